From an optimization exercise on the open Yosys and OpenROAD flow, aimed at small area; shortcuts taken in it are not production practice. Where RTL was checked, it was by simulation tests only, not by an equivalence proof against the original. Runs are listed by start time; runs that overlapped did not see each other's results, and the first one shown may already differ from the original design. Some runs may be left out. An edit can pass the tests and still lose a function that they never use. No functional check of the RTL was part of runs 2, 3, 6 to 8, 15 to 17, 21, 24 and 27. Power is estimated from default activity; no workload was simulated.

===== flow/run.sh =====
#!/bin/bash
# synth_recipe.tcl (not shown) runs the flow's synth.tcl, then flattens the netlist and writes it again
# the make line also repeats each setting of config.mk as NAME=value (left out here)
make -C /OpenROAD-flow-scripts/flow DESIGN_CONFIG=/design/flow/config.mk WORK_HOME=/design/flow/orfs CLKGATE_MAP_FILE= SYNTH_SCRIPT=/design/flow/synth_recipe.tcl finish

===== flow/config.mk =====
export PLATFORM = sky130hd
export DESIGN_NAME = cpu65xx
export DESIGN_NICKNAME = cpu65xx
export VERILOG_FILES = /design/flow/design.v
export SDC_FILE = /design/flow/constraint.sdc
export NUM_CORES = 4
export LEC_CHECK = 0
export CAP_MARGIN = 20
export CORE_MARGIN = 2
export CORE_UTILIZATION = 40
export SLEW_MARGIN = 20

===== flow/constraint.sdc =====
create_clock -name core_clock -period 10.0 [get_ports {clk}]
set_input_delay 2.0000 -clock core_clock [delete_from_list [all_inputs] [get_ports {clk}]]
set_output_delay 2.0000 -clock core_clock [all_outputs]
set_load 0.01 [all_outputs]

===== flow/design.v =====
module cpu65xx
(
  clk,
  enable,
  reset,
  nmi_n,
  irq_n,
  so_n,
  din,
  dout,
  addr,
  we,
  debugOpcode,
  debugPc,
  debugA,
  debugX,
  debugY,
  debugS
);
parameter pipelineOpcode = 1'b0;
parameter pipelineAluMux = 1'b0;
parameter pipelineAluOut = 1'b0;
input         clk;
input         enable;
input         reset;
input         nmi_n;
input         irq_n;
input         so_n;
input   [7:0] din;
output  [7:0] dout;
output [15:0] addr;
output        we;
output  [7:0] debugOpcode;
output [15:0] debugPc;
output  [7:0] debugA;
output  [7:0] debugX;
output  [7:0] debugY;
output  [7:0] debugS;
localparam [4:0]
  opcodeFetch       = 5'b00000,   
  cycle2            = 5'b00001,
  cycle3            = 5'b00010,
  cyclePreIndirect  = 5'b00011,
  cycleIndirect     = 5'b00100,
  cycleBranchTaken  = 5'b00101,
  cycleBranchPage   = 5'b00110,
  cyclePreRead      = 5'b00111,   
  cycleRead         = 5'b01000,   
  cycleRead2        = 5'b01001,   
  cycleRmw          = 5'b01010,   
  cyclePreWrite     = 5'b01011,   
  cycleWrite        = 5'b01100,   
  cycleStack1       = 5'b01101,
  cycleStack2       = 5'b01110,
  cycleStack3       = 5'b01111,
  cycleStack4       = 5'b10000,
  cycleJump         = 5'b10001,   
  cycleEnd          = 5'b10010;
  reg  [4:0] theCpuCycle;
  reg  [4:0] nextCpuCycle;
  reg        updateRegisters;
  reg        processIrq;
  reg        nmiReg;
  reg        nmiEdge;
  reg        irqReg;  
  reg        soReg;   
localparam [15:0]
          immediate        = 16'b1000000000000000,
          implied          = 16'b0000000000000000,
          readZp           = 16'b1010000000000000,
          writeZp          = 16'b1010000000010000,
          rmwZp            = 16'b1010000000001000,
          readZpX          = 16'b1010000010000000,
          writeZpX         = 16'b1010000010010000,
          rmwZpX           = 16'b1010000010001000,
          readZpY          = 16'b1010000001000000,
          writeZpY         = 16'b1010000001010000,
          rmwZpY           = 16'b1010000001001000,
          readIndX         = 16'b1001000010000000,
          writeIndX        = 16'b1001000010010000,
          rmwIndX          = 16'b1001000010001000,
          readIndY         = 16'b1001000001000000,
          writeIndY        = 16'b1001000001010000,
          rmwIndY          = 16'b1001000001001000,
          readAbs          = 16'b1100000000000000,
          writeAbs         = 16'b1100000000010000,
          rmwAbs           = 16'b1100000000001000,
          readAbsX         = 16'b1100000010000000,
          writeAbsX        = 16'b1100000010010000,
          rmwAbsX          = 16'b1100000010001000,
          readAbsY         = 16'b1100000001000000,
          writeAbsY        = 16'b1100000001010000,
          rmwAbsY          = 16'b1100000001001000,
          push             = 16'b0000010000000000,
          pop              = 16'b0000010000100000,
          jsr              = 16'b1000101000000000,
          jumpAbs          = 16'b1000001000000000,
          jumpInd          = 16'b1100001000000000,
          relative         = 16'b1000000100000000,
          rts              = 16'b0000101000100100,
          rti              = 16'b0000111000100010,
          brk              = 16'b1000111000000001,
          xxxxxxxx         = 16'b0000000000000000;
localparam [7:0]
  aluInA   = 8'b10000000,
  aluInE   = 8'b01000000,
  aluInEXT = 8'b01100100,
  aluInET  = 8'b01000100,
  aluInX   = 8'b00100000,
  aluInXH  = 8'b00100010,
  aluInY   = 8'b00010000,
  aluInYH  = 8'b00010010,
  aluInS   = 8'b00001000,
  aluInT   = 8'b00000100,
  aluInAX  = 8'b10100000,
  aluInAXH = 8'b10100010,
  aluInAT  = 8'b10000100,
  aluInXT  = 8'b00100100,
  aluInST  = 8'b00001100,
  aluInSet = 8'b00000000,
  aluInClr = 8'b00000001,
  aluInXXX = 8'b00000000;
localparam [3:0]
  aluModeInp = 4'b0000,
  aluModeP   = 4'b0001,
  aluModeInc = 4'b0010,
  aluModeDec = 4'b0011,
  aluModeFlg = 4'b0100,
  aluModeBit = 4'b0101,
  aluModeLsr = 4'b1000,
  aluModeRor = 4'b1001,
  aluModeAsl = 4'b1010,
  aluModeRol = 4'b1011,
  aluModeAnc = 4'b1111;
localparam [2:0]
  aluModePss = 3'b000,
  aluModeCmp = 3'b001,
  aluModeAdc = 3'b010,
  aluModeSbc = 3'b011,
  aluModeAnd = 3'b100,
  aluModeOra = 3'b101,
  aluModeEor = 3'b110,
  aluModeArr = 3'b111;
localparam [9:0]
  aluInp = { aluModeInp, aluModePss, 3'b000 },
  aluP   = { aluModeP  , aluModePss, 3'b000 },
  aluInc = { aluModeInc, aluModePss, 3'b000 },
  aluDec = { aluModeDec, aluModePss, 3'b000 },
  aluFlg = { aluModeFlg, aluModePss, 3'b000 },
  aluBit = { aluModeBit, aluModeAnd, 3'b000 },
  aluRor = { aluModeRor, aluModePss, 3'b000 },
  aluLsr = { aluModeLsr, aluModePss, 3'b000 },
  aluRol = { aluModeRol, aluModePss, 3'b000 },
  aluAsl = { aluModeAsl, aluModePss, 3'b000 },
  aluCmp = { aluModeInp, aluModeCmp, 3'b100 },
  aluCpx = { aluModeInp, aluModeCmp, 3'b010 },
  aluCpy = { aluModeInp, aluModeCmp, 3'b001 },
  aluAdc = { aluModeInp, aluModeAdc, 3'b000 },
  aluSbc = { aluModeInp, aluModeSbc, 3'b000 },
  aluAnd = { aluModeInp, aluModeAnd, 3'b000 },
  aluOra = { aluModeInp, aluModeOra, 3'b000 },
  aluEor = { aluModeInp, aluModeEor, 3'b000 },
  aluSlo = { aluModeAsl, aluModeOra, 3'b000 },
  aluSre = { aluModeLsr, aluModeEor, 3'b000 },
  aluRra = { aluModeRor, aluModeAdc, 3'b000 },
  aluRla = { aluModeRol, aluModeAnd, 3'b000 },
  aluDcp = { aluModeDec, aluModeCmp, 3'b100 },
  aluIsc = { aluModeInc, aluModeSbc, 3'b000 },
  aluAnc = { aluModeAnc, aluModeAnd, 3'b000 },
  aluArr = { aluModeRor, aluModeArr, 3'b000 },
  aluSbx = { aluModeInp, aluModeCmp, 3'b110 },
  aluXXX = { 4'b0000   , 3'b000    , 3'b000 };
localparam [0:0]
  stackInc = 1'b0,
  stackDec = 1'b1,
  stackXXX = 1'b0;
  wire [43:0] opcodeInfoTable [0:255];
  assign opcodeInfoTable[8'h00] = { 4'b0000, 6'b000100, brk       , aluInXXX , aluP   };   
  assign opcodeInfoTable[8'h01] = { 4'b1000, 6'b100010, readIndX  , aluInT   , aluOra };   
  assign opcodeInfoTable[8'h02] = { 4'b0000, 6'b000000, xxxxxxxx  , aluInXXX , aluXXX };   
  assign opcodeInfoTable[8'h03] = { 4'b1000, 6'b100011, rmwIndX   , aluInT   , aluSlo };   
  assign opcodeInfoTable[8'h04] = { 4'b0000, 6'b000000, readZp    , aluInXXX , aluXXX };   
  assign opcodeInfoTable[8'h05] = { 4'b1000, 6'b100010, readZp    , aluInT   , aluOra };   
  assign opcodeInfoTable[8'h06] = { 4'b0000, 6'b100011, rmwZp     , aluInT   , aluAsl };   
  assign opcodeInfoTable[8'h07] = { 4'b1000, 6'b100011, rmwZp     , aluInT   , aluSlo };   
  assign opcodeInfoTable[8'h08] = { 4'b0000, 6'b000000, push      , aluInXXX , aluP   };   
  assign opcodeInfoTable[8'h09] = { 4'b1000, 6'b100010, immediate , aluInT   , aluOra };   
  assign opcodeInfoTable[8'h0A] = { 4'b1000, 6'b100011, implied   , aluInA   , aluAsl };   
  assign opcodeInfoTable[8'h0B] = { 4'b1000, 6'b100011, immediate , aluInT   , aluAnc };   
  assign opcodeInfoTable[8'h0C] = { 4'b0000, 6'b000000, readAbs   , aluInXXX , aluXXX };   
  assign opcodeInfoTable[8'h0D] = { 4'b1000, 6'b100010, readAbs   , aluInT   , aluOra };   
  assign opcodeInfoTable[8'h0E] = { 4'b0000, 6'b100011, rmwAbs    , aluInT   , aluAsl };   
  assign opcodeInfoTable[8'h0F] = { 4'b1000, 6'b100011, rmwAbs    , aluInT   , aluSlo };   
  assign opcodeInfoTable[8'h10] = { 4'b0000, 6'b000000, relative  , aluInXXX , aluXXX };   
  assign opcodeInfoTable[8'h11] = { 4'b1000, 6'b100010, readIndY  , aluInT   , aluOra };   
  assign opcodeInfoTable[8'h12] = { 4'b0000, 6'b000000, xxxxxxxx  , aluInXXX , aluXXX };   
  assign opcodeInfoTable[8'h13] = { 4'b1000, 6'b100011, rmwIndY   , aluInT   , aluSlo };   
  assign opcodeInfoTable[8'h14] = { 4'b0000, 6'b000000, readZpX   , aluInXXX , aluXXX };   
  assign opcodeInfoTable[8'h15] = { 4'b1000, 6'b100010, readZpX   , aluInT   , aluOra };   
  assign opcodeInfoTable[8'h16] = { 4'b0000, 6'b100011, rmwZpX    , aluInT   , aluAsl };   
  assign opcodeInfoTable[8'h17] = { 4'b1000, 6'b100011, rmwZpX    , aluInT   , aluSlo };   
  assign opcodeInfoTable[8'h18] = { 4'b0000, 6'b000001, implied   , aluInClr , aluFlg };   
  assign opcodeInfoTable[8'h19] = { 4'b1000, 6'b100010, readAbsY  , aluInT   , aluOra };   
  assign opcodeInfoTable[8'h1A] = { 4'b0000, 6'b000000, implied   , aluInXXX , aluXXX };   
  assign opcodeInfoTable[8'h1B] = { 4'b1000, 6'b100011, rmwAbsY   , aluInT   , aluSlo };   
  assign opcodeInfoTable[8'h1C] = { 4'b0000, 6'b000000, readAbsX  , aluInXXX , aluXXX };   
  assign opcodeInfoTable[8'h1D] = { 4'b1000, 6'b100010, readAbsX  , aluInT   , aluOra };   
  assign opcodeInfoTable[8'h1E] = { 4'b0000, 6'b100011, rmwAbsX   , aluInT   , aluAsl };   
  assign opcodeInfoTable[8'h1F] = { 4'b1000, 6'b100011, rmwAbsX   , aluInT   , aluSlo };   
  assign opcodeInfoTable[8'h20] = { 4'b0000, 6'b000000, jsr       , aluInXXX , aluXXX };   
  assign opcodeInfoTable[8'h21] = { 4'b1000, 6'b100010, readIndX  , aluInT   , aluAnd };   
  assign opcodeInfoTable[8'h22] = { 4'b0000, 6'b000000, xxxxxxxx  , aluInXXX , aluXXX };   
  assign opcodeInfoTable[8'h23] = { 4'b1000, 6'b100011, rmwIndX   , aluInT   , aluRla };   
  assign opcodeInfoTable[8'h24] = { 4'b0000, 6'b110010, readZp    , aluInT   , aluBit };   
  assign opcodeInfoTable[8'h25] = { 4'b1000, 6'b100010, readZp    , aluInT   , aluAnd };   
  assign opcodeInfoTable[8'h26] = { 4'b0000, 6'b100011, rmwZp     , aluInT   , aluRol };   
  assign opcodeInfoTable[8'h27] = { 4'b1000, 6'b100011, rmwZp     , aluInT   , aluRla };   
  assign opcodeInfoTable[8'h28] = { 4'b0000, 6'b111111, pop       , aluInT   , aluFlg };   
  assign opcodeInfoTable[8'h29] = { 4'b1000, 6'b100010, immediate , aluInT   , aluAnd };   
  assign opcodeInfoTable[8'h2A] = { 4'b1000, 6'b100011, implied   , aluInA   , aluRol };   
  assign opcodeInfoTable[8'h2B] = { 4'b1000, 6'b100011, immediate , aluInT   , aluAnc };   
  assign opcodeInfoTable[8'h2C] = { 4'b0000, 6'b110010, readAbs   , aluInT   , aluBit };   
  assign opcodeInfoTable[8'h2D] = { 4'b1000, 6'b100010, readAbs   , aluInT   , aluAnd };   
  assign opcodeInfoTable[8'h2E] = { 4'b0000, 6'b100011, rmwAbs    , aluInT   , aluRol };   
  assign opcodeInfoTable[8'h2F] = { 4'b1000, 6'b100011, rmwAbs    , aluInT   , aluRla };   
  assign opcodeInfoTable[8'h30] = { 4'b0000, 6'b000000, relative  , aluInXXX , aluXXX };   
  assign opcodeInfoTable[8'h31] = { 4'b1000, 6'b100010, readIndY  , aluInT   , aluAnd };   
  assign opcodeInfoTable[8'h32] = { 4'b0000, 6'b000000, xxxxxxxx  , aluInXXX , aluXXX };   
  assign opcodeInfoTable[8'h33] = { 4'b1000, 6'b100011, rmwIndY   , aluInT   , aluRla };   
  assign opcodeInfoTable[8'h34] = { 4'b0000, 6'b000000, readZpX   , aluInXXX , aluXXX };   
  assign opcodeInfoTable[8'h35] = { 4'b1000, 6'b100010, readZpX   , aluInT   , aluAnd };   
  assign opcodeInfoTable[8'h36] = { 4'b0000, 6'b100011, rmwZpX    , aluInT   , aluRol };   
  assign opcodeInfoTable[8'h37] = { 4'b1000, 6'b100011, rmwZpX    , aluInT   , aluRla };   
  assign opcodeInfoTable[8'h38] = { 4'b0000, 6'b000001, implied   , aluInSet , aluFlg };   
  assign opcodeInfoTable[8'h39] = { 4'b1000, 6'b100010, readAbsY  , aluInT   , aluAnd };   
  assign opcodeInfoTable[8'h3A] = { 4'b0000, 6'b000000, implied   , aluInXXX , aluXXX };   
  assign opcodeInfoTable[8'h3B] = { 4'b1000, 6'b100011, rmwAbsY   , aluInT   , aluRla };   
  assign opcodeInfoTable[8'h3C] = { 4'b0000, 6'b000000, readAbsX  , aluInXXX , aluXXX };   
  assign opcodeInfoTable[8'h3D] = { 4'b1000, 6'b100010, readAbsX  , aluInT   , aluAnd };   
  assign opcodeInfoTable[8'h3E] = { 4'b0000, 6'b100011, rmwAbsX   , aluInT   , aluRol };   
  assign opcodeInfoTable[8'h3F] = { 4'b1000, 6'b100011, rmwAbsX   , aluInT   , aluRla };   
  assign opcodeInfoTable[8'h40] = { 4'b0000, 6'b111111, rti       , aluInT   , aluFlg };   
  assign opcodeInfoTable[8'h41] = { 4'b1000, 6'b100010, readIndX  , aluInT   , aluEor };   
  assign opcodeInfoTable[8'h42] = { 4'b0000, 6'b000000, xxxxxxxx  , aluInXXX , aluXXX };   
  assign opcodeInfoTable[8'h43] = { 4'b1000, 6'b100011, rmwIndX   , aluInT   , aluSre };   
  assign opcodeInfoTable[8'h44] = { 4'b0000, 6'b000000, readZp    , aluInXXX , aluXXX };   
  assign opcodeInfoTable[8'h45] = { 4'b1000, 6'b100010, readZp    , aluInT   , aluEor };   
  assign opcodeInfoTable[8'h46] = { 4'b0000, 6'b100011, rmwZp     , aluInT   , aluLsr };   
  assign opcodeInfoTable[8'h47] = { 4'b1000, 6'b100011, rmwZp     , aluInT   , aluSre };   
  assign opcodeInfoTable[8'h48] = { 4'b0000, 6'b000000, push      , aluInA   , aluInp };   
  assign opcodeInfoTable[8'h49] = { 4'b1000, 6'b100010, immediate , aluInT   , aluEor };   
  assign opcodeInfoTable[8'h4A] = { 4'b1000, 6'b100011, implied   , aluInA   , aluLsr };   
  assign opcodeInfoTable[8'h4B] = { 4'b1000, 6'b100011, immediate , aluInAT  , aluLsr };   
  assign opcodeInfoTable[8'h4C] = { 4'b0000, 6'b000000, jumpAbs   , aluInXXX , aluXXX };   
  assign opcodeInfoTable[8'h4D] = { 4'b1000, 6'b100010, readAbs   , aluInT   , aluEor };   
  assign opcodeInfoTable[8'h4E] = { 4'b0000, 6'b100011, rmwAbs    , aluInT   , aluLsr };   
  assign opcodeInfoTable[8'h4F] = { 4'b1000, 6'b100011, rmwAbs    , aluInT   , aluSre };   
  assign opcodeInfoTable[8'h50] = { 4'b0000, 6'b000000, relative  , aluInXXX , aluXXX };   
  assign opcodeInfoTable[8'h51] = { 4'b1000, 6'b100010, readIndY  , aluInT   , aluEor };   
  assign opcodeInfoTable[8'h52] = { 4'b0000, 6'b000000, xxxxxxxx  , aluInXXX , aluXXX };   
  assign opcodeInfoTable[8'h53] = { 4'b1000, 6'b100011, rmwIndY   , aluInT   , aluSre };   
  assign opcodeInfoTable[8'h54] = { 4'b0000, 6'b000000, readZpX   , aluInXXX , aluXXX };   
  assign opcodeInfoTable[8'h55] = { 4'b1000, 6'b100010, readZpX   , aluInT   , aluEor };   
  assign opcodeInfoTable[8'h56] = { 4'b0000, 6'b100011, rmwZpX    , aluInT   , aluLsr };   
  assign opcodeInfoTable[8'h57] = { 4'b1000, 6'b100011, rmwZpX    , aluInT   , aluSre };   
  assign opcodeInfoTable[8'h58] = { 4'b0000, 6'b000100, implied   , aluInClr , aluXXX };   
  assign opcodeInfoTable[8'h59] = { 4'b1000, 6'b100010, readAbsY  , aluInT   , aluEor };   
  assign opcodeInfoTable[8'h5A] = { 4'b0000, 6'b000000, implied   , aluInXXX , aluXXX };   
  assign opcodeInfoTable[8'h5B] = { 4'b1000, 6'b100011, rmwAbsY   , aluInT   , aluSre };   
  assign opcodeInfoTable[8'h5C] = { 4'b0000, 6'b000000, readAbsX  , aluInXXX , aluXXX };   
  assign opcodeInfoTable[8'h5D] = { 4'b1000, 6'b100010, readAbsX  , aluInT   , aluEor };   
  assign opcodeInfoTable[8'h5E] = { 4'b0000, 6'b100011, rmwAbsX   , aluInT   , aluLsr };   
  assign opcodeInfoTable[8'h5F] = { 4'b1000, 6'b100011, rmwAbsX   , aluInT   , aluSre };   
  assign opcodeInfoTable[8'h60] = { 4'b0000, 6'b000000, rts       , aluInXXX , aluXXX };   
  assign opcodeInfoTable[8'h61] = { 4'b1000, 6'b110011, readIndX  , aluInT   , aluAdc };   
  assign opcodeInfoTable[8'h62] = { 4'b0000, 6'b000000, xxxxxxxx  , aluInXXX , aluXXX };   
  assign opcodeInfoTable[8'h63] = { 4'b1000, 6'b110011, rmwIndX   , aluInT   , aluRra };   
  assign opcodeInfoTable[8'h64] = { 4'b0000, 6'b000000, readZp    , aluInXXX , aluXXX };   
  assign opcodeInfoTable[8'h65] = { 4'b1000, 6'b110011, readZp    , aluInT   , aluAdc };   
  assign opcodeInfoTable[8'h66] = { 4'b0000, 6'b100011, rmwZp     , aluInT   , aluRor };   
  assign opcodeInfoTable[8'h67] = { 4'b1000, 6'b110011, rmwZp     , aluInT   , aluRra };   
  assign opcodeInfoTable[8'h68] = { 4'b1000, 6'b100010, pop       , aluInT   , aluInp };   
  assign opcodeInfoTable[8'h69] = { 4'b1000, 6'b110011, immediate , aluInT   , aluAdc };   
  assign opcodeInfoTable[8'h6A] = { 4'b1000, 6'b100011, implied   , aluInA   , aluRor };   
  assign opcodeInfoTable[8'h6B] = { 4'b1000, 6'b110011, immediate , aluInAT  , aluArr };   
  assign opcodeInfoTable[8'h6C] = { 4'b0000, 6'b000000, jumpInd   , aluInXXX , aluXXX };   
  assign opcodeInfoTable[8'h6D] = { 4'b1000, 6'b110011, readAbs   , aluInT   , aluAdc };   
  assign opcodeInfoTable[8'h6E] = { 4'b0000, 6'b100011, rmwAbs    , aluInT   , aluRor };   
  assign opcodeInfoTable[8'h6F] = { 4'b1000, 6'b110011, rmwAbs    , aluInT   , aluRra };   
  assign opcodeInfoTable[8'h70] = { 4'b0000, 6'b000000, relative  , aluInXXX , aluXXX };   
  assign opcodeInfoTable[8'h71] = { 4'b1000, 6'b110011, readIndY  , aluInT   , aluAdc };   
  assign opcodeInfoTable[8'h72] = { 4'b0000, 6'b000000, xxxxxxxx  , aluInXXX , aluXXX };   
  assign opcodeInfoTable[8'h73] = { 4'b1000, 6'b110011, rmwIndY   , aluInT   , aluRra };   
  assign opcodeInfoTable[8'h74] = { 4'b0000, 6'b000000, readZpX   , aluInXXX , aluXXX };   
  assign opcodeInfoTable[8'h75] = { 4'b1000, 6'b110011, readZpX   , aluInT   , aluAdc };   
  assign opcodeInfoTable[8'h76] = { 4'b0000, 6'b100011, rmwZpX    , aluInT   , aluRor };   
  assign opcodeInfoTable[8'h77] = { 4'b1000, 6'b110011, rmwZpX    , aluInT   , aluRra };   
  assign opcodeInfoTable[8'h78] = { 4'b0000, 6'b000100, implied   , aluInSet , aluXXX };   
  assign opcodeInfoTable[8'h79] = { 4'b1000, 6'b110011, readAbsY  , aluInT   , aluAdc };   
  assign opcodeInfoTable[8'h7A] = { 4'b0000, 6'b000000, implied   , aluInXXX , aluXXX };   
  assign opcodeInfoTable[8'h7B] = { 4'b1000, 6'b110011, rmwAbsY   , aluInT   , aluRra };   
  assign opcodeInfoTable[8'h7C] = { 4'b0000, 6'b000000, readAbsX  , aluInXXX , aluXXX };   
  assign opcodeInfoTable[8'h7D] = { 4'b1000, 6'b110011, readAbsX  , aluInT   , aluAdc };   
  assign opcodeInfoTable[8'h7E] = { 4'b0000, 6'b100011, rmwAbsX   , aluInT   , aluRor };   
  assign opcodeInfoTable[8'h7F] = { 4'b1000, 6'b110011, rmwAbsX   , aluInT   , aluRra };   
  assign opcodeInfoTable[8'h80] = { 4'b0000, 6'b000000, immediate , aluInXXX , aluXXX };   
  assign opcodeInfoTable[8'h81] = { 4'b0000, 6'b000000, writeIndX , aluInA   , aluInp };   
  assign opcodeInfoTable[8'h82] = { 4'b0000, 6'b000000, immediate , aluInXXX , aluXXX };   
  assign opcodeInfoTable[8'h83] = { 4'b0000, 6'b000000, writeIndX , aluInAX  , aluInp };   
  assign opcodeInfoTable[8'h84] = { 4'b0000, 6'b000000, writeZp   , aluInY   , aluInp };   
  assign opcodeInfoTable[8'h85] = { 4'b0000, 6'b000000, writeZp   , aluInA   , aluInp };   
  assign opcodeInfoTable[8'h86] = { 4'b0000, 6'b000000, writeZp   , aluInX   , aluInp };   
  assign opcodeInfoTable[8'h87] = { 4'b0000, 6'b000000, writeZp   , aluInAX  , aluInp };   
  assign opcodeInfoTable[8'h88] = { 4'b0010, 6'b100010, implied   , aluInY   , aluDec };   
  assign opcodeInfoTable[8'h89] = { 4'b0000, 6'b000000, immediate , aluInXXX , aluXXX };   
  assign opcodeInfoTable[8'h8A] = { 4'b1000, 6'b100010, implied   , aluInX   , aluInp };   
  assign opcodeInfoTable[8'h8B] = { 4'b1000, 6'b100010, immediate , aluInEXT , aluInp };   
  assign opcodeInfoTable[8'h8C] = { 4'b0000, 6'b000000, writeAbs  , aluInY   , aluInp };   
  assign opcodeInfoTable[8'h8D] = { 4'b0000, 6'b000000, writeAbs  , aluInA   , aluInp };   
  assign opcodeInfoTable[8'h8E] = { 4'b0000, 6'b000000, writeAbs  , aluInX   , aluInp };   
  assign opcodeInfoTable[8'h8F] = { 4'b0000, 6'b000000, writeAbs  , aluInAX  , aluInp };   
  assign opcodeInfoTable[8'h90] = { 4'b0000, 6'b000000, relative  , aluInXXX , aluXXX };   
  assign opcodeInfoTable[8'h91] = { 4'b0000, 6'b000000, writeIndY , aluInA   , aluInp };   
  assign opcodeInfoTable[8'h92] = { 4'b0000, 6'b000000, xxxxxxxx  , aluInXXX , aluXXX };   
  assign opcodeInfoTable[8'h93] = { 4'b0000, 6'b000000, writeIndY , aluInAXH , aluInp };   
  assign opcodeInfoTable[8'h94] = { 4'b0000, 6'b000000, writeZpX  , aluInY   , aluInp };   
  assign opcodeInfoTable[8'h95] = { 4'b0000, 6'b000000, writeZpX  , aluInA   , aluInp };   
  assign opcodeInfoTable[8'h96] = { 4'b0000, 6'b000000, writeZpY  , aluInX   , aluInp };   
  assign opcodeInfoTable[8'h97] = { 4'b0000, 6'b000000, writeZpY  , aluInAX  , aluInp };   
  assign opcodeInfoTable[8'h98] = { 4'b1000, 6'b100010, implied   , aluInY   , aluInp };   
  assign opcodeInfoTable[8'h99] = { 4'b0000, 6'b000000, writeAbsY , aluInA   , aluInp };   
  assign opcodeInfoTable[8'h9A] = { 4'b0001, 6'b000000, implied   , aluInX   , aluInp };   
  assign opcodeInfoTable[8'h9B] = { 4'b0001, 6'b000000, writeAbsY , aluInAXH , aluInp };   
  assign opcodeInfoTable[8'h9C] = { 4'b0000, 6'b000000, writeAbsX , aluInYH  , aluInp };   
  assign opcodeInfoTable[8'h9D] = { 4'b0000, 6'b000000, writeAbsX , aluInA   , aluInp };   
  assign opcodeInfoTable[8'h9E] = { 4'b0000, 6'b000000, writeAbsY , aluInXH  , aluInp };   
  assign opcodeInfoTable[8'h9F] = { 4'b0000, 6'b000000, writeAbsY , aluInAXH , aluInp };   
  assign opcodeInfoTable[8'hA0] = { 4'b0010, 6'b100010, immediate , aluInT   , aluInp };   
  assign opcodeInfoTable[8'hA1] = { 4'b1000, 6'b100010, readIndX  , aluInT   , aluInp };   
  assign opcodeInfoTable[8'hA2] = { 4'b0100, 6'b100010, immediate , aluInT   , aluInp };   
  assign opcodeInfoTable[8'hA3] = { 4'b1100, 6'b100010, readIndX  , aluInT   , aluInp };   
  assign opcodeInfoTable[8'hA4] = { 4'b0010, 6'b100010, readZp    , aluInT   , aluInp };   
  assign opcodeInfoTable[8'hA5] = { 4'b1000, 6'b100010, readZp    , aluInT   , aluInp };   
  assign opcodeInfoTable[8'hA6] = { 4'b0100, 6'b100010, readZp    , aluInT   , aluInp };   
  assign opcodeInfoTable[8'hA7] = { 4'b1100, 6'b100010, readZp    , aluInT   , aluInp };   
  assign opcodeInfoTable[8'hA8] = { 4'b0010, 6'b100010, implied   , aluInA   , aluInp };   
  assign opcodeInfoTable[8'hA9] = { 4'b1000, 6'b100010, immediate , aluInT   , aluInp };   
  assign opcodeInfoTable[8'hAA] = { 4'b0100, 6'b100010, implied   , aluInA   , aluInp };   
  assign opcodeInfoTable[8'hAB] = { 4'b1100, 6'b100010, immediate , aluInET  , aluInp };   
  assign opcodeInfoTable[8'hAC] = { 4'b0010, 6'b100010, readAbs   , aluInT   , aluInp };   
  assign opcodeInfoTable[8'hAD] = { 4'b1000, 6'b100010, readAbs   , aluInT   , aluInp };   
  assign opcodeInfoTable[8'hAE] = { 4'b0100, 6'b100010, readAbs   , aluInT   , aluInp };   
  assign opcodeInfoTable[8'hAF] = { 4'b1100, 6'b100010, readAbs   , aluInT   , aluInp };   
  assign opcodeInfoTable[8'hB0] = { 4'b0000, 6'b000000, relative  , aluInXXX , aluXXX };   
  assign opcodeInfoTable[8'hB1] = { 4'b1000, 6'b100010, readIndY  , aluInT   , aluInp };   
  assign opcodeInfoTable[8'hB2] = { 4'b0000, 6'b000000, xxxxxxxx  , aluInXXX , aluXXX };   
  assign opcodeInfoTable[8'hB3] = { 4'b1100, 6'b100010, readIndY  , aluInT   , aluInp };   
  assign opcodeInfoTable[8'hB4] = { 4'b0010, 6'b100010, readZpX   , aluInT   , aluInp };   
  assign opcodeInfoTable[8'hB5] = { 4'b1000, 6'b100010, readZpX   , aluInT   , aluInp };   
  assign opcodeInfoTable[8'hB6] = { 4'b0100, 6'b100010, readZpY   , aluInT   , aluInp };   
  assign opcodeInfoTable[8'hB7] = { 4'b1100, 6'b100010, readZpY   , aluInT   , aluInp };   
  assign opcodeInfoTable[8'hB8] = { 4'b0000, 6'b010000, implied   , aluInClr , aluFlg };   
  assign opcodeInfoTable[8'hB9] = { 4'b1000, 6'b100010, readAbsY  , aluInT   , aluInp };   
  assign opcodeInfoTable[8'hBA] = { 4'b0100, 6'b100010, implied   , aluInS   , aluInp };   
  assign opcodeInfoTable[8'hBB] = { 4'b1101, 6'b100010, readAbsY  , aluInST  , aluInp };   
  assign opcodeInfoTable[8'hBC] = { 4'b0010, 6'b100010, readAbsX  , aluInT   , aluInp };   
  assign opcodeInfoTable[8'hBD] = { 4'b1000, 6'b100010, readAbsX  , aluInT   , aluInp };   
  assign opcodeInfoTable[8'hBE] = { 4'b0100, 6'b100010, readAbsY  , aluInT   , aluInp };   
  assign opcodeInfoTable[8'hBF] = { 4'b1100, 6'b100010, readAbsY  , aluInT   , aluInp };   
  assign opcodeInfoTable[8'hC0] = { 4'b0000, 6'b100011, immediate , aluInT   , aluCpy };   
  assign opcodeInfoTable[8'hC1] = { 4'b0000, 6'b100011, readIndX  , aluInT   , aluCmp };   
  assign opcodeInfoTable[8'hC2] = { 4'b0000, 6'b000000, immediate , aluInXXX , aluXXX };   
  assign opcodeInfoTable[8'hC3] = { 4'b0000, 6'b100011, rmwIndX   , aluInT   , aluDcp };   
  assign opcodeInfoTable[8'hC4] = { 4'b0000, 6'b100011, readZp    , aluInT   , aluCpy };   
  assign opcodeInfoTable[8'hC5] = { 4'b0000, 6'b100011, readZp    , aluInT   , aluCmp };   
  assign opcodeInfoTable[8'hC6] = { 4'b0000, 6'b100010, rmwZp     , aluInT   , aluDec };   
  assign opcodeInfoTable[8'hC7] = { 4'b0000, 6'b100011, rmwZp     , aluInT   , aluDcp };   
  assign opcodeInfoTable[8'hC8] = { 4'b0010, 6'b100010, implied   , aluInY   , aluInc };   
  assign opcodeInfoTable[8'hC9] = { 4'b0000, 6'b100011, immediate , aluInT   , aluCmp };   
  assign opcodeInfoTable[8'hCA] = { 4'b0100, 6'b100010, implied   , aluInX   , aluDec };   
  assign opcodeInfoTable[8'hCB] = { 4'b0100, 6'b100011, immediate , aluInT   , aluSbx };   
  assign opcodeInfoTable[8'hCC] = { 4'b0000, 6'b100011, readAbs   , aluInT   , aluCpy };   
  assign opcodeInfoTable[8'hCD] = { 4'b0000, 6'b100011, readAbs   , aluInT   , aluCmp };   
  assign opcodeInfoTable[8'hCE] = { 4'b0000, 6'b100010, rmwAbs    , aluInT   , aluDec };   
  assign opcodeInfoTable[8'hCF] = { 4'b0000, 6'b100011, rmwAbs    , aluInT   , aluDcp };   
  assign opcodeInfoTable[8'hD0] = { 4'b0000, 6'b000000, relative  , aluInXXX , aluXXX };   
  assign opcodeInfoTable[8'hD1] = { 4'b0000, 6'b100011, readIndY  , aluInT   , aluCmp };   
  assign opcodeInfoTable[8'hD2] = { 4'b0000, 6'b000000, xxxxxxxx  , aluInXXX , aluXXX };   
  assign opcodeInfoTable[8'hD3] = { 4'b0000, 6'b100011, rmwIndY   , aluInT   , aluDcp };   
  assign opcodeInfoTable[8'hD4] = { 4'b0000, 6'b000000, readZpX   , aluInXXX , aluXXX };   
  assign opcodeInfoTable[8'hD5] = { 4'b0000, 6'b100011, readZpX   , aluInT   , aluCmp };   
  assign opcodeInfoTable[8'hD6] = { 4'b0000, 6'b100010, rmwZpX    , aluInT   , aluDec };   
  assign opcodeInfoTable[8'hD7] = { 4'b0000, 6'b100011, rmwZpX    , aluInT   , aluDcp };   
  assign opcodeInfoTable[8'hD8] = { 4'b0000, 6'b001000, implied   , aluInClr , aluXXX };   
  assign opcodeInfoTable[8'hD9] = { 4'b0000, 6'b100011, readAbsY  , aluInT   , aluCmp };   
  assign opcodeInfoTable[8'hDA] = { 4'b0000, 6'b000000, implied   , aluInXXX , aluXXX };   
  assign opcodeInfoTable[8'hDB] = { 4'b0000, 6'b100011, rmwAbsY   , aluInT   , aluDcp };   
  assign opcodeInfoTable[8'hDC] = { 4'b0000, 6'b000000, readAbsX  , aluInXXX , aluXXX };   
  assign opcodeInfoTable[8'hDD] = { 4'b0000, 6'b100011, readAbsX  , aluInT   , aluCmp };   
  assign opcodeInfoTable[8'hDE] = { 4'b0000, 6'b100010, rmwAbsX   , aluInT   , aluDec };   
  assign opcodeInfoTable[8'hDF] = { 4'b0000, 6'b100011, rmwAbsX   , aluInT   , aluDcp };   
  assign opcodeInfoTable[8'hE0] = { 4'b0000, 6'b100011, immediate , aluInT   , aluCpx };   
  assign opcodeInfoTable[8'hE1] = { 4'b1000, 6'b110011, readIndX  , aluInT   , aluSbc };   
  assign opcodeInfoTable[8'hE2] = { 4'b0000, 6'b000000, immediate , aluInXXX , aluXXX };   
  assign opcodeInfoTable[8'hE3] = { 4'b1000, 6'b110011, rmwIndX   , aluInT   , aluIsc };   
  assign opcodeInfoTable[8'hE4] = { 4'b0000, 6'b100011, readZp    , aluInT   , aluCpx };   
  assign opcodeInfoTable[8'hE5] = { 4'b1000, 6'b110011, readZp    , aluInT   , aluSbc };   
  assign opcodeInfoTable[8'hE6] = { 4'b0000, 6'b100010, rmwZp     , aluInT   , aluInc };   
  assign opcodeInfoTable[8'hE7] = { 4'b1000, 6'b110011, rmwZp     , aluInT   , aluIsc };   
  assign opcodeInfoTable[8'hE8] = { 4'b0100, 6'b100010, implied   , aluInX   , aluInc };   
  assign opcodeInfoTable[8'hE9] = { 4'b1000, 6'b110011, immediate , aluInT   , aluSbc };   
  assign opcodeInfoTable[8'hEA] = { 4'b0000, 6'b000000, implied   , aluInXXX , aluXXX };   
  assign opcodeInfoTable[8'hEB] = { 4'b1000, 6'b110011, immediate , aluInT   , aluSbc };   
  assign opcodeInfoTable[8'hEC] = { 4'b0000, 6'b100011, readAbs   , aluInT   , aluCpx };   
  assign opcodeInfoTable[8'hED] = { 4'b1000, 6'b110011, readAbs   , aluInT   , aluSbc };   
  assign opcodeInfoTable[8'hEE] = { 4'b0000, 6'b100010, rmwAbs    , aluInT   , aluInc };   
  assign opcodeInfoTable[8'hEF] = { 4'b1000, 6'b110011, rmwAbs    , aluInT   , aluIsc };   
  assign opcodeInfoTable[8'hF0] = { 4'b0000, 6'b000000, relative  , aluInXXX , aluXXX };   
  assign opcodeInfoTable[8'hF1] = { 4'b1000, 6'b110011, readIndY  , aluInT   , aluSbc };   
  assign opcodeInfoTable[8'hF2] = { 4'b0000, 6'b000000, xxxxxxxx  , aluInXXX , aluXXX };   
  assign opcodeInfoTable[8'hF3] = { 4'b1000, 6'b110011, rmwIndY   , aluInT   , aluIsc };   
  assign opcodeInfoTable[8'hF4] = { 4'b0000, 6'b000000, readZpX   , aluInXXX , aluXXX };   
  assign opcodeInfoTable[8'hF5] = { 4'b1000, 6'b110011, readZpX   , aluInT   , aluSbc };   
  assign opcodeInfoTable[8'hF6] = { 4'b0000, 6'b100010, rmwZpX    , aluInT   , aluInc };   
  assign opcodeInfoTable[8'hF7] = { 4'b1000, 6'b110011, rmwZpX    , aluInT   , aluIsc };   
  assign opcodeInfoTable[8'hF8] = { 4'b0000, 6'b001000, implied   , aluInSet , aluXXX };   
  assign opcodeInfoTable[8'hF9] = { 4'b1000, 6'b110011, readAbsY  , aluInT   , aluSbc };   
  assign opcodeInfoTable[8'hFA] = { 4'b0000, 6'b000000, implied   , aluInXXX , aluXXX };   
  assign opcodeInfoTable[8'hFB] = { 4'b1000, 6'b110011, rmwAbsY   , aluInT   , aluIsc };   
  assign opcodeInfoTable[8'hFC] = { 4'b0000, 6'b000000, readAbsX  , aluInXXX , aluXXX };   
  assign opcodeInfoTable[8'hFD] = { 4'b1000, 6'b110011, readAbsX  , aluInT   , aluSbc };   
  assign opcodeInfoTable[8'hFE] = { 4'b0000, 6'b100010, rmwAbsX   , aluInT   , aluInc };   
  assign opcodeInfoTable[8'hFF] = { 4'b1000, 6'b110011, rmwAbsX   , aluInT   , aluIsc };   
  reg  [43:0] opcInfo;
  wire [43:0] nextOpcInfo;      
  reg  [43:0] nextOpcInfoReg;   
  reg  [ 7:0] theOpcode;
  wire [ 7:0] nextOpcode;
  reg  [15:0] PC;               
localparam [3:0]
  nextAddrHold       = 4'b0000,
  nextAddrIncr       = 4'b0001,
  nextAddrIncrL      = 4'b0010,  
  nextAddrIncrH      = 4'b0011,  
  nextAddrDecrH      = 4'b0100,  
  nextAddrPc         = 4'b0101,
  nextAddrIrq        = 4'b0110,
  nextAddrReset      = 4'b0111,
  nextAddrAbs        = 4'b1000,
  nextAddrAbsIndexed = 4'b1001,
  nextAddrZeroPage   = 4'b1010,
  nextAddrZPIndexed  = 4'b1011,
  nextAddrStack      = 4'b1100,
  nextAddrRelative   = 4'b1101;
  reg   [3:0] nextAddr;
  reg  [15:0] myAddr;
  wire [15:0] myAddrIncr;
  wire  [7:0] myAddrIncrH;
  wire  [7:0] myAddrDecrH;
  reg         theWe;
  reg         irqActive;
  reg   [7:0] doReg;
  reg   [7:0] T;
  reg   [7:0] A;  
  reg   [7:0] X;  
  reg   [7:0] Y;  
  reg   [7:0] S;  
  reg         C;  
  reg         Z;  
  reg         I;  
  reg         D;  
  reg         V;  
  reg         N;  
  wire  [7:0] aluInput;
  wire  [7:0] aluCmpInput;
  wire  [7:0] aluRegisterOut;
  wire  [7:0] aluRmwOut;
  wire        aluC;
  wire        aluZ;
  wire        aluV;
  wire        aluN;
  reg   [7:0] aluInputReg;
  reg   [7:0] aluCmpInputReg;
  reg   [7:0] aluRmwReg;
  reg   [7:0] aluNineReg;
  reg         aluCReg;
  reg         aluZReg;
  reg         aluVReg;
  reg         aluNReg;
  reg   [8:0] indexOut;
  wire  [7:0] aluTemp;
  wire  [7:0] aluTemp0;
  wire  [7:0] aluTemp1;
  wire  [7:0] aluTemp2;
  wire  [7:0] aluTemp3;
  wire  [7:0] aluTemp4;
  wire  [7:0] aluTemp5;
  wire  [7:0] aluTemp6;
  wire  [7:0] cmpTemp;
  wire  [7:0] cmpTemp0;
  wire  [7:0] cmpTemp1;
  wire  [7:0] cmpTemp2;
  wire  [5:0] lowBits;
  wire  [8:0] nineBits;
  wire  [8:0] nineBits0;
  wire  [8:0] nineBits1;
  wire  [8:0] rmwBits;
  wire        varC;
  wire        varC0;
  wire        varZ;
  wire        varV;
  wire        varV0;
  wire        varV1;
  wire        varN;
  wire  [3:0] aluMode1;
  wire  [2:0] aluMode2;
  wire  [7:0] myNextOpcode;
  reg   [7:0] sIncDec;
  reg         updateFlag;
  assign aluTemp0 =                        8'hFF;
  assign aluTemp1 = opcInfo[17]     ? (aluTemp0 & A)           : aluTemp0;
  assign aluTemp2 = opcInfo[16]     ? (aluTemp1 & (A | 8'hEE)) : aluTemp1;
  assign aluTemp3 = opcInfo[15]     ? (aluTemp2 & X)           : aluTemp2;
  assign aluTemp4 = opcInfo[14]     ? (aluTemp3 & Y)           : aluTemp3;
  assign aluTemp5 = opcInfo[13]     ? (aluTemp4 & S)           : aluTemp4;
  assign aluTemp6 = opcInfo[12]     ? (aluTemp5 & T)           : aluTemp5;
  assign aluTemp  = opcInfo[10] ? 8'h00                    : aluTemp6;
  always @(posedge clk)
  begin
    aluInputReg <= aluTemp;
  end
  assign aluInput = pipelineAluMux ? aluInputReg : aluTemp;
  assign cmpTemp0 =                      8'hFF;
  assign cmpTemp1 = opcInfo[2] ? (cmpTemp0 & A) : cmpTemp0;
  assign cmpTemp2 = opcInfo[1] ? (cmpTemp1 & X) : cmpTemp1;
  assign cmpTemp  = opcInfo[0] ? (cmpTemp2 & Y) : cmpTemp2;
  always @(posedge clk)
  begin
    aluCmpInputReg <= cmpTemp;
  end
  assign aluCmpInput = pipelineAluMux ? aluCmpInputReg : cmpTemp;
  assign varV0 = aluInput[6];
  assign aluMode1 = opcInfo[9:6];
  assign rmwBits = (aluMode1 == aluModeInp) ? {C, aluInput} :
                   (aluMode1 == aluModeP  ) ? {C, N, V, 1'b1, ~irqActive, D, I, Z, C} :
                   (aluMode1 == aluModeInc) ? {C, aluInput + 8'd1} :
                   (aluMode1 == aluModeDec) ? {C, aluInput - 8'd1} :
                   (aluMode1 == aluModeAsl) ? {aluInput, 1'b0} :
                   (aluMode1 == aluModeFlg) ? {aluInput[0], aluInput} :
                   (aluMode1 == aluModeLsr) ? {aluInput[0], 1'b0, aluInput[7:1]} :
                   (aluMode1 == aluModeRol) ? {aluInput, C} :
                   (aluMode1 == aluModeRor) ? {aluInput[0], C, aluInput[7:1]} :
                   (aluMode1 == aluModeAnc) ? {aluInput[7] & A[7], aluInput} :
                   {C, aluInput};
  assign aluMode2 = opcInfo[5:3];
  assign lowBits = (aluMode2 == aluModeAdc) ? {1'b0, A[3:0], rmwBits[8]} + {1'b0, rmwBits[3:0], 1'b1} :
                   (aluMode2 == aluModeSbc) ? {1'b0, A[3:0], rmwBits[8]} + {1'b0, ~rmwBits[3:0], 1'b1} :
                   {6'b111111};
  assign nineBits0 = (aluMode2 == aluModeAdc) ? {1'b0, A} + {1'b0, rmwBits[7:0]} + {8'b00000000, rmwBits[8]} :
                     (aluMode2 == aluModeSbc) ? {1'b0, A} + {1'b0, ~rmwBits[7:0]} + {8'b00000000, rmwBits[8]} :
                     (aluMode2 == aluModeCmp) ? {1'b0, aluCmpInput} + {1'b0, ~rmwBits[7:0]} + 9'd1 :
                     (aluMode2 == aluModeAnd) ? {rmwBits[8], A & rmwBits[7:0]} :
                     (aluMode2 == aluModeEor) ? {rmwBits[8], A ^ rmwBits[7:0]} :
                     (aluMode2 == aluModeOra) ? {rmwBits[8], A | rmwBits[7:0]} :
                     rmwBits;
  assign varZ = (aluMode1 == aluModeFlg) ? rmwBits[1] :
                (nineBits0[7:0] == 8'd0) ? 1'b1 :
                1'b0;
  assign nineBits1[3:0] = (aluMode2 == aluModeAdc) & D & (lowBits[5:1] > 5'd9)
                          ? nineBits0[3:0] + 4'd6 : nineBits0[3:0];
  assign nineBits1[8:4] = (aluMode2 == aluModeAdc) & D & (lowBits[5:1] > 5'd9)
                          & ~lowBits[5]
                          ? nineBits0[8:4] + 5'd1 : nineBits0[8:4];
  assign varN = (aluMode1 == aluModeBit) || (aluMode1 == aluModeFlg) ? rmwBits[7] : nineBits1[7];
  assign varC0 = (aluMode2 == aluModeArr) ? aluInput[7] : nineBits1[8];
  assign varV1 = (aluMode2 == aluModeArr) ? aluInput[7] ^ aluInput[6] : varV0;
  assign varV = (aluMode2 == aluModeAdc) ? (A[7] ^ nineBits1[7]) & (rmwBits[7] ^ nineBits1[7]) :
                (aluMode2 == aluModeSbc) ? (A[7] ^ nineBits1[7]) & (~rmwBits[7] ^ nineBits1[7]) :
                varV1;
  assign nineBits[8:4] = (aluMode2 == aluModeAdc) & D & (nineBits1[8:4] > 5'd9) ? nineBits1[8:4] + 5'd6 :
                         (aluMode2 == aluModeSbc) & D & ~nineBits1[8] ? nineBits1[8:4] - 5'd6 :
                         (aluMode2 == aluModeArr) & D & (({1'b0, aluInput[7:4]} + {4'd0, aluInput[4]}) > 5'd5) ? nineBits1[8:4] + 5'd6 :
                         nineBits1[8:4];
  assign nineBits[3:0] = (aluMode2 == aluModeSbc) & D & ~lowBits[5] ? nineBits1[3:0] - 4'd6 :
                         (aluMode2 == aluModeArr) & D & (({1'b0, aluInput[3:0]} + {4'd0, aluInput[0]}) > 5'd5) ? nineBits1[3:0] + 4'd6 :
                         nineBits1[3:0];
  assign varC = (aluMode2 == aluModeAdc) & D & (nineBits1[8:4] > 5'd9) ? 1'b1 :
                (aluMode2 == aluModeArr) & D & (({1'b0, aluInput[7:4]} + {4'd0, aluInput[4]}) > 5'd5) ? 1'b1 :
                (aluMode2 == aluModeArr) & D ? 1'b0 :
                varC0;
  always @(posedge clk)
  begin
    aluRmwReg <= rmwBits[7:0];
    aluNineReg <= nineBits[7:0];
    aluCReg <= varC;
    aluZReg <= varZ;
    aluVReg <= varV;
    aluNReg <= varN;
  end
  assign aluRmwOut = pipelineAluOut ? aluRmwReg : rmwBits[7:0];
  assign aluRegisterOut = pipelineAluOut ? aluNineReg : nineBits[7:0];
  assign aluC = pipelineAluOut ? aluCReg : varC;
  assign aluZ = pipelineAluOut ? aluZReg : varZ;
  assign aluV = pipelineAluOut ? aluVReg : varV;
  assign aluN = pipelineAluOut ? aluNReg : varN;
  always @(posedge clk)
  begin
    if (enable) begin
      if ((theCpuCycle == cycleStack4) || reset) begin
        nmiReg <= 1'b1;
      end
      if ((nextCpuCycle != cycleBranchTaken) && (nextCpuCycle != opcodeFetch)) begin
        irqReg <= irq_n;
        nmiEdge <= nmi_n;
        if (nmiEdge && !nmi_n) begin
          nmiReg <= 1'b0;
        end
      end
      processIrq <= !((nmiReg && (irqReg || I)) || opcInfo[18]);
    end
  end
  assign myNextOpcode = reset ? 8'h4C :
                        processIrq ? 8'h00 :
                        din;
  assign nextOpcode = myNextOpcode;
  assign nextOpcInfo = opcodeInfoTable[nextOpcode];
  always @(posedge clk)
  begin
    nextOpcInfoReg <= nextOpcInfo;
  end
  always @(posedge clk)
  begin
    if (enable) begin
      if (reset || (theCpuCycle == opcodeFetch)) begin
        opcInfo <= nextOpcInfo;
        if (pipelineOpcode) begin
          opcInfo <= nextOpcInfoReg;
        end
      end
    end
  end
  always @(posedge clk)
  begin
    if (enable) begin
      if (theCpuCycle == opcodeFetch) begin
        irqActive <= 1'b0;
        if (processIrq) begin
          irqActive <= 1'b1;
        end
        theOpcode <= nextOpcode;
      end
    end
  end
  always @(*)
  begin
    updateRegisters = 1'b0;
    if (enable) begin
      if (opcInfo[19]) begin
        if (theCpuCycle == cycleRead) begin
          updateRegisters = 1'b1;
        end
      end else if (theCpuCycle == opcodeFetch) begin
        updateRegisters = 1'b1;
      end
    end
  end
  assign debugOpcode = theOpcode;
  always @(posedge clk)
  begin
    if (enable) begin
      theCpuCycle <= nextCpuCycle;
    end
    if (reset) begin
      theCpuCycle <= cycle2;
    end
  end
  always @(*)
  begin
    nextCpuCycle = opcodeFetch;
    case (theCpuCycle)
      opcodeFetch : begin
        nextCpuCycle = cycle2;
      end
      cycle2 : begin
        if (opcInfo[26]) begin
          if ( ((N == theOpcode[5]) && (theOpcode[7:6] == 2'b00))
            || ((V == theOpcode[5]) && (theOpcode[7:6] == 2'b01))
            || ((C == theOpcode[5]) && (theOpcode[7:6] == 2'b10))
            || ((Z == theOpcode[5]) && (theOpcode[7:6] == 2'b11)) ) begin
            nextCpuCycle = cycleBranchTaken;
          end
        end else if (opcInfo[23]) begin
          nextCpuCycle = cycleStack1;
        end else if (opcInfo[29] && opcInfo[28]) begin
          nextCpuCycle = cycleStack2;
        end else if (opcInfo[29]) begin
          nextCpuCycle = cycleStack1;
        end else if (opcInfo[28]) begin
          nextCpuCycle = cycleWrite;
        end else if (opcInfo[32]) begin
          nextCpuCycle = cycle3;
        end else if (opcInfo[30]) begin
          if (opcInfo[25]) begin
            nextCpuCycle = cyclePreIndirect;
          end else begin
            nextCpuCycle = cycleIndirect;
          end
        end else if (opcInfo[31]) begin
          if (opcInfo[22]) begin
            if (opcInfo[25] || opcInfo[24]) begin
              nextCpuCycle = cyclePreWrite;
            end else begin
              nextCpuCycle = cycleWrite;
            end
          end else begin
            if (opcInfo[25] || opcInfo[24]) begin
              nextCpuCycle = cyclePreRead;
            end else begin
              nextCpuCycle = cycleRead2;
            end
          end
        end else if (opcInfo[27]) begin
          nextCpuCycle = cycleJump;
        end
      end
      cycle3 : begin
        nextCpuCycle = cycleRead;
        if (opcInfo[22]) begin
          if (opcInfo[25] || opcInfo[24]) begin
            nextCpuCycle = cyclePreWrite;
          end else begin
            nextCpuCycle = cycleWrite;
          end
        end
        if (opcInfo[30] && opcInfo[25]) begin
          if (opcInfo[22]) begin
            nextCpuCycle = cycleWrite;
          end else begin
            nextCpuCycle = cycleRead2;
          end
        end
      end
      cyclePreIndirect : begin
        nextCpuCycle = cycleIndirect;
      end
      cycleIndirect : begin
        nextCpuCycle = cycle3;
      end
      cycleBranchTaken : begin
        if (indexOut[8] != T[7]) begin
          nextCpuCycle = cycleBranchPage;
        end
      end
      cyclePreRead : begin
        if (opcInfo[31]) begin
          nextCpuCycle = cycleRead2;
        end
      end
      cycleRead : begin
        if (opcInfo[27]) begin
          nextCpuCycle = cycleJump;
        end else if (indexOut[8]) begin
          nextCpuCycle = cycleRead2;
        end else if (opcInfo[21]) begin
          nextCpuCycle = cycleRmw;
          if (opcInfo[25] || opcInfo[24]) begin
            nextCpuCycle = cycleRead2;
          end
        end
      end
      cycleRead2 : begin
        if (opcInfo[21]) begin
          nextCpuCycle = cycleRmw;
        end
      end
      cycleRmw : begin
         nextCpuCycle = cycleWrite;
      end
      cyclePreWrite : begin
        nextCpuCycle = cycleWrite;
      end
      cycleStack1 : begin
        nextCpuCycle = cycleRead;
        if (opcInfo[29]) begin
          nextCpuCycle = cycleStack2;
        end
      end
      cycleStack2 : begin
        nextCpuCycle = cycleStack3;
        if (opcInfo[19]) begin
          nextCpuCycle = cycleRead;
        end
        if (!opcInfo[28] && opcInfo[23]) begin
          nextCpuCycle = cycleJump;
        end
      end
      cycleStack3 : begin
        nextCpuCycle = cycleRead;
        if (!opcInfo[28] || opcInfo[23]) begin
          nextCpuCycle = cycleJump;
        end else if (opcInfo[29]) begin
          nextCpuCycle = cycleStack4;
        end
      end
      cycleStack4 : begin
        nextCpuCycle = cycleRead;
      end
      cycleJump : begin
        if (opcInfo[20]) begin
          nextCpuCycle = cycleEnd;
        end
      end
      default : begin
      end
    endcase
  end
  always @(posedge clk)
  begin
    if (enable) begin
      case (theCpuCycle)
        cycle2 : begin
          T <= din;
        end
        cycleStack1, cycleStack2 : begin
          if (opcInfo[23]) begin
            T <= din;
          end
        end
        cycleIndirect, cycleRead, cycleRead2 : begin
          T <= din;
        end
        default : begin
        end
      endcase
    end
  end
  always @(posedge clk)
  begin
    if (updateRegisters) begin
      if (opcInfo[43]) begin
        A <= aluRegisterOut;
      end
    end
  end
  always @(posedge clk)
  begin
    if (updateRegisters) begin
      if (opcInfo[42]) begin
        X <= aluRegisterOut;
      end
    end
  end
  always @(posedge clk)
  begin
    if (updateRegisters) begin
      if (opcInfo[41]) begin
        Y <= aluRegisterOut;
      end
    end
  end
  always @(posedge clk)
  begin
  if (updateRegisters) begin
      if (opcInfo[34]) begin
        C <= aluC;
      end
    end
  end
  always @(posedge clk)
  begin
    if (updateRegisters) begin
      if (opcInfo[35]) begin
        Z <= aluZ;
      end
    end
  end
  always @(posedge clk)
  begin
    if (updateRegisters) begin
      if (opcInfo[36]) begin
        I <= aluInput[2];
      end
    end
  end
  always @(posedge clk)
  begin
    if (updateRegisters) begin
      if (opcInfo[37]) begin
        D <= aluInput[3];
      end
    end
  end
  always @(posedge clk)
  begin
    if (updateRegisters) begin
      if (opcInfo[38]) begin
        V <= aluV;
      end
    end
    if (enable) begin
      if (soReg && !so_n) begin
        V <= 1'b1;
      end
      soReg <= so_n;
    end
  end
  always @(posedge clk)
  begin
    if (updateRegisters) begin
      if (opcInfo[39]) begin
        N <= aluN;
      end
    end
  end
  always @(*)
  begin
    if (opcInfo[23]) begin
      sIncDec = S + 1;
    end else begin
      sIncDec = S - 1;
    end
    updateFlag = 1'b0;
    case (nextCpuCycle)
      cycleStack1 : begin
        if (opcInfo[23] || opcInfo[28]) begin
          updateFlag = 1'b1;
        end
      end
      cycleStack2, cycleStack3, cycleStack4 : begin
        updateFlag = 1'b1;
      end
      cycleRead : begin
        if (opcInfo[19]) begin
          updateFlag = 1'b1;
        end
      end
      cycleWrite : begin
        if (opcInfo[28]) begin
          updateFlag = 1'b1;
        end
      end
      default : begin
      end
    endcase
  end
  always @(posedge clk)
  begin
    if (enable) begin
      if (updateFlag) begin
        S <= sIncDec;
      end
    end
    if (updateRegisters) begin
      if (opcInfo[40]) begin
        S <= aluRegisterOut;
      end
    end
  end
  always @(posedge clk)
  begin
    if (enable) begin
      doReg <= aluRmwOut;
      if (opcInfo[11]) begin
        doReg <= aluRmwOut & myAddrIncrH;
      end
      case (nextCpuCycle)
        cycleStack2 : begin
          if (opcInfo[18] && !irqActive) begin
            doReg <= myAddrIncr[15:8];
          end else begin
            doReg <= PC[15:8];
          end
        end
        cycleStack3 : begin
          doReg <= PC[7:0];
        end
        cycleRmw : begin
          doReg <= din;  
        end
        default : begin
        end
      endcase
    end
  end
  assign dout = doReg;
  always @(posedge clk)
  begin
    if (enable) begin
      theWe <= 1'b0;
      case (nextCpuCycle)
        cycleStack1 : begin
          if (!opcInfo[23]
              && (!opcInfo[29] || opcInfo[28])) begin
             theWe <= 1'b1;
          end
        end
        cycleStack2, cycleStack3, cycleStack4 : begin
          if (!opcInfo[23]) begin
            theWe <= 1'b1;
          end
        end
        cycleRmw, cycleWrite : begin
          theWe <= 1'b1;
        end
        default : begin
        end
      endcase
    end
  end
  assign we = theWe;
  always @(posedge clk)
  begin
    if (enable) begin
      case (theCpuCycle)
        opcodeFetch : begin
          PC <= myAddr;
        end
        cycle2 :  begin
          if (!irqActive) begin
            if (opcInfo[33]) begin
              PC <= myAddrIncr;
             end else begin
              PC <= myAddr;
            end
          end
        end
        cycle3 : begin
          if (opcInfo[32]) begin
            PC <= myAddrIncr;
          end
        end
        default: begin
        end
      endcase
    end
  end
  assign debugPc = PC;
  always @(*)
  begin
    nextAddr = nextAddrIncr;
    case (theCpuCycle)
      cycle2 : begin
        if (opcInfo[29] || opcInfo[28]) begin
          nextAddr = nextAddrStack;
        end else if (opcInfo[32]) begin
          nextAddr = nextAddrIncr;
        end else if (opcInfo[31]) begin
          nextAddr = nextAddrZeroPage;
        end else if (opcInfo[30]) begin
          nextAddr = nextAddrZeroPage;
        end else if (opcInfo[33]) begin
          nextAddr = nextAddrIncr;
        end else begin
          nextAddr = nextAddrHold;
        end
      end
      cycle3 : begin
        if (opcInfo[30] && opcInfo[25]) begin
          nextAddr = nextAddrAbs;
        end else begin
          nextAddr = nextAddrAbsIndexed;
        end
      end
      cyclePreIndirect : begin
        nextAddr = nextAddrZPIndexed;
      end
      cycleIndirect : begin
         nextAddr = nextAddrIncrL;
      end
      cycleBranchTaken : begin
        nextAddr = nextAddrRelative;
      end
      cycleBranchPage : begin
        if (!T[7]) begin
          nextAddr = nextAddrIncrH;
        end else begin
          nextAddr = nextAddrDecrH;
        end
      end
      cyclePreRead : begin
        nextAddr = nextAddrZPIndexed;
      end
      cycleRead : begin
        nextAddr = nextAddrPc;
        if (opcInfo[27]) begin
          nextAddr = nextAddrIncrL;
        end else if (indexOut[8]) begin
          nextAddr = nextAddrIncrH;
        end else if (opcInfo[21]) begin
          nextAddr = nextAddrHold;
        end
      end
      cycleRead2 : begin
        nextAddr = nextAddrPc;
        if (opcInfo[21]) begin
          nextAddr = nextAddrHold;
        end
      end
      cycleRmw : begin
        nextAddr = nextAddrHold;
      end
      cyclePreWrite : begin
        nextAddr = nextAddrHold;
        if (opcInfo[31]) begin
          nextAddr = nextAddrZPIndexed;
        end else if (indexOut[8]) begin
          nextAddr = nextAddrIncrH;
        end
      end
      cycleWrite : begin
        nextAddr = nextAddrPc;
      end
      cycleStack1, cycleStack2 : begin
        nextAddr = nextAddrStack;
      end
      cycleStack3 : begin
        nextAddr = nextAddrStack;
        if (!opcInfo[28]) begin
          nextAddr = nextAddrPc;
        end
      end
      cycleStack4 : begin
        nextAddr = nextAddrIrq;
      end
      cycleJump : begin
        nextAddr = nextAddrAbs;
      end
      default : begin
      end
    endcase
    if (reset) begin
      nextAddr = nextAddrReset;
    end
  end
  always @(*)
  begin
    if (opcInfo[25]) begin
      indexOut = {1'b0, T} + {1'b0, X};
    end else if (opcInfo[24]) begin
      indexOut = {1'b0, T} + {1'b0, Y};
    end else if (opcInfo[26]) begin
      indexOut = {1'b0, T} + {1'b0, myAddr[7:0]};
    end else begin
      indexOut = {1'b0, T};
    end
  end
  always @(posedge clk)
  begin
    if (enable) begin
      case (nextAddr)
        nextAddrIncr : begin
          myAddr <= myAddrIncr;
        end
        nextAddrIncrL : begin
          myAddr[7:0] <= myAddrIncr[7:0];
        end
        nextAddrIncrH : begin
          myAddr[15:8] <= myAddrIncrH;
        end
        nextAddrDecrH : begin
          myAddr[15:8] <= myAddrDecrH;
        end
        nextAddrPc : begin
          myAddr <= PC;
        end
        nextAddrIrq : begin
          myAddr <= 16'hFFFE;
          if (!nmiReg) begin
            myAddr <= 16'hFFFA;
          end
        end
        nextAddrReset : begin
          myAddr <= 16'hFFFC;
        end
        nextAddrAbs : begin
          myAddr <= {din, T};
        end
        nextAddrAbsIndexed : begin
         myAddr <= {din, indexOut[7:0]};
        end
        nextAddrZeroPage : begin
          myAddr <= {8'd0, din};
        end
        nextAddrZPIndexed : begin
          myAddr <= {8'd0, indexOut[7:0]};
        end
        nextAddrStack : begin
          myAddr <= {8'd1, S};
        end
        nextAddrRelative : begin
          myAddr[7:0] <= indexOut[7:0];
        end
        default : begin
        end
      endcase
    end
  end
  assign myAddrIncr = myAddr + 1'b1;
  assign myAddrIncrH = myAddr[15:8] + 1'b1;
  assign myAddrDecrH = myAddr[15:8] - 1'b1;
  assign addr = myAddr;
  assign debugA = A;
  assign debugX = X;
  assign debugY = Y;
  assign debugS = S;
endmodule

==> results of run 1 <==
## critical path: stages (launching register included)
cell	delay [ps]
edfxtp_1	720
nor2_1	330
nand2_1	120
or2_2	380
o22ai_1	150
a311oi_1	70
a21oi_1	780
inv_1	270
fa_1	500
fa_1	440
a21o_1	180
a21oi_1	310
o21bai_1	100
a21oi_1	310
xnor2_1	160
o22ai_1	100
a21o_1	270
nor4_4	260
xor2_2	290
mux2i_1	620
a221oi_1	190
a211o_1	240
## cell families (layout without fill, tap and decap cells)
group	after synthesis	count (layout)	synth area share [%]
multiplexers	30	30	2.195
AO/OA/AOI/OAI	678	678	29.05
XOR/XNOR	94	94	5.319
AND/OR/NAND/NOR	724	724	22.35
adder cells (fa/ha/maj)	91	91	7.722
flip-flops	149	149	27.75
buffers and inverters	220	258	5.615
## per-layer routing
layer / routed length [µm] / part of all wire [%]
met1: 27070 / 40
met5: 0 / 0
met3: 7073 / 10
met2: 29700 / 44
met4: 4174 / 6.1
## path summary, 6_finish.rpt
check             to  slack (ps)  depth (start not counted)
setup reg to reg   V        3090                         21
hold reg to reg    I         550                          1
setup / recovery   V        3090                         21
hold / removal     I         550                          1
## cells in the final DEF, fill, tap and decap left out, types with 42 or more instances in the layout
master,count
inv_1,89
edfxtp_1,135
nand2_1,194
nand3_1,66
nor2_1,221
xnor2_1,58
nand2b_1,42
clkdlybuf4s50_1,94
o22ai_1,56
ha_1,82
o21ai_0,115
a21oi_1,188
## layout make-up
cell class	count	area share [%]
clock buffer	19	2.464
clock inverter	13	0.8332
inverter	105	2.293
sequential	149	24.67
tap	518	3.689
timing repair buffer	121	6.509
multi-input combinational	1617	59.55
## power by group
part / switching [mW] / internal, mW / total [mW]
Sequential: 0.167 / 0.798 / 0.964
Clock: 0.288 / 0.372 / 0.659
Combinational: 0.793 / 0.529 / 1.32
==> results_dict.tcl, run 1 <==
set metrics [dict create \
    htreeDepth 4 \
    synth_seq_cells 149 \
    setup_slack_ps 3090 \
    diodes 0 \
    n_fill_cell 3920 \
    grt_pass1_vias 15870 \
    setup_tns_ps 0 \
    syn_area_per_cell_um2 7.865 \
    ios 95 \
    drc 0 \
    synth_top_area_share_pct 25.95 \
    holdBufCountCts 0 \
    synth_flop_cell "edfxtp_1" \
    top_usage_layer "met2" \
    drt_iter0_drc 2350 \
    p_per_area_nw_per_um2 167.7 \
    multi_input_area_um2 10460 \
    root_buffer "clkbuf_16" \
    hold_path_class "flip-flop to flip-flop" \
    post_cts_resized 0 \
    grt_pass1_wl_mm 101.7 \
    holdWs_ps 554.9 \
    synth.distinct_cells 109 \
    die_w_um 201.6 \
    startpoint_type "flip-flop" \
    drive_gt1_share_pct 7.164 \
    r2r-start "opcInfo[7]" \
    vias_per_cell 6.613 \
    place_inst 2509 \
    crit_type "flip-flop to flip-flop" \
    vias 16810 \
    grt-ovfl-total 0 \
    hp-start "opcInfo[36]" \
    finalCritPeriodShare_pct 69.10 \
    synth-edff-count 135 \
    final_net_count 2116 \
    regArea_um2 4334 \
    ant_nets 0 \
    wl_mm 68.02 \
    skew_ps 14.68 \
    use_met1_pct 42.34 \
    postSynthCellCount 1986 \
    cts.sink_count 149 \
    met3_usage_pct 8.487 \
    post_drt_wl_per_cell_um 26.76 \
    synth_top_area_cell "edfxtp_1" \
    gp_congestion 1.060 \
    ir_drop_uv 105.5 \
    hold_violations 0 \
    p_leak_nw 6.557 \
    placed_cell_area_um2 16960 \
    die_h_um 201.6 \
    drt_pass1_iterations 7 \
    stdcell_count 2542 \
    pre_cts_ws_ps 3145 \
    antenna_found_initial 0 \
    clock_latency_ps 440 \
    max_flop_register "opcInfo" \
    initial_core_util_pct 40.51 \
    post-cts-setup-buffers 0 \
    syn_area_um2 15620 \
    top_regs "opcInfo (43), PC (16), myAddr (16)" \
    report.power.total_mw 2.946 \
    final_util_pct 45.57 \
    rows 72 \
    setup_viol 0 \
    grt.met2_usage_pct 50.02 \
    drv_cap 0 \
    post-synth-top-count-cell "nor2_1" \
    maxClockFrequency_mhz 144.7 \
    synth_area_leaders "edfxtp_1 (26%), ha_1 (6.6%), a21oi_1 (6.0%)" \
    die_area_um2 40650 \
    grt.total_usage_pct 32.85 \
    synthesis.nets 2091 \
    startpoint "opcInfo[7]" \
    grt_max_degree 49 \
    synth_common_cells "nor2_1 (223), nand2_1 (194), a21oi_1 (188), edfxtp_1 (135), o21ai_0 (115)" \
    cts_tree "yes" \
    clkTransAtPathRegs_ps 60 \
    ys_warn_count 1 \
    fin_area_um2 17570 \
    coreArea_um2 38560 \
    worst_slew_pin_slew_ps 1262 \
    async_flop_share_pct 0 \
    min_period_ps 6910 \
    max-clock-path-buffers 2 \
    relSlewSlack_pct 15.56 \
    maxSlewViolCount 0 \
    endpoint_kind "flip-flop" \
    dpl.hpwl_mm 51.25 \
    cts_buffers 17 \
    largest_reg_flops 43 \
    outcome "no timing/DRC/antenna violations" \
    arrival_ps 7230 \
    yosysSeqAreaShare_pct 27.75 \
    path_max_fanout 23 \
    cp_data_required_time_ps 10320 \
    area_growth_pct 12.49 \
    io_buffer_count 94 \
    rsz0062_at_grt "false" \
]
==> inputs of run 2 (changes only) <==
--- a/flow/design.v
+++ b/flow/design.v
@@ -431,7 +431,7 @@
   assign opcodeInfoTable[8'hFD] = { 4'b1000, 6'b110011, readAbsX  , aluInT   , aluSbc };   
   assign opcodeInfoTable[8'hFE] = { 4'b0000, 6'b100010, rmwAbsX   , aluInT   , aluInc };   
   assign opcodeInfoTable[8'hFF] = { 4'b1000, 6'b110011, rmwAbsX   , aluInT   , aluIsc };   
-  reg  [43:0] opcInfo;
+  wire [43:0] opcInfo;
   wire [43:0] nextOpcInfo;      
   reg  [43:0] nextOpcInfoReg;   
   reg  [ 7:0] theOpcode;
@@ -517,34 +517,22 @@
   wire  [7:0] myNextOpcode;
   reg   [7:0] sIncDec;
   reg         updateFlag;
-  assign aluTemp0 =                        8'hFF;
-  assign aluTemp1 = opcInfo[17]     ? (aluTemp0 & A)           : aluTemp0;
-  assign aluTemp2 = opcInfo[16]     ? (aluTemp1 & (A | 8'hEE)) : aluTemp1;
-  assign aluTemp3 = opcInfo[15]     ? (aluTemp2 & X)           : aluTemp2;
-  assign aluTemp4 = opcInfo[14]     ? (aluTemp3 & Y)           : aluTemp3;
-  assign aluTemp5 = opcInfo[13]     ? (aluTemp4 & S)           : aluTemp4;
-  assign aluTemp6 = opcInfo[12]     ? (aluTemp5 & T)           : aluTemp5;
-  assign aluTemp  = opcInfo[10] ? 8'h00                    : aluTemp6;
-  always @(posedge clk)
-  begin
-    aluInputReg <= aluTemp;
-  end
-  assign aluInput = pipelineAluMux ? aluInputReg : aluTemp;
-  assign cmpTemp0 =                      8'hFF;
-  assign cmpTemp1 = opcInfo[2] ? (cmpTemp0 & A) : cmpTemp0;
-  assign cmpTemp2 = opcInfo[1] ? (cmpTemp1 & X) : cmpTemp1;
-  assign cmpTemp  = opcInfo[0] ? (cmpTemp2 & Y) : cmpTemp2;
-  always @(posedge clk)
-  begin
-    aluCmpInputReg <= cmpTemp;
-  end
-  assign aluCmpInput = pipelineAluMux ? aluCmpInputReg : cmpTemp;
-  assign varV0 = aluInput[6];
+  assign aluInput = opcInfo[10] ? 8'h00 :
+                    ((opcInfo[17] ? A : 8'hFF) &
+                     (opcInfo[16] ? (A | 8'hEE) : 8'hFF) &
+                     (opcInfo[15] ? X : 8'hFF) &
+                     (opcInfo[14] ? Y : 8'hFF) &
+                     (opcInfo[13] ? S : 8'hFF) &
+                     (opcInfo[12] ? T : 8'hFF));
+  assign aluCmpInput = (opcInfo[2] ? A : 8'hFF) &
+                       (opcInfo[1] ? X : 8'hFF) &
+                       (opcInfo[0] ? Y : 8'hFF);
   assign aluMode1 = opcInfo[9:6];
-  assign rmwBits = (aluMode1 == aluModeInp) ? {C, aluInput} :
-                   (aluMode1 == aluModeP  ) ? {C, N, V, 1'b1, ~irqActive, D, I, Z, C} :
-                   (aluMode1 == aluModeInc) ? {C, aluInput + 8'd1} :
-                   (aluMode1 == aluModeDec) ? {C, aluInput - 8'd1} :
+  assign aluMode2 = opcInfo[5:3];
+  wire       modeIncDec = (aluMode1 == aluModeInc) || (aluMode1 == aluModeDec);
+  wire [7:0] incDecOut  = aluInput + {{7{aluMode1[0]}}, 1'b1};
+  assign rmwBits = (aluMode1 == aluModeP  ) ? {C, N, V, 1'b1, ~irqActive, D, I, Z, C} :
+                   modeIncDec               ? {C, incDecOut} :
                    (aluMode1 == aluModeAsl) ? {aluInput, 1'b0} :
                    (aluMode1 == aluModeFlg) ? {aluInput[0], aluInput} :
                    (aluMode1 == aluModeLsr) ? {aluInput[0], 1'b0, aluInput[7:1]} :
@@ -552,57 +540,53 @@
                    (aluMode1 == aluModeRor) ? {aluInput[0], C, aluInput[7:1]} :
                    (aluMode1 == aluModeAnc) ? {aluInput[7] & A[7], aluInput} :
                    {C, aluInput};
-  assign aluMode2 = opcInfo[5:3];
-  assign lowBits = (aluMode2 == aluModeAdc) ? {1'b0, A[3:0], rmwBits[8]} + {1'b0, rmwBits[3:0], 1'b1} :
-                   (aluMode2 == aluModeSbc) ? {1'b0, A[3:0], rmwBits[8]} + {1'b0, ~rmwBits[3:0], 1'b1} :
-                   {6'b111111};
-  assign nineBits0 = (aluMode2 == aluModeAdc) ? {1'b0, A} + {1'b0, rmwBits[7:0]} + {8'b00000000, rmwBits[8]} :
-                     (aluMode2 == aluModeSbc) ? {1'b0, A} + {1'b0, ~rmwBits[7:0]} + {8'b00000000, rmwBits[8]} :
-                     (aluMode2 == aluModeCmp) ? {1'b0, aluCmpInput} + {1'b0, ~rmwBits[7:0]} + 9'd1 :
-                     (aluMode2 == aluModeAnd) ? {rmwBits[8], A & rmwBits[7:0]} :
-                     (aluMode2 == aluModeEor) ? {rmwBits[8], A ^ rmwBits[7:0]} :
-                     (aluMode2 == aluModeOra) ? {rmwBits[8], A | rmwBits[7:0]} :
+  wire modeAdc = (aluMode2 == aluModeAdc);
+  wire modeSbc = (aluMode2 == aluModeSbc);
+  wire modeCmp = (aluMode2 == aluModeCmp);
+  wire modeArr = (aluMode2 == aluModeArr);
+  wire modeSub = modeSbc || modeCmp;
+  wire [7:0] addA   = modeCmp ? aluCmpInput : A;
+  wire [7:0] addB   = rmwBits[7:0] ^ {8{modeSub}};
+  wire       addCin = modeCmp | rmwBits[8];
+  wire [4:0] sumLo  = {1'b0, addA[3:0]} + {1'b0, addB[3:0]} + {4'd0, addCin};
+  wire       decLo  = modeAdc & D & (sumLo > 5'd9);
+  wire [4:0] sumHi  = {1'b0, addA[7:4]} + {1'b0, addB[7:4]} + {4'd0, sumLo[4] | decLo};
+  wire       decCy  = decLo & ~sumLo[4];
+  wire       zeroHi = (sumHi[3:1] == 3'd0) & (sumHi[0] == decCy);
+  assign nineBits0 = (modeAdc | modeSub)         ? {sumHi, sumLo[3:0]} :
+                     (aluMode2 == aluModeAnd)    ? {rmwBits[8], A & rmwBits[7:0]} :
+                     (aluMode2 == aluModeEor)    ? {rmwBits[8], A ^ rmwBits[7:0]} :
+                     (aluMode2 == aluModeOra)    ? {rmwBits[8], A | rmwBits[7:0]} :
                      rmwBits;
   assign varZ = (aluMode1 == aluModeFlg) ? rmwBits[1] :
-                (nineBits0[7:0] == 8'd0) ? 1'b1 :
-                1'b0;
-  assign nineBits1[3:0] = (aluMode2 == aluModeAdc) & D & (lowBits[5:1] > 5'd9)
-                          ? nineBits0[3:0] + 4'd6 : nineBits0[3:0];
-  assign nineBits1[8:4] = (aluMode2 == aluModeAdc) & D & (lowBits[5:1] > 5'd9)
-                          & ~lowBits[5]
-                          ? nineBits0[8:4] + 5'd1 : nineBits0[8:4];
+                (modeAdc | modeSub) ? (zeroHi & (sumLo[3:0] == 4'd0)) :
+                (nineBits0[7:0] == 8'd0);
+  assign nineBits1[8:4] = modeAdc ? sumHi : nineBits0[8:4];
   assign varN = (aluMode1 == aluModeBit) || (aluMode1 == aluModeFlg) ? rmwBits[7] : nineBits1[7];
-  assign varC0 = (aluMode2 == aluModeArr) ? aluInput[7] : nineBits1[8];
-  assign varV1 = (aluMode2 == aluModeArr) ? aluInput[7] ^ aluInput[6] : varV0;
-  assign varV = (aluMode2 == aluModeAdc) ? (A[7] ^ nineBits1[7]) & (rmwBits[7] ^ nineBits1[7]) :
-                (aluMode2 == aluModeSbc) ? (A[7] ^ nineBits1[7]) & (~rmwBits[7] ^ nineBits1[7]) :
-                varV1;
-  assign nineBits[8:4] = (aluMode2 == aluModeAdc) & D & (nineBits1[8:4] > 5'd9) ? nineBits1[8:4] + 5'd6 :
-                         (aluMode2 == aluModeSbc) & D & ~nineBits1[8] ? nineBits1[8:4] - 5'd6 :
-                         (aluMode2 == aluModeArr) & D & (({1'b0, aluInput[7:4]} + {4'd0, aluInput[4]}) > 5'd5) ? nineBits1[8:4] + 5'd6 :
-                         nineBits1[8:4];
-  assign nineBits[3:0] = (aluMode2 == aluModeSbc) & D & ~lowBits[5] ? nineBits1[3:0] - 4'd6 :
-                         (aluMode2 == aluModeArr) & D & (({1'b0, aluInput[3:0]} + {4'd0, aluInput[0]}) > 5'd5) ? nineBits1[3:0] + 4'd6 :
-                         nineBits1[3:0];
-  assign varC = (aluMode2 == aluModeAdc) & D & (nineBits1[8:4] > 5'd9) ? 1'b1 :
-                (aluMode2 == aluModeArr) & D & (({1'b0, aluInput[7:4]} + {4'd0, aluInput[4]}) > 5'd5) ? 1'b1 :
-                (aluMode2 == aluModeArr) & D ? 1'b0 :
-                varC0;
-  always @(posedge clk)
-  begin
-    aluRmwReg <= rmwBits[7:0];
-    aluNineReg <= nineBits[7:0];
-    aluCReg <= varC;
-    aluZReg <= varZ;
-    aluVReg <= varV;
-    aluNReg <= varN;
-  end
-  assign aluRmwOut = pipelineAluOut ? aluRmwReg : rmwBits[7:0];
-  assign aluRegisterOut = pipelineAluOut ? aluNineReg : nineBits[7:0];
-  assign aluC = pipelineAluOut ? aluCReg : varC;
-  assign aluZ = pipelineAluOut ? aluZReg : varZ;
-  assign aluV = pipelineAluOut ? aluVReg : varV;
-  assign aluN = pipelineAluOut ? aluNReg : varN;
+  assign varV = modeAdc ? (A[7] ^ nineBits1[7]) & (rmwBits[7] ^ nineBits1[7]) :
+                modeSbc ? (A[7] ^ nineBits1[7]) & (~rmwBits[7] ^ nineBits1[7]) :
+                modeArr ? aluInput[7] ^ aluInput[6] :
+                aluInput[6];
+  wire arrHi = modeArr & D & (({1'b0, aluInput[7:4]} + {4'd0, aluInput[4]}) > 5'd5);
+  wire arrLo = modeArr & D & (({1'b0, aluInput[3:0]} + {4'd0, aluInput[0]}) > 5'd5);
+  wire adcHi = modeAdc & D & (nineBits1[8:4] > 5'd9);
+  wire sbcHi = modeSbc & D & ~nineBits1[8];
+  wire sbcLo = modeSbc & D & ~sumLo[4];
+  wire fixHi = adcHi | arrHi;
+  wire fixLo = decLo | arrLo;
+  assign nineBits[7:4] = nineBits1[7:4] + {sbcHi, fixHi, fixHi | sbcHi, 1'b0};
+  assign nineBits[3:0] = nineBits0[3:0] + {sbcLo, fixLo, fixLo | sbcLo, 1'b0};
+  assign nineBits[8]   = 1'b0;
+  assign varC = fixHi ? 1'b1 :
+                (modeArr & D) ? 1'b0 :
+                modeArr ? aluInput[7] :
+                nineBits1[8];
+  assign aluRmwOut = rmwBits[7:0];
+  assign aluRegisterOut = nineBits[7:0];
+  assign aluC = varC;
+  assign aluZ = varZ;
+  assign aluV = varV;
+  assign aluN = varN;
   always @(posedge clk)
   begin
     if (enable) begin
@@ -628,25 +612,14 @@
   begin
     nextOpcInfoReg <= nextOpcInfo;
   end
-  always @(posedge clk)
-  begin
-    if (enable) begin
-      if (reset || (theCpuCycle == opcodeFetch)) begin
-        opcInfo <= nextOpcInfo;
-        if (pipelineOpcode) begin
-          opcInfo <= nextOpcInfoReg;
-        end
-      end
-    end
-  end
+  assign opcInfo = opcodeInfoTable[theOpcode];
   always @(posedge clk)
   begin
     if (enable) begin
       if (theCpuCycle == opcodeFetch) begin
-        irqActive <= 1'b0;
-        if (processIrq) begin
-          irqActive <= 1'b1;
-        end
+        irqActive <= processIrq;
+      end
+      if (reset || (theCpuCycle == opcodeFetch)) begin
         theOpcode <= nextOpcode;
       end
     end
==> results_dict.tcl, run 2 <==
set metrics [dict create \
    post_cts_resized 0 \
    r2r-start "theOpcode[2]" \
    drt_pass1_iterations 8 \
    ys_warn_count 1 \
    drive_gt1_share_pct 8.374 \
    min_period_ps 9554 \
    top_regs "PC (16), myAddr (16)" \
    synth_seq_cells 106 \
    p_per_area_nw_per_um2 172.2 \
    endpoint_kind "flip-flop" \
    async_flop_share_pct 0 \
    die_w_um 189.7 \
    drc 0 \
    hold_path_class "flip-flop to flip-flop" \
    syn_area_per_cell_um2 7.716 \
    maxSlewViolCount 0 \
    startpoint_type "flip-flop" \
    clkTransAtPathRegs_ps 100 \
    io_buffer_count 94 \
    cts_buffers 9 \
    relSlewSlack_pct 22.85 \
    synth_area_leaders "edfxtp_1 (20%), ha_1 (6.4%), nor2_1 (5.7%)" \
    vias_per_cell 6.921 \
    crit_type "flip-flop to flip-flop" \
    skew_ps 21.29 \
    worst_slew_pin_slew_ps 1153 \
    postSynthCellCount 1787 \
    n_fill_cell 3469 \
    area_growth_pct 14.40 \
    holdBufCountCts 0 \
    ir_drop_uv 126.3 \
    htreeDepth 3 \
    setup_viol 0 \
    antenna_found_initial 7 \
    fin_area_um2 15770 \
    post-cts-setup-buffers 0 \
    cts.sink_count 106 \
    cp_top_family "compound AO/OA/AOI/OAI gates" \
    max-clock-path-buffers 2 \
    synth_top_area_cell "edfxtp_1" \
    p_leak_nw 5.850 \
    synth_top_area_share_pct 20.04 \
    holdPathStages 2 \
    synth-edff-count 92 \
    drv_cap 0 \
    grt-ovfl-total 0 \
    r2r_slack_ps 450 \
    post-synth-top-count-cell "nor2_1" \
    path_max_fanout 19 \
    die_h_um 189.7 \
    crit_slowest_cell "edfxtp_1" \
    mostFrequentLayoutCell "nor2_1" \
    setup_tns_ps 0 \
    rsz0062_at_grt "false" \
    ios 95 \
    finalCritPeriodShare_pct 95.54 \
    reg2reg_depth 35 \
    grt_max_degree 70 \
    cpPeakStageDelay_ps 680 \
    cts_tree "yes" \
    grt.total_usage_pct 37.97 \
    grt_pass1_wl_mm 101.1 \
    root_buffer "clkbuf_16" \
    cp_data_required_time_ps 10340 \
    clock_latency_ps 400 \
    yosysSeqAreaShare_pct 22.07 \
    drt_iter0_drc 2196 \
    initial_core_util_pct 40.91 \
    coreArea_um2 33700 \
    pre_cts_ws_ps 746.7 \
    hp-start "PC[15]" \
    arrival_ps 9890 \
    rows 67 \
    placed_cell_area_um2 15460 \
    min_to "myAddr[15]" \
    grt_pass1_vias 14900 \
    vias 16020 \
    report.power.total_mw 2.717 \
    die_area_um2 35970 \
    syn_area_um2 13790 \
    dpl.hpwl_mm 53.93 \
    setup_slack_ps 445.7 \
    synth_flop_cell "edfxtp_1" \
    gp_congestion 1.029 \
    path_buf_inv 2 \
    synthesis.nets 1883 \
    synth_common_cells "nor2_1 (211), nand2_1 (140), a21oi_1 (114), o21ai_0 (93), edfxtp_1 (92)" \
    synth.distinct_cells 97 \
    final_cell_mix "nor2_1 (211), nand2_1 (140), a21oi_1 (114)" \
    final_net_count 1954 \
    cpMostUsedCell "fa_1" \
    outcome "no timing/DRC/antenna violations" \
    hold_violations 0 \
    r2r_end "S[7]" \
    maxClockFrequency_mhz 104.7 \
    post_drt_wl_per_cell_um 30.08 \
    wl_mm 69.64 \
    ant_nets 0 \
]
run 2: cell count changes after synthesis, sizes merged, moves of 14 or more:
| cell | before | now |
|---|---|---|
| a21oi | 188 | 114 |
| nor3 | 43 | 61 |
| clkbuf | 86 | 69 |
| nor2 | 227 | 211 |
| o22ai | 56 | 27 |
| edfxtp | 135 | 92 |
| nand2 | 200 | 140 |
| xnor2 | 58 | 44 |
| inv | 98 | 69 |
| o21ai | 122 | 95 |
| buf | 29 | 57 |
run 2: layout make-up:
| type | instances | area, µm² | share of cell area [%] |
|---|---|---|---|
| diodes | 4 | 10.01 | 0.06346 |
| clock buffers | 9 | 225.2 | 1.428 |
| clock inverters | 7 | 80.08 | 0.5077 |
| inverters | 72 | 270.3 | 1.713 |
| multi-input cells | 1483 | 9903 | 62.78 |
| flip-flops and latches | 106 | 3043 | 19.29 |
| well taps | 448 | 560.5 | 3.554 |
| repair buffers | 186 | 1682 | 10.66 |
run 2: worst reg2reg max path, delay by kind of cell (launching register included):
family / cells / cell delay [ps]
AOI/OAI and AO/OA: 15 / 2750
and+or+nand+nor: 8 / 2450
adders and majority gates: 6 / 2150
xor gates and xnor gates: 4 / 890
DFF: 1 / 680
buffers and inverters: 2 / 550
run 2: report_power, final:
group / switching (mW) / internal [mW] / leakage (nW)
Sequential: 0.126 / 0.588 / 0.967
Clock: 0.216 / 0.179 / 0.146
Combinational: 0.972 / 0.635 / 4.74
Total: 1.31 / 1.40 / 5.85
run 2: per-stage QoR:
step                      utilization, %  instances  hold slack, ps
after floorplan                        -       1787           451.0
after global placement             45.87       2295           589.6
after detailed placement           45.87       2295           600.0
after CTS                          46.78       2311           608.8
after global routing               46.78       2311           636.7
final                              46.81       2315           605.4
run 2: kinds of logic (layout without fill, tap and decap cells):
family / Yosys count / after routing / share of synthesized area [%]
AND/OR/NAND/NOR: 706 / 706 / 26.30
AO/OA/AOI/OAI: 581 / 581 / 29.79
buffers and inverters: 198 / 274 / 6.234
flip-flops: 106 / 106 / 22.07
XOR/XNOR: 89 / 89 / 5.653
adder cells (fa/ha/maj): 82 / 82 / 8.040
multiplexers: 25 / 25 / 1.915
other: 0 / 4 / 0
run 2: how the worst max path moves through the flow:
stage / startpoint / to / slack [ps] / cells past startpoint
after CTS: theOpcode[5] / S[7] / 710 / 37
after global placement: theOpcode[0] / S[7] / 800 / 32
final: theOpcode[2] / S[7] / 450 / 35
after detailed placement: theOpcode[5] / S[7] / 750 / 37
after floorplan: theOpcode[6] / S[7] / 1520 / 36
after global routing: theOpcode[4] / S[7] / 60 / 35
run 2: routing by layer:
layer,track usage [%],part of all wire (%),vias to the layer above
met5,0,0.033,-
met4,17.29,4.9,4
met3,8.486,11,226
met2,58.03,43,1177
met1,51.11,40,7660
li1,-,-,6956
==> inputs of run 3 (changes only) <==
==> flow/design.v (replaced) <==
module cpu65xx
(
  clk,
  enable,
  reset,
  nmi_n,
  irq_n,
  so_n,
  din,
  dout,
  addr,
  we,
  debugOpcode,
  debugPc,
  debugA,
  debugX,
  debugY,
  debugS
);
parameter pipelineOpcode = 1'b0;
parameter pipelineAluMux = 1'b0;
parameter pipelineAluOut = 1'b0;
input         clk;
input         enable;
input         reset;
input         nmi_n;
input         irq_n;
input         so_n;
input   [7:0] din;
output  [7:0] dout;
output [15:0] addr;
output        we;
output  [7:0] debugOpcode;
output [15:0] debugPc;
output  [7:0] debugA;
output  [7:0] debugX;
output  [7:0] debugY;
output  [7:0] debugS;
localparam [4:0]
  opcodeFetch       = 5'b00000,   
  cycle2            = 5'b00001,
  cycle3            = 5'b00010,
  cyclePreIndirect  = 5'b00011,
  cycleIndirect     = 5'b00100,
  cycleBranchTaken  = 5'b00101,
  cycleBranchPage   = 5'b00110,
  cyclePreRead      = 5'b00111,   
  cycleRead         = 5'b01000,   
  cycleRead2        = 5'b01001,   
  cycleRmw          = 5'b01010,   
  cyclePreWrite     = 5'b01011,   
  cycleWrite        = 5'b01100,   
  cycleStack1       = 5'b01101,
  cycleStack2       = 5'b01110,
  cycleStack3       = 5'b01111,
  cycleStack4       = 5'b10000,
  cycleJump         = 5'b10001,   
  cycleEnd          = 5'b10010;
  reg  [4:0] theCpuCycle;
  reg  [4:0] nextCpuCycle;
  reg        updateRegisters;
  reg        processIrq;
  reg        nmiReg;
  reg        nmiEdge;
  reg        irqReg;  
  reg        soReg;   
localparam [15:0]
          immediate        = 16'b1000000000000000,
          implied          = 16'b0000000000000000,
          readZp           = 16'b1010000000000000,
          writeZp          = 16'b1010000000010000,
          rmwZp            = 16'b1010000000001000,
          readZpX          = 16'b1010000010000000,
          writeZpX         = 16'b1010000010010000,
          rmwZpX           = 16'b1010000010001000,
          readZpY          = 16'b1010000001000000,
          writeZpY         = 16'b1010000001010000,
          rmwZpY           = 16'b1010000001001000,
          readIndX         = 16'b1001000010000000,
          writeIndX        = 16'b1001000010010000,
          rmwIndX          = 16'b1001000010001000,
          readIndY         = 16'b1001000001000000,
          writeIndY        = 16'b1001000001010000,
          rmwIndY          = 16'b1001000001001000,
          readAbs          = 16'b1100000000000000,
          writeAbs         = 16'b1100000000010000,
          rmwAbs           = 16'b1100000000001000,
          readAbsX         = 16'b1100000010000000,
          writeAbsX        = 16'b1100000010010000,
          rmwAbsX          = 16'b1100000010001000,
          readAbsY         = 16'b1100000001000000,
          writeAbsY        = 16'b1100000001010000,
          rmwAbsY          = 16'b1100000001001000,
          push             = 16'b0000010000000000,
          pop              = 16'b0000010000100000,
          jsr              = 16'b1000101000000000,
          jumpAbs          = 16'b1000001000000000,
          jumpInd          = 16'b1100001000000000,
          relative         = 16'b1000000100000000,
          rts              = 16'b0000101000100100,
          rti              = 16'b0000111000100010,
          brk              = 16'b1000111000000001,
          xxxxxxxx         = 16'b0000000000000000;
localparam [7:0]
  aluInA   = 8'b10000000,
  aluInE   = 8'b01000000,
  aluInEXT = 8'b01100100,
  aluInET  = 8'b01000100,
  aluInX   = 8'b00100000,
  aluInXH  = 8'b00100010,
  aluInY   = 8'b00010000,
  aluInYH  = 8'b00010010,
  aluInS   = 8'b00001000,
  aluInT   = 8'b00000100,
  aluInAX  = 8'b10100000,
  aluInAXH = 8'b10100010,
  aluInAT  = 8'b10000100,
  aluInXT  = 8'b00100100,
  aluInST  = 8'b00001100,
  aluInSet = 8'b00000000,
  aluInClr = 8'b00000001,
  aluInXXX = 8'b00000000;
localparam [3:0]
  aluModeInp = 4'b0000,
  aluModeP   = 4'b0001,
  aluModeInc = 4'b0010,
  aluModeDec = 4'b0011,
  aluModeFlg = 4'b0100,
  aluModeBit = 4'b0101,
  aluModeLsr = 4'b1000,
  aluModeRor = 4'b1001,
  aluModeAsl = 4'b1010,
  aluModeRol = 4'b1011,
  aluModeAnc = 4'b1111;
localparam [2:0]
  aluModePss = 3'b000,
  aluModeCmp = 3'b001,
  aluModeAdc = 3'b010,
  aluModeSbc = 3'b011,
  aluModeAnd = 3'b100,
  aluModeOra = 3'b101,
  aluModeEor = 3'b110,
  aluModeArr = 3'b111;
localparam [9:0]
  aluInp = { aluModeInp, aluModePss, 3'b000 },
  aluP   = { aluModeP  , aluModePss, 3'b000 },
  aluInc = { aluModeInc, aluModePss, 3'b000 },
  aluDec = { aluModeDec, aluModePss, 3'b000 },
  aluFlg = { aluModeFlg, aluModePss, 3'b000 },
  aluBit = { aluModeBit, aluModeAnd, 3'b000 },
  aluRor = { aluModeRor, aluModePss, 3'b000 },
  aluLsr = { aluModeLsr, aluModePss, 3'b000 },
  aluRol = { aluModeRol, aluModePss, 3'b000 },
  aluAsl = { aluModeAsl, aluModePss, 3'b000 },
  aluCmp = { aluModeInp, aluModeCmp, 3'b100 },
  aluCpx = { aluModeInp, aluModeCmp, 3'b010 },
  aluCpy = { aluModeInp, aluModeCmp, 3'b001 },
  aluAdc = { aluModeInp, aluModeAdc, 3'b000 },
  aluSbc = { aluModeInp, aluModeSbc, 3'b000 },
  aluAnd = { aluModeInp, aluModeAnd, 3'b000 },
  aluOra = { aluModeInp, aluModeOra, 3'b000 },
  aluEor = { aluModeInp, aluModeEor, 3'b000 },
  aluSlo = { aluModeAsl, aluModeOra, 3'b000 },
  aluSre = { aluModeLsr, aluModeEor, 3'b000 },
  aluRra = { aluModeRor, aluModeAdc, 3'b000 },
  aluRla = { aluModeRol, aluModeAnd, 3'b000 },
  aluDcp = { aluModeDec, aluModeCmp, 3'b100 },
  aluIsc = { aluModeInc, aluModeSbc, 3'b000 },
  aluAnc = { aluModeAnc, aluModeAnd, 3'b000 },
  aluArr = { aluModeRor, aluModeArr, 3'b000 },
  aluSbx = { aluModeInp, aluModeCmp, 3'b110 },
  aluXXX = { 4'b0000   , 3'b000    , 3'b000 };
localparam [0:0]
  stackInc = 1'b0,
  stackDec = 1'b1,
  stackXXX = 1'b0;
  wire [43:0] opcInfo;
  reg  [ 7:0] theOpcode;
  wire [ 7:0] nextOpcode;
  reg  [15:0] PC;               
localparam [3:0]
  nextAddrHold       = 4'b0000,
  nextAddrIncr       = 4'b0001,
  nextAddrIncrL      = 4'b0010,  
  nextAddrIncrH      = 4'b0011,  
  nextAddrDecrH      = 4'b0100,  
  nextAddrPc         = 4'b0101,
  nextAddrIrq        = 4'b0110,
  nextAddrReset      = 4'b0111,
  nextAddrAbs        = 4'b1000,
  nextAddrAbsIndexed = 4'b1001,
  nextAddrZeroPage   = 4'b1010,
  nextAddrZPIndexed  = 4'b1011,
  nextAddrStack      = 4'b1100,
  nextAddrRelative   = 4'b1101;
  reg   [3:0] nextAddr;
  reg  [15:0] myAddr;
  wire [15:0] myAddrIncr;
  wire  [7:0] myAddrIncrH;
  wire  [7:0] myAddrDecrH;
  reg         theWe;
  reg         irqActive;
  reg   [7:0] doReg;
  reg   [7:0] T;
  reg   [7:0] A;  
  reg   [7:0] X;  
  reg   [7:0] Y;  
  reg   [7:0] S;  
  reg         C;  
  reg         Z;  
  reg         I;  
  reg         D;  
  reg         V;  
  reg         N;  
  wire  [7:0] aluInput;
  wire  [7:0] aluCmpInput;
  wire  [7:0] aluRegisterOut;
  wire  [7:0] aluRmwOut;
  wire        aluC;
  wire        aluZ;
  wire        aluV;
  wire        aluN;
  reg   [7:0] aluInputReg;
  reg   [7:0] aluCmpInputReg;
  reg   [7:0] aluRmwReg;
  reg   [7:0] aluNineReg;
  reg         aluCReg;
  reg         aluZReg;
  reg         aluVReg;
  reg         aluNReg;
  reg   [8:0] indexOut;
  wire  [7:0] aluTemp;
  wire  [7:0] aluTemp0;
  wire  [7:0] aluTemp1;
  wire  [7:0] aluTemp2;
  wire  [7:0] aluTemp3;
  wire  [7:0] aluTemp4;
  wire  [7:0] aluTemp5;
  wire  [7:0] aluTemp6;
  wire  [7:0] cmpTemp;
  wire  [7:0] cmpTemp0;
  wire  [7:0] cmpTemp1;
  wire  [7:0] cmpTemp2;
  wire  [5:0] lowBits;
  wire  [8:0] nineBits;
  wire  [8:0] nineBits0;
  wire  [8:0] nineBits1;
  wire  [8:0] rmwBits;
  wire        varC;
  wire        varC0;
  wire        varZ;
  wire        varV;
  wire        varV0;
  wire        varV1;
  wire        varN;
  wire  [3:0] aluMode1;
  wire  [2:0] aluMode2;
  wire  [7:0] myNextOpcode;
  reg   [7:0] sIncDec;
  reg         updateFlag;
  assign aluInput = opcInfo[10] ? 8'h00 :
                    ((opcInfo[17] ? A : 8'hFF) &
                     (opcInfo[16] ? (A | 8'hEE) : 8'hFF) &
                     (opcInfo[15] ? X : 8'hFF) &
                     (opcInfo[14] ? Y : 8'hFF) &
                     (opcInfo[13] ? S : 8'hFF) &
                     (opcInfo[12] ? T : 8'hFF));
  assign aluCmpInput = (opcInfo[2] ? A : 8'hFF) &
                       (opcInfo[1] ? X : 8'hFF) &
                       (opcInfo[0] ? Y : 8'hFF);
  assign aluMode1 = opcInfo[9:6];
  assign aluMode2 = opcInfo[5:3];
  wire       modeIncDec = (aluMode1 == aluModeInc) || (aluMode1 == aluModeDec);
  wire [7:0] incDecOut  = aluInput + {{7{aluMode1[0]}}, 1'b1};
  assign rmwBits = (aluMode1 == aluModeP  ) ? {C, N, V, 1'b1, ~irqActive, D, I, Z, C} :
                   modeIncDec               ? {C, incDecOut} :
                   (aluMode1 == aluModeAsl) ? {aluInput, 1'b0} :
                   (aluMode1 == aluModeFlg) ? {aluInput[0], aluInput} :
                   (aluMode1 == aluModeLsr) ? {aluInput[0], 1'b0, aluInput[7:1]} :
                   (aluMode1 == aluModeRol) ? {aluInput, C} :
                   (aluMode1 == aluModeRor) ? {aluInput[0], C, aluInput[7:1]} :
                   (aluMode1 == aluModeAnc) ? {aluInput[7] & A[7], aluInput} :
                   {C, aluInput};
  wire modeAdc = (aluMode2 == aluModeAdc);
  wire modeSbc = (aluMode2 == aluModeSbc);
  wire modeCmp = (aluMode2 == aluModeCmp);
  wire modeArr = (aluMode2 == aluModeArr);
  wire modeSub = modeSbc || modeCmp;
  wire [7:0] addA   = modeCmp ? aluCmpInput : A;
  wire [7:0] addB   = rmwBits[7:0] ^ {8{modeSub}};
  wire       addCin = modeCmp | rmwBits[8];
  wire [4:0] sumLo  = {1'b0, addA[3:0]} + {1'b0, addB[3:0]} + {4'd0, addCin};
  wire       decLo  = modeAdc & D & (sumLo > 5'd9);
  wire [4:0] sumHi  = {1'b0, addA[7:4]} + {1'b0, addB[7:4]} + {4'd0, sumLo[4] | decLo};
  wire       decCy  = decLo & ~sumLo[4];
  wire       zeroHi = (sumHi[3:1] == 3'd0) & (sumHi[0] == decCy);
  assign nineBits0 = (modeAdc | modeSub)         ? {sumHi, sumLo[3:0]} :
                     (aluMode2 == aluModeAnd)    ? {rmwBits[8], A & rmwBits[7:0]} :
                     (aluMode2 == aluModeEor)    ? {rmwBits[8], A ^ rmwBits[7:0]} :
                     (aluMode2 == aluModeOra)    ? {rmwBits[8], A | rmwBits[7:0]} :
                     rmwBits;
  assign varZ = (aluMode1 == aluModeFlg) ? rmwBits[1] :
                (modeAdc | modeSub) ? (zeroHi & (sumLo[3:0] == 4'd0)) :
                (nineBits0[7:0] == 8'd0);
  assign nineBits1[8:4] = modeAdc ? sumHi : nineBits0[8:4];
  assign varN = (aluMode1 == aluModeBit) || (aluMode1 == aluModeFlg) ? rmwBits[7] : nineBits1[7];
  assign varV = modeAdc ? (A[7] ^ nineBits1[7]) & (rmwBits[7] ^ nineBits1[7]) :
                modeSbc ? (A[7] ^ nineBits1[7]) & (~rmwBits[7] ^ nineBits1[7]) :
                modeArr ? aluInput[7] ^ aluInput[6] :
                aluInput[6];
  wire arrHi = modeArr & D & (({1'b0, aluInput[7:4]} + {4'd0, aluInput[4]}) > 5'd5);
  wire arrLo = modeArr & D & (({1'b0, aluInput[3:0]} + {4'd0, aluInput[0]}) > 5'd5);
  wire adcHi = modeAdc & D & (nineBits1[8:4] > 5'd9);
  wire sbcHi = modeSbc & D & ~nineBits1[8];
  wire sbcLo = modeSbc & D & ~sumLo[4];
  wire fixHi = adcHi | arrHi;
  wire fixLo = decLo | arrLo;
  assign nineBits[7:4] = nineBits1[7:4] + {sbcHi, fixHi, fixHi | sbcHi, 1'b0};
  assign nineBits[3:0] = nineBits0[3:0] + {sbcLo, fixLo, fixLo | sbcLo, 1'b0};
  assign nineBits[8]   = 1'b0;
  assign varC = fixHi ? 1'b1 :
                (modeArr & D) ? 1'b0 :
                modeArr ? aluInput[7] :
                nineBits1[8];
  assign aluRmwOut = rmwBits[7:0];
  assign aluRegisterOut = nineBits[7:0];
  assign aluC = varC;
  assign aluZ = varZ;
  assign aluV = varV;
  assign aluN = varN;
  always @(posedge clk)
  begin
    if (enable) begin
      if ((theCpuCycle == cycleStack4) || reset) begin
        nmiReg <= 1'b1;
      end
      if ((nextCpuCycle != cycleBranchTaken) && (nextCpuCycle != opcodeFetch)) begin
        irqReg <= irq_n;
        nmiEdge <= nmi_n;
        if (nmiEdge && !nmi_n) begin
          nmiReg <= 1'b0;
        end
      end
      processIrq <= !((nmiReg && (irqReg || I)) || opcInfo[18]);
    end
  end
  assign myNextOpcode = reset ? 8'h4C :
                        processIrq ? 8'h00 :
                        din;
  assign nextOpcode = myNextOpcode;
  wire dec000;
  wire dec001;
  wire dec002;
  wire dec003;
  wire dec004;
  wire dec005;
  wire dec006;
  wire dec007;
  wire dec008;
  wire dec009;
  wire dec010;
  wire dec011;
  wire dec012;
  wire dec013;
  wire dec014;
  wire dec015;
  wire dec016;
  wire dec017;
  wire dec018;
  wire dec019;
  wire dec020;
  wire dec021;
  wire dec022;
  wire dec023;
  wire dec024;
  wire dec025;
  wire dec026;
  wire dec027;
  wire dec028;
  wire dec029;
  wire dec030;
  wire dec031;
  wire dec032;
  wire dec033;
  wire dec034;
  wire dec035;
  wire dec036;
  wire dec037;
  wire dec038;
  wire dec039;
  wire dec040;
  wire dec041;
  wire dec042;
  wire dec043;
  wire dec044;
  wire dec045;
  wire dec046;
  wire dec047;
  wire dec048;
  wire dec049;
  wire dec050;
  wire dec051;
  wire dec052;
  wire dec053;
  wire dec054;
  wire dec055;
  wire dec056;
  wire dec057;
  wire dec058;
  wire dec059;
  wire dec060;
  wire dec061;
  wire dec062;
  wire dec063;
  wire dec064;
  wire dec065;
  wire dec066;
  wire dec067;
  wire dec068;
  wire dec069;
  wire dec070;
  wire dec071;
  wire dec072;
  wire dec073;
  wire dec074;
  wire dec075;
  wire dec076;
  wire dec077;
  wire dec078;
  wire dec079;
  wire dec080;
  wire dec081;
  wire dec082;
  wire dec083;
  wire dec084;
  wire dec085;
  wire dec086;
  wire dec087;
  wire dec088;
  wire dec089;
  wire dec090;
  wire dec091;
  wire dec092;
  wire dec093;
  wire dec094;
  wire dec095;
  wire dec096;
  wire dec097;
  wire dec098;
  wire dec099;
  wire dec100;
  wire dec101;
  wire dec102;
  wire dec103;
  wire dec104;
  wire dec105;
  wire dec106;
  wire dec107;
  wire dec108;
  wire dec109;
  wire dec110;
  wire dec111;
  wire dec112;
  wire dec113;
  wire dec114;
  wire dec115;
  wire dec116;
  wire dec117;
  wire dec118;
  wire dec119;
  wire dec120;
  wire dec121;
  wire dec122;
  wire dec123;
  wire dec124;
  wire dec125;
  wire dec126;
  wire dec127;
  wire dec128;
  wire dec129;
  wire dec130;
  wire dec131;
  wire dec132;
  wire dec133;
  wire dec134;
  wire dec135;
  wire dec136;
  wire dec137;
  wire dec138;
  wire dec139;
  wire dec140;
  wire dec141;
  wire dec142;
  wire dec143;
  wire dec144;
  wire dec145;
  wire dec146;
  wire dec147;
  wire dec148;
  wire dec149;
  wire dec150;
  wire dec151;
  wire dec152;
  wire dec153;
  wire dec154;
  wire dec155;
  wire dec156;
  wire dec157;
  wire dec158;
  wire dec159;
  wire dec160;
  wire dec161;
  wire dec162;
  wire dec163;
  wire dec164;
  wire dec165;
  wire dec166;
  wire dec167;
  wire dec168;
  wire dec169;
  wire dec170;
  wire dec171;
  wire dec172;
  wire dec173;
  wire dec174;
  wire dec175;
  wire dec176;
  wire dec177;
  wire dec178;
  wire dec179;
  wire dec180;
  wire dec181;
  wire dec182;
  wire dec183;
  wire dec184;
  wire dec185;
  wire dec186;
  wire dec187;
  wire dec188;
  wire dec189;
  wire dec190;
  wire dec191;
  wire dec192;
  wire dec193;
  wire dec194;
  wire dec195;
  wire dec196;
  wire dec197;
  wire dec198;
  wire dec199;
  wire dec200;
  wire dec201;
  wire dec202;
  wire dec203;
  wire dec204;
  wire dec205;
  wire dec206;
  wire dec207;
  wire dec208;
  wire dec209;
  wire dec210;
  wire dec211;
  wire dec212;
  assign dec168 = ~theOpcode[1];
  assign dec169 = theOpcode[7] & ~(theOpcode[6]);
  assign dec170 = dec169 & ~(dec168);
  assign dec171 = ~(theOpcode[4] & theOpcode[2]);
  assign dec172 = dec170 & ~(dec171);
  assign dec173 = theOpcode[2] | ~(theOpcode[4]);
  assign dec174 = theOpcode[0] & ~(dec173);
  assign opcInfo[24] = dec174 | dec172;
  assign dec175 = ~(theOpcode[0] | theOpcode[1]);
  assign dec176 = dec173 | theOpcode[3];
  assign opcInfo[26] = dec175 & ~(dec176);
  assign dec177 = ~theOpcode[4];
  assign dec178 = ~(theOpcode[3] | theOpcode[2]);
  assign dec179 = ~(dec178 & dec177);
  assign dec180 = theOpcode[0] & ~(dec179);
  assign dec181 = ~(dec171 | dec170);
  assign opcInfo[25] = dec181 | dec180;
  assign dec182 = ~theOpcode[5];
  assign dec183 = theOpcode[6] & ~(dec179);
  assign dec184 = ~(dec183 & dec168);
  assign dec185 = dec182 & ~(dec184);
  assign dec186 = ~(theOpcode[2] | theOpcode[0]);
  assign dec187 = ~dec186;
  assign dec188 = dec175 | dec169;
  assign dec189 = dec187 & ~(dec188);
  assign dec190 = theOpcode[5] & theOpcode[0];
  assign dec191 = theOpcode[5] & theOpcode[2];
  assign dec192 = theOpcode[6] | theOpcode[4];
  assign dec193 = dec191 & ~(dec192);
  assign dec194 = dec193 | dec190;
  assign dec195 = dec194 | dec189;
  assign dec196 = dec195 | dec185;
  assign dec197 = ~theOpcode[6];
  assign dec198 = theOpcode[7] & ~(theOpcode[4]);
  assign dec199 = dec198 & ~(dec197);
  assign dec200 = dec199 & ~(theOpcode[1]);
  assign dec201 = dec200 & ~(theOpcode[3]);
  assign dec202 = theOpcode[3] & ~(theOpcode[2]);
  assign dec203 = ~(dec169 & theOpcode[5]);
  assign dec204 = dec173 & ~(dec203);
  assign dec205 = dec204 & ~(dec202);
  assign dec206 = dec205 | dec201;
  assign dec207 = ~(theOpcode[7] | theOpcode[4]);
  assign dec208 = ~(dec207 & dec202);
  assign dec209 = theOpcode[5] & ~(dec208);
  assign dec210 = dec209 & ~(theOpcode[1]);
  assign dec211 = ~theOpcode[0];
  assign dec212 = ~(theOpcode[4] | theOpcode[2]);
  assign dec000 = ~(theOpcode[3] & theOpcode[1]);
  assign dec001 = dec212 & ~(dec000);
  assign dec002 = dec001 & ~(dec211);
  assign dec003 = dec199 & theOpcode[2];
  assign dec004 = dec003 | dec002;
  assign dec005 = dec004 | dec210;
  assign dec006 = dec005 | dec206;
  assign opcInfo[12] = dec006 | dec196;
  assign dec007 = theOpcode[7] & ~(theOpcode[5]);
  assign dec008 = dec007 & ~(theOpcode[6]);
  assign dec009 = theOpcode[0] & ~(theOpcode[1]);
  assign dec010 = dec008 & ~(dec009);
  assign dec011 = theOpcode[3] & theOpcode[2];
  assign dec012 = ~(dec011 & theOpcode[4]);
  assign dec013 = dec012 & ~(dec174);
  assign opcInfo[11] = dec010 & ~(dec013);
  assign dec014 = theOpcode[3] & ~(dec173);
  assign dec015 = theOpcode[5] & ~(theOpcode[0]);
  assign dec016 = dec015 & ~(theOpcode[1]);
  assign dec017 = ~(dec016 & dec169);
  assign dec018 = ~(theOpcode[5] | theOpcode[0]);
  assign dec019 = dec018 & ~(theOpcode[1]);
  assign dec020 = dec019 & ~(dec169);
  assign dec021 = dec017 & ~(dec020);
  assign opcInfo[10] = dec014 & ~(dec021);
  assign dec022 = dec207 & ~(dec000);
  assign dec023 = theOpcode[1] & ~(dec186);
  assign dec024 = dec023 & ~(theOpcode[7]);
  assign dec025 = ~(dec024 | dec022);
  assign opcInfo[9] = ~dec025;
  assign dec026 = ~dec178;
  assign dec027 = ~theOpcode[7];
  assign dec028 = dec027 & ~(dec192);
  assign dec029 = ~(dec028 & dec026);
  assign dec030 = dec016 & ~(dec029);
  assign dec031 = ~dec019;
  assign dec032 = ~(dec207 & dec178);
  assign dec033 = theOpcode[6] & ~(dec032);
  assign dec034 = dec033 & ~(dec031);
  assign dec035 = dec034 | dec030;
  assign dec036 = ~(theOpcode[6] | theOpcode[7]);
  assign dec037 = ~dec036;
  assign dec038 = dec002 & ~(dec037);
  assign dec039 = ~dec175;
  assign dec040 = dec014 & ~(dec039);
  assign dec041 = theOpcode[6] | ~(theOpcode[5]);
  assign dec042 = dec040 & ~(dec041);
  assign dec043 = dec040 & ~(dec037);
  assign dec044 = dec043 | dec042;
  assign dec045 = dec044 | dec038;
  assign opcInfo[8] = dec045 | dec035;
  assign dec046 = ~(dec170 & theOpcode[5]);
  assign opcInfo[13] = dec014 & ~(dec046);
  assign dec047 = theOpcode[3] & ~(theOpcode[4]);
  assign dec048 = dec047 & ~(theOpcode[2]);
  assign dec049 = ~(dec019 & dec048);
  assign dec050 = theOpcode[7] & ~(dec049);
  assign dec051 = ~(dec019 & dec169);
  assign dec052 = dec026 & ~(dec051);
  assign opcInfo[14] = dec052 | dec050;
  assign dec053 = theOpcode[5] & ~(dec025);
  assign dec054 = theOpcode[6] & theOpcode[7];
  assign dec055 = dec054 & ~(dec168);
  assign dec056 = dec048 | dec186;
  assign dec057 = dec055 & ~(dec056);
  assign dec058 = dec057 & ~(theOpcode[5]);
  assign dec059 = dec058 | dec053;
  assign dec060 = theOpcode[2] | ~(dec019);
  assign dec061 = dec191 & ~(theOpcode[0]);
  assign dec062 = dec060 & ~(dec061);
  assign dec063 = dec028 & ~(dec062);
  assign dec064 = ~(dec018 & dec047);
  assign dec065 = dec055 & ~(dec064);
  assign dec066 = dec065 | dec038;
  assign dec067 = dec197 & ~(dec049);
  assign dec068 = dec067 | dec066;
  assign dec069 = dec068 | dec063;
  assign opcInfo[6] = dec069 | dec059;
  assign dec070 = theOpcode[6] | ~(theOpcode[0]);
  assign dec071 = dec027 & ~(dec070);
  assign dec072 = ~dec190;
  assign dec073 = dec022 & ~(theOpcode[2]);
  assign dec074 = dec073 & ~(dec072);
  assign dec075 = dec074 | dec071;
  assign dec076 = theOpcode[5] | ~(theOpcode[0]);
  assign dec077 = dec027 & ~(dec076);
  assign dec078 = dec077 & ~(dec001);
  assign dec079 = ~(dec193 & dec027);
  assign dec080 = dec168 & ~(dec079);
  assign dec081 = dec080 | dec078;
  assign opcInfo[5] = dec081 | dec075;
  assign dec082 = dec202 & dec175;
  assign dec083 = dec060 & ~(dec082);
  assign opcInfo[28] = dec207 & ~(dec083);
  assign dec084 = ~(dec001 & dec182);
  assign dec085 = theOpcode[0] & ~(dec007);
  assign dec086 = ~(dec085 & theOpcode[6]);
  assign opcInfo[4] = dec084 & ~(dec086);
  assign dec087 = dec054 & ~(dec211);
  assign dec088 = dec200 & ~(dec202);
  assign dec089 = dec088 | dec087;
  assign dec090 = dec190 & ~(dec197);
  assign dec091 = dec090 & dec001;
  assign dec092 = dec078 & ~(theOpcode[6]);
  assign dec093 = dec092 | dec091;
  assign opcInfo[3] = dec093 | dec089;
  assign dec094 = dec197 & ~(dec025);
  assign dec095 = dec082 & dec199;
  assign dec096 = dec095 | dec065;
  assign dec097 = dec096 | dec057;
  assign dec098 = dec097 | dec050;
  assign opcInfo[7] = dec098 | dec094;
  assign opcInfo[29] = dec175 & ~(dec032);
  assign dec099 = theOpcode[7] | ~(theOpcode[6]);
  assign dec100 = dec177 & ~(dec099);
  assign dec101 = ~(dec011 & dec175);
  assign dec102 = dec100 & ~(dec101);
  assign opcInfo[27] = dec102 | opcInfo[29];
  assign opcInfo[20] = dec033 & dec016;
  assign dec103 = ~(dec100 & dec019);
  assign opcInfo[19] = dec178 & ~(dec103);
  assign dec104 = dec048 | dec169;
  assign opcInfo[21] = dec023 & ~(dec104);
  assign dec105 = ~(dec033 | dec209);
  assign opcInfo[23] = dec175 & ~(dec105);
  assign dec106 = dec001 & ~(theOpcode[6]);
  assign dec107 = ~(dec106 | dec209);
  assign dec108 = dec041 & ~(dec107);
  assign dec109 = dec085 | dec073;
  assign dec110 = dec014 & ~(dec051);
  assign dec111 = dec110 | dec109;
  assign opcInfo[43] = dec111 | dec108;
  assign dec112 = ~dec015;
  assign dec113 = dec088 & ~(dec112);
  assign dec114 = ~(dec007 & theOpcode[6]);
  assign dec115 = dec001 & ~(dec114);
  assign dec116 = dec115 & ~(dec211);
  assign opcInfo[1] = dec116 | dec113;
  assign opcInfo[0] = dec088 & dec018;
  assign dec117 = dec000 & ~(dec023);
  assign dec118 = dec008 & ~(dec117);
  assign dec119 = ~(dec016 & dec202);
  assign dec120 = dec199 & ~(dec119);
  assign dec121 = ~(dec018 & theOpcode[7]);
  assign dec122 = dec001 & ~(dec121);
  assign dec123 = dec122 | dec120;
  assign opcInfo[15] = dec123 | dec118;
  assign opcInfo[22] = dec008 & ~(dec056);
  assign dec124 = ~(dec015 & dec048);
  assign dec125 = ~(dec076 | dec048);
  assign dec126 = dec124 & ~(dec125);
  assign dec127 = dec169 & ~(dec126);
  assign dec128 = dec073 & dec070;
  assign dec129 = ~(dec099 | theOpcode[2]);
  assign dec130 = dec129 & ~(dec064);
  assign dec131 = dec130 | dec128;
  assign opcInfo[17] = dec131 | dec127;
  assign dec132 = dec176 & ~(dec046);
  assign dec133 = dec132 | dec120;
  assign dec134 = dec170 & ~(dec072);
  assign dec135 = dec134 | dec115;
  assign opcInfo[42] = dec135 | dec133;
  assign dec136 = ~(dec014 & dec170);
  assign opcInfo[40] = dec112 & ~(dec136);
  assign dec137 = dec014 & ~(dec017);
  assign dec138 = dec090 | dec137;
  assign opcInfo[38] = dec138 | dec035;
  assign dec139 = ~(dec016 & dec048);
  assign dec140 = dec036 & ~(dec139);
  assign dec141 = dec040 & dec054;
  assign dec142 = dec141 | dec034;
  assign opcInfo[37] = dec142 | dec140;
  assign dec143 = dec204 & ~(dec039);
  assign opcInfo[41] = dec143 | dec050;
  assign opcInfo[2] = dec054 & ~(dec076);
  assign dec144 = theOpcode[3] & ~(dec046);
  assign dec145 = ~(dec022 | dec204);
  assign dec146 = ~(dec145 & dec107);
  assign dec147 = dec146 | dec144;
  assign dec148 = dec047 & ~(dec114);
  assign dec149 = dec082 & dec008;
  assign dec150 = dec149 | dec200;
  assign dec151 = dec150 | dec148;
  assign dec152 = dec151 | dec196;
  assign opcInfo[35] = dec152 | dec147;
  assign opcInfo[16] = dec002 & dec169;
  assign dec153 = dec183 & ~(dec031);
  assign dec154 = dec036 & ~(dec119);
  assign dec155 = dec154 | dec043;
  assign dec156 = dec155 | dec153;
  assign dec157 = dec090 | ~(dec025);
  assign dec158 = dec157 | dec089;
  assign opcInfo[34] = dec158 | dec156;
  assign dec159 = dec040 & ~(dec099);
  assign dec160 = dec019 & ~(dec032);
  assign dec161 = dec160 | dec140;
  assign opcInfo[36] = dec161 | dec159;
  assign opcInfo[18] = dec160 & ~(theOpcode[6]);
  assign dec162 = ~theOpcode[3];
  assign dec163 = dec186 | dec162;
  assign dec164 = dec163 | dec212;
  assign opcInfo[32] = dec103 & ~(dec164);
  assign opcInfo[31] = theOpcode[2] & ~(theOpcode[3]);
  assign opcInfo[30] = dec178 & ~(dec211);
  assign dec165 = theOpcode[1] & ~(dec198);
  assign dec166 = dec165 | dec100;
  assign dec167 = dec162 & ~(dec166);
  assign opcInfo[33] = dec167 | dec187;
  assign \opcodeInfoTable[255]  = 44'h8cf02201098;
  assign \opcodeInfoTable[254]  = 44'h08b02201080;
  assign \opcodeInfoTable[253]  = 44'h8cf02001018;
  assign \opcodeInfoTable[252]  = 44'h00302000000;
  assign \opcodeInfoTable[251]  = 44'h8cf01201098;
  assign \opcodeInfoTable[250]  = 44'h00000000000;
  assign \opcodeInfoTable[249]  = 44'h8cf01001018;
  assign \opcodeInfoTable[248]  = 44'h02000000000;
  assign \opcodeInfoTable[247]  = 44'h8ce82201098;
  assign \opcodeInfoTable[246]  = 44'h08a82201080;
  assign \opcodeInfoTable[245]  = 44'h8ce82001018;
  assign \opcodeInfoTable[244]  = 44'h00282000000;
  assign \opcodeInfoTable[243]  = 44'h8ce41201098;
  assign \opcodeInfoTable[242]  = 44'h00000000000;
  assign \opcodeInfoTable[241]  = 44'h8ce41001018;
  assign \opcodeInfoTable[240]  = 44'h00204000000;
  assign \opcodeInfoTable[239]  = 44'h8cf00201098;
  assign \opcodeInfoTable[238]  = 44'h08b00201080;
  assign \opcodeInfoTable[237]  = 44'h8cf00001018;
  assign \opcodeInfoTable[236]  = 44'h08f0000100a;
  assign \opcodeInfoTable[235]  = 44'h8ce00001018;
  assign \opcodeInfoTable[234]  = 44'h00000000000;
  assign \opcodeInfoTable[233]  = 44'h8ce00001018;
  assign \opcodeInfoTable[232]  = 44'h48800008080;
  assign \opcodeInfoTable[231]  = 44'h8ce80201098;
  assign \opcodeInfoTable[230]  = 44'h08a80201080;
  assign \opcodeInfoTable[229]  = 44'h8ce80001018;
  assign \opcodeInfoTable[228]  = 44'h08e8000100a;
  assign \opcodeInfoTable[227]  = 44'h8ce42201098;
  assign \opcodeInfoTable[226]  = 44'h00200000000;
  assign \opcodeInfoTable[225]  = 44'h8ce42001018;
  assign \opcodeInfoTable[224]  = 44'h08e0000100a;
  assign \opcodeInfoTable[223]  = 44'h08f022010cc;
  assign \opcodeInfoTable[222]  = 44'h08b022010c0;
  assign \opcodeInfoTable[221]  = 44'h08f0200100c;
  assign \opcodeInfoTable[220]  = 44'h00302000000;
  assign \opcodeInfoTable[219]  = 44'h08f012010cc;
  assign \opcodeInfoTable[218]  = 44'h00000000000;
  assign \opcodeInfoTable[217]  = 44'h08f0100100c;
  assign \opcodeInfoTable[216]  = 44'h02000000400;
  assign \opcodeInfoTable[215]  = 44'h08e822010cc;
  assign \opcodeInfoTable[214]  = 44'h08a822010c0;
  assign \opcodeInfoTable[213]  = 44'h08e8200100c;
  assign \opcodeInfoTable[212]  = 44'h00282000000;
  assign \opcodeInfoTable[211]  = 44'h08e412010cc;
  assign \opcodeInfoTable[210]  = 44'h00000000000;
  assign \opcodeInfoTable[209]  = 44'h08e4100100c;
  assign \opcodeInfoTable[208]  = 44'h00204000000;
  assign \opcodeInfoTable[207]  = 44'h08f002010cc;
  assign \opcodeInfoTable[206]  = 44'h08b002010c0;
  assign \opcodeInfoTable[205]  = 44'h08f0000100c;
  assign \opcodeInfoTable[204]  = 44'h08f00001009;
  assign \opcodeInfoTable[203]  = 44'h48e0000100e;
  assign \opcodeInfoTable[202]  = 44'h488000080c0;
  assign \opcodeInfoTable[201]  = 44'h08e0000100c;
  assign \opcodeInfoTable[200]  = 44'h28800004080;
  assign \opcodeInfoTable[199]  = 44'h08e802010cc;
  assign \opcodeInfoTable[198]  = 44'h08a802010c0;
  assign \opcodeInfoTable[197]  = 44'h08e8000100c;
  assign \opcodeInfoTable[196]  = 44'h08e80001009;
  assign \opcodeInfoTable[195]  = 44'h08e422010cc;
  assign \opcodeInfoTable[194]  = 44'h00200000000;
  assign \opcodeInfoTable[193]  = 44'h08e4200100c;
  assign \opcodeInfoTable[192]  = 44'h08e00001009;
  assign \opcodeInfoTable[191]  = 44'hc8b01001000;
  assign \opcodeInfoTable[190]  = 44'h48b01001000;
  assign \opcodeInfoTable[189]  = 44'h88b02001000;
  assign \opcodeInfoTable[188]  = 44'h28b02001000;
  assign \opcodeInfoTable[187]  = 44'hd8b01003000;
  assign \opcodeInfoTable[186]  = 44'h48800002000;
  assign \opcodeInfoTable[185]  = 44'h88b01001000;
  assign \opcodeInfoTable[184]  = 44'h04000000500;
  assign \opcodeInfoTable[183]  = 44'hc8a81001000;
  assign \opcodeInfoTable[182]  = 44'h48a81001000;
  assign \opcodeInfoTable[181]  = 44'h88a82001000;
  assign \opcodeInfoTable[180]  = 44'h28a82001000;
  assign \opcodeInfoTable[179]  = 44'hc8a41001000;
  assign \opcodeInfoTable[178]  = 44'h00000000000;
  assign \opcodeInfoTable[177]  = 44'h88a41001000;
  assign \opcodeInfoTable[176]  = 44'h00204000000;
  assign \opcodeInfoTable[175]  = 44'hc8b00001000;
  assign \opcodeInfoTable[174]  = 44'h48b00001000;
  assign \opcodeInfoTable[173]  = 44'h88b00001000;
  assign \opcodeInfoTable[172]  = 44'h28b00001000;
  assign \opcodeInfoTable[171]  = 44'hc8a00011000;
  assign \opcodeInfoTable[170]  = 44'h48800020000;
  assign \opcodeInfoTable[169]  = 44'h88a00001000;
  assign \opcodeInfoTable[168]  = 44'h28800020000;
  assign \opcodeInfoTable[167]  = 44'hc8a80001000;
  assign \opcodeInfoTable[166]  = 44'h48a80001000;
  assign \opcodeInfoTable[165]  = 44'h88a80001000;
  assign \opcodeInfoTable[164]  = 44'h28a80001000;
  assign \opcodeInfoTable[163]  = 44'hc8a42001000;
  assign \opcodeInfoTable[162]  = 44'h48a00001000;
  assign \opcodeInfoTable[161]  = 44'h88a42001000;
  assign \opcodeInfoTable[160]  = 44'h28a00001000;
  assign \opcodeInfoTable[159]  = 44'h00301428800;
  assign \opcodeInfoTable[158]  = 44'h00301408800;
  assign \opcodeInfoTable[157]  = 44'h00302420000;
  assign \opcodeInfoTable[156]  = 44'h00302404800;
  assign \opcodeInfoTable[155]  = 44'h10301428800;
  assign \opcodeInfoTable[154]  = 44'h10000008000;
  assign \opcodeInfoTable[153]  = 44'h00301420000;
  assign \opcodeInfoTable[152]  = 44'h88800004000;
  assign \opcodeInfoTable[151]  = 44'h00281428000;
  assign \opcodeInfoTable[150]  = 44'h00281408000;
  assign \opcodeInfoTable[149]  = 44'h00282420000;
  assign \opcodeInfoTable[148]  = 44'h00282404000;
  assign \opcodeInfoTable[147]  = 44'h00241428800;
  assign \opcodeInfoTable[146]  = 44'h00000000000;
  assign \opcodeInfoTable[145]  = 44'h00241420000;
  assign \opcodeInfoTable[144]  = 44'h00204000000;
  assign \opcodeInfoTable[143]  = 44'h00300428000;
  assign \opcodeInfoTable[142]  = 44'h00300408000;
  assign \opcodeInfoTable[141]  = 44'h00300420000;
  assign \opcodeInfoTable[140]  = 44'h00300404000;
  assign \opcodeInfoTable[139]  = 44'h88a00019000;
  assign \opcodeInfoTable[138]  = 44'h88800008000;
  assign \opcodeInfoTable[137]  = 44'h00200000000;
  assign \opcodeInfoTable[136]  = 44'h288000040c0;
  assign \opcodeInfoTable[135]  = 44'h00280428000;
  assign \opcodeInfoTable[134]  = 44'h00280408000;
  assign \opcodeInfoTable[133]  = 44'h00280420000;
  assign \opcodeInfoTable[132]  = 44'h00280404000;
  assign \opcodeInfoTable[131]  = 44'h00242428000;
  assign \opcodeInfoTable[130]  = 44'h00200000000;
  assign \opcodeInfoTable[129]  = 44'h00242420000;
  assign \opcodeInfoTable[128]  = 44'h00200000000;
  assign \opcodeInfoTable[127]  = 44'h8cf02201250;
  assign \opcodeInfoTable[126]  = 44'h08f02201240;
  assign \opcodeInfoTable[125]  = 44'h8cf02001010;
  assign \opcodeInfoTable[124]  = 44'h00302000000;
  assign \opcodeInfoTable[123]  = 44'h8cf01201250;
  assign \opcodeInfoTable[122]  = 44'h00000000000;
  assign \opcodeInfoTable[121]  = 44'h8cf01001010;
  assign \opcodeInfoTable[120]  = 44'h01000000000;
  assign \opcodeInfoTable[119]  = 44'h8ce82201250;
  assign \opcodeInfoTable[118]  = 44'h08e82201240;
  assign \opcodeInfoTable[117]  = 44'h8ce82001010;
  assign \opcodeInfoTable[116]  = 44'h00282000000;
  assign \opcodeInfoTable[115]  = 44'h8ce41201250;
  assign \opcodeInfoTable[114]  = 44'h00000000000;
  assign \opcodeInfoTable[113]  = 44'h8ce41001010;
  assign \opcodeInfoTable[112]  = 44'h00204000000;
  assign \opcodeInfoTable[111]  = 44'h8cf00201250;
  assign \opcodeInfoTable[110]  = 44'h08f00201240;
  assign \opcodeInfoTable[109]  = 44'h8cf00001010;
  assign \opcodeInfoTable[108]  = 44'h00308000000;
  assign \opcodeInfoTable[107]  = 44'h8ce00021278;
  assign \opcodeInfoTable[106]  = 44'h88c00020240;
  assign \opcodeInfoTable[105]  = 44'h8ce00001010;
  assign \opcodeInfoTable[104]  = 44'h88810801000;
  assign \opcodeInfoTable[103]  = 44'h8ce80201250;
  assign \opcodeInfoTable[102]  = 44'h08e80201240;
  assign \opcodeInfoTable[101]  = 44'h8ce80001010;
  assign \opcodeInfoTable[100]  = 44'h00280000000;
  assign \opcodeInfoTable[99]  = 44'h8ce42201250;
  assign \opcodeInfoTable[98]  = 44'h00000000000;
  assign \opcodeInfoTable[97]  = 44'h8ce42001010;
  assign \opcodeInfoTable[96]  = 44'h00028900000;
  assign \opcodeInfoTable[95]  = 44'h88f02201230;
  assign \opcodeInfoTable[94]  = 44'h08f02201200;
  assign \opcodeInfoTable[93]  = 44'h88b02001030;
  assign \opcodeInfoTable[92]  = 44'h00302000000;
  assign \opcodeInfoTable[91]  = 44'h88f01201230;
  assign \opcodeInfoTable[90]  = 44'h00000000000;
  assign \opcodeInfoTable[89]  = 44'h88b01001030;
  assign \opcodeInfoTable[88]  = 44'h01000000400;
  assign \opcodeInfoTable[87]  = 44'h88e82201230;
  assign \opcodeInfoTable[86]  = 44'h08e82201200;
  assign \opcodeInfoTable[85]  = 44'h88a82001030;
  assign \opcodeInfoTable[84]  = 44'h00282000000;
  assign \opcodeInfoTable[83]  = 44'h88e41201230;
  assign \opcodeInfoTable[82]  = 44'h00000000000;
  assign \opcodeInfoTable[81]  = 44'h88a41001030;
  assign \opcodeInfoTable[80]  = 44'h00204000000;
  assign \opcodeInfoTable[79]  = 44'h88f00201230;
  assign \opcodeInfoTable[78]  = 44'h08f00201200;
  assign \opcodeInfoTable[77]  = 44'h88b00001030;
  assign \opcodeInfoTable[76]  = 44'h00208000000;
  assign \opcodeInfoTable[75]  = 44'h88e00021200;
  assign \opcodeInfoTable[74]  = 44'h88c00020200;
  assign \opcodeInfoTable[73]  = 44'h88a00001030;
  assign \opcodeInfoTable[72]  = 44'h00010020000;
  assign \opcodeInfoTable[71]  = 44'h88e80201230;
  assign \opcodeInfoTable[70]  = 44'h08e80201200;
  assign \opcodeInfoTable[69]  = 44'h88a80001030;
  assign \opcodeInfoTable[68]  = 44'h00280000000;
  assign \opcodeInfoTable[67]  = 44'h88e42201230;
  assign \opcodeInfoTable[66]  = 44'h00000000000;
  assign \opcodeInfoTable[65]  = 44'h88a42001030;
  assign \opcodeInfoTable[64]  = 44'h0fc38881100;
  assign \opcodeInfoTable[63]  = 44'h88f022012e0;
  assign \opcodeInfoTable[62]  = 44'h08f022012c0;
  assign \opcodeInfoTable[61]  = 44'h88b02001020;
  assign \opcodeInfoTable[60]  = 44'h00302000000;
  assign \opcodeInfoTable[59]  = 44'h88f012012e0;
  assign \opcodeInfoTable[58]  = 44'h00000000000;
  assign \opcodeInfoTable[57]  = 44'h88b01001020;
  assign \opcodeInfoTable[56]  = 44'h00400000100;
  assign \opcodeInfoTable[55]  = 44'h88e822012e0;
  assign \opcodeInfoTable[54]  = 44'h08e822012c0;
  assign \opcodeInfoTable[53]  = 44'h88a82001020;
  assign \opcodeInfoTable[52]  = 44'h00282000000;
  assign \opcodeInfoTable[51]  = 44'h88e412012e0;
  assign \opcodeInfoTable[50]  = 44'h00000000000;
  assign \opcodeInfoTable[49]  = 44'h88a41001020;
  assign \opcodeInfoTable[48]  = 44'h00204000000;
  assign \opcodeInfoTable[47]  = 44'h88f002012e0;
  assign \opcodeInfoTable[46]  = 44'h08f002012c0;
  assign \opcodeInfoTable[45]  = 44'h88b00001020;
  assign \opcodeInfoTable[44]  = 44'h0cb00001160;
  assign \opcodeInfoTable[43]  = 44'h88e000013e0;
  assign \opcodeInfoTable[42]  = 44'h88c000202c0;
  assign \opcodeInfoTable[41]  = 44'h88a00001020;
  assign \opcodeInfoTable[40]  = 44'h0fc10801100;
  assign \opcodeInfoTable[39]  = 44'h88e802012e0;
  assign \opcodeInfoTable[38]  = 44'h08e802012c0;
  assign \opcodeInfoTable[37]  = 44'h88a80001020;
  assign \opcodeInfoTable[36]  = 44'h0ca80001160;
  assign \opcodeInfoTable[35]  = 44'h88e422012e0;
  assign \opcodeInfoTable[34]  = 44'h00000000000;
  assign \opcodeInfoTable[33]  = 44'h88a42001020;
  assign \opcodeInfoTable[32]  = 44'h00228000000;
  assign \opcodeInfoTable[31]  = 44'h88f022012a8;
  assign \opcodeInfoTable[30]  = 44'h08f02201280;
  assign \opcodeInfoTable[29]  = 44'h88b02001028;
  assign \opcodeInfoTable[28]  = 44'h00302000000;
  assign \opcodeInfoTable[27]  = 44'h88f012012a8;
  assign \opcodeInfoTable[26]  = 44'h00000000000;
  assign \opcodeInfoTable[25]  = 44'h88b01001028;
  assign \opcodeInfoTable[24]  = 44'h00400000500;
  assign \opcodeInfoTable[23]  = 44'h88e822012a8;
  assign \opcodeInfoTable[22]  = 44'h08e82201280;
  assign \opcodeInfoTable[21]  = 44'h88a82001028;
  assign \opcodeInfoTable[20]  = 44'h00282000000;
  assign \opcodeInfoTable[19]  = 44'h88e412012a8;
  assign \opcodeInfoTable[18]  = 44'h00000000000;
  assign \opcodeInfoTable[17]  = 44'h88a41001028;
  assign \opcodeInfoTable[16]  = 44'h00204000000;
  assign \opcodeInfoTable[15]  = 44'h88f002012a8;
  assign \opcodeInfoTable[14]  = 44'h08f00201280;
  assign \opcodeInfoTable[13]  = 44'h88b00001028;
  assign \opcodeInfoTable[12]  = 44'h00300000000;
  assign \opcodeInfoTable[11]  = 44'h88e000013e0;
  assign \opcodeInfoTable[10]  = 44'h88c00020280;
  assign \opcodeInfoTable[9]  = 44'h88a00001028;
  assign \opcodeInfoTable[8]  = 44'h00010000040;
  assign \opcodeInfoTable[7]  = 44'h88e802012a8;
  assign \opcodeInfoTable[6]  = 44'h08e80201280;
  assign \opcodeInfoTable[5]  = 44'h88a80001028;
  assign \opcodeInfoTable[4]  = 44'h00280000000;
  assign \opcodeInfoTable[3]  = 44'h88e422012a8;
  assign \opcodeInfoTable[2]  = 44'h00000000000;
  assign \opcodeInfoTable[1]  = 44'h88a42001028;
  assign \opcodeInfoTable[0]  = 44'h01238040040;
  assign opcInfo[39] = opcInfo[35];
  always @(posedge clk)
  begin
    if (enable) begin
      if (theCpuCycle == opcodeFetch) begin
        irqActive <= processIrq;
      end
      if (reset || (theCpuCycle == opcodeFetch)) begin
        theOpcode <= nextOpcode;
      end
    end
  end
  always @(*)
  begin
    updateRegisters = 1'b0;
    if (enable) begin
      if (opcInfo[19]) begin
        if (theCpuCycle == cycleRead) begin
          updateRegisters = 1'b1;
        end
      end else if (theCpuCycle == opcodeFetch) begin
        updateRegisters = 1'b1;
      end
    end
  end
  assign debugOpcode = theOpcode;
  always @(posedge clk)
  begin
    if (enable) begin
      theCpuCycle <= nextCpuCycle;
    end
    if (reset) begin
      theCpuCycle <= cycle2;
    end
  end
  always @(*)
  begin
    nextCpuCycle = opcodeFetch;
    case (theCpuCycle)
      opcodeFetch : begin
        nextCpuCycle = cycle2;
      end
      cycle2 : begin
        if (opcInfo[26]) begin
          if ( ((N == theOpcode[5]) && (theOpcode[7:6] == 2'b00))
            || ((V == theOpcode[5]) && (theOpcode[7:6] == 2'b01))
            || ((C == theOpcode[5]) && (theOpcode[7:6] == 2'b10))
            || ((Z == theOpcode[5]) && (theOpcode[7:6] == 2'b11)) ) begin
            nextCpuCycle = cycleBranchTaken;
          end
        end else if (opcInfo[23]) begin
          nextCpuCycle = cycleStack1;
        end else if (opcInfo[29] && opcInfo[28]) begin
          nextCpuCycle = cycleStack2;
        end else if (opcInfo[29]) begin
          nextCpuCycle = cycleStack1;
        end else if (opcInfo[28]) begin
          nextCpuCycle = cycleWrite;
        end else if (opcInfo[32]) begin
          nextCpuCycle = cycle3;
        end else if (opcInfo[30]) begin
          if (opcInfo[25]) begin
            nextCpuCycle = cyclePreIndirect;
          end else begin
            nextCpuCycle = cycleIndirect;
          end
        end else if (opcInfo[31]) begin
          if (opcInfo[22]) begin
            if (opcInfo[25] || opcInfo[24]) begin
              nextCpuCycle = cyclePreWrite;
            end else begin
              nextCpuCycle = cycleWrite;
            end
          end else begin
            if (opcInfo[25] || opcInfo[24]) begin
              nextCpuCycle = cyclePreRead;
            end else begin
              nextCpuCycle = cycleRead2;
            end
          end
        end else if (opcInfo[27]) begin
          nextCpuCycle = cycleJump;
        end
      end
      cycle3 : begin
        nextCpuCycle = cycleRead;
        if (opcInfo[22]) begin
          if (opcInfo[25] || opcInfo[24]) begin
            nextCpuCycle = cyclePreWrite;
          end else begin
            nextCpuCycle = cycleWrite;
          end
        end
        if (opcInfo[30] && opcInfo[25]) begin
          if (opcInfo[22]) begin
            nextCpuCycle = cycleWrite;
          end else begin
            nextCpuCycle = cycleRead2;
          end
        end
      end
      cyclePreIndirect : begin
        nextCpuCycle = cycleIndirect;
      end
      cycleIndirect : begin
        nextCpuCycle = cycle3;
      end
      cycleBranchTaken : begin
        if (indexOut[8] != T[7]) begin
          nextCpuCycle = cycleBranchPage;
        end
      end
      cyclePreRead : begin
        if (opcInfo[31]) begin
          nextCpuCycle = cycleRead2;
        end
      end
      cycleRead : begin
        if (opcInfo[27]) begin
          nextCpuCycle = cycleJump;
        end else if (indexOut[8]) begin
          nextCpuCycle = cycleRead2;
        end else if (opcInfo[21]) begin
          nextCpuCycle = cycleRmw;
          if (opcInfo[25] || opcInfo[24]) begin
            nextCpuCycle = cycleRead2;
          end
        end
      end
      cycleRead2 : begin
        if (opcInfo[21]) begin
          nextCpuCycle = cycleRmw;
        end
      end
      cycleRmw : begin
         nextCpuCycle = cycleWrite;
      end
      cyclePreWrite : begin
        nextCpuCycle = cycleWrite;
      end
      cycleStack1 : begin
        nextCpuCycle = cycleRead;
        if (opcInfo[29]) begin
          nextCpuCycle = cycleStack2;
        end
      end
      cycleStack2 : begin
        nextCpuCycle = cycleStack3;
        if (opcInfo[19]) begin
          nextCpuCycle = cycleRead;
        end
        if (!opcInfo[28] && opcInfo[23]) begin
          nextCpuCycle = cycleJump;
        end
      end
      cycleStack3 : begin
        nextCpuCycle = cycleRead;
        if (!opcInfo[28] || opcInfo[23]) begin
          nextCpuCycle = cycleJump;
        end else if (opcInfo[29]) begin
          nextCpuCycle = cycleStack4;
        end
      end
      cycleStack4 : begin
        nextCpuCycle = cycleRead;
      end
      cycleJump : begin
        if (opcInfo[20]) begin
          nextCpuCycle = cycleEnd;
        end
      end
      default : begin
      end
    endcase
  end
  always @(posedge clk)
  begin
    if (enable) begin
      case (theCpuCycle)
        cycle2 : begin
          T <= din;
        end
        cycleStack1, cycleStack2 : begin
          if (opcInfo[23]) begin
            T <= din;
          end
        end
        cycleIndirect, cycleRead, cycleRead2 : begin
          T <= din;
        end
        default : begin
        end
      endcase
    end
  end
  always @(posedge clk)
  begin
    if (updateRegisters) begin
      if (opcInfo[43]) begin
        A <= aluRegisterOut;
      end
    end
  end
  always @(posedge clk)
  begin
    if (updateRegisters) begin
      if (opcInfo[42]) begin
        X <= aluRegisterOut;
      end
    end
  end
  always @(posedge clk)
  begin
    if (updateRegisters) begin
      if (opcInfo[41]) begin
        Y <= aluRegisterOut;
      end
    end
  end
  always @(posedge clk)
  begin
  if (updateRegisters) begin
      if (opcInfo[34]) begin
        C <= aluC;
      end
    end
  end
  always @(posedge clk)
  begin
    if (updateRegisters) begin
      if (opcInfo[35]) begin
        Z <= aluZ;
      end
    end
  end
  always @(posedge clk)
  begin
    if (updateRegisters) begin
      if (opcInfo[36]) begin
        I <= aluInput[2];
      end
    end
  end
  always @(posedge clk)
  begin
    if (updateRegisters) begin
      if (opcInfo[37]) begin
        D <= aluInput[3];
      end
    end
  end
  always @(posedge clk)
  begin
    if (updateRegisters) begin
      if (opcInfo[38]) begin
        V <= aluV;
      end
    end
    if (enable) begin
      if (soReg && !so_n) begin
        V <= 1'b1;
      end
      soReg <= so_n;
    end
  end
  always @(posedge clk)
  begin
    if (updateRegisters) begin
      if (opcInfo[39]) begin
        N <= aluN;
      end
    end
  end
  always @(*)
  begin
    sIncDec = S + {{7{~opcInfo[23]}}, 1'b1};
    updateFlag = 1'b0;
    case (nextCpuCycle)
      cycleStack1 : begin
        if (opcInfo[23] || opcInfo[28]) begin
          updateFlag = 1'b1;
        end
      end
      cycleStack2, cycleStack3, cycleStack4 : begin
        updateFlag = 1'b1;
      end
      cycleRead : begin
        if (opcInfo[19]) begin
          updateFlag = 1'b1;
        end
      end
      cycleWrite : begin
        if (opcInfo[28]) begin
          updateFlag = 1'b1;
        end
      end
      default : begin
      end
    endcase
  end
  always @(posedge clk)
  begin
    if (enable) begin
      if (updateFlag) begin
        S <= sIncDec;
      end
    end
    if (updateRegisters) begin
      if (opcInfo[40]) begin
        S <= aluRegisterOut;
      end
    end
  end
  always @(posedge clk)
  begin
    if (enable) begin
      doReg <= aluRmwOut;
      if (opcInfo[11]) begin
        doReg <= aluRmwOut & myAddrIncrH;
      end
      case (nextCpuCycle)
        cycleStack2 : begin
          if (opcInfo[18] && !irqActive) begin
            doReg <= myAddrIncr[15:8];
          end else begin
            doReg <= PC[15:8];
          end
        end
        cycleStack3 : begin
          doReg <= PC[7:0];
        end
        cycleRmw : begin
          doReg <= din;  
        end
        default : begin
        end
      endcase
    end
  end
  assign dout = doReg;
  always @(posedge clk)
  begin
    if (enable) begin
      theWe <= 1'b0;
      case (nextCpuCycle)
        cycleStack1 : begin
          if (!opcInfo[23]
              && (!opcInfo[29] || opcInfo[28])) begin
             theWe <= 1'b1;
          end
        end
        cycleStack2, cycleStack3, cycleStack4 : begin
          if (!opcInfo[23]) begin
            theWe <= 1'b1;
          end
        end
        cycleRmw, cycleWrite : begin
          theWe <= 1'b1;
        end
        default : begin
        end
      endcase
    end
  end
  assign we = theWe;
  always @(posedge clk)
  begin
    if (enable) begin
      case (theCpuCycle)
        opcodeFetch : begin
          PC <= myAddr;
        end
        cycle2 :  begin
          if (!irqActive) begin
            if (opcInfo[33]) begin
              PC <= myAddrIncr;
             end else begin
              PC <= myAddr;
            end
          end
        end
        cycle3 : begin
          if (opcInfo[32]) begin
            PC <= myAddrIncr;
          end
        end
        default: begin
        end
      endcase
    end
  end
  assign debugPc = PC;
  always @(*)
  begin
    nextAddr = nextAddrIncr;
    case (theCpuCycle)
      cycle2 : begin
        if (opcInfo[29] || opcInfo[28]) begin
          nextAddr = nextAddrStack;
        end else if (opcInfo[32]) begin
          nextAddr = nextAddrIncr;
        end else if (opcInfo[31]) begin
          nextAddr = nextAddrZeroPage;
        end else if (opcInfo[30]) begin
          nextAddr = nextAddrZeroPage;
        end else if (opcInfo[33]) begin
          nextAddr = nextAddrIncr;
        end else begin
          nextAddr = nextAddrHold;
        end
      end
      cycle3 : begin
        if (opcInfo[30] && opcInfo[25]) begin
          nextAddr = nextAddrAbs;
        end else begin
          nextAddr = nextAddrAbsIndexed;
        end
      end
      cyclePreIndirect : begin
        nextAddr = nextAddrZPIndexed;
      end
      cycleIndirect : begin
         nextAddr = nextAddrIncrL;
      end
      cycleBranchTaken : begin
        nextAddr = nextAddrRelative;
      end
      cycleBranchPage : begin
        if (!T[7]) begin
          nextAddr = nextAddrIncrH;
        end else begin
          nextAddr = nextAddrDecrH;
        end
      end
      cyclePreRead : begin
        nextAddr = nextAddrZPIndexed;
      end
      cycleRead : begin
        nextAddr = nextAddrPc;
        if (opcInfo[27]) begin
          nextAddr = nextAddrIncrL;
        end else if (indexOut[8]) begin
          nextAddr = nextAddrIncrH;
        end else if (opcInfo[21]) begin
          nextAddr = nextAddrHold;
        end
      end
      cycleRead2 : begin
        nextAddr = nextAddrPc;
        if (opcInfo[21]) begin
          nextAddr = nextAddrHold;
        end
      end
      cycleRmw : begin
        nextAddr = nextAddrHold;
      end
      cyclePreWrite : begin
        nextAddr = nextAddrHold;
        if (opcInfo[31]) begin
          nextAddr = nextAddrZPIndexed;
        end else if (indexOut[8]) begin
          nextAddr = nextAddrIncrH;
        end
      end
      cycleWrite : begin
        nextAddr = nextAddrPc;
      end
      cycleStack1, cycleStack2 : begin
        nextAddr = nextAddrStack;
      end
      cycleStack3 : begin
        nextAddr = nextAddrStack;
        if (!opcInfo[28]) begin
          nextAddr = nextAddrPc;
        end
      end
      cycleStack4 : begin
        nextAddr = nextAddrIrq;
      end
      cycleJump : begin
        nextAddr = nextAddrAbs;
      end
      default : begin
      end
    endcase
    if (reset) begin
      nextAddr = nextAddrReset;
    end
  end
  always @(*)
  begin
    indexOut = {1'b0, T} + {1'b0, ({8{opcInfo[25]}} & X) |
                                  ({8{opcInfo[24]}} & Y) |
                                  ({8{opcInfo[26]}} & myAddr[7:0])};
  end
  always @(posedge clk)
  begin
    if (enable) begin
      case (nextAddr)
        nextAddrIncr : begin
          myAddr <= myAddrIncr;
        end
        nextAddrIncrL : begin
          myAddr[7:0] <= myAddrIncr[7:0];
        end
        nextAddrIncrH : begin
          myAddr[15:8] <= myAddrIncrH;
        end
        nextAddrDecrH : begin
          myAddr[15:8] <= myAddrDecrH;
        end
        nextAddrPc : begin
          myAddr <= PC;
        end
        nextAddrIrq : begin
          myAddr <= 16'hFFFE;
          if (!nmiReg) begin
            myAddr <= 16'hFFFA;
          end
        end
        nextAddrReset : begin
          myAddr <= 16'hFFFC;
        end
        nextAddrAbs : begin
          myAddr <= {din, T};
        end
        nextAddrAbsIndexed : begin
         myAddr <= {din, indexOut[7:0]};
        end
        nextAddrZeroPage : begin
          myAddr <= {8'd0, din};
        end
        nextAddrZPIndexed : begin
          myAddr <= {8'd0, indexOut[7:0]};
        end
        nextAddrStack : begin
          myAddr <= {8'd1, S};
        end
        nextAddrRelative : begin
          myAddr[7:0] <= indexOut[7:0];
        end
        default : begin
        end
      endcase
    end
  end
  wire [8:0] myAddrLoIncr = {1'b0, myAddr[7:0]} + 9'd1;
  wire       hiDec = (nextAddr == nextAddrDecrH);
  wire       hiInc = (nextAddr == nextAddrIncrH) ||
                     (opcInfo[11] && (theCpuCycle == cyclePreWrite));
  wire [7:0] hiAdd = myAddr[15:8] + {{7{hiDec}}, hiDec | hiInc | myAddrLoIncr[8]};
  assign myAddrIncr = {hiAdd, myAddrLoIncr[7:0]};
  assign myAddrIncrH = hiAdd;
  assign myAddrDecrH = hiAdd;
  assign addr = myAddr;
  assign debugA = A;
  assign debugX = X;
  assign debugY = Y;
  assign debugS = S;
endmodule
==> results_dict.tcl, run 3 <==
set metrics [dict create \
    outcome "no timing/DRC/antenna violations" \
    relSlewSlack_pct 31.75 \
    path_max_fanout 25 \
    n_fill_cell 2761 \
    crit_type "flip-flop to flip-flop" \
    r2r-start "theOpcode[4]" \
    startpoint_type "flip-flop" \
    die_h_um 172.0 \
    rows 61 \
    synth_top_area_cell "edfxtp_1" \
    grt_pass1_wl_mm 68.27 \
    syn_area_um2 11290 \
    max-clock-path-buffers 2 \
    stdcell_count 1772 \
    p_leak_nw 4.781 \
    synth_mux_area_share_pct 3.935 \
    synth.distinct_cells 114 \
    gp_congestion 1.012 \
    die_area_um2 29580 \
    synthesis.nets 1418 \
    synth_compound_area_share_pct 28.76 \
    drv_cap 0 \
    r2r_slack_ps 1060 \
    postSynthCellCount 1334 \
    syn_area_per_cell_um2 8.462 \
    rsz0062_at_grt "false" \
    vias_per_cell 6.605 \
    post-synth-top-count-cell "nor2_1" \
    cp_top_family "adder cells" \
    maxSlewViolCount 0 \
    cts.sink_count 106 \
    final_net_count 1473 \
    worst_slew_pin_slew_ps 1024 \
    setup_viol 0 \
    drive_gt1_share_pct 8.824 \
    report.power.total_mw 1.959 \
    area_growth_pct 14.07 \
    synth_flop_cell "edfxtp_1" \
    maxClockFrequency_mhz 111.9 \
    antenna_found_initial 0 \
    setup_tns_ps 0 \
    final_cell_mix "nor2_1 (117), a21oi_1 (108), clkdlybuf4s50_1 (94)" \
    grt_pass1_vias 10910 \
    initial_core_util_pct 40.63 \
    synth_xor_area_share_pct 4.489 \
    cp_data_required_time_ps 10100 \
    synth_common_cells "nor2_1 (117), a21oi_1 (108), edfxtp_1 (92), nand2_1 (87), inv_1 (76)" \
    post-cts-setup-buffers 0 \
    endpoint_kind "flip-flop" \
    drc 0 \
    ios 95 \
    p_per_area_nw_per_um2 152.1 \
    cpMostUsedCell "fa_1" \
    top_regs "PC (16), myAddr (16)" \
    min_period_ps 8937 \
    ant_nets 0 \
    synth-edff-count 92 \
    hp-start "processIrq" \
    clkTransAtPathRegs_ps 80 \
    htreeDepth 3 \
    io_buffer_count 94 \
    synth-simple-area-share_pct 21.81 \
    cpPeakStageDelay_ps 730 \
    diodes 0 \
    drt_iter0_drc 1820 \
    crit_slowest_cell "edfxtp_1" \
    grt-ovfl-total 0 \
    wl_mm 45.61 \
    synth_top_area_share_pct 24.47 \
    grt_max_degree 40 \
    finalCritPeriodShare_pct 89.37 \
    root_buffer "clkbuf_16" \
    clock_latency_ps 370 \
    async_flop_share_pct 0 \
    synth_area_leaders "edfxtp_1 (24%), ha_1 (6.7%), a21oi_1 (4.8%)" \
    arrival_ps 9040 \
    drt_pass1_iterations 8 \
    ir_drop_uv 125.6 \
    skew_ps 13.48 \
    ys_warn_count 257 \
    place_inst 1756 \
    path_buf_inv 4 \
    startpoint "theOpcode[4]" \
    coreArea_um2 27780 \
    vias 11700 \
    grt.total_usage_pct 30.91 \
    synth_seq_cells 106 \
    yosysSeqAreaShare_pct 26.96 \
    dpl.hpwl_mm 35.37 \
    hold_violations 0 \
    die_w_um 172.0 \
    cts_tree "yes" \
    holdBufCountCts 0 \
    post_drt_wl_per_cell_um 25.74 \
    synthAdderAreaFrac_pct 8.424 \
    hold_path_class "flip-flop to flip-flop" \
    synth_top_family_by_area "compound AO/OA/AOI/OAI gates" \
    mostFrequentLayoutCell "nor2_1" \
    cts_buffers 9 \
    post_cts_resized 0 \
    final_util_pct 46.35 \
]
-- run 3: cell count changes in the layout (fill, tap and decap cells not counted), sizes merged, moves of 11 or more --
cell	change
a22o	-11
nor2	-92
nor3	-33
o21ai	-25
xor2	-27
ha	-11
a2111oi	-12
buf	-68
mux2	+16
o32ai	-14
nand2	-53
-- run 3: cell families after synthesis --
group,Yosys count
AOI/OAI and AO/OA,454
DFF,106
xor gates and xnor gates,57
adders and majority gates,70
buffers and inverters,153
and+or+nand+nor,453
muxes,41
-- run 3: metrics by stage --
stage	worst slack (ps)	cell area (µm²)	hold slack, ps
2_1_floorplan	2540	11290	451.0
3_3_place_gp	1448	12570	478.9
3_5_place_dp	1236	12570	469.6
4_1_cts	1220	12860	500.9
5_1_grt	554.7	12880	529.9
6_report	1063	12880	505.4
-- run 3: worst paths after layout --
check	endpoint	cells past startpoint
setup / recovery	A[7]	33
hold / removal	irqActive	0
setup reg to reg	A[7]	33
hold reg to reg	irqActive	0
-- run 3: worst reg2reg max path: cells and delay by family (launching register included) --
| kind | cells | cell delay (ps) |
|---|---|---|
| buffers and inverters | 4 | 670 |
| AND/OR/NAND/NOR | 9 | 2030 |
| multiplexers | 1 | 260 |
| flip-flops | 1 | 730 |
| AO/OA/AOI/OAI | 9 | 2030 |
| adder cells (fa/ha/maj) | 6 | 2230 |
| XOR/XNOR | 4 | 720 |
-- run 3: power breakdown --
part | total, mW | switching (mW) | internal [mW]
combinational | 0.932 | 0.551 | 0.381
clock | 0.370 | 0.193 | 0.177
sequential | 0.657 | 0.0966 | 0.560
total | 1.96 | 0.841 | 1.12
-- run 3: layer usage --
metal / vias up / wire length, µm / global-route usage, %
li1: 5192 / - / -
met1: 5654 / 19380 / 44.16
met2: 759 / 19640 / 45.99
met3: 99 / 4955 / 6.821
met4: 0 / 1635 / 10.41
met5: - / 0 / 0
-- run 3: cell type report --
type | instances | area, µm² | area share, %
inverters | 79 | 296.5 | 2.303
clock buffers | 9 | 225.2 | 1.749
repair buffers | 118 | 1134 | 8.804
multi-input cells | 1075 | 7635 | 59.29
clock inverters | 7 | 70.07 | 0.5442
flip-flops and latches | 106 | 3043 | 23.63
well taps | 378 | 473.0 | 3.673
==> inputs of run 4 (changes only) <==
--- a/flow/design.v
+++ b/flow/design.v
@@ -201,6 +201,7 @@
   reg         theWe;
   reg         irqActive;
   reg   [7:0] doReg;
+  reg         Vprev;   
   reg   [7:0] T;
   reg   [7:0] A;  
   reg   [7:0] X;  
@@ -272,7 +273,7 @@
   assign aluMode2 = opcInfo[5:3];
   wire       modeIncDec = (aluMode1 == aluModeInc) || (aluMode1 == aluModeDec);
   wire [7:0] incDecOut  = aluInput + {{7{aluMode1[0]}}, 1'b1};
-  assign rmwBits = (aluMode1 == aluModeP  ) ? {C, N, V, 1'b1, ~irqActive, D, I, Z, C} :
+  assign rmwBits = (aluMode1 == aluModeP  ) ? {C, N, Vprev, 1'b1, ~irqActive, D, I, Z, C} :
                    modeIncDec               ? {C, incDecOut} :
                    (aluMode1 == aluModeAsl) ? {aluInput, 1'b0} :
                    (aluMode1 == aluModeFlg) ? {aluInput[0], aluInput} :
@@ -1332,6 +1333,7 @@
       end
     end
     if (enable) begin
+      Vprev <= V;
       if (soReg && !so_n) begin
         V <= 1'b1;
       end
@@ -1386,56 +1388,37 @@
       end
     end
   end
-  always @(posedge clk)
+  always @(*)
   begin
-    if (enable) begin
-      doReg <= aluRmwOut;
-      if (opcInfo[11]) begin
-        doReg <= aluRmwOut & myAddrIncrH;
-      end
-      case (nextCpuCycle)
-        cycleStack2 : begin
-          if (opcInfo[18] && !irqActive) begin
-            doReg <= myAddrIncr[15:8];
-          end else begin
-            doReg <= PC[15:8];
-          end
-        end
-        cycleStack3 : begin
-          doReg <= PC[7:0];
-        end
-        cycleRmw : begin
-          doReg <= din;  
-        end
-        default : begin
-        end
-      endcase
-    end
+    case (theCpuCycle)
+      cycleRmw : begin
+        doReg = T;
+      end
+      cycleStack2 : begin
+        doReg = PC[15:8];
+      end
+      cycleStack3 : begin
+        doReg = PC[7:0];
+      end
+      default : begin
+        doReg = aluRmwOut & (opcInfo[11] ? myAddrIncrH : 8'hFF);
+      end
+    endcase
   end
   assign dout = doReg;
-  always @(posedge clk)
+  always @(*)
   begin
-    if (enable) begin
-      theWe <= 1'b0;
-      case (nextCpuCycle)
-        cycleStack1 : begin
-          if (!opcInfo[23]
-              && (!opcInfo[29] || opcInfo[28])) begin
-             theWe <= 1'b1;
-          end
-        end
-        cycleStack2, cycleStack3, cycleStack4 : begin
-          if (!opcInfo[23]) begin
-            theWe <= 1'b1;
-          end
-        end
-        cycleRmw, cycleWrite : begin
-          theWe <= 1'b1;
-        end
-        default : begin
-        end
-      endcase
-    end
+    theWe = 1'b0;
+    case (theCpuCycle)
+      cycleStack2, cycleStack3, cycleStack4 : begin
+        theWe = !opcInfo[23];
+      end
+      cycleRmw, cycleWrite : begin
+        theWe = 1'b1;
+      end
+      default : begin
+      end
+    endcase
   end
   assign we = theWe;
   always @(posedge clk)
@@ -1622,7 +1605,7 @@
   wire [8:0] myAddrLoIncr = {1'b0, myAddr[7:0]} + 9'd1;
   wire       hiDec = (nextAddr == nextAddrDecrH);
   wire       hiInc = (nextAddr == nextAddrIncrH) ||
-                     (opcInfo[11] && (theCpuCycle == cyclePreWrite));
+                     (opcInfo[11] && (theCpuCycle == cycleWrite) && !indexOut[8]);
   wire [7:0] hiAdd = myAddr[15:8] + {{7{hiDec}}, hiDec | hiInc | myAddrLoIncr[8]};
   assign myAddrIncr = {hiAdd, myAddrLoIncr[7:0]};
   assign myAddrIncrH = hiAdd;
==> results_dict.tcl, run 4 <==
set metrics [dict create \
    coreArea_um2 25910 \
    diodes 0 \
    vias_per_cell 6.481 \
    clock_latency_ps 370 \
    post_drt_wl_per_cell_um 24.95 \
    outcome "no timing/DRC/antenna violations" \
    final_cell_mix "nor2_1 (118), clkdlybuf4s50_1 (94), a21oi_1 (91)" \
    rsz0062_at_grt "false" \
    io_buffer_count 94 \
    initial_core_util_pct 40.53 \
    swShare_pct 41.42 \
    holdPathStages 0 \
    min_to "Vprev" \
    ys_warn_count 257 \
    ant_nets 0 \
    dpl.hpwl_mm 31.49 \
    synth_top_area_share_pct 24.02 \
    synth_common_cells "nor2_1 (119), a21oi_1 (92), edfxtp_1 (84), nand2_1 (75)" \
    synth_seq_cells 98 \
    crit_type "flip-flop to primary output" \
    cpPeakStageDelay_ps 570 \
    power_switching_mw 0.7459 \
    post-synth-top-count-cell "nor2_1" \
    vias 10730 \
    cp_data_required_time_ps 8000 \
    clock_power_share_pct 19.6 \
    final_util_pct 46.82 \
    grt.total_usage_pct 29.08 \
    drv_cap 0 \
    synth.distinct_cells 104 \
    maxClockFrequency_mhz 109.5 \
    synth_flop_cell "edfxtp_1" \
    crit_slowest_cell "clkdlybuf4s50_1" \
    postSynthCellCount 1247 \
    r2r_slack_ps 950 \
    ios 95 \
    async_flop_share_pct 0 \
    arrival_ps 7130 \
    synthesis.nets 1331 \
    rows 59 \
    grt-ovfl-total 0 \
    p_leak_nw 4.491 \
    comb_power_share_pct 46.9 \
    final_net_count 1400 \
    path_max_fanout 12 \
    endpoint_kind "primary output" \
    grt_pass1_wl_mm 62.73 \
    hold_path_class "flip-flop to flip-flop" \
    hp-start "V" \
    reg2reg_depth 35 \
    max-clock-path-buffers 2 \
    maxSlewViolCount 0 \
    r2r_end "S[7]" \
    r2r-start "theOpcode[5]" \
    pwr-share-seq_pct 33.5 \
    p_per_area_nw_per_um2 148.4 \
    grt_max_degree 28 \
    clkTransAtPathRegs_ps 80 \
    internal-power_mw 1.055 \
    cpMostUsedCell "o21ai_0" \
    cts.sink_count 98 \
    grt_pass1_vias 10140 \
    min_period_ps 9132 \
    cts_tree "yes" \
    syn_area_per_cell_um2 8.421 \
    worst_slew_pin_slew_ps 1057 \
    startpoint_type "flip-flop" \
    cts_buffers 9 \
    htreeDepth 3 \
    antenna_found_initial 0 \
    ir_drop_uv 88.53 \
    die_area_um2 27570 \
    die_h_um 166.0 \
    skew_ps 19.42 \
    drt_pass1_iterations 6 \
    syn_area_um2 10500 \
    hold_violations 0 \
    relSlewSlack_pct 29.29 \
    finalCritPeriodShare_pct 91.32 \
    setup_tns_ps 0 \
    wl_mm 41.31 \
    drive_gt1_share_pct 10.90 \
    setup_viol 0 \
    synth_area_leaders "edfxtp_1 (24%), ha_1 (7.1%), a21oi_1 (4.4%)" \
    synth-edff-count 84 \
    holdBufCountCts 0 \
    root_buffer "clkbuf_16" \
    holdWs_ps 466.0 \
    mostFrequentLayoutCell "nor2_1" \
    die_w_um 166.0 \
    synth_top_area_cell "edfxtp_1" \
    area_growth_pct 15.51 \
    drc 0 \
    gp_congestion 1.010 \
    yosysSeqAreaShare_pct 26.69 \
    drt_iter0_drc 1325 \
    top_regs "PC (16), myAddr (16)" \
]
-- run 4: cell types whose count changed after synthesis, moves of 16 or more --
cell / change
nand3_1: -19
o22ai_1: -19
a21oi_1: -16
mux2i_1: -16
o21ai_0: +16
-- run 4: logic make-up after synthesis --
family	Yosys count	share of synthesized area [%]
buf+inv	157	6.481
simple gates	417	20.90
xor+xnor	59	4.921
flops	98	26.69
fa+ha+maj	70	9.055
mux	29	3.134
compound gates	417	28.82
-- run 4: metrics by stage --
step / instance area, µm² / setup slack [ps] / power (mW) / cells
after floorplan: 10500 / 1833 / 1.119 / 1247
after global placement: 11780 / 1117 / 1.423 / 1635
after detailed placement: 11790 / 857.0 / 1.429 / 1635
after CTS: 12080 / 445.8 / 1.781 / 1651
after global routing: 12130 / 186.0 / 1.892 / 1656
final: 12130 / 867.5 / 1.801 / 1656
-- run 4: metal layers --
layer / track usage (%) / up-vias / share of wire (%)
met2: 46.78 / 642 / 45
met3: 3.003 / 117 / 8.1
li1: - / 4864 / -
met1: 40.00 / 5109 / 42
met5: 0 / - / 0
met4: 12.10 / 0 / 4.3
-- run 4: power by group through the flow --
stage | Sequential (mW) | Combinational [mW] | Clock, mW
after global placement | 0.610 | 0.813 | 0
after CTS | 0.601 | 0.826 | 0.354
final | 0.603 | 0.844 | 0.353
after global routing | 0.607 | 0.915 | 0.371
after detailed placement | 0.609 | 0.820 | 0
after floorplan | 0.577 | 0.542 | 0
-- run 4: timing repair --
item	in CTS	in global routing
buffers inserted	0	5
setup endpoints to repair	0	1
gates resized for setup	0	4
-- run 4: worst max-delay path by stage --
| stage | start | end | slack, ps | cells past startpoint |
|---|---|---|---|---|
| floorplan | theOpcode[2] | dout[7] | 1830 | 33 |
| global placement | theOpcode[0] | dout[7] | 1120 | 31 |
| detailed placement | theOpcode[3] | dout[7] | 860 | 28 |
| CTS | theOpcode[6] | dout[7] | 450 | 31 |
| global route | theOpcode[6] | dout[7] | 190 | 31 |
| finish | theOpcode[6] | dout[7] | 870 | 31 |
-- run 4: critical path, delay by kind of cell, from the launching register on --
kind,cells,cell delay (ps)
buffers and inverters,5,1130
AOI/OAI and AO/OA,13,2600
and+or+nand+nor,8,1530
adders and majority gates,3,670
xor gates and xnor gates,2,370
DFF,1,480
-- run 4: final cells by class --
class                   count  area [µm²]
well taps                 335       419.2
inverters                  79       296.5
multi-input cells         992        7061
clock inverters             6       56.30
fillers                  2587       13780
flip-flops and latches     98        2803
clock buffers              10       239.0
repair buffers            136        1256
==> inputs of run 5 (changes only) <==
==> flow/flow/run.sh (new file) <==
#!/bin/bash
# Standard ORFS layout (standard.sh), with two changes:
#  - the port buffers are the smallest buffer (buf_1) instead of the
#    default choice;
#  - clock tree synthesis inserts no dummy loads.
set -euo pipefail
export BUFFER_PORTS_ARGS="-buffer_cell sky130_fd_sc_hd__buf_1"
export CTS_ARGS="-sink_clustering_enable -repair_clock_nets -dont_use_dummy_load"
bash standard.sh > standard.log 2>&1
==> flow/standard.sh (new file) <==
#!/bin/bash
# synth_recipe.tcl (not shown) runs the flow's synth.tcl, then flattens the netlist and writes it again
# the make line also repeats each setting of config.mk as NAME=value (left out here)
make -C /OpenROAD-flow-scripts/flow DESIGN_CONFIG=/design/flow/config.mk WORK_HOME=/design/flow/orfs CLKGATE_MAP_FILE= SYNTH_SCRIPT=/design/flow/synth_recipe.tcl "${@:-finish}"
removed: flow/run.sh
==> results_dict.tcl, run 5 <==
set metrics [dict create \
    grt_max_degree 41 \
    finalCritPeriodShare_pct 93.13 \
    die_area_um2 27570 \
    crit_type "flip-flop to primary output" \
    path_max_fanout 16 \
    pwr-share-seq_pct 35.9 \
    clock_power_share_pct 18.0 \
    hold_violations 0 \
    post-synth-top-count-cell "nor2_1" \
    rsz0062_at_grt "false" \
    min_period_ps 9313 \
    fin_area_um2 11370 \
    io_buffer_count 94 \
    mostFrequentLayoutCell "nor2_1" \
    worst_slew_pin_slew_ps 1028 \
    setup_tns_ps 0 \
    maxSlewViolCount 0 \
    diodes 0 \
    coreArea_um2 25910 \
    r2r_slack_ps 750 \
    setup_viol 0 \
    die_w_um 166.0 \
    vias_per_cell 6.628 \
    comb_power_share_pct 46.1 \
    crit_slowest_cell "edfxtp_1" \
    startpoint "theOpcode[0]" \
    drc 0 \
    gp_congestion 1.001 \
    power_switching_mw 0.7189 \
    synthAdderAreaFrac_pct 9.055 \
    synth_flop_cell "edfxtp_1" \
    synth.distinct_cells 104 \
    n_fill_cell 2570 \
    ir_drop_uv 90.13 \
    synth_top_area_share_pct 24.02 \
    hold_path_class "flip-flop to flip-flop" \
    cp_data_required_time_ps 8000 \
    htreeDepth 3 \
    synth-edff-count 84 \
    cts.sink_count 98 \
    placed_cell_area_um2 11130 \
    r2r-start "theOpcode[4]" \
    p_per_area_nw_per_um2 148.7 \
    arrival_ps 7310 \
    antenna_found_initial 1 \
    syn_area_per_cell_um2 8.421 \
    relSlewSlack_pct 30.89 \
    holdBufCountCts 0 \
    area_growth_pct 8.317 \
    ios 95 \
    startpoint_type "flip-flop" \
    drt_iter0_drc 1408 \
    wl_mm 42.10 \
    final_net_count 1388 \
    yosysSeqAreaShare_pct 26.69 \
    synth_top_area_cell "edfxtp_1" \
    ant_nets 0 \
    drt_pass1_iterations 6 \
    grt_pass1_vias 10050 \
    cts_buffers 9 \
    reg2reg_depth 35 \
    synth_compound_area_share_pct 28.82 \
    synth_top_family_by_area "compound AO/OA/AOI/OAI gates" \
    synth_common_cells "nor2_1 (119), a21oi_1 (92), edfxtp_1 (84), nand2_1 (75)" \
    internal-power_mw 0.9727 \
    drv_cap 0 \
    vias 10850 \
    final_cell_mix "nor2_1 (118), buf_1 (94), a21oi_1 (92)" \
    clock_latency_ps 360 \
    top_regs "PC (16), myAddr (16)" \
    grt.total_usage_pct 29.45 \
    synth_xor_area_share_pct 4.921 \
    grt-ovfl-total 0 \
    grt_pass1_wl_mm 63.16 \
    outcome "no timing/DRC/antenna violations" \
    async_flop_share_pct 0 \
    report.power.total_mw 1.692 \
    rows 59 \
    synth-simple-area-share_pct 20.90 \
    synth_mux_area_share_pct 3.134 \
    cpMostUsedCell "o21ai_0" \
    ys_warn_count 257 \
    clkTransAtPathRegs_ps 60 \
    endpoint_kind "primary output" \
    cp-endpoint "dout[7]" \
    synth_seq_cells 98 \
    cts_tree "yes" \
    post_drt_wl_per_cell_um 25.72 \
    syn_area_um2 10500 \
    swShare_pct 42.50 \
    r2r_end "S[7]" \
    skew_ps 25.40 \
    die_h_um 166.0 \
    synthesis.nets 1331 \
    p_leak_nw 4.143 \
    root_buffer "clkbuf_16" \
    drive_gt1_share_pct 9.601 \
    initial_core_util_pct 40.53 \
    max-clock-path-buffers 2 \
    dpl.hpwl_mm 32.02 \
    maxClockFrequency_mhz 107.4 \
    postSynthCellCount 1247 \
    synth_area_leaders "edfxtp_1 (24%), ha_1 (7.1%), a21oi_1 (4.4%)" \
    cpPeakStageDelay_ps 670 \
]
## run 5: layout make-up
| class | instances | area [µm²] | area share [%] |
|---|---|---|---|
| multi-input combinational | 992 | 7049 | 61.97 |
| sequential | 98 | 2803 | 24.64 |
| timing repair buffer | 124 | 581.8 | 5.115 |
| tap | 335 | 419.2 | 3.685 |
| inverter | 79 | 296.5 | 2.607 |
| clock buffer | 9 | 225.2 | 1.980 |
## run 5: metal layers
metal	GRT usage, %	routed length [µm]	vias up
met3	3.932	3669	125
met2	46.92	19260	690
met1	40.52	17460	5199
li1	-	-	4836
met5	0	0	-
met4	11.76	1708	0
## run 5: worst max-delay path: cells and delay by family (launching register included)
kind,cells,cell delay (ps)
AO/OA/AOI/OAI,12,2600
AND/OR/NAND/NOR,9,1580
buffers and inverters,6,1020
adder cells (fa/ha/maj),3,730
flip-flops,1,670
XOR/XNOR,2,370
## run 5: power by group through the flow
stage / clock network, mW / logic [mW] / registers (mW)
global placement: 0 / 0.754 / 0.612
global route: 0.318 / 0.850 / 0.610
detailed placement: 0 / 0.758 / 0.612
CTS: 0.309 / 0.763 / 0.604
floorplan: 0 / 0.542 / 0.577
finish: 0.305 / 0.780 / 0.607
## run 5: cell families after synthesis
| family | Yosys count |
|---|---|
| muxes | 29 |
| DFF | 98 |
| and+or+nand+nor | 417 |
| xor gates and xnor gates | 59 |
| adders and majority gates | 70 |
| AOI/OAI and AO/OA | 417 |
| buffers and inverters | 157 |
## run 5: how the worst min path moves through the flow
stage / start / to / cells past startpoint
finish: processIrq / irqActive / 0
global route: processIrq / irqActive / 0
CTS: processIrq / irqActive / 0
detailed placement: V / Vprev / 0
global placement: V / Vprev / 0
floorplan: V / Vprev / 0
## run 5: timing repair
action / CTS / global route
resized for setup: 0 / 2
buffers inserted: 0 / 1
setup endpoints to repair: 0 / 5
## run 5: through the flow
stage	setup WS, ps	hold WS [ps]	util (%)	std cells
floorplan	1833	425.5	-	1247
global placement	855.6	448.9	42.95	1627
detailed placement	797.3	467.6	42.95	1627
CTS	646.4	468.0	43.82	1636
global route	187.7	496.1	43.90	1637
finish	686.5	470.1	43.90	1637
==> run 6: too many edits to list; what changed since run 5 <==
flow/design.v: 1618 -> 3265 lines; modules unchanged: 0
  cpu65xx: edited, 1618 -> 3265 lines, shown in part
==> module cpu65xx as of run 6, first 104 of 3265 lines <==
module cpu65xx(clk, enable, reset, nmi_n, irq_n, so_n, din, dout, addr, we, debugOpcode, debugPc, debugA, debugX, debugY, debugS);
  input clk;
  wire clk;
  input enable;
  wire enable;
  input reset;
  wire reset;
  input nmi_n;
  wire nmi_n;
  input irq_n;
  wire irq_n;
  input so_n;
  wire so_n;
  input [7:0] din;
  wire [7:0] din;
  output [7:0] dout;
  wire [7:0] dout;
  output [15:0] addr;
  reg [15:0] addr;
  output we;
  wire we;
  output [7:0] debugOpcode;
  reg [7:0] debugOpcode;
  output [15:0] debugPc;
  reg [15:0] debugPc;
  output [7:0] debugA;
  reg [7:0] debugA;
  output [7:0] debugX;
  reg [7:0] debugX;
  output [7:0] debugY;
  reg [7:0] debugY;
  output [7:0] debugS;
  reg [7:0] debugS;
  wire [7:0] _0000_;
  wire _0001_;
  wire _0002_;
  wire _0003_;
  wire _0004_;
  wire _0005_;
  wire _0006_;
  wire _0007_;
  wire _0008_;
  wire _0009_;
  wire _0010_;
  wire _0011_;
  wire _0012_;
  wire _0013_;
  wire _0014_;
  wire _0015_;
  wire _0016_;
  wire _0017_;
  wire _0018_;
  wire _0019_;
  wire _0020_;
  wire _0021_;
  wire _0022_;
  wire _0023_;
  wire _0024_;
  wire _0025_;
  wire _0026_;
  wire _0027_;
  wire _0028_;
  wire _0029_;
  wire _0030_;
  wire _0031_;
  wire _0032_;
  wire _0033_;
  wire _0034_;
  wire _0035_;
  wire _0036_;
  wire _0037_;
  wire _0038_;
  wire _0039_;
  wire _0040_;
  wire _0041_;
  wire _0042_;
  wire _0043_;
  wire _0044_;
  wire _0045_;
  wire _0046_;
  wire _0047_;
  wire _0048_;
  wire _0049_;
  wire _0050_;
  wire _0051_;
  wire _0052_;
  wire _0053_;
  wire _0054_;
  wire _0055_;
  wire _0056_;
  wire _0057_;
  wire _0058_;
  wire _0059_;
  wire _0060_;
  wire _0061_;
  wire _0062_;
  wire _0063_;
  wire _0064_;
  wire _0065_;
  wire _0066_;
  wire _0067_;
  wire _0068_;
  wire _0069_;
  wire _0070_;
==> flow/flow/run.sh (replaced) <==
#!/bin/bash
# Standard ORFS layout (standard.sh), with two changes:
#  - the port buffers are the smallest buffer (buf_1) instead of the
#    default choice;
#  - clock tree synthesis uses clkbuf_8 and inserts no dummy loads.
set -euo pipefail
export BUFFER_PORTS_ARGS="-buffer_cell sky130_fd_sc_hd__buf_1"
export CTS_ARGS="-sink_clustering_enable -repair_clock_nets -dont_use_dummy_load -buf_list sky130_fd_sc_hd__clkbuf_8"
bash standard.sh > standard.log 2>&1
==> results_dict.tcl, run 6 <==
set metrics [dict create \
    failed_checks "negative setup slack" \
    synth_top_area_cell "edfxtp_1" \
    async_flop_share_pct 0 \
    gp_congestion 1.002 \
    endpoint_kind "primary output" \
    clock_latency_ps 410 \
    cts_buffers 9 \
    drive_gt1_share_pct 13.26 \
    dpl.hpwl_mm 29.76 \
    arrival_ps 8350 \
    grt-ovfl-total 0 \
    drc 0 \
    drv_cap 0 \
    maxSlewViolCount 0 \
    p_per_area_nw_per_um2 134.0 \
    final_cell_mix "nor2_1 (107), nand2_1 (101), buf_1 (91)" \
    hold_path_class "flip-flop to flip-flop" \
    mostFrequentLayoutCell "nor2_1" \
    antenna_found_initial 1 \
    p_leak_nw 4.121 \
    final_net_count 1314 \
    skew_ps 45.22 \
    synth_flop_cell "edfxtp_1" \
    rows 57 \
    cpPeakStageDelay_ps 540 \
    synthesis.nets 1218 \
    crit_slowest_cell "or4b_4" \
    initial_core_util_pct 40.67 \
    path_max_fanout 4 \
    setup_slack_ps -347.6 \
    report.power.total_mw 1.477 \
    grt_pass1_vias 9763 \
    setup_tns_ps -591.2 \
    fin_area_um2 11020 \
    ys_warn_count 1 \
    synth-edff-count 90 \
    setup_viol 3 \
    synth_area_leaders "edfxtp_1 (27%), fa_1 (5.1%), ha_1 (4.6%)" \
    ios 95 \
    top_regs "addr (16), debugPc (16)" \
    max-clock-path-buffers 2 \
    drt_iter0_drc 1501 \
    synth_common_cells "nor2_1 (108), nand2_1 (103), edfxtp_1 (90), a21oi_1 (61), inv_1 (59)" \
    placed_cell_area_um2 10750 \
    ir_drop_uv 74.94 \
    ant_nets 0 \
    finalCritPeriodShare_pct 103.5 \
    hold_violations 0 \
    maxClockFrequency_mhz 96.64 \
    synth_seq_cells 98 \
    die_area_um2 25920 \
    coreArea_um2 24250 \
    vias_per_cell 6.535 \
    grt_max_degree 37 \
    io_buffer_count 94 \
    cts.sink_count 98 \
    outcome "finished with violations" \
    root_buffer "clkbuf_8" \
    synth_top_area_share_pct 27.41 \
    die_h_um 161.0 \
    drt_pass1_iterations 6 \
    cts_tree "yes" \
    min_period_ps 10350 \
    clkTransAtPathRegs_ps 90 \
    vias 10210 \
    yosysSeqAreaShare_pct 29.03 \
    wl_mm 39.60 \
    holdWs_ps 506.5 \
    crit_type "flip-flop to primary output" \
    grt_pass1_wl_mm 60.09 \
    syn_area_um2 9861 \
    cpMostUsedCell "fa_2" \
    synth.distinct_cells 101 \
    die_w_um 161.0 \
    startpoint_type "flip-flop" \
    grt.total_usage_pct 30.19 \
    post-synth-top-count-cell "nor2_1" \
    syn_area_per_cell_um2 8.627 \
    worst_slew_pin_slew_ps 1092 \
    rsz0062_at_grt "true" \
    post_drt_wl_per_cell_um 25.35 \
    relSlewSlack_pct 27.18 \
    area_growth_pct 11.80 \
    htreeDepth 3 \
    cp_data_required_time_ps 8000 \
    postSynthCellCount 1143 \
]
run 6: changes by cell type in the layout (fill, tap and decap cells not counted), moves of 11 or more:
cell / change
nand2_1: +26
fa_2: +12
xnor2_1: -32
nor2_1: -11
o21ai_0: -16
o221a_2: -13
ha_1: -26
o22ai_1: +13
buf_4: +31
a21oi_1: -31
inv_1: -16
run 6: area by class of cell:
type	count	area, µm²
fill	2470	13220
tap	324	405.4
inverter	64	244.0
multi-input combinational	911	6559
clock buffer	9	123.9
antenna	1	2.502
sequential	98	2863
timing repair buffer	155	827.0
run 6: critical path, delay by kind of cell (launching register included):
family / cells / cell delay [ps]
flip-flops: 1 / 380
adder cells (fa/ha/maj): 14 / 4430
AO/OA/AOI/OAI: 8 / 1500
AND/OR/NAND/NOR: 5 / 1180
buffers and inverters: 4 / 360
XOR/XNOR: 1 / 140
run 6: path summary, 6_finish.rpt:
kind	slack (ps)	cells past startpoint	endpoint	from
max reg2reg	530	32	debugS[7]	debugOpcode[2]
min	510	0	irqActive	processIrq
min reg2reg	510	0	irqActive	processIrq
max	-350	32	dout[7]	debugOpcode[6]
run 6: power by group:
group          internal, mW  total [mW]  switching [mW]
Combinational         0.269       0.704           0.435
Clock                0.0811       0.217           0.136
Sequential            0.506       0.557          0.0509
run 6: logic make-up after synthesis:
family,after synthesis,synth area share (%)
AO/OA/AOI/OAI,360,26.77
XOR/XNOR,25,2.221
adder cells (fa/ha/maj),61,9.643
buffers and inverters,134,5.659
flip-flops,98,29.03
multiplexers,37,4.162
AND/OR/NAND/NOR,428,22.51
run 6: metal layers:
layer / wire, µm / global-route usage [%]
met1: 15720 / 40.49
met2: 17600 / 46.31
met3: 4116 / 6.086
met4: 2164 / 15.54
met5: 0 / 0
run 6: per-stage QoR:
step	instances	setup WS (ps)	util, %
after floorplan	1143	-369.4	-
after global placement	1541	-40.47	44.34
after detailed placement	1541	-171.9	44.34
after CTS	1559	-334.3	45.33
after global routing	1561	-664.9	45.45
final	1562	-347.6	45.46
run 6: repair_timing:
action	4_1_cts	5_1_grt
resized for setup	11	3
endpoints found under the setup margin	4	6
setup buffers	9	2
hold buffers	0	0
pin swaps	11	2
==> inputs of run 7 (changes only) <==
==> flow/design.v (replaced) <==
module cpu65xx
(
  clk,
  enable,
  reset,
  nmi_n,
  irq_n,
  so_n,
  din,
  dout,
  addr,
  we,
  debugOpcode,
  debugPc,
  debugA,
  debugX,
  debugY,
  debugS
);
parameter pipelineOpcode = 1'b0;
parameter pipelineAluMux = 1'b0;
parameter pipelineAluOut = 1'b0;
input         clk;
input         enable;
input         reset;
input         nmi_n;
input         irq_n;
input         so_n;
input   [7:0] din;
output  [7:0] dout;
output [15:0] addr;
output        we;
output  [7:0] debugOpcode;
output [15:0] debugPc;
output  [7:0] debugA;
output  [7:0] debugX;
output  [7:0] debugY;
output  [7:0] debugS;
localparam [4:0]
  opcodeFetch       = 5'b00000,   
  cycle2            = 5'b00001,
  cycle3            = 5'b00010,
  cyclePreIndirect  = 5'b00011,
  cycleIndirect     = 5'b00100,
  cycleBranchTaken  = 5'b00101,
  cycleBranchPage   = 5'b00110,
  cyclePreRead      = 5'b00111,   
  cycleRead         = 5'b01000,   
  cycleRead2        = 5'b01001,   
  cycleRmw          = 5'b01010,   
  cyclePreWrite     = 5'b01011,   
  cycleWrite        = 5'b01100,   
  cycleStack1       = 5'b01101,
  cycleStack2       = 5'b01110,
  cycleStack3       = 5'b01111,
  cycleStack4       = 5'b10000,
  cycleJump         = 5'b10001,   
  cycleEnd          = 5'b10010;
  reg  [4:0] theCpuCycle;
  reg  [4:0] nextCpuCycle;
  reg        updateRegisters;
  reg        processIrq;
  reg        nmiReg;
  reg        nmiEdge;
  reg        irqReg;  
  reg        soReg;   
localparam [15:0]
          immediate        = 16'b1000000000000000,
          implied          = 16'b0000000000000000,
          readZp           = 16'b1010000000000000,
          writeZp          = 16'b1010000000010000,
          rmwZp            = 16'b1010000000001000,
          readZpX          = 16'b1010000010000000,
          writeZpX         = 16'b1010000010010000,
          rmwZpX           = 16'b1010000010001000,
          readZpY          = 16'b1010000001000000,
          writeZpY         = 16'b1010000001010000,
          rmwZpY           = 16'b1010000001001000,
          readIndX         = 16'b1001000010000000,
          writeIndX        = 16'b1001000010010000,
          rmwIndX          = 16'b1001000010001000,
          readIndY         = 16'b1001000001000000,
          writeIndY        = 16'b1001000001010000,
          rmwIndY          = 16'b1001000001001000,
          readAbs          = 16'b1100000000000000,
          writeAbs         = 16'b1100000000010000,
          rmwAbs           = 16'b1100000000001000,
          readAbsX         = 16'b1100000010000000,
          writeAbsX        = 16'b1100000010010000,
          rmwAbsX          = 16'b1100000010001000,
          readAbsY         = 16'b1100000001000000,
          writeAbsY        = 16'b1100000001010000,
          rmwAbsY          = 16'b1100000001001000,
          push             = 16'b0000010000000000,
          pop              = 16'b0000010000100000,
          jsr              = 16'b1000101000000000,
          jumpAbs          = 16'b1000001000000000,
          jumpInd          = 16'b1100001000000000,
          relative         = 16'b1000000100000000,
          rts              = 16'b0000101000100100,
          rti              = 16'b0000111000100010,
          brk              = 16'b1000111000000001,
          xxxxxxxx         = 16'b0000000000000000;
localparam [7:0]
  aluInA   = 8'b10000000,
  aluInE   = 8'b01000000,
  aluInEXT = 8'b01100100,
  aluInET  = 8'b01000100,
  aluInX   = 8'b00100000,
  aluInXH  = 8'b00100010,
  aluInY   = 8'b00010000,
  aluInYH  = 8'b00010010,
  aluInS   = 8'b00001000,
  aluInT   = 8'b00000100,
  aluInAX  = 8'b10100000,
  aluInAXH = 8'b10100010,
  aluInAT  = 8'b10000100,
  aluInXT  = 8'b00100100,
  aluInST  = 8'b00001100,
  aluInSet = 8'b00000000,
  aluInClr = 8'b00000001,
  aluInXXX = 8'b00000000;
localparam [3:0]
  aluModeInp = 4'b0000,
  aluModeP   = 4'b0001,
  aluModeInc = 4'b0010,
  aluModeDec = 4'b0011,
  aluModeFlg = 4'b0100,
  aluModeBit = 4'b0101,
  aluModeLsr = 4'b1000,
  aluModeRor = 4'b1001,
  aluModeAsl = 4'b1010,
  aluModeRol = 4'b1011,
  aluModeAnc = 4'b1111;
localparam [2:0]
  aluModePss = 3'b000,
  aluModeCmp = 3'b001,
  aluModeAdc = 3'b010,
  aluModeSbc = 3'b011,
  aluModeAnd = 3'b100,
  aluModeOra = 3'b101,
  aluModeEor = 3'b110,
  aluModeArr = 3'b111;
localparam [9:0]
  aluInp = { aluModeInp, aluModePss, 3'b000 },
  aluP   = { aluModeP  , aluModePss, 3'b000 },
  aluInc = { aluModeInc, aluModePss, 3'b000 },
  aluDec = { aluModeDec, aluModePss, 3'b000 },
  aluFlg = { aluModeFlg, aluModePss, 3'b000 },
  aluBit = { aluModeBit, aluModeAnd, 3'b000 },
  aluRor = { aluModeRor, aluModePss, 3'b000 },
  aluLsr = { aluModeLsr, aluModePss, 3'b000 },
  aluRol = { aluModeRol, aluModePss, 3'b000 },
  aluAsl = { aluModeAsl, aluModePss, 3'b000 },
  aluCmp = { aluModeInp, aluModeCmp, 3'b100 },
  aluCpx = { aluModeInp, aluModeCmp, 3'b010 },
  aluCpy = { aluModeInp, aluModeCmp, 3'b001 },
  aluAdc = { aluModeInp, aluModeAdc, 3'b000 },
  aluSbc = { aluModeInp, aluModeSbc, 3'b000 },
  aluAnd = { aluModeInp, aluModeAnd, 3'b000 },
  aluOra = { aluModeInp, aluModeOra, 3'b000 },
  aluEor = { aluModeInp, aluModeEor, 3'b000 },
  aluSlo = { aluModeAsl, aluModeOra, 3'b000 },
  aluSre = { aluModeLsr, aluModeEor, 3'b000 },
  aluRra = { aluModeRor, aluModeAdc, 3'b000 },
  aluRla = { aluModeRol, aluModeAnd, 3'b000 },
  aluDcp = { aluModeDec, aluModeCmp, 3'b100 },
  aluIsc = { aluModeInc, aluModeSbc, 3'b000 },
  aluAnc = { aluModeAnc, aluModeAnd, 3'b000 },
  aluArr = { aluModeRor, aluModeArr, 3'b000 },
  aluSbx = { aluModeInp, aluModeCmp, 3'b110 },
  aluXXX = { 4'b0000   , 3'b000    , 3'b000 };
localparam [0:0]
  stackInc = 1'b0,
  stackDec = 1'b1,
  stackXXX = 1'b0;
  wire [43:0] opcInfo;
  reg  [ 7:0] theOpcode;
  wire [ 7:0] nextOpcode;
  reg  [15:0] PC;               
localparam [3:0]
  nextAddrHold       = 4'b0000,
  nextAddrIncr       = 4'b0001,
  nextAddrIncrL      = 4'b0010,  
  nextAddrIncrH      = 4'b0011,  
  nextAddrDecrH      = 4'b0100,  
  nextAddrPc         = 4'b0101,
  nextAddrIrq        = 4'b0110,
  nextAddrReset      = 4'b0111,
  nextAddrAbs        = 4'b1000,
  nextAddrAbsIndexed = 4'b1001,
  nextAddrZeroPage   = 4'b1010,
  nextAddrZPIndexed  = 4'b1011,
  nextAddrStack      = 4'b1100,
  nextAddrRelative   = 4'b1101;
  reg   [3:0] nextAddr;
  reg  [15:0] myAddr;
  wire [15:0] myAddrIncr;
  wire  [7:0] myAddrIncrH;
  wire  [7:0] myAddrDecrH;
  reg         theWe;
  reg         irqActive;
  reg   [7:0] doReg;
  reg         Vprev;   
  reg   [7:0] T;
  reg   [7:0] A;  
  reg   [7:0] X;  
  reg   [7:0] Y;  
  reg   [7:0] S;  
  reg         C;  
  reg         Z;  
  reg         I;  
  reg         D;  
  reg         V;  
  reg         N;  
  wire  [7:0] aluInput;
  wire  [7:0] aluCmpInput;
  wire  [7:0] aluRegisterOut;
  wire  [7:0] aluRmwOut;
  wire        aluC;
  wire        aluZ;
  wire        aluV;
  wire        aluN;
  reg   [7:0] aluInputReg;
  reg   [7:0] aluCmpInputReg;
  reg   [7:0] aluRmwReg;
  reg   [7:0] aluNineReg;
  reg         aluCReg;
  reg         aluZReg;
  reg         aluVReg;
  reg         aluNReg;
  reg   [8:0] indexOut;
  wire  [7:0] aluTemp;
  wire  [7:0] aluTemp0;
  wire  [7:0] aluTemp1;
  wire  [7:0] aluTemp2;
  wire  [7:0] aluTemp3;
  wire  [7:0] aluTemp4;
  wire  [7:0] aluTemp5;
  wire  [7:0] aluTemp6;
  wire  [7:0] cmpTemp;
  wire  [7:0] cmpTemp0;
  wire  [7:0] cmpTemp1;
  wire  [7:0] cmpTemp2;
  wire  [5:0] lowBits;
  wire  [8:0] nineBits;
  wire  [8:0] nineBits0;
  wire  [8:0] nineBits1;
  wire  [8:0] rmwBits;
  wire        varC;
  wire        varC0;
  wire        varZ;
  wire        varV;
  wire        varV0;
  wire        varV1;
  wire        varN;
  wire  [3:0] aluMode1;
  wire  [2:0] aluMode2;
  wire  [7:0] myNextOpcode;
  reg   [7:0] sIncDec;
  reg         updateFlag;
  assign aluInput = opcInfo[10] ? 8'h00 :
                    ((opcInfo[17] ? A : 8'hFF) &
                     (opcInfo[16] ? (A | 8'hEE) : 8'hFF) &
                     (opcInfo[15] ? X : 8'hFF) &
                     (opcInfo[14] ? Y : 8'hFF) &
                     (opcInfo[13] ? S : 8'hFF) &
                     (opcInfo[12] ? T : 8'hFF));
  assign aluCmpInput = (opcInfo[2] ? A : 8'hFF) &
                       (opcInfo[1] ? X : 8'hFF) &
                       (opcInfo[0] ? Y : 8'hFF);
  assign aluMode1 = opcInfo[9:6];
  assign aluMode2 = opcInfo[5:3];
  wire       modeIncDec = (aluMode1 == aluModeInc) || (aluMode1 == aluModeDec);
  wire [7:0] incDecOut  = aluInput + {{7{aluMode1[0]}}, 1'b1};
  assign rmwBits = (aluMode1 == aluModeP  ) ? {C, N, Vprev, 1'b1, ~irqActive, D, I, Z, C} :
                   modeIncDec               ? {C, incDecOut} :
                   (aluMode1 == aluModeAsl) ? {aluInput, 1'b0} :
                   (aluMode1 == aluModeFlg) ? {aluInput[0], aluInput} :
                   (aluMode1 == aluModeLsr) ? {aluInput[0], 1'b0, aluInput[7:1]} :
                   (aluMode1 == aluModeRol) ? {aluInput, C} :
                   (aluMode1 == aluModeRor) ? {aluInput[0], C, aluInput[7:1]} :
                   (aluMode1 == aluModeAnc) ? {aluInput[7] & A[7], aluInput} :
                   {C, aluInput};
  wire modeAdc = (aluMode2 == aluModeAdc);
  wire modeSbc = (aluMode2 == aluModeSbc);
  wire modeCmp = (aluMode2 == aluModeCmp);
  wire modeArr = (aluMode2 == aluModeArr);
  wire modeSub = modeSbc || modeCmp;
  wire [7:0] addA   = modeCmp ? aluCmpInput : A;
  wire [7:0] addB   = rmwBits[7:0] ^ {8{modeSub}};
  wire       addCin = modeCmp | rmwBits[8];
  wire [4:0] sumLo  = {1'b0, addA[3:0]} + {1'b0, addB[3:0]} + {4'd0, addCin};
  wire       decLo  = modeAdc & D & (sumLo > 5'd9);
  wire [4:0] sumHi  = {1'b0, addA[7:4]} + {1'b0, addB[7:4]} + {4'd0, sumLo[4] | decLo};
  wire       decCy  = decLo & ~sumLo[4];
  wire       zeroHi = (sumHi[3:1] == 3'd0) & (sumHi[0] == decCy);
  assign nineBits0 = (modeAdc | modeSub)         ? {sumHi, sumLo[3:0]} :
                     (aluMode2 == aluModeAnd)    ? {rmwBits[8], A & rmwBits[7:0]} :
                     (aluMode2 == aluModeEor)    ? {rmwBits[8], A ^ rmwBits[7:0]} :
                     (aluMode2 == aluModeOra)    ? {rmwBits[8], A | rmwBits[7:0]} :
                     rmwBits;
  assign varZ = (aluMode1 == aluModeFlg) ? rmwBits[1] :
                (modeAdc | modeSub) ? (zeroHi & (sumLo[3:0] == 4'd0)) :
                (nineBits0[7:0] == 8'd0);
  assign nineBits1[8:4] = modeAdc ? sumHi : nineBits0[8:4];
  assign varN = (aluMode1 == aluModeBit) || (aluMode1 == aluModeFlg) ? rmwBits[7] : nineBits1[7];
  assign varV = modeAdc ? (A[7] ^ nineBits1[7]) & (rmwBits[7] ^ nineBits1[7]) :
                modeSbc ? (A[7] ^ nineBits1[7]) & (~rmwBits[7] ^ nineBits1[7]) :
                modeArr ? aluInput[7] ^ aluInput[6] :
                aluInput[6];
  wire arrHi = modeArr & D & (({1'b0, aluInput[7:4]} + {4'd0, aluInput[4]}) > 5'd5);
  wire arrLo = modeArr & D & (({1'b0, aluInput[3:0]} + {4'd0, aluInput[0]}) > 5'd5);
  wire adcHi = modeAdc & D & (nineBits1[8:4] > 5'd9);
  wire sbcHi = modeSbc & D & ~nineBits1[8];
  wire sbcLo = modeSbc & D & ~sumLo[4];
  wire fixHi = adcHi | arrHi;
  wire fixLo = decLo | arrLo;
  assign nineBits[7:4] = nineBits1[7:4] + {sbcHi, fixHi, fixHi | sbcHi, 1'b0};
  assign nineBits[3:0] = nineBits0[3:0] + {sbcLo, fixLo, fixLo | sbcLo, 1'b0};
  assign nineBits[8]   = 1'b0;
  assign varC = fixHi ? 1'b1 :
                (modeArr & D) ? 1'b0 :
                modeArr ? aluInput[7] :
                nineBits1[8];
  assign aluRmwOut = rmwBits[7:0];
  assign aluRegisterOut = nineBits[7:0];
  assign aluC = varC;
  assign aluZ = varZ;
  assign aluV = varV;
  assign aluN = varN;
  always @(posedge clk)
  begin
    if (enable) begin
      if ((theCpuCycle == cycleStack4) || reset) begin
        nmiReg <= 1'b1;
      end
      if ((nextCpuCycle != cycleBranchTaken) && (nextCpuCycle != opcodeFetch)) begin
        irqReg <= irq_n;
        nmiEdge <= nmi_n;
        if (nmiEdge && !nmi_n) begin
          nmiReg <= 1'b0;
        end
      end
      processIrq <= !((nmiReg && (irqReg || I)) || opcInfo[18]);
    end
  end
  assign myNextOpcode = reset ? 8'h4C :
                        processIrq ? 8'h00 :
                        din;
  assign nextOpcode = myNextOpcode;
  wire dec000;
  wire dec001;
  wire dec002;
  wire dec003;
  wire dec004;
  wire dec005;
  wire dec006;
  wire dec007;
  wire dec008;
  wire dec009;
  wire dec010;
  wire dec011;
  wire dec012;
  wire dec013;
  wire dec014;
  wire dec015;
  wire dec016;
  wire dec017;
  wire dec018;
  wire dec019;
  wire dec020;
  wire dec021;
  wire dec022;
  wire dec023;
  wire dec024;
  wire dec025;
  wire dec026;
  wire dec027;
  wire dec028;
  wire dec029;
  wire dec030;
  wire dec031;
  wire dec032;
  wire dec033;
  wire dec034;
  wire dec035;
  wire dec036;
  wire dec037;
  wire dec038;
  wire dec039;
  wire dec040;
  wire dec041;
  wire dec042;
  wire dec043;
  wire dec044;
  wire dec045;
  wire dec046;
  wire dec047;
  wire dec048;
  wire dec049;
  wire dec050;
  wire dec051;
  wire dec052;
  wire dec053;
  wire dec054;
  wire dec055;
  wire dec056;
  wire dec057;
  wire dec058;
  wire dec059;
  wire dec060;
  wire dec061;
  wire dec062;
  wire dec063;
  wire dec064;
  wire dec065;
  wire dec066;
  wire dec067;
  wire dec068;
  wire dec069;
  wire dec070;
  wire dec071;
  wire dec072;
  wire dec073;
  wire dec074;
  wire dec075;
  wire dec076;
  wire dec077;
  wire dec078;
  wire dec079;
  wire dec080;
  wire dec081;
  wire dec082;
  wire dec083;
  wire dec084;
  wire dec085;
  wire dec086;
  wire dec087;
  wire dec088;
  wire dec089;
  wire dec090;
  wire dec091;
  wire dec092;
  wire dec093;
  wire dec094;
  wire dec095;
  wire dec096;
  wire dec097;
  wire dec098;
  wire dec099;
  wire dec100;
  wire dec101;
  wire dec102;
  wire dec103;
  wire dec104;
  wire dec105;
  wire dec106;
  wire dec107;
  wire dec108;
  wire dec109;
  wire dec110;
  wire dec111;
  wire dec112;
  wire dec113;
  wire dec114;
  wire dec115;
  wire dec116;
  wire dec117;
  wire dec118;
  wire dec119;
  wire dec120;
  wire dec121;
  wire dec122;
  wire dec123;
  wire dec124;
  wire dec125;
  wire dec126;
  wire dec127;
  wire dec128;
  wire dec129;
  wire dec130;
  wire dec131;
  wire dec132;
  wire dec133;
  wire dec134;
  wire dec135;
  wire dec136;
  wire dec137;
  wire dec138;
  wire dec139;
  wire dec140;
  wire dec141;
  wire dec142;
  wire dec143;
  wire dec144;
  wire dec145;
  wire dec146;
  wire dec147;
  wire dec148;
  wire dec149;
  wire dec150;
  wire dec151;
  wire dec152;
  wire dec153;
  wire dec154;
  wire dec155;
  wire dec156;
  wire dec157;
  wire dec158;
  wire dec159;
  wire dec160;
  wire dec161;
  wire dec162;
  wire dec163;
  wire dec164;
  wire dec165;
  wire dec166;
  wire dec167;
  wire dec168;
  wire dec169;
  wire dec170;
  wire dec171;
  wire dec172;
  wire dec173;
  wire dec174;
  wire dec175;
  wire dec176;
  wire dec177;
  wire dec178;
  wire dec179;
  wire dec180;
  wire dec181;
  wire dec182;
  wire dec183;
  wire dec184;
  wire dec185;
  wire dec186;
  wire dec187;
  wire dec188;
  wire dec189;
  wire dec190;
  wire dec191;
  wire dec192;
  wire dec193;
  wire dec194;
  wire dec195;
  wire dec196;
  wire dec197;
  wire dec198;
  wire dec199;
  wire dec200;
  wire dec201;
  wire dec202;
  wire dec203;
  wire dec204;
  wire dec205;
  wire dec206;
  wire dec207;
  wire dec208;
  wire dec209;
  wire dec210;
  wire dec211;
  wire dec212;
  assign dec168 = ~theOpcode[1];
  assign dec169 = theOpcode[7] & ~(theOpcode[6]);
  assign dec170 = dec169 & ~(dec168);
  assign dec171 = ~(theOpcode[4] & theOpcode[2]);
  assign dec172 = dec170 & ~(dec171);
  assign dec173 = theOpcode[2] | ~(theOpcode[4]);
  assign dec174 = theOpcode[0] & ~(dec173);
  assign opcInfo[24] = dec174 | dec172;
  assign dec175 = ~(theOpcode[0] | theOpcode[1]);
  assign dec176 = dec173 | theOpcode[3];
  assign opcInfo[26] = dec175 & ~(dec176);
  assign dec177 = ~theOpcode[4];
  assign dec178 = ~(theOpcode[3] | theOpcode[2]);
  assign dec179 = ~(dec178 & dec177);
  assign dec180 = theOpcode[0] & ~(dec179);
  assign dec181 = ~(dec171 | dec170);
  assign opcInfo[25] = dec181 | dec180;
  assign dec182 = ~theOpcode[5];
  assign dec183 = theOpcode[6] & ~(dec179);
  assign dec184 = ~(dec183 & dec168);
  assign dec185 = dec182 & ~(dec184);
  assign dec186 = ~(theOpcode[2] | theOpcode[0]);
  assign dec187 = ~dec186;
  assign dec188 = dec175 | dec169;
  assign dec189 = dec187 & ~(dec188);
  assign dec190 = theOpcode[5] & theOpcode[0];
  assign dec191 = theOpcode[5] & theOpcode[2];
  assign dec192 = theOpcode[6] | theOpcode[4];
  assign dec193 = dec191 & ~(dec192);
  assign dec194 = dec193 | dec190;
  assign dec195 = dec194 | dec189;
  assign dec196 = dec195 | dec185;
  assign dec197 = ~theOpcode[6];
  assign dec198 = theOpcode[7] & ~(theOpcode[4]);
  assign dec199 = dec198 & ~(dec197);
  assign dec200 = dec199 & ~(theOpcode[1]);
  assign dec201 = dec200 & ~(theOpcode[3]);
  assign dec202 = theOpcode[3] & ~(theOpcode[2]);
  assign dec203 = ~(dec169 & theOpcode[5]);
  assign dec204 = dec173 & ~(dec203);
  assign dec205 = dec204 & ~(dec202);
  assign dec206 = dec205 | dec201;
  assign dec207 = ~(theOpcode[7] | theOpcode[4]);
  assign dec208 = ~(dec207 & dec202);
  assign dec209 = theOpcode[5] & ~(dec208);
  assign dec210 = dec209 & ~(theOpcode[1]);
  assign dec211 = ~theOpcode[0];
  assign dec212 = ~(theOpcode[4] | theOpcode[2]);
  assign dec000 = ~(theOpcode[3] & theOpcode[1]);
  assign dec001 = dec212 & ~(dec000);
  assign dec002 = dec001 & ~(dec211);
  assign dec003 = dec199 & theOpcode[2];
  assign dec004 = dec003 | dec002;
  assign dec005 = dec004 | dec210;
  assign dec006 = dec005 | dec206;
  assign opcInfo[12] = dec006 | dec196;
  assign dec007 = theOpcode[7] & ~(theOpcode[5]);
  assign dec008 = dec007 & ~(theOpcode[6]);
  assign dec009 = theOpcode[0] & ~(theOpcode[1]);
  assign dec010 = dec008 & ~(dec009);
  assign dec011 = theOpcode[3] & theOpcode[2];
  assign dec012 = ~(dec011 & theOpcode[4]);
  assign dec013 = dec012 & ~(dec174);
  assign opcInfo[11] = dec010 & ~(dec013);
  assign dec014 = theOpcode[3] & ~(dec173);
  assign dec015 = theOpcode[5] & ~(theOpcode[0]);
  assign dec016 = dec015 & ~(theOpcode[1]);
  assign dec017 = ~(dec016 & dec169);
  assign dec018 = ~(theOpcode[5] | theOpcode[0]);
  assign dec019 = dec018 & ~(theOpcode[1]);
  assign dec020 = dec019 & ~(dec169);
  assign dec021 = dec017 & ~(dec020);
  assign opcInfo[10] = dec014 & ~(dec021);
  assign dec022 = dec207 & ~(dec000);
  assign dec023 = theOpcode[1] & ~(dec186);
  assign dec024 = dec023 & ~(theOpcode[7]);
  assign dec025 = ~(dec024 | dec022);
  assign opcInfo[9] = ~dec025;
  assign dec026 = ~dec178;
  assign dec027 = ~theOpcode[7];
  assign dec028 = dec027 & ~(dec192);
  assign dec029 = ~(dec028 & dec026);
  assign dec030 = dec016 & ~(dec029);
  assign dec031 = ~dec019;
  assign dec032 = ~(dec207 & dec178);
  assign dec033 = theOpcode[6] & ~(dec032);
  assign dec034 = dec033 & ~(dec031);
  assign dec035 = dec034 | dec030;
  assign dec036 = ~(theOpcode[6] | theOpcode[7]);
  assign dec037 = ~dec036;
  assign dec038 = dec002 & ~(dec037);
  assign dec039 = ~dec175;
  assign dec040 = dec014 & ~(dec039);
  assign dec041 = theOpcode[6] | ~(theOpcode[5]);
  assign dec042 = dec040 & ~(dec041);
  assign dec043 = dec040 & ~(dec037);
  assign dec044 = dec043 | dec042;
  assign dec045 = dec044 | dec038;
  assign opcInfo[8] = dec045 | dec035;
  assign dec046 = ~(dec170 & theOpcode[5]);
  assign opcInfo[13] = dec014 & ~(dec046);
  assign dec047 = theOpcode[3] & ~(theOpcode[4]);
  assign dec048 = dec047 & ~(theOpcode[2]);
  assign dec049 = ~(dec019 & dec048);
  assign dec050 = theOpcode[7] & ~(dec049);
  assign dec051 = ~(dec019 & dec169);
  assign dec052 = dec026 & ~(dec051);
  assign opcInfo[14] = dec052 | dec050;
  assign dec053 = theOpcode[5] & ~(dec025);
  assign dec054 = theOpcode[6] & theOpcode[7];
  assign dec055 = dec054 & ~(dec168);
  assign dec056 = dec048 | dec186;
  assign dec057 = dec055 & ~(dec056);
  assign dec058 = dec057 & ~(theOpcode[5]);
  assign dec059 = dec058 | dec053;
  assign dec060 = theOpcode[2] | ~(dec019);
  assign dec061 = dec191 & ~(theOpcode[0]);
  assign dec062 = dec060 & ~(dec061);
  assign dec063 = dec028 & ~(dec062);
  assign dec064 = ~(dec018 & dec047);
  assign dec065 = dec055 & ~(dec064);
  assign dec066 = dec065 | dec038;
  assign dec067 = dec197 & ~(dec049);
  assign dec068 = dec067 | dec066;
  assign dec069 = dec068 | dec063;
  assign opcInfo[6] = dec069 | dec059;
  assign dec070 = theOpcode[6] | ~(theOpcode[0]);
  assign dec071 = dec027 & ~(dec070);
  assign dec072 = ~dec190;
  assign dec073 = dec022 & ~(theOpcode[2]);
  assign dec074 = dec073 & ~(dec072);
  assign dec075 = dec074 | dec071;
  assign dec076 = theOpcode[5] | ~(theOpcode[0]);
  assign dec077 = dec027 & ~(dec076);
  assign dec078 = dec077 & ~(dec001);
  assign dec079 = ~(dec193 & dec027);
  assign dec080 = dec168 & ~(dec079);
  assign dec081 = dec080 | dec078;
  assign opcInfo[5] = dec081 | dec075;
  assign dec082 = dec202 & dec175;
  assign dec083 = dec060 & ~(dec082);
  assign opcInfo[28] = dec207 & ~(dec083);
  assign dec084 = ~(dec001 & dec182);
  assign dec085 = theOpcode[0] & ~(dec007);
  assign dec086 = ~(dec085 & theOpcode[6]);
  assign opcInfo[4] = dec084 & ~(dec086);
  assign dec087 = dec054 & ~(dec211);
  assign dec088 = dec200 & ~(dec202);
  assign dec089 = dec088 | dec087;
  assign dec090 = dec190 & ~(dec197);
  assign dec091 = dec090 & dec001;
  assign dec092 = dec078 & ~(theOpcode[6]);
  assign dec093 = dec092 | dec091;
  assign opcInfo[3] = dec093 | dec089;
  assign dec094 = dec197 & ~(dec025);
  assign dec095 = dec082 & dec199;
  assign dec096 = dec095 | dec065;
  assign dec097 = dec096 | dec057;
  assign dec098 = dec097 | dec050;
  assign opcInfo[7] = dec098 | dec094;
  assign opcInfo[29] = dec175 & ~(dec032);
  assign dec099 = theOpcode[7] | ~(theOpcode[6]);
  assign dec100 = dec177 & ~(dec099);
  assign dec101 = ~(dec011 & dec175);
  assign dec102 = dec100 & ~(dec101);
  assign opcInfo[27] = dec102 | opcInfo[29];
  assign opcInfo[20] = dec033 & dec016;
  assign dec103 = ~(dec100 & dec019);
  assign opcInfo[19] = dec178 & ~(dec103);
  assign dec104 = dec048 | dec169;
  assign opcInfo[21] = dec023 & ~(dec104);
  assign dec105 = ~(dec033 | dec209);
  assign opcInfo[23] = dec175 & ~(dec105);
  assign dec106 = dec001 & ~(theOpcode[6]);
  assign dec107 = ~(dec106 | dec209);
  assign dec108 = dec041 & ~(dec107);
  assign dec109 = dec085 | dec073;
  assign dec110 = dec014 & ~(dec051);
  assign dec111 = dec110 | dec109;
  assign opcInfo[43] = dec111 | dec108;
  assign dec112 = ~dec015;
  assign dec113 = dec088 & ~(dec112);
  assign dec114 = ~(dec007 & theOpcode[6]);
  assign dec115 = dec001 & ~(dec114);
  assign dec116 = dec115 & ~(dec211);
  assign opcInfo[1] = dec116 | dec113;
  assign opcInfo[0] = dec088 & dec018;
  assign dec117 = dec000 & ~(dec023);
  assign dec118 = dec008 & ~(dec117);
  assign dec119 = ~(dec016 & dec202);
  assign dec120 = dec199 & ~(dec119);
  assign dec121 = ~(dec018 & theOpcode[7]);
  assign dec122 = dec001 & ~(dec121);
  assign dec123 = dec122 | dec120;
  assign opcInfo[15] = dec123 | dec118;
  assign opcInfo[22] = dec008 & ~(dec056);
  assign dec124 = ~(dec015 & dec048);
  assign dec125 = ~(dec076 | dec048);
  assign dec126 = dec124 & ~(dec125);
  assign dec127 = dec169 & ~(dec126);
  assign dec128 = dec073 & dec070;
  assign dec129 = ~(dec099 | theOpcode[2]);
  assign dec130 = dec129 & ~(dec064);
  assign dec131 = dec130 | dec128;
  assign opcInfo[17] = dec131 | dec127;
  assign dec132 = dec176 & ~(dec046);
  assign dec133 = dec132 | dec120;
  assign dec134 = dec170 & ~(dec072);
  assign dec135 = dec134 | dec115;
  assign opcInfo[42] = dec135 | dec133;
  assign dec136 = ~(dec014 & dec170);
  assign opcInfo[40] = dec112 & ~(dec136);
  assign dec137 = dec014 & ~(dec017);
  assign dec138 = dec090 | dec137;
  assign opcInfo[38] = dec138 | dec035;
  assign dec139 = ~(dec016 & dec048);
  assign dec140 = dec036 & ~(dec139);
  assign dec141 = dec040 & dec054;
  assign dec142 = dec141 | dec034;
  assign opcInfo[37] = dec142 | dec140;
  assign dec143 = dec204 & ~(dec039);
  assign opcInfo[41] = dec143 | dec050;
  assign opcInfo[2] = dec054 & ~(dec076);
  assign dec144 = theOpcode[3] & ~(dec046);
  assign dec145 = ~(dec022 | dec204);
  assign dec146 = ~(dec145 & dec107);
  assign dec147 = dec146 | dec144;
  assign dec148 = dec047 & ~(dec114);
  assign dec149 = dec082 & dec008;
  assign dec150 = dec149 | dec200;
  assign dec151 = dec150 | dec148;
  assign dec152 = dec151 | dec196;
  assign opcInfo[35] = dec152 | dec147;
  assign opcInfo[16] = dec002 & dec169;
  assign dec153 = dec183 & ~(dec031);
  assign dec154 = dec036 & ~(dec119);
  assign dec155 = dec154 | dec043;
  assign dec156 = dec155 | dec153;
  assign dec157 = dec090 | ~(dec025);
  assign dec158 = dec157 | dec089;
  assign opcInfo[34] = dec158 | dec156;
  assign dec159 = dec040 & ~(dec099);
  assign dec160 = dec019 & ~(dec032);
  assign dec161 = dec160 | dec140;
  assign opcInfo[36] = dec161 | dec159;
  assign opcInfo[18] = dec160 & ~(theOpcode[6]);
  assign dec162 = ~theOpcode[3];
  assign dec163 = dec186 | dec162;
  assign dec164 = dec163 | dec212;
  assign opcInfo[32] = dec103 & ~(dec164);
  assign opcInfo[31] = theOpcode[2] & ~(theOpcode[3]);
  assign opcInfo[30] = dec178 & ~(dec211);
  assign dec165 = theOpcode[1] & ~(dec198);
  assign dec166 = dec165 | dec100;
  assign dec167 = dec162 & ~(dec166);
  assign opcInfo[33] = dec167 | dec187;
  assign opcInfo[39] = opcInfo[35];
  always @(posedge clk)
  begin
    if (enable) begin
      if (theCpuCycle == opcodeFetch) begin
        irqActive <= processIrq;
      end
      if (reset || (theCpuCycle == opcodeFetch)) begin
        theOpcode <= nextOpcode;
      end
    end
  end
  always @(*)
  begin
    updateRegisters = 1'b0;
    if (enable) begin
      if (opcInfo[19]) begin
        if (theCpuCycle == cycleRead) begin
          updateRegisters = 1'b1;
        end
      end else if (theCpuCycle == opcodeFetch) begin
        updateRegisters = 1'b1;
      end
    end
  end
  assign debugOpcode = theOpcode;
  always @(posedge clk)
  begin
    if (enable) begin
      theCpuCycle <= nextCpuCycle;
    end
    if (reset) begin
      theCpuCycle <= cycle2;
    end
  end
  always @(*)
  begin
    nextCpuCycle = opcodeFetch;
    case (theCpuCycle)
      opcodeFetch : begin
        nextCpuCycle = cycle2;
      end
      cycle2 : begin
        if (opcInfo[26]) begin
          if ( ((N == theOpcode[5]) && (theOpcode[7:6] == 2'b00))
            || ((V == theOpcode[5]) && (theOpcode[7:6] == 2'b01))
            || ((C == theOpcode[5]) && (theOpcode[7:6] == 2'b10))
            || ((Z == theOpcode[5]) && (theOpcode[7:6] == 2'b11)) ) begin
            nextCpuCycle = cycleBranchTaken;
          end
        end else if (opcInfo[23]) begin
          nextCpuCycle = cycleStack1;
        end else if (opcInfo[29] && opcInfo[28]) begin
          nextCpuCycle = cycleStack2;
        end else if (opcInfo[29]) begin
          nextCpuCycle = cycleStack1;
        end else if (opcInfo[28]) begin
          nextCpuCycle = cycleWrite;
        end else if (opcInfo[32]) begin
          nextCpuCycle = cycle3;
        end else if (opcInfo[30]) begin
          if (opcInfo[25]) begin
            nextCpuCycle = cyclePreIndirect;
          end else begin
            nextCpuCycle = cycleIndirect;
          end
        end else if (opcInfo[31]) begin
          if (opcInfo[22]) begin
            if (opcInfo[25] || opcInfo[24]) begin
              nextCpuCycle = cyclePreWrite;
            end else begin
              nextCpuCycle = cycleWrite;
            end
          end else begin
            if (opcInfo[25] || opcInfo[24]) begin
              nextCpuCycle = cyclePreRead;
            end else begin
              nextCpuCycle = cycleRead2;
            end
          end
        end else if (opcInfo[27]) begin
          nextCpuCycle = cycleJump;
        end
      end
      cycle3 : begin
        nextCpuCycle = cycleRead;
        if (opcInfo[22]) begin
          if (opcInfo[25] || opcInfo[24]) begin
            nextCpuCycle = cyclePreWrite;
          end else begin
            nextCpuCycle = cycleWrite;
          end
        end
        if (opcInfo[30] && opcInfo[25]) begin
          if (opcInfo[22]) begin
            nextCpuCycle = cycleWrite;
          end else begin
            nextCpuCycle = cycleRead2;
          end
        end
      end
      cyclePreIndirect : begin
        nextCpuCycle = cycleIndirect;
      end
      cycleIndirect : begin
        nextCpuCycle = cycle3;
      end
      cycleBranchTaken : begin
        if (indexOut[8] != T[7]) begin
          nextCpuCycle = cycleBranchPage;
        end
      end
      cyclePreRead : begin
        if (opcInfo[31]) begin
          nextCpuCycle = cycleRead2;
        end
      end
      cycleRead : begin
        if (opcInfo[27]) begin
          nextCpuCycle = cycleJump;
        end else if (indexOut[8]) begin
          nextCpuCycle = cycleRead2;
        end else if (opcInfo[21]) begin
          nextCpuCycle = cycleRmw;
          if (opcInfo[25] || opcInfo[24]) begin
            nextCpuCycle = cycleRead2;
          end
        end
      end
      cycleRead2 : begin
        if (opcInfo[21]) begin
          nextCpuCycle = cycleRmw;
        end
      end
      cycleRmw : begin
         nextCpuCycle = cycleWrite;
      end
      cyclePreWrite : begin
        nextCpuCycle = cycleWrite;
      end
      cycleStack1 : begin
        nextCpuCycle = cycleRead;
        if (opcInfo[29]) begin
          nextCpuCycle = cycleStack2;
        end
      end
      cycleStack2 : begin
        nextCpuCycle = cycleStack3;
        if (opcInfo[19]) begin
          nextCpuCycle = cycleRead;
        end
        if (!opcInfo[28] && opcInfo[23]) begin
          nextCpuCycle = cycleJump;
        end
      end
      cycleStack3 : begin
        nextCpuCycle = cycleRead;
        if (!opcInfo[28] || opcInfo[23]) begin
          nextCpuCycle = cycleJump;
        end else if (opcInfo[29]) begin
          nextCpuCycle = cycleStack4;
        end
      end
      cycleStack4 : begin
        nextCpuCycle = cycleRead;
      end
      cycleJump : begin
        if (opcInfo[20]) begin
          nextCpuCycle = cycleEnd;
        end
      end
      default : begin
      end
    endcase
  end
  always @(posedge clk)
  begin
    if (enable) begin
      case (theCpuCycle)
        cycle2 : begin
          T <= din;
        end
        cycleStack1, cycleStack2 : begin
          if (opcInfo[23]) begin
            T <= din;
          end
        end
        cycleIndirect, cycleRead, cycleRead2 : begin
          T <= din;
        end
        default : begin
        end
      endcase
    end
  end
  always @(posedge clk)
  begin
    if (updateRegisters) begin
      if (opcInfo[43]) begin
        A <= aluRegisterOut;
      end
    end
  end
  always @(posedge clk)
  begin
    if (updateRegisters) begin
      if (opcInfo[42]) begin
        X <= aluRegisterOut;
      end
    end
  end
  always @(posedge clk)
  begin
    if (updateRegisters) begin
      if (opcInfo[41]) begin
        Y <= aluRegisterOut;
      end
    end
  end
  always @(posedge clk)
  begin
  if (updateRegisters) begin
      if (opcInfo[34]) begin
        C <= aluC;
      end
    end
  end
  always @(posedge clk)
  begin
    if (updateRegisters) begin
      if (opcInfo[35]) begin
        Z <= aluZ;
      end
    end
  end
  always @(posedge clk)
  begin
    if (updateRegisters) begin
      if (opcInfo[36]) begin
        I <= aluInput[2];
      end
    end
  end
  always @(posedge clk)
  begin
    if (updateRegisters) begin
      if (opcInfo[37]) begin
        D <= aluInput[3];
      end
    end
  end
  always @(posedge clk)
  begin
    if (updateRegisters) begin
      if (opcInfo[38]) begin
        V <= aluV;
      end
    end
    if (enable) begin
      Vprev <= V;
      if (soReg && !so_n) begin
        V <= 1'b1;
      end
      soReg <= so_n;
    end
  end
  always @(posedge clk)
  begin
    if (updateRegisters) begin
      if (opcInfo[39]) begin
        N <= aluN;
      end
    end
  end
  always @(*)
  begin
    sIncDec = S + {{7{~opcInfo[23]}}, 1'b1};
    updateFlag = 1'b0;
    case (nextCpuCycle)
      cycleStack1 : begin
        if (opcInfo[23] || opcInfo[28]) begin
          updateFlag = 1'b1;
        end
      end
      cycleStack2, cycleStack3, cycleStack4 : begin
        updateFlag = 1'b1;
      end
      cycleRead : begin
        if (opcInfo[19]) begin
          updateFlag = 1'b1;
        end
      end
      cycleWrite : begin
        if (opcInfo[28]) begin
          updateFlag = 1'b1;
        end
      end
      default : begin
      end
    endcase
  end
  always @(posedge clk)
  begin
    if (enable) begin
      if (updateFlag) begin
        S <= sIncDec;
      end
    end
    if (updateRegisters) begin
      if (opcInfo[40]) begin
        S <= aluRegisterOut;
      end
    end
  end
  always @(*)
  begin
    case (theCpuCycle)
      cycleRmw : begin
        doReg = T;
      end
      cycleStack2 : begin
        doReg = PC[15:8];
      end
      cycleStack3 : begin
        doReg = PC[7:0];
      end
      default : begin
        doReg = aluRmwOut & (opcInfo[11] ? (indexOut[8] ? myAddr[15:8] : myAddrIncrH) : 8'hFF);
      end
    endcase
  end
  assign dout = doReg;
  always @(*)
  begin
    theWe = 1'b0;
    case (theCpuCycle)
      cycleStack2, cycleStack3, cycleStack4 : begin
        theWe = !opcInfo[23];
      end
      cycleRmw, cycleWrite : begin
        theWe = 1'b1;
      end
      default : begin
      end
    endcase
  end
  assign we = theWe;
  always @(posedge clk)
  begin
    if (enable) begin
      case (theCpuCycle)
        opcodeFetch : begin
          PC <= myAddr;
        end
        cycle2 :  begin
          if (!irqActive) begin
            if (opcInfo[33]) begin
              PC <= myAddrIncr;
             end else begin
              PC <= myAddr;
            end
          end
        end
        cycle3 : begin
          if (opcInfo[32]) begin
            PC <= myAddrIncr;
          end
        end
        default: begin
        end
      endcase
    end
  end
  assign debugPc = PC;
  always @(*)
  begin
    nextAddr = nextAddrIncr;
    case (theCpuCycle)
      cycle2 : begin
        if (opcInfo[29] || opcInfo[28]) begin
          nextAddr = nextAddrStack;
        end else if (opcInfo[32]) begin
          nextAddr = nextAddrIncr;
        end else if (opcInfo[31]) begin
          nextAddr = nextAddrZeroPage;
        end else if (opcInfo[30]) begin
          nextAddr = nextAddrZeroPage;
        end else if (opcInfo[33]) begin
          nextAddr = nextAddrIncr;
        end else begin
          nextAddr = nextAddrHold;
        end
      end
      cycle3 : begin
        if (opcInfo[30] && opcInfo[25]) begin
          nextAddr = nextAddrAbs;
        end else begin
          nextAddr = nextAddrAbsIndexed;
        end
      end
      cyclePreIndirect : begin
        nextAddr = nextAddrZPIndexed;
      end
      cycleIndirect : begin
         nextAddr = nextAddrIncrL;
      end
      cycleBranchTaken : begin
        nextAddr = nextAddrRelative;
      end
      cycleBranchPage : begin
        if (!T[7]) begin
          nextAddr = nextAddrIncrH;
        end else begin
          nextAddr = nextAddrDecrH;
        end
      end
      cyclePreRead : begin
        nextAddr = nextAddrZPIndexed;
      end
      cycleRead : begin
        nextAddr = nextAddrPc;
        if (opcInfo[27]) begin
          nextAddr = nextAddrIncrL;
        end else if (indexOut[8]) begin
          nextAddr = nextAddrIncrH;
        end else if (opcInfo[21]) begin
          nextAddr = nextAddrHold;
        end
      end
      cycleRead2 : begin
        nextAddr = nextAddrPc;
        if (opcInfo[21]) begin
          nextAddr = nextAddrHold;
        end
      end
      cycleRmw : begin
        nextAddr = nextAddrHold;
      end
      cyclePreWrite : begin
        nextAddr = nextAddrHold;
        if (opcInfo[31]) begin
          nextAddr = nextAddrZPIndexed;
        end else if (indexOut[8]) begin
          nextAddr = nextAddrIncrH;
        end
      end
      cycleWrite : begin
        nextAddr = nextAddrPc;
      end
      cycleStack1, cycleStack2 : begin
        nextAddr = nextAddrStack;
      end
      cycleStack3 : begin
        nextAddr = nextAddrStack;
        if (!opcInfo[28]) begin
          nextAddr = nextAddrPc;
        end
      end
      cycleStack4 : begin
        nextAddr = nextAddrIrq;
      end
      cycleJump : begin
        nextAddr = nextAddrAbs;
      end
      default : begin
      end
    endcase
    if (reset) begin
      nextAddr = nextAddrReset;
    end
  end
  always @(*)
  begin
    indexOut = {1'b0, T} + {1'b0, ({8{opcInfo[25]}} & X) |
                                  ({8{opcInfo[24]}} & Y) |
                                  ({8{opcInfo[26]}} & myAddr[7:0])};
  end
  always @(posedge clk)
  begin
    if (enable) begin
      case (nextAddr)
        nextAddrIncr : begin
          myAddr <= myAddrIncr;
        end
        nextAddrIncrL : begin
          myAddr[7:0] <= myAddrIncr[7:0];
        end
        nextAddrIncrH : begin
          myAddr[15:8] <= myAddrIncrH;
        end
        nextAddrDecrH : begin
          myAddr[15:8] <= myAddrDecrH;
        end
        nextAddrPc : begin
          myAddr <= PC;
        end
        nextAddrIrq : begin
          myAddr <= 16'hFFFE;
          if (!nmiReg) begin
            myAddr <= 16'hFFFA;
          end
        end
        nextAddrReset : begin
          myAddr <= 16'hFFFC;
        end
        nextAddrAbs : begin
          myAddr <= {din, T};
        end
        nextAddrAbsIndexed : begin
         myAddr <= {din, indexOut[7:0]};
        end
        nextAddrZeroPage : begin
          myAddr <= {8'd0, din};
        end
        nextAddrZPIndexed : begin
          myAddr <= {8'd0, indexOut[7:0]};
        end
        nextAddrStack : begin
          myAddr <= {8'd1, S};
        end
        nextAddrRelative : begin
          myAddr[7:0] <= indexOut[7:0];
        end
        default : begin
        end
      endcase
    end
  end
  wire [8:0] myAddrLoIncr = {1'b0, myAddr[7:0]} + 9'd1;
  wire       hiDec = (nextAddr == nextAddrDecrH);
  wire       hiInc = (nextAddr == nextAddrIncrH) || (theCpuCycle == cycleWrite);
  wire [7:0] hiAdd = myAddr[15:8] + {{7{hiDec}}, hiDec | hiInc | myAddrLoIncr[8]};
  assign myAddrIncr = {hiAdd, myAddrLoIncr[7:0]};
  assign myAddrIncrH = hiAdd;
  assign myAddrDecrH = hiAdd;
  assign addr = myAddr;
  assign debugA = A;
  assign debugX = X;
  assign debugY = Y;
  assign debugS = S;
endmodule
==> flow/flow/run.sh (replaced) <==
#!/bin/bash
# Standard ORFS layout (standard.sh), with two changes:
#  - the port buffers are the smallest buffer (buf_1) instead of the
#    default choice;
#  - clock tree synthesis inserts no dummy loads.
set -euo pipefail
export BUFFER_PORTS_ARGS="-buffer_cell sky130_fd_sc_hd__buf_1"
export CTS_ARGS="-sink_clustering_enable -repair_clock_nets -dont_use_dummy_load"
bash standard.sh > standard.log 2>&1
==> results_dict.tcl, run 7 <==
set metrics [dict create \
    reg2reg_depth 33 \
    maxClockFrequency_mhz 107.6 \
    setup_slack_ps 704.1 \
    finalCritPeriodShare_pct 92.96 \
    endpoint_kind "primary output" \
    htreeDepth 3 \
    cts_buffers 9 \
    grt-ovfl-total 0 \
    post-synth-top-count-cell "nand2_1" \
    syn_area_per_cell_um2 8.234 \
    synth.distinct_cells 94 \
    rows 59 \
    drt_iter0_drc 1442 \
    multi_input_area_um2 7062 \
    drc 0 \
    initial_core_util_pct 40.41 \
    fin_area_um2 11380 \
    r2r_end "S[7]" \
    pre_cts_ws_ps 742.1 \
    crit_slowest_cell "or4_4" \
    antenna_found_initial 2 \
    ys_warn_count 1 \
    coreArea_um2 25840 \
    io_buffer_count 94 \
    post_drt_wl_per_cell_um 24.12 \
    die_w_um 165.6 \
    synth-edff-count 84 \
    post-cts-setup-buffers 0 \
    mostFrequentLayoutCell "nand2_1" \
    p_per_area_nw_per_um2 156.6 \
    rsz0062_at_grt "false" \
    cpMostUsedCell "inv_1" \
    holdPathStages 0 \
    skew_ps 22.19 \
    diodes 0 \
    drv_cap 0 \
    cpPeakStageDelay_ps 630 \
    ios 95 \
    gp_congestion 1.007 \
    grt.total_usage_pct 29.23 \
    syn_area_um2 10440 \
    vias 10740 \
    stdcell_count 1664 \
    min_to "Vprev" \
    final_net_count 1415 \
    synth_area_leaders "edfxtp_1 (24%), ha_1 (7.2%), nand2_1 (4.6%)" \
    min_period_ps 9296 \
    outcome "no timing/DRC/antenna violations" \
    cts.sink_count 98 \
    synth_top_area_cell "edfxtp_1" \
    crit_type "flip-flop to primary output" \
    cp_data_required_time_ps 8000 \
    r2r-start "theOpcode[2]" \
    drt_pass1_iterations 6 \
    hold_path_class "flip-flop to flip-flop" \
    final_cell_mix "nand2_1 (127), nor2_1 (123), buf_1 (94)" \
    regArea_um2 2803 \
    use_met1_pct 39.96 \
    grt_pass1_wl_mm 60.46 \
    p_leak_nw 4.309 \
    grt_pass1_vias 9889 \
    die_h_um 165.6 \
    setup_viol 0 \
    cts_tree "yes" \
    async_flop_share_pct 0 \
    placed_cell_area_um2 11140 \
    path_max_fanout 39 \
    relSlewSlack_pct 28.91 \
    clkTransAtPathRegs_ps 60 \
    n_fill_cell 2621 \
    ant_nets 0 \
    hp-start "V" \
    drive_gt1_share_pct 7.148 \
    synth_seq_cells 98 \
    grt.met2_usage_pct 46.72 \
    worst_slew_pin_slew_ps 1057 \
    dpl.hpwl_mm 30.45 \
    setup_tns_ps 0 \
    max-clock-path-buffers 2 \
    top_usage_layer "met2" \
    synth_common_cells "nand2_1 (127), nor2_1 (125), a21oi_1 (85), edfxtp_1 (84)" \
    wl_mm 40.14 \
    top_regs "PC (16), myAddr (16)" \
    grt_max_degree 47 \
    arrival_ps 7300 \
    report.power.total_mw 1.782 \
    postSynthCellCount 1268 \
    maxSlewViolCount 0 \
    holdWs_ps 463.1 \
    area_growth_pct 8.988 \
    root_buffer "clkbuf_16" \
    hold_violations 0 \
    synthesis.nets 1352 \
    synth_top_area_share_pct 24.16 \
    clock_latency_ps 370 \
    synth_flop_cell "edfxtp_1" \
    die_area_um2 27410 \
    startpoint_type "flip-flop" \
    vias_per_cell 6.456 \
    final_util_pct 44.04 \
    met3_usage_pct 3.347 \
    r2r_slack_ps 1340 \
    yosysSeqAreaShare_pct 26.84 \
    place_inst 1655 \
    ir_drop_uv 92.18 \
]
[run 7: timing repair]
action	in CTS	in global routing
resized for setup	0	6
endpoints found under the setup margin	0	1
hold buffers	0	0
[run 7: routing by layer]
metal | wire length [µm] | part of all wire [%]
met4 | 1798 | 4.5
met5 | 0 | 0
met3 | 3367 | 8.4
met2 | 18290 | 46
met1 | 16690 | 42
[run 7: layout make-up]
type                    count  share of cell area (%)
multi-input cells        1028                   62.06
flip-flops and latches     98                   24.63
repair buffers            131                   5.574
well taps                 335                   3.683
inverters                  63                   2.078
clock buffers               9                   1.979
[run 7: worst max-delay path, delay by kind of cell, from the launching register on]
family                     cells  cell delay [ps]
adders and majority gates      3              630
xor gates and xnor gates       2              370
DFF                            1              360
AOI/OAI and AO/OA             13             2900
and+or+nand+nor                8             1670
buffers and inverters          6             1010
[run 7: logic make-up after synthesis]
| group | Yosys count | share of synthesized area, % |
|---|---|---|
| fa+ha+maj | 70 | 9.107 |
| compound gates | 397 | 27.24 |
| xor+xnor | 65 | 5.452 |
| mux | 31 | 3.283 |
| simple gates | 465 | 22.44 |
| flops | 98 | 26.84 |
| buf+inv | 142 | 5.632 |
[run 7: how the worst max path moves through the flow]
stage / startpoint / endpoint / slack (ps) / depth (start not counted)
5_1_grt: theOpcode[1] / dout[7] / 60 / 32
3_3_place_gp: theOpcode[1] / dout[7] / 930 / 31
3_5_place_dp: theOpcode[1] / dout[7] / 740 / 31
2_1_floorplan: theOpcode[2] / dout[7] / 1210 / 34
6_report: theOpcode[1] / dout[7] / 700 / 32
4_1_cts: theOpcode[1] / dout[7] / 340 / 31
[run 7: report_power, final]
group          switching [mW]  internal [mW]
Clock                   0.149          0.159
Combinational           0.515          0.334
Sequential              0.102          0.522
==> run 8: too many edits to list; what changed since run 7 <==
flow/design.v: 1361 -> 3319 lines; modules unchanged: 0
  cpu65xx: edited, 1361 -> 3319 lines, shown in part
==> module cpu65xx as of run 8, first 104 of 3319 lines <==
module cpu65xx(clk, enable, reset, nmi_n, irq_n, so_n, din, dout, addr, we, debugOpcode, debugPc, debugA, debugX, debugY, debugS);
  input clk;
  wire clk;
  input enable;
  wire enable;
  input reset;
  wire reset;
  input nmi_n;
  wire nmi_n;
  input irq_n;
  wire irq_n;
  input so_n;
  wire so_n;
  input [7:0] din;
  wire [7:0] din;
  output [7:0] dout;
  wire [7:0] dout;
  output [15:0] addr;
  reg [15:0] addr;
  output we;
  wire we;
  output [7:0] debugOpcode;
  reg [7:0] debugOpcode;
  output [15:0] debugPc;
  reg [15:0] debugPc;
  output [7:0] debugA;
  reg [7:0] debugA;
  output [7:0] debugX;
  reg [7:0] debugX;
  output [7:0] debugY;
  reg [7:0] debugY;
  output [7:0] debugS;
  reg [7:0] debugS;
  wire [7:0] _0000_;
  wire _0001_;
  wire _0002_;
  wire _0003_;
  wire _0004_;
  wire _0005_;
  wire _0006_;
  wire _0007_;
  wire _0008_;
  wire _0009_;
  wire _0010_;
  wire _0011_;
  wire _0012_;
  wire _0013_;
  wire _0014_;
  wire _0015_;
  wire _0016_;
  wire _0017_;
  wire _0018_;
  wire _0019_;
  wire _0020_;
  wire _0021_;
  wire _0022_;
  wire _0023_;
  wire _0024_;
  wire _0025_;
  wire _0026_;
  wire _0027_;
  wire _0028_;
  wire _0029_;
  wire _0030_;
  wire _0031_;
  wire _0032_;
  wire _0033_;
  wire _0034_;
  wire _0035_;
  wire _0036_;
  wire _0037_;
  wire _0038_;
  wire _0039_;
  wire _0040_;
  wire _0041_;
  wire _0042_;
  wire _0043_;
  wire _0044_;
  wire _0045_;
  wire _0046_;
  wire _0047_;
  wire _0048_;
  wire _0049_;
  wire _0050_;
  wire _0051_;
  wire _0052_;
  wire _0053_;
  wire _0054_;
  wire _0055_;
  wire _0056_;
  wire _0057_;
  wire _0058_;
  wire _0059_;
  wire _0060_;
  wire _0061_;
  wire _0062_;
  wire _0063_;
  wire _0064_;
  wire _0065_;
  wire _0066_;
  wire _0067_;
  wire _0068_;
  wire _0069_;
  wire _0070_;
==> results_dict.tcl, run 8 <==
set metrics [dict create \
    r2r_end "debugS[7]" \
    coreArea_um2 23610 \
    grt.total_usage_pct 30.09 \
    wl_mm 39.36 \
    top_usage_layer "met1" \
    crit_slowest_cell "edfxtp_1" \
    grt-ovfl-total 0 \
    p_leak_nw 3.884 \
    root_buffer "clkbuf_16" \
    worst_slew_pin_slew_ps 1018 \
    holdPathStages 0 \
    synth_top_area_share_pct 27.87 \
    r2r-start "debugOpcode[2]" \
    clock_latency_ps 370 \
    cts_tree "yes" \
    antenna_found_initial 1 \
    path_max_fanout 5 \
    synth-edff-count 90 \
    synth_area_leaders "edfxtp_1 (28%), fa_1 (5.6%), nor2_1 (4.4%)" \
    setup_tns_ps -462.2 \
    endpoint_kind "primary output" \
    r2r_slack_ps 770 \
    syn_area_um2 9696 \
    hp-start "V" \
    die_area_um2 25500 \
    use_met1_pct 44.80 \
    min_to "Vprev" \
    arrival_ps 8310 \
    grt_pass1_vias 9233 \
    post_drt_wl_per_cell_um 25.61 \
    top_regs "addr (16), debugPc (16)" \
    postSynthCellCount 1133 \
    drive_gt1_share_pct 12.15 \
    final_net_count 1294 \
    place_inst 1515 \
    drc 0 \
    startpoint_type "flip-flop" \
    drt_pass1_iterations 7 \
    syn_area_per_cell_um2 8.557 \
    cp_data_required_time_ps 8000 \
    ios 95 \
    grt_pass1_wl_mm 59.11 \
    failed_checks "negative setup slack" \
    max-clock-path-buffers 2 \
    crit_type "flip-flop to primary output" \
    synth_top_area_cell "edfxtp_1" \
    p_per_area_nw_per_um2 145.4 \
    maxSlewViolCount 0 \
    drt_iter0_drc 1298 \
    yosysSeqAreaShare_pct 29.53 \
    holdBufCountCts 0 \
    path_buf_inv 3 \
    synth_flop_cell "edfxtp_1" \
    min_period_ps 10310 \
    setup_viol 2 \
    ys_warn_count 1 \
    dpl.hpwl_mm 29.56 \
    grt_max_degree 44 \
    die_w_um 159.7 \
    cpPeakStageDelay_ps 460 \
    die_h_um 159.7 \
    holdWs_ps 482.6 \
    rsz0062_at_grt "true" \
    relSlewSlack_pct 31.86 \
    hold_path_class "flip-flop to flip-flop" \
    htreeDepth 3 \
    cpMostUsedCell "fa_2" \
    cts.sink_count 98 \
    async_flop_share_pct 0 \
    setup_slack_ps -312.2 \
    synth_common_cells "nor2_1 (113), nand2_1 (95), edfxtp_1 (90), a21oi_1 (70), o21ai_0 (58)" \
    cts_buffers 9 \
    reg2reg_depth 39 \
    initial_core_util_pct 41.06 \
    outcome "finished with violations" \
    drv_cap 0 \
    synthesis.nets 1207 \
    hold_violations 0 \
    gp_congestion 0.9790 \
    finalCritPeriodShare_pct 103.1 \
    synth.distinct_cells 93 \
    met3_usage_pct 4.805 \
    area_growth_pct 12.62 \
    maxClockFrequency_mhz 96.97 \
    cp_num_cells 33 \
    skew_ps 26.50 \
    cp_top_family "adder cells" \
    vias_per_cell 6.617 \
    vias 10170 \
    rows 56 \
    grt.met2_usage_pct 43.31 \
    diodes 0 \
    ir_drop_uv 96.97 \
    io_buffer_count 94 \
    final_cell_mix "nor2_1 (112), nand2_1 (94), buf_1 (91)" \
    mostFrequentLayoutCell "nor2_1" \
    pre_cts_ws_ps -23.45 \
    stdcell_count 1537 \
    synth_seq_cells 98 \
    clkTransAtPathRegs_ps 60 \
    ant_nets 0 \
    post-synth-top-count-cell "nor2_1" \
    final_util_pct 46.24 \
]
## run 8: per-stage QoR
step           area, µm²  total power, mW
6_report           10920            1.588
3_3_place_gp       10530            1.250
2_1_floorplan       9861            1.028
4_1_cts            10820            1.564
5_1_grt            10920            1.670
3_5_place_dp       10540            1.250
## run 8: timing repair
action                                  CTS  global route
pin swaps                                 3             3
resized for setup                         7             5
endpoints found under the setup margin    2             4
setup buffers                             4             9
## run 8: cells by family (layout without fill, tap and decap cells)
| logic type | count (synthesis) | in the layout | synth area share [%] |
|---|---|---|---|
| and+or+nand+nor | 413 | 413 | 21.54 |
| xor gates and xnor gates | 28 | 28 | 2.529 |
| AOI/OAI and AO/OA | 373 | 373 | 27.16 |
| muxes | 36 | 36 | 4.078 |
| buffers and inverters | 125 | 210 | 5.330 |
| DFF | 98 | 98 | 29.53 |
| adders and majority gates | 60 | 60 | 9.834 |
## run 8: worst max path at each step
stage | startpoint | endpoint | slack (ps)
2_1_floorplan | debugOpcode[4] | dout[7] | -260
3_3_place_gp | debugOpcode[7] | dout[7] | 100
3_5_place_dp | debugOpcode[7] | dout[7] | -20
4_1_cts | debugOpcode[6] | dout[7] | -250
5_1_grt | debugOpcode[6] | dout[7] | -550
6_report | debugOpcode[6] | dout[7] | -310
## run 8: final cells by class
type / instances / area [µm²]
inverter: 53 / 198.9
sequential: 98 / 2863
timing repair buffer: 148 / 762.0
fill: 2372 / 12690
tap: 319 / 399.1
clock buffer: 9 / 225.2
multi-input combinational: 910 / 6471
## run 8: where the power goes
group          total, mW  internal [mW]  switching, mW  leakage (nW)
sequential         0.564          0.510         0.0539         0.897
combinational      0.712          0.268          0.443          2.88
clock              0.312          0.159          0.153         0.111
## run 8: layer usage
metal | vias up | routed length, µm
li1 | 4494 | -
met3 | 88 | 4076
met1 | 4919 | 16860
met4 | 2 | 1602
met5 | - | 13
met2 | 667 | 16810
==> run 9: too many edits to list; what changed since run 8 <==
flow/design.v: 3319 -> 3297 lines; modules unchanged: 0
  cpu65xx: edited, 3319 -> 3297 lines, shown in part
==> module cpu65xx as of run 9, first 104 of 3297 lines <==
module cpu65xx(clk, enable, reset, nmi_n, irq_n, so_n, din, dout, addr, we, debugOpcode, debugPc, debugA, debugX, debugY, debugS);
  input clk;
  wire clk;
  input enable;
  wire enable;
  input reset;
  wire reset;
  input nmi_n;
  wire nmi_n;
  input irq_n;
  wire irq_n;
  input so_n;
  wire so_n;
  input [7:0] din;
  wire [7:0] din;
  output [7:0] dout;
  wire [7:0] dout;
  output [15:0] addr;
  reg [15:0] addr;
  output we;
  wire we;
  output [7:0] debugOpcode;
  reg [7:0] debugOpcode;
  output [15:0] debugPc;
  reg [15:0] debugPc;
  output [7:0] debugA;
  reg [7:0] debugA;
  output [7:0] debugX;
  reg [7:0] debugX;
  output [7:0] debugY;
  reg [7:0] debugY;
  output [7:0] debugS;
  reg [7:0] debugS;
  wire [7:0] _0000_;
  wire _0001_;
  wire _0002_;
  wire _0003_;
  wire _0004_;
  wire _0005_;
  wire _0006_;
  wire _0007_;
  wire _0008_;
  wire _0009_;
  wire _0010_;
  wire _0011_;
  wire _0012_;
  wire _0013_;
  wire _0014_;
  wire _0015_;
  wire _0016_;
  wire _0017_;
  wire _0018_;
  wire _0019_;
  wire _0020_;
  wire _0021_;
  wire _0022_;
  wire _0023_;
  wire _0024_;
  wire _0025_;
  wire _0026_;
  wire _0027_;
  wire _0028_;
  wire _0029_;
  wire _0030_;
  wire _0031_;
  wire _0032_;
  wire _0033_;
  wire _0034_;
  wire _0035_;
  wire _0036_;
  wire _0037_;
  wire _0038_;
  wire _0039_;
  wire _0040_;
  wire _0041_;
  wire _0042_;
  wire _0043_;
  wire _0044_;
  wire _0045_;
  wire _0046_;
  wire _0047_;
  wire _0048_;
  wire _0049_;
  wire _0050_;
  wire _0051_;
  wire _0052_;
  wire _0053_;
  wire _0054_;
  wire _0055_;
  wire _0056_;
  wire _0057_;
  wire _0058_;
  wire _0059_;
  wire _0060_;
  wire _0061_;
  wire _0062_;
  wire _0063_;
  wire _0064_;
  wire _0065_;
  wire _0066_;
  wire _0067_;
  wire _0068_;
  wire _0069_;
  wire _0070_;
--- a/flow/config.mk
+++ b/flow/config.mk
@@ -5,6 +5,7 @@
 export SDC_FILE = /design/flow/constraint.sdc
 export NUM_CORES = 4
 export LEC_CHECK = 0
+export ABC_AREA = 1
 export CAP_MARGIN = 20
 export CORE_MARGIN = 2
 export CORE_UTILIZATION = 40
==> results_dict.tcl, run 9 <==
set metrics [dict create \
    cts_tree "yes" \
    setup_tns_ps 0 \
    finalCritPeriodShare_pct 91.12 \
    synth_flop_cell "edfxtp_1" \
    post_cts_resized 0 \
    ir_drop_uv 81.56 \
    synthesis.nets 1431 \
    n_fill_cell 2608 \
    synth_seq_cells 98 \
    maxClockFrequency_mhz 109.7 \
    internal-power_mw 0.8827 \
    initial_core_util_pct 40.80 \
    min_period_ps 9112 \
    grt_max_degree 25 \
    cts.sink_count 98 \
    cpMostUsedCell "fa_1" \
    final_net_count 1524 \
    regArea_um2 2863 \
    area_growth_pct 9.241 \
    vias_per_cell 5.700 \
    endpoint_kind "flip-flop" \
    holdBufCountCts 0 \
    ys_warn_count 1 \
    synth_top_area_share_pct 27.16 \
    rsz0062_at_grt "false" \
    die_h_um 161.7 \
    async_flop_share_pct 0 \
    crit_slowest_cell "edfxtp_1" \
    yosysSeqAreaShare_pct 28.77 \
    p_per_area_nw_per_um2 140.7 \
    clkTransAtPathRegs_ps 90 \
    root_buffer "clkbuf_16" \
    post_drt_wl_per_cell_um 21.34 \
    final_cell_mix "nand2_1 (297), inv_1 (216), nor2_1 (137)" \
    syn_area_um2 9952 \
    maxSlewViolCount 0 \
    drv_cap 0 \
    outcome "no timing/DRC/antenna violations" \
    drc 0 \
    relSlewSlack_pct 26.17 \
    coreArea_um2 24390 \
    die_area_um2 26160 \
    synth_top_area_cell "edfxtp_1" \
    clock_power_share_pct 20.2 \
    swShare_pct 42.29 \
    syn_area_per_cell_um2 7.394 \
    path_max_fanout 10 \
    setup_viol 0 \
    post-synth-top-count-cell "nand2_1" \
    hold_path_class "flip-flop to flip-flop" \
    vias 10040 \
    synth.distinct_cells 67 \
    p_leak_nw 4.892 \
    postSynthCellCount 1346 \
    multi_input_area_um2 6043 \
    htreeDepth 3 \
    grt.total_usage_pct 28.81 \
    grt-ovfl-total 0 \
    drt_pass1_iterations 5 \
    ant_nets 0 \
    cp_data_required_time_ps 10080 \
    cpPeakStageDelay_ps 770 \
    arrival_ps 9200 \
    grt_pass1_vias 9644 \
    mostFrequentLayoutCell "nand2_1" \
    comb_power_share_pct 43.0 \
    clock_latency_ps 370 \
    startpoint_type "flip-flop" \
    die_w_um 161.7 \
    grt_pass1_wl_mm 57.50 \
    max-clock-path-buffers 2 \
    top_regs "addr (16), debugPc (16)" \
    hold_violations 0 \
    synth_area_leaders "edfxtp_1 (27%), nand2_1 (11%), inv_1 (8.1%)" \
    dpl.hpwl_mm 30.54 \
    antenna_found_initial 2 \
    drive_gt1_share_pct 12.04 \
    report.power.total_mw 1.530 \
    wl_mm 37.59 \
    worst_slew_pin_slew_ps 1107 \
    post-cts-setup-buffers 0 \
    ios 95 \
    cts_buffers 9 \
    power_switching_mw 0.6468 \
    crit_type "flip-flop to flip-flop" \
    skew_ps 36.74 \
    synth-edff-count 90 \
    io_buffer_count 94 \
    pwr-share-seq_pct 36.8 \
    gp_congestion 0.9568 \
    rows 57 \
    drt_iter0_drc 1176 \
    synth_common_cells "nand2_1 (297), inv_1 (216), nor2_1 (137), edfxtp_1 (90)" \
]
-- run 9: cell types whose count changed after synthesis, sizes merged, moves of 19 or more --
cell,change
nand2,+243
inv,+194
nand3,+57
nor2,+54
clkbuf,-40
o21ai,+28
nand2b,-22
a21oi,-19
-- run 9: power groups by stage --
| stage | Sequential [mW] | Clock, mW | Combinational, mW |
|---|---|---|---|
| after detailed placement | 0.571 | 0 | 0.643 |
| after global routing | 0.567 | 0.326 | 0.730 |
| after global placement | 0.571 | 0 | 0.646 |
| after floorplan | 0.560 | 0 | 0.439 |
| after CTS | 0.562 | 0.314 | 0.649 |
| final | 0.563 | 0.308 | 0.658 |
-- run 9: worst max-delay path: cells and delay by family, from the launching register on --
| family | cells | cell delay [ps] |
|---|---|---|
| flip-flops | 1 | 770 |
| AND/OR/NAND/NOR | 7 | 880 |
| XOR/XNOR | 1 | 150 |
| adder cells (fa/ha/maj) | 14 | 5110 |
| buffers and inverters | 7 | 810 |
| AO/OA/AOI/OAI | 7 | 1140 |
-- run 9: logic make-up after synthesis --
kind of cell / after synthesis / synth area share, %
buffers and inverters: 265 / 10.69
adders and majority gates: 71 / 10.96
and+or+nand+nor: 654 / 32.20
DFF: 98 / 28.77
AOI/OAI and AO/OA: 233 / 14.94
xor gates and xnor gates: 18 / 1.660
muxes: 7 / 0.7921
-- run 9: cell type report --
class,instances,share of cell area [%]
diodes,1,0.02302
flip-flops and latches,98,26.33
clock buffers,9,2.072
inverters,247,8.597
repair buffers,100,3.660
multi-input cells,983,55.59
well taps,324,3.729
-- run 9: layer usage --
layer | track usage [%] | vias up | share of wire [%]
met3 | 3.805 | 90 | 7.9
li1 | - | 4633 | -
met2 | 43.40 | 500 | 43
met5 | 0 | - | 0.035
met4 | 11.63 | 2 | 4.2
met1 | 41.87 | 4818 | 44
-- run 9: per-stage QoR --
step                      setup WS, ps  util (%)  area [µm²]  cells  hold slack (ps)
after floorplan                   1986         -        9952   1346            430.8
after global placement            1125     43.58       10630   1751            490.3
after detailed placement         937.8     43.58       10630   1751            485.5
after CTS                        950.8     44.51       10860   1760            492.5
after global routing             356.3     44.56       10870   1761            525.9
final                            887.7     44.57       10870   1762            486.2
-- run 9: worst paths after layout --
path                                     start          end  slack [ps]  depth (start not counted)
worst max-delay path            debugOpcode[7]  debugPc[15]         890                         36
worst min register to register               V        Vprev         490                          0
worst min-delay path                         V        Vprev         490                          0
worst max register to register  debugOpcode[7]  debugPc[15]         890                         36
==> inputs of run 10 (changes only) <==
==> flow/flow/run.sh (replaced) <==
#!/bin/bash
# Standard ORFS layout (standard.sh), with two changes:
#  - the port buffers are the smallest buffer (buf_1) instead of the
#    default choice;
#  - clock tree synthesis clusters up to 50 sinks per buffer and inserts
#    no dummy loads.
set -euo pipefail
export BUFFER_PORTS_ARGS="-buffer_cell sky130_fd_sc_hd__buf_1"
export CTS_ARGS="-sink_clustering_enable -sink_clustering_size 50 -sink_clustering_max_diameter 300 -repair_clock_nets -dont_use_dummy_load"
bash standard.sh > standard.log 2>&1
--- a/flow/config.mk
+++ b/flow/config.mk
@@ -5,7 +5,6 @@
 export SDC_FILE = /design/flow/constraint.sdc
 export NUM_CORES = 4
 export LEC_CHECK = 0
-export ABC_AREA = 1
 export CAP_MARGIN = 20
 export CORE_MARGIN = 2
 export CORE_UTILIZATION = 40
==> results_dict.tcl, run 10 <==
set metrics [dict create \
    holdBufCountCts 0 \
    coreArea_um2 24320 \
    swShare_pct 39.83 \
    finalCritPeriodShare_pct 94.71 \
    io_buffer_count 94 \
    ys_warn_count 1 \
    crit_type "flip-flop to flip-flop" \
    report.power.total_mw 1.500 \
    hold_path_class "flip-flop to flip-flop" \
    worst_slew_pin_slew_ps 962.8 \
    power_switching_mw 0.5974 \
    async_flop_share_pct 0 \
    rsz0062_at_grt "false" \
    drt_iter0_drc 1462 \
    cts.sink_count 98 \
    diodes 0 \
    reg2reg_depth 32 \
    grt-ovfl-total 0 \
    cts_buffers 9 \
    cp_data_required_time_ps 10290 \
    min_to "Vprev" \
    crit_slowest_cell "edfxtp_1" \
    synth_compound_area_share_pct 25.59 \
    hp-start "V" \
    synthAdderAreaFrac_pct 11.01 \
    synth_xor_area_share_pct 2.740 \
    synth_mux_area_share_pct 3.990 \
    synth.distinct_cells 115 \
    setup_tns_ps 0 \
    yosysSeqAreaShare_pct 28.89 \
    startpoint_type "flip-flop" \
    cpMostUsedCell "fa_1" \
    max-clock-path-buffers 2 \
    ant_nets 0 \
    postSynthCellCount 1107 \
    stdcell_count 1493 \
    arrival_ps 9770 \
    pwr-share-seq_pct 38.2 \
    die_h_um 161.4 \
    holdPathStages 0 \
    post-cts-setup-buffers 0 \
    mostFrequentLayoutCell "nor2_1" \
    synth_top_area_cell "edfxtp_1" \
    clock_power_share_pct 20.4 \
    drt_pass1_iterations 7 \
    n_fill_cell 2453 \
    r2r_slack_ps 530 \
    initial_core_util_pct 40.75 \
    r2r-start "debugOpcode[2]" \
    syn_area_per_cell_um2 8.952 \
    synth_area_leaders "edfxtp_1 (27%), ha_1 (5.6%), fa_1 (5.5%)" \
    gp_congestion 0.9568 \
    top_regs "addr (16), debugPc (16)" \
    clock_latency_ps 360 \
    maxClockFrequency_mhz 105.6 \
    endpoint_kind "flip-flop" \
    min_period_ps 9471 \
    skew_ps 17.76 \
    multi_input_area_um2 6485 \
    post-synth-top-count-cell "nor2_1" \
    synth_top_family_by_area "compound AO/OA/AOI/OAI gates" \
    vias 9806 \
    synth_top_area_share_pct 27.27 \
    final_net_count 1256 \
    outcome "no timing/DRC/antenna violations" \
    setup_viol 0 \
    synthesis.nets 1192 \
    die_w_um 161.4 \
    internal-power_mw 0.9023 \
    grt_max_degree 38 \
    antenna_found_initial 0 \
    synth_flop_cell "edfxtp_1" \
    hold_violations 0 \
    path_max_fanout 22 \
    clkTransAtPathRegs_ps 60 \
    synth_seq_cells 98 \
    cpPeakStageDelay_ps 900 \
    grt_pass1_wl_mm 59.95 \
    post_cts_resized 0 \
    grt.total_usage_pct 30.22 \
    rows 57 \
    root_buffer "clkbuf_16" \
    p_per_area_nw_per_um2 139.4 \
    htreeDepth 3 \
    post_drt_wl_per_cell_um 26.45 \
    drc 0 \
    drive_gt1_share_pct 10.61 \
    synth_common_cells "nor2_1 (114), edfxtp_1 (90), nand2_1 (72), a21oi_1 (68), inv_1 (51)" \
    drv_cap 0 \
    ios 95 \
    wl_mm 39.48 \
    relSlewSlack_pct 35.81 \
    ir_drop_uv 90.08 \
    vias_per_cell 6.568 \
    synth-edff-count 90 \
    grt_pass1_vias 9376 \
    dpl.hpwl_mm 30.59 \
    cts_tree "yes" \
    syn_area_um2 9910 \
    die_area_um2 26050 \
    r2r_end "debugS[7]" \
    final_cell_mix "nor2_1 (114), buf_1 (94), edfxtp_1 (90)" \
    area_growth_pct 8.586 \
    place_inst 1483 \
    synth-simple-area-share_pct 21.96 \
    regArea_um2 2863 \
    p_leak_nw 3.899 \
    comb_power_share_pct 41.4 \
    maxSlewViolCount 0 \
]
-- run 10: changes by cell type in the layout (fill, tap and decap cells not counted), sizes merged, moves of 19 or more --
cell,previous run,this run
nand2,338,73
o21ai,91,56
nand2b,0,20
nor2b,0,21
a21oi,51,70
inv,245,53
nor2,168,117
buf,100,121
and2,1,25
nand3,90,38
-- run 10: kinds of logic (layout without fill, tap and decap cells) --
family,after synthesis,in the layout
adder cells (fa/ha/maj),71,71
AND/OR/NAND/NOR,403,403
multiplexers,35,35
buffers and inverters,124,186
XOR/XNOR,31,31
flip-flops,98,98
AO/OA/AOI/OAI,345,345
-- run 10: stage by stage --
| step | setup slack (ps) | hold WS [ps] | util (%) | instance area, µm² |
|---|---|---|---|---|
| after floorplan | 1397 | 426.9 | - | 9910 |
| after global placement | 932.6 | 459.9 | 43.27 | 10520 |
| after detailed placement | 718.1 | 462.9 | 43.27 | 10520 |
| after CTS | 676.0 | 476.0 | 44.20 | 10750 |
| after global routing | 114.2 | 489.1 | 44.25 | 10760 |
| final | 528.5 | 470.3 | 44.25 | 10760 |
-- run 10: layer usage --
layer	GRT usage [%]	routed length, µm	vias to the layer above
li1	-	-	4327
met1	41.48	16230	4763
met2	48.29	18260	626
met3	5.598	3716	90
met4	9.740	1276	0
met5	0	0	-
-- run 10: layout make-up --
cell class / count / area share [%]
Inverter: 55 / 1.919
Sequential cell: 98 / 26.60
Clock buffer: 9 / 2.093
Tap cell: 324 / 3.767
Timing Repair Buffer: 122 / 5.349
Multi-Input combinational cell: 885 / 60.27
-- run 10: power groups by stage --
stage / sequential [mW] / combinational (mW) / clock [mW]
floorplan: 0.554 / 0.423 / 0
finish: 0.573 / 0.620 / 0.306
CTS: 0.571 / 0.607 / 0.309
detailed placement: 0.580 / 0.603 / 0
global route: 0.577 / 0.676 / 0.323
global placement: 0.581 / 0.604 / 0
-- run 10: worst max path at each step --
stage	from	endpoint	slack, ps	depth (start not counted)
after floorplan	debugOpcode[4]	debugPc[15]	1400	33
after global placement	debugOpcode[2]	debugS[7]	930	32
after detailed placement	debugOpcode[2]	debugS[7]	720	32
after CTS	debugOpcode[2]	debugS[7]	680	32
after global routing	debugOpcode[2]	debugS[7]	110	32
final	debugOpcode[2]	debugS[7]	530	32
-- run 10: critical path, delay by kind of cell, from the launching register on --
| kind | cells | cell delay, ps |
|---|---|---|
| AO/OA/AOI/OAI | 9 | 1720 |
| XOR/XNOR | 3 | 850 |
| adder cells (fa/ha/maj) | 10 | 3680 |
| buffers and inverters | 2 | 400 |
| flip-flops | 1 | 900 |
| multiplexers | 2 | 360 |
| AND/OR/NAND/NOR | 6 | 1450 |
==> inputs of run 11 (changes only) <==
==> flow/flow/run.sh (replaced) <==
#!/bin/bash
# Standard ORFS layout (standard.sh), with two changes:
#  - the port buffers are the smallest buffer (buf_1) instead of the
#    default choice;
#  - clock tree synthesis inserts no dummy loads.
set -euo pipefail
export BUFFER_PORTS_ARGS="-buffer_cell sky130_fd_sc_hd__buf_1"
export CTS_ARGS="-sink_clustering_enable -repair_clock_nets -dont_use_dummy_load"
bash standard.sh > standard.log 2>&1
==> results_dict.tcl, run 11 <==
set metrics [dict create \
    relSlewSlack_pct 35.81 \
    endpoint_kind "flip-flop" \
    arrival_ps 9770 \
    synth-edff-count 90 \
    dpl.hpwl_mm 30.59 \
    drv_cap 0 \
    clkTransAtPathRegs_ps 60 \
    holdWs_ps 470.3 \
    cp_data_required_time_ps 10290 \
    n_fill_cell 2453 \
    top_regs "addr (16), debugPc (16)" \
    hold_path_class "flip-flop to flip-flop" \
    worst_slew_pin_slew_ps 962.8 \
    htreeDepth 3 \
    max-clock-path-buffers 2 \
    die_w_um 161.4 \
    crit_slowest_cell "edfxtp_1" \
    syn_area_um2 9910 \
    cts.sink_count 98 \
    die_h_um 161.4 \
    p_leak_nw 3.899 \
    synth_flop_cell "edfxtp_1" \
    post_drt_wl_per_cell_um 26.45 \
    post-cts-setup-buffers 0 \
    fin_area_um2 10760 \
    maxSlewViolCount 0 \
    final_net_count 1256 \
    gp_congestion 0.9568 \
    clock_latency_ps 360 \
    die_area_um2 26050 \
    post_cts_resized 0 \
    cpMostUsedCell "fa_1" \
    cpPeakStageDelay_ps 900 \
    hold_violations 0 \
    async_flop_share_pct 0 \
    outcome "no timing/DRC/antenna violations" \
    rows 57 \
    mostFrequentLayoutCell "nor2_1" \
    post-synth-top-count-cell "nor2_1" \
    ant_nets 0 \
    root_buffer "clkbuf_16" \
    area_growth_pct 8.586 \
    diodes 0 \
    setup_viol 0 \
    skew_ps 17.76 \
    coreArea_um2 24320 \
    synth_common_cells "nor2_1 (114), edfxtp_1 (90), nand2_1 (72), a21oi_1 (68), inv_1 (51)" \
    grt_max_degree 38 \
    startpoint_type "flip-flop" \
    cts_buffers 9 \
    maxClockFrequency_mhz 105.6 \
    yosysSeqAreaShare_pct 28.89 \
    grt-ovfl-total 0 \
    grt_pass1_vias 9376 \
    place_inst 1483 \
    synth_top_area_share_pct 27.27 \
    cts_tree "yes" \
    path_max_fanout 22 \
    synthesis.nets 1192 \
    holdBufCountCts 0 \
    io_buffer_count 94 \
    drt_iter0_drc 1462 \
    drt_pass1_iterations 7 \
    drc 0 \
    vias 9806 \
    synth.distinct_cells 115 \
    p_per_area_nw_per_um2 139.4 \
    ys_warn_count 1 \
    min_period_ps 9471 \
    regArea_um2 2863 \
    stdcell_count 1493 \
    grt_pass1_wl_mm 59.95 \
    setup_tns_ps 0 \
    multi_input_area_um2 6485 \
    vias_per_cell 6.568 \
    postSynthCellCount 1107 \
    final_cell_mix "nor2_1 (114), buf_1 (94), edfxtp_1 (90)" \
    final_util_pct 44.25 \
    syn_area_per_cell_um2 8.952 \
    ir_drop_uv 90.08 \
    synth_area_leaders "edfxtp_1 (27%), ha_1 (5.6%), fa_1 (5.5%)" \
    initial_core_util_pct 40.75 \
    synth_top_area_cell "edfxtp_1" \
    crit_type "flip-flop to flip-flop" \
    drive_gt1_share_pct 10.61 \
    rsz0062_at_grt "false" \
    grt.total_usage_pct 30.22 \
    antenna_found_initial 0 \
    wl_mm 39.48 \
    finalCritPeriodShare_pct 94.71 \
    synth_seq_cells 98 \
    placed_cell_area_um2 10520 \
    ios 95 \
]
## run 11: report_power, final
part	internal [mW]	total (mW)	leakage, nW	switching, mW
logic	0.235	0.620	2.89	0.385
registers	0.508	0.573	0.895	0.0653
clock network	0.159	0.306	0.111	0.147
## run 11: final cells by class
type / count / share of cell area [%]
multi-input combinational: 885 / 60.27
sequential: 98 / 26.60
timing repair buffer: 122 / 5.349
tap: 324 / 3.767
clock buffer: 9 / 2.093
inverter: 55 / 1.919
## run 11: worst paths after layout
check,from,endpoint,slack (ps),cells after the start
worst max register to register,debugOpcode[2],debugS[7],530,32
worst min-delay path,V,Vprev,470,0
worst min register to register,V,Vprev,470,0
worst max-delay path,debugOpcode[2],debugS[7],530,32
## run 11: cells by family after synthesis
kind of cell | synth area share, %
adder cells (fa/ha/maj) | 11.01
XOR/XNOR | 2.740
AND/OR/NAND/NOR | 21.96
flip-flops | 28.89
AO/OA/AOI/OAI | 25.59
buffers and inverters | 5.821
multiplexers | 3.990
## run 11: stage by stage
step	worst slack [ps]	power [mW]
2_1_floorplan	1397	0.9768
3_3_place_gp	932.6	1.185
3_5_place_dp	718.1	1.183
4_1_cts	676.0	1.487
5_1_grt	114.2	1.575
6_report	528.5	1.500
## run 11: critical path, delay by kind of cell, from the launching register on
| family | cells | cell delay, ps |
|---|---|---|
| adders and majority gates | 10 | 3680 |
| and+or+nand+nor | 6 | 1450 |
| buffers and inverters | 2 | 400 |
| xor gates and xnor gates | 3 | 850 |
| AOI/OAI and AO/OA | 9 | 1720 |
| muxes | 2 | 360 |
| DFF | 1 | 900 |
## run 11: per-layer routing
metal	GRT usage, %	vias up	routed length, µm
li1	-	4327	-
met1	41.48	4763	16230
met2	48.29	626	18260
met3	5.598	90	3716
met4	9.740	0	1276
met5	0	-	0
==> inputs of run 12 (changes only) <==
==> flow/flow/run.sh (replaced) <==
#!/bin/bash
# Standard ORFS layout (standard.sh), with two changes:
#  - the port buffers are the smallest buffer (buf_1) instead of the
#    default choice;
#  - clock tree synthesis uses clkbuf_8 below the root buffer and
#    inserts no dummy loads.
set -euo pipefail
export BUFFER_PORTS_ARGS="-buffer_cell sky130_fd_sc_hd__buf_1"
export CTS_ARGS="-sink_clustering_enable -repair_clock_nets -dont_use_dummy_load -root_buf sky130_fd_sc_hd__clkbuf_16 -buf_list sky130_fd_sc_hd__clkbuf_8"
bash standard.sh > standard.log 2>&1
==> results_dict.tcl, run 12 <==
set metrics [dict create \
    drive_gt1_share_pct 10.61 \
    syn_area_per_cell_um2 8.952 \
    top_regs "addr (16), debugPc (16)" \
    path_max_fanout 22 \
    clkTransAtPathRegs_ps 60 \
    gp_congestion 0.9568 \
    cp_top_family "adder cells" \
    holdWs_ps 470.3 \
    wl_met1_mm 16.23 \
    hold_violations 0 \
    setup_viol 0 \
    arrival_ps 9770 \
    die_w_um 161.4 \
    root_buffer "clkbuf_16" \
    ir_drop_uv 90.08 \
    cp_data_required_time_ps 10290 \
    synth.distinct_cells 115 \
    post-synth-top-count-cell "nor2_1" \
    drv_cap 0 \
    drt_pass1_iterations 7 \
    placed_cell_area_um2 10520 \
    syn_area_um2 9910 \
    p_per_area_nw_per_um2 139.4 \
    crit_type "flip-flop to flip-flop" \
    synth-edff-count 90 \
    diodes 0 \
    synth_top_area_share_pct 27.27 \
    fin_area_um2 10760 \
    startpoint_type "flip-flop" \
    skew_ps 17.76 \
    antenna_found_initial 0 \
    maxClockFrequency_mhz 105.6 \
    coreArea_um2 24320 \
    grt_pass1_wl_mm 59.95 \
    relSlewSlack_pct 35.81 \
    initial_core_util_pct 40.75 \
    area_growth_pct 8.586 \
    worst_slew_pin_slew_ps 962.8 \
    cts_buffers 9 \
    crit_slowest_cell "edfxtp_1" \
    synth_top_area_cell "edfxtp_1" \
    rsz0062_at_grt "false" \
    post_drt_wl_per_cell_um 26.45 \
    htreeDepth 3 \
    endpoint_kind "flip-flop" \
    finalCritPeriodShare_pct 94.71 \
    clock_latency_ps 360 \
    grt-ovfl-total 0 \
    cts_tree "yes" \
    grt_pass1_vias 9376 \
    highest_layer "met4" \
    cpMostUsedCell "fa_1" \
    dr_wl_met3_mm 3.716 \
    final_cell_mix "nor2_1 (114), buf_1 (94), edfxtp_1 (90)" \
    maxSlewViolCount 0 \
    r2r_slack_ps 530 \
    vias_per_cell 6.568 \
    grt_max_degree 38 \
    synthesis.nets 1192 \
    wl_mm 39.48 \
    p_leak_nw 3.899 \
    dpl.hpwl_mm 30.59 \
    async_flop_share_pct 0 \
    die_area_um2 26050 \
    die_h_um 161.4 \
    synth_common_cells "nor2_1 (114), edfxtp_1 (90), nand2_1 (72), a21oi_1 (68), inv_1 (51)" \
    drt_iter0_drc 1462 \
    ys_warn_count 1 \
    setup_tns_ps 0 \
    yosysSeqAreaShare_pct 28.89 \
    outcome "no timing/DRC/antenna violations" \
    final_net_count 1256 \
    drc 0 \
    post_cts_resized 0 \
    ant_nets 0 \
    wl_met2_mm 18.26 \
    cpPeakStageDelay_ps 900 \
    mostFrequentLayoutCell "nor2_1" \
    min_period_ps 9471 \
    synth_seq_cells 98 \
    post-cts-setup-buffers 0 \
    grt.total_usage_pct 30.22 \
    io_buffer_count 94 \
    ios 95 \
    cts.sink_count 98 \
    path_buf_inv 2 \
    synth_flop_cell "edfxtp_1" \
    max-clock-path-buffers 2 \
    hold_path_class "flip-flop to flip-flop" \
    rows 57 \
    synth_area_leaders "edfxtp_1 (27%), ha_1 (5.6%), fa_1 (5.5%)" \
    holdBufCountCts 0 \
    vias 9806 \
    postSynthCellCount 1107 \
]
-- run 12: final timing paths --
path             startpoint         to  cells past startpoint
max          debugOpcode[2]  debugS[7]                     32
min                       V      Vprev                      0
max reg2reg  debugOpcode[2]  debugS[7]                     32
min reg2reg               V      Vprev                      0
-- run 12: cell families (layout without fill, tap and decap cells) --
group	count (synthesis)	in the layout	share of synthesized area [%]
compound gates	345	345	25.59
xor+xnor	31	31	2.740
fa+ha+maj	71	71	11.01
buf+inv	124	186	5.821
flops	98	98	28.89
mux	35	35	3.990
simple gates	403	403	21.96
-- run 12: stage by stage --
step / instances / power, mW / utilization, % / setup slack, ps
global route: 1493 / 1.575 / 44.25 / 114.2
CTS: 1492 / 1.487 / 44.20 / 676.0
detailed placement: 1483 / 1.183 / 43.27 / 718.1
floorplan: 1107 / 0.9768 / - / 1397
global placement: 1483 / 1.185 / 43.27 / 932.6
finish: 1493 / 1.500 / 44.25 / 528.5
-- run 12: layout make-up --
cell class                 instances  area [µm²]
sequential                        98        2863
multi-input combinational        885        6485
tap                              324       405.4
clock buffer                       9       225.2
fill                            2453       13560
timing repair buffer             122       575.6
inverter                          55       206.4
-- run 12: where the power goes --
group	leakage (nW)	switching [mW]	internal [mW]
Sequential	0.895	0.0653	0.508
Combinational	2.89	0.385	0.235
Clock	0.111	0.147	0.159
Total	3.90	0.597	0.902
-- run 12: layer usage --
layer  vias up  GRT usage, %
li1       4327             -
met1      4763         41.48
met2       626         48.29
met3        90         5.598
met4         0         9.740
met5         -             0
-- run 12: worst register-to-register path: cells and delay by family, from the launching register on --
family | cells | cell delay, ps
adders and majority gates | 10 | 3680
AOI/OAI and AO/OA | 9 | 1720
and+or+nand+nor | 6 | 1450
DFF | 1 | 900
xor gates and xnor gates | 3 | 850
buffers and inverters | 2 | 400
muxes | 2 | 360
==> inputs of run 13 (changes only) <==
==> flow/flow/run.sh (replaced) <==
#!/bin/bash
# Standard ORFS layout (standard.sh), with two changes:
#  - the port buffers are the smallest buffer (buf_1) instead of the
#    default choice;
#  - clock tree synthesis inserts no dummy loads.
set -euo pipefail
export BUFFER_PORTS_ARGS="-buffer_cell sky130_fd_sc_hd__buf_1"
export CTS_ARGS="-sink_clustering_enable -repair_clock_nets -dont_use_dummy_load"
bash standard.sh > standard.log 2>&1
--- a/flow/config.mk
+++ b/flow/config.mk
@@ -7,5 +7,5 @@
 export LEC_CHECK = 0
 export CAP_MARGIN = 20
 export CORE_MARGIN = 2
-export CORE_UTILIZATION = 40
+export CORE_UTILIZATION = 55
 export SLEW_MARGIN = 20
==> results_dict.tcl, run 13 <==
set metrics [dict create \
    outcome "no timing/DRC/antenna violations" \
    syn_area_per_cell_um2 8.952 \
    synthesis.nets 1192 \
    vias 9820 \
    maxSlewViolCount 0 \
    ys_warn_count 1 \
    worst_slew_pin_slew_ps 1035 \
    report.power.total_mw 1.488 \
    die_area_um2 19110 \
    area_growth_pct 6.995 \
    r2r-start "debugOpcode[4]" \
    setup_viol 0 \
    ant_nets 0 \
    async_flop_share_pct 0 \
    synth_seq_cells 98 \
    post-cts-setup-buffers 0 \
    crit_type "flip-flop to flip-flop" \
    drt_iter0_drc 1450 \
    place_inst 1384 \
    rows 49 \
    final_util_pct 59.43 \
    drc 0 \
    maxClockFrequency_mhz 107.0 \
    clock_power_share_pct 20.0 \
    wl_mm 37.72 \
    die_w_um 138.2 \
    root_buffer "clkbuf_16" \
    synth_top_area_cell "edfxtp_1" \
    n_fill_cell 1659 \
    top_regs "addr (16), debugPc (16)" \
    antenna_found_initial 1 \
    grt-ovfl-total 0 \
    synth_area_leaders "edfxtp_1 (27%), ha_1 (5.6%), fa_1 (5.5%)" \
    p_leak_nw 3.873 \
    holdBufCountCts 0 \
    skew_ps 26.79 \
    mostFrequentLayoutCell "nor2_1" \
    synth_flop_cell "edfxtp_1" \
    p_per_area_nw_per_um2 140.3 \
    cpPeakStageDelay_ps 810 \
    post_cts_resized 0 \
    startpoint "debugOpcode[4]" \
    ir_drop_uv 95.96 \
    fin_area_um2 10600 \
    vias_per_cell 7.044 \
    drv_cap 0 \
    htreeDepth 3 \
    grt_max_degree 41 \
    path_max_fanout 20 \
    multi_input_area_um2 6481 \
    setup_slack_ps 654.2 \
    startpoint_type "flip-flop" \
    hold_path_class "flip-flop to flip-flop" \
    postSynthCellCount 1107 \
    yosysSeqAreaShare_pct 28.89 \
    post_drt_wl_per_cell_um 27.06 \
    grt_pass1_vias 9280 \
    synth-edff-count 90 \
    stdcell_count 1394 \
    max-clock-path-buffers 2 \
    cts_tree "yes" \
    finalCritPeriodShare_pct 93.46 \
    min_period_ps 9346 \
    initial_core_util_pct 55.54 \
    hold_violations 0 \
    synth_top_area_share_pct 27.27 \
    grt.total_usage_pct 38.88 \
    clkTransAtPathRegs_ps 60 \
    swShare_pct 39.52 \
    final_net_count 1251 \
    holdWs_ps 472.1 \
    comb_power_share_pct 41.4 \
    synth.distinct_cells 115 \
    cts_buffers 9 \
    internal-power_mw 0.9000 \
    grt_pass1_wl_mm 57.13 \
    drive_gt1_share_pct 10.14 \
    cp_data_required_time_ps 10290 \
    endpoint_kind "flip-flop" \
    relSlewSlack_pct 31.01 \
    syn_area_um2 9910 \
    hp-start "V" \
    synth_common_cells "nor2_1 (114), edfxtp_1 (90), nand2_1 (72), a21oi_1 (68), inv_1 (51)" \
    rsz0062_at_grt "false" \
    post-synth-top-count-cell "nor2_1" \
    clock_latency_ps 350 \
    regArea_um2 2863 \
    placed_cell_area_um2 10380 \
    final_cell_mix "nor2_1 (114), buf_1 (94), edfxtp_1 (90)" \
    dpl.hpwl_mm 28.84 \
    setup_tns_ps 0 \
    cts.sink_count 98 \
    arrival_ps 9630 \
    die_h_um 138.2 \
    coreArea_um2 17840 \
    ios 95 \
    power_switching_mw 0.5880 \
    pwr-share-seq_pct 38.5 \
    gp_congestion 1.007 \
    io_buffer_count 94 \
    pre_cts_ws_ps 790.7 \
    drt_pass1_iterations 9 \
    crit_slowest_cell "edfxtp_1" \
]
[run 13: worst paths after layout]
check,end,slack [ps],cells past startpoint
setup / recovery,debugS[7],650,33
hold / removal,Vprev,470,0
setup reg to reg,debugS[7],650,33
hold reg to reg,Vprev,470,0
[run 13: logic make-up (layout without fill, tap and decap cells)]
family	Yosys count	in the layout	share of synthesized area (%)
AO/OA/AOI/OAI	345	345	25.59
adder cells (fa/ha/maj)	71	71	11.01
other	0	1	0
AND/OR/NAND/NOR	403	403	21.96
XOR/XNOR	31	31	2.740
flip-flops	98	98	28.89
buffers and inverters	124	181	5.821
multiplexers	35	35	3.990
[run 13: layout make-up]
cell class	instances	share of cell area, %
sequential	98	27.00
inverter	55	1.947
multi-input combinational	885	61.13
antenna	1	0.02360
timing repair buffer	117	5.074
tap	229	2.702
clock buffer	9	2.124
[run 13: power by group through the flow]
stage               logic [mW]  clock network [mW]  registers (mW)
finish                   0.617               0.298           0.573
global route             0.666               0.313           0.576
CTS                      0.601               0.302           0.570
detailed placement       0.597                   0           0.579
global placement         0.595                   0           0.579
floorplan                0.423                   0           0.554
[run 13: critical path: cells and delay by family, from the launching register on]
family / cells / cell delay [ps]
adder cells (fa/ha/maj): 10 / 3370
AO/OA/AOI/OAI: 10 / 1880
AND/OR/NAND/NOR: 5 / 1440
XOR/XNOR: 4 / 1060
flip-flops: 1 / 810
buffers and inverters: 2 / 370
multiplexers: 2 / 360
[run 13: layer usage]
metal | part of all wire (%) | GRT usage [%] | wire length, µm
met5 | 0 | 0 | 0
met4 | 5.7 | 19.60 | 2151
met3 | 11 | 6.962 | 4104
met2 | 46 | 61.33 | 17210
met1 | 38 | 51.71 | 14250
==> inputs of run 14 (changes only) <==
--- a/flow/config.mk
+++ b/flow/config.mk
@@ -5,7 +5,8 @@
 export SDC_FILE = /design/flow/constraint.sdc
 export NUM_CORES = 4
 export LEC_CHECK = 0
+export ABC_CLOCK_PERIOD_IN_PS = 14000
 export CAP_MARGIN = 20
 export CORE_MARGIN = 2
-export CORE_UTILIZATION = 55
+export CORE_UTILIZATION = 40
 export SLEW_MARGIN = 20
==> results_dict.tcl, run 14 <==
set metrics [dict create \
    diodes 0 \
    post-cts-setup-buffers 0 \
    synth_seq_cells 98 \
    cpPeakStageDelay_ps 900 \
    drt_pass1_iterations 7 \
    clkTransAtPathRegs_ps 60 \
    setup_viol 0 \
    final_net_count 1256 \
    initial_core_util_pct 40.75 \
    synth_flop_cell "edfxtp_1" \
    postSynthCellCount 1107 \
    ant_nets 0 \
    die_area_um2 26050 \
    syn_area_per_cell_um2 8.952 \
    drv_cap 0 \
    synth_common_cells "nor2_1 (114), edfxtp_1 (90), nand2_1 (72), a21oi_1 (68), inv_1 (51)" \
    endpoint_kind "flip-flop" \
    synth_area_leaders "edfxtp_1 (27%), ha_1 (5.6%), fa_1 (5.5%)" \
    area_growth_pct 8.586 \
    relSlewSlack_pct 35.81 \
    synth-edff-count 90 \
    htreeDepth 3 \
    wl_met1_mm 16.23 \
    grt_max_degree 38 \
    grt_pass1_vias 9376 \
    hold_path_class "flip-flop to flip-flop" \
    startpoint_type "flip-flop" \
    p_leak_nw 3.899 \
    post-synth-top-count-cell "nor2_1" \
    clock_latency_ps 360 \
    max-clock-path-buffers 2 \
    rows 57 \
    dpl.hpwl_mm 30.59 \
    drive_gt1_share_pct 10.61 \
    p_per_area_nw_per_um2 139.4 \
    root_buffer "clkbuf_16" \
    maxSlewViolCount 0 \
    top_regs "addr (16), debugPc (16)" \
    ys_warn_count 1 \
    worst_slew_pin_slew_ps 962.8 \
    wl_mm 39.48 \
    synth_top_area_cell "edfxtp_1" \
    die_w_um 161.4 \
    hold_violations 0 \
    grt_pass1_wl_mm 59.95 \
    cp_data_required_time_ps 10290 \
    holdWs_ps 470.3 \
    min_period_ps 9471 \
    die_h_um 161.4 \
    cts_buffers 9 \
    final_cell_mix "nor2_1 (114), buf_1 (94), edfxtp_1 (90)" \
    skew_ps 17.76 \
    vias_per_cell 6.568 \
    finalCritPeriodShare_pct 94.71 \
    cpMostUsedCell "fa_1" \
    synthesis.nets 1192 \
    grt-ovfl-total 0 \
    rsz0062_at_grt "false" \
    highest_layer "met4" \
    synth.distinct_cells 115 \
    async_flop_share_pct 0 \
    ir_drop_uv 90.08 \
    yosysSeqAreaShare_pct 28.89 \
    maxClockFrequency_mhz 105.6 \
    vias 9806 \
    syn_area_um2 9910 \
    wl_met2_mm 18.26 \
    crit_type "flip-flop to flip-flop" \
    grt.total_usage_pct 30.22 \
    post_drt_wl_per_cell_um 26.45 \
    setup_tns_ps 0 \
    drc 0 \
    mostFrequentLayoutCell "nor2_1" \
    drt_iter0_drc 1462 \
    gp_congestion 0.9568 \
    cts_tree "yes" \
    outcome "no timing/DRC/antenna violations" \
    io_buffer_count 94 \
    path_max_fanout 22 \
    post_cts_resized 0 \
    cts.sink_count 98 \
    antenna_found_initial 0 \
    arrival_ps 9770 \
    dr_wl_met3_mm 3.716 \
    stdcell_count 1493 \
    place_inst 1483 \
    ios 95 \
    holdBufCountCts 0 \
    synth_top_area_share_pct 27.27 \
    crit_slowest_cell "edfxtp_1" \
    coreArea_um2 24320 \
]
run 14: cell counts after synthesis:
No cell type changed its count.
run 14: layout make-up:
cell class / count / area (µm²)
Tap cell: 324 / 405.4
Timing Repair Buffer: 122 / 575.6
Sequential cell: 98 / 2863
Clock buffer: 9 / 225.2
Multi-Input combinational cell: 885 / 6485
Inverter: 55 / 206.4
Fill cell: 2453 / 13560
run 14: layer usage:
layer | track usage (%) | vias to the layer above
met1 | 41.48 | 4763
met2 | 48.29 | 626
li1 | - | 4327
met5 | 0 | -
met3 | 5.598 | 90
met4 | 9.740 | 0
run 14: final timing paths:
kind	slack (ps)	startpoint	to	cells past startpoint
worst max-delay path	530	debugOpcode[2]	debugS[7]	32
worst min register to register	470	V	Vprev	0
worst min-delay path	470	V	Vprev	0
worst max register to register	530	debugOpcode[2]	debugS[7]	32
run 14: kinds of logic (layout without fill, tap and decap cells):
| group | Yosys count | after routing | share of synthesized area (%) |
|---|---|---|---|
| and+or+nand+nor | 403 | 403 | 21.96 |
| adders and majority gates | 71 | 71 | 11.01 |
| xor gates and xnor gates | 31 | 31 | 2.740 |
| muxes | 35 | 35 | 3.990 |
| AOI/OAI and AO/OA | 345 | 345 | 25.59 |
| DFF | 98 | 98 | 28.89 |
| buffers and inverters | 124 | 186 | 5.821 |
run 14: critical path, delay by kind of cell, from the launching register on:
| kind | cells | cell delay [ps] |
|---|---|---|
| compound gates | 9 | 1720 |
| xor+xnor | 3 | 850 |
| fa+ha+maj | 10 | 3680 |
| buf+inv | 2 | 400 |
| flops | 1 | 900 |
| mux | 2 | 360 |
| simple gates | 6 | 1450 |
run 14: stage by stage:
stage / setup WS (ps) / utilization (%) / total power [mW] / area [µm²]
detailed placement: 718.1 / 43.27 / 1.183 / 10520
floorplan: 1397 / - / 0.9768 / 9910
global placement: 932.6 / 43.27 / 1.185 / 10520
CTS: 676.0 / 44.20 / 1.487 / 10750
finish: 528.5 / 44.25 / 1.500 / 10760
global route: 114.2 / 44.25 / 1.575 / 10760
run 14: power breakdown:
| part | internal, mW | total, mW | leakage [nW] | switching (mW) |
|---|---|---|---|---|
| registers | 0.508 | 0.573 | 0.895 | 0.0653 |
| logic | 0.235 | 0.620 | 2.89 | 0.385 |
| clock network | 0.159 | 0.306 | 0.111 | 0.147 |
| total | 0.902 | 1.50 | 3.90 | 0.597 |
## Run 15: large edit since run 14, in outline
flow/design.v: 3297 -> 2901 lines; modules unchanged: 0
  cpu65xx: edited, 3297 -> 2901 lines, shown in part
==> module cpu65xx as of run 15, first 104 of 2901 lines <==
module cpu65xx(clk, enable, reset, nmi_n, irq_n, so_n, din, dout, addr, we, debugOpcode, debugPc, debugA, debugX, debugY, debugS);
  input clk;
  wire clk;
  input enable;
  wire enable;
  input reset;
  wire reset;
  input nmi_n;
  wire nmi_n;
  input irq_n;
  wire irq_n;
  input so_n;
  wire so_n;
  input [7:0] din;
  wire [7:0] din;
  output [7:0] dout;
  wire [7:0] dout;
  output [15:0] addr;
  reg [15:0] addr;
  output we;
  wire we;
  output [7:0] debugOpcode;
  reg [7:0] debugOpcode;
  output [15:0] debugPc;
  reg [15:0] debugPc;
  output [7:0] debugA;
  reg [7:0] debugA;
  output [7:0] debugX;
  reg [7:0] debugX;
  output [7:0] debugY;
  reg [7:0] debugY;
  output [7:0] debugS;
  reg [7:0] debugS;
  wire [7:0] _0000_;
  wire _0001_;
  wire _0002_;
  wire _0003_;
  wire _0004_;
  wire _0005_;
  wire _0006_;
  wire _0007_;
  wire _0008_;
  wire _0009_;
  wire _0010_;
  wire _0011_;
  wire _0012_;
  wire _0013_;
  wire _0014_;
  wire _0015_;
  wire _0016_;
  wire _0017_;
  wire _0018_;
  wire _0019_;
  wire _0020_;
  wire _0021_;
  wire _0022_;
  wire _0023_;
  wire _0024_;
  wire _0025_;
  wire _0026_;
  wire _0027_;
  wire _0028_;
  wire _0029_;
  wire _0030_;
  wire _0031_;
  wire _0032_;
  wire _0033_;
  wire _0034_;
  wire _0035_;
  wire _0036_;
  wire _0037_;
  wire _0038_;
  wire _0039_;
  wire _0040_;
  wire _0041_;
  wire _0042_;
  wire _0043_;
  wire _0044_;
  wire _0045_;
  wire _0046_;
  wire _0047_;
  wire _0048_;
  wire _0049_;
  wire _0050_;
  wire _0051_;
  wire _0052_;
  wire _0053_;
  wire _0054_;
  wire _0055_;
  wire _0056_;
  wire _0057_;
  wire _0058_;
  wire _0059_;
  wire _0060_;
  wire _0061_;
  wire _0062_;
  wire _0063_;
  wire _0064_;
  wire _0065_;
  wire _0066_;
  wire _0067_;
  wire _0068_;
  wire _0069_;
  wire _0070_;
--- a/flow/config.mk
+++ b/flow/config.mk
@@ -5,7 +5,6 @@
 export SDC_FILE = /design/flow/constraint.sdc
 export NUM_CORES = 4
 export LEC_CHECK = 0
-export ABC_CLOCK_PERIOD_IN_PS = 14000
 export CAP_MARGIN = 20
 export CORE_MARGIN = 2
 export CORE_UTILIZATION = 40
==> results_dict.tcl, run 15 <==
set metrics [dict create \
    synth_seq_cells 98 \
    diodes 0 \
    crit_type "flip-flop to flip-flop" \
    drc 0 \
    holdBufCountCts 0 \
    vias_per_cell 6.461 \
    cp_data_required_time_ps 10310 \
    maxClockFrequency_mhz 104.7 \
    drive_gt1_share_pct 12.81 \
    synth_flop_cell "edfxtp_1" \
    synth-edff-count 84 \
    drv_cap 0 \
    clock_power_share_pct 17.6 \
    path_max_fanout 5 \
    cts.sink_count 98 \
    fin_area_um2 10910 \
    clock_latency_ps 360 \
    power_switching_mw 0.7688 \
    grt-ovfl-total 0 \
    n_fill_cell 2301 \
    area_growth_pct 15.67 \
    gp_congestion 1.103 \
    die_h_um 157.6 \
    die_area_um2 24830 \
    hold_violations 0 \
    setup_viol 0 \
    crit_slowest_cell "or4_1" \
    synth.distinct_cells 96 \
    grt_max_degree 27 \
    yosysSeqAreaShare_pct 29.70 \
    min_period_ps 9550 \
    async_flop_share_pct 0 \
    coreArea_um2 23330 \
    root_buffer "clkbuf_16" \
    final_net_count 1312 \
    placed_cell_area_um2 10520 \
    rows 56 \
    grt_pass1_wl_mm 56.94 \
    final_cell_mix "nand2_1 (110), nor2_1 (97), buf_1 (94)" \
    cts_buffers 9 \
    startpoint_type "flip-flop" \
    ios 95 \
    r2r-start "debugOpcode[2]" \
    synth_common_cells "nand2_1 (110), nor2_1 (100), edfxtp_1 (84), o21ai_0 (65), ha_1 (63)" \
    top_regs "addr (16), debugPc (16)" \
    hold_path_class "flip-flop to flip-flop" \
    initial_core_util_pct 40.44 \
    ir_drop_uv 111.5 \
    synthesis.nets 1185 \
    internal-power_mw 1.016 \
    ys_warn_count 1 \
    endpoint_kind "flip-flop" \
    mostFrequentLayoutCell "nand2_1" \
    vias 9982 \
    p_per_area_nw_per_um2 163.5 \
    startpoint "debugOpcode[2]" \
    grt_pass1_vias 9096 \
    reg2reg_depth 44 \
    dpl.hpwl_mm 29.94 \
    finalCritPeriodShare_pct 95.50 \
    maxSlewViolCount 0 \
    holdPathStages 0 \
    postSynthCellCount 1101 \
    cts_tree "yes" \
    io_buffer_count 94 \
    relSlewSlack_pct 26.98 \
    comb_power_share_pct 47.9 \
    post_drt_wl_per_cell_um 25.06 \
    arrival_ps 9860 \
    place_inst 1529 \
    max-clock-path-buffers 2 \
    wl_mm 38.72 \
    swShare_pct 43.08 \
    post-synth-top-count-cell "nand2_1" \
    path_buf_inv 6 \
    ant_nets 0 \
    worst_slew_pin_slew_ps 1090 \
    hp-start "V" \
    min_to "Vprev" \
    r2r_slack_ps 450 \
    grt.total_usage_pct 30.79 \
    skew_ps 25.27 \
    cpMostUsedCell "ha_1" \
    p_leak_nw 4.170 \
    clkTransAtPathRegs_ps 80 \
    synth_top_area_share_pct 26.73 \
    syn_area_per_cell_um2 8.570 \
    drt_pass1_iterations 8 \
    stdcell_count 1545 \
    htreeDepth 3 \
    die_w_um 157.6 \
    setup_tns_ps 0 \
    pwr-share-seq_pct 34.5 \
    antenna_found_initial 0 \
    drt_iter0_drc 1379 \
    outcome "no timing/DRC/antenna violations" \
    synth_top_area_cell "edfxtp_1" \
    cp_top_family "simple AND/OR/NAND/NOR gates" \
    synth_area_leaders "edfxtp_1 (27%), ha_1 (8.4%), nand2_1 (4.4%)" \
    syn_area_um2 9435 \
    cpPeakStageDelay_ps 560 \
    r2r_end "debugS[6]" \
]
## run 15: cells by family after synthesis
| family | Yosys count | synth area share [%] |
|---|---|---|
| simple gates | 405 | 21.40 |
| compound gates | 333 | 25.55 |
| buf+inv | 113 | 4.655 |
| flops | 98 | 29.70 |
| fa+ha+maj | 70 | 9.840 |
| mux | 45 | 5.331 |
| xor+xnor | 37 | 3.514 |
## run 15: layout make-up
class,count,area (µm²),share of cell area (%)
Inverter,61,229.0,2.098
Timing Repair Buffer,168,933.4,8.552
Clock buffer,9,225.2,2.064
Sequential cell,98,2803,25.68
Multi-Input combinational cell,890,6325,57.95
Tap cell,319,399.1,3.657
## run 15: timing repair
action                                  in CTS  in global routing
gates cloned                                 0                  0
endpoints found under the setup margin       1                 14
buffers inserted                             0                  7
pin swaps                                    0                  9
endpoints found under the hold margin        0                  0
resized for setup                            1                 26
## run 15: per-layer routing
| layer | global-route usage [%] | up-vias | share of wire [%] |
|---|---|---|---|
| li1 | - | 4435 | - |
| met2 | 44.44 | 659 | 42 |
| met4 | 15.54 | 0 | 4.9 |
| met5 | 0 | - | 0 |
| met3 | 6.625 | 114 | 10 |
| met1 | 43.28 | 4774 | 43 |
## run 15: how the worst max path moves through the flow
stage	depth (start not counted)	endpoint
global route	52	debugS[6]
global placement	44	debugS[6]
detailed placement	44	debugS[6]
floorplan	50	debugA[7]
finish	44	debugS[6]
CTS	44	debugS[6]
## run 15: stage by stage
step	worst slack [ps]	util, %	total power [mW]	hold WS (ps)
3_5_place_dp	-11.86	45.09	1.432	474.0
3_3_place_gp	256.6	45.09	1.430	465.4
2_1_floorplan	54.00	-	1.129	426.5
6_report	449.6	46.78	1.785	489.0
4_1_cts	94.11	46.06	1.744	491.1
5_1_grt	-74.32	46.78	1.875	504.2
## run 15: power groups by stage
stage                     Combinational [mW]  Clock, mW  Sequential [mW]
final                                  0.854      0.314            0.616
after global routing                   0.929      0.326            0.620
after CTS                              0.815      0.315            0.614
after detailed placement               0.810          0            0.623
after global placement                 0.807          0            0.623
after floorplan                        0.528          0            0.600
--- run 16: outline of the changes from run 15 ---
flow/design.v: 2901 -> 3442 lines; modules unchanged: 0
  cpu65xx: edited, 2901 -> 3442 lines, shown in part
==> module cpu65xx, changes in run 16, first 110 of 3526 lines <==
@@ -1311,14 +1311,283 @@
   wire _1277_;
   wire _1278_;
   wire _1279_;
-  wire [7:0] _1280_;
-  wire [7:0] _1281_;
-  wire [15:0] _1282_;
+  wire _1280_;
+  wire _1281_;
+  wire _1282_;
+  wire _1283_;
+  wire _1284_;
+  wire _1285_;
+  wire _1286_;
+  wire _1287_;
+  wire _1288_;
+  wire _1289_;
+  wire _1290_;
+  wire _1291_;
+  wire _1292_;
+  wire _1293_;
+  wire _1294_;
+  wire _1295_;
+  wire _1296_;
+  wire _1297_;
+  wire _1298_;
+  wire _1299_;
+  wire _1300_;
+  wire _1301_;
+  wire _1302_;
+  wire _1303_;
+  wire _1304_;
+  wire _1305_;
+  wire _1306_;
+  wire _1307_;
+  wire _1308_;
+  wire _1309_;
+  wire _1310_;
+  wire _1311_;
+  wire _1312_;
+  wire _1313_;
+  wire _1314_;
+  wire _1315_;
+  wire _1316_;
+  wire _1317_;
+  wire _1318_;
+  wire _1319_;
+  wire _1320_;
+  wire _1321_;
+  wire _1322_;
+  wire _1323_;
+  wire _1324_;
+  wire _1325_;
+  wire _1326_;
+  wire _1327_;
+  wire _1328_;
+  wire _1329_;
+  wire _1330_;
+  wire _1331_;
+  wire _1332_;
+  wire _1333_;
+  wire _1334_;
+  wire _1335_;
+  wire _1336_;
+  wire _1337_;
+  wire _1338_;
+  wire _1339_;
+  wire _1340_;
+  wire _1341_;
+  wire _1342_;
+  wire _1343_;
+  wire _1344_;
+  wire _1345_;
+  wire _1346_;
+  wire _1347_;
+  wire _1348_;
+  wire _1349_;
+  wire _1350_;
+  wire _1351_;
+  wire _1352_;
+  wire _1353_;
+  wire _1354_;
+  wire _1355_;
+  wire _1356_;
+  wire _1357_;
+  wire _1358_;
+  wire _1359_;
+  wire _1360_;
+  wire _1361_;
+  wire _1362_;
+  wire _1363_;
+  wire _1364_;
+  wire _1365_;
+  wire _1366_;
+  wire _1367_;
+  wire _1368_;
+  wire _1369_;
+  wire _1370_;
+  wire _1371_;
+  wire _1372_;
+  wire _1373_;
+  wire _1374_;
+  wire _1375_;
+  wire _1376_;
+  wire _1377_;
+  wire _1378_;
+  wire _1379_;
+  wire _1380_;
+  wire _1381_;
+  wire _1382_;
==> results_dict.tcl, run 16 <==
set metrics [dict create \
    cts_tree "yes" \
    holdWs_ps 475.0 \
    cts_buffers 9 \
    gp_congestion 1.030 \
    mostFrequentLayoutCell "nor2_1" \
    async_flop_share_pct 0 \
    coreArea_um2 25910 \
    synth_top_area_cell "edfxtp_1" \
    die_area_um2 27620 \
    grt.total_usage_pct 31.08 \
    maxSlewViolCount 0 \
    drt_iter0_drc 1613 \
    syn_area_per_cell_um2 8.492 \
    setup_tns_ps 0 \
    post_cts_resized 0 \
    finalCritPeriodShare_pct 93.84 \
    max-clock-path-buffers 2 \
    place_inst 1610 \
    final_net_count 1374 \
    postSynthCellCount 1239 \
    vias_per_cell 6.775 \
    cp_data_required_time_ps 10080 \
    p_leak_nw 4.290 \
    root_buffer "clkbuf_16" \
    drv_cap 0 \
    area_growth_pct 7.682 \
    top_regs "addr (16), debugPc (16)" \
    ant_nets 0 \
    rsz0062_at_grt "false" \
    ir_drop_uv 86.36 \
    synth_common_cells "nor2_1 (132), nand2_1 (110), edfxtp_1 (89), a21oi_1 (82), o21ai_0 (77)" \
    cpMostUsedCell "fa_1" \
    post-cts-setup-buffers 0 \
    setup_slack_ps 615.5 \
    post-synth-top-count-cell "nor2_1" \
    cts.sink_count 99 \
    final_cell_mix "nor2_1 (132), nand2_1 (110), buf_1 (94)" \
    stdcell_count 1619 \
    worst_slew_pin_slew_ps 1072 \
    ios 95 \
    cpPeakStageDelay_ps 810 \
    outcome "no timing/DRC/antenna violations" \
    report.power.total_mw 1.528 \
    startpoint_type "flip-flop" \
    synth_top_area_share_pct 25.40 \
    crit_slowest_cell "edfxtp_1" \
    dpl.hpwl_mm 33.95 \
    grt_pass1_vias 10240 \
    multi_input_area_um2 6990 \
    skew_ps 32.78 \
    yosysSeqAreaShare_pct 27.30 \
    htreeDepth 3 \
    rows 59 \
    post_drt_wl_per_cell_um 27.16 \
    n_fill_cell 2634 \
    setup_viol 0 \
    syn_area_um2 10520 \
    synth.distinct_cells 108 \
    hold_violations 0 \
    synthesis.nets 1327 \
    synth_seq_cells 99 \
    antenna_found_initial 0 \
    p_per_area_nw_per_um2 134.9 \
    synth_area_leaders "edfxtp_1 (25%), ha_1 (5.6%), fa_1 (5.1%)" \
    arrival_ps 9470 \
    io_buffer_count 94 \
    maxClockFrequency_mhz 106.6 \
    holdBufCountCts 0 \
    synth_flop_cell "edfxtp_1" \
    grt_max_degree 47 \
    fin_area_um2 11330 \
    synth-edff-count 89 \
    wl_mm 43.98 \
    vias 10970 \
    clock_latency_ps 370 \
    drt_pass1_iterations 6 \
    clkTransAtPathRegs_ps 70 \
    relSlewSlack_pct 28.54 \
    ys_warn_count 1 \
    die_h_um 166.2 \
    endpoint_kind "flip-flop" \
    regArea_um2 2873 \
    hold_path_class "flip-flop to flip-flop" \
    crit_type "flip-flop to flip-flop" \
    grt_pass1_wl_mm 65.73 \
    min_period_ps 9384 \
    pre_cts_ws_ps 704.7 \
    initial_core_util_pct 40.61 \
    drive_gt1_share_pct 8.801 \
    drc 0 \
    grt-ovfl-total 0 \
    diodes 0 \
    path_max_fanout 21 \
    final_util_pct 43.73 \
    placed_cell_area_um2 11100 \
    die_w_um 166.2 \
]
==> run 16: changes by cell type after synthesis, sizes merged, moves of 17 or more <==
cell / previous run / this run
a21oi: 61 / 82
buf: 9 / 41
fa: 7 / 27
mux2i: 31 / 11
nor2: 102 / 133
o22ai: 5 / 22
==> run 16: metal layers <==
layer / vias up / wire (µm) / part of all wire (%) / track usage [%]
li1: 4774 / - / - / -
met1: 5309 / 17590 / 40 / 41.00
met2: 741 / 19950 / 45 / 49.94
met3: 144 / 4304 / 9.8 / 5.601
met4: 0 / 2134 / 4.9 / 13.80
met5: - / 0 / 0 / 0
==> run 16: logic make-up (layout without fill, tap and decap cells) <==
logic type / after synthesis / after routing / share of synthesized area (%)
mux: 38 / 38 / 4.043
flops: 99 / 99 / 27.30
buf+inv: 157 / 202 / 6.350
fa+ha+maj: 74 / 74 / 10.73
simple gates: 440 / 440 / 21.54
compound gates: 404 / 404 / 27.66
xor+xnor: 27 / 27 / 2.378
==> run 16: power breakdown <==
| part | internal (mW) | leakage [nW] | total [mW] | switching (mW) |
|---|---|---|---|---|
| Clock | 0.160 | 0.111 | 0.315 | 0.155 |
| Combinational | 0.230 | 3.28 | 0.640 | 0.410 |
| Sequential | 0.509 | 0.899 | 0.574 | 0.0648 |
| Total | 0.898 | 4.29 | 1.53 | 0.630 |
==> run 16: area by class of cell <==
type	instances	share of cell area, %
Clock buffer	9	1.988
Multi-Input combinational cell	983	61.70
Inverter	73	2.419
Timing Repair Buffer	120	4.837
Sequential cell	99	25.36
Tap cell	335	3.700
==> run 16: final timing paths <==
kind | startpoint | endpoint | slack, ps | depth (start not counted)
max | debugOpcode[2] | addr[15] | 620 | 28
max reg2reg | debugOpcode[2] | addr[15] | 620 | 28
min reg2reg | V | Vprev | 480 | 0
min | V | Vprev | 480 | 0
==> run 16: worst max-delay path, delay by kind of cell, from the launching register on <==
family                     cells  cell delay, ps
xor gates and xnor gates       1             150
and+or+nand+nor                4            1320
DFF                            1             810
AOI/OAI and AO/OA              7            1370
buffers and inverters          2             160
adders and majority gates     14            5330
--- run 17: outline of the changes from run 16 ---
flow/design.v: 3442 -> 3030 lines; modules unchanged: 0
  cpu65xx: edited, 3442 -> 3030 lines, shown in part
==> module cpu65xx as of run 17, first 104 of 3030 lines <==
module cpu65xx(clk, enable, reset, nmi_n, irq_n, so_n, din, dout, addr, we, debugOpcode, debugPc, debugA, debugX, debugY, debugS);
  input clk;
  wire clk;
  input enable;
  wire enable;
  input reset;
  wire reset;
  input nmi_n;
  wire nmi_n;
  input irq_n;
  wire irq_n;
  input so_n;
  wire so_n;
  input [7:0] din;
  wire [7:0] din;
  output [7:0] dout;
  wire [7:0] dout;
  output [15:0] addr;
  reg [15:0] addr;
  output we;
  wire we;
  output [7:0] debugOpcode;
  reg [7:0] debugOpcode;
  output [15:0] debugPc;
  reg [15:0] debugPc;
  output [7:0] debugA;
  reg [7:0] debugA;
  output [7:0] debugX;
  reg [7:0] debugX;
  output [7:0] debugY;
  reg [7:0] debugY;
  output [7:0] debugS;
  reg [7:0] debugS;
  wire [7:0] _0000_;
  wire _0001_;
  wire _0002_;
  wire _0003_;
  wire _0004_;
  wire _0005_;
  wire _0006_;
  wire _0007_;
  wire _0008_;
  wire _0009_;
  wire _0010_;
  wire _0011_;
  wire _0012_;
  wire _0013_;
  wire _0014_;
  wire _0015_;
  wire _0016_;
  wire _0017_;
  wire _0018_;
  wire _0019_;
  wire _0020_;
  wire _0021_;
  wire _0022_;
  wire _0023_;
  wire _0024_;
  wire _0025_;
  wire _0026_;
  wire _0027_;
  wire _0028_;
  wire _0029_;
  wire _0030_;
  wire _0031_;
  wire _0032_;
  wire _0033_;
  wire _0034_;
  wire _0035_;
  wire _0036_;
  wire _0037_;
  wire _0038_;
  wire _0039_;
  wire _0040_;
  wire _0041_;
  wire _0042_;
  wire _0043_;
  wire _0044_;
  wire _0045_;
  wire _0046_;
  wire _0047_;
  wire _0048_;
  wire _0049_;
  wire _0050_;
  wire _0051_;
  wire _0052_;
  wire _0053_;
  wire _0054_;
  wire _0055_;
  wire _0056_;
  wire _0057_;
  wire _0058_;
  wire _0059_;
  wire _0060_;
  wire _0061_;
  wire _0062_;
  wire _0063_;
  wire _0064_;
  wire _0065_;
  wire _0066_;
  wire _0067_;
  wire _0068_;
  wire _0069_;
  wire _0070_;
==> results_dict.tcl, run 17 <==
set metrics [dict create \
    drc 0 \
    diodes 0 \
    final_cell_mix "nor2_1 (134), nand2_1 (102), buf_1 (94)" \
    mostFrequentLayoutCell "nor2_1" \
    yosysSeqAreaShare_pct 28.58 \
    gp_congestion 1.062 \
    area_growth_pct 15.66 \
    startpoint_type "flip-flop" \
    coreArea_um2 24320 \
    root_buffer "clkbuf_16" \
    path_buf_inv 5 \
    path_max_fanout 6 \
    outcome "no timing/DRC/antenna violations" \
    ios 95 \
    regArea_um2 2833 \
    setup_viol 0 \
    initial_core_util_pct 40.76 \
    die_area_um2 26060 \
    dpl.hpwl_mm 33.55 \
    multi_input_area_um2 6665 \
    cpMostUsedCell "ha_1" \
    hold_violations 0 \
    drt_iter0_drc 1283 \
    min_to "irqActive" \
    vias_per_cell 6.437 \
    die_h_um 161.4 \
    hp-start "processIrq" \
    worst_slew_pin_slew_ps 1081 \
    hold_path_class "flip-flop to flip-flop" \
    synth_top_area_cell "edfxtp_1" \
    io_buffer_count 94 \
    synth_flop_cell "edfxtp_1" \
    rows 57 \
    reg2reg_depth 51 \
    holdBufCountCts 0 \
    min_period_ps 9592 \
    syn_area_um2 9913 \
    cts.sink_count 99 \
    drv_cap 0 \
    maxSlewViolCount 0 \
    antenna_found_initial 0 \
    stdcell_count 1635 \
    place_inst 1617 \
    n_fill_cell 2392 \
    holdWs_ps 490.7 \
    cp_top_family "simple AND/OR/NAND/NOR gates" \
    drive_gt1_share_pct 14.57 \
    htreeDepth 3 \
    cts_buffers 9 \
    post_drt_wl_per_cell_um 26.32 \
    r2r_slack_ps 410 \
    vias 10520 \
    grt.total_usage_pct 32.67 \
    max-clock-path-buffers 2 \
    endpoint_kind "flip-flop" \
    ir_drop_uv 86.72 \
    placed_cell_area_um2 11040 \
    cts_tree "yes" \
    grt_pass1_wl_mm 64.15 \
    wl_mm 43.03 \
    arrival_ps 9830 \
    fin_area_um2 11470 \
    maxClockFrequency_mhz 104.3 \
    syn_area_per_cell_um2 8.415 \
    r2r_end "debugS[7]" \
    synthesis.nets 1252 \
    synth_seq_cells 99 \
    clkTransAtPathRegs_ps 60 \
    p_per_area_nw_per_um2 139.0 \
    drt_pass1_iterations 6 \
    synth_top_area_share_pct 25.75 \
    holdPathStages 0 \
    cpPeakStageDelay_ps 510 \
    crit_type "flip-flop to flip-flop" \
    ant_nets 0 \
    p_leak_nw 4.384 \
    synth-edff-count 85 \
    grt_pass1_vias 9894 \
    clock_latency_ps 370 \
    grt-ovfl-total 0 \
    final_net_count 1387 \
    relSlewSlack_pct 27.96 \
    postSynthCellCount 1178 \
    skew_ps 29.48 \
    top_regs "addr (16), debugPc (16)" \
    async_flop_share_pct 0 \
    synth_common_cells "nor2_1 (135), nand2_1 (102), edfxtp_1 (85), a21oi_1 (83), o21ai_0 (71)" \
    startpoint "debugOpcode[2]" \
    post-synth-top-count-cell "nor2_1" \
    r2r-start "debugOpcode[2]" \
    report.power.total_mw 1.594 \
    ys_warn_count 1 \
    finalCritPeriodShare_pct 95.92 \
    grt_max_degree 32 \
    crit_slowest_cell "edfxtp_1" \
    cp_data_required_time_ps 10230 \
    synth_area_leaders "edfxtp_1 (26%), ha_1 (6.6%), nor2_1 (5.1%)" \
    synth.distinct_cells 111 \
    die_w_um 161.4 \
]
[run 17: report_power, final]
part / total [mW] / switching (mW) / internal [mW]
sequential: 0.571 / 0.0628 / 0.508
combinational: 0.705 / 0.440 / 0.265
clock: 0.318 / 0.158 / 0.160
total: 1.59 / 0.661 / 0.933
[run 17: worst register-to-register path: cells and delay by family (launching register included)]
family	cells	cell delay [ps]
buffers and inverters	5	580
XOR/XNOR	5	900
AO/OA/AOI/OAI	14	2000
flip-flops	1	510
adder cells (fa/ha/maj)	9	2440
multiplexers	2	380
AND/OR/NAND/NOR	16	2720
[run 17: worst max-delay path by stage]
stage	endpoint	slack (ps)	depth (start not counted)
finish	debugS[7]	410	51
global route	debugS[7]	-80	53
CTS	debugS[7]	30	53
detailed placement	debugS[7]	-90	50
global placement	debugS[7]	240	50
floorplan	debugS[7]	5	53
[run 17: final cells by class]
cell class	count	area share, %
Inverter	63	2.073
Clock buffer	9	1.964
Multi-Input combinational cell	952	58.13
Tap cell	324	3.536
Timing Repair Buffer	188	9.592
Sequential cell	99	24.71
[run 17: kinds of logic after synthesis]
logic type | count (synthesis) | share of synthesized area, %
XOR/XNOR | 44 | 3.887
AND/OR/NAND/NOR | 433 | 21.71
flip-flops | 99 | 28.58
buffers and inverters | 127 | 5.642
AO/OA/AOI/OAI | 373 | 27.54
adder cells (fa/ha/maj) | 61 | 8.280
multiplexers | 41 | 4.367
[run 17: routing by layer]
layer	GRT usage (%)	share of wire, %	wire length, µm	vias to the layer above
met2	50.17	44	19050	662
met3	5.701	9.2	3979	150
met4	15.91	5.5	2356	0
met5	0	0	0	-
li1	-	-	-	4694
met1	44.48	41	17650	5018
[run 17: what timing repair did]
action | 4_1_cts | 5_1_grt
setup endpoints to repair | 4 | 13
pin swaps | 0 | 7
setup buffers | 1 | 8
hold endpoints to repair | 0 | 0
resized for setup | 3 | 26
[run 17: per-stage QoR]
| stage | setup TNS [ps] | utilization, % | setup slack, ps |
|---|---|---|---|
| after floorplan | 0 | - | 5.145 |
| after global placement | 0 | 45.38 | 243.9 |
| after detailed placement | -94.34 | 45.38 | -94.34 |
| after CTS | 0 | 46.38 | 27.61 |
| after global routing | -81.59 | 47.15 | -81.59 |
| final | 0 | 47.15 | 408.0 |
==> inputs of run 18 (changes only) <==
==> flow/design.v: back to that of run 9 <==
--- a/flow/config.mk
+++ b/flow/config.mk
@@ -7,5 +7,6 @@
 export LEC_CHECK = 0
 export CAP_MARGIN = 20
 export CORE_MARGIN = 2
-export CORE_UTILIZATION = 40
+export CORE_UTILIZATION = 55
+export GPL_TIMING_DRIVEN = 0
 export SLEW_MARGIN = 20
==> results_dict.tcl, run 18 <==
set metrics [dict create \
    r2r-start "debugOpcode[4]" \
    maxClockFrequency_mhz 103.9 \
    cpMostUsedCell "fa_1" \
    final_cell_mix "nor2_1 (114), buf_1 (94), edfxtp_1 (90)" \
    syn_area_um2 9910 \
    p_leak_nw 3.971 \
    startpoint_type "flip-flop" \
    finalCritPeriodShare_pct 96.29 \
    cp_top_family "adder cells" \
    area_growth_pct 9.217 \
    drive_gt1_share_pct 10.81 \
    stdcell_count 1442 \
    synth.distinct_cells 115 \
    top_regs "addr (16), debugPc (16)" \
    wl_mm 39.54 \
    initial_core_util_pct 55.54 \
    grt_pass1_wl_mm 59.36 \
    grt-ovfl-total 0 \
    post-synth-top-count-cell "nor2_1" \
    place_inst 1431 \
    n_fill_cell 1633 \
    ios 95 \
    arrival_ps 9920 \
    grt_max_degree 17 \
    synth-edff-count 90 \
    path_max_fanout 10 \
    ys_warn_count 1 \
    ir_drop_uv 107.8 \
    crit_type "flip-flop to flip-flop" \
    crit_slowest_cell "xnor2_1" \
    cts_buffers 9 \
    synthesis.nets 1192 \
    min_period_ps 9629 \
    drt_iter0_drc 1871 \
    synth_common_cells "nor2_1 (114), edfxtp_1 (90), nand2_1 (72), a21oi_1 (68), inv_1 (51)" \
    die_w_um 138.2 \
    cp_num_cells 31 \
    startpoint "debugOpcode[4]" \
    cp_data_required_time_ps 10290 \
    setup_tns_ps 0 \
    path_buf_inv 2 \
    drt_pass1_iterations 7 \
    hold_path_class "flip-flop to flip-flop" \
    syn_area_per_cell_um2 8.952 \
    synth_seq_cells 98 \
    setup_viol 0 \
    root_buffer "clkbuf_16" \
    die_area_um2 19110 \
    cts_tree "yes" \
    reg2reg_depth 31 \
    rows 49 \
    clock_latency_ps 360 \
    worst_slew_pin_slew_ps 1144 \
    htreeDepth 3 \
    skew_ps 21.50 \
    hold_violations 0 \
    yosysSeqAreaShare_pct 28.89 \
    pre_cts_ws_ps 194.8 \
    vias 10360 \
    holdWs_ps 490.7 \
    p_per_area_nw_per_um2 140.0 \
    synth_area_leaders "edfxtp_1 (27%), ha_1 (5.6%), fa_1 (5.5%)" \
    outcome "no timing/DRC/antenna violations" \
    gp_congestion 1.037 \
    mostFrequentLayoutCell "nor2_1" \
    hp-start "processIrq" \
    clkTransAtPathRegs_ps 70 \
    max-clock-path-buffers 2 \
    final_net_count 1299 \
    setup_slack_ps 371.4 \
    postSynthCellCount 1107 \
    holdPathStages 0 \
    synth_top_area_cell "edfxtp_1" \
    drv_cap 0 \
    rsz0062_at_grt "false" \
    regArea_um2 2863 \
    maxSlewViolCount 0 \
    ant_nets 0 \
    synth_flop_cell "edfxtp_1" \
    async_flop_share_pct 0 \
    grt_pass1_vias 9738 \
    grt.total_usage_pct 40.45 \
    coreArea_um2 17840 \
    endpoint_kind "flip-flop" \
    vias_per_cell 7.182 \
    die_h_um 138.2 \
    dpl.hpwl_mm 30.71 \
    final_util_pct 60.66 \
    io_buffer_count 94 \
    relSlewSlack_pct 23.56 \
    cts.sink_count 98 \
    drc 0 \
    post_drt_wl_per_cell_um 27.42 \
    antenna_found_initial 0 \
    cpPeakStageDelay_ps 610 \
    synth_top_area_share_pct 27.27 \
    multi_input_area_um2 6492 \
]
==> run 18: stage by stage <==
step / area, µm² / power, mW
after floorplan: 9910 / 0.9768
after global placement: 10550 / 1.179
after detailed placement: 10580 / 1.186
after CTS: 10800 / 1.486
after global routing: 10820 / 1.577
final: 10820 / 1.515
==> run 18: logic make-up after synthesis <==
family,after synthesis,synth area share [%]
multiplexers,35,3.990
XOR/XNOR,31,2.740
AND/OR/NAND/NOR,403,21.96
AO/OA/AOI/OAI,345,25.59
adder cells (fa/ha/maj),71,11.01
buffers and inverters,124,5.821
flip-flops,98,28.89
==> run 18: repair_timing <==
action                                  4_1_cts  5_1_grt
setup buffers                                 0        1
endpoints found under the setup margin        0        3
gates resized for setup                       0        3
hold buffers                                  0        0
==> run 18: worst paths after layout <==
check        slack (ps)        end
max                 370  debugS[7]
min                 490  irqActive
max reg2reg         370  debugS[7]
min reg2reg         490  irqActive
==> run 18: cell type report <==
type | instances | area share [%]
repair buffers | 96 | 3.468
plain buffers | 69 | 3.434
clock buffers | 9 | 2.081
multi-input cells | 885 | 59.99
diodes | 1 | 0.02312
inverters | 55 | 1.908
flip-flops and latches | 98 | 26.45
well taps | 229 | 2.647
==> run 18: power breakdown <==
part / internal (mW) / switching, mW / total [mW]
clock: 0.159 / 0.147 / 0.306
combinational: 0.239 / 0.408 / 0.647
sequential: 0.508 / 0.0540 / 0.562
==> run 18: per-layer routing <==
layer	wire length (µm)	global-route usage, %	share of wire [%]	up-vias
met2	17470	63.34	44	829
met1	15020	53.72	38	4961
met4	2139	17.24	5.4	0
met5	0	0	0	-
met3	4915	10.05	12	165
li1	-	-	-	4401
==> inputs of run 19 (changes only) <==
==> flow/config.mk (replaced) <==
export PLATFORM = sky130hd
export DESIGN_NAME = cpu65xx
export DESIGN_NICKNAME = cpu65xx
export VERILOG_FILES = /design/flow/design.v
export SDC_FILE = /design/flow/constraint.sdc
export NUM_CORES = 4
export LEC_CHECK = 0
export CAP_MARGIN = 5
export CORE_MARGIN = 2
export CORE_UTILIZATION = 55
export SLEW_MARGIN = 5
==> results_dict.tcl, run 19 <==
set metrics [dict create \
    setup_tns_ps 0 \
    ys_warn_count 1 \
    drive_gt1_share_pct 10.14 \
    pre_cts_ws_ps 790.7 \
    clock_latency_ps 360 \
    relSlewSlack_pct 14.74 \
    ant_nets 0 \
    synth.distinct_cells 115 \
    synth_seq_cells 98 \
    crit_type "flip-flop to flip-flop" \
    endpoint_kind "flip-flop" \
    drv_cap 0 \
    rows 49 \
    coreArea_um2 17840 \
    clock_power_share_pct 20.2 \
    initial_core_util_pct 55.54 \
    die_h_um 138.2 \
    ir_drop_uv 96.00 \
    setup_slack_ps 636.1 \
    max-clock-path-buffers 2 \
    async_flop_share_pct 0 \
    outcome "no timing/DRC/antenna violations" \
    grt-ovfl-total 0 \
    post-cts-setup-buffers 0 \
    dpl.hpwl_mm 28.84 \
    skew_ps 27.81 \
    cp_data_required_time_ps 10290 \
    synth_flop_cell "edfxtp_1" \
    synth_area_leaders "edfxtp_1 (27%), ha_1 (5.6%), fa_1 (5.5%)" \
    synthesis.nets 1192 \
    maxSlewViolCount 0 \
    drt_iter0_drc 1449 \
    antenna_found_initial 1 \
    die_w_um 138.2 \
    p_leak_nw 3.873 \
    pwr-share-seq_pct 38.5 \
    postSynthCellCount 1107 \
    hold_violations 0 \
    io_buffer_count 94 \
    die_area_um2 19110 \
    hold_path_class "flip-flop to flip-flop" \
    internal-power_mw 0.8999 \
    clkTransAtPathRegs_ps 60 \
    cpPeakStageDelay_ps 810 \
    worst_slew_pin_slew_ps 1268 \
    synth-edff-count 90 \
    area_growth_pct 6.995 \
    holdWs_ps 476.8 \
    grt_pass1_wl_mm 57.13 \
    wl_mm 37.71 \
    mostFrequentLayoutCell "nor2_1" \
    min_period_ps 9364 \
    yosysSeqAreaShare_pct 28.89 \
    ios 95 \
    final_net_count 1251 \
    cts_tree "yes" \
    syn_area_um2 9910 \
    vias 9864 \
    comb_power_share_pct 41.4 \
    cts.sink_count 98 \
    startpoint_type "flip-flop" \
    htreeDepth 3 \
    top_regs "addr (16), debugPc (16)" \
    setup_viol 0 \
    arrival_ps 9650 \
    grt.total_usage_pct 38.88 \
    synth_top_area_share_pct 27.27 \
    path_max_fanout 20 \
    finalCritPeriodShare_pct 93.64 \
    rsz0062_at_grt "false" \
    post_drt_wl_per_cell_um 27.05 \
    root_buffer "clkbuf_16" \
    cts_buffers 9 \
    gp_congestion 1.007 \
    syn_area_per_cell_um2 8.952 \
    synth_top_area_cell "edfxtp_1" \
    drc 0 \
    synth_common_cells "nor2_1 (114), edfxtp_1 (90), nand2_1 (72), a21oi_1 (68), inv_1 (51)" \
    drt_pass1_iterations 11 \
    maxClockFrequency_mhz 106.8 \
    vias_per_cell 7.076 \
    holdBufCountCts 0 \
    swShare_pct 39.58 \
    report.power.total_mw 1.489 \
    p_per_area_nw_per_um2 140.5 \
    power_switching_mw 0.5895 \
    post_cts_resized 0 \
    final_cell_mix "nor2_1 (114), buf_1 (94), edfxtp_1 (90)" \
    grt_max_degree 41 \
    post-synth-top-count-cell "nor2_1" \
    grt_pass1_vias 9280 \
    crit_slowest_cell "edfxtp_1" \
]
## run 19: cell counts after synthesis
No cell type changed its count.
## run 19: area by class of cell
| type | count | area (µm²) |
|---|---|---|
| Antenna cell | 1 | 2.502 |
| Clock buffer | 9 | 225.2 |
| Fill cell | 1659 | 7238 |
| Inverter | 55 | 206.4 |
| Multi-Input combinational cell | 885 | 6481 |
| Sequential cell | 98 | 2863 |
| Tap cell | 229 | 286.5 |
| Timing Repair Buffer | 117 | 538.0 |
## run 19: final timing paths
check	from	endpoint	slack [ps]	cells after the start
setup reg to reg	debugOpcode[4]	debugS[7]	640	33
setup / recovery	debugOpcode[4]	debugS[7]	640	33
hold reg to reg	V	Vprev	480	0
hold / removal	V	Vprev	480	0
## run 19: worst max-delay path: cells and delay by family, from the launching register on
family	cells	cell delay [ps]
flops	1	810
xor+xnor	4	1060
compound gates	10	1890
mux	2	360
simple gates	5	1450
buf+inv	2	370
fa+ha+maj	10	3380
## run 19: logic make-up (layout without fill, tap and decap cells)
group | count (synthesis) | count (layout) | synth area share [%]
compound gates | 345 | 345 | 25.59
xor+xnor | 31 | 31 | 2.740
fa+ha+maj | 71 | 71 | 11.01
buf+inv | 124 | 181 | 5.821
flops | 98 | 98 | 28.89
mux | 35 | 35 | 3.990
other cells | 0 | 1 | 0
simple gates | 403 | 403 | 21.96
## run 19: stage by stage
stage	cells	cell area, µm²	util [%]
detailed placement	1384	10380	58.15
global route	1393	10600	59.42
global placement	1384	10380	58.15
floorplan	1107	9910	-
finish	1394	10600	59.43
CTS	1393	10600	59.42
## run 19: routing by layer
metal | track usage (%) | share of wire, % | vias up
met5 | 0 | 0 | -
met4 | 19.60 | 5.8 | 0
met3 | 6.962 | 11 | 129
met2 | 61.33 | 46 | 721
met1 | 51.71 | 38 | 4698
li1 | - | - | 4316
## run 19: power by group through the flow
stage               logic, mW  clock network (mW)  registers (mW)
CTS                     0.601               0.302           0.570
global route            0.666               0.313           0.576
floorplan               0.423                   0           0.554
finish                  0.616               0.300           0.573
global placement        0.595                   0           0.579
detailed placement      0.597                   0           0.579
==> run 20: too many edits to list; what changed since run 19 <==
flow/design.v: 3297 -> 3249 lines; modules unchanged: 0
  cpu65xx: edited, 3297 -> 3249 lines, shown in part
==> module cpu65xx as of run 20, first 104 of 3249 lines <==
module cpu65xx(clk, enable, reset, nmi_n, irq_n, so_n, din, dout, addr, we, debugOpcode, debugPc, debugA, debugX, debugY, debugS);
  input clk;
  wire clk;
  input enable;
  wire enable;
  input reset;
  wire reset;
  input nmi_n;
  wire nmi_n;
  input irq_n;
  wire irq_n;
  input so_n;
  wire so_n;
  input [7:0] din;
  wire [7:0] din;
  output [7:0] dout;
  wire [7:0] dout;
  output [15:0] addr;
  reg [15:0] addr;
  output we;
  wire we;
  output [7:0] debugOpcode;
  reg [7:0] debugOpcode;
  output [15:0] debugPc;
  reg [15:0] debugPc;
  output [7:0] debugA;
  reg [7:0] debugA;
  output [7:0] debugX;
  reg [7:0] debugX;
  output [7:0] debugY;
  reg [7:0] debugY;
  output [7:0] debugS;
  reg [7:0] debugS;
  wire [7:0] _0000_;
  wire _0001_;
  wire _0002_;
  wire _0003_;
  wire _0004_;
  wire _0005_;
  wire _0006_;
  wire _0007_;
  wire _0008_;
  wire _0009_;
  wire _0010_;
  wire _0011_;
  wire _0012_;
  wire _0013_;
  wire _0014_;
  wire _0015_;
  wire _0016_;
  wire _0017_;
  wire _0018_;
  wire _0019_;
  wire _0020_;
  wire _0021_;
  wire _0022_;
  wire _0023_;
  wire _0024_;
  wire _0025_;
  wire _0026_;
  wire _0027_;
  wire _0028_;
  wire _0029_;
  wire _0030_;
  wire _0031_;
  wire _0032_;
  wire _0033_;
  wire _0034_;
  wire _0035_;
  wire _0036_;
  wire _0037_;
  wire _0038_;
  wire _0039_;
  wire _0040_;
  wire _0041_;
  wire _0042_;
  wire _0043_;
  wire _0044_;
  wire _0045_;
  wire _0046_;
  wire _0047_;
  wire _0048_;
  wire _0049_;
  wire _0050_;
  wire _0051_;
  wire _0052_;
  wire _0053_;
  wire _0054_;
  wire _0055_;
  wire _0056_;
  wire _0057_;
  wire _0058_;
  wire _0059_;
  wire _0060_;
  wire _0061_;
  wire _0062_;
  wire _0063_;
  wire _0064_;
  wire _0065_;
  wire _0066_;
  wire _0067_;
  wire _0068_;
  wire _0069_;
  wire _0070_;
==> flow/config.mk (replaced) <==
export PLATFORM = sky130hd
export DESIGN_NAME = cpu65xx
export DESIGN_NICKNAME = cpu65xx
export VERILOG_FILES = /design/flow/design.v
export SDC_FILE = /design/flow/constraint.sdc
export NUM_CORES = 4
export LEC_CHECK = 0
export CAP_MARGIN = 20
export CORE_MARGIN = 2
export CORE_UTILIZATION = 40
export SLEW_MARGIN = 20
==> results_dict.tcl, run 20 <==
set metrics [dict create \
    synth_seq_cells 98 \
    ir_drop_uv 107.0 \
    coreArea_um2 24180 \
    synth_area_leaders "edfxtp_1 (28%), fa_1 (5.9%), ha_1 (5.1%)" \
    wl_met1_mm 16.05 \
    dr_wl_met3_mm 3.553 \
    cpPeakStageDelay_ps 830 \
    post-cts-setup-buffers 0 \
    drv_cap 0 \
    clock_latency_ps 370 \
    drt_iter0_drc 1318 \
    reg2reg_depth 31 \
    drive_gt1_share_pct 8.944 \
    n_fill_cell 2413 \
    post_drt_wl_per_cell_um 25.08 \
    dpl.hpwl_mm 29.11 \
    min_to "Vprev" \
    ant_nets 0 \
    synth_top_area_share_pct 27.55 \
    max-clock-path-buffers 2 \
    drc 0 \
    synth_flop_cell "edfxtp_1" \
    wl_met2_mm 16.44 \
    relSlewSlack_pct 27.27 \
    htreeDepth 3 \
    antenna_found_initial 0 \
    vias_per_cell 6.495 \
    synth_common_cells "nand2_1 (103), edfxtp_1 (90), nor2_1 (84), a21oi_1 (78), o21ai_0 (55)" \
    wl_mm 37.58 \
    mostFrequentLayoutCell "nand2_1" \
    holdWs_ps 477.7 \
    top_regs "addr (16), debugPc (16)" \
    finalCritPeriodShare_pct 94.83 \
    synth_top_area_cell "edfxtp_1" \
    grt-ovfl-total 0 \
    arrival_ps 9560 \
    outcome "no timing/DRC/antenna violations" \
    grt_max_degree 37 \
    p_leak_nw 3.864 \
    cp_data_required_time_ps 10070 \
    final_net_count 1259 \
    diodes 0 \
    syn_area_um2 9808 \
    skew_ps 28.64 \
    io_buffer_count 94 \
    highest_layer "met4" \
    maxSlewViolCount 0 \
    rows 57 \
    setup_tns_ps 0 \
    ys_warn_count 1 \
    syn_area_per_cell_um2 8.828 \
    rsz0062_at_grt "false" \
    synthesis.nets 1194 \
    min_period_ps 9483 \
    drt_pass1_iterations 5 \
    cts_tree "yes" \
    worst_slew_pin_slew_ps 1091 \
    cpMostUsedCell "fa_1" \
    holdPathStages 0 \
    root_buffer "clkbuf_16" \
    die_area_um2 25790 \
    hold_violations 0 \
    grt_pass1_wl_mm 56.25 \
    ios 95 \
    vias 9729 \
    r2r_slack_ps 520 \
    postSynthCellCount 1111 \
    r2r_end "addr[15]" \
    path_max_fanout 24 \
    yosysSeqAreaShare_pct 29.19 \
    grt.total_usage_pct 28.41 \
    die_h_um 160.6 \
    holdBufCountCts 0 \
    maxClockFrequency_mhz 105.4 \
    clkTransAtPathRegs_ps 80 \
    post_cts_resized 0 \
    initial_core_util_pct 40.57 \
    grt_pass1_vias 9003 \
    r2r-start "debugOpcode[4]" \
    cts_buffers 9 \
    startpoint_type "flip-flop" \
    final_cell_mix "nand2_1 (103), buf_1 (94), edfxtp_1 (90)" \
    crit_slowest_cell "edfxtp_1" \
    async_flop_share_pct 0 \
    synth-edff-count 90 \
    gp_congestion 0.9845 \
    synth.distinct_cells 100 \
    die_w_um 160.6 \
    crit_type "flip-flop to flip-flop" \
    setup_viol 0 \
    p_per_area_nw_per_um2 140.9 \
    hold_path_class "flip-flop to flip-flop" \
    cts.sink_count 98 \
    post-synth-top-count-cell "nand2_1" \
    area_growth_pct 9.223 \
    hp-start "V" \
    endpoint_kind "flip-flop" \
]
run 20: cell types whose count changed after synthesis, sizes merged, moves of 11 or more:
| cell | change |
|---|---|
| o22ai | -14 |
| and2 | -11 |
| nor2 | -30 |
| nand2 | +30 |
run 20: report_power, final:
group | switching, mW | internal [mW]
registers | 0.0602 | 0.512
clock network | 0.151 | 0.159
logic | 0.390 | 0.236
total | 0.602 | 0.908
run 20: area by class of cell:
cell class	count	area, µm²	area share [%]
Timing Repair Buffer	130	620.6	5.793
Tap cell	324	405.4	3.784
Clock buffer	9	225.2	2.102
Inverter	56	210.2	1.962
Sequential cell	98	2863	26.72
Multi-Input combinational cell	881	6389	59.64
run 20: logic make-up (layout without fill, tap and decap cells):
group | Yosys count | after routing | synth area share (%)
adder cells (fa/ha/maj) | 69 | 69 | 11.02
XOR/XNOR | 27 | 27 | 2.411
AO/OA/AOI/OAI | 368 | 368 | 27.24
multiplexers | 28 | 28 | 3.227
AND/OR/NAND/NOR | 389 | 389 | 21.18
buffers and inverters | 132 | 195 | 5.741
flip-flops | 98 | 98 | 29.19
run 20: per-stage QoR:
| stage | utilization (%) | total power [mW] | setup slack (ps) | area, µm² | std cells |
|---|---|---|---|---|---|
| 2_1_floorplan | - | 0.9873 | 1333 | 9808 | 1111 |
| 3_3_place_gp | 43.36 | 1.188 | 745.8 | 10480 | 1488 |
| 3_5_place_dp | 43.36 | 1.193 | 675.7 | 10480 | 1488 |
| 4_1_cts | 44.29 | 1.496 | 655.3 | 10710 | 1497 |
| 5_1_grt | 44.31 | 1.583 | 138.4 | 10710 | 1498 |
| 6_report | 44.31 | 1.510 | 516.5 | 10710 | 1498 |
run 20: worst max path at each step:
stage | from | end | slack (ps) | cells after the start
6_report | debugOpcode[4] | addr[15] | 520 | 31
5_1_grt | debugOpcode[4] | debugS[7] | 140 | 34
4_1_cts | debugOpcode[4] | addr[15] | 660 | 31
3_5_place_dp | debugOpcode[4] | addr[15] | 680 | 31
3_3_place_gp | debugOpcode[4] | addr[15] | 750 | 31
2_1_floorplan | debugOpcode[4] | debugPc[15] | 1330 | 34
run 20: worst max-delay path, delay by kind of cell, from the launching register on:
kind	cells	cell delay, ps
AO/OA/AOI/OAI	8	1550
buffers and inverters	5	860
flip-flops	1	830
adder cells (fa/ha/maj)	14	5260
XOR/XNOR	1	150
AND/OR/NAND/NOR	3	550
run 20: per-layer routing:
metal	track usage, %	vias up
met1	40.18	4701
met3	5.114	85
met2	43.03	612
met4	11.51	0
li1	-	4331
met5	0	-
==> run 21: too many edits to list; what changed since run 20 <==
flow/design.v: 3249 -> 3370 lines; modules unchanged: 0
  cpu65xx: edited, 3249 -> 3370 lines, shown in part
==> module cpu65xx, changes in run 21, first 99 of 3506 lines <==
@@ -1485,1749 +1485,1869 @@
   wire _1451_;
   wire _1452_;
   wire _1453_;
-  wire [7:0] _1454_;
-  wire [7:0] _1455_;
-  wire [15:0] _1456_;
+  wire _1454_;
+  wire _1455_;
+  wire _1456_;
+  wire _1457_;
+  wire _1458_;
+  wire _1459_;
+  wire _1460_;
+  wire _1461_;
+  wire _1462_;
+  wire _1463_;
+  wire _1464_;
+  wire _1465_;
+  wire _1466_;
+  wire _1467_;
+  wire _1468_;
+  wire _1469_;
+  wire _1470_;
+  wire _1471_;
+  wire _1472_;
+  wire _1473_;
+  wire _1474_;
+  wire _1475_;
+  wire _1476_;
+  wire _1477_;
+  wire _1478_;
+  wire _1479_;
+  wire _1480_;
+  wire _1481_;
+  wire _1482_;
+  wire _1483_;
+  wire _1484_;
+  wire _1485_;
+  wire _1486_;
+  wire _1487_;
+  wire _1488_;
+  wire _1489_;
+  wire _1490_;
+  wire _1491_;
+  wire _1492_;
+  wire _1493_;
+  wire _1494_;
+  wire _1495_;
+  wire _1496_;
+  wire _1497_;
+  wire _1498_;
+  wire _1499_;
+  wire _1500_;
+  wire _1501_;
+  wire _1502_;
+  wire _1503_;
+  wire _1504_;
+  wire _1505_;
+  wire _1506_;
+  wire _1507_;
+  wire _1508_;
+  wire _1509_;
+  wire _1510_;
+  wire _1511_;
+  wire _1512_;
+  wire _1513_;
+  wire _1514_;
+  wire _1515_;
   reg C;
   reg D;
   reg I;
   reg N;
-  reg [7:0] T;
+  wire [7:0] T;
   reg V;
   reg Vprev;
   reg Z;
   wire [7:0] aluInput;
-  wire aluN;
   wire [7:0] aluRegisterOut;
-  wire aluZ;
-  reg irqActive;
+  reg \ctrl.T7 ;
+  reg \ctrl.irqActive ;
+  wire [4:0] \ctrl.nextCpuCycle ;
+  reg [4:0] \ctrl.theCpuCycle ;
   reg irqReg;
-  wire [4:0] nextCpuCycle;
   reg nmiEdge;
   reg nmiReg;
   reg processIrq;
   reg soReg;
-  reg [4:0] theCpuCycle;
-  assign _0664_ = ~T[3];
-  assign _0665_ = ~(debugOpcode[4] | debugOpcode[2]);
-  assign _0666_ = _0665_ & ~(debugOpcode[3]);
-  assign _0667_ = debugOpcode[6] & ~(debugOpcode[5]);
-  assign _0668_ = ~_0667_;
==> results_dict.tcl, run 21 <==
set metrics [dict create \
    rsz0062_at_grt "false" \
    synth_area_leaders "edfxtp_1 (27%), fa_1 (5.8%), ha_1 (4.7%)" \
    ant_nets 0 \
    pwr-share-seq_pct 36.4 \
    reg2reg_depth 37 \
    drt_pass1_iterations 6 \
    syn_area_um2 10030 \
    synth_common_cells "nor2_1 (114), nand2_1 (98), edfxtp_1 (90), inv_1 (68), o21ai_0 (65)" \
    synth-edff-count 90 \
    die_w_um 162.4 \
    rows 57 \
    startpoint "debugOpcode[2]" \
    antenna_found_initial 1 \
    drt_iter0_drc 1360 \
    dpl.hpwl_mm 30.15 \
    clkTransAtPathRegs_ps 80 \
    relSlewSlack_pct 26.26 \
    initial_core_util_pct 41.01 \
    finalCritPeriodShare_pct 95.36 \
    startpoint_type "flip-flop" \
    holdWs_ps 480.9 \
    synth.distinct_cells 107 \
    setup_tns_ps 0 \
    syn_area_per_cell_um2 8.707 \
    final_cell_mix "nor2_1 (114), nand2_1 (97), buf_1 (94)" \
    grt-ovfl-total 0 \
    top_regs "addr (16), debugPc (16)" \
    min_to "Vprev" \
    holdPathStages 0 \
    postSynthCellCount 1152 \
    gp_congestion 0.9938 \
    endpoint_kind "flip-flop" \
    cts_tree "yes" \
    synth_top_area_share_pct 26.94 \
    cts_buffers 9 \
    grt_max_degree 45 \
    synth_top_area_cell "edfxtp_1" \
    skew_ps 29.97 \
    post_drt_wl_per_cell_um 25.31 \
    cpPeakStageDelay_ps 580 \
    async_flop_share_pct 0 \
    min_period_ps 9536 \
    worst_slew_pin_slew_ps 1106 \
    synth_flop_cell "edfxtp_1" \
    swShare_pct 40.14 \
    p_leak_nw 3.911 \
    cts.sink_count 98 \
    io_buffer_count 94 \
    mostFrequentLayoutCell "nor2_1" \
    drv_cap 0 \
    htreeDepth 3 \
    clock_latency_ps 370 \
    hold_path_class "flip-flop to flip-flop" \
    hp-start "V" \
    crit_type "flip-flop to flip-flop" \
    root_buffer "clkbuf_16" \
    r2r-start "debugOpcode[2]" \
    outcome "no timing/DRC/antenna violations" \
    final_net_count 1294 \
    hold_violations 0 \
    yosysSeqAreaShare_pct 28.54 \
    synthesis.nets 1233 \
    diodes 0 \
    crit_slowest_cell "or4_1" \
    wl_mm 38.86 \
    ios 95 \
    power_switching_mw 0.6333 \
    coreArea_um2 24460 \
    comb_power_share_pct 44.4 \
    grt.total_usage_pct 29.40 \
    post-synth-top-count-cell "nor2_1" \
    drc 0 \
    r2r_slack_ps 460 \
    drive_gt1_share_pct 11.15 \
    p_per_area_nw_per_um2 144.8 \
    ys_warn_count 1 \
    grt_pass1_vias 9439 \
    r2r_end "addr[15]" \
    cp_data_required_time_ps 10120 \
    arrival_ps 9660 \
    cpMostUsedCell "fa_1" \
    vias_per_cell 6.448 \
    ir_drop_uv 78.14 \
    maxSlewViolCount 0 \
    die_h_um 162.4 \
    path_max_fanout 15 \
    internal-power_mw 0.9443 \
    vias 9898 \
    die_area_um2 26360 \
    synth_seq_cells 98 \
    max-clock-path-buffers 2 \
    clock_power_share_pct 19.2 \
    grt_pass1_wl_mm 58.64 \
    setup_viol 0 \
    maxClockFrequency_mhz 104.9 \
    area_growth_pct 8.632 \
]
## run 21: metrics by stage
step	cell area (µm²)	setup slack [ps]	std cells	power (mW)	utilization, %
after floorplan	10030	354.1	1152	1.034	-
after global placement	10670	521.8	1526	1.262	43.60
after detailed placement	10670	307.9	1526	1.264	43.60
after CTS	10890	318.5	1535	1.567	44.52
after global routing	10900	34.04	1535	1.660	44.55
final	10900	464.0	1535	1.578	44.55
## run 21: power groups by stage
stage | sequential (mW) | clock [mW] | combinational, mW
floorplan | 0.561 | 0 | 0.473
global placement | 0.580 | 0 | 0.681
detailed placement | 0.581 | 0 | 0.683
CTS | 0.572 | 0.307 | 0.688
global route | 0.577 | 0.320 | 0.763
finish | 0.574 | 0.304 | 0.700
## run 21: how the worst max path moves through the flow
stage | to | cells past startpoint
2_1_floorplan | addr[15] | 41
3_3_place_gp | addr[15] | 40
3_5_place_dp | addr[15] | 40
4_1_cts | addr[15] | 40
5_1_grt | addr[15] | 37
6_report | addr[15] | 37
## run 21: kinds of logic after synthesis
kind of cell	count (synthesis)	share of synthesized area, %
AND/OR/NAND/NOR	408	21.33
AO/OA/AOI/OAI	362	25.66
buffers and inverters	143	6.025
flip-flops	98	28.54
adder cells (fa/ha/maj)	67	10.53
multiplexers	48	5.376
XOR/XNOR	26	2.545
## run 21: layout make-up
type / instances / area, µm²
fillers: 2508 / 13570
multi-input cells: 911 / 6566
flip-flops and latches: 98 / 2863
repair buffers: 123 / 574.3
well taps: 324 / 405.4
inverters: 70 / 262.8
clock buffers: 9 / 225.2
## run 21: worst max-delay path: cells and delay by family (launching register included)
kind,cells,cell delay [ps]
compound gates,3,350
buf+inv,7,590
xor+xnor,1,310
simple gates,9,1910
flops,1,560
fa+ha+maj,16,5320
mux,1,260
## run 21: timing repair
| item | CTS | global route |
|---|---|---|
| resized for setup | 0 | 3 |
| setup buffers | 0 | 0 |
| hold buffers | 0 | 0 |
| setup endpoints to repair | 0 | 1 |
## run 21: routing by layer
layer  up-vias  routed length (µm)  part of all wire [%]  track usage, %
met5         -                  13                 0.033               0
met4         2                1812                   4.7           12.39
met3       114                3573                   9.2           5.373
met2       577               17600                    45           47.27
met1      4732               15850                    41           39.04
li1       4473                   -                     -               -
==> inputs of run 22 (changes only) <==
==> flow/design.v: back to that of run 20 <==
--- a/flow/config.mk
+++ b/flow/config.mk
@@ -7,5 +7,5 @@
 export LEC_CHECK = 0
 export CAP_MARGIN = 20
 export CORE_MARGIN = 2
-export CORE_UTILIZATION = 40
+export CORE_UTILIZATION = 65
 export SLEW_MARGIN = 20
==> results_dict.tcl, run 22 <==
set metrics [dict create \
    die_w_um 126.8 \
    endpoint_kind "flip-flop" \
    cpMostUsedCell "fa_1" \
    cp_top_family "adder cells" \
    post-synth-top-count-cell "nand2_1" \
    mostFrequentLayoutCell "nand2_1" \
    io_buffer_count 94 \
    maxClockFrequency_mhz 105.7 \
    min_period_ps 9465 \
    final_cell_mix "nand2_1 (103), buf_1 (94), edfxtp_1 (90)" \
    synth_top_area_cell "edfxtp_1" \
    place_inst 1343 \
    grt-ovfl-total 0 \
    post-cts-setup-buffers 0 \
    drv_cap 0 \
    vias_per_cell 7.487 \
    rsz0062_at_grt "false" \
    stdcell_count 1352 \
    path_buf_inv 5 \
    post_drt_wl_per_cell_um 26.61 \
    hold_path_class "flip-flop to flip-flop" \
    synthesis.nets 1194 \
    coreArea_um2 14640 \
    grt.total_usage_pct 44.09 \
    clkTransAtPathRegs_ps 80 \
    crit_slowest_cell "edfxtp_1" \
    initial_core_util_pct 66.98 \
    die_h_um 126.8 \
    relSlewSlack_pct 19.01 \
    diodes 0 \
    max-clock-path-buffers 2 \
    synth_common_cells "nand2_1 (103), edfxtp_1 (90), nor2_1 (84), a21oi_1 (78), o21ai_0 (55)" \
    synth_seq_cells 98 \
    p_per_area_nw_per_um2 144.3 \
    cp_data_required_time_ps 10090 \
    synth.distinct_cells 100 \
    clock_latency_ps 360 \
    cts_tree "yes" \
    hold_violations 0 \
    async_flop_share_pct 0 \
    maxSlewViolCount 0 \
    antenna_found_initial 0 \
    startpoint "debugOpcode[2]" \
    drt_iter0_drc 2000 \
    drive_gt1_share_pct 8.476 \
    postSynthCellCount 1111 \
    dpl.hpwl_mm 27.12 \
    syn_area_per_cell_um2 8.828 \
    cts_buffers 9 \
    holdWs_ps 476.7 \
    setup_tns_ps 0 \
    cpPeakStageDelay_ps 630 \
    synth-edff-count 90 \
    root_buffer "clkbuf_16" \
    skew_ps 20.88 \
    p_leak_nw 3.834 \
    post_cts_resized 0 \
    path_max_fanout 21 \
    ys_warn_count 1 \
    holdBufCountCts 0 \
    arrival_ps 9560 \
    final_net_count 1253 \
    rows 44 \
    ant_nets 0 \
    setup_viol 0 \
    top_regs "addr (16), debugPc (16)" \
    synth_top_area_share_pct 27.55 \
    ios 95 \
    grt_max_degree 34 \
    synth_flop_cell "edfxtp_1" \
    finalCritPeriodShare_pct 94.65 \
    cts.sink_count 98 \
    crit_type "flip-flop to flip-flop" \
    startpoint_type "flip-flop" \
    area_growth_pct 7.004 \
    r2r_slack_ps 540 \
    outcome "no timing/DRC/antenna violations" \
    synth_area_leaders "edfxtp_1 (28%), fa_1 (5.9%), ha_1 (5.1%)" \
    die_area_um2 16090 \
    htreeDepth 3 \
    grt_pass1_wl_mm 54.48 \
    syn_area_um2 9808 \
    fin_area_um2 10500 \
    vias 10120 \
    gp_congestion 1.005 \
    drt_pass1_iterations 7 \
    worst_slew_pin_slew_ps 1206 \
    wl_mm 35.97 \
    r2r-start "debugOpcode[2]" \
    placed_cell_area_um2 10270 \
    drc 0 \
    yosysSeqAreaShare_pct 29.19 \
    hp-start "V" \
    ir_drop_uv 100.4 \
    grt_pass1_vias 9284 \
]
[run 22: cell count changes after synthesis, sizes merged, moves of 10 or more]
cell and change:
a21o +10, a21oi +18, a22oi +14, a31oi -12
buf -11, clkbuf +14, inv -16, mux2 -18
nor2 -31, nor2b +11, o21ai -12, o22ai -20
[run 22: layer usage]
layer | share of wire [%] | track usage, % | vias up
li1 | - | - | 4324
met1 | 38 | 62.25 | 4726
met2 | 42 | 64.17 | 929
met3 | 15 | 11.64 | 144
met4 | 5.3 | 19.07 | 0
met5 | 0 | 0 | -
[run 22: per-stage QoR]
| step | util [%] | total power [mW] | setup WS (ps) |
|---|---|---|---|
| 6_report | 71.67 | 1.514 | 535.4 |
| 5_1_grt | 71.67 | 1.569 | 130.1 |
| 4_1_cts | 71.67 | 1.486 | 668.4 |
| 3_5_place_dp | 70.13 | 1.181 | 733.6 |
| 3_3_place_gp | 70.13 | 1.166 | 892.0 |
| 2_1_floorplan | - | 0.9873 | 1333 |
[run 22: final timing paths]
path	endpoint	cells after the start
worst max-delay path	addr[15]	31
worst max register to register	addr[15]	31
worst min register to register	Vprev	0
worst min-delay path	Vprev	0
[run 22: cells by family (layout without fill, tap and decap cells)]
family | count (synthesis) | after routing | share of synthesized area, %
muxes | 28 | 28 | 3.227
and+or+nand+nor | 389 | 389 | 21.18
DFF | 98 | 98 | 29.19
xor gates and xnor gates | 27 | 27 | 2.411
adders and majority gates | 69 | 69 | 11.02
AOI/OAI and AO/OA | 368 | 368 | 27.24
buffers and inverters | 132 | 189 | 5.741
[run 22: worst register-to-register path, delay by kind of cell (launching register included)]
kind            cells  cell delay [ps]
fa+ha+maj          14             5290
buf+inv             5              850
compound gates      7             1230
simple gates        4             1050
xor+xnor            1              170
flops               1              630
[run 22: cell type report]
class                      count  area, µm²
inverter                      56      210.2
timing repair buffer         124      578.1
tap                          184      230.2
clock buffer                   9      225.2
sequential                    98       2863
fill                        1152       4149
multi-input combinational    881       6389
[run 22: power breakdown]
group / switching (mW) / total [mW] / internal, mW
Combinational: 0.397 / 0.633 / 0.236
Sequential: 0.0576 / 0.570 / 0.512
Clock: 0.152 / 0.312 / 0.159
==> inputs of run 23 (changes only) <==
--- a/flow/config.mk
+++ b/flow/config.mk
@@ -7,5 +7,5 @@
 export LEC_CHECK = 0
 export CAP_MARGIN = 20
 export CORE_MARGIN = 2
-export CORE_UTILIZATION = 65
+export CORE_UTILIZATION = 55
 export SLEW_MARGIN = 20
==> results_dict.tcl, run 23 <==
set metrics [dict create \
    vias 9923 \
    ios 95 \
    drv_cap 0 \
    drive_gt1_share_pct 8.640 \
    initial_core_util_pct 56.51 \
    endpoint_kind "flip-flop" \
    finalCritPeriodShare_pct 95.01 \
    yosysSeqAreaShare_pct 29.19 \
    hold_violations 0 \
    synth.distinct_cells 100 \
    cp_data_required_time_ps 10290 \
    post-synth-top-count-cell "nand2_1" \
    synth_common_cells "nand2_1 (103), edfxtp_1 (90), nor2_1 (84), a21oi_1 (78), o21ai_0 (55)" \
    post_cts_resized 0 \
    ys_warn_count 1 \
    diodes 0 \
    synth_area_leaders "edfxtp_1 (28%), fa_1 (5.9%), ha_1 (5.1%)" \
    fin_area_um2 10560 \
    placed_cell_area_um2 10330 \
    wl_mm 36.93 \
    io_buffer_count 94 \
    min_period_ps 9501 \
    synth_top_area_share_pct 27.55 \
    vias_per_cell 7.118 \
    hp-start "processIrq" \
    rows 48 \
    htreeDepth 3 \
    area_growth_pct 7.654 \
    holdBufCountCts 0 \
    maxClockFrequency_mhz 105.3 \
    top_regs "addr (16), debugPc (16)" \
    gp_congestion 1.008 \
    arrival_ps 9790 \
    cts_tree "yes" \
    setup_viol 0 \
    drc 0 \
    met3_usage_pct 11.11 \
    cpMostUsedCell "fa_1" \
    async_flop_share_pct 0 \
    grt_pass1_vias 9002 \
    multi_input_area_um2 6394 \
    grt_pass1_wl_mm 54.95 \
    die_area_um2 18920 \
    synthesis.nets 1194 \
    r2r-start "debugOpcode[4]" \
    setup_tns_ps 0 \
    path_buf_inv 4 \
    cp_top_family "adder cells" \
    grt-ovfl-total 0 \
    maxSlewViolCount 0 \
    startpoint "debugOpcode[4]" \
    post-cts-setup-buffers 0 \
    cts_buffers 9 \
    grt_max_degree 37 \
    top_usage_layer "met2" \
    final_net_count 1254 \
    ant_nets 0 \
    max-clock-path-buffers 2 \
    crit_slowest_cell "edfxtp_1" \
    root_buffer "clkbuf_16" \
    synth_top_area_cell "edfxtp_1" \
    clkTransAtPathRegs_ps 70 \
    ir_drop_uv 110.4 \
    mostFrequentLayoutCell "nand2_1" \
    use_met1_pct 56.60 \
    skew_ps 25.36 \
    clock_latency_ps 360 \
    report.power.total_mw 1.510 \
    die_h_um 137.5 \
    die_w_um 137.5 \
    cpPeakStageDelay_ps 950 \
    drt_iter0_drc 1606 \
    dpl.hpwl_mm 28.12 \
    synth_flop_cell "edfxtp_1" \
    outcome "no timing/DRC/antenna violations" \
    postSynthCellCount 1111 \
    synth_seq_cells 98 \
    synth-edff-count 90 \
    grt.total_usage_pct 39.52 \
    p_per_area_nw_per_um2 143.0 \
    coreArea_um2 17360 \
    drt_pass1_iterations 6 \
    grt.met2_usage_pct 56.74 \
    worst_slew_pin_slew_ps 1198 \
    crit_type "flip-flop to flip-flop" \
    post_drt_wl_per_cell_um 26.49 \
    startpoint_type "flip-flop" \
    final_cell_mix "nand2_1 (103), buf_1 (94), edfxtp_1 (90)" \
    regArea_um2 2863 \
    antenna_found_initial 0 \
    syn_area_um2 9808 \
    relSlewSlack_pct 20.14 \
    path_max_fanout 28 \
    cts.sink_count 98 \
    p_leak_nw 3.840 \
    n_fill_cell 1585 \
    rsz0062_at_grt "false" \
    syn_area_per_cell_um2 8.828 \
    hold_path_class "flip-flop to flip-flop" \
]
[run 23: area by class of cell]
type	instances	area share, %
multi-input cells	881	60.55
flip-flops and latches	98	27.11
repair buffers	125	5.546
well taps	225	2.666
clock buffers	9	2.133
inverters	56	1.991
[run 23: final timing paths]
check | cells past startpoint | end | slack (ps)
setup / recovery | 34 | debugS[7] | 500
hold / removal | 0 | irqActive | 500
setup reg to reg | 34 | debugS[7] | 500
hold reg to reg | 0 | irqActive | 500
[run 23: cells by family after synthesis]
| group | after synthesis | synth area share [%] |
|---|---|---|
| AND/OR/NAND/NOR | 389 | 21.18 |
| buffers and inverters | 132 | 5.741 |
| adder cells (fa/ha/maj) | 69 | 11.02 |
| AO/OA/AOI/OAI | 368 | 27.24 |
| multiplexers | 28 | 3.227 |
| XOR/XNOR | 27 | 2.411 |
| flip-flops | 98 | 29.19 |
[run 23: power breakdown]
part	internal, mW	leakage (nW)	switching, mW	total (mW)
combinational	0.233	2.83	0.392	0.625
clock	0.159	0.111	0.153	0.312
sequential	0.512	0.896	0.0606	0.573
total	0.905	3.84	0.605	1.51
[run 23: stage by stage]
| stage | util [%] | hold slack (ps) | setup WS [ps] | cells |
|---|---|---|---|---|
| CTS | 60.81 | 489.1 | 650.6 | 1394 |
| global route | 60.83 | 499.1 | 1.276 | 1394 |
| global placement | 59.51 | 454.6 | 716.2 | 1385 |
| finish | 60.83 | 499.6 | 498.8 | 1394 |
| floorplan | - | 425.6 | 1333 | 1111 |
| detailed placement | 59.51 | 479.4 | 680.7 | 1385 |
[run 23: layer usage]
layer  vias to the layer above  routed length (µm)
met1                      4748               15100
met3                        94                4587
li1                       4324                   -
met4                         0                1386
met5                         -                   0
met2                       757               15850
## Run 24: large edit since run 23, in outline
flow/design.v: 3249 -> 2969 lines; modules unchanged: 0
  cpu65xx: edited, 3249 -> 2969 lines, shown in part
==> module cpu65xx as of run 24, first 104 of 2969 lines <==
module cpu65xx(clk, enable, reset, nmi_n, irq_n, so_n, din, dout, addr, we, debugOpcode, debugPc, debugA, debugX, debugY, debugS);
  input clk;
  wire clk;
  input enable;
  wire enable;
  input reset;
  wire reset;
  input nmi_n;
  wire nmi_n;
  input irq_n;
  wire irq_n;
  input so_n;
  wire so_n;
  input [7:0] din;
  wire [7:0] din;
  output [7:0] dout;
  wire [7:0] dout;
  output [15:0] addr;
  reg [15:0] addr;
  output we;
  wire we;
  output [7:0] debugOpcode;
  reg [7:0] debugOpcode;
  output [15:0] debugPc;
  reg [15:0] debugPc;
  output [7:0] debugA;
  reg [7:0] debugA;
  output [7:0] debugX;
  reg [7:0] debugX;
  output [7:0] debugY;
  reg [7:0] debugY;
  output [7:0] debugS;
  reg [7:0] debugS;
  wire [7:0] _0000_;
  wire _0001_;
  wire _0002_;
  wire _0003_;
  wire _0004_;
  wire _0005_;
  wire _0006_;
  wire _0007_;
  wire _0008_;
  wire _0009_;
  wire _0010_;
  wire _0011_;
  wire _0012_;
  wire _0013_;
  wire _0014_;
  wire _0015_;
  wire _0016_;
  wire _0017_;
  wire _0018_;
  wire _0019_;
  wire _0020_;
  wire _0021_;
  wire _0022_;
  wire _0023_;
  wire _0024_;
  wire _0025_;
  wire _0026_;
  wire _0027_;
  wire _0028_;
  wire _0029_;
  wire _0030_;
  wire _0031_;
  wire _0032_;
  wire _0033_;
  wire _0034_;
  wire _0035_;
  wire _0036_;
  wire _0037_;
  wire _0038_;
  wire _0039_;
  wire _0040_;
  wire _0041_;
  wire _0042_;
  wire _0043_;
  wire _0044_;
  wire _0045_;
  wire _0046_;
  wire _0047_;
  wire _0048_;
  wire _0049_;
  wire _0050_;
  wire _0051_;
  wire _0052_;
  wire _0053_;
  wire _0054_;
  wire _0055_;
  wire _0056_;
  wire _0057_;
  wire _0058_;
  wire _0059_;
  wire _0060_;
  wire _0061_;
  wire _0062_;
  wire _0063_;
  wire _0064_;
  wire _0065_;
  wire _0066_;
  wire _0067_;
  wire _0068_;
  wire _0069_;
  wire _0070_;
--- a/flow/config.mk
+++ b/flow/config.mk
@@ -5,6 +5,7 @@
 export SDC_FILE = /design/flow/constraint.sdc
 export NUM_CORES = 4
 export LEC_CHECK = 0
+export ABC_AREA = 1
 export CAP_MARGIN = 20
 export CORE_MARGIN = 2
 export CORE_UTILIZATION = 55
==> results_dict.tcl, run 24 <==
set metrics [dict create \
    grt_pass1_vias 9111 \
    startpoint_type "flip-flop" \
    drt_pass1_iterations 8 \
    grt.total_usage_pct 40.28 \
    met3_usage_pct 10.46 \
    ys_warn_count 1 \
    synth_mux_area_share_pct 0 \
    synthAdderAreaFrac_pct 9.238 \
    clock_latency_ps 370 \
    grt-ovfl-total 0 \
    skew_ps 19.25 \
    postSynthCellCount 1232 \
    drv_cap 0 \
    cts.sink_count 98 \
    drc 0 \
    top_regs "addr (16), debugPc (16)" \
    wl_mm 35.84 \
    swShare_pct 43.56 \
    post-synth-top-count-cell "nand2_1" \
    final_net_count 1452 \
    synth_seq_cells 98 \
    top_usage_layer "met2" \
    comb_power_share_pct 44.9 \
    max-clock-path-buffers 2 \
    synth_top_area_cell "edfxtp_1" \
    power_switching_mw 0.7156 \
    pre_cts_ws_ps 67.71 \
    synth-edff-count 84 \
    clkTransAtPathRegs_ps 70 \
    die_h_um 131.7 \
    placed_cell_area_um2 9731 \
    htreeDepth 3 \
    worst_slew_pin_slew_ps 1104 \
    synth_compound_area_share_pct 18.41 \
    initial_core_util_pct 56.44 \
    maxSlewViolCount 0 \
    ios 95 \
    root_buffer "clkbuf_16" \
    use_met1_pct 56.43 \
    cpMostUsedCell "nand2_1" \
    setup_viol 0 \
    hold_path_class "flip-flop to flip-flop" \
    antenna_found_initial 0 \
    die_area_um2 17340 \
    io_buffer_count 94 \
    yosysSeqAreaShare_pct 31.26 \
    n_fill_cell 1477 \
    coreArea_um2 15890 \
    synth_flop_cell "edfxtp_1" \
    synthesis.nets 1308 \
    diodes 0 \
    cp_top_family "simple AND/OR/NAND/NOR gates" \
    synth_area_leaders "edfxtp_1 (28%), nand2_1 (9.6%), inv_1 (8.0%)" \
    ant_nets 0 \
    syn_area_per_cell_um2 7.278 \
    crit_type "flip-flop to flip-flop" \
    cts_buffers 9 \
    synth_top_area_share_pct 28.13 \
    rows 46 \
    grt_pass1_wl_mm 53.34 \
    pwr-share-seq_pct 36.0 \
    drive_gt1_share_pct 13.83 \
    vias_per_cell 6.275 \
    setup_slack_ps 377.3 \
    internal-power_mw 0.9272 \
    cp_data_required_time_ps 10110 \
    ir_drop_uv 137.6 \
    async_flop_share_pct 0 \
    grt.met2_usage_pct 58.70 \
    drt_iter0_drc 1534 \
    stdcell_count 1590 \
    final_cell_mix "nand2_1 (222), inv_1 (186), nor2_1 (130)" \
    holdWs_ps 512.4 \
    synth_top_family_by_area "simple AND/OR/NAND/NOR gates" \
    synth.distinct_cells 61 \
    syn_area_um2 8966 \
    cts_tree "yes" \
    maxClockFrequency_mhz 103.9 \
    min_period_ps 9623 \
    holdBufCountCts 0 \
    synth_common_cells "nand2_1 (230), inv_1 (190), nor2_1 (136), edfxtp_1 (84), nand3_1 (74)" \
    outcome "no timing/DRC/antenna violations" \
    hold_violations 0 \
    gp_congestion 1.077 \
    place_inst 1554 \
    post_drt_wl_per_cell_um 22.54 \
    grt_max_degree 21 \
    p_per_area_nw_per_um2 158.6 \
    arrival_ps 9730 \
    fin_area_um2 10350 \
    path_buf_inv 5 \
    cpPeakStageDelay_ps 540 \
    p_leak_nw 4.579 \
    report.power.total_mw 1.643 \
    synth_xor_area_share_pct 2.721 \
    crit_slowest_cell "edfxtp_1" \
    path_max_fanout 6 \
    dpl.hpwl_mm 28.22 \
    finalCritPeriodShare_pct 96.23 \
    endpoint_kind "flip-flop" \
    synth-simple-area-share_pct 28.59 \
    area_growth_pct 15.49 \
    clock_power_share_pct 19.2 \
    mostFrequentLayoutCell "nand2_1" \
    die_w_um 131.7 \
    vias 9978 \
    relSlewSlack_pct 26.40 \
]
[run 24: changes by cell type after synthesis, sizes merged, moves of 22 or more]
| cell | before | now |
|---|---|---|
| buf | 32 | 10 |
| nand2b | 23 | 0 |
| clkbuf | 44 | 4 |
| nand3 | 33 | 85 |
| o21ai | 60 | 91 |
| nor2 | 87 | 156 |
| inv | 54 | 211 |
| fa | 29 | 7 |
| nor2b | 26 | 0 |
| nand2 | 103 | 249 |
[run 24: final cells by class]
cell class              count  area (µm²)  share of cell area [%]
inverters                 213       807.0                   7.794
multi-input cells         907        5455                   52.68
clock buffers               9       225.2                   2.175
flip-flops and latches     98        2803                   27.07
well taps                 216       270.3                   2.610
repair buffers            147       794.5                   7.673
[run 24: kinds of logic after synthesis]
group | Yosys count
fa+ha+maj | 62
xor+xnor | 27
compound gates | 262
simple gates | 556
buf+inv | 227
flops | 98
[run 24: per-stage QoR]
stage	setup TNS, ps	util, %
after global routing	-1340	65.19
final	0	65.19
after detailed placement	0	61.26
after floorplan	0	-
after global placement	0	61.26
after CTS	0	62.77
[run 24: path summary, 6_finish.rpt]
path	cells past startpoint	slack, ps	end	startpoint
max	59	380	debugX[6]	debugOpcode[2]
min	0	510	Vprev	V
max reg2reg	59	380	debugX[6]	debugOpcode[2]
min reg2reg	0	510	Vprev	V
[run 24: power by group through the flow]
stage | Clock (mW) | Combinational [mW] | Sequential, mW
6_report | 0.315 | 0.737 | 0.591
4_1_cts | 0.312 | 0.663 | 0.590
5_1_grt | 0.325 | 0.795 | 0.594
2_1_floorplan | 0 | 0.432 | 0.581
3_5_place_dp | 0 | 0.656 | 0.600
3_3_place_gp | 0 | 0.648 | 0.600
[run 24: repair_timing]
| item | 4_1_cts | 5_1_grt |
|---|---|---|
| buffers inserted | 2 | 24 |
| setup endpoints to repair | 3 | 16 |
| gates resized for setup | 0 | 50 |
| pin swaps | 0 | 15 |
| cloned | 0 | 1 |
[run 24: routing by layer]
| metal | wire length [µm] | share of wire [%] | up-vias |
|---|---|---|---|
| met2 | 15020 | 42 | 761 |
| met4 | 1908 | 5.3 | 0 |
| li1 | - | - | 4468 |
| met3 | 4789 | 13 | 158 |
| met1 | 14120 | 39 | 4591 |
| met5 | 0 | 0 | - |
==> inputs of run 25 (changes only) <==
==> flow/design.v: back to that of run 20 <==
--- a/flow/config.mk
+++ b/flow/config.mk
@@ -8,5 +8,5 @@
 export ABC_AREA = 1
 export CAP_MARGIN = 20
 export CORE_MARGIN = 2
-export CORE_UTILIZATION = 55
+export CORE_UTILIZATION = 65
 export SLEW_MARGIN = 20
==> results_dict.tcl, run 25 <==
set metrics [dict create \
    final_net_count 1445 \
    cp_data_required_time_ps 8000 \
    skew_ps 22.68 \
    drt_iter0_drc 2042 \
    die_w_um 124.7 \
    final_util_pct 71.15 \
    drt_pass1_iterations 7 \
    mostFrequentLayoutCell "nand2_1" \
    rows 44 \
    synthesis.nets 1352 \
    root_buffer "clkbuf_16" \
    synth_flop_cell "edfxtp_1" \
    stdcell_count 1544 \
    worst_slew_pin_slew_ps 1142 \
    cts_buffers 9 \
    crit_slowest_cell "edfxtp_1" \
    syn_area_per_cell_um2 7.468 \
    antenna_found_initial 0 \
    synth_top_area_share_pct 28.52 \
    post_cts_resized 0 \
    ir_drop_uv 120.7 \
    postSynthCellCount 1269 \
    rsz0062_at_grt "false" \
    fin_area_um2 10220 \
    yosysSeqAreaShare_pct 30.21 \
    coreArea_um2 14370 \
    maxClockFrequency_mhz 111.0 \
    p_per_area_nw_per_um2 144.1 \
    arrival_ps 7010 \
    path_max_fanout 13 \
    synth_area_leaders "edfxtp_1 (29%), nand2_1 (12%), inv_1 (6.7%)" \
    die_h_um 124.7 \
    min_period_ps 9007 \
    diodes 0 \
    drc 0 \
    maxSlewViolCount 0 \
    htreeDepth 3 \
    ant_nets 0 \
    cpMostUsedCell "ha_1" \
    setup_slack_ps 992.7 \
    synth_seq_cells 98 \
    gp_congestion 1.023 \
    drive_gt1_share_pct 9.706 \
    cts.sink_count 98 \
    async_flop_share_pct 0 \
    top_regs "addr (16), debugPc (16)" \
    synth-edff-count 90 \
    setup_tns_ps 0 \
    vias 10090 \
    crit_type "flip-flop to primary output" \
    synth_common_cells "nand2_1 (304), inv_1 (168), nor2_1 (136), edfxtp_1 (90), nand3_1 (70)" \
    grt_pass1_vias 9324 \
    setup_viol 0 \
    wl_mm 33.73 \
    placed_cell_area_um2 9998 \
    relSlewSlack_pct 23.85 \
    hold_violations 0 \
    place_inst 1535 \
    holdWs_ps 504.5 \
    post-synth-top-count-cell "nand2_1" \
    post_drt_wl_per_cell_um 21.85 \
    die_area_um2 15560 \
    grt.total_usage_pct 43.01 \
    cts_tree "yes" \
    cpPeakStageDelay_ps 560 \
    area_growth_pct 7.883 \
    grt_pass1_wl_mm 51.73 \
    drv_cap 0 \
    report.power.total_mw 1.473 \
    pre_cts_ws_ps 1241 \
    final_cell_mix "nand2_1 (304), inv_1 (168), nor2_1 (136)" \
    endpoint_kind "primary output" \
    syn_area_um2 9477 \
    grt_max_degree 20 \
    ios 95 \
    finalCritPeriodShare_pct 90.07 \
    clock_latency_ps 370 \
    n_fill_cell 1217 \
    holdBufCountCts 0 \
    vias_per_cell 6.532 \
    p_leak_nw 4.479 \
    io_buffer_count 94 \
    startpoint_type "flip-flop" \
    initial_core_util_pct 65.95 \
    dpl.hpwl_mm 26.46 \
    ys_warn_count 1 \
    clkTransAtPathRegs_ps 60 \
    grt-ovfl-total 0 \
    max-clock-path-buffers 2 \
    outcome "no timing/DRC/antenna violations" \
    post-cts-setup-buffers 0 \
    hold_path_class "flip-flop to flip-flop" \
    synth_top_area_cell "edfxtp_1" \
    synth.distinct_cells 61 \
]
==> run 25: cell count changes after synthesis, moves of 8 or more <==
cell / change
nand2_1: +74
o2111ai_1: +9
o21ai_0: -26
o21ai_1: -8
mux2_2: +10
a221oi_1: -12
nor3_1: -9
inv_2: +8
a21oi_1: +9
o22ai_1: -10
ha_1: -15
fa_1: +22
inv_1: -22
==> run 25: cell type report <==
| class | instances | area [µm²] | area share, % |
|---|---|---|---|
| sequential | 98 | 2863 | 28.00 |
| multi-input combinational | 951 | 5744 | 56.19 |
| tap | 184 | 230.2 | 2.252 |
| timing repair buffer | 100 | 397.9 | 3.892 |
| clock buffer | 9 | 225.2 | 2.203 |
| inverter | 202 | 763.2 | 7.465 |
==> run 25: cells by family (layout without fill, tap and decap cells) <==
kind of cell | Yosys count | in the layout | synth area share (%)
AO/OA/AOI/OAI | 229 | 229 | 15.72
multiplexers | 10 | 10 | 1.188
buffers and inverters | 220 | 311 | 9.295
adder cells (fa/ha/maj) | 69 | 69 | 11.41
flip-flops | 98 | 98 | 30.21
AND/OR/NAND/NOR | 624 | 624 | 30.42
XOR/XNOR | 19 | 19 | 1.756
==> run 25: power breakdown <==
part / switching, mW / internal, mW / total (mW)
combinational: 0.399 / 0.195 / 0.594
sequential: 0.0503 / 0.510 / 0.561
clock: 0.158 / 0.159 / 0.318
total: 0.608 / 0.865 / 1.47
==> run 25: worst paths after layout <==
kind	depth (start not counted)	endpoint	startpoint	slack, ps
hold reg to reg	0	Vprev	V	500
setup / recovery	26	dout[7]	debugOpcode[6]	990
setup reg to reg	35	debugPc[15]	debugOpcode[6]	1090
hold / removal	0	Vprev	V	500
==> run 25: routing by layer <==
metal / share of wire, % / track usage (%)
met2: 42 / 62.49
met5: 0 / 0
met3: 14 / 10.87
met1: 38 / 60.06
met4: 5.9 / 21.02
==> run 25: critical path, delay by kind of cell (launching register included) <==
family,cells,cell delay (ps)
compound gates,3,360
xor+xnor,1,210
fa+ha+maj,15,4060
buf+inv,3,700
flops,1,560
simple gates,4,760
==> inputs of run 26 (changes only) <==
--- a/flow/config.mk
+++ b/flow/config.mk
@@ -8,5 +8,5 @@
 export ABC_AREA = 1
 export CAP_MARGIN = 20
 export CORE_MARGIN = 2
-export CORE_UTILIZATION = 65
+export CORE_UTILIZATION = 55
 export SLEW_MARGIN = 20
==> results_dict.tcl, run 26 <==
set metrics [dict create \
    outcome "no timing/DRC/antenna violations" \
    startpoint_type "flip-flop" \
    postSynthCellCount 1269 \
    final_net_count 1448 \
    root_buffer "clkbuf_16" \
    synth_seq_cells 98 \
    path_max_fanout 13 \
    io_buffer_count 94 \
    post_drt_wl_per_cell_um 22.12 \
    synth.distinct_cells 61 \
    clkTransAtPathRegs_ps 70 \
    holdBufCountCts 0 \
    reg2reg_depth 35 \
    ios 95 \
    grt_pass1_vias 9172 \
    final_cell_mix "nand2_1 (304), inv_1 (168), nor2_1 (136)" \
    crit_slowest_cell "edfxtp_1" \
    drc 0 \
    mostFrequentLayoutCell "nand2_1" \
    endpoint_kind "primary output" \
    grt_pass1_wl_mm 53.87 \
    relSlewSlack_pct 32.35 \
    drt_pass1_iterations 8 \
    r2r_end "debugPc[15]" \
    min_period_ps 8846 \
    coreArea_um2 16700 \
    post-cts-setup-buffers 0 \
    ant_nets 0 \
    ir_drop_uv 96.01 \
    regArea_um2 2863 \
    top_regs "addr (16), debugPc (16)" \
    die_h_um 135.3 \
    finalCritPeriodShare_pct 88.46 \
    setup_tns_ps 0 \
    p_per_area_nw_per_um2 142.5 \
    synth_top_area_cell "edfxtp_1" \
    synth_area_leaders "edfxtp_1 (29%), nand2_1 (12%), inv_1 (6.7%)" \
    wl_mm 35.02 \
    cp_data_required_time_ps 8000 \
    synth-edff-count 90 \
    crit_type "flip-flop to primary output" \
    maxSlewViolCount 0 \
    grt_max_degree 20 \
    skew_ps 24.60 \
    initial_core_util_pct 56.74 \
    syn_area_um2 9477 \
    max-clock-path-buffers 2 \
    n_fill_cell 1583 \
    post-synth-top-count-cell "nand2_1" \
    diodes 0 \
    clock_latency_ps 370 \
    synth_common_cells "nand2_1 (304), inv_1 (168), nor2_1 (136), edfxtp_1 (90), nand3_1 (70)" \
    grt-ovfl-total 0 \
    dpl.hpwl_mm 28.06 \
    holdWs_ps 525.5 \
    holdPathStages 0 \
    yosysSeqAreaShare_pct 30.21 \
    vias 9986 \
    hold_path_class "flip-flop to flip-flop" \
    rows 47 \
    syn_area_per_cell_um2 7.468 \
    synth_flop_cell "edfxtp_1" \
    hp-start "V" \
    worst_slew_pin_slew_ps 1015 \
    drive_gt1_share_pct 9.831 \
    antenna_found_initial 0 \
    multi_input_area_um2 5738 \
    min_to "Vprev" \
    area_growth_pct 8.530 \
    synth_top_area_share_pct 28.52 \
    ys_warn_count 1 \
    r2r_slack_ps 1220 \
    die_w_um 135.3 \
    synthesis.nets 1352 \
    vias_per_cell 6.308 \
    maxClockFrequency_mhz 113.0 \
    p_leak_nw 4.495 \
    grt.total_usage_pct 38.86 \
    die_area_um2 18300 \
    cts.sink_count 98 \
    htreeDepth 3 \
    post_cts_resized 0 \
    gp_congestion 1.015 \
    rsz0062_at_grt "false" \
    cpPeakStageDelay_ps 600 \
    drt_iter0_drc 1707 \
    drv_cap 0 \
    arrival_ps 6850 \
    async_flop_share_pct 0 \
    r2r-start "debugOpcode[6]" \
    cts_buffers 9 \
    hold_violations 0 \
    cpMostUsedCell "ha_1" \
    setup_viol 0 \
    cts_tree "yes" \
]
run 26: changes by cell type in the layout (fill, tap and decap cells not counted), sizes merged:
cell    change
buf         +2
clkbuf      +1
run 26: power breakdown:
| group | switching (mW) | total (mW) | internal, mW |
|---|---|---|---|
| registers | 0.0517 | 0.562 | 0.510 |
| logic | 0.396 | 0.590 | 0.194 |
| clock network | 0.153 | 0.313 | 0.159 |
run 26: how the worst max path moves through the flow:
stage	from	depth (start not counted)	to
final	debugOpcode[6]	26	dout[7]
after global routing	debugOpcode[6]	35	debugPc[15]
after CTS	debugOpcode[6]	26	dout[7]
after detailed placement	debugOpcode[6]	35	debugPc[15]
after global placement	debugOpcode[6]	35	debugPc[15]
after floorplan	debugOpcode[4]	34	addr[15]
run 26: cell families after synthesis:
| family | share of synthesized area [%] |
|---|---|
| compound gates | 15.72 |
| xor+xnor | 1.756 |
| fa+ha+maj | 11.41 |
| buf+inv | 9.295 |
| flops | 30.21 |
| mux | 1.188 |
| simple gates | 30.42 |
run 26: through the flow:
| stage | power (mW) | instance area [µm²] | std cells | setup slack (ps) | utilization (%) |
|---|---|---|---|---|---|
| floorplan | 0.9555 | 9477 | 1269 | 2292 | - |
| global placement | 1.137 | 10050 | 1573 | 1606 | 60.19 |
| detailed placement | 1.139 | 10050 | 1573 | 1323 | 60.19 |
| CTS | 1.444 | 10280 | 1582 | 1269 | 61.54 |
| global route | 1.533 | 10280 | 1583 | 638.3 | 61.58 |
| finish | 1.465 | 10280 | 1583 | 1154 | 61.58 |
run 26: routing by layer:
layer	vias to the layer above	wire length, µm	track usage [%]
met2	796	15150	57.45
met1	4633	14340	56.32
li1	4454	-	-
met5	-	0	0
met3	103	4303	8.679
met4	0	1229	13.54
run 26: worst max-delay path: cells and delay by family, from the launching register on:
| kind | cells | cell delay, ps |
|---|---|---|
| compound gates | 4 | 780 |
| fa+ha+maj | 15 | 4070 |
| flops | 1 | 600 |
| buf+inv | 4 | 550 |
| xor+xnor | 1 | 170 |
| simple gates | 2 | 300 |
run 26: final cells by class:
cell class,instances,area share (%)
sequential,98,27.83
inverter,202,7.421
tap,220,2.676
clock buffer,9,2.190
multi-input combinational,951,55.79
timing repair buffer,103,4.088
==> inputs of run 27 (changes only) <==
==> flow/design.v: back to that of run 21 <==
--- a/flow/config.mk
+++ b/flow/config.mk
@@ -8,5 +8,5 @@
 export ABC_AREA = 1
 export CAP_MARGIN = 20
 export CORE_MARGIN = 2
-export CORE_UTILIZATION = 55
+export CORE_UTILIZATION = 65
 export SLEW_MARGIN = 20
==> results_dict.tcl, run 27 <==
set metrics [dict create \
    outcome "no timing/DRC/antenna violations" \
    comb_power_share_pct 44.6 \
    area_growth_pct 7.738 \
    yosysSeqAreaShare_pct 30.16 \
    grt_pass1_vias 9801 \
    path_buf_inv 11 \
    synth_common_cells "nand2_1 (318), inv_1 (186), nor2_1 (134), edfxtp_1 (90), o21ai_0 (84)" \
    ir_drop_uv 191.5 \
    mostFrequentLayoutCell "nand2_1" \
    grt_max_degree 25 \
    grt-ovfl-total 0 \
    setup_tns_ps 0 \
    root_buffer "clkbuf_16" \
    holdPathStages 0 \
    n_fill_cell 1208 \
    crit_slowest_cell "edfxtp_1" \
    drt_pass1_iterations 8 \
    drt_iter0_drc 1929 \
    antenna_found_initial 0 \
    holdBufCountCts 0 \
    cts_buffers 9 \
    post-synth-top-count-cell "nand2_1" \
    vias 10760 \
    relSlewSlack_pct 22.33 \
    cp_num_cells 40 \
    cp_top_family "adder cells" \
    endpoint_kind "flip-flop" \
    crit_type "flip-flop to flip-flop" \
    finalCritPeriodShare_pct 95.08 \
    rows 44 \
    internal-power_mw 0.9053 \
    postSynthCellCount 1330 \
    hold_path_class "flip-flop to flip-flop" \
    grt.met2_usage_pct 67.18 \
    rsz0062_at_grt "false" \
    grt.total_usage_pct 46.15 \
    ant_nets 0 \
    maxClockFrequency_mhz 105.2 \
    die_w_um 124.8 \
    skew_ps 22.77 \
    clock_power_share_pct 19.5 \
    gp_congestion 1.089 \
    maxSlewViolCount 0 \
    synth.distinct_cells 59 \
    cpPeakStageDelay_ps 490 \
    cts_tree "yes" \
    cpMostUsedCell "fa_1" \
    vias_per_cell 6.727 \
    coreArea_um2 14420 \
    swShare_pct 43.26 \
    reg2reg_depth 40 \
    initial_core_util_pct 65.80 \
    syn_area_um2 9492 \
    post_cts_resized 0 \
    final_cell_mix "nand2_1 (318), inv_1 (186), nor2_1 (132)" \
    diodes 0 \
    synth-edff-count 90 \
    top_usage_layer "met2" \
    drc 0 \
    cts.sink_count 98 \
    place_inst 1590 \
    synth_top_area_share_pct 28.47 \
    synthesis.nets 1411 \
    setup_viol 0 \
    worst_slew_pin_slew_ps 1161 \
    min_period_ps 9508 \
    synth_flop_cell "edfxtp_1" \
    grt_pass1_wl_mm 55.58 \
    wl_mm 36.38 \
    syn_area_per_cell_um2 7.137 \
    dpl.hpwl_mm 28.60 \
    htreeDepth 3 \
    post-cts-setup-buffers 0 \
    arrival_ps 9620 \
    stdcell_count 1599 \
    synth_area_leaders "edfxtp_1 (28%), nand2_1 (13%), inv_1 (7.4%)" \
    drive_gt1_share_pct 7.208 \
    post_drt_wl_per_cell_um 22.75 \
    max-clock-path-buffers 2 \
    cp_data_required_time_ps 10110 \
    p_per_area_nw_per_um2 156.0 \
    p_leak_nw 4.582 \
    clkTransAtPathRegs_ps 80 \
    synth_top_area_cell "edfxtp_1" \
    ys_warn_count 1 \
    power_switching_mw 0.6902 \
    r2r_slack_ps 490 \
    synth_seq_cells 98 \
    drv_cap 0 \
    path_max_fanout 16 \
    met3_usage_pct 13.40 \
    clock_latency_ps 370 \
    ios 95 \
    final_net_count 1498 \
    holdWs_ps 501.8 \
    use_met1_pct 63.43 \
    startpoint_type "flip-flop" \
    io_buffer_count 94 \
    die_h_um 124.8 \
    async_flop_share_pct 0 \
    pwr-share-seq_pct 35.9 \
    die_area_um2 15590 \
    top_regs "addr (16), debugPc (16)" \
    hold_violations 0 \
]
run 27: worst paths after layout:
| check | start | to |
|---|---|---|
| worst min-delay path | V | Vprev |
| worst max register to register | debugOpcode[6] | debugPc[15] |
| worst min register to register | V | Vprev |
| worst max-delay path | debugOpcode[6] | debugPc[15] |
run 27: per-stage QoR:
step	worst slack, ps	cell area (µm²)	power [mW]	util (%)
finish	491.9	10230	1.595	70.90
global route	8.747	10230	1.664	70.90
CTS	568.6	10220	1.559	70.83
detailed placement	533.0	9991	1.245	69.27
global placement	996.7	9983	1.226	69.21
floorplan	1535	9492	1.025	-
run 27: cell type report:
type	instances	area, µm²	area share (%)
clock buffer	9	225.2	2.202
inverter	214	804.5	7.867
multi-input combinational	996	5720	55.94
sequential	98	2863	27.99
tap	184	230.2	2.251
timing repair buffer	98	382.9	3.744
run 27: worst reg2reg max path, delay by kind of cell, from the launching register on:
kind,cells,cell delay (ps)
AO/OA/AOI/OAI,4,660
AND/OR/NAND/NOR,6,980
XOR/XNOR,2,260
flip-flops,1,490
adder cells (fa/ha/maj),16,5290
buffers and inverters,11,1250
multiplexers,1,330
run 27: layer usage:
metal	part of all wire, %	wire length [µm]
met4	6.1	2229
met3	16	5670
met1	36	13260
met5	0	0
met2	42	15230
run 27: cells by family after synthesis:
family                   Yosys count  share of synthesized area [%]
AND/OR/NAND/NOR                  634                          29.46
XOR/XNOR                          18                          1.661
AO/OA/AOI/OAI                    270                          16.95
buffers and inverters            236                          9.808
multiplexers                       7                         0.8305
adder cells (fa/ha/maj)           67                          11.13
flip-flops                        98                          30.16
run 27: power by group through the flow:
stage	sequential [mW]	combinational, mW	clock [mW]
floorplan	0.571	0.455	0
global placement	0.576	0.649	0
detailed placement	0.577	0.668	0
CTS	0.569	0.680	0.310
global route	0.575	0.768	0.321
finish	0.572	0.712	0.311
==> inputs of run 28 (changes only) <==
==> flow/design.v: back to that of run 9 <==
==> results_dict.tcl, run 28 <==
set metrics [dict create \
    reg2reg_depth 36 \
    post_drt_wl_per_cell_um 21.96 \
    drc 0 \
    n_fill_cell 1232 \
    die_area_um2 16320 \
    holdBufCountCts 0 \
    final_util_pct 70.98 \
    cts.sink_count 98 \
    postSynthCellCount 1346 \
    hold_violations 0 \
    synthesis.nets 1431 \
    ir_drop_uv 127.1 \
    r2r-start "debugOpcode[7]" \
    relSlewSlack_pct 22.04 \
    clock_latency_ps 360 \
    post_cts_resized 0 \
    vias_per_cell 6.583 \
    coreArea_um2 15090 \
    maxClockFrequency_mhz 106.3 \
    synth-edff-count 90 \
    drt_iter0_drc 1880 \
    grt_pass1_wl_mm 54.80 \
    grt-ovfl-total 0 \
    setup_tns_ps 0 \
    root_buffer "clkbuf_16" \
    io_buffer_count 94 \
    antenna_found_initial 0 \
    rows 45 \
    crit_slowest_cell "edfxtp_1" \
    grt.total_usage_pct 44.18 \
    maxSlewViolCount 0 \
    cp_data_required_time_ps 10080 \
    hp-start "V" \
    synth_top_area_share_pct 27.16 \
    grt_pass1_vias 9735 \
    r2r_end "debugPc[15]" \
    async_flop_share_pct 0 \
    arrival_ps 9490 \
    yosysSeqAreaShare_pct 28.77 \
    grt_max_degree 25 \
    synth_common_cells "nand2_1 (297), inv_1 (216), nor2_1 (137), edfxtp_1 (90)" \
    synth_seq_cells 98 \
    syn_area_per_cell_um2 7.394 \
    syn_area_um2 9952 \
    r2r_slack_ps 590 \
    multi_input_area_um2 6047 \
    holdPathStages 0 \
    max-clock-path-buffers 2 \
    die_h_um 127.7 \
    ant_nets 0 \
    synth.distinct_cells 67 \
    post-cts-setup-buffers 0 \
    cpPeakStageDelay_ps 810 \
    cpMostUsedCell "fa_1" \
    drv_cap 0 \
    p_per_area_nw_per_um2 143.9 \
    cts_buffers 9 \
    area_growth_pct 7.619 \
    startpoint "debugOpcode[7]" \
    diodes 0 \
    setup_viol 0 \
    final_cell_mix "nand2_1 (297), inv_1 (216), nor2_1 (137)" \
    dpl.hpwl_mm 28.36 \
    drive_gt1_share_pct 12.17 \
    outcome "no timing/DRC/antenna violations" \
    clkTransAtPathRegs_ps 80 \
    min_to "Vprev" \
    die_w_um 127.7 \
    min_period_ps 9409 \
    endpoint_kind "flip-flop" \
    wl_mm 35.71 \
    rsz0062_at_grt "false" \
    p_leak_nw 4.897 \
    cts_tree "yes" \
    htreeDepth 3 \
    synth_top_area_cell "edfxtp_1" \
    synth_area_leaders "edfxtp_1 (27%), nand2_1 (11%), inv_1 (8.1%)" \
    mostFrequentLayoutCell "nand2_1" \
    skew_ps 20.20 \
    worst_slew_pin_slew_ps 1169 \
    vias 10700 \
    ys_warn_count 1 \
    regArea_um2 2863 \
    initial_core_util_pct 65.95 \
    synth_flop_cell "edfxtp_1" \
    post-synth-top-count-cell "nand2_1" \
    hold_path_class "flip-flop to flip-flop" \
    report.power.total_mw 1.541 \
    startpoint_type "flip-flop" \
    finalCritPeriodShare_pct 94.09 \
    path_max_fanout 10 \
    top_regs "addr (16), debugPc (16)" \
    drt_pass1_iterations 8 \
    crit_type "flip-flop to flip-flop" \
    gp_congestion 1.031 \
    ios 95 \
    final_net_count 1525 \
]
-- run 28: stage by stage --
stage | instance area, µm² | hold WS [ps] | cells | setup slack (ps)
global route | 10710 | 495.5 | 1626 | 241.5
detailed placement | 10470 | 478.6 | 1616 | 769.2
CTS | 10690 | 482.1 | 1625 | 768.7
global placement | 10470 | 443.1 | 1616 | 1167
floorplan | 9952 | 430.8 | 1346 | 1986
finish | 10710 | 485.5 | 1626 | 591.0
-- run 28: worst max path at each step --
stage                        endpoint  cells after the start
after detailed placement  debugPc[15]                     36
final                     debugPc[15]                     36
after global placement    debugPc[15]                     36
after global routing      debugPc[15]                     36
after floorplan              addr[15]                     37
after CTS                 debugPc[15]                     36
-- run 28: kinds of logic after synthesis --
family	Yosys count	share of synthesized area, %
and+or+nand+nor	654	32.20
buffers and inverters	265	10.69
xor gates and xnor gates	18	1.660
adders and majority gates	71	10.96
AOI/OAI and AO/OA	233	14.94
muxes	7	0.7921
DFF	98	28.77
-- run 28: layout make-up --
cell class                      instances  area share [%]
Multi-Input combinational cell        983           56.46
Sequential cell                        98           26.73
Inverter                              247           8.727
Timing Repair Buffer                  101           3.785
Tap cell                              188           2.196
Clock buffer                            9           2.103
-- run 28: power breakdown --
group | total [mW] | internal, mW | switching [mW]
clock network | 0.311 | 0.159 | 0.152
registers | 0.563 | 0.514 | 0.0493
logic | 0.667 | 0.212 | 0.454
-- run 28: per-layer routing --
layer / vias up / share of wire (%) / track usage, %
li1: 4655 / - / -
met1: 4880 / 37 / 61.58
met2: 998 / 43 / 66.81
met3: 171 / 14 / 8.013
met4: 0 / 6.0 / 21.65
met5: - / 0 / 0
-- run 28: critical path, delay by kind of cell, from the launching register on --
family	cells	cell delay, ps
xor gates and xnor gates	1	160
buffers and inverters	7	850
DFF	1	810
AOI/OAI and AO/OA	7	1170
and+or+nand+nor	7	890
adders and majority gates	14	5250
==> inputs of run 29 (changes only) <==
==> flow/design.v: back to that of run 20 <==
==> flow/flow/run.sh (replaced) <==
#!/bin/bash
# Standard ORFS layout (standard.sh), with two changes:
#  - the port buffers are the smallest buffer (buf_1) instead of the
#    default choice;
#  - clock tree synthesis uses clkbuf_8 and inserts no dummy loads.
set -euo pipefail
export BUFFER_PORTS_ARGS="-buffer_cell sky130_fd_sc_hd__buf_1"
export CTS_ARGS="-sink_clustering_enable -repair_clock_nets -dont_use_dummy_load -buf_list sky130_fd_sc_hd__clkbuf_8"
bash standard.sh > standard.log 2>&1
==> results_dict.tcl, run 29 <==
set metrics [dict create \
    vias 10050 \
    io_buffer_count 94 \
    synth_seq_cells 98 \
    synth.distinct_cells 61 \
    async_flop_share_pct 0 \
    post-cts-setup-buffers 0 \
    synthesis.nets 1352 \
    vias_per_cell 6.508 \
    gp_congestion 1.023 \
    top_regs "addr (16), debugPc (16)" \
    syn_area_per_cell_um2 7.468 \
    wl_mm 33.39 \
    clock_latency_ps 410 \
    drive_gt1_share_pct 9.706 \
    min_period_ps 9032 \
    rsz0062_at_grt "false" \
    post-synth-top-count-cell "nand2_1" \
    yosysSeqAreaShare_pct 30.21 \
    finalCritPeriodShare_pct 90.32 \
    p_leak_nw 4.433 \
    worst_slew_pin_slew_ps 1127 \
    grt.total_usage_pct 42.78 \
    synth_area_leaders "edfxtp_1 (29%), nand2_1 (12%), inv_1 (6.7%)" \
    final_util_pct 70.45 \
    final_cell_mix "nand2_1 (304), inv_1 (168), nor2_1 (136)" \
    rows 44 \
    max-clock-path-buffers 2 \
    grt-ovfl-total 0 \
    ant_nets 0 \
    grt_max_degree 20 \
    skew_ps 34.76 \
    syn_area_um2 9477 \
    path_max_fanout 13 \
    cts.sink_count 98 \
    final_net_count 1445 \
    die_w_um 124.7 \
    synth-edff-count 90 \
    relSlewSlack_pct 24.89 \
    synth_flop_cell "edfxtp_1" \
    post_cts_resized 0 \
    p_per_area_nw_per_um2 136.2 \
    diodes 0 \
    drt_pass1_iterations 7 \
    cts_buffers 9 \
    area_growth_pct 6.813 \
    initial_core_util_pct 65.95 \
    maxSlewViolCount 0 \
    cp_data_required_time_ps 8000 \
    die_area_um2 15560 \
    arrival_ps 7030 \
    maxClockFrequency_mhz 110.7 \
    mostFrequentLayoutCell "nand2_1" \
    setup_tns_ps 0 \
    coreArea_um2 14370 \
    synth_top_area_cell "edfxtp_1" \
    postSynthCellCount 1269 \
    hold_path_class "flip-flop to flip-flop" \
    dpl.hpwl_mm 26.46 \
    hold_violations 0 \
    die_h_um 124.7 \
    synth_top_area_share_pct 28.52 \
    root_buffer "clkbuf_8" \
    clkTransAtPathRegs_ps 80 \
    outcome "no timing/DRC/antenna violations" \
    antenna_found_initial 0 \
    drv_cap 0 \
    htreeDepth 3 \
    ios 95 \
    holdWs_ps 512.7 \
    synth_common_cells "nand2_1 (304), inv_1 (168), nor2_1 (136), edfxtp_1 (90), nand3_1 (70)" \
    cts_tree "yes" \
    startpoint_type "flip-flop" \
    grt_pass1_wl_mm 51.46 \
    setup_viol 0 \
    drc 0 \
    ir_drop_uv 116.7 \
    grt_pass1_vias 9264 \
    post_drt_wl_per_cell_um 21.63 \
    drt_iter0_drc 1911 \
    holdBufCountCts 0 \
    crit_type "flip-flop to primary output" \
    endpoint_kind "primary output" \
    ys_warn_count 1 \
]
## run 29: layer usage
layer	vias up	part of all wire, %	global-route usage [%]
met1	4602	40	60.30
met2	835	42	63.10
met5	-	0	0
li1	4462	-	-
met4	0	5.4	20.29
met3	150	13	9.064
## run 29: critical path: stages, from the launching register on
cell and delay [ps]:
edfxtp_1 570, inv_1 430, nand2_1 300, nor3_4 260, nor2_4 90, nand2_4 100, o221ai_1 120, ha_1 220
fa_1 380, fa_1 390, fa_1 390, fa_1 390, fa_1 410, fa_1 440, inv_1 90, fa_1 270
ha_1 210, ha_1 170, ha_1 150, ha_1 170, ha_1 160, ha_1 150, ha_1 150, xor2_1 210
o211ai_1 110, o2111ai_1 130, buf_1 180
## run 29: cell type report
type | instances | area [µm²]
well taps | 184 | 230.2
multi-input cells | 951 | 5744
clock buffers | 9 | 123.9
fillers | 1239 | 4247
repair buffers | 100 | 397.9
inverters | 202 | 763.2
flip-flops and latches | 98 | 2863
## run 29: worst paths after layout
check,start,endpoint,slack (ps),cells past startpoint
max,debugOpcode[6],dout[7],970,26
min,V,Vprev,510,0
max reg2reg,debugOpcode[6],debugPc[15],1130,35
min reg2reg,V,Vprev,510,0
## run 29: through the flow
| step | worst slack, ps | total power, mW | cell area (µm²) | instances |
|---|---|---|---|---|
| floorplan | 2292 | 0.9555 | 9477 | 1269 |
| global placement | 1505 | 1.121 | 9992 | 1535 |
| detailed placement | 1241 | 1.135 | 9998 | 1535 |
| CTS | 1105 | 1.355 | 10120 | 1544 |
| global route | 626.7 | 1.450 | 10120 | 1544 |
| finish | 968.2 | 1.378 | 10120 | 1544 |
## run 29: kinds of logic after synthesis
kind of cell | share of synthesized area (%)
compound gates | 15.72
xor+xnor | 1.756
fa+ha+maj | 11.41
buf+inv | 9.295
flops | 30.21
mux | 1.188
simple gates | 30.42
## run 29: where the power goes
group / switching [mW] / internal (mW)
registers: 0.0502 / 0.510
clock network: 0.144 / 0.0813
logic: 0.397 / 0.195

re-timing with driven ports:
The results above use ideal ports. As a check the final layouts listed here were re-extracted and re-timed, cells and wires unchanged. Step 1 sets driving cells, clkbuf_16 on the clock port and buf_2 on the other inputs (assumed; they add their load-dependent delay and slew). Step 2 adds t to the input delays and takes it off the output delays; t is the mean of the earliest and latest rising clock arrival at the registers after step 1. Input paths then give back, and output paths get back, about the clock's delay inside the block. Slacks: no drivers / after step 1 / after step 2; pairs: no drivers / after step 1.
run | t (ns) | setup slack, ns | worst hold slack (ns) | worst setup path at the end | slew at the worst register clock pin (ns)
run 1 | 0.485 | 3.090 / 3.090 / 3.090 | 0.555 / 0.555 / 0.555 | register to register | 0.07 / 0.07
run 2 | 0.444 | 0.446 / 0.446 / 0.446 | 0.605 / 0.605 / 0.605 | register to register | 0.10 / 0.10
run 3 | 0.404 | 1.063 / 1.063 / 1.063 | 0.505 / 0.505 / 0.505 | register to register | 0.09 / 0.09
run 4 | 0.404 | 0.868 / 0.821 / 0.948 | 0.466 / 0.466 / 0.466 | register to register | 0.08 / 0.08
run 5 | 0.393 | 0.687 / 0.641 / 0.746 | 0.470 / 0.470 / 0.470 | register to register | 0.08 / 0.08
run 6 | 0.431 | -0.348 / -0.391 / 0.040 | 0.506 / 0.506 / 0.506 | register to output | 0.12 / 0.12
run 7 | 0.399 | 0.704 / 0.659 / 1.058 | 0.463 / 0.463 / 0.463 | register to output | 0.08 / 0.08
run 8 | 0.401 | -0.312 / -0.360 / 0.041 | 0.483 / 0.483 / 0.483 | register to output | 0.08 / 0.08
run 9 | 0.393 | 0.888 / 0.888 / 0.888 | 0.486 / 0.486 / 0.486 | register to register | 0.09 / 0.09
run 10 | 0.398 | 0.529 / 0.529 / 0.529 | 0.470 / 0.470 / 0.470 | register to register | 0.08 / 0.08
run 11 | 0.398 | 0.529 / 0.529 / 0.529 | 0.470 / 0.470 / 0.470 | register to register | 0.08 / 0.08
run 12 | 0.398 | 0.529 / 0.529 / 0.529 | 0.470 / 0.470 / 0.470 | register to register | 0.08 / 0.08
run 13 | 0.389 | 0.654 / 0.654 / 0.654 | 0.472 / 0.472 / 0.472 | register to register | 0.07 / 0.07
run 14 | 0.398 | 0.529 / 0.529 / 0.529 | 0.470 / 0.470 / 0.470 | register to register | 0.08 / 0.08
run 15 | 0.400 | 0.450 / 0.450 / 0.450 | 0.489 / 0.489 / 0.489 | register to register | 0.08 / 0.08
run 16 | 0.405 | 0.616 / 0.616 / 0.616 | 0.475 / 0.475 / 0.475 | register to register | 0.09 / 0.09
run 17 | 0.402 | 0.408 / 0.408 / 0.408 | 0.491 / 0.491 / 0.491 | register to register | 0.09 / 0.09
run 18 | 0.395 | 0.371 / 0.371 / 0.371 | 0.491 / 0.491 / 0.491 | register to register | 0.07 / 0.07
run 19 | 0.390 | 0.636 / 0.636 / 0.636 | 0.477 / 0.477 / 0.477 | register to register | 0.07 / 0.07
run 20 | 0.398 | 0.517 / 0.516 / 0.516 | 0.478 / 0.478 / 0.478 | register to register | 0.09 / 0.09
run 21 | 0.406 | 0.464 / 0.464 / 0.464 | 0.481 / 0.481 / 0.481 | register to register | 0.08 / 0.08
run 22 | 0.400 | 0.535 / 0.535 / 0.535 | 0.477 / 0.477 / 0.477 | register to register | 0.08 / 0.08
run 23 | 0.399 | 0.499 / 0.499 / 0.499 | 0.500 / 0.500 / 0.500 | register to register | 0.08 / 0.08
run 24 | 0.403 | 0.377 / 0.377 / 0.377 | 0.512 / 0.512 / 0.512 | register to register | 0.08 / 0.08
run 25 | 0.404 | 0.993 / 0.946 / 1.093 | 0.504 / 0.504 / 0.504 | register to register | 0.08 / 0.08
run 26 | 0.405 | 1.154 / 1.107 / 1.217 | 0.525 / 0.525 / 0.525 | register to register | 0.08 / 0.08
run 27 | 0.398 | 0.492 / 0.492 / 0.492 | 0.502 / 0.502 / 0.502 | register to register | 0.08 / 0.08
run 28 | 0.400 | 0.591 / 0.591 / 0.591 | 0.485 / 0.485 / 0.485 | register to register | 0.08 / 0.08
run 29 | 0.436 | 0.968 / 0.925 / 1.133 | 0.513 / 0.513 / 0.513 | register to register | 0.11 / 0.11
For run 20, which loses most, drivers alone change the setup slack by -0.001 ns; drivers and shift together by -0.001 ns.
